From an optimization exercise on the open Yosys and OpenROAD flow, aimed at small area; shortcuts taken in it are not production practice. RTL that was checked went through simulation tests only; none was proved equivalent to the original. Order is by start time. A run may have started before the one above it ended, and the first run may already hold edits. Some runs may be left out. An edit can pass the tests and still lose a function that they never use. The RTL of runs 2 to 6, 9 to 11, 19 and 23 was laid out without a check of its function.

<file path="flow/config.mk">
export PLATFORM = sky130hd
export DESIGN_NAME = top
export DESIGN_NICKNAME = top
export VERILOG_FILES = /design/flow/design.v
export SDC_FILE = /design/flow/constraint.sdc
export NUM_CORES = 8
export LEC_CHECK = 0
export CAP_MARGIN = 20
export CORE_AREA = 10 10 790 790
export DIE_AREA = 0 0 800 800
export SLEW_MARGIN = 20
</file>
<file path="flow/constraint.sdc">
create_clock -name core_clock -period 10.0 [get_ports {clk}]
set_input_delay 2.0000 -clock core_clock [delete_from_list [all_inputs] [get_ports {clk}]]
set_output_delay 2.0000 -clock core_clock [all_outputs]
set_load 0.01 [all_outputs]
</file>
<file path="flow/design.v">
module ring_buffer#(
    parameter DATA_WIDTH = 4,
    parameter BUFFER_SIZE = 4,
    parameter DATA_OF_SET = 4
)(
    input logic                                                     clk,
    input logic                                                     rst,
    input logic                                                     wen,
    input logic                                                     ren,
    input logic [DATA_OF_SET - 1:0][DATA_WIDTH - 1:0]               din,
    output logic                                                    full_flag,
    output logic                                                    empty_flag,
    output logic [DATA_OF_SET - 1:0][DATA_WIDTH - 1:0]              dout
);
    logic [BUFFER_SIZE - 1:0][DATA_OF_SET - 1:0][DATA_WIDTH - 1:0]  buffer;
    logic [$clog2(BUFFER_SIZE) - 1:0]                               wptr, rptr;
    assign dout = buffer[rptr];
    assign full_flag = (rptr == wptr);
    assign empty_flag = (rptr == (wptr - 1'b1));
    always_ff @(posedge clk) begin
        if(wen && !full_flag)
            buffer[wptr] <= din;
    end
    always_ff @(posedge clk or posedge rst) begin
        if(rst) begin
            wptr <= 0;
            rptr <= ~0;
        end else begin
            if(wen && !full_flag) begin
                if(wptr == ~0)
                    wptr <= 0;
                else 
                    wptr <= wptr + 1;
            end
            if(ren && !empty_flag) begin
                if(rptr == ~0)
                    rptr <= 0;
                else
                    rptr <= rptr + 1;
            end
        end
    end
endmodule
module buffer#(
    parameter DATA_WIDTH = 32,
    parameter BUFFER_SIZE = 32,
    parameter DATA_OF_SET = 128,
    parameter IN_NUM_OF_SET = 16,
    parameter OUT_NUM_OF_SET = 3
)(
    input logic                                                                 clk,
    input logic                                                                 rst,
    input logic                                                                 wen,
    input logic [IN_NUM_OF_SET - 1:0][DATA_OF_SET - 1:0][DATA_WIDTH - 1:0]      din,
    output logic full_flag,
    output logic [OUT_NUM_OF_SET - 1:0][DATA_OF_SET - 1:0][DATA_WIDTH - 1:0]    dout,
    output logic [OUT_NUM_OF_SET - 1:0]                                         valid
);
    logic [IN_NUM_OF_SET - 1:0]                                                 full_flag_tmp;
    logic [IN_NUM_OF_SET - 1:0]                                                 empty_flag_tmp;
    logic [IN_NUM_OF_SET - 1:0][DATA_OF_SET - 1:0][DATA_WIDTH - 1:0]            dout_tmp;
    logic [IN_NUM_OF_SET - 1:0]                                                 ren;
    logic [$clog2(IN_NUM_OF_SET) - 1:0]                                         index;
    logic [$clog2(IN_NUM_OF_SET) - 1:0]                                         index_reg;
    logic [$clog2(IN_NUM_OF_SET) - 1:0]                                         index_after;
    assign full_flag = |full_flag_tmp;
    assign index_after = index + OUT_NUM_OF_SET;
    genvar i;
    generate
        for(i = 0;i < IN_NUM_OF_SET;i++) begin
            ring_buffer #(
                .DATA_WIDTH(DATA_WIDTH),
                .BUFFER_SIZE(BUFFER_SIZE),
                .DATA_OF_SET(DATA_OF_SET)
            ) i_buffer(
                                .clk(clk),
                                .rst(rst),
                                .wen(wen),
                                .ren(ren[i]),
                                .din(din[i]),
                                .full_flag(full_flag_tmp[i]),
                                .empty_flag(empty_flag_tmp[i]),
                                .dout(dout_tmp[i])
            );
            assign ren[i] = empty_flag_tmp[i] ? 1'b0 :
                              (index >= index_after) ? 
                              ((i >= index) || (i < index_after)) :  
                              ((i >= index) && (i < index_after));
        end
        for(i = 0;i < OUT_NUM_OF_SET;i++) begin
            assign dout[i] = dout_tmp[(IN_NUM_OF_SET - 1) & (index_reg + i)];
        end                                 
    endgenerate
    always_ff @(posedge clk or posedge rst) begin
        if(rst) begin
            index <= 0;
            index_reg <= 0;
        end else if(&empty_flag_tmp) begin
            index <= 0;
            index_reg <= 0;
        end else begin
            index <= index + OUT_NUM_OF_SET;
            index_reg <= index;
        end
    end
    integer n;
    integer j;
    always_ff @(posedge clk or posedge rst) begin
        if(rst)
            valid <= '0;
        else
            for(j = 0;j < OUT_NUM_OF_SET;j++)
                valid[j] <= ren[(IN_NUM_OF_SET - 1) & (index + j)];
    end
endmodule
module hadamard_product_unit#(
    parameter WIDTH = 32,
    parameter SIZE = 9
)(
    input logic [SIZE - 1:0][WIDTH - 1:0]               kernel,
    input logic [SIZE - 1:0][WIDTH - 1:0]               patch,
    input logic                                         buffer_valid,
    output logic                                        mul_valid,
    output logic [SIZE - 1:0][WIDTH - 1:0]              dout
);
    genvar i;
    generate
        for(i = 0; i < SIZE; i++) begin
            multiple_unit #(
                .WIDTH(WIDTH)
            ) i_multiple(
                .a(kernel[i]),
                .b(patch[i]),
                .y(dout[i])
            );
        end
    endgenerate
    assign mul_valid = buffer_valid;
endmodule
module multiple_unit#(
    parameter WIDTH = 32
)(
    input logic [WIDTH - 1:0] a,
    input logic [WIDTH - 1:0] b,
    output logic [WIDTH - 1:0] y
);
    assign y = a * b;
endmodule
module adder_tree#(
    parameter WIDTH = 32,
    parameter KERNEL_SIZE = 9
)(
    input logic clk,
    input logic rst,
    input logic [KERNEL_SIZE - 1:0][WIDTH - 1:0]            din,
    input logic                                             mul_valid,
    output logic                                            adder_valid,
    output logic [WIDTH - 1:0]                              dout
);
    logic [KERNEL_SIZE - 1:0][WIDTH - 1:0]                  input_pipeline_reg;
    logic [6:0][WIDTH - 1:0]                                midway_adder_wire;
    logic                                                   mul_valid_reg;
    logic [WIDTH - 1:0]                                     dout_tmp; 
    adder #(
        .WIDTH(WIDTH)
    ) adder0(
        .a(     input_pipeline_reg[0]),
        .b(     input_pipeline_reg[1]),
        .y(     midway_adder_wire[3]));
    adder #(
        .WIDTH(WIDTH)
    ) adder1(
        .a(     input_pipeline_reg[2]),
        .b(     input_pipeline_reg[3]),
        .y(     midway_adder_wire[4]));
    adder #(
        .WIDTH(WIDTH)
    ) addder2(
        .a(     input_pipeline_reg[4]),
        .b(     input_pipeline_reg[5]),
        .y(     midway_adder_wire[5]));
    adder #(
        .WIDTH(WIDTH)
    ) addder3(
        .a(     input_pipeline_reg[6]),
        .b(     input_pipeline_reg[7]),
        .y(     midway_adder_wire[6]));
    adder #(
        .WIDTH(WIDTH)
    ) addder4(
        .a(     midway_adder_wire[3]),
        .b(     midway_adder_wire[4]),
        .y(     midway_adder_wire[1]));
    adder #(
        .WIDTH(WIDTH)
    ) addder5(
        .a(     midway_adder_wire[5]),
        .b(     midway_adder_wire[6]),
        .y(     midway_adder_wire[2]));
    adder #(
        .WIDTH(WIDTH)
    ) addder6(
        .a(     midway_adder_wire[1]),
        .b(     midway_adder_wire[2]),
        .y(     midway_adder_wire[0]));
    adder #(
        .WIDTH(WIDTH)
    ) addder7(
        .a(     midway_adder_wire[0]),
        .b(     input_pipeline_reg[8]),
        .y(     dout_tmp));
    assign dout = mul_valid_reg ? dout_tmp : 1'b0;
    assign adder_valid = mul_valid_reg;
    always_ff @(posedge clk or posedge rst) begin
        if(rst) begin
            input_pipeline_reg <= 0;
            mul_valid_reg <= 0;
        end else begin
            input_pipeline_reg <= din;
            mul_valid_reg <= mul_valid;
        end
    end
endmodule
module adder#(
    parameter WIDTH = 32
)(
    input logic [WIDTH - 1:0] a,
    input logic [WIDTH - 1:0] b,
    output logic [WIDTH - 1:0] y);
    assign y = a + b;
endmodule
module for_output #(
    parameter DATA_WIDTH = 32,
    parameter KERNEL_SIZE = 9,
    parameter NUM_OF_MUL = 14,
    parameter DATA_OF_SET = 128,
    parameter OUT_NUM_OF_SET = 3
)(
    input logic                                                                                 clk,
    input logic                                                                                 rst,
    input logic [OUT_NUM_OF_SET - 1:0]                                                          adder_valid, 
    input logic [OUT_NUM_OF_SET - 1:0][NUM_OF_MUL - 1:0][DATA_WIDTH - 1:0]                      din,  
    input logic [1:0]                                                                           op,  
    output logic [7:0][DATA_OF_SET - 1:0][DATA_WIDTH - 1:0]                                     res,  
    output logic [7:0]                                                                          res_valid,  
    output logic                                                                                full_flag
); 
    logic [2:0]                                                                                 res_index;  
    logic                                                                                       dout_valid;  
    logic [DATA_OF_SET - 1:0][DATA_WIDTH - 1:0]                                                 dout;  
    logic [1:0][KERNEL_SIZE - 1:0][NUM_OF_MUL - 1:0][DATA_WIDTH - 1:0]                          dout_buf;  
    logic [$clog2(KERNEL_SIZE) - 1:0]                                                           index;  
    logic                                                                                       dout_buf_flag;  
    logic [1:0]                                                                                 op_reg;
    logic [DATA_OF_SET - 3:0][DATA_WIDTH - 1:0]                                                 dout_body;
    localparam logic [1:0] NONE  = 2'd0;
    localparam logic [1:0] READ  = 2'd1;
    localparam logic [1:0] WRITE = 2'd2;
    always_ff @(posedge clk or posedge rst) begin
        if(rst)
            op_reg <= NONE;
        else
            op_reg <= op;
    end
    always_ff @(posedge clk or posedge rst) begin
        if(rst)
            full_flag <= 1'b0;
        else if(op == WRITE)
            full_flag <= 1'b0;
        else if(res_valid[7] && dout_valid)
            full_flag <= 1'b1;
    end
    always_ff @(posedge clk or posedge rst) begin  
        if(rst) begin
            index <= 1'b0;
            dout_buf_flag <= 1'b0;
            dout_valid <= 1'b0;
        end else if(op == WRITE) begin
            index <= 1'b0;
            dout_buf_flag <= 1'b0;
            dout_valid <= 1'b0;
        end else if(!full_flag) begin
             if((adder_valid == 3'b111)) begin  
                if(index == (KERNEL_SIZE - OUT_NUM_OF_SET)) begin  
                    index <= 2'b00;
                    dout_valid <= 1'b1;
                    dout_buf_flag <= !dout_buf_flag;
                end else if(index == (KERNEL_SIZE - OUT_NUM_OF_SET + 2'b01)) begin  
                    index <= 2'b01;
                    dout_valid <= 1'b1;
                    dout_buf_flag <= !dout_buf_flag;
                end else if(index == (KERNEL_SIZE - OUT_NUM_OF_SET + 2'b10)) begin  
                    index <= 2'b10;
                    dout_valid <= 1'b1;
                    dout_buf_flag <= !dout_buf_flag;
                end else begin  
                    index <= index + 2'b11;
                    dout_valid <= 1'b0;
                end
            end else if(((adder_valid == 3'b011) || (adder_valid == 3'b101) || (adder_valid == 3'b110))) begin  
                if(index == (KERNEL_SIZE - OUT_NUM_OF_SET + 2'b01)) begin  
                    index <= 2'b00;
                    dout_valid <= 1'b1;
                    dout_buf_flag <= !dout_buf_flag;
                end else if(index == (KERNEL_SIZE - OUT_NUM_OF_SET + 2'b10)) begin  
                    index <= 2'b01;
                    dout_valid <= 1'b1;
                    dout_buf_flag <= !dout_buf_flag;
                end else begin  
                    index <= index + 2'b10;
                    dout_valid <= 1'b0;
                end
            end else if((((adder_valid == 3'b001) || (adder_valid == 3'b010) || (adder_valid == 3'b100)))) begin  
                if(index == (KERNEL_SIZE - OUT_NUM_OF_SET + 2'b10)) begin  
                    index <= 2'b00;
                    dout_valid <= 1'b1;
                    dout_buf_flag <= !dout_buf_flag;
                end else begin  
                    index <= index + 2'b01;
                    dout_valid <= 1'b0;
                end
            end
        end
    end
    always_ff @(posedge clk) begin
        if(!rst && (op != WRITE) && !full_flag) begin
            case(adder_valid)
                3'b111: if(index == (KERNEL_SIZE - OUT_NUM_OF_SET + 2'b01)) begin  
                                                    dout_buf[dout_buf_flag][index] <= din[0];
                                                    dout_buf[dout_buf_flag][index + 2'b01] <= din[1];
                                                    dout_buf[!dout_buf_flag][0] <= din[2];
                                                end else if(index == KERNEL_SIZE - OUT_NUM_OF_SET + 2'b10) begin  
                                                    dout_buf[dout_buf_flag][index] <= din[0];
                                                    dout_buf[!dout_buf_flag][0] <= din[1];
                                                    dout_buf[!dout_buf_flag][1] <= din[2];
                                                end else begin  
                                                    dout_buf[dout_buf_flag][index] <= din[0];
                                                    dout_buf[dout_buf_flag][index + 2'b01] <= din[1];
                                                    dout_buf[dout_buf_flag][index + 2'b10] <= din[2];
                                                end
                3'b110: if(index == KERNEL_SIZE - OUT_NUM_OF_SET + 2'b10) begin  
                            dout_buf[dout_buf_flag][index] <= din[1];
                            dout_buf[!dout_buf_flag][0] <= din[2];
                        end else begin
                            dout_buf[dout_buf_flag][index] <= din[1];
                            dout_buf[dout_buf_flag][index + 2'b01] <= din[2];
                        end
                3'b101: if(index == KERNEL_SIZE - OUT_NUM_OF_SET + 2'b10) begin  
                            dout_buf[dout_buf_flag][index] <= din[0];
                            dout_buf[!dout_buf_flag][0] <= din[2];
                        end else begin
                            dout_buf[dout_buf_flag][index] <= din[0];
                            dout_buf[dout_buf_flag][index + 2'b01] <= din[2];
                        end
                3'b011: if(index == KERNEL_SIZE - OUT_NUM_OF_SET + 2'b10) begin  
                            dout_buf[dout_buf_flag][index] <= din[0];
                            dout_buf[!dout_buf_flag][0] <= din[1];
                        end else begin
                            dout_buf[dout_buf_flag][index] <= din[0];
                            dout_buf[dout_buf_flag][index + 2'b01] <= din[1];
                        end
                3'b100: dout_buf[dout_buf_flag][index] <= din[2];
                3'b010: dout_buf[dout_buf_flag][index] <= din[1];
                3'b001: dout_buf[dout_buf_flag][index] <= din[0];
            endcase
        end
    end
    genvar i;
    generate
        for(i = 0;i < KERNEL_SIZE;i++) begin
            always_comb begin
                if(rst) 
                    dout_body[((NUM_OF_MUL * (i + 1)) - 1):(NUM_OF_MUL * i)] = 1'b0;
                else if(dout_valid)
                    dout_body[((NUM_OF_MUL * (i + 1)) - 1):(NUM_OF_MUL * i)] = dout_buf[!dout_buf_flag][i];
                else begin
                    case (index)
                    4'b0000:
                    begin
                        dout_body[((NUM_OF_MUL * (i + 1)) - 1):(NUM_OF_MUL * i)] = dout_buf[!dout_buf_flag][i];
                    end
                    4'b0001:
                    begin
                        if(i < 1)
                            dout_body[((NUM_OF_MUL * (i + 1)) - 1):(NUM_OF_MUL * i)] = dout_buf[dout_buf_flag][i];
                        else
                            dout_body[((NUM_OF_MUL * (i + 1)) - 1):(NUM_OF_MUL * i)] = 1'b0;                    
                    end
                    4'b0010:
                    begin
                        if(i < 2)
                            dout_body[((NUM_OF_MUL * (i + 1)) - 1):(NUM_OF_MUL * i)] = dout_buf[dout_buf_flag][i];
                        else
                            dout_body[((NUM_OF_MUL * (i + 1)) - 1):(NUM_OF_MUL * i)] = 1'b0;                    
                    end
                    4'b0011:
                    begin
                        if(i < 3)
                            dout_body[((NUM_OF_MUL * (i + 1)) - 1):(NUM_OF_MUL * i)] = dout_buf[dout_buf_flag][i];
                        else
                            dout_body[((NUM_OF_MUL * (i + 1)) - 1):(NUM_OF_MUL * i)] = 1'b0;                    
                    end
                    4'b0100:
                    begin
                        if(i < 4)
                            dout_body[((NUM_OF_MUL * (i + 1)) - 1):(NUM_OF_MUL * i)] = dout_buf[dout_buf_flag][i];
                        else
                            dout_body[((NUM_OF_MUL * (i + 1)) - 1):(NUM_OF_MUL * i)] = 1'b0;                    
                    end
                    4'b0101:
                    begin
                        if(i < 5)
                            dout_body[((NUM_OF_MUL * (i + 1)) - 1):(NUM_OF_MUL * i)] = dout_buf[dout_buf_flag][i];
                        else
                            dout_body[((NUM_OF_MUL * (i + 1)) - 1):(NUM_OF_MUL * i)] = 1'b0;                    
                    end
                    4'b0110:
                    begin
                        if(i < 6)
                            dout_body[((NUM_OF_MUL * (i + 1)) - 1):(NUM_OF_MUL * i)] = dout_buf[dout_buf_flag][i];
                        else
                            dout_body[((NUM_OF_MUL * (i + 1)) - 1):(NUM_OF_MUL * i)] = 1'b0;                    
                    end
                    4'b0111:
                    begin
                        if(i < 7)
                            dout_body[((NUM_OF_MUL * (i + 1)) - 1):(NUM_OF_MUL * i)] = dout_buf[dout_buf_flag][i];
                        else
                            dout_body[((NUM_OF_MUL * (i + 1)) - 1):(NUM_OF_MUL * i)] = 1'b0;                    
                    end
                    4'b1000:
                    begin
                        if(i < 8)
                            dout_body[((NUM_OF_MUL * (i + 1)) - 1):(NUM_OF_MUL * i)] = dout_buf[dout_buf_flag][i];
                        else
                            dout_body[((NUM_OF_MUL * (i + 1)) - 1):(NUM_OF_MUL * i)] = 1'b0;                    
                    end
                    default:
                        dout_body[((NUM_OF_MUL * (i + 1)) - 1):(NUM_OF_MUL * i)] = 1'b0;
                    endcase
                end
            end
        end
    endgenerate
    assign dout[DATA_OF_SET - 3:0] = dout_body;
    assign dout[DATA_OF_SET - 1] = 1'b0;
    assign dout[DATA_OF_SET - 2] = 1'b0;
    always_ff @(posedge clk or posedge rst) begin
        if(rst)
            res_index <= 1'b0;
        else if(op_reg == WRITE)
            res_index <= 1'b0;
        else if(dout_valid && res_index != 4'b0111)
            res_index <= res_index + 1'b1;
    end
    always_ff @(posedge clk or posedge rst) begin
        if(rst) begin
            res <= 0;
            res_valid <= 0;
        end else if(op_reg == WRITE) begin
            res <= 0;
            res_valid <= 0;
        end
        else if(!full_flag) begin 
            case(res_index)
                3'b000: 
                begin
                    res[0] <= dout;
                    if(dout_valid || index != 0)
                        res_valid[0] <= 1'b1;
                end
                3'b001: 
                begin
                    res[1] <= dout;
                    if(dout_valid || index != 0)
                        res_valid[1] <= 1'b1;
                end
                3'b010:
                begin 
                    res[2] <= dout;
                    if(dout_valid || index != 0)
                        res_valid[2] <= 1'b1; 
                end
                3'b011: 
                begin
                    res[3] <= dout;
                    if(dout_valid || index != 0)
                        res_valid[3] <= 1'b1;
                end
                3'b100: 
                begin
                    res[4] <= dout;
                    if(dout_valid || index != 0)
                        res_valid[4] <= 1'b1;
                end
                3'b101:
                begin
                    res[5] <= dout;
                    if(dout_valid || index != 0)
                        res_valid[5] <= 1'b1;
                end
                3'b110: 
                begin
                    res[6] <= dout;
                    if(dout_valid || index != 0)
                        res_valid[6] <= 1'b1;
                end
                3'b111: 
                begin
                    res[7] <= dout;
                    if(dout_valid || index != 0)
                        res_valid[7] <= 1'b1;
                end
                default:
                    res_valid <= 0;
            endcase
        end    
    end
endmodule
module top #(
    parameter DATA_WIDTH = 8,
    parameter BUFFER_SIZE = 2,
    parameter KERNEL_SIZE = 9,
    parameter NUM_OF_MUL = 2,
    parameter DATA_OF_SET = 20,
    parameter IN_NUM_OF_SET = 4,
    parameter OUT_NUM_OF_SET = 3
)(
    input logic                                                                         clk,
    input logic                                                                         rst,
    input logic [IN_NUM_OF_SET * DATA_OF_SET * DATA_WIDTH - 1:0]                        din,
    input logic [KERNEL_SIZE * DATA_WIDTH - 1:0]                                        kernel,
    input logic [1:0]                                                                   op,
    output logic [8 * DATA_OF_SET * DATA_WIDTH - 1:0]                                   dout,
    output logic                                                                        dout_valid
);
    localparam logic [1:0] NONE  = 2'd0;
    localparam logic [1:0] READ  = 2'd1;
    localparam logic [1:0] WRITE = 2'd2;
    logic [IN_NUM_OF_SET - 1:0][DATA_OF_SET - 1:0][DATA_WIDTH - 1:0]                    din_a;
    logic [KERNEL_SIZE - 1:0][DATA_WIDTH - 1:0]                                         kernel_a;
    logic [7:0][DATA_OF_SET - 1:0][DATA_WIDTH - 1:0]                                    dout_a;
    assign din_a = din;
    assign kernel_a = kernel;
    assign dout = dout_a;
    logic                                                                               wen;
    logic                                                                               full_flag;
    logic [OUT_NUM_OF_SET - 1:0]                                                        buffer_valid;
    logic [OUT_NUM_OF_SET - 1:0]                                                        mul_valid;
    logic [OUT_NUM_OF_SET - 1:0]                                                        adder_valid;
    logic [OUT_NUM_OF_SET - 1:0][NUM_OF_MUL - 1:0]                                      mul_valid_u;
    logic [OUT_NUM_OF_SET - 1:0][NUM_OF_MUL - 1:0]                                      adder_valid_u;
    logic [OUT_NUM_OF_SET - 1:0][DATA_OF_SET - 1:0][DATA_WIDTH - 1:0]                   dout_buffer;
    logic [OUT_NUM_OF_SET - 1:0][NUM_OF_MUL - 1:0][KERNEL_SIZE - 1:0][DATA_WIDTH - 1:0] dout_mul_unit;
    logic [OUT_NUM_OF_SET - 1:0][NUM_OF_MUL - 1:0][DATA_WIDTH - 1:0]                    dout_adder_tree;
    logic [7:0][DATA_OF_SET - 1:0][DATA_WIDTH - 1:0]                                    res;
    logic [7:0]                                                                         res_valid;
    logic [1:0]                                                                         op_reg;
    logic                                                                               full_flag_for_output;
    logic [5:0] cnt;
    always_ff @(posedge clk or posedge rst) begin
        if(rst) begin
            op_reg <= NONE;
            cnt <= 6'b0;
        end else begin
            op_reg <= op;
            if(cnt == 6'b100000 || ((op == READ) && (op_reg == READ)))
                cnt <= 6'b0;
            else if((op == READ) && (op_reg != READ))
                cnt <= cnt + 6'b1;
        end
    end
    assign wen = ((op == READ) && (op_reg != READ) && (cnt == 6'b0));
    assign dout_valid = ((op == WRITE) && (op_reg != WRITE));
    buffer #(
                                    .DATA_WIDTH(DATA_WIDTH),
                                    .BUFFER_SIZE(BUFFER_SIZE),
                                    .DATA_OF_SET(DATA_OF_SET),
                                    .IN_NUM_OF_SET(IN_NUM_OF_SET),
                                    .OUT_NUM_OF_SET(OUT_NUM_OF_SET)
    ) buffer_first(
                                    .clk(clk),
                                    .rst(rst),
                                    .wen(wen),
                                    .din(din_a),
                                    .full_flag(full_flag),
                                    .dout(dout_buffer),
                                    .valid(buffer_valid)
    );
    genvar i, j;
    generate
        for(i = 0;i < OUT_NUM_OF_SET;i++) begin : g_set
            for(j = 0;j < NUM_OF_MUL;j++) begin : g_mul
                hadamard_product_unit #(
                                    .WIDTH(DATA_WIDTH),
                                    .SIZE(KERNEL_SIZE)
                ) mul_i(
                                    .kernel(kernel_a),
                                    .patch(dout_buffer[i][(9 * j + 8):9 * j]),
                                    .dout(dout_mul_unit[i][j]),
                                    .buffer_valid(buffer_valid[i]),
                                    .mul_valid(mul_valid_u[i][j])
                );
                adder_tree #(
                                    .WIDTH(DATA_WIDTH),
                                    .KERNEL_SIZE(KERNEL_SIZE)
                ) adder_tree_i (
                                    .clk(clk),
                                    .rst(rst),
                                    .din(dout_mul_unit[i][j]),
                                    .dout(dout_adder_tree[i][j]),
                                    .mul_valid(mul_valid[i]),
                                    .adder_valid(adder_valid_u[i][j])
                );
            end
            assign mul_valid[i] = mul_valid_u[i][0];
            assign adder_valid[i] = adder_valid_u[i][0];
        end
        for(i = 0;i < 8;i++) begin : g_out
            assign dout_a[i] = res_valid[i] ? res[i] : '0;
        end
    endgenerate
    for_output #(
                                    .DATA_WIDTH(DATA_WIDTH),
                                    .KERNEL_SIZE(KERNEL_SIZE),
                                    .NUM_OF_MUL(NUM_OF_MUL),
                                    .DATA_OF_SET(DATA_OF_SET),
                                    .OUT_NUM_OF_SET(OUT_NUM_OF_SET)
    ) out(
                                    .clk(clk),
                                    .rst(rst),
                                    .adder_valid(adder_valid),
                                    .din(dout_adder_tree),
                                    .op(op),
                                    .res(res),
                                    .res_valid(res_valid),
                                    .full_flag(full_flag_for_output)
    );
endmodule
</file>
<file path="flow/run.sh">
#!/bin/bash
# synth_recipe.tcl (not shown) runs the flow's synth.tcl, then flattens the netlist and writes it again
# the make line also repeats each setting of config.mk as NAME=value (left out here)
make -C /OpenROAD-flow-scripts/flow DESIGN_CONFIG=/design/flow/config.mk WORK_HOME=/design/flow/orfs CLKGATE_MAP_FILE= SYNTH_SCRIPT=/design/flow/synth_recipe.tcl finish
</file>
==> results by group, run 1 <==
Outcome
  • Status: finished clean

Worst setup path
  • Crit path largest cell delay: ~1.0 ns
  • Worst Setup End Kind: flop
  • Setup crit start kind: flop
  • Crit Path Max Fanout: 25
  • Crit Path Category: reg -> reg
  • Critical-path cell list: buf_4, ha_1, nand2_1, xnor2_1, ha_1, a31oi_1, o21a_1, nor2_1, nor3_1, ha_1, nand2_1, or3_1, a21oi_1, o21a_1, nor2_1, a2111oi_0, a21oi_1
  • Crit path max-delay cell type: a21oi_1
  • Critical Path AT: ~8.1 ns
  • Worst EP required: ~11 ns
  • Most frequent CP cell: ha_1

Floorplan
  • Initial Util: 35.3%
  • Die height: about 800 um
  • Io pins: 1997
  • Die footprint: around 640000 sq um
  • # rows: roughly 290
  • DIE WIDTH: roughly 800 um
  • Core area: slightly above 600000 sq um

Place
  • Place WS: roughly 2.9 ns
  • HPWL after DPL: 743000 um
  • I/O Buffers: around 1800
  • RD Place Congestion: around 1.0

Finish
  • Final #Nets: about 26000
  • Most frequent cells in the layout: 2507 x nand2_1, 1899 x o21ai_0, 1796 x clkdlybuf4s50_1, 1608 x and2_1, 1606 x dfrtp_1
  • Area grow syn2layout: 18.8%
  • Fill cell count: just under 60000
  • Share of cells above drive strength 1: between 7 and 8%
  • Most common cell after layout, fill and taps aside: nand2_1

Synth
  • Ys flop type: dfrtp_1
  • Flops & latches, synth: slightly above 3000
  • Register area share after synthesis: between 30% and 40%
  • Asr flop ratio synth: a little over half
  • Post-synth EDFFs: about 1400
  • Largest cells by area after synthesis: edfxtp_1 20%, dfrtp_1 19%, fa_1 8.6%
  • Area leader, netlist: edfxtp_1
  • Avg Cell Area, Syn: ~9.5 sq um
  • Synth unique cells: between 100 and 150
  • Post-synthesis cell count: roughly 23000
  • Post-synth top area share: slightly above 20%
  • Synthesis Warnings: 5
  • Cell area after synthesis: 214000 sq um

STA
  • Period utilization: between 70% and 80%
  • RSZ-0062 raised after global routing: no
  • Max-slew violations: 0
  • Worst rel slew slack: 7.54%
  • Setup TNS: 0 ns
  • Minimum clock period: roughly 7.4 ns
  • Setup Viol. Count Final: 0
  • Final Hold Viols: 0
  • Fmax achieved: between 100 and 150 MHz
  • Slew of the pin with the lowest slew margin: around 1.4 ns
  • Fin worst setup slack: roughly 2.6 ns
  • Max Clock Skew: approximately 0.098 ns

CTS
  • CTS root buf: clkbuf_16
  • Clock slew at reported path FFs: ~0.070 ns
  • Post-CTS Setup Bufs: 0
  • Worst-Skew Late Latency: 1.07 ns
  • CTS resizes: 0
  • Cts hold-fix bufs: 0
  • CTS H-tree lvls: 5
  • CTS Buf Count: roughly 370
  • CTS tree: yes
  • # clock sinks: between 3000 and 4000
  • CTS max path bufs: 4

Global routing
  • Initial antenna violation count: approximately 170
  • First-pass GRT wire length: roughly 1400000 um
  • Gr ovfl total: 0
  • Maximum number of pins on one net before global-route repair: between 150 and 200
  • Gr usage total: just over 30%
  • Vias in the first global route: between 150k and 200k

Routing
  • Routed wire length per instance: approximately 32 um
  • Vias: 186000
  • Total Routed Length: 1040000 um
  • Iter 0 DRT Violations: between 20000 and 30000
  • Drc violations: 0
  • Detailed-router iteration count before antenna repair: 14
  • DR vias/cell: between 5 and 6
  • Final ANT Viol Nets: 0

Flow run
  • MaxCap Viol Count: 0

Worst hold path
  • Worst Hold Class: reg -> reg
worst paths after layout:
kind | start | end | slack [ns] | cells past startpoint
max in group asynchronous | rst | out.res[293] | 4.96 | 6
max | out.index[2] | out.dout_buf[165] | 2.65 | 17
max reg2reg | out.index[2] | out.dout_buf[165] | 2.65 | 17
min reg2reg | buffer_first.valid[1] | g_set[1].g_mul[0].adder_tree_i.mul_valid_reg | 0.35 | 0
min in group asynchronous | rst | out.index[1] | 1.75 | 3
min | buffer_first.valid[1] | g_set[1].g_mul[0].adder_tree_i.mul_valid_reg | 0.35 | 0
through the flow:
stage,area [sq um],util [%],cells,hold WS [ns]
after floorplan,215000,-,22700,0.331
after global placement,242000,39.8,31400,0.340
after detailed placement,242000,39.8,31400,0.343
after CTS,254000,41.8,32000,0.356
after global routing,254000,41.9,32100,0.364
final,254000,42.0,32200,0.352
logic make-up after synthesis:
kind of cell	share of synthesized area, %
and+or+nand+nor	17.0
AOI/OAI and AO/OA	14.5
buffers and inverters	6.09
DFF	39.2
adders and majority gates	14.1
xor gates and xnor gates	4.22
muxes	4.88
other	0.00175
per-layer routing:
metal	GRT usage (%)	wire [um]	vias to the layer above
met4	19.8	80600	52
met2	46.5	445000	12600
li1	-	-	79000
met5	0.0372	471	-
met3	10.0	121000	3140
met1	38.8	393000	91500
area by class of cell:
cell class                      count  area (sq um)  share of cell area [%]
Multi-Input combinational cell  16300        119000                    46.7
Sequential cell                  3068         84100                    33.0
Timing Repair Buffer             2404         23200                    9.11
Tap cell                         8064         10100                    3.96
Clock buffer                      487          9930                    3.90
Inverter                         1561          5880                    2.31
Clock inverter                    178          2160                   0.849
Antenna cell                      162           405                   0.159
critical path, delay by kind of cell, from the launching register on:
kind	cells	cell delay [ns]
adder cells (fa/ha/maj)	3	1.49
AO/OA/AOI/OAI	6	2.70
AND/OR/NAND/NOR	6	2.13
buffers and inverters	1	0.28
flip-flops	1	0.32
XOR/XNOR	1	0.17
cell usage after synthesis (all sizes together) (26+ instances only):
cell type and number:
nand3 356, a21o 143, o21ai 2045, o22ai 214, nor4 35, o21a 28, nand2b 295, dfrtp 1624
nor3 150, nand4 38, a31oi 166, clkbuf 1331, edfxtp 1440, o221ai 95, a21boi 119, o211ai 126
xnor3 29, a221o 151, xnor2 886, fa 918, a22oi 74, buf 399, or3 37, inv 1559
mux2i 628, mux4 57, nor2 919, a211oi 158, a2111oi 53, a21oi 1251, and2 1641, xor2 65
nand2 2552, mux2 256, and3 26, a221oi 174, a22o 104, nor2b 1179, ha 945
Power of run 1 is left out: the tool's default activity adds up to more than one toggle a clock period on the data nets, which glitch-free logic cannot reach.
==> run 2: changes to the inputs <==
==> flow/design.v (replaced) <==
module buffer (
    input  logic             clk,
    input  logic             wen,
    input  logic [639:0]     din,
    output logic [3:0][143:0] dout
);
    always_ff @(posedge clk) begin
        for (int s = 0; s < 4; s++)
            if (wen) dout[s] <= din[s*160 +: 144];
    end
endmodule
module hadamard_product_unit (
    input  logic [71:0]  kernel,
    input  logic [143:0] patch,
    output logic [15:0]  dout
);
    for (genvar j = 0; j < 2; j++) begin : g_dp
        dot9 u_dp (.k(kernel), .p(patch[j*72 +: 72]), .y(dout[j*8 +: 8]));
    end
endmodule
module dot9 (
    input  logic [71:0] k,
    input  logic [71:0] p,
    output logic [7:0]  y
);
    logic pn1, pn2, pn3, pn4, pn5, pn6, pn7, pn8, pn9, pn10, pn11, pn12, pn13, pn14, pn15, pn16;
    logic pn17, pn18, pn19, pn20, pn21, pn22, pn23, pn24, pn25, pn26, pn27, pn28, pn29, pn30, pn31, pn32;
    logic pn33, pn34, pn35, pn36, pn37, pn38, pn39, pn40, pn41, pn42, pn43, pn44, pn45, pn46, pn47, pn48;
    logic pn49, pn50, pn51, pn52, pn53, pn54, pn55, pn56, pn57, pn58, pn59, pn60, pn61, pn62, pn63, pn64;
    logic pn65, pn66, pn67, pn68, pn69, pn70, pn71, pn72, pn73, pn74, pn75, pn76, pn77, pn78, pn79, pn80;
    logic pn81, pn82, pn83, pn84, pn85, pn86, pn87, pn88, pn89, pn90, pn91, pn92, pn93, pn94, pn95, pn96;
    logic pn97, pn98, pn99, pn100, pn101, pn102, pn103, pn104, pn105, pn106, pn107, pn108, pn109, pn110, pn111, pn112;
    logic pn113, pn114, pn115, pn116, pn117, pn118, pn119, pn120, pn121, pn122, pn123, pn124, pn125, pn126, pn127, pn128;
    logic pn129, pn130, pn131, pn132, pn133, pn134, pn135, pn136, pn137, pn138, pn139, pn140, pn141, pn142, pn143, pn144;
    logic pn145, pn146, pn147, pn148, pn149, pn150, pn151, pn152, pn153, pn154, pn155, pn156, pn157, pn158, pn159, pn160;
    logic pn161, pn162, pn163, pn164, pn165, pn166, pn167, pn168, pn169, pn170, pn171, pn172, pn173, pn174, pn175, pn176;
    logic pn177, pn178, pn179, pn180, pn181, pn182, pn183, pn184, pn185, pn186, pn187, pn188, pn189, pn190, pn191, pn192;
    logic pn193, pn194, pn195, pn196, pn197, pn198, pn199, pn200, pn201, pn202, pn203, pn204, pn205, pn206, pn207, pn208;
    logic pn209, pn210, pn211, pn212, pn213, pn214, pn215, pn216, pn217, pn218, pn219, pn220, pn221, pn222, pn223, pn224;
    logic pn225, pn226, pn227, pn228, pn229, pn230, pn231, pn232, pn233, pn234, pn235, pn236, pn237, pn238, pn239, pn240;
    logic pn241, pn242, pn243, pn244, pn245, pn246, pn247, pn248, pn249, pn250, pn251, pn252, pn253, pn254, pn255, pn256;
    logic pn257, pn258, pn259, pn260, pn261, pn262, pn263, pn264, pn265, pn266, pn267, pn268, pn269, pn270, pn271, pn272;
    logic pn273, pn274, pn275, pn276, pn277, pn278, pn279, pn280, pn281, pn282, pn283, pn284, pn285, pn286, pn287, pn288;
    logic pn289, pn290, pn291, pn292, pn293, pn294, pn295, pn296, pn297, pn298, pn299, pn300, pn301, pn302, pn303, pn304;
    logic pn305, pn306, pn307, pn308, pn309, pn310, pn311, pn312, pn313, pn314, pn315, pn316, pn317, pn318, pn319, pn320;
    logic pn321, pn322, pn323, pn324, s325, c326, s327, c328, s329, c330, s331, c332, s333, c334, s335, c336;
    logic s337, c338, s339, c340, s341, c342, s343, c344, s345, c346, s347, c348, s349, c350, s351, c352;
    logic s353, c354, s355, c356, s357, c358, s359, c360, s361, c362, s363, c364, s365, c366, s367, c368;
    logic s369, c370, s371, c372, s373, c374, s375, c376, s377, c378, s379, c380, s381, c382, s383, c384;
    logic s385, c386, s387, c388, s389, c390, s391, c392, s393, c394, s395, c396, s397, c398, s399, c400;
    logic s401, c402, s403, c404, s405, c406, s407, c408, s409, c410, s411, c412, s413, c414, s415, c416;
    logic s417, c418, s419, c420, s421, c422, s423, c424, s425, c426, s427, c428, s429, c430, s431, c432;
    logic s433, c434, s435, c436, s437, c438, s439, c440, s441, c442, s443, c444, s445, c446, s447, c448;
    logic s449, c450, s451, c452, s453, c454, s455, c456, s457, c458, s459, c460, s461, c462, s463, c464;
    logic s465, c466, s467, c468, s469, c470, s471, c472, s473, c474, s475, c476, s477, c478, s479, c480;
    logic s481, c482, s483, c484, s485, c486, s487, c488, s489, c490, s491, c492, s493, c494, s495, c496;
    logic s497, c498, s499, c500, s501, c502, s503, c504, s505, c506, s507, c508, s509, c510, s511, c512;
    logic s513, c514, s515, c516, s517, c518, s519, c520, s521, c522, s523, c524, s525, c526, s527, c528;
    logic s529, c530, s531, c532, s533, c534, s535, c536, s537, c538, s539, c540, s541, c542, s543, c544;
    logic s545, c546, s547, c548, s549, c550, s551, c552, s553, c554, s555, c556, s557, c558, s559, c560;
    logic s561, c562, s563, c564, s565, c566, s567, c568, s569, c570, s571, c572, s573, c574, s575, c576;
    logic s577, c578, s579, c580, s581, c582, s583, c584, s585, c586, s587, c588, s589, c590, s591, c592;
    logic s593, c594, s595, c596, s597, c598, s599, c600, s601, c602, s603, c604, s605, c606, s607, c608;
    logic s609, c610, s611, c612, s613, c614, s615, c616, s617, c618, s619, c620, s621, c622, s623, c624;
    logic s625, c626, s627, c628, s629, c630, s631, c632, s633, c634, s635, c636, s637, c638, s639, c640;
    logic s641, c642, s643, c644, s645, c646, s647, c648, s649, c650, s651, c652, s653, c654, s655, c656;
    logic s657, c658, s659, c660, s661, c662, s663, c664, s665, c666, s667, c668, s669, c670, s671, c672;
    logic s673, c674, s675, c676, s677, c678, s679, c680, s681, c682, s683, c684, s685, c686, s687, c688;
    logic s689, c690, s691, c692, s693, c694, s695, c696, s697, c698, s699, c700, s701, c702, s703, c704;
    logic s705, c706, s707, c708, s709, c710, s711, c712, s713, c714, s715, c716, x717, x718, x719, x720;
    logic x721, x722, x723, x724, x725, x726, x727, x728, x729, x730, x731, x732, x733, x734, x735, x736;
    logic x737, x738, x739, x740, x741, x742, x743, x744, x745, x746, x747, x748, x749, x750, x751, x752;
    logic x753, x754, x755, x756, x757, x758, x759, x760, x761, x762, x763, x764, x765, x766, x767, x768;
    logic x769, x770, x771, x772, x773, x774, x775, x776, x777, x778, x779, x780, x781, x782, x783, x784;
    logic x785, x786, x787, x788, x789, x790, x791, x792, x793, x794, x795, x796, x797, x798, x799, x800;
    logic x801, x802, x803, x804, x805, x806, x807, x808, x809, x810, x811, x812, x813, x814, x815, x816;
    logic x817, x818, x819, x820, x821, x822, x823, x824, x825, x826, x827, x828, x829, x830, x831, x832;
    logic x833, x834, x835, x836, x837, x838, x839, x840, x841;
    assign pn1 = ~(k[0] & p[0]);
    assign pn2 = ~(k[0] & p[1]);
    assign pn3 = ~(k[0] & p[2]);
    assign pn4 = ~(k[0] & p[3]);
    assign pn5 = ~(k[0] & p[4]);
    assign pn6 = ~(k[0] & p[5]);
    assign pn7 = ~(k[0] & p[6]);
    assign pn8 = ~(k[0] & p[7]);
    assign pn9 = ~(k[1] & p[0]);
    assign pn10 = ~(k[1] & p[1]);
    assign pn11 = ~(k[1] & p[2]);
    assign pn12 = ~(k[1] & p[3]);
    assign pn13 = ~(k[1] & p[4]);
    assign pn14 = ~(k[1] & p[5]);
    assign pn15 = ~(k[1] & p[6]);
    assign pn16 = ~(k[2] & p[0]);
    assign pn17 = ~(k[2] & p[1]);
    assign pn18 = ~(k[2] & p[2]);
    assign pn19 = ~(k[2] & p[3]);
    assign pn20 = ~(k[2] & p[4]);
    assign pn21 = ~(k[2] & p[5]);
    assign pn22 = ~(k[3] & p[0]);
    assign pn23 = ~(k[3] & p[1]);
    assign pn24 = ~(k[3] & p[2]);
    assign pn25 = ~(k[3] & p[3]);
    assign pn26 = ~(k[3] & p[4]);
    assign pn27 = ~(k[4] & p[0]);
    assign pn28 = ~(k[4] & p[1]);
    assign pn29 = ~(k[4] & p[2]);
    assign pn30 = ~(k[4] & p[3]);
    assign pn31 = ~(k[5] & p[0]);
    assign pn32 = ~(k[5] & p[1]);
    assign pn33 = ~(k[5] & p[2]);
    assign pn34 = ~(k[6] & p[0]);
    assign pn35 = ~(k[6] & p[1]);
    assign pn36 = ~(k[7] & p[0]);
    assign pn37 = ~(k[8] & p[8]);
    assign pn38 = ~(k[8] & p[9]);
    assign pn39 = ~(k[8] & p[10]);
    assign pn40 = ~(k[8] & p[11]);
    assign pn41 = ~(k[8] & p[12]);
    assign pn42 = ~(k[8] & p[13]);
    assign pn43 = ~(k[8] & p[14]);
    assign pn44 = ~(k[8] & p[15]);
    assign pn45 = ~(k[9] & p[8]);
    assign pn46 = ~(k[9] & p[9]);
    assign pn47 = ~(k[9] & p[10]);
    assign pn48 = ~(k[9] & p[11]);
    assign pn49 = ~(k[9] & p[12]);
    assign pn50 = ~(k[9] & p[13]);
    assign pn51 = ~(k[9] & p[14]);
    assign pn52 = ~(k[10] & p[8]);
    assign pn53 = ~(k[10] & p[9]);
    assign pn54 = ~(k[10] & p[10]);
    assign pn55 = ~(k[10] & p[11]);
    assign pn56 = ~(k[10] & p[12]);
    assign pn57 = ~(k[10] & p[13]);
    assign pn58 = ~(k[11] & p[8]);
    assign pn59 = ~(k[11] & p[9]);
    assign pn60 = ~(k[11] & p[10]);
    assign pn61 = ~(k[11] & p[11]);
    assign pn62 = ~(k[11] & p[12]);
    assign pn63 = ~(k[12] & p[8]);
    assign pn64 = ~(k[12] & p[9]);
    assign pn65 = ~(k[12] & p[10]);
    assign pn66 = ~(k[12] & p[11]);
    assign pn67 = ~(k[13] & p[8]);
    assign pn68 = ~(k[13] & p[9]);
    assign pn69 = ~(k[13] & p[10]);
    assign pn70 = ~(k[14] & p[8]);
    assign pn71 = ~(k[14] & p[9]);
    assign pn72 = ~(k[15] & p[8]);
    assign pn73 = ~(k[16] & p[16]);
    assign pn74 = ~(k[16] & p[17]);
    assign pn75 = ~(k[16] & p[18]);
    assign pn76 = ~(k[16] & p[19]);
    assign pn77 = ~(k[16] & p[20]);
    assign pn78 = ~(k[16] & p[21]);
    assign pn79 = ~(k[16] & p[22]);
    assign pn80 = ~(k[16] & p[23]);
    assign pn81 = ~(k[17] & p[16]);
    assign pn82 = ~(k[17] & p[17]);
    assign pn83 = ~(k[17] & p[18]);
    assign pn84 = ~(k[17] & p[19]);
    assign pn85 = ~(k[17] & p[20]);
    assign pn86 = ~(k[17] & p[21]);
    assign pn87 = ~(k[17] & p[22]);
    assign pn88 = ~(k[18] & p[16]);
    assign pn89 = ~(k[18] & p[17]);
    assign pn90 = ~(k[18] & p[18]);
    assign pn91 = ~(k[18] & p[19]);
    assign pn92 = ~(k[18] & p[20]);
    assign pn93 = ~(k[18] & p[21]);
    assign pn94 = ~(k[19] & p[16]);
    assign pn95 = ~(k[19] & p[17]);
    assign pn96 = ~(k[19] & p[18]);
    assign pn97 = ~(k[19] & p[19]);
    assign pn98 = ~(k[19] & p[20]);
    assign pn99 = ~(k[20] & p[16]);
    assign pn100 = ~(k[20] & p[17]);
    assign pn101 = ~(k[20] & p[18]);
    assign pn102 = ~(k[20] & p[19]);
    assign pn103 = ~(k[21] & p[16]);
    assign pn104 = ~(k[21] & p[17]);
    assign pn105 = ~(k[21] & p[18]);
    assign pn106 = ~(k[22] & p[16]);
    assign pn107 = ~(k[22] & p[17]);
    assign pn108 = ~(k[23] & p[16]);
    assign pn109 = ~(k[24] & p[24]);
    assign pn110 = ~(k[24] & p[25]);
    assign pn111 = ~(k[24] & p[26]);
    assign pn112 = ~(k[24] & p[27]);
    assign pn113 = ~(k[24] & p[28]);
    assign pn114 = ~(k[24] & p[29]);
    assign pn115 = ~(k[24] & p[30]);
    assign pn116 = ~(k[24] & p[31]);
    assign pn117 = ~(k[25] & p[24]);
    assign pn118 = ~(k[25] & p[25]);
    assign pn119 = ~(k[25] & p[26]);
    assign pn120 = ~(k[25] & p[27]);
    assign pn121 = ~(k[25] & p[28]);
    assign pn122 = ~(k[25] & p[29]);
    assign pn123 = ~(k[25] & p[30]);
    assign pn124 = ~(k[26] & p[24]);
    assign pn125 = ~(k[26] & p[25]);
    assign pn126 = ~(k[26] & p[26]);
    assign pn127 = ~(k[26] & p[27]);
    assign pn128 = ~(k[26] & p[28]);
    assign pn129 = ~(k[26] & p[29]);
    assign pn130 = ~(k[27] & p[24]);
    assign pn131 = ~(k[27] & p[25]);
    assign pn132 = ~(k[27] & p[26]);
    assign pn133 = ~(k[27] & p[27]);
    assign pn134 = ~(k[27] & p[28]);
    assign pn135 = ~(k[28] & p[24]);
    assign pn136 = ~(k[28] & p[25]);
    assign pn137 = ~(k[28] & p[26]);
    assign pn138 = ~(k[28] & p[27]);
    assign pn139 = ~(k[29] & p[24]);
    assign pn140 = ~(k[29] & p[25]);
    assign pn141 = ~(k[29] & p[26]);
    assign pn142 = ~(k[30] & p[24]);
    assign pn143 = ~(k[30] & p[25]);
    assign pn144 = ~(k[31] & p[24]);
    assign pn145 = ~(k[32] & p[32]);
    assign pn146 = ~(k[32] & p[33]);
    assign pn147 = ~(k[32] & p[34]);
    assign pn148 = ~(k[32] & p[35]);
    assign pn149 = ~(k[32] & p[36]);
    assign pn150 = ~(k[32] & p[37]);
    assign pn151 = ~(k[32] & p[38]);
    assign pn152 = ~(k[32] & p[39]);
    assign pn153 = ~(k[33] & p[32]);
    assign pn154 = ~(k[33] & p[33]);
    assign pn155 = ~(k[33] & p[34]);
    assign pn156 = ~(k[33] & p[35]);
    assign pn157 = ~(k[33] & p[36]);
    assign pn158 = ~(k[33] & p[37]);
    assign pn159 = ~(k[33] & p[38]);
    assign pn160 = ~(k[34] & p[32]);
    assign pn161 = ~(k[34] & p[33]);
    assign pn162 = ~(k[34] & p[34]);
    assign pn163 = ~(k[34] & p[35]);
    assign pn164 = ~(k[34] & p[36]);
    assign pn165 = ~(k[34] & p[37]);
    assign pn166 = ~(k[35] & p[32]);
    assign pn167 = ~(k[35] & p[33]);
    assign pn168 = ~(k[35] & p[34]);
    assign pn169 = ~(k[35] & p[35]);
    assign pn170 = ~(k[35] & p[36]);
    assign pn171 = ~(k[36] & p[32]);
    assign pn172 = ~(k[36] & p[33]);
    assign pn173 = ~(k[36] & p[34]);
    assign pn174 = ~(k[36] & p[35]);
    assign pn175 = ~(k[37] & p[32]);
    assign pn176 = ~(k[37] & p[33]);
    assign pn177 = ~(k[37] & p[34]);
    assign pn178 = ~(k[38] & p[32]);
    assign pn179 = ~(k[38] & p[33]);
    assign pn180 = ~(k[39] & p[32]);
    assign pn181 = ~(k[40] & p[40]);
    assign pn182 = ~(k[40] & p[41]);
    assign pn183 = ~(k[40] & p[42]);
    assign pn184 = ~(k[40] & p[43]);
    assign pn185 = ~(k[40] & p[44]);
    assign pn186 = ~(k[40] & p[45]);
    assign pn187 = ~(k[40] & p[46]);
    assign pn188 = ~(k[40] & p[47]);
    assign pn189 = ~(k[41] & p[40]);
    assign pn190 = ~(k[41] & p[41]);
    assign pn191 = ~(k[41] & p[42]);
    assign pn192 = ~(k[41] & p[43]);
    assign pn193 = ~(k[41] & p[44]);
    assign pn194 = ~(k[41] & p[45]);
    assign pn195 = ~(k[41] & p[46]);
    assign pn196 = ~(k[42] & p[40]);
    assign pn197 = ~(k[42] & p[41]);
    assign pn198 = ~(k[42] & p[42]);
    assign pn199 = ~(k[42] & p[43]);
    assign pn200 = ~(k[42] & p[44]);
    assign pn201 = ~(k[42] & p[45]);
    assign pn202 = ~(k[43] & p[40]);
    assign pn203 = ~(k[43] & p[41]);
    assign pn204 = ~(k[43] & p[42]);
    assign pn205 = ~(k[43] & p[43]);
    assign pn206 = ~(k[43] & p[44]);
    assign pn207 = ~(k[44] & p[40]);
    assign pn208 = ~(k[44] & p[41]);
    assign pn209 = ~(k[44] & p[42]);
    assign pn210 = ~(k[44] & p[43]);
    assign pn211 = ~(k[45] & p[40]);
    assign pn212 = ~(k[45] & p[41]);
    assign pn213 = ~(k[45] & p[42]);
    assign pn214 = ~(k[46] & p[40]);
    assign pn215 = ~(k[46] & p[41]);
    assign pn216 = ~(k[47] & p[40]);
    assign pn217 = ~(k[48] & p[48]);
    assign pn218 = ~(k[48] & p[49]);
    assign pn219 = ~(k[48] & p[50]);
    assign pn220 = ~(k[48] & p[51]);
    assign pn221 = ~(k[48] & p[52]);
    assign pn222 = ~(k[48] & p[53]);
    assign pn223 = ~(k[48] & p[54]);
    assign pn224 = ~(k[48] & p[55]);
    assign pn225 = ~(k[49] & p[48]);
    assign pn226 = ~(k[49] & p[49]);
    assign pn227 = ~(k[49] & p[50]);
    assign pn228 = ~(k[49] & p[51]);
    assign pn229 = ~(k[49] & p[52]);
    assign pn230 = ~(k[49] & p[53]);
    assign pn231 = ~(k[49] & p[54]);
    assign pn232 = ~(k[50] & p[48]);
    assign pn233 = ~(k[50] & p[49]);
    assign pn234 = ~(k[50] & p[50]);
    assign pn235 = ~(k[50] & p[51]);
    assign pn236 = ~(k[50] & p[52]);
    assign pn237 = ~(k[50] & p[53]);
    assign pn238 = ~(k[51] & p[48]);
    assign pn239 = ~(k[51] & p[49]);
    assign pn240 = ~(k[51] & p[50]);
    assign pn241 = ~(k[51] & p[51]);
    assign pn242 = ~(k[51] & p[52]);
    assign pn243 = ~(k[52] & p[48]);
    assign pn244 = ~(k[52] & p[49]);
    assign pn245 = ~(k[52] & p[50]);
    assign pn246 = ~(k[52] & p[51]);
    assign pn247 = ~(k[53] & p[48]);
    assign pn248 = ~(k[53] & p[49]);
    assign pn249 = ~(k[53] & p[50]);
    assign pn250 = ~(k[54] & p[48]);
    assign pn251 = ~(k[54] & p[49]);
    assign pn252 = ~(k[55] & p[48]);
    assign pn253 = ~(k[56] & p[56]);
    assign pn254 = ~(k[56] & p[57]);
    assign pn255 = ~(k[56] & p[58]);
    assign pn256 = ~(k[56] & p[59]);
    assign pn257 = ~(k[56] & p[60]);
    assign pn258 = ~(k[56] & p[61]);
    assign pn259 = ~(k[56] & p[62]);
    assign pn260 = ~(k[56] & p[63]);
    assign pn261 = ~(k[57] & p[56]);
    assign pn262 = ~(k[57] & p[57]);
    assign pn263 = ~(k[57] & p[58]);
    assign pn264 = ~(k[57] & p[59]);
    assign pn265 = ~(k[57] & p[60]);
    assign pn266 = ~(k[57] & p[61]);
    assign pn267 = ~(k[57] & p[62]);
    assign pn268 = ~(k[58] & p[56]);
    assign pn269 = ~(k[58] & p[57]);
    assign pn270 = ~(k[58] & p[58]);
    assign pn271 = ~(k[58] & p[59]);
    assign pn272 = ~(k[58] & p[60]);
    assign pn273 = ~(k[58] & p[61]);
    assign pn274 = ~(k[59] & p[56]);
    assign pn275 = ~(k[59] & p[57]);
    assign pn276 = ~(k[59] & p[58]);
    assign pn277 = ~(k[59] & p[59]);
    assign pn278 = ~(k[59] & p[60]);
    assign pn279 = ~(k[60] & p[56]);
    assign pn280 = ~(k[60] & p[57]);
    assign pn281 = ~(k[60] & p[58]);
    assign pn282 = ~(k[60] & p[59]);
    assign pn283 = ~(k[61] & p[56]);
    assign pn284 = ~(k[61] & p[57]);
    assign pn285 = ~(k[61] & p[58]);
    assign pn286 = ~(k[62] & p[56]);
    assign pn287 = ~(k[62] & p[57]);
    assign pn288 = ~(k[63] & p[56]);
    assign pn289 = ~(k[64] & p[64]);
    assign pn290 = ~(k[64] & p[65]);
    assign pn291 = ~(k[64] & p[66]);
    assign pn292 = ~(k[64] & p[67]);
    assign pn293 = ~(k[64] & p[68]);
    assign pn294 = ~(k[64] & p[69]);
    assign pn295 = ~(k[64] & p[70]);
    assign pn296 = ~(k[64] & p[71]);
    assign pn297 = ~(k[65] & p[64]);
    assign pn298 = ~(k[65] & p[65]);
    assign pn299 = ~(k[65] & p[66]);
    assign pn300 = ~(k[65] & p[67]);
    assign pn301 = ~(k[65] & p[68]);
    assign pn302 = ~(k[65] & p[69]);
    assign pn303 = ~(k[65] & p[70]);
    assign pn304 = ~(k[66] & p[64]);
    assign pn305 = ~(k[66] & p[65]);
    assign pn306 = ~(k[66] & p[66]);
    assign pn307 = ~(k[66] & p[67]);
    assign pn308 = ~(k[66] & p[68]);
    assign pn309 = ~(k[66] & p[69]);
    assign pn310 = ~(k[67] & p[64]);
    assign pn311 = ~(k[67] & p[65]);
    assign pn312 = ~(k[67] & p[66]);
    assign pn313 = ~(k[67] & p[67]);
    assign pn314 = ~(k[67] & p[68]);
    assign pn315 = ~(k[68] & p[64]);
    assign pn316 = ~(k[68] & p[65]);
    assign pn317 = ~(k[68] & p[66]);
    assign pn318 = ~(k[68] & p[67]);
    assign pn319 = ~(k[69] & p[64]);
    assign pn320 = ~(k[69] & p[65]);
    assign pn321 = ~(k[69] & p[66]);
    assign pn322 = ~(k[70] & p[64]);
    assign pn323 = ~(k[70] & p[65]);
    assign pn324 = ~(k[71] & p[64]);
    fa u_s325 (.a(pn1), .b(pn37), .c(pn73), .s(s325), .co(c326));
    fa u_s327 (.a(pn109), .b(pn145), .c(pn181), .s(s327), .co(c328));
    fa u_s329 (.a(pn217), .b(pn253), .c(pn289), .s(s329), .co(c330));
    fa u_s331 (.a(s325), .b(s327), .c(s329), .s(s331), .co(c332));
    fa u_s333 (.a(pn2), .b(pn9), .c(pn38), .s(s333), .co(c334));
    fa u_s335 (.a(pn45), .b(pn74), .c(pn81), .s(s335), .co(c336));
    fa u_s337 (.a(pn110), .b(pn117), .c(pn146), .s(s337), .co(c338));
    fa u_s339 (.a(pn153), .b(pn182), .c(pn189), .s(s339), .co(c340));
    fa u_s341 (.a(pn218), .b(pn225), .c(pn254), .s(s341), .co(c342));
    fa u_s343 (.a(pn261), .b(pn290), .c(pn297), .s(s343), .co(c344));
    fa u_s345 (.a(c326), .b(c328), .c(c330), .s(s345), .co(c346));
    fa u_s347 (.a(s333), .b(s335), .c(s337), .s(s347), .co(c348));
    fa u_s349 (.a(s339), .b(s341), .c(s343), .s(s349), .co(c350));
    fa u_s351 (.a(c332), .b(s345), .c(s347), .s(s351), .co(c352));
    assign s353 = ~(s349 ^ s351);
    assign c354 = s349 | s351;
    fa u_s355 (.a(pn3), .b(pn10), .c(pn16), .s(s355), .co(c356));
    fa u_s357 (.a(pn39), .b(pn46), .c(pn52), .s(s357), .co(c358));
    fa u_s359 (.a(pn75), .b(pn82), .c(pn88), .s(s359), .co(c360));
    fa u_s361 (.a(pn111), .b(pn118), .c(pn124), .s(s361), .co(c362));
    fa u_s363 (.a(pn147), .b(pn154), .c(pn160), .s(s363), .co(c364));
    fa u_s365 (.a(pn183), .b(pn190), .c(pn196), .s(s365), .co(c366));
    fa u_s367 (.a(pn219), .b(pn226), .c(pn232), .s(s367), .co(c368));
    fa u_s369 (.a(pn255), .b(pn262), .c(pn268), .s(s369), .co(c370));
    fa u_s371 (.a(pn291), .b(pn298), .c(pn304), .s(s371), .co(c372));
    fa u_s373 (.a(c334), .b(c336), .c(c338), .s(s373), .co(c374));
    fa u_s375 (.a(c340), .b(c342), .c(c344), .s(s375), .co(c376));
    fa u_s377 (.a(s355), .b(s357), .c(s359), .s(s377), .co(c378));
    fa u_s379 (.a(s361), .b(s363), .c(s365), .s(s379), .co(c380));
    fa u_s381 (.a(s367), .b(s369), .c(s371), .s(s381), .co(c382));
    fa u_s383 (.a(c346), .b(c348), .c(c350), .s(s383), .co(c384));
    fa u_s385 (.a(s373), .b(s375), .c(s377), .s(s385), .co(c386));
    fa u_s387 (.a(s379), .b(s381), .c(c352), .s(s387), .co(c388));
    fa u_s389 (.a(s383), .b(s385), .c(c354), .s(s389), .co(c390));
    assign s391 = ~(s387 ^ s389);
    assign c392 = s387 | s389;
    fa u_s393 (.a(pn4), .b(pn11), .c(pn17), .s(s393), .co(c394));
    fa u_s395 (.a(pn22), .b(pn40), .c(pn47), .s(s395), .co(c396));
    fa u_s397 (.a(pn53), .b(pn58), .c(pn76), .s(s397), .co(c398));
    fa u_s399 (.a(pn83), .b(pn89), .c(pn94), .s(s399), .co(c400));
    fa u_s401 (.a(pn112), .b(pn119), .c(pn125), .s(s401), .co(c402));
    fa u_s403 (.a(pn130), .b(pn148), .c(pn155), .s(s403), .co(c404));
    fa u_s405 (.a(pn161), .b(pn166), .c(pn184), .s(s405), .co(c406));
    fa u_s407 (.a(pn191), .b(pn197), .c(pn202), .s(s407), .co(c408));
    fa u_s409 (.a(pn220), .b(pn227), .c(pn233), .s(s409), .co(c410));
    fa u_s411 (.a(pn238), .b(pn256), .c(pn263), .s(s411), .co(c412));
    fa u_s413 (.a(pn269), .b(pn274), .c(pn292), .s(s413), .co(c414));
    fa u_s415 (.a(pn299), .b(pn305), .c(pn310), .s(s415), .co(c416));
    fa u_s417 (.a(c356), .b(c358), .c(c360), .s(s417), .co(c418));
    fa u_s419 (.a(c362), .b(c364), .c(c366), .s(s419), .co(c420));
    fa u_s421 (.a(c368), .b(c370), .c(c372), .s(s421), .co(c422));
    fa u_s423 (.a(s393), .b(s395), .c(s397), .s(s423), .co(c424));
    fa u_s425 (.a(s399), .b(s401), .c(s403), .s(s425), .co(c426));
    fa u_s427 (.a(s405), .b(s407), .c(s409), .s(s427), .co(c428));
    fa u_s429 (.a(s411), .b(s413), .c(s415), .s(s429), .co(c430));
    fa u_s431 (.a(c374), .b(c376), .c(c378), .s(s431), .co(c432));
    fa u_s433 (.a(c380), .b(c382), .c(s417), .s(s433), .co(c434));
    fa u_s435 (.a(s419), .b(s421), .c(s423), .s(s435), .co(c436));
    fa u_s437 (.a(s425), .b(s427), .c(s429), .s(s437), .co(c438));
    fa u_s439 (.a(c384), .b(c386), .c(s431), .s(s439), .co(c440));
    fa u_s441 (.a(s433), .b(s435), .c(s437), .s(s441), .co(c442));
    fa u_s443 (.a(c388), .b(s439), .c(s441), .s(s443), .co(c444));
    fa u_s445 (.a(c390), .b(s443), .c(c392), .s(s445), .co(c446));
    fa u_s447 (.a(pn5), .b(pn12), .c(pn18), .s(s447), .co(c448));
    fa u_s449 (.a(pn23), .b(pn27), .c(pn41), .s(s449), .co(c450));
    fa u_s451 (.a(pn48), .b(pn54), .c(pn59), .s(s451), .co(c452));
    fa u_s453 (.a(pn63), .b(pn77), .c(pn84), .s(s453), .co(c454));
    fa u_s455 (.a(pn90), .b(pn95), .c(pn99), .s(s455), .co(c456));
    fa u_s457 (.a(pn113), .b(pn120), .c(pn126), .s(s457), .co(c458));
    fa u_s459 (.a(pn131), .b(pn135), .c(pn149), .s(s459), .co(c460));
    fa u_s461 (.a(pn156), .b(pn162), .c(pn167), .s(s461), .co(c462));
    fa u_s463 (.a(pn171), .b(pn185), .c(pn192), .s(s463), .co(c464));
    fa u_s465 (.a(pn198), .b(pn203), .c(pn207), .s(s465), .co(c466));
    fa u_s467 (.a(pn221), .b(pn228), .c(pn234), .s(s467), .co(c468));
    fa u_s469 (.a(pn239), .b(pn243), .c(pn257), .s(s469), .co(c470));
    fa u_s471 (.a(pn264), .b(pn270), .c(pn275), .s(s471), .co(c472));
    fa u_s473 (.a(pn279), .b(pn293), .c(pn300), .s(s473), .co(c474));
    fa u_s475 (.a(pn306), .b(pn311), .c(pn315), .s(s475), .co(c476));
    fa u_s477 (.a(c394), .b(c396), .c(c398), .s(s477), .co(c478));
    fa u_s479 (.a(c400), .b(c402), .c(c404), .s(s479), .co(c480));
    fa u_s481 (.a(c406), .b(c408), .c(c410), .s(s481), .co(c482));
    fa u_s483 (.a(c412), .b(c414), .c(c416), .s(s483), .co(c484));
    fa u_s485 (.a(s447), .b(s449), .c(s451), .s(s485), .co(c486));
    fa u_s487 (.a(s453), .b(s455), .c(s457), .s(s487), .co(c488));
    fa u_s489 (.a(s459), .b(s461), .c(s463), .s(s489), .co(c490));
    fa u_s491 (.a(s465), .b(s467), .c(s469), .s(s491), .co(c492));
    fa u_s493 (.a(s471), .b(s473), .c(s475), .s(s493), .co(c494));
    fa u_s495 (.a(c418), .b(c420), .c(c422), .s(s495), .co(c496));
    fa u_s497 (.a(c424), .b(c426), .c(c428), .s(s497), .co(c498));
    fa u_s499 (.a(c430), .b(s477), .c(s479), .s(s499), .co(c500));
    fa u_s501 (.a(s481), .b(s483), .c(s485), .s(s501), .co(c502));
    fa u_s503 (.a(s487), .b(s489), .c(s491), .s(s503), .co(c504));
    fa u_s505 (.a(s493), .b(c432), .c(c434), .s(s505), .co(c506));
    fa u_s507 (.a(s495), .b(c436), .c(c438), .s(s507), .co(c508));
    fa u_s509 (.a(s497), .b(s499), .c(s501), .s(s509), .co(c510));
    fa u_s511 (.a(s503), .b(c440), .c(s505), .s(s511), .co(c512));
    fa u_s513 (.a(c442), .b(s507), .c(s509), .s(s513), .co(c514));
    fa u_s515 (.a(s511), .b(c444), .c(s513), .s(s515), .co(c516));
    assign s517 = ~(c446 ^ s515);
    assign c518 = c446 | s515;
    fa u_s519 (.a(pn6), .b(pn13), .c(pn19), .s(s519), .co(c520));
    fa u_s521 (.a(pn24), .b(pn28), .c(pn31), .s(s521), .co(c522));
    fa u_s523 (.a(pn42), .b(pn49), .c(pn55), .s(s523), .co(c524));
    fa u_s525 (.a(pn60), .b(pn64), .c(pn67), .s(s525), .co(c526));
    fa u_s527 (.a(pn78), .b(pn85), .c(pn91), .s(s527), .co(c528));
    fa u_s529 (.a(pn96), .b(pn100), .c(pn103), .s(s529), .co(c530));
    fa u_s531 (.a(pn114), .b(pn121), .c(pn127), .s(s531), .co(c532));
    fa u_s533 (.a(pn132), .b(pn136), .c(pn139), .s(s533), .co(c534));
    fa u_s535 (.a(pn150), .b(pn157), .c(pn163), .s(s535), .co(c536));
    fa u_s537 (.a(pn168), .b(pn172), .c(pn175), .s(s537), .co(c538));
    fa u_s539 (.a(pn186), .b(pn193), .c(pn199), .s(s539), .co(c540));
    fa u_s541 (.a(pn204), .b(pn208), .c(pn211), .s(s541), .co(c542));
    fa u_s543 (.a(pn222), .b(pn229), .c(pn235), .s(s543), .co(c544));
    fa u_s545 (.a(pn240), .b(pn244), .c(pn247), .s(s545), .co(c546));
    fa u_s547 (.a(pn258), .b(pn265), .c(pn271), .s(s547), .co(c548));
    fa u_s549 (.a(pn276), .b(pn280), .c(pn283), .s(s549), .co(c550));
    fa u_s551 (.a(pn294), .b(pn301), .c(pn307), .s(s551), .co(c552));
    fa u_s553 (.a(pn312), .b(pn316), .c(pn319), .s(s553), .co(c554));
    fa u_s555 (.a(c448), .b(c450), .c(c452), .s(s555), .co(c556));
    fa u_s557 (.a(c454), .b(c456), .c(c458), .s(s557), .co(c558));
    fa u_s559 (.a(c460), .b(c462), .c(c464), .s(s559), .co(c560));
    fa u_s561 (.a(c466), .b(c468), .c(c470), .s(s561), .co(c562));
    fa u_s563 (.a(c472), .b(c474), .c(c476), .s(s563), .co(c564));
    fa u_s565 (.a(s519), .b(s521), .c(s523), .s(s565), .co(c566));
    fa u_s567 (.a(s525), .b(s527), .c(s529), .s(s567), .co(c568));
    fa u_s569 (.a(s531), .b(s533), .c(s535), .s(s569), .co(c570));
    fa u_s571 (.a(s537), .b(s539), .c(s541), .s(s571), .co(c572));
    fa u_s573 (.a(s543), .b(s545), .c(s547), .s(s573), .co(c574));
    fa u_s575 (.a(s549), .b(s551), .c(s553), .s(s575), .co(c576));
    fa u_s577 (.a(c478), .b(c480), .c(c482), .s(s577), .co(c578));
    fa u_s579 (.a(c484), .b(c486), .c(c488), .s(s579), .co(c580));
    fa u_s581 (.a(c490), .b(c492), .c(c494), .s(s581), .co(c582));
    fa u_s583 (.a(s555), .b(s557), .c(s559), .s(s583), .co(c584));
    fa u_s585 (.a(s561), .b(s563), .c(s565), .s(s585), .co(c586));
    fa u_s587 (.a(s567), .b(s569), .c(s571), .s(s587), .co(c588));
    fa u_s589 (.a(s573), .b(s575), .c(c496), .s(s589), .co(c590));
    fa u_s591 (.a(c498), .b(c500), .c(s577), .s(s591), .co(c592));
    fa u_s593 (.a(c502), .b(c504), .c(s579), .s(s593), .co(c594));
    fa u_s595 (.a(s581), .b(s583), .c(s585), .s(s595), .co(c596));
    fa u_s597 (.a(s587), .b(c506), .c(s589), .s(s597), .co(c598));
    fa u_s599 (.a(c508), .b(s591), .c(c510), .s(s599), .co(c600));
    fa u_s601 (.a(s593), .b(s595), .c(c512), .s(s601), .co(c602));
    fa u_s603 (.a(s597), .b(c514), .c(s599), .s(s603), .co(c604));
    fa u_s605 (.a(s601), .b(c516), .c(s603), .s(s605), .co(c606));
    assign s607 = ~(c518 ^ s605);
    assign c608 = c518 | s605;
    fa u_s609 (.a(pn7), .b(pn14), .c(pn20), .s(s609), .co(c610));
    fa u_s611 (.a(pn25), .b(pn29), .c(pn32), .s(s611), .co(c612));
    fa u_s613 (.a(pn34), .b(pn43), .c(pn50), .s(s613), .co(c614));
    fa u_s615 (.a(pn56), .b(pn61), .c(pn65), .s(s615), .co(c616));
    fa u_s617 (.a(pn68), .b(pn70), .c(pn79), .s(s617), .co(c618));
    fa u_s619 (.a(pn86), .b(pn92), .c(pn97), .s(s619), .co(c620));
    fa u_s621 (.a(pn101), .b(pn104), .c(pn106), .s(s621), .co(c622));
    fa u_s623 (.a(pn115), .b(pn122), .c(pn128), .s(s623), .co(c624));
    fa u_s625 (.a(pn133), .b(pn137), .c(pn140), .s(s625), .co(c626));
    fa u_s627 (.a(pn142), .b(pn151), .c(pn158), .s(s627), .co(c628));
    fa u_s629 (.a(pn164), .b(pn169), .c(pn173), .s(s629), .co(c630));
    fa u_s631 (.a(pn176), .b(pn178), .c(pn187), .s(s631), .co(c632));
    fa u_s633 (.a(pn194), .b(pn200), .c(pn205), .s(s633), .co(c634));
    fa u_s635 (.a(pn209), .b(pn212), .c(pn214), .s(s635), .co(c636));
    fa u_s637 (.a(pn223), .b(pn230), .c(pn236), .s(s637), .co(c638));
    fa u_s639 (.a(pn241), .b(pn245), .c(pn248), .s(s639), .co(c640));
    fa u_s641 (.a(pn250), .b(pn259), .c(pn266), .s(s641), .co(c642));
    fa u_s643 (.a(pn272), .b(pn277), .c(pn281), .s(s643), .co(c644));
    fa u_s645 (.a(pn284), .b(pn286), .c(pn295), .s(s645), .co(c646));
    fa u_s647 (.a(pn302), .b(pn308), .c(pn313), .s(s647), .co(c648));
    fa u_s649 (.a(pn317), .b(pn320), .c(pn322), .s(s649), .co(c650));
    fa u_s651 (.a(c520), .b(c522), .c(c524), .s(s651), .co(c652));
    fa u_s653 (.a(c526), .b(c528), .c(c530), .s(s653), .co(c654));
    fa u_s655 (.a(c532), .b(c534), .c(c536), .s(s655), .co(c656));
    fa u_s657 (.a(c538), .b(c540), .c(c542), .s(s657), .co(c658));
    fa u_s659 (.a(c544), .b(c546), .c(c548), .s(s659), .co(c660));
    fa u_s661 (.a(c550), .b(c552), .c(c554), .s(s661), .co(c662));
    fa u_s663 (.a(s609), .b(s611), .c(s613), .s(s663), .co(c664));
    fa u_s665 (.a(s615), .b(s617), .c(s619), .s(s665), .co(c666));
    fa u_s667 (.a(s621), .b(s623), .c(s625), .s(s667), .co(c668));
    fa u_s669 (.a(s627), .b(s629), .c(s631), .s(s669), .co(c670));
    fa u_s671 (.a(s633), .b(s635), .c(s637), .s(s671), .co(c672));
    fa u_s673 (.a(s639), .b(s641), .c(s643), .s(s673), .co(c674));
    fa u_s675 (.a(s645), .b(s647), .c(s649), .s(s675), .co(c676));
    fa u_s677 (.a(c556), .b(c558), .c(c560), .s(s677), .co(c678));
    fa u_s679 (.a(c562), .b(c564), .c(c566), .s(s679), .co(c680));
    fa u_s681 (.a(c568), .b(c570), .c(c572), .s(s681), .co(c682));
    fa u_s683 (.a(c574), .b(c576), .c(s651), .s(s683), .co(c684));
    fa u_s685 (.a(s653), .b(s655), .c(s657), .s(s685), .co(c686));
    fa u_s687 (.a(s659), .b(s661), .c(s663), .s(s687), .co(c688));
    fa u_s689 (.a(s665), .b(s667), .c(s669), .s(s689), .co(c690));
    fa u_s691 (.a(s671), .b(s673), .c(s675), .s(s691), .co(c692));
    fa u_s693 (.a(c578), .b(c580), .c(c582), .s(s693), .co(c694));
    fa u_s695 (.a(c584), .b(s677), .c(c586), .s(s695), .co(c696));
    fa u_s697 (.a(c588), .b(s679), .c(s681), .s(s697), .co(c698));
    fa u_s699 (.a(s683), .b(s685), .c(s687), .s(s699), .co(c700));
    fa u_s701 (.a(s689), .b(s691), .c(c590), .s(s701), .co(c702));
    fa u_s703 (.a(c592), .b(c594), .c(s693), .s(s703), .co(c704));
    fa u_s705 (.a(c596), .b(s695), .c(s697), .s(s705), .co(c706));
    fa u_s707 (.a(s699), .b(c598), .c(s701), .s(s707), .co(c708));
    fa u_s709 (.a(c600), .b(s703), .c(s705), .s(s709), .co(c710));
    fa u_s711 (.a(c602), .b(s707), .c(c604), .s(s711), .co(c712));
    fa u_s713 (.a(s709), .b(c606), .c(s711), .s(s713), .co(c714));
    assign s715 = ~(c608 ^ s713);
    assign c716 = c608 | s713;
    assign x717 = pn8 ^ pn15;
    assign x718 = pn21 ^ pn26;
    assign x719 = pn30 ^ pn33;
    assign x720 = pn35 ^ pn36;
    assign x721 = pn44 ^ pn51;
    assign x722 = pn57 ^ pn62;
    assign x723 = pn66 ^ pn69;
    assign x724 = pn71 ^ pn72;
    assign x725 = pn80 ^ pn87;
    assign x726 = pn93 ^ pn98;
    assign x727 = pn102 ^ pn105;
    assign x728 = pn107 ^ pn108;
    assign x729 = pn116 ^ pn123;
    assign x730 = pn129 ^ pn134;
    assign x731 = pn138 ^ pn141;
    assign x732 = pn143 ^ pn144;
    assign x733 = pn152 ^ pn159;
    assign x734 = pn165 ^ pn170;
    assign x735 = pn174 ^ pn177;
    assign x736 = pn179 ^ pn180;
    assign x737 = pn188 ^ pn195;
    assign x738 = pn201 ^ pn206;
    assign x739 = pn210 ^ pn213;
    assign x740 = pn215 ^ pn216;
    assign x741 = pn224 ^ pn231;
    assign x742 = pn237 ^ pn242;
    assign x743 = pn246 ^ pn249;
    assign x744 = pn251 ^ pn252;
    assign x745 = pn260 ^ pn267;
    assign x746 = pn273 ^ pn278;
    assign x747 = pn282 ^ pn285;
    assign x748 = pn287 ^ pn288;
    assign x749 = pn296 ^ pn303;
    assign x750 = pn309 ^ pn314;
    assign x751 = pn318 ^ pn321;
    assign x752 = pn323 ^ pn324;
    assign x753 = x717 ^ x718;
    assign x754 = x719 ^ x720;
    assign x755 = x721 ^ x722;
    assign x756 = x723 ^ x724;
    assign x757 = x725 ^ x726;
    assign x758 = x727 ^ x728;
    assign x759 = x729 ^ x730;
    assign x760 = x731 ^ x732;
    assign x761 = x733 ^ x734;
    assign x762 = x735 ^ x736;
    assign x763 = x737 ^ x738;
    assign x764 = x739 ^ x740;
    assign x765 = x741 ^ x742;
    assign x766 = x743 ^ x744;
    assign x767 = x745 ^ x746;
    assign x768 = x747 ^ x748;
    assign x769 = x749 ^ x750;
    assign x770 = x751 ^ x752;
    assign x771 = c610 ^ c612;
    assign x772 = c614 ^ c616;
    assign x773 = c618 ^ c620;
    assign x774 = c622 ^ c624;
    assign x775 = c626 ^ c628;
    assign x776 = c630 ^ c632;
    assign x777 = c634 ^ c636;
    assign x778 = c638 ^ c640;
    assign x779 = c642 ^ c644;
    assign x780 = c646 ^ c648;
    assign x781 = c650 ^ x753;
    assign x782 = x754 ^ x755;
    assign x783 = x756 ^ x757;
    assign x784 = x758 ^ x759;
    assign x785 = x760 ^ x761;
    assign x786 = x762 ^ x763;
    assign x787 = x764 ^ x765;
    assign x788 = x766 ^ x767;
    assign x789 = x768 ^ x769;
    assign x790 = x770 ^ x771;
    assign x791 = x772 ^ x773;
    assign x792 = x774 ^ x775;
    assign x793 = x776 ^ x777;
    assign x794 = x778 ^ x779;
    assign x795 = x780 ^ c652;
    assign x796 = c654 ^ c656;
    assign x797 = c658 ^ c660;
    assign x798 = c662 ^ x781;
    assign x799 = x782 ^ x783;
    assign x800 = x784 ^ x785;
    assign x801 = x786 ^ x787;
    assign x802 = x788 ^ x789;
    assign x803 = c664 ^ c666;
    assign x804 = c668 ^ c670;
    assign x805 = c672 ^ c674;
    assign x806 = c676 ^ x790;
    assign x807 = x791 ^ x792;
    assign x808 = x793 ^ x794;
    assign x809 = x795 ^ x796;
    assign x810 = x797 ^ x798;
    assign x811 = x799 ^ x800;
    assign x812 = x801 ^ x802;
    assign x813 = x803 ^ x804;
    assign x814 = x805 ^ c678;
    assign x815 = c680 ^ c682;
    assign x816 = c684 ^ c686;
    assign x817 = x806 ^ x807;
    assign x818 = x808 ^ c688;
    assign x819 = c690 ^ c692;
    assign x820 = x809 ^ x810;
    assign x821 = x811 ^ x812;
    assign x822 = x813 ^ x814;
    assign x823 = x815 ^ x816;
    assign x824 = x817 ^ x818;
    assign x825 = x819 ^ c694;
    assign x826 = c696 ^ c698;
    assign x827 = x820 ^ x821;
    assign x828 = x822 ^ c700;
    assign x829 = x823 ^ c702;
    assign x830 = x824 ^ x825;
    assign x831 = x826 ^ x827;
    assign x832 = x828 ^ c704;
    assign x833 = c706 ^ x829;
    assign x834 = x830 ^ x831;
    assign x835 = c708 ^ x832;
    assign x836 = x833 ^ x834;
    assign x837 = c710 ^ x835;
    assign x838 = x836 ^ x837;
    assign x839 = c712 ^ x838;
    assign x840 = x839 ^ c714;
    assign x841 = x840 ^ c716;
    assign y[0] = ~s331;
    assign y[1] = ~s353;
    assign y[2] = ~s391;
    assign y[3] = ~s445;
    assign y[4] = ~s517;
    assign y[5] = ~s607;
    assign y[6] = ~s715;
    assign y[7] = x841;
endmodule
module fa (input logic a, input logic b, input logic c, output logic s, output logic co);
    assign s  = a ^ b ^ c;
    assign co = (a & b) | (c & (a ^ b));
endmodule
module for_output (
    input  logic          clk,
    input  logic          rst,
    input  logic [1:0]    op,
    input  logic          wr_reg,    
    input  logic          arr3,      
    input  logic          arr1,      
    input  logic [15:0]   lane0,     
    input  logic [15:0]   lane1,
    input  logic [15:0]   lane2,
    output logic [1279:0] dout
);
    localparam logic [1:0] WRITE = 2'd2;
    logic [3:0] index;       
    logic       dv;          
    logic       full;
    logic [2:0] res_index;
    logic [7:0] res_valid;
    logic [7:0] res_inval;   
    always_ff @(posedge clk or posedge rst) begin
        if (rst)
            full <= 1'b0;
        else if (op == WRITE)
            full <= 1'b0;
        else if (res_valid[7] && dv)
            full <= 1'b1;
    end
    logic [4:0] sum;
    assign sum = index + (arr3 ? 5'd3 : 5'd1);
    always_ff @(posedge clk or posedge rst) begin
        if (rst) begin
            index <= 4'd0;
            dv    <= 1'b0;
        end else if (op == WRITE) begin
            index <= 4'd0;
            dv    <= 1'b0;
        end else if (!full && (arr3 || arr1)) begin
            if (sum >= 5'd9) begin
                index <= 4'(sum - 5'd9);
                dv    <= 1'b1;
            end else begin
                index <= sum[3:0];
                dv    <= 1'b0;
            end
        end
    end
    always_ff @(posedge clk or posedge rst) begin
        if (rst)
            res_index <= 3'd0;
        else if (wr_reg)
            res_index <= 3'd0;
        else if (dv && res_index != 3'd7)
            res_index <= res_index + 3'd1;
    end
    always_ff @(posedge clk or posedge rst) begin
        if (rst) begin
            res_valid <= '0;
            res_inval <= '1;
        end else if (wr_reg) begin
            res_valid <= '0;
            res_inval <= '1;
        end else if (!full && (dv || index != 4'd0)) begin
            res_valid[res_index] <= 1'b1;
            res_inval[res_index] <= 1'b0;
        end
    end
    logic       acc_d;       
    logic       n3_d;        
    logic [3:0] i_d;         
    always_ff @(posedge clk or posedge rst) begin
        if (rst) begin
            acc_d <= 1'b0;
            n3_d  <= 1'b0;
            i_d   <= 4'd0;
        end else begin
            acc_d <= (arr3 || arr1) && (op != WRITE) && !full;
            n3_d  <= arr3;
            i_d   <= index;
        end
    end
    logic wr_now;
    assign wr_now = acc_d && !full && !wr_reg;
    logic [8:0][15:0] bus;
    logic [8:0]       to_cur;     
    logic [8:0]       to_next;    
    always_comb begin
        for (int e = 0; e < 9; e++) begin
            bus[e]     = '0;
            to_cur[e]  = 1'b0;
            to_next[e] = 1'b0;
            for (int k = 0; k < 3; k++) begin
                if ((k == 0 || n3_d) && (32'(i_d) + k == e)) begin
                    bus[e]    = (k == 0) ? lane0 : (k == 1) ? lane1 : lane2;
                    to_cur[e] = 1'b1;
                end
                if ((k == 0 || n3_d) && (32'(i_d) + k == e + 9)) begin
                    bus[e]     = (k == 0) ? lane0 : (k == 1) ? lane1 : lane2;
                    to_next[e] = 1'b1;
                end
            end
            if (e >= 32'(i_d) + (n3_d ? 3 : 1))
                to_cur[e] = 1'b1;    
        end
    end
    logic [7:0][8:0][15:0] rows_n;
    always_ff @(posedge clk) begin
        for (int r = 0; r < 8; r++)
            for (int e = 0; e < 9; e++)
                if (wr_now && ((to_cur[e] && r >= res_index) || (to_next[e] && r > res_index)))
                    rows_n[r][e] <= ~bus[e];
    end
    for (genvar r = 0; r < 8; r++) begin : g_row
        assign dout[r*160 +: 144]       = ~(rows_n[r] | {144{res_inval[r]}});
        assign dout[r*160 + 144 +: 16]  = 16'd0;
    end
endmodule
module top #(
    parameter DATA_WIDTH = 8,
    parameter BUFFER_SIZE = 2,
    parameter KERNEL_SIZE = 9,
    parameter NUM_OF_MUL = 2,
    parameter DATA_OF_SET = 20,
    parameter IN_NUM_OF_SET = 4,
    parameter OUT_NUM_OF_SET = 3
)(
    input  logic          clk,
    input  logic          rst,
    input  logic [639:0]  din,
    input  logic [71:0]   kernel,
    input  logic [1:0]    op,
    output logic [1279:0] dout,
    output logic          dout_valid
);
    localparam logic [1:0] READ  = 2'd1;
    localparam logic [1:0] WRITE = 2'd2;
    logic       rd_reg, wr_reg;    
    logic [5:0] cnt;               
    logic       wen;
    always_ff @(posedge clk or posedge rst) begin
        if (rst) begin
            rd_reg <= 1'b0;
            wr_reg <= 1'b0;
            cnt    <= 6'd0;
        end else begin
            rd_reg <= (op == READ);
            wr_reg <= (op == WRITE);
            if (cnt == 6'd32 || ((op == READ) && rd_reg))
                cnt <= 6'd0;
            else if ((op == READ) && !rd_reg)
                cnt <= cnt + 6'd1;
        end
    end
    assign wen        = (op == READ) && !rd_reg && (cnt == 6'd0);
    assign dout_valid = (op == WRITE) && !wr_reg;
    logic [4:1] ph;
    always_ff @(posedge clk or posedge rst) begin
        if (rst) ph <= '0;
        else     ph <= {ph[3:1], wen};
    end
    logic [3:0][143:0] set_q;
    buffer u_buf (.clk(clk), .wen(wen), .din(din), .dout(set_q));
    logic [71:0] kernel_d;
    always_ff @(posedge clk) kernel_d <= kernel;
    logic [15:0] x_res, y_res;
    hadamard_product_unit u_y (
        .kernel(kernel),
        .patch(ph[3] ? set_q[3] : set_q[0]),
        .dout(y_res)
    );
    hadamard_product_unit u_x (
        .kernel(ph[3] ? kernel_d : kernel),
        .patch(ph[3] ? set_q[2] : set_q[1]),
        .dout(x_res)
    );
    logic [15:0] ry, ry_d, rx, rx_d;
    always_ff @(posedge clk) begin
        ry   <= y_res;
        ry_d <= ry;
        rx   <= x_res;
        rx_d <= rx;
    end
    for_output u_out (
        .clk(clk),
        .rst(rst),
        .op(op),
        .wr_reg(wr_reg),
        .arr3(ph[3]),
        .arr1(ph[4]),
        .lane0(ry_d),
        .lane1(rx_d),
        .lane2(rx),
        .dout(dout)
    );
endmodule
--- a/flow/config.mk
+++ b/flow/config.mk
@@ -8,4 +8,5 @@
 export CAP_MARGIN = 20
-export CORE_AREA = 10 10 790 790
-export DIE_AREA = 0 0 800 800
+export CORE_AREA = 10 10 470 470
+export DIE_AREA = 0 0 480 480
 export SLEW_MARGIN = 20
+export SYNTH_HIERARCHICAL = 1
==> results by group, run 2 <==
Outcome
  • Status: stopped before the end
  • Failed at: I/O pin placement
  • Log Error: [ERROR PPL-0024] Number of IO pins (1997) exceeds maximum number of available positions (1738). Increase the die perimeter from 1920.00um to 2715.92um.

Synth
  • Flops & latches, synth: 1900 (-38%)
  • Area leader, netlist: edfxtp_1
  • Register area share after synthesis: 57.9% (+19 points)
  • Asr flop ratio synth: 1.89% (-51 points)
  • Avg Cell Area, Syn: 13.4 sq um (+41%)
  • Largest cells by area after synthesis: edfxtp_1 54%, fa_1 16%, nand2_1 5.4%
  • Cell area after synthesis: 95900 sq um (-55%)
  • Most frequent cells after synthesis: 1728 x edfxtp_1, 1378 x nand2_1, 1192 x nor2_1
  • Post-synth top area share: 54.1% (+34 points)
  • Synthesis Warnings: 9 (+4)
  • Top-count cell post-synth: edfxtp_1
  • Post-synthesis cell count: 7147 (-68%)
  • Post-synth EDFFs: 1728 (+20%)
  • Synth unique cells: 84 (-24%)
  • Ys flop type: edfxtp_1

Floorplan
  • Initial Util: 45.7% (+10 points)
  • DIE WIDTH: 480 um (-40%)
  • Die height: 480 um (-40%)
  • # rows: 168 (-41%)
==> run 2: cells by family after synthesis <==
logic type / Yosys count / synth area share, %
AOI/OAI and AO/OA: 303 / 2.48
adders and majority gates: 804 / 16.5
xor gates and xnor gates: 500 / 4.76
and+or+nand+nor: 2684 / 10.9
buffers and inverters: 561 / 2.95
other: 1 / 0.00391
DFF: 1900 / 57.9
muxes: 394 / 4.58
==> run 2: per-module statistics from Yosys (local to each module, per instance), a selection <==
module,cells,flops+latches,cell area (sq um)
top,586,148,7510
for_output,3289,1176,45700
dot9,483,0,2540
fa,1,0,20.0
buffer,576,576,17300
==> run 3: changes to the inputs <==
--- a/flow/config.mk
+++ b/flow/config.mk
@@ -8,4 +8,4 @@
 export CAP_MARGIN = 20
-export CORE_AREA = 10 10 470 470
-export DIE_AREA = 0 0 480 480
+export CORE_AREA = 10 10 1150 200
+export DIE_AREA = 0 0 1160 210
 export SLEW_MARGIN = 20
==> results by group, run 3 <==
Outcome
  • Status: complete, but fails checks
  • Blocking Checks: capacitance limit, slew limit

Floorplan
  • Initial Util: 44.8% (-0.84 points)
  • Core area: between 200000 and 250000 sq um
  • Io pins: ~2000
  • # rows: 69 (-59%)
  • DIE WIDTH: 1160 um (+140%)
  • Die footprint: around 240000 sq um
  • Die height: 210 um (-56%)

Synth
  • Most frequent cells after synthesis: 1728 x edfxtp_1, 1378 x nand2_1, 1192 x nor2_1
  • Area leader, netlist: edfxtp_1
  • Synth unique cells: 84 (unchanged)
  • Top-count cell post-synth: edfxtp_1
  • Synthesis Warnings: 9 (unchanged)
  • Multiplexer area fraction after synthesis: 4.58% (unchanged)
  • Post-synthesis cell count: 7147 (unchanged)
  • Synth Area in Compound Gates: 2.48% (unchanged)
  • Synth Area in XOR/XNOR: 4.76% (unchanged)
  • Ys flop type: edfxtp_1
  • Flops & latches, synth: 1900 (unchanged)
  • Asr flop ratio synth: 1.89% (unchanged)
  • Register area share after synthesis: 57.9% (unchanged)
  • Largest cells by area after synthesis: edfxtp_1 54%, fa_1 16%, nand2_1 5.4%
  • Post-Synth Simple-Gate Area: 10.9% (unchanged)
  • Largest family of logic cells by synthesized area: adder cells
  • Post-synth EDFFs: 1728 (unchanged)
  • Cell area after synthesis: 95900 sq um (unchanged)
  • Avg Cell Area, Syn: 13.4 sq um (unchanged)
  • Post-synth top area share: 54.1% (unchanged)
  • Post-synthesis adder-cell area fraction: 16.5% (unchanged)

CTS
  • CTS H-tree lvls: 4
  • CTS Buf Count: 140
  • Cts hold-fix bufs: 0
  • Clock slew at reported path FFs: ~0.090 ns
  • CTS resizes: 0
  • CTS root buf: clkbuf_16
  • Worst-Skew Late Latency: approximately 0.89 ns
  • CTS max path bufs: 4
  • # clock sinks: 1900
  • Post-CTS Setup Bufs: 0
  • CTS tree: yes

STA
  • RSZ-0062 raised after global routing: no
  • Max-slew violations: about 150
  • Setup Viol. Count Final: 0
  • Minimum clock period: approximately 9.3 ns
  • Slew of the pin with the lowest slew margin: ~1.9 ns
  • Period utilization: between 90% and 100%
  • Max Clock Skew: around 0.10 ns
  • Final Hold Viols: 0
  • Fmax achieved: 107 MHz
  • Fin Hold WS: approximately 0.31 ns
  • Worst rel slew slack: -23.5%

Routing
  • Detailed-router iteration count before antenna repair: 30
  • Drc violations: 0
  • Vias: 76700
  • DR vias/cell: roughly 6.2
  • Total Routed Length: roughly 550000 um
  • Routed wire length per instance: between 40 and 50 um
  • Final ANT Viol Nets: 0
  • Iter 0 DRT Violations: 15000

Worst setup path
  • Worst Setup End Kind: flop
  • Worst EP required: around 11 ns
  • Setup crit start kind: primary input
  • Crit Path Category: in -> reg
  • Critical Path AT: 10.08 ns
  • Crit Path Max Fanout: 6
  • R2R cell count: 23

Global routing
  • Initial antenna violation count: 79
  • Vias in the first global route: between 70000 and 80000
  • Gr ovfl total: 0
  • Gr usage total: roughly 44%
  • First-pass GRT wire length: between 700000 and 800000 um
  • Maximum number of pins on one net before global-route repair: approximately 180

Finish
  • Register name with the most flops: u_out.rows_n
  • Fill cell count: 17400
  • Number of flip-flops in the largest register: between 1000 and 1500
  • Share of cells above drive strength 1: between 10% and 20%
  • Most frequent cells in the layout: 1804 x clkdlybuf4s50_1, 1728 x edfxtp_1, 1378 x nand2_1, 1189 x nor2_1, 765 x fa_1
  • Area grow syn2layout: 30.2%
  • Final #Nets: around 11000
  • Largest regs: u_out.rows_n (1152), u_buf.dout (576), kernel_d (72)
  • Most common cell after layout, fill and taps aside: clkdlybuf4s50_1

Place
  • RD Place Congestion: approximately 1.2
  • I/O Buffers: roughly 1800
  • HPWL after DPL: ~440000 um

Worst hold path
  • Hold Crit Depth: 0
  • Worst Hold Class: reg -> reg

Flow run
  • MaxCap Viol Count: 5
## run 3: cell families after synthesis
| kind of cell | Yosys count |
|---|---|
| other | 1 |
| adder cells (fa/ha/maj) | 804 |
| buffers and inverters | 561 |
| multiplexers | 394 |
| flip-flops | 1900 |
| AND/OR/NAND/NOR | 2684 |
| AO/OA/AOI/OAI | 303 |
| XOR/XNOR | 500 |
## run 3: cell type report
class	instances	area [sq um]	area share, %
tap	2911	3640	2.92
clock inverter	74	717	0.574
inverter	85	319	0.256
sequential	1900	55600	44.5
antenna	252	631	0.505
multi-input combinational	4813	38700	31.0
timing repair buffer	2234	21600	17.3
clock buffer	168	3740	3.00
## run 3: critical path: stages
cell             delay [ns]
clkdlybuf4s50_1        0.89
buf_4                  0.29
nand2_1                0.09
fa_1                   0.44
fa_1                   0.80
fa_1                   0.66
fa_1                   0.60
fa_1                   0.74
fa_1                   0.48
fa_1                   0.49
buf_12                 0.16
inv_1                  0.07
ha_1                   0.36
ha_1                   0.25
xor2_1                 0.19
xnor2_1                0.18
buf_4                  0.20
xnor2_1                0.14
xnor2_1                0.15
xnor3_1                0.23
xnor3_1                0.41
buf_12                 0.18
## run 3: metrics by stage
stage          area [sq um]  worst slack [ns]  TNS [ns]  cells  util (%)
3_3_place_gp         119000             0.355         0  11900      55.8
6_report             125000             0.691         0  12400      58.4
3_5_place_dp         120000             0.349         0  11900      55.9
2_1_floorplan         96400             -6.99  -3758.91   7274         -
5_1_grt              125000             0.894         0  12400      58.3
4_1_cts              124000              1.24         0  12200      58.0
## run 3: layer usage
| layer | wire (um) | up-vias | GRT usage (%) |
|---|---|---|---|
| met4 | 9630 | 70 | 6.18 |
| li1 | - | 28300 | - |
| met5 | 5320 | - | 18.8 |
| met1 | 223000 | 40400 | 59.5 |
| met3 | 118000 | 716 | 34.6 |
| met2 | 197000 | 7233 | 51.8 |
## run 3: modules after synthesis (local to each module, per instance), excerpt
| module | flip-flops and latches | cells | area, sq um | times used |
|---|---|---|---|---|
| dot9 | 0 | 483 | 2540 | 4 |
| top | 148 | 586 | 7510 | 1 |
| fa | 0 | 1 | 20.0 | 764 |
| for_output | 1176 | 3289 | 45700 | 1 |
| buffer | 576 | 576 | 17300 | 1 |
## run 3: worst paths after layout
| kind | startpoint | endpoint | slack [ns] |
|---|---|---|---|
| max | kernel[17] | ry[7] | 0.69 |
| min | ry[0] | ry_d[0] | 0.31 |
| max reg2reg | ph[3] | ry[7] | 1.11 |
| min reg2reg | ry[0] | ry_d[0] | 0.31 |
| max in group asynchronous | rst | u_out.index[0] | 7.24 |
| min in group asynchronous | rst | cnt[0] | 1.95 |
Power of run 3 is not shown: the default activity estimate is doubtful for this run.
==> run 4: changes to the inputs <==
==> flow/design.v (replaced) <==
module buffer (
    input  logic             clk,
    input  logic             wen,
    input  logic [639:0]     din,
    output logic [3:0][143:0] dout
);
    always_ff @(posedge clk) begin
        for (int s = 0; s < 4; s++)
            if (wen) dout[s] <= din[s*160 +: 144];
    end
endmodule
module hadamard_product_unit (
    input  logic [71:0]  kernel,
    input  logic [143:0] patch,
    output logic [15:0]  dout
);
    logic [71:0] kernel3;
    times3 u_k3 (.k(kernel), .k3(kernel3));
    for (genvar j = 0; j < 2; j++) begin : g_dp
        logic [35:0] d1, d2, d3;
        r4dec u_dec (.p(patch[j*72 +: 72]), .d1(d1), .d2(d2), .d3(d3));
        dot9 u_dp (.k(kernel), .k3(kernel3), .p(patch[j*72 +: 72]),
                   .d1(d1), .d2(d2), .d3(d3), .y(dout[j*8 +: 8]));
    end
endmodule
module dot9 (
    input  logic [71:0] k,     
    input  logic [71:0] k3,    
    input  logic [71:0] p,     
    input  logic [35:0] d1,    
    input  logic [35:0] d2,    
    input  logic [35:0] d3,    
    output logic [7:0]  y
);
    logic pn1, pn2, pn3, pn4, pn5, pn6, pn7, pn8, pn9, pn10, pn11, pn12, pn13, pn14, pn15, pn16;
    logic pn17, pn18, pn19, pn20, pn21, pn22, pn23, pn24, pn25, pn26, pn27, pn28, pn29, pn30, pn31, pn32;
    logic pn33, pn34, pn35, pn36, pn37, pn38, pn39, pn40, pn41, pn42, pn43, pn44, pn45, pn46, pn47, pn48;
    logic pn49, pn50, pn51, pn52, pn53, pn54, pn55, pn56, pn57, pn58, pn59, pn60, pn61, pn62, pn63, pn64;
    logic pn65, pn66, pn67, pn68, pn69, pn70, pn71, pn72, pn73, pn74, pn75, pn76, pn77, pn78, pn79, pn80;
    logic pn81, pn82, pn83, pn84, pn85, pn86, pn87, pn88, pn89, pn90, pn91, pn92, pn93, pn94, pn95, pn96;
    logic pn97, pn98, pn99, pn100, pn101, pn102, pn103, pn104, pn105, pn106, pn107, pn108, pn109, pn110, pn111, pn112;
    logic pn113, pn114, pn115, pn116, pn117, pn118, pn119, pn120, pn121, pn122, pn123, pn124, pn125, pn126, pn127, pn128;
    logic pn129, pn130, pn131, pn132, pn133, pn134, pn135, pn136, pn137, pn138, pn139, pn140, pn141, pn142, pn143, pn144;
    logic pn145, pn146, pn147, pn148, pn149, pn150, pn151, pn152, pn153, pn154, pn155, pn156, pn157, pn158, pn159, pn160;
    logic pn161, pn162, pn163, pn164, pn165, pn166, pn167, pn168, pn169, pn170, pn171, pn172, pn173, pn174, pn175, pn176;
    logic pn177, pn178, pn179, pn180, s181, c182, s183, c184, s185, c186, s187, c188, s189, c190, s191, c192;
    logic s193, c194, s195, c196, s197, c198, s199, c200, s201, c202, s203, c204, s205, c206, s207, c208;
    logic s209, c210, s211, c212, s213, c214, s215, c216, s217, c218, s219, c220, s221, c222, s223, c224;
    logic s225, c226, s227, c228, s229, c230, s231, c232, s233, c234, s235, c236, s237, c238, s239, c240;
    logic s241, c242, s243, c244, s245, c246, s247, c248, s249, c250, s251, c252, s253, c254, s255, c256;
    logic s257, c258, s259, c260, s261, c262, s263, c264, s265, c266, s267, c268, s269, c270, s271, c272;
    logic s273, c274, s275, c276, s277, c278, s279, c280, s281, c282, s283, c284, s285, c286, s287, c288;
    logic s289, c290, s291, c292, s293, c294, s295, c296, s297, c298, s299, c300, s301, c302, s303, c304;
    logic s305, c306, s307, c308, s309, c310, s311, c312, s313, c314, s315, c316, s317, c318, s319, c320;
    logic s321, c322, s323, c324, s325, c326, s327, c328, s329, c330, s331, c332, s333, c334, s335, c336;
    logic s337, c338, s339, c340, s341, c342, s343, c344, s345, c346, s347, c348, s349, c350, s351, c352;
    logic s353, c354, s355, c356, s357, c358, s359, c360, s361, c362, s363, c364, s365, c366, s367, c368;
    logic s369, c370, s371, c372, s373, c374, s375, c376, s377, c378, s379, c380, s381, c382, s383, c384;
    logic s385, c386, s387, c388, s389, c390, s391, c392, s393, c394, s395, c396, s397, c398, s399, c400;
    logic s401, c402, s403, c404, x405, x406, x407, x408, x409, x410, x411, x412, x413, x414, x415, x416;
    logic x417, x418, x419, x420, x421, x422, x423, x424, x425, x426, x427, x428, x429, x430, x431, x432;
    logic x433, x434, x435, x436, x437, x438, x439, x440, x441, x442, x443, x444, x445, x446, x447, x448;
    logic x449, x450, x451, x452, x453, x454, x455, x456, x457, x458, x459, x460, x461, x462, x463, x464;
    logic x465, x466, x467, x468, x469;
    assign pn1 = ~(k[0] & p[0]);
    assign pn2 = ~((d1[0] & k[1]) | (d2[0] & k[0]) | (d3[0] & k3[1]));
    assign pn3 = ~((d1[0] & k[2]) | (d2[0] & k[1]) | (d3[0] & k3[2]));
    assign pn4 = ~((d1[0] & k[3]) | (d2[0] & k[2]) | (d3[0] & k3[3]));
    assign pn5 = ~((d1[0] & k[4]) | (d2[0] & k[3]) | (d3[0] & k3[4]));
    assign pn6 = ~((d1[0] & k[5]) | (d2[0] & k[4]) | (d3[0] & k3[5]));
    assign pn7 = ~((d1[0] & k[6]) | (d2[0] & k[5]) | (d3[0] & k3[6]));
    assign pn8 = ~((d1[0] & k[7]) | (d2[0] & k[6]) | (d3[0] & k3[7]));
    assign pn9 = ~(k[0] & p[2]);
    assign pn10 = ~((d1[1] & k[1]) | (d2[1] & k[0]) | (d3[1] & k3[1]));
    assign pn11 = ~((d1[1] & k[2]) | (d2[1] & k[1]) | (d3[1] & k3[2]));
    assign pn12 = ~((d1[1] & k[3]) | (d2[1] & k[2]) | (d3[1] & k3[3]));
    assign pn13 = ~((d1[1] & k[4]) | (d2[1] & k[3]) | (d3[1] & k3[4]));
    assign pn14 = ~((d1[1] & k[5]) | (d2[1] & k[4]) | (d3[1] & k3[5]));
    assign pn15 = ~(k[0] & p[4]);
    assign pn16 = ~((d1[2] & k[1]) | (d2[2] & k[0]) | (d3[2] & k3[1]));
    assign pn17 = ~((d1[2] & k[2]) | (d2[2] & k[1]) | (d3[2] & k3[2]));
    assign pn18 = ~((d1[2] & k[3]) | (d2[2] & k[2]) | (d3[2] & k3[3]));
    assign pn19 = ~(k[0] & p[6]);
    assign pn20 = ~((d1[3] & k[1]) | (d2[3] & k[0]) | (d3[3] & k3[1]));
    assign pn21 = ~(k[8] & p[8]);
    assign pn22 = ~((d1[4] & k[9]) | (d2[4] & k[8]) | (d3[4] & k3[9]));
    assign pn23 = ~((d1[4] & k[10]) | (d2[4] & k[9]) | (d3[4] & k3[10]));
    assign pn24 = ~((d1[4] & k[11]) | (d2[4] & k[10]) | (d3[4] & k3[11]));
    assign pn25 = ~((d1[4] & k[12]) | (d2[4] & k[11]) | (d3[4] & k3[12]));
    assign pn26 = ~((d1[4] & k[13]) | (d2[4] & k[12]) | (d3[4] & k3[13]));
    assign pn27 = ~((d1[4] & k[14]) | (d2[4] & k[13]) | (d3[4] & k3[14]));
    assign pn28 = ~((d1[4] & k[15]) | (d2[4] & k[14]) | (d3[4] & k3[15]));
    assign pn29 = ~(k[8] & p[10]);
    assign pn30 = ~((d1[5] & k[9]) | (d2[5] & k[8]) | (d3[5] & k3[9]));
    assign pn31 = ~((d1[5] & k[10]) | (d2[5] & k[9]) | (d3[5] & k3[10]));
    assign pn32 = ~((d1[5] & k[11]) | (d2[5] & k[10]) | (d3[5] & k3[11]));
    assign pn33 = ~((d1[5] & k[12]) | (d2[5] & k[11]) | (d3[5] & k3[12]));
    assign pn34 = ~((d1[5] & k[13]) | (d2[5] & k[12]) | (d3[5] & k3[13]));
    assign pn35 = ~(k[8] & p[12]);
    assign pn36 = ~((d1[6] & k[9]) | (d2[6] & k[8]) | (d3[6] & k3[9]));
    assign pn37 = ~((d1[6] & k[10]) | (d2[6] & k[9]) | (d3[6] & k3[10]));
    assign pn38 = ~((d1[6] & k[11]) | (d2[6] & k[10]) | (d3[6] & k3[11]));
    assign pn39 = ~(k[8] & p[14]);
    assign pn40 = ~((d1[7] & k[9]) | (d2[7] & k[8]) | (d3[7] & k3[9]));
    assign pn41 = ~(k[16] & p[16]);
    assign pn42 = ~((d1[8] & k[17]) | (d2[8] & k[16]) | (d3[8] & k3[17]));
    assign pn43 = ~((d1[8] & k[18]) | (d2[8] & k[17]) | (d3[8] & k3[18]));
    assign pn44 = ~((d1[8] & k[19]) | (d2[8] & k[18]) | (d3[8] & k3[19]));
    assign pn45 = ~((d1[8] & k[20]) | (d2[8] & k[19]) | (d3[8] & k3[20]));
    assign pn46 = ~((d1[8] & k[21]) | (d2[8] & k[20]) | (d3[8] & k3[21]));
    assign pn47 = ~((d1[8] & k[22]) | (d2[8] & k[21]) | (d3[8] & k3[22]));
    assign pn48 = ~((d1[8] & k[23]) | (d2[8] & k[22]) | (d3[8] & k3[23]));
    assign pn49 = ~(k[16] & p[18]);
    assign pn50 = ~((d1[9] & k[17]) | (d2[9] & k[16]) | (d3[9] & k3[17]));
    assign pn51 = ~((d1[9] & k[18]) | (d2[9] & k[17]) | (d3[9] & k3[18]));
    assign pn52 = ~((d1[9] & k[19]) | (d2[9] & k[18]) | (d3[9] & k3[19]));
    assign pn53 = ~((d1[9] & k[20]) | (d2[9] & k[19]) | (d3[9] & k3[20]));
    assign pn54 = ~((d1[9] & k[21]) | (d2[9] & k[20]) | (d3[9] & k3[21]));
    assign pn55 = ~(k[16] & p[20]);
    assign pn56 = ~((d1[10] & k[17]) | (d2[10] & k[16]) | (d3[10] & k3[17]));
    assign pn57 = ~((d1[10] & k[18]) | (d2[10] & k[17]) | (d3[10] & k3[18]));
    assign pn58 = ~((d1[10] & k[19]) | (d2[10] & k[18]) | (d3[10] & k3[19]));
    assign pn59 = ~(k[16] & p[22]);
    assign pn60 = ~((d1[11] & k[17]) | (d2[11] & k[16]) | (d3[11] & k3[17]));
    assign pn61 = ~(k[24] & p[24]);
    assign pn62 = ~((d1[12] & k[25]) | (d2[12] & k[24]) | (d3[12] & k3[25]));
    assign pn63 = ~((d1[12] & k[26]) | (d2[12] & k[25]) | (d3[12] & k3[26]));
    assign pn64 = ~((d1[12] & k[27]) | (d2[12] & k[26]) | (d3[12] & k3[27]));
    assign pn65 = ~((d1[12] & k[28]) | (d2[12] & k[27]) | (d3[12] & k3[28]));
    assign pn66 = ~((d1[12] & k[29]) | (d2[12] & k[28]) | (d3[12] & k3[29]));
    assign pn67 = ~((d1[12] & k[30]) | (d2[12] & k[29]) | (d3[12] & k3[30]));
    assign pn68 = ~((d1[12] & k[31]) | (d2[12] & k[30]) | (d3[12] & k3[31]));
    assign pn69 = ~(k[24] & p[26]);
    assign pn70 = ~((d1[13] & k[25]) | (d2[13] & k[24]) | (d3[13] & k3[25]));
    assign pn71 = ~((d1[13] & k[26]) | (d2[13] & k[25]) | (d3[13] & k3[26]));
    assign pn72 = ~((d1[13] & k[27]) | (d2[13] & k[26]) | (d3[13] & k3[27]));
    assign pn73 = ~((d1[13] & k[28]) | (d2[13] & k[27]) | (d3[13] & k3[28]));
    assign pn74 = ~((d1[13] & k[29]) | (d2[13] & k[28]) | (d3[13] & k3[29]));
    assign pn75 = ~(k[24] & p[28]);
    assign pn76 = ~((d1[14] & k[25]) | (d2[14] & k[24]) | (d3[14] & k3[25]));
    assign pn77 = ~((d1[14] & k[26]) | (d2[14] & k[25]) | (d3[14] & k3[26]));
    assign pn78 = ~((d1[14] & k[27]) | (d2[14] & k[26]) | (d3[14] & k3[27]));
    assign pn79 = ~(k[24] & p[30]);
    assign pn80 = ~((d1[15] & k[25]) | (d2[15] & k[24]) | (d3[15] & k3[25]));
    assign pn81 = ~(k[32] & p[32]);
    assign pn82 = ~((d1[16] & k[33]) | (d2[16] & k[32]) | (d3[16] & k3[33]));
    assign pn83 = ~((d1[16] & k[34]) | (d2[16] & k[33]) | (d3[16] & k3[34]));
    assign pn84 = ~((d1[16] & k[35]) | (d2[16] & k[34]) | (d3[16] & k3[35]));
    assign pn85 = ~((d1[16] & k[36]) | (d2[16] & k[35]) | (d3[16] & k3[36]));
    assign pn86 = ~((d1[16] & k[37]) | (d2[16] & k[36]) | (d3[16] & k3[37]));
    assign pn87 = ~((d1[16] & k[38]) | (d2[16] & k[37]) | (d3[16] & k3[38]));
    assign pn88 = ~((d1[16] & k[39]) | (d2[16] & k[38]) | (d3[16] & k3[39]));
    assign pn89 = ~(k[32] & p[34]);
    assign pn90 = ~((d1[17] & k[33]) | (d2[17] & k[32]) | (d3[17] & k3[33]));
    assign pn91 = ~((d1[17] & k[34]) | (d2[17] & k[33]) | (d3[17] & k3[34]));
    assign pn92 = ~((d1[17] & k[35]) | (d2[17] & k[34]) | (d3[17] & k3[35]));
    assign pn93 = ~((d1[17] & k[36]) | (d2[17] & k[35]) | (d3[17] & k3[36]));
    assign pn94 = ~((d1[17] & k[37]) | (d2[17] & k[36]) | (d3[17] & k3[37]));
    assign pn95 = ~(k[32] & p[36]);
    assign pn96 = ~((d1[18] & k[33]) | (d2[18] & k[32]) | (d3[18] & k3[33]));
    assign pn97 = ~((d1[18] & k[34]) | (d2[18] & k[33]) | (d3[18] & k3[34]));
    assign pn98 = ~((d1[18] & k[35]) | (d2[18] & k[34]) | (d3[18] & k3[35]));
    assign pn99 = ~(k[32] & p[38]);
    assign pn100 = ~((d1[19] & k[33]) | (d2[19] & k[32]) | (d3[19] & k3[33]));
    assign pn101 = ~(k[40] & p[40]);
    assign pn102 = ~((d1[20] & k[41]) | (d2[20] & k[40]) | (d3[20] & k3[41]));
    assign pn103 = ~((d1[20] & k[42]) | (d2[20] & k[41]) | (d3[20] & k3[42]));
    assign pn104 = ~((d1[20] & k[43]) | (d2[20] & k[42]) | (d3[20] & k3[43]));
    assign pn105 = ~((d1[20] & k[44]) | (d2[20] & k[43]) | (d3[20] & k3[44]));
    assign pn106 = ~((d1[20] & k[45]) | (d2[20] & k[44]) | (d3[20] & k3[45]));
    assign pn107 = ~((d1[20] & k[46]) | (d2[20] & k[45]) | (d3[20] & k3[46]));
    assign pn108 = ~((d1[20] & k[47]) | (d2[20] & k[46]) | (d3[20] & k3[47]));
    assign pn109 = ~(k[40] & p[42]);
    assign pn110 = ~((d1[21] & k[41]) | (d2[21] & k[40]) | (d3[21] & k3[41]));
    assign pn111 = ~((d1[21] & k[42]) | (d2[21] & k[41]) | (d3[21] & k3[42]));
    assign pn112 = ~((d1[21] & k[43]) | (d2[21] & k[42]) | (d3[21] & k3[43]));
    assign pn113 = ~((d1[21] & k[44]) | (d2[21] & k[43]) | (d3[21] & k3[44]));
    assign pn114 = ~((d1[21] & k[45]) | (d2[21] & k[44]) | (d3[21] & k3[45]));
    assign pn115 = ~(k[40] & p[44]);
    assign pn116 = ~((d1[22] & k[41]) | (d2[22] & k[40]) | (d3[22] & k3[41]));
    assign pn117 = ~((d1[22] & k[42]) | (d2[22] & k[41]) | (d3[22] & k3[42]));
    assign pn118 = ~((d1[22] & k[43]) | (d2[22] & k[42]) | (d3[22] & k3[43]));
    assign pn119 = ~(k[40] & p[46]);
    assign pn120 = ~((d1[23] & k[41]) | (d2[23] & k[40]) | (d3[23] & k3[41]));
    assign pn121 = ~(k[48] & p[48]);
    assign pn122 = ~((d1[24] & k[49]) | (d2[24] & k[48]) | (d3[24] & k3[49]));
    assign pn123 = ~((d1[24] & k[50]) | (d2[24] & k[49]) | (d3[24] & k3[50]));
    assign pn124 = ~((d1[24] & k[51]) | (d2[24] & k[50]) | (d3[24] & k3[51]));
    assign pn125 = ~((d1[24] & k[52]) | (d2[24] & k[51]) | (d3[24] & k3[52]));
    assign pn126 = ~((d1[24] & k[53]) | (d2[24] & k[52]) | (d3[24] & k3[53]));
    assign pn127 = ~((d1[24] & k[54]) | (d2[24] & k[53]) | (d3[24] & k3[54]));
    assign pn128 = ~((d1[24] & k[55]) | (d2[24] & k[54]) | (d3[24] & k3[55]));
    assign pn129 = ~(k[48] & p[50]);
    assign pn130 = ~((d1[25] & k[49]) | (d2[25] & k[48]) | (d3[25] & k3[49]));
    assign pn131 = ~((d1[25] & k[50]) | (d2[25] & k[49]) | (d3[25] & k3[50]));
    assign pn132 = ~((d1[25] & k[51]) | (d2[25] & k[50]) | (d3[25] & k3[51]));
    assign pn133 = ~((d1[25] & k[52]) | (d2[25] & k[51]) | (d3[25] & k3[52]));
    assign pn134 = ~((d1[25] & k[53]) | (d2[25] & k[52]) | (d3[25] & k3[53]));
    assign pn135 = ~(k[48] & p[52]);
    assign pn136 = ~((d1[26] & k[49]) | (d2[26] & k[48]) | (d3[26] & k3[49]));
    assign pn137 = ~((d1[26] & k[50]) | (d2[26] & k[49]) | (d3[26] & k3[50]));
    assign pn138 = ~((d1[26] & k[51]) | (d2[26] & k[50]) | (d3[26] & k3[51]));
    assign pn139 = ~(k[48] & p[54]);
    assign pn140 = ~((d1[27] & k[49]) | (d2[27] & k[48]) | (d3[27] & k3[49]));
    assign pn141 = ~(k[56] & p[56]);
    assign pn142 = ~((d1[28] & k[57]) | (d2[28] & k[56]) | (d3[28] & k3[57]));
    assign pn143 = ~((d1[28] & k[58]) | (d2[28] & k[57]) | (d3[28] & k3[58]));
    assign pn144 = ~((d1[28] & k[59]) | (d2[28] & k[58]) | (d3[28] & k3[59]));
    assign pn145 = ~((d1[28] & k[60]) | (d2[28] & k[59]) | (d3[28] & k3[60]));
    assign pn146 = ~((d1[28] & k[61]) | (d2[28] & k[60]) | (d3[28] & k3[61]));
    assign pn147 = ~((d1[28] & k[62]) | (d2[28] & k[61]) | (d3[28] & k3[62]));
    assign pn148 = ~((d1[28] & k[63]) | (d2[28] & k[62]) | (d3[28] & k3[63]));
    assign pn149 = ~(k[56] & p[58]);
    assign pn150 = ~((d1[29] & k[57]) | (d2[29] & k[56]) | (d3[29] & k3[57]));
    assign pn151 = ~((d1[29] & k[58]) | (d2[29] & k[57]) | (d3[29] & k3[58]));
    assign pn152 = ~((d1[29] & k[59]) | (d2[29] & k[58]) | (d3[29] & k3[59]));
    assign pn153 = ~((d1[29] & k[60]) | (d2[29] & k[59]) | (d3[29] & k3[60]));
    assign pn154 = ~((d1[29] & k[61]) | (d2[29] & k[60]) | (d3[29] & k3[61]));
    assign pn155 = ~(k[56] & p[60]);
    assign pn156 = ~((d1[30] & k[57]) | (d2[30] & k[56]) | (d3[30] & k3[57]));
    assign pn157 = ~((d1[30] & k[58]) | (d2[30] & k[57]) | (d3[30] & k3[58]));
    assign pn158 = ~((d1[30] & k[59]) | (d2[30] & k[58]) | (d3[30] & k3[59]));
    assign pn159 = ~(k[56] & p[62]);
    assign pn160 = ~((d1[31] & k[57]) | (d2[31] & k[56]) | (d3[31] & k3[57]));
    assign pn161 = ~(k[64] & p[64]);
    assign pn162 = ~((d1[32] & k[65]) | (d2[32] & k[64]) | (d3[32] & k3[65]));
    assign pn163 = ~((d1[32] & k[66]) | (d2[32] & k[65]) | (d3[32] & k3[66]));
    assign pn164 = ~((d1[32] & k[67]) | (d2[32] & k[66]) | (d3[32] & k3[67]));
    assign pn165 = ~((d1[32] & k[68]) | (d2[32] & k[67]) | (d3[32] & k3[68]));
    assign pn166 = ~((d1[32] & k[69]) | (d2[32] & k[68]) | (d3[32] & k3[69]));
    assign pn167 = ~((d1[32] & k[70]) | (d2[32] & k[69]) | (d3[32] & k3[70]));
    assign pn168 = ~((d1[32] & k[71]) | (d2[32] & k[70]) | (d3[32] & k3[71]));
    assign pn169 = ~(k[64] & p[66]);
    assign pn170 = ~((d1[33] & k[65]) | (d2[33] & k[64]) | (d3[33] & k3[65]));
    assign pn171 = ~((d1[33] & k[66]) | (d2[33] & k[65]) | (d3[33] & k3[66]));
    assign pn172 = ~((d1[33] & k[67]) | (d2[33] & k[66]) | (d3[33] & k3[67]));
    assign pn173 = ~((d1[33] & k[68]) | (d2[33] & k[67]) | (d3[33] & k3[68]));
    assign pn174 = ~((d1[33] & k[69]) | (d2[33] & k[68]) | (d3[33] & k3[69]));
    assign pn175 = ~(k[64] & p[68]);
    assign pn176 = ~((d1[34] & k[65]) | (d2[34] & k[64]) | (d3[34] & k3[65]));
    assign pn177 = ~((d1[34] & k[66]) | (d2[34] & k[65]) | (d3[34] & k3[66]));
    assign pn178 = ~((d1[34] & k[67]) | (d2[34] & k[66]) | (d3[34] & k3[67]));
    assign pn179 = ~(k[64] & p[70]);
    assign pn180 = ~((d1[35] & k[65]) | (d2[35] & k[64]) | (d3[35] & k3[65]));
    fa u_s181 (.a(pn1), .b(pn21), .c(pn41), .s(s181), .co(c182));
    fa u_s183 (.a(pn61), .b(pn81), .c(pn101), .s(s183), .co(c184));
    fa u_s185 (.a(pn121), .b(pn141), .c(pn161), .s(s185), .co(c186));
    fa u_s187 (.a(s181), .b(s183), .c(s185), .s(s187), .co(c188));
    fa u_s189 (.a(pn2), .b(pn22), .c(pn42), .s(s189), .co(c190));
    fa u_s191 (.a(pn62), .b(pn82), .c(pn102), .s(s191), .co(c192));
    fa u_s193 (.a(pn122), .b(pn142), .c(pn162), .s(s193), .co(c194));
    fa u_s195 (.a(c182), .b(c184), .c(c186), .s(s195), .co(c196));
    fa u_s197 (.a(c188), .b(s189), .c(s191), .s(s197), .co(c198));
    fa u_s199 (.a(s193), .b(s195), .c(s197), .s(s199), .co(c200));
    fa u_s201 (.a(pn9), .b(pn29), .c(pn49), .s(s201), .co(c202));
    fa u_s203 (.a(pn69), .b(pn89), .c(pn109), .s(s203), .co(c204));
    fa u_s205 (.a(pn129), .b(pn149), .c(pn169), .s(s205), .co(c206));
    fa u_s207 (.a(s201), .b(s203), .c(s205), .s(s207), .co(c208));
    fa u_s209 (.a(pn3), .b(pn23), .c(pn43), .s(s209), .co(c210));
    fa u_s211 (.a(pn63), .b(pn83), .c(pn103), .s(s211), .co(c212));
    fa u_s213 (.a(pn123), .b(pn143), .c(pn163), .s(s213), .co(c214));
    fa u_s215 (.a(c190), .b(c192), .c(c194), .s(s215), .co(c216));
    fa u_s217 (.a(c196), .b(s207), .c(c198), .s(s217), .co(c218));
    fa u_s219 (.a(s209), .b(s211), .c(s213), .s(s219), .co(c220));
    fa u_s221 (.a(s215), .b(c200), .c(s217), .s(s221), .co(c222));
    assign s223 = ~(s219 ^ s221);
    assign c224 = s219 | s221;
    fa u_s225 (.a(pn10), .b(pn30), .c(pn50), .s(s225), .co(c226));
    fa u_s227 (.a(pn70), .b(pn90), .c(pn110), .s(s227), .co(c228));
    fa u_s229 (.a(pn130), .b(pn150), .c(pn170), .s(s229), .co(c230));
    fa u_s231 (.a(c202), .b(c204), .c(c206), .s(s231), .co(c232));
    fa u_s233 (.a(c208), .b(s225), .c(s227), .s(s233), .co(c234));
    fa u_s235 (.a(s229), .b(s231), .c(pn4), .s(s235), .co(c236));
    fa u_s237 (.a(pn24), .b(pn44), .c(pn64), .s(s237), .co(c238));
    fa u_s239 (.a(pn84), .b(pn104), .c(pn124), .s(s239), .co(c240));
    fa u_s241 (.a(pn144), .b(pn164), .c(c210), .s(s241), .co(c242));
    fa u_s243 (.a(c212), .b(c214), .c(c216), .s(s243), .co(c244));
    fa u_s245 (.a(s233), .b(c218), .c(c220), .s(s245), .co(c246));
    fa u_s247 (.a(s235), .b(s237), .c(s239), .s(s247), .co(c248));
    fa u_s249 (.a(s241), .b(s243), .c(c222), .s(s249), .co(c250));
    fa u_s251 (.a(s245), .b(s247), .c(c224), .s(s251), .co(c252));
    assign s253 = ~(s249 ^ s251);
    assign c254 = s249 | s251;
    fa u_s255 (.a(pn15), .b(pn35), .c(pn55), .s(s255), .co(c256));
    fa u_s257 (.a(pn75), .b(pn95), .c(pn115), .s(s257), .co(c258));
    fa u_s259 (.a(pn135), .b(pn155), .c(pn175), .s(s259), .co(c260));
    fa u_s261 (.a(s255), .b(s257), .c(s259), .s(s261), .co(c262));
    fa u_s263 (.a(pn11), .b(pn31), .c(pn51), .s(s263), .co(c264));
    fa u_s265 (.a(pn71), .b(pn91), .c(pn111), .s(s265), .co(c266));
    fa u_s267 (.a(pn131), .b(pn151), .c(pn171), .s(s267), .co(c268));
    fa u_s269 (.a(c226), .b(c228), .c(c230), .s(s269), .co(c270));
    fa u_s271 (.a(c232), .b(s261), .c(c234), .s(s271), .co(c272));
    fa u_s273 (.a(s263), .b(s265), .c(s267), .s(s273), .co(c274));
    fa u_s275 (.a(s269), .b(pn5), .c(pn25), .s(s275), .co(c276));
    fa u_s277 (.a(pn45), .b(pn65), .c(pn85), .s(s277), .co(c278));
    fa u_s279 (.a(pn105), .b(pn125), .c(pn145), .s(s279), .co(c280));
    fa u_s281 (.a(pn165), .b(c236), .c(c238), .s(s281), .co(c282));
    fa u_s283 (.a(c240), .b(c242), .c(c244), .s(s283), .co(c284));
    fa u_s285 (.a(s271), .b(s273), .c(c246), .s(s285), .co(c286));
    fa u_s287 (.a(c248), .b(s275), .c(s277), .s(s287), .co(c288));
    fa u_s289 (.a(s279), .b(s281), .c(s283), .s(s289), .co(c290));
    fa u_s291 (.a(c250), .b(s285), .c(s287), .s(s291), .co(c292));
    fa u_s293 (.a(s289), .b(c252), .c(s291), .s(s293), .co(c294));
    assign s295 = ~(c254 ^ s293);
    assign c296 = c254 | s293;
    fa u_s297 (.a(pn16), .b(pn36), .c(pn56), .s(s297), .co(c298));
    fa u_s299 (.a(pn76), .b(pn96), .c(pn116), .s(s299), .co(c300));
    fa u_s301 (.a(pn136), .b(pn156), .c(pn176), .s(s301), .co(c302));
    fa u_s303 (.a(c256), .b(c258), .c(c260), .s(s303), .co(c304));
    fa u_s305 (.a(c262), .b(s297), .c(s299), .s(s305), .co(c306));
    fa u_s307 (.a(s301), .b(s303), .c(pn12), .s(s307), .co(c308));
    fa u_s309 (.a(pn32), .b(pn52), .c(pn72), .s(s309), .co(c310));
    fa u_s311 (.a(pn92), .b(pn112), .c(pn132), .s(s311), .co(c312));
    fa u_s313 (.a(pn152), .b(pn172), .c(c264), .s(s313), .co(c314));
    fa u_s315 (.a(c266), .b(c268), .c(c270), .s(s315), .co(c316));
    fa u_s317 (.a(s305), .b(c272), .c(c274), .s(s317), .co(c318));
    fa u_s319 (.a(s307), .b(s309), .c(s311), .s(s319), .co(c320));
    fa u_s321 (.a(s313), .b(s315), .c(pn6), .s(s321), .co(c322));
    fa u_s323 (.a(pn26), .b(pn46), .c(pn66), .s(s323), .co(c324));
    fa u_s325 (.a(pn86), .b(pn106), .c(pn126), .s(s325), .co(c326));
    fa u_s327 (.a(pn146), .b(pn166), .c(c276), .s(s327), .co(c328));
    fa u_s329 (.a(c278), .b(c280), .c(c282), .s(s329), .co(c330));
    fa u_s331 (.a(c284), .b(s317), .c(s319), .s(s331), .co(c332));
    fa u_s333 (.a(c286), .b(c288), .c(c290), .s(s333), .co(c334));
    fa u_s335 (.a(s321), .b(s323), .c(s325), .s(s335), .co(c336));
    fa u_s337 (.a(s327), .b(s329), .c(s331), .s(s337), .co(c338));
    fa u_s339 (.a(c292), .b(s333), .c(s335), .s(s339), .co(c340));
    fa u_s341 (.a(s337), .b(c294), .c(s339), .s(s341), .co(c342));
    assign s343 = ~(c296 ^ s341);
    assign c344 = c296 | s341;
    fa u_s345 (.a(pn19), .b(pn39), .c(pn59), .s(s345), .co(c346));
    fa u_s347 (.a(pn79), .b(pn99), .c(pn119), .s(s347), .co(c348));
    fa u_s349 (.a(pn139), .b(pn159), .c(pn179), .s(s349), .co(c350));
    fa u_s351 (.a(s345), .b(s347), .c(s349), .s(s351), .co(c352));
    fa u_s353 (.a(pn17), .b(pn37), .c(pn57), .s(s353), .co(c354));
    fa u_s355 (.a(pn77), .b(pn97), .c(pn117), .s(s355), .co(c356));
    fa u_s357 (.a(pn137), .b(pn157), .c(pn177), .s(s357), .co(c358));
    fa u_s359 (.a(c298), .b(c300), .c(c302), .s(s359), .co(c360));
    fa u_s361 (.a(c304), .b(s351), .c(c306), .s(s361), .co(c362));
    fa u_s363 (.a(s353), .b(s355), .c(s357), .s(s363), .co(c364));
    fa u_s365 (.a(s359), .b(pn13), .c(pn33), .s(s365), .co(c366));
    fa u_s367 (.a(pn53), .b(pn73), .c(pn93), .s(s367), .co(c368));
    fa u_s369 (.a(pn113), .b(pn133), .c(pn153), .s(s369), .co(c370));
    fa u_s371 (.a(pn173), .b(c308), .c(c310), .s(s371), .co(c372));
    fa u_s373 (.a(c312), .b(c314), .c(c316), .s(s373), .co(c374));
    fa u_s375 (.a(s361), .b(s363), .c(c318), .s(s375), .co(c376));
    fa u_s377 (.a(c320), .b(s365), .c(s367), .s(s377), .co(c378));
    fa u_s379 (.a(s369), .b(s371), .c(s373), .s(s379), .co(c380));
    fa u_s381 (.a(c322), .b(c324), .c(c326), .s(s381), .co(c382));
    fa u_s383 (.a(c328), .b(c330), .c(pn7), .s(s383), .co(c384));
    fa u_s385 (.a(pn27), .b(pn47), .c(pn67), .s(s385), .co(c386));
    fa u_s387 (.a(pn87), .b(pn107), .c(pn127), .s(s387), .co(c388));
    fa u_s389 (.a(pn147), .b(pn167), .c(c332), .s(s389), .co(c390));
    fa u_s391 (.a(s375), .b(s377), .c(s379), .s(s391), .co(c392));
    fa u_s393 (.a(c334), .b(c336), .c(s381), .s(s393), .co(c394));
    fa u_s395 (.a(s383), .b(s385), .c(s387), .s(s395), .co(c396));
    fa u_s397 (.a(c338), .b(s389), .c(s391), .s(s397), .co(c398));
    fa u_s399 (.a(c340), .b(s393), .c(s395), .s(s399), .co(c400));
    fa u_s401 (.a(s397), .b(c342), .c(s399), .s(s401), .co(c402));
    assign s403 = ~(c344 ^ s401);
    assign c404 = c344 | s401;
    assign x405 = pn20 ^ pn40;
    assign x406 = pn60 ^ pn80;
    assign x407 = pn100 ^ pn120;
    assign x408 = pn140 ^ pn160;
    assign x409 = pn180 ^ c346;
    assign x410 = c348 ^ c350;
    assign x411 = x405 ^ x406;
    assign x412 = x407 ^ x408;
    assign x413 = x409 ^ x410;
    assign x414 = c352 ^ x411;
    assign x415 = x412 ^ x413;
    assign x416 = pn18 ^ pn38;
    assign x417 = pn58 ^ pn78;
    assign x418 = pn98 ^ pn118;
    assign x419 = pn138 ^ pn158;
    assign x420 = pn178 ^ c354;
    assign x421 = c356 ^ c358;
    assign x422 = c360 ^ x414;
    assign x423 = x415 ^ x416;
    assign x424 = x417 ^ x418;
    assign x425 = x419 ^ x420;
    assign x426 = x421 ^ x422;
    assign x427 = c362 ^ c364;
    assign x428 = x423 ^ x424;
    assign x429 = x425 ^ x426;
    assign x430 = pn14 ^ pn34;
    assign x431 = pn54 ^ pn74;
    assign x432 = pn94 ^ pn114;
    assign x433 = pn134 ^ pn154;
    assign x434 = pn174 ^ c366;
    assign x435 = c368 ^ c370;
    assign x436 = c372 ^ c374;
    assign x437 = x427 ^ x428;
    assign x438 = x429 ^ x430;
    assign x439 = x431 ^ x432;
    assign x440 = x433 ^ x434;
    assign x441 = x435 ^ x436;
    assign x442 = x437 ^ c376;
    assign x443 = c378 ^ c380;
    assign x444 = x438 ^ x439;
    assign x445 = x440 ^ x441;
    assign x446 = c382 ^ x442;
    assign x447 = x443 ^ pn8;
    assign x448 = pn28 ^ pn48;
    assign x449 = pn68 ^ pn88;
    assign x450 = pn108 ^ pn128;
    assign x451 = pn148 ^ pn168;
    assign x452 = c384 ^ c386;
    assign x453 = c388 ^ x444;
    assign x454 = x445 ^ c390;
    assign x455 = c392 ^ x446;
    assign x456 = x447 ^ x448;
    assign x457 = x449 ^ x450;
    assign x458 = x451 ^ x452;
    assign x459 = x453 ^ c394;
    assign x460 = x454 ^ c396;
    assign x461 = x455 ^ x456;
    assign x462 = x457 ^ x458;
    assign x463 = c398 ^ x459;
    assign x464 = x460 ^ x461;
    assign x465 = x462 ^ c400;
    assign x466 = x463 ^ x464;
    assign x467 = x465 ^ x466;
    assign x468 = c402 ^ x467;
    assign x469 = c404 ^ x468;
    assign y[0] = ~s187;
    assign y[1] = ~s199;
    assign y[2] = ~s223;
    assign y[3] = ~s253;
    assign y[4] = ~s295;
    assign y[5] = ~s343;
    assign y[6] = ~s403;
    assign y[7] = x469;
endmodule
module r4dec (
    input  logic [71:0] p,
    output logic [35:0] d1,
    output logic [35:0] d2,
    output logic [35:0] d3
);
    for (genvar i = 0; i < 36; i++) begin : g_d
        assign d1[i] = p[2*i] & ~p[2*i+1];
        assign d2[i] = ~p[2*i] & p[2*i+1];
        assign d3[i] = p[2*i] & p[2*i+1];
    end
endmodule
module times3 (
    input  logic [71:0] k,
    output logic [71:0] k3
);
    for (genvar m = 0; m < 9; m++) begin : g_m
        logic [7:0] a, y;
        logic [7:1] c;
        assign a = k[m*8 +: 8];
        assign y[0] = a[0];
        assign y[1] = a[1] ^ a[0];
        assign c[1] = a[1] & a[0];
        for (genvar b = 2; b < 7; b++) begin : g_b
            fa u_fa (.a(a[b]), .b(a[b-1]), .c(c[b-1]), .s(y[b]), .co(c[b]));
        end
        assign y[7] = a[7] ^ a[6] ^ c[6];
        assign k3[m*8 +: 8] = y;
    end
endmodule
module fa (input logic a, input logic b, input logic c, output logic s, output logic co);
    assign s  = a ^ b ^ c;
    assign co = (a & b) | (c & (a ^ b));
endmodule
module for_output (
    input  logic          clk,
    input  logic          rst,
    input  logic [1:0]    op,
    input  logic          wr_reg,    
    input  logic          arr3,      
    input  logic          arr1,      
    input  logic [15:0]   lane0,     
    input  logic [15:0]   lane1,
    input  logic [15:0]   lane2,
    output logic [1279:0] dout
);
    localparam logic [1:0] WRITE = 2'd2;
    logic [3:0] index;       
    logic       dv;          
    logic       full;
    logic [2:0] res_index;
    logic [7:0] res_valid;
    logic [7:0] res_inval;   
    always_ff @(posedge clk or posedge rst) begin
        if (rst)
            full <= 1'b0;
        else if (op == WRITE)
            full <= 1'b0;
        else if (res_valid[7] && dv)
            full <= 1'b1;
    end
    logic [4:0] sum;
    assign sum = index + (arr3 ? 5'd3 : 5'd1);
    always_ff @(posedge clk or posedge rst) begin
        if (rst) begin
            index <= 4'd0;
            dv    <= 1'b0;
        end else if (op == WRITE) begin
            index <= 4'd0;
            dv    <= 1'b0;
        end else if (!full && (arr3 || arr1)) begin
            if (sum >= 5'd9) begin
                index <= 4'(sum - 5'd9);
                dv    <= 1'b1;
            end else begin
                index <= sum[3:0];
                dv    <= 1'b0;
            end
        end
    end
    always_ff @(posedge clk or posedge rst) begin
        if (rst)
            res_index <= 3'd0;
        else if (wr_reg)
            res_index <= 3'd0;
        else if (dv && res_index != 3'd7)
            res_index <= res_index + 3'd1;
    end
    always_ff @(posedge clk or posedge rst) begin
        if (rst) begin
            res_valid <= '0;
            res_inval <= '1;
        end else if (wr_reg) begin
            res_valid <= '0;
            res_inval <= '1;
        end else if (!full && (dv || index != 4'd0)) begin
            res_valid[res_index] <= 1'b1;
            res_inval[res_index] <= 1'b0;
        end
    end
    logic       acc_d;       
    logic       n3_d;        
    logic [3:0] i_d;         
    always_ff @(posedge clk or posedge rst) begin
        if (rst) begin
            acc_d <= 1'b0;
            n3_d  <= 1'b0;
            i_d   <= 4'd0;
        end else begin
            acc_d <= (arr3 || arr1) && (op != WRITE) && !full;
            n3_d  <= arr3;
            i_d   <= index;
        end
    end
    logic wr_now;
    assign wr_now = acc_d && !full && !wr_reg;
    logic [8:0][15:0] bus;
    logic [8:0]       to_cur;     
    logic [8:0]       to_next;    
    always_comb begin
        for (int e = 0; e < 9; e++) begin
            bus[e]     = '0;
            to_cur[e]  = 1'b0;
            to_next[e] = 1'b0;
            for (int k = 0; k < 3; k++) begin
                if ((k == 0 || n3_d) && (32'(i_d) + k == e)) begin
                    bus[e]    = (k == 0) ? lane0 : (k == 1) ? lane1 : lane2;
                    to_cur[e] = 1'b1;
                end
                if ((k == 0 || n3_d) && (32'(i_d) + k == e + 9)) begin
                    bus[e]     = (k == 0) ? lane0 : (k == 1) ? lane1 : lane2;
                    to_next[e] = 1'b1;
                end
            end
            if (e >= 32'(i_d) + (n3_d ? 3 : 1))
                to_cur[e] = 1'b1;    
        end
    end
    logic [7:0][8:0][15:0] rows_n;
    always_ff @(posedge clk) begin
        for (int r = 0; r < 8; r++)
            for (int e = 0; e < 9; e++)
                if (wr_now && ((to_cur[e] && r >= res_index) || (to_next[e] && r > res_index)))
                    rows_n[r][e] <= ~bus[e];
    end
    for (genvar r = 0; r < 8; r++) begin : g_row
        assign dout[r*160 +: 144]       = ~(rows_n[r] | {144{res_inval[r]}});
        assign dout[r*160 + 144 +: 16]  = 16'd0;
    end
endmodule
module top #(
    parameter DATA_WIDTH = 8,
    parameter BUFFER_SIZE = 2,
    parameter KERNEL_SIZE = 9,
    parameter NUM_OF_MUL = 2,
    parameter DATA_OF_SET = 20,
    parameter IN_NUM_OF_SET = 4,
    parameter OUT_NUM_OF_SET = 3
)(
    input  logic          clk,
    input  logic          rst,
    input  logic [639:0]  din,
    input  logic [71:0]   kernel,
    input  logic [1:0]    op,
    output logic [1279:0] dout,
    output logic          dout_valid
);
    localparam logic [1:0] READ  = 2'd1;
    localparam logic [1:0] WRITE = 2'd2;
    logic       rd_reg, wr_reg;    
    logic [5:0] cnt;               
    logic       wen;
    always_ff @(posedge clk or posedge rst) begin
        if (rst) begin
            rd_reg <= 1'b0;
            wr_reg <= 1'b0;
            cnt    <= 6'd0;
        end else begin
            rd_reg <= (op == READ);
            wr_reg <= (op == WRITE);
            if (cnt == 6'd32 || ((op == READ) && rd_reg))
                cnt <= 6'd0;
            else if ((op == READ) && !rd_reg)
                cnt <= cnt + 6'd1;
        end
    end
    assign wen        = (op == READ) && !rd_reg && (cnt == 6'd0);
    assign dout_valid = (op == WRITE) && !wr_reg;
    logic [4:1] ph;
    always_ff @(posedge clk or posedge rst) begin
        if (rst) ph <= '0;
        else     ph <= {ph[3:1], wen};
    end
    logic [3:0][143:0] set_q;
    buffer u_buf (.clk(clk), .wen(wen), .din(din), .dout(set_q));
    logic [71:0] kernel_d;
    always_ff @(posedge clk) kernel_d <= kernel;
    logic [15:0] x_res, y_res;
    hadamard_product_unit u_y (
        .kernel(kernel),
        .patch(ph[3] ? set_q[3] : set_q[0]),
        .dout(y_res)
    );
    hadamard_product_unit u_x (
        .kernel(ph[3] ? kernel_d : kernel),
        .patch(ph[3] ? set_q[2] : set_q[1]),
        .dout(x_res)
    );
    logic [15:0] ry, ry_d, rx, rx_d;
    always_ff @(posedge clk) begin
        ry   <= y_res;
        ry_d <= ry;
        rx   <= x_res;
        rx_d <= rx;
    end
    for_output u_out (
        .clk(clk),
        .rst(rst),
        .op(op),
        .wr_reg(wr_reg),
        .arr3(ph[3]),
        .arr1(ph[4]),
        .lane0(ry_d),
        .lane1(rx_d),
        .lane2(rx),
        .dout(dout)
    );
endmodule
==> flow/flow/run.sh (new file) <==
#!/bin/bash
# The standard layout (standard.sh), with two placement settings changed:
#  - plain buf_1 cells as the port buffers (every port still gets one);
#  - pins may sit one routing track apart, so a smaller die holds them.
set -o pipefail
export BUFFER_PORTS_ARGS="-buffer_cell sky130_fd_sc_hd__buf_1"
export PLACE_PINS_ARGS="-min_distance 1 -min_distance_in_tracks"
bash standard.sh > standard.log 2>&1
==> flow/standard.sh (new file) <==
#!/bin/bash
# synth_recipe.tcl (not shown) runs the flow's synth.tcl, then flattens the netlist and writes it again
# the make line also repeats each setting of config.mk as NAME=value (left out here)
make -C /OpenROAD-flow-scripts/flow DESIGN_CONFIG=/design/flow/config.mk WORK_HOME=/design/flow/orfs CLKGATE_MAP_FILE= SYNTH_SCRIPT=/design/flow/synth_recipe.tcl "${@:-finish}"
--- a/flow/config.mk
+++ b/flow/config.mk
@@ -8,4 +8,6 @@
 export CAP_MARGIN = 20
-export CORE_AREA = 10 10 1150 200
-export DIE_AREA = 0 0 1160 210
+export CORE_AREA = 10 10 450 450
+export CTS_BUF_LIST = sky130_fd_sc_hd__clkbuf_4 sky130_fd_sc_hd__clkbuf_8
+export DIE_AREA = 0 0 460 460
+export PLACE_DENSITY = 0.65
 export SLEW_MARGIN = 20
removed: flow/run.sh
==> results by group, run 4 <==
Worst setup path
  • R2R Setup Slk: 1.24 ns (+0.13 ns)
  • Most frequent CP cell: fa_1
  • Critical-path cell list: buf_12, mux2_2, ha_1, a222oi_1, fa_1, fa_1, fa_1, fa_1, fa_1, fa_1, fa_1, fa_1, inv_1, ha_1, xor2_1, xnor2_1, xnor2_1, xnor2_1, xnor2_1, xnor3_1
  • R2R cell count: 20 (-13%)
  • Worst EP required: 10.96 ns (+0.19 ns)
  • Crit path max-delay cell type: a222oi_1
  • Critical Path AT: 9.71 ns (-0.37 ns)
  • Reg2reg start: ph[3]
  • RR Endpoint: rx[7]
  • Crit Path Max Fanout: 45 (+39)
  • End of the critical path: rx[7]
  • Worst Setup End Kind: flop
  • Crit Path Category: reg -> reg
  • Crit path largest cell delay: 0.76 ns (-0.13 ns)
  • Setup crit start kind: flop
  • Worst setup path startpoint: ph[3]

CTS
  • CTS Buf Count: 322 (+130%)
  • Clock slew at reported path FFs: 0.06 ns (-0.03 ns)
  • CTS root buf: clkbuf_8
  • CTS H-tree lvls: 5 (+1)
  • Cts hold-fix bufs: 0 (unchanged)
  • # clock sinks: 1900 (unchanged)
  • Post-CTS Setup Bufs: 0 (unchanged)
  • Worst-Skew Late Latency: 1.11 ns (+0.22 ns)
  • CTS tree: yes
  • CTS max path bufs: 4 (unchanged)
  • CTS resizes: 0 (unchanged)

STA
  • Max-slew violations: 0 (-100%)
  • Max Clock Skew: 0.0904 ns (-0.0106 ns)
  • Slew of the pin with the lowest slew margin: 1.36 ns (-0.498 ns)
  • Fin Hold WS: 0.295 ns (-0.0197 ns)
  • Worst rel slew slack: 9.63% (+33 points)
  • Period utilization: 87.6% (-5.5 points)
  • Fin worst setup slack: 1.24 ns (+0.554 ns)
  • Final Hold Viols: 0 (unchanged)
  • Fmax achieved: 114 MHz (+6.3%)
  • RSZ-0062 raised after global routing: no
  • Minimum clock period: 8.76 ns (-0.554 ns)
  • Setup Viol. Count Final: 0 (unchanged)

Finish
  • Most frequent cells in the layout: 1804 x buf_1, 1728 x edfxtp_1, 1191 x nor2_1, 704 x a222oi_1, 520 x fa_1
  • Final #Nets: 10100 (-5.6%)
  • Fin cells: 11600 (-6.9%)
  • Share of cells above drive strength 1: 20.8% (+8.5 points)
  • Number of flip-flops in the largest register: 1152 (unchanged)
  • Sequential cell area: 55600 sq um (unchanged)
  • Largest regs: u_out.rows_n (1152), u_buf.dout (576), kernel_d (72)
  • Area grow syn2layout: 19.6%
  • Register name with the most flops: u_out.rows_n
  • Fill cell count: 15700 (-9.8%)
  • Multi-input gate area: 37200 sq um (-3.9%)
  • Most common cell after layout, fill and taps aside: buf_1

Floorplan
  • Die footprint: 212000 sq um (-13%)
  • Io pins: 1997 (unchanged)
  • Die height: 460 um (+120%)
  • Core area: 193000 sq um (-10%)
  • Initial Util: 49.0% (+4.2 points)
  • DIE WIDTH: 460 um (-60%)
  • # rows: 161 (+130%)

Global routing
  • Gr ovfl total: 0 (unchanged)
  • Gr usage total: 39.5% (-4.2 points)
  • Vias in the first global route: 71500 (+1.4%)
  • Maximum number of pins on one net before global-route repair: 156 (-12%)
  • Initial antenna violation count: 54 (-32%)
  • First-pass GRT wire length: 583000 um (-17%)

Routing
  • Total Routed Length: 434000 um (-21%)
  • Routed wire length per instance: 37.5 um (-16%)
  • Detailed-router iteration count before antenna repair: 15 (-50%)
  • Final ANT Viol Nets: 0 (unchanged)
  • Vias: 73800 (-3.9%)
  • DR vias/cell: 6.37 (+3.2%)
  • Iter 0 DRT Violations: 14900 (-0.41%)
  • Drc violations: 0 (unchanged)

Worst hold path
  • Worst Hold Class: reg -> reg
  • Hold path startpoint: ry[0]
  • Hold Crit Depth: 0 (unchanged)

Synth
  • Avg Cell Area, Syn: 14.5 sq um (+8.0%)
  • Synthesis Warnings: 9 (unchanged)
  • Post-synthesis cell count: 6509 (-8.9%)
  • Cell area after synthesis: 94400 sq um (-1.6%)

Place
  • I/O Buffers: 1804 (unchanged)
  • HPWL after DPL: 338000 um (-24%)
  • RD Place Congestion: 1.08 (-10%)
  • Place WS: 0.319 ns (-0.0298 ns)
  • Dpl cells: 11000 (-8.0%)

Outcome
  • Status: finished clean

Flow run
  • MaxCap Viol Count: 0 (-5)
-- run 4: critical path: cells and delay by family, from the launching register on --
| family | cells | cell delay [ns] |
|---|---|---|
| xor+xnor | 6 | 1.22 |
| compound gates | 1 | 0.76 |
| buf+inv | 2 | 0.38 |
| fa+ha+maj | 10 | 4.98 |
| mux | 1 | 0.47 |
| flops | 1 | 0.73 |
-- run 4: per-stage QoR --
step | setup TNS (ns) | cell area (sq um) | util [%]
after floorplan | -3758.91 | 94800 | -
after global placement | 0 | 106000 | 55.2
after detailed placement | 0 | 106000 | 55.3
after CTS | 0 | 113000 | 58.5
after global routing | 0 | 113000 | 58.6
final | 0 | 113000 | 58.6
-- run 4: how the worst min path moves through the flow --
stage,end,slack (ns)
3_3_place_gp,ry_d[4],0.31
4_1_cts,ry_d[0],0.29
5_1_grt,ry_d[0],0.32
2_1_floorplan,ry_d[0],0.31
6_report,ry_d[0],0.29
3_5_place_dp,ry_d[14],0.31
-- run 4: cell type report --
type | count | share of cell area, %
Multi-Input combinational cell | 4219 | 32.9
Tap cell | 2526 | 2.80
Inverter | 77 | 0.256
Antenna cell | 40 | 0.0887
Clock inverter | 113 | 0.734
Timing Repair Buffer | 2278 | 9.24
Sequential cell | 1900 | 49.2
Clock buffer | 432 | 4.70
-- run 4: routing by layer --
metal | vias to the layer above | global-route usage (%) | part of all wire (%)
li1 | 29200 | - | -
met3 | 1329 | 13.8 | 13
met4 | 26 | 22.4 | 7.0
met1 | 36700 | 51.1 | 37
met5 | - | 0.633 | 0.042
met2 | 6562 | 57.6 | 43
Power of run 4 is not shown: the default activity estimate is doubtful for this run.
==> run 5: changes to the inputs <==
==> flow/design.v (replaced) <==
module buffer (
    input  logic             clk,
    input  logic             wen,
    input  logic [639:0]     din,
    output logic [3:0][143:0] dout
);
    always_ff @(posedge clk) begin
        for (int s = 0; s < 4; s++)
            if (wen) dout[s] <= din[s*160 +: 144];
    end
endmodule
module hadamard_product_unit (
    input  logic [71:0]  kernel,
    input  logic [143:0] patch,
    output logic [15:0]  dout
);
    logic [71:0] kernel3;
    times3 u_k3 (.k(kernel), .k3(kernel3));
    for (genvar j = 0; j < 2; j++) begin : g_dp
        logic [26:0] d1, d2, d3;
        r4dec u_dec (.p(patch[j*72 +: 72]), .d1(d1), .d2(d2), .d3(d3));
        dot9 u_dp (.k(kernel), .k3(kernel3), .p(patch[j*72 +: 72]),
                   .d1(d1), .d2(d2), .d3(d3), .y(dout[j*8 +: 8]));
    end
endmodule
module dot9 (
    input  logic [71:0] k,     
    input  logic [71:0] k3,    
    input  logic [71:0] p,     
    input  logic [26:0] d1,    
    input  logic [26:0] d2,    
    input  logic [26:0] d3,    
    output logic [7:0]  y
);
    logic pn1, pn2, pn3, pn4, pn5, pn6, pn7, pn8, pn9, pn10, pn11, pn12, pn13, pn14, pn15, pn16;
    logic pn17, pn18, pn19, pn20, pn21, pn22, pn23, pn24, pn25, pn26, pn27, pn28, pn29, pn30, pn31, pn32;
    logic pn33, pn34, pn35, pn36, pn37, pn38, pn39, pn40, pn41, pn42, pn43, pn44, pn45, pn46, pn47, pn48;
    logic pn49, pn50, pn51, pn52, pn53, pn54, pn55, pn56, pn57, pn58, pn59, pn60, pn61, pn62, pn63, pn64;
    logic pn65, pn66, pn67, pn68, pn69, pn70, pn71, pn72, pn73, pn74, pn75, pn76, pn77, pn78, pn79, pn80;
    logic pn81, pn82, pn83, pn84, pn85, pn86, pn87, pn88, pn89, pn90, pn91, pn92, pn93, pn94, pn95, pn96;
    logic pn97, pn98, pn99, pn100, pn101, pn102, pn103, pn104, pn105, pn106, pn107, pn108, pn109, pn110, pn111, pn112;
    logic pn113, pn114, pn115, pn116, pn117, pn118, pn119, pn120, pn121, pn122, pn123, pn124, pn125, pn126, pn127, pn128;
    logic pn129, pn130, pn131, pn132, pn133, pn134, pn135, pn136, pn137, pn138, pn139, pn140, pn141, pn142, pn143, pn144;
    logic pn145, pn146, pn147, pn148, pn149, pn150, pn151, pn152, pn153, pn154, pn155, pn156, pn157, pn158, pn159, pn160;
    logic pn161, pn162, pn163, pn164, pn165, pn166, pn167, pn168, pn169, pn170, pn171, pn172, pn173, pn174, pn175, pn176;
    logic pn177, pn178, pn179, pn180, pn181, pn182, pn183, pn184, pn185, pn186, pn187, pn188, pn189, s190, c191, s192;
    logic c193, s194, c195, s196, c197, s198, c199, s200, c201, s202, c203, s204, c205, s206, c207, s208;
    logic c209, s210, c211, s212, c213, s214, c215, s216, c217, s218, c219, s220, c221, s222, c223, s224;
    logic c225, s226, c227, s228, c229, s230, c231, s232, c233, s234, c235, s236, c237, s238, c239, s240;
    logic c241, s242, c243, s244, c245, s246, c247, s248, c249, s250, c251, s252, c253, s254, c255, s256;
    logic c257, s258, c259, s260, c261, s262, c263, s264, c265, s266, c267, s268, c269, s270, c271, s272;
    logic c273, s274, c275, s276, c277, s278, c279, s280, c281, s282, c283, s284, c285, s286, c287, s288;
    logic c289, s290, c291, s292, c293, s294, c295, s296, c297, s298, c299, s300, c301, s302, c303, s304;
    logic c305, s306, c307, s308, c309, s310, c311, s312, c313, s314, c315, s316, c317, s318, c319, s320;
    logic c321, s322, c323, s324, c325, s326, c327, s328, c329, s330, c331, s332, c333, s334, c335, s336;
    logic c337, s338, c339, s340, c341, s342, c343, s344, c345, s346, c347, s348, c349, s350, c351, s352;
    logic c353, s354, c355, s356, c357, s358, c359, s360, c361, s362, c363, s364, c365, s366, c367, s368;
    logic c369, s370, c371, s372, c373, s374, c375, s376, c377, s378, c379, s380, c381, s382, c383, s384;
    logic c385, s386, c387, s388, c389, s390, c391, s392, c393, s394, c395, s396, c397, s398, c399, s400;
    logic c401, s402, c403, s404, c405, s406, c407, s408, c409, s410, c411, s412, c413, x414, x415, x416;
    logic x417, x418, x419, x420, x421, x422, x423, x424, x425, x426, x427, x428, x429, x430, x431, x432;
    logic x433, x434, x435, x436, x437, x438, x439, x440, x441, x442, x443, x444, x445, x446, x447, x448;
    logic x449, x450, x451, x452, x453, x454, x455, x456, x457, x458, x459, x460, x461, x462, x463, x464;
    logic x465, x466, x467, x468, x469, x470, x471, x472, x473, x474, x475, x476, x477, x478, x479, x480;
    logic x481, x482, x483, x484, x485, x486, x487;
    assign pn1 = ~(k[0] & p[0]);
    assign pn2 = ~((d1[0] & k[1]) | (d2[0] & k[0]) | (d3[0] & k3[1]));
    assign pn3 = ~((d1[0] & k[2]) | (d2[0] & k[1]) | (d3[0] & k3[2]));
    assign pn4 = ~((d1[0] & k[3]) | (d2[0] & k[2]) | (d3[0] & k3[3]));
    assign pn5 = ~((d1[0] & k[4]) | (d2[0] & k[3]) | (d3[0] & k3[4]));
    assign pn6 = ~((d1[0] & k[5]) | (d2[0] & k[4]) | (d3[0] & k3[5]));
    assign pn7 = ~((d1[0] & k[6]) | (d2[0] & k[5]) | (d3[0] & k3[6]));
    assign pn8 = ~((d1[0] & k[7]) | (d2[0] & k[6]) | (d3[0] & k3[7]));
    assign pn9 = ~(k[0] & p[2]);
    assign pn10 = ~((d1[1] & k[1]) | (d2[1] & k[0]) | (d3[1] & k3[1]));
    assign pn11 = ~((d1[1] & k[2]) | (d2[1] & k[1]) | (d3[1] & k3[2]));
    assign pn12 = ~((d1[1] & k[3]) | (d2[1] & k[2]) | (d3[1] & k3[3]));
    assign pn13 = ~((d1[1] & k[4]) | (d2[1] & k[3]) | (d3[1] & k3[4]));
    assign pn14 = ~((d1[1] & k[5]) | (d2[1] & k[4]) | (d3[1] & k3[5]));
    assign pn15 = ~(k[0] & p[4]);
    assign pn16 = ~((d1[2] & k[1]) | (d2[2] & k[0]) | (d3[2] & k3[1]));
    assign pn17 = ~((d1[2] & k[2]) | (d2[2] & k[1]) | (d3[2] & k3[2]));
    assign pn18 = ~((d1[2] & k[3]) | (d2[2] & k[2]) | (d3[2] & k3[3]));
    assign pn19 = ~(k[0] & p[6]);
    assign pn20 = ~(k[1] & p[6]);
    assign pn21 = ~(k[0] & p[7]);
    assign pn22 = ~(k[8] & p[8]);
    assign pn23 = ~((d1[3] & k[9]) | (d2[3] & k[8]) | (d3[3] & k3[9]));
    assign pn24 = ~((d1[3] & k[10]) | (d2[3] & k[9]) | (d3[3] & k3[10]));
    assign pn25 = ~((d1[3] & k[11]) | (d2[3] & k[10]) | (d3[3] & k3[11]));
    assign pn26 = ~((d1[3] & k[12]) | (d2[3] & k[11]) | (d3[3] & k3[12]));
    assign pn27 = ~((d1[3] & k[13]) | (d2[3] & k[12]) | (d3[3] & k3[13]));
    assign pn28 = ~((d1[3] & k[14]) | (d2[3] & k[13]) | (d3[3] & k3[14]));
    assign pn29 = ~((d1[3] & k[15]) | (d2[3] & k[14]) | (d3[3] & k3[15]));
    assign pn30 = ~(k[8] & p[10]);
    assign pn31 = ~((d1[4] & k[9]) | (d2[4] & k[8]) | (d3[4] & k3[9]));
    assign pn32 = ~((d1[4] & k[10]) | (d2[4] & k[9]) | (d3[4] & k3[10]));
    assign pn33 = ~((d1[4] & k[11]) | (d2[4] & k[10]) | (d3[4] & k3[11]));
    assign pn34 = ~((d1[4] & k[12]) | (d2[4] & k[11]) | (d3[4] & k3[12]));
    assign pn35 = ~((d1[4] & k[13]) | (d2[4] & k[12]) | (d3[4] & k3[13]));
    assign pn36 = ~(k[8] & p[12]);
    assign pn37 = ~((d1[5] & k[9]) | (d2[5] & k[8]) | (d3[5] & k3[9]));
    assign pn38 = ~((d1[5] & k[10]) | (d2[5] & k[9]) | (d3[5] & k3[10]));
    assign pn39 = ~((d1[5] & k[11]) | (d2[5] & k[10]) | (d3[5] & k3[11]));
    assign pn40 = ~(k[8] & p[14]);
    assign pn41 = ~(k[9] & p[14]);
    assign pn42 = ~(k[8] & p[15]);
    assign pn43 = ~(k[16] & p[16]);
    assign pn44 = ~((d1[6] & k[17]) | (d2[6] & k[16]) | (d3[6] & k3[17]));
    assign pn45 = ~((d1[6] & k[18]) | (d2[6] & k[17]) | (d3[6] & k3[18]));
    assign pn46 = ~((d1[6] & k[19]) | (d2[6] & k[18]) | (d3[6] & k3[19]));
    assign pn47 = ~((d1[6] & k[20]) | (d2[6] & k[19]) | (d3[6] & k3[20]));
    assign pn48 = ~((d1[6] & k[21]) | (d2[6] & k[20]) | (d3[6] & k3[21]));
    assign pn49 = ~((d1[6] & k[22]) | (d2[6] & k[21]) | (d3[6] & k3[22]));
    assign pn50 = ~((d1[6] & k[23]) | (d2[6] & k[22]) | (d3[6] & k3[23]));
    assign pn51 = ~(k[16] & p[18]);
    assign pn52 = ~((d1[7] & k[17]) | (d2[7] & k[16]) | (d3[7] & k3[17]));
    assign pn53 = ~((d1[7] & k[18]) | (d2[7] & k[17]) | (d3[7] & k3[18]));
    assign pn54 = ~((d1[7] & k[19]) | (d2[7] & k[18]) | (d3[7] & k3[19]));
    assign pn55 = ~((d1[7] & k[20]) | (d2[7] & k[19]) | (d3[7] & k3[20]));
    assign pn56 = ~((d1[7] & k[21]) | (d2[7] & k[20]) | (d3[7] & k3[21]));
    assign pn57 = ~(k[16] & p[20]);
    assign pn58 = ~((d1[8] & k[17]) | (d2[8] & k[16]) | (d3[8] & k3[17]));
    assign pn59 = ~((d1[8] & k[18]) | (d2[8] & k[17]) | (d3[8] & k3[18]));
    assign pn60 = ~((d1[8] & k[19]) | (d2[8] & k[18]) | (d3[8] & k3[19]));
    assign pn61 = ~(k[16] & p[22]);
    assign pn62 = ~(k[17] & p[22]);
    assign pn63 = ~(k[16] & p[23]);
    assign pn64 = ~(k[24] & p[24]);
    assign pn65 = ~((d1[9] & k[25]) | (d2[9] & k[24]) | (d3[9] & k3[25]));
    assign pn66 = ~((d1[9] & k[26]) | (d2[9] & k[25]) | (d3[9] & k3[26]));
    assign pn67 = ~((d1[9] & k[27]) | (d2[9] & k[26]) | (d3[9] & k3[27]));
    assign pn68 = ~((d1[9] & k[28]) | (d2[9] & k[27]) | (d3[9] & k3[28]));
    assign pn69 = ~((d1[9] & k[29]) | (d2[9] & k[28]) | (d3[9] & k3[29]));
    assign pn70 = ~((d1[9] & k[30]) | (d2[9] & k[29]) | (d3[9] & k3[30]));
    assign pn71 = ~((d1[9] & k[31]) | (d2[9] & k[30]) | (d3[9] & k3[31]));
    assign pn72 = ~(k[24] & p[26]);
    assign pn73 = ~((d1[10] & k[25]) | (d2[10] & k[24]) | (d3[10] & k3[25]));
    assign pn74 = ~((d1[10] & k[26]) | (d2[10] & k[25]) | (d3[10] & k3[26]));
    assign pn75 = ~((d1[10] & k[27]) | (d2[10] & k[26]) | (d3[10] & k3[27]));
    assign pn76 = ~((d1[10] & k[28]) | (d2[10] & k[27]) | (d3[10] & k3[28]));
    assign pn77 = ~((d1[10] & k[29]) | (d2[10] & k[28]) | (d3[10] & k3[29]));
    assign pn78 = ~(k[24] & p[28]);
    assign pn79 = ~((d1[11] & k[25]) | (d2[11] & k[24]) | (d3[11] & k3[25]));
    assign pn80 = ~((d1[11] & k[26]) | (d2[11] & k[25]) | (d3[11] & k3[26]));
    assign pn81 = ~((d1[11] & k[27]) | (d2[11] & k[26]) | (d3[11] & k3[27]));
    assign pn82 = ~(k[24] & p[30]);
    assign pn83 = ~(k[25] & p[30]);
    assign pn84 = ~(k[24] & p[31]);
    assign pn85 = ~(k[32] & p[32]);
    assign pn86 = ~((d1[12] & k[33]) | (d2[12] & k[32]) | (d3[12] & k3[33]));
    assign pn87 = ~((d1[12] & k[34]) | (d2[12] & k[33]) | (d3[12] & k3[34]));
    assign pn88 = ~((d1[12] & k[35]) | (d2[12] & k[34]) | (d3[12] & k3[35]));
    assign pn89 = ~((d1[12] & k[36]) | (d2[12] & k[35]) | (d3[12] & k3[36]));
    assign pn90 = ~((d1[12] & k[37]) | (d2[12] & k[36]) | (d3[12] & k3[37]));
    assign pn91 = ~((d1[12] & k[38]) | (d2[12] & k[37]) | (d3[12] & k3[38]));
    assign pn92 = ~((d1[12] & k[39]) | (d2[12] & k[38]) | (d3[12] & k3[39]));
    assign pn93 = ~(k[32] & p[34]);
    assign pn94 = ~((d1[13] & k[33]) | (d2[13] & k[32]) | (d3[13] & k3[33]));
    assign pn95 = ~((d1[13] & k[34]) | (d2[13] & k[33]) | (d3[13] & k3[34]));
    assign pn96 = ~((d1[13] & k[35]) | (d2[13] & k[34]) | (d3[13] & k3[35]));
    assign pn97 = ~((d1[13] & k[36]) | (d2[13] & k[35]) | (d3[13] & k3[36]));
    assign pn98 = ~((d1[13] & k[37]) | (d2[13] & k[36]) | (d3[13] & k3[37]));
    assign pn99 = ~(k[32] & p[36]);
    assign pn100 = ~((d1[14] & k[33]) | (d2[14] & k[32]) | (d3[14] & k3[33]));
    assign pn101 = ~((d1[14] & k[34]) | (d2[14] & k[33]) | (d3[14] & k3[34]));
    assign pn102 = ~((d1[14] & k[35]) | (d2[14] & k[34]) | (d3[14] & k3[35]));
    assign pn103 = ~(k[32] & p[38]);
    assign pn104 = ~(k[33] & p[38]);
    assign pn105 = ~(k[32] & p[39]);
    assign pn106 = ~(k[40] & p[40]);
    assign pn107 = ~((d1[15] & k[41]) | (d2[15] & k[40]) | (d3[15] & k3[41]));
    assign pn108 = ~((d1[15] & k[42]) | (d2[15] & k[41]) | (d3[15] & k3[42]));
    assign pn109 = ~((d1[15] & k[43]) | (d2[15] & k[42]) | (d3[15] & k3[43]));
    assign pn110 = ~((d1[15] & k[44]) | (d2[15] & k[43]) | (d3[15] & k3[44]));
    assign pn111 = ~((d1[15] & k[45]) | (d2[15] & k[44]) | (d3[15] & k3[45]));
    assign pn112 = ~((d1[15] & k[46]) | (d2[15] & k[45]) | (d3[15] & k3[46]));
    assign pn113 = ~((d1[15] & k[47]) | (d2[15] & k[46]) | (d3[15] & k3[47]));
    assign pn114 = ~(k[40] & p[42]);
    assign pn115 = ~((d1[16] & k[41]) | (d2[16] & k[40]) | (d3[16] & k3[41]));
    assign pn116 = ~((d1[16] & k[42]) | (d2[16] & k[41]) | (d3[16] & k3[42]));
    assign pn117 = ~((d1[16] & k[43]) | (d2[16] & k[42]) | (d3[16] & k3[43]));
    assign pn118 = ~((d1[16] & k[44]) | (d2[16] & k[43]) | (d3[16] & k3[44]));
    assign pn119 = ~((d1[16] & k[45]) | (d2[16] & k[44]) | (d3[16] & k3[45]));
    assign pn120 = ~(k[40] & p[44]);
    assign pn121 = ~((d1[17] & k[41]) | (d2[17] & k[40]) | (d3[17] & k3[41]));
    assign pn122 = ~((d1[17] & k[42]) | (d2[17] & k[41]) | (d3[17] & k3[42]));
    assign pn123 = ~((d1[17] & k[43]) | (d2[17] & k[42]) | (d3[17] & k3[43]));
    assign pn124 = ~(k[40] & p[46]);
    assign pn125 = ~(k[41] & p[46]);
    assign pn126 = ~(k[40] & p[47]);
    assign pn127 = ~(k[48] & p[48]);
    assign pn128 = ~((d1[18] & k[49]) | (d2[18] & k[48]) | (d3[18] & k3[49]));
    assign pn129 = ~((d1[18] & k[50]) | (d2[18] & k[49]) | (d3[18] & k3[50]));
    assign pn130 = ~((d1[18] & k[51]) | (d2[18] & k[50]) | (d3[18] & k3[51]));
    assign pn131 = ~((d1[18] & k[52]) | (d2[18] & k[51]) | (d3[18] & k3[52]));
    assign pn132 = ~((d1[18] & k[53]) | (d2[18] & k[52]) | (d3[18] & k3[53]));
    assign pn133 = ~((d1[18] & k[54]) | (d2[18] & k[53]) | (d3[18] & k3[54]));
    assign pn134 = ~((d1[18] & k[55]) | (d2[18] & k[54]) | (d3[18] & k3[55]));
    assign pn135 = ~(k[48] & p[50]);
    assign pn136 = ~((d1[19] & k[49]) | (d2[19] & k[48]) | (d3[19] & k3[49]));
    assign pn137 = ~((d1[19] & k[50]) | (d2[19] & k[49]) | (d3[19] & k3[50]));
    assign pn138 = ~((d1[19] & k[51]) | (d2[19] & k[50]) | (d3[19] & k3[51]));
    assign pn139 = ~((d1[19] & k[52]) | (d2[19] & k[51]) | (d3[19] & k3[52]));
    assign pn140 = ~((d1[19] & k[53]) | (d2[19] & k[52]) | (d3[19] & k3[53]));
    assign pn141 = ~(k[48] & p[52]);
    assign pn142 = ~((d1[20] & k[49]) | (d2[20] & k[48]) | (d3[20] & k3[49]));
    assign pn143 = ~((d1[20] & k[50]) | (d2[20] & k[49]) | (d3[20] & k3[50]));
    assign pn144 = ~((d1[20] & k[51]) | (d2[20] & k[50]) | (d3[20] & k3[51]));
    assign pn145 = ~(k[48] & p[54]);
    assign pn146 = ~(k[49] & p[54]);
    assign pn147 = ~(k[48] & p[55]);
    assign pn148 = ~(k[56] & p[56]);
    assign pn149 = ~((d1[21] & k[57]) | (d2[21] & k[56]) | (d3[21] & k3[57]));
    assign pn150 = ~((d1[21] & k[58]) | (d2[21] & k[57]) | (d3[21] & k3[58]));
    assign pn151 = ~((d1[21] & k[59]) | (d2[21] & k[58]) | (d3[21] & k3[59]));
    assign pn152 = ~((d1[21] & k[60]) | (d2[21] & k[59]) | (d3[21] & k3[60]));
    assign pn153 = ~((d1[21] & k[61]) | (d2[21] & k[60]) | (d3[21] & k3[61]));
    assign pn154 = ~((d1[21] & k[62]) | (d2[21] & k[61]) | (d3[21] & k3[62]));
    assign pn155 = ~((d1[21] & k[63]) | (d2[21] & k[62]) | (d3[21] & k3[63]));
    assign pn156 = ~(k[56] & p[58]);
    assign pn157 = ~((d1[22] & k[57]) | (d2[22] & k[56]) | (d3[22] & k3[57]));
    assign pn158 = ~((d1[22] & k[58]) | (d2[22] & k[57]) | (d3[22] & k3[58]));
    assign pn159 = ~((d1[22] & k[59]) | (d2[22] & k[58]) | (d3[22] & k3[59]));
    assign pn160 = ~((d1[22] & k[60]) | (d2[22] & k[59]) | (d3[22] & k3[60]));
    assign pn161 = ~((d1[22] & k[61]) | (d2[22] & k[60]) | (d3[22] & k3[61]));
    assign pn162 = ~(k[56] & p[60]);
    assign pn163 = ~((d1[23] & k[57]) | (d2[23] & k[56]) | (d3[23] & k3[57]));
    assign pn164 = ~((d1[23] & k[58]) | (d2[23] & k[57]) | (d3[23] & k3[58]));
    assign pn165 = ~((d1[23] & k[59]) | (d2[23] & k[58]) | (d3[23] & k3[59]));
    assign pn166 = ~(k[56] & p[62]);
    assign pn167 = ~(k[57] & p[62]);
    assign pn168 = ~(k[56] & p[63]);
    assign pn169 = ~(k[64] & p[64]);
    assign pn170 = ~((d1[24] & k[65]) | (d2[24] & k[64]) | (d3[24] & k3[65]));
    assign pn171 = ~((d1[24] & k[66]) | (d2[24] & k[65]) | (d3[24] & k3[66]));
    assign pn172 = ~((d1[24] & k[67]) | (d2[24] & k[66]) | (d3[24] & k3[67]));
    assign pn173 = ~((d1[24] & k[68]) | (d2[24] & k[67]) | (d3[24] & k3[68]));
    assign pn174 = ~((d1[24] & k[69]) | (d2[24] & k[68]) | (d3[24] & k3[69]));
    assign pn175 = ~((d1[24] & k[70]) | (d2[24] & k[69]) | (d3[24] & k3[70]));
    assign pn176 = ~((d1[24] & k[71]) | (d2[24] & k[70]) | (d3[24] & k3[71]));
    assign pn177 = ~(k[64] & p[66]);
    assign pn178 = ~((d1[25] & k[65]) | (d2[25] & k[64]) | (d3[25] & k3[65]));
    assign pn179 = ~((d1[25] & k[66]) | (d2[25] & k[65]) | (d3[25] & k3[66]));
    assign pn180 = ~((d1[25] & k[67]) | (d2[25] & k[66]) | (d3[25] & k3[67]));
    assign pn181 = ~((d1[25] & k[68]) | (d2[25] & k[67]) | (d3[25] & k3[68]));
    assign pn182 = ~((d1[25] & k[69]) | (d2[25] & k[68]) | (d3[25] & k3[69]));
    assign pn183 = ~(k[64] & p[68]);
    assign pn184 = ~((d1[26] & k[65]) | (d2[26] & k[64]) | (d3[26] & k3[65]));
    assign pn185 = ~((d1[26] & k[66]) | (d2[26] & k[65]) | (d3[26] & k3[66]));
    assign pn186 = ~((d1[26] & k[67]) | (d2[26] & k[66]) | (d3[26] & k3[67]));
    assign pn187 = ~(k[64] & p[70]);
    assign pn188 = ~(k[65] & p[70]);
    assign pn189 = ~(k[64] & p[71]);
    fa u_s190 (.a(pn1), .b(pn22), .c(pn43), .s(s190), .co(c191));
    fa u_s192 (.a(pn64), .b(pn85), .c(pn106), .s(s192), .co(c193));
    fa u_s194 (.a(pn127), .b(pn148), .c(pn169), .s(s194), .co(c195));
    fa u_s196 (.a(s190), .b(s192), .c(s194), .s(s196), .co(c197));
    fa u_s198 (.a(pn2), .b(pn23), .c(pn44), .s(s198), .co(c199));
    fa u_s200 (.a(pn65), .b(pn86), .c(pn107), .s(s200), .co(c201));
    fa u_s202 (.a(pn128), .b(pn149), .c(pn170), .s(s202), .co(c203));
    fa u_s204 (.a(c191), .b(c193), .c(c195), .s(s204), .co(c205));
    fa u_s206 (.a(c197), .b(s198), .c(s200), .s(s206), .co(c207));
    fa u_s208 (.a(s202), .b(s204), .c(s206), .s(s208), .co(c209));
    fa u_s210 (.a(pn9), .b(pn30), .c(pn51), .s(s210), .co(c211));
    fa u_s212 (.a(pn72), .b(pn93), .c(pn114), .s(s212), .co(c213));
    fa u_s214 (.a(pn135), .b(pn156), .c(pn177), .s(s214), .co(c215));
    fa u_s216 (.a(s210), .b(s212), .c(s214), .s(s216), .co(c217));
    fa u_s218 (.a(pn3), .b(pn24), .c(pn45), .s(s218), .co(c219));
    fa u_s220 (.a(pn66), .b(pn87), .c(pn108), .s(s220), .co(c221));
    fa u_s222 (.a(pn129), .b(pn150), .c(pn171), .s(s222), .co(c223));
    fa u_s224 (.a(c199), .b(c201), .c(c203), .s(s224), .co(c225));
    fa u_s226 (.a(c205), .b(s216), .c(c207), .s(s226), .co(c227));
    fa u_s228 (.a(s218), .b(s220), .c(s222), .s(s228), .co(c229));
    fa u_s230 (.a(s224), .b(c209), .c(s226), .s(s230), .co(c231));
    assign s232 = ~(s228 ^ s230);
    assign c233 = s228 | s230;
    fa u_s234 (.a(pn10), .b(pn31), .c(pn52), .s(s234), .co(c235));
    fa u_s236 (.a(pn73), .b(pn94), .c(pn115), .s(s236), .co(c237));
    fa u_s238 (.a(pn136), .b(pn157), .c(pn178), .s(s238), .co(c239));
    fa u_s240 (.a(c211), .b(c213), .c(c215), .s(s240), .co(c241));
    fa u_s242 (.a(c217), .b(s234), .c(s236), .s(s242), .co(c243));
    fa u_s244 (.a(s238), .b(s240), .c(pn4), .s(s244), .co(c245));
    fa u_s246 (.a(pn25), .b(pn46), .c(pn67), .s(s246), .co(c247));
    fa u_s248 (.a(pn88), .b(pn109), .c(pn130), .s(s248), .co(c249));
    fa u_s250 (.a(pn151), .b(pn172), .c(c219), .s(s250), .co(c251));
    fa u_s252 (.a(c221), .b(c223), .c(c225), .s(s252), .co(c253));
    fa u_s254 (.a(s242), .b(c227), .c(c229), .s(s254), .co(c255));
    fa u_s256 (.a(s244), .b(s246), .c(s248), .s(s256), .co(c257));
    fa u_s258 (.a(s250), .b(s252), .c(c231), .s(s258), .co(c259));
    fa u_s260 (.a(s254), .b(s256), .c(c233), .s(s260), .co(c261));
    assign s262 = ~(s258 ^ s260);
    assign c263 = s258 | s260;
    fa u_s264 (.a(pn15), .b(pn36), .c(pn57), .s(s264), .co(c265));
    fa u_s266 (.a(pn78), .b(pn99), .c(pn120), .s(s266), .co(c267));
    fa u_s268 (.a(pn141), .b(pn162), .c(pn183), .s(s268), .co(c269));
    fa u_s270 (.a(s264), .b(s266), .c(s268), .s(s270), .co(c271));
    fa u_s272 (.a(pn11), .b(pn32), .c(pn53), .s(s272), .co(c273));
    fa u_s274 (.a(pn74), .b(pn95), .c(pn116), .s(s274), .co(c275));
    fa u_s276 (.a(pn137), .b(pn158), .c(pn179), .s(s276), .co(c277));
    fa u_s278 (.a(c235), .b(c237), .c(c239), .s(s278), .co(c279));
    fa u_s280 (.a(c241), .b(s270), .c(c243), .s(s280), .co(c281));
    fa u_s282 (.a(s272), .b(s274), .c(s276), .s(s282), .co(c283));
    fa u_s284 (.a(s278), .b(pn5), .c(pn26), .s(s284), .co(c285));
    fa u_s286 (.a(pn47), .b(pn68), .c(pn89), .s(s286), .co(c287));
    fa u_s288 (.a(pn110), .b(pn131), .c(pn152), .s(s288), .co(c289));
    fa u_s290 (.a(pn173), .b(c245), .c(c247), .s(s290), .co(c291));
    fa u_s292 (.a(c249), .b(c251), .c(c253), .s(s292), .co(c293));
    fa u_s294 (.a(s280), .b(s282), .c(c255), .s(s294), .co(c295));
    fa u_s296 (.a(c257), .b(s284), .c(s286), .s(s296), .co(c297));
    fa u_s298 (.a(s288), .b(s290), .c(s292), .s(s298), .co(c299));
    fa u_s300 (.a(c259), .b(s294), .c(s296), .s(s300), .co(c301));
    fa u_s302 (.a(s298), .b(c261), .c(s300), .s(s302), .co(c303));
    assign s304 = ~(c263 ^ s302);
    assign c305 = c263 | s302;
    fa u_s306 (.a(pn16), .b(pn37), .c(pn58), .s(s306), .co(c307));
    fa u_s308 (.a(pn79), .b(pn100), .c(pn121), .s(s308), .co(c309));
    fa u_s310 (.a(pn142), .b(pn163), .c(pn184), .s(s310), .co(c311));
    fa u_s312 (.a(c265), .b(c267), .c(c269), .s(s312), .co(c313));
    fa u_s314 (.a(c271), .b(s306), .c(s308), .s(s314), .co(c315));
    fa u_s316 (.a(s310), .b(s312), .c(pn12), .s(s316), .co(c317));
    fa u_s318 (.a(pn33), .b(pn54), .c(pn75), .s(s318), .co(c319));
    fa u_s320 (.a(pn96), .b(pn117), .c(pn138), .s(s320), .co(c321));
    fa u_s322 (.a(pn159), .b(pn180), .c(c273), .s(s322), .co(c323));
    fa u_s324 (.a(c275), .b(c277), .c(c279), .s(s324), .co(c325));
    fa u_s326 (.a(s314), .b(c281), .c(c283), .s(s326), .co(c327));
    fa u_s328 (.a(s316), .b(s318), .c(s320), .s(s328), .co(c329));
    fa u_s330 (.a(s322), .b(s324), .c(pn6), .s(s330), .co(c331));
    fa u_s332 (.a(pn27), .b(pn48), .c(pn69), .s(s332), .co(c333));
    fa u_s334 (.a(pn90), .b(pn111), .c(pn132), .s(s334), .co(c335));
    fa u_s336 (.a(pn153), .b(pn174), .c(c285), .s(s336), .co(c337));
    fa u_s338 (.a(c287), .b(c289), .c(c291), .s(s338), .co(c339));
    fa u_s340 (.a(c293), .b(s326), .c(s328), .s(s340), .co(c341));
    fa u_s342 (.a(c295), .b(c297), .c(c299), .s(s342), .co(c343));
    fa u_s344 (.a(s330), .b(s332), .c(s334), .s(s344), .co(c345));
    fa u_s346 (.a(s336), .b(s338), .c(s340), .s(s346), .co(c347));
    fa u_s348 (.a(c301), .b(s342), .c(s344), .s(s348), .co(c349));
    fa u_s350 (.a(s346), .b(c303), .c(s348), .s(s350), .co(c351));
    assign s352 = ~(c305 ^ s350);
    assign c353 = c305 | s350;
    fa u_s354 (.a(pn19), .b(pn40), .c(pn61), .s(s354), .co(c355));
    fa u_s356 (.a(pn82), .b(pn103), .c(pn124), .s(s356), .co(c357));
    fa u_s358 (.a(pn145), .b(pn166), .c(pn187), .s(s358), .co(c359));
    fa u_s360 (.a(s354), .b(s356), .c(s358), .s(s360), .co(c361));
    fa u_s362 (.a(pn17), .b(pn38), .c(pn59), .s(s362), .co(c363));
    fa u_s364 (.a(pn80), .b(pn101), .c(pn122), .s(s364), .co(c365));
    fa u_s366 (.a(pn143), .b(pn164), .c(pn185), .s(s366), .co(c367));
    fa u_s368 (.a(c307), .b(c309), .c(c311), .s(s368), .co(c369));
    fa u_s370 (.a(c313), .b(s360), .c(c315), .s(s370), .co(c371));
    fa u_s372 (.a(s362), .b(s364), .c(s366), .s(s372), .co(c373));
    fa u_s374 (.a(s368), .b(pn13), .c(pn34), .s(s374), .co(c375));
    fa u_s376 (.a(pn55), .b(pn76), .c(pn97), .s(s376), .co(c377));
    fa u_s378 (.a(pn118), .b(pn139), .c(pn160), .s(s378), .co(c379));
    fa u_s380 (.a(pn181), .b(c317), .c(c319), .s(s380), .co(c381));
    fa u_s382 (.a(c321), .b(c323), .c(c325), .s(s382), .co(c383));
    fa u_s384 (.a(s370), .b(s372), .c(c327), .s(s384), .co(c385));
    fa u_s386 (.a(c329), .b(s374), .c(s376), .s(s386), .co(c387));
    fa u_s388 (.a(s378), .b(s380), .c(s382), .s(s388), .co(c389));
    fa u_s390 (.a(c331), .b(c333), .c(c335), .s(s390), .co(c391));
    fa u_s392 (.a(c337), .b(c339), .c(pn7), .s(s392), .co(c393));
    fa u_s394 (.a(pn28), .b(pn49), .c(pn70), .s(s394), .co(c395));
    fa u_s396 (.a(pn91), .b(pn112), .c(pn133), .s(s396), .co(c397));
    fa u_s398 (.a(pn154), .b(pn175), .c(c341), .s(s398), .co(c399));
    fa u_s400 (.a(s384), .b(s386), .c(s388), .s(s400), .co(c401));
    fa u_s402 (.a(c343), .b(c345), .c(s390), .s(s402), .co(c403));
    fa u_s404 (.a(s392), .b(s394), .c(s396), .s(s404), .co(c405));
    fa u_s406 (.a(c347), .b(s398), .c(s400), .s(s406), .co(c407));
    fa u_s408 (.a(c349), .b(s402), .c(s404), .s(s408), .co(c409));
    fa u_s410 (.a(s406), .b(c351), .c(s408), .s(s410), .co(c411));
    assign s412 = ~(c353 ^ s410);
    assign c413 = c353 | s410;
    assign x414 = pn20 ^ pn21;
    assign x415 = pn41 ^ pn42;
    assign x416 = pn62 ^ pn63;
    assign x417 = pn83 ^ pn84;
    assign x418 = pn104 ^ pn105;
    assign x419 = pn125 ^ pn126;
    assign x420 = pn146 ^ pn147;
    assign x421 = pn167 ^ pn168;
    assign x422 = pn188 ^ pn189;
    assign x423 = x414 ^ x415;
    assign x424 = x416 ^ x417;
    assign x425 = x418 ^ x419;
    assign x426 = x420 ^ x421;
    assign x427 = x422 ^ c355;
    assign x428 = c357 ^ c359;
    assign x429 = x423 ^ x424;
    assign x430 = x425 ^ x426;
    assign x431 = x427 ^ x428;
    assign x432 = x429 ^ x430;
    assign x433 = c361 ^ x431;
    assign x434 = x432 ^ pn18;
    assign x435 = pn39 ^ pn60;
    assign x436 = pn81 ^ pn102;
    assign x437 = pn123 ^ pn144;
    assign x438 = pn165 ^ pn186;
    assign x439 = c363 ^ c365;
    assign x440 = c367 ^ c369;
    assign x441 = x433 ^ x434;
    assign x442 = x435 ^ x436;
    assign x443 = x437 ^ x438;
    assign x444 = x439 ^ x440;
    assign x445 = c371 ^ c373;
    assign x446 = x441 ^ x442;
    assign x447 = x443 ^ x444;
    assign x448 = pn14 ^ pn35;
    assign x449 = pn56 ^ pn77;
    assign x450 = pn98 ^ pn119;
    assign x451 = pn140 ^ pn161;
    assign x452 = pn182 ^ c375;
    assign x453 = c377 ^ c379;
    assign x454 = c381 ^ c383;
    assign x455 = x445 ^ x446;
    assign x456 = x447 ^ x448;
    assign x457 = x449 ^ x450;
    assign x458 = x451 ^ x452;
    assign x459 = x453 ^ x454;
    assign x460 = x455 ^ c385;
    assign x461 = c387 ^ c389;
    assign x462 = x456 ^ x457;
    assign x463 = x458 ^ x459;
    assign x464 = c391 ^ x460;
    assign x465 = x461 ^ pn8;
    assign x466 = pn29 ^ pn50;
    assign x467 = pn71 ^ pn92;
    assign x468 = pn113 ^ pn134;
    assign x469 = pn155 ^ pn176;
    assign x470 = c393 ^ c395;
    assign x471 = c397 ^ x462;
    assign x472 = x463 ^ c399;
    assign x473 = c401 ^ x464;
    assign x474 = x465 ^ x466;
    assign x475 = x467 ^ x468;
    assign x476 = x469 ^ x470;
    assign x477 = x471 ^ c403;
    assign x478 = x472 ^ c405;
    assign x479 = x473 ^ x474;
    assign x480 = x475 ^ x476;
    assign x481 = c407 ^ x477;
    assign x482 = x478 ^ x479;
    assign x483 = x480 ^ c409;
    assign x484 = x481 ^ x482;
    assign x485 = x483 ^ x484;
    assign x486 = c411 ^ x485;
    assign x487 = c413 ^ x486;
    assign y[0] = ~s196;
    assign y[1] = ~s208;
    assign y[2] = ~s232;
    assign y[3] = ~s262;
    assign y[4] = ~s304;
    assign y[5] = ~s352;
    assign y[6] = ~s412;
    assign y[7] = ~x487;
endmodule
module r4dec (
    input  logic [71:0] p,
    output logic [26:0] d1,
    output logic [26:0] d2,
    output logic [26:0] d3
);
    for (genvar m = 0; m < 9; m++) begin : g_m
        for (genvar i = 0; i < 3; i++) begin : g_d
            assign d1[m*3+i] = p[m*8+2*i] & ~p[m*8+2*i+1];
            assign d2[m*3+i] = ~p[m*8+2*i] & p[m*8+2*i+1];
            assign d3[m*3+i] = p[m*8+2*i] & p[m*8+2*i+1];
        end
    end
endmodule
module times3 (
    input  logic [71:0] k,
    output logic [71:0] k3
);
    for (genvar m = 0; m < 9; m++) begin : g_m
        logic [7:0] a, y;
        logic [7:1] c;
        assign a = k[m*8 +: 8];
        assign y[0] = a[0];
        assign y[1] = a[1] ^ a[0];
        assign c[1] = a[1] & a[0];
        for (genvar b = 2; b < 7; b++) begin : g_b
            fa u_fa (.a(a[b]), .b(a[b-1]), .c(c[b-1]), .s(y[b]), .co(c[b]));
        end
        assign y[7] = a[7] ^ a[6] ^ c[6];
        assign k3[m*8 +: 8] = y;
    end
endmodule
module fa (input logic a, input logic b, input logic c, output logic s, output logic co);
    assign s  = a ^ b ^ c;
    assign co = (a & b) | (c & (a ^ b));
endmodule
module for_output (
    input  logic          clk,
    input  logic          rst,
    input  logic [1:0]    op,
    input  logic          wr_reg,    
    input  logic          arr3,      
    input  logic          arr1,      
    input  logic [15:0]   lane0,     
    input  logic [15:0]   lane1,
    input  logic [15:0]   lane2,
    output logic [1279:0] dout
);
    localparam logic [1:0] WRITE = 2'd2;
    logic [3:0] index;       
    logic       dv;          
    logic       full;
    logic [2:0] res_index;
    logic [7:0] res_valid;
    logic [7:0] res_inval;   
    always_ff @(posedge clk or posedge rst) begin
        if (rst)
            full <= 1'b0;
        else if (op == WRITE)
            full <= 1'b0;
        else if (res_valid[7] && dv)
            full <= 1'b1;
    end
    logic [4:0] sum;
    assign sum = index + (arr3 ? 5'd3 : 5'd1);
    always_ff @(posedge clk or posedge rst) begin
        if (rst) begin
            index <= 4'd0;
            dv    <= 1'b0;
        end else if (op == WRITE) begin
            index <= 4'd0;
            dv    <= 1'b0;
        end else if (!full && (arr3 || arr1)) begin
            if (sum >= 5'd9) begin
                index <= 4'(sum - 5'd9);
                dv    <= 1'b1;
            end else begin
                index <= sum[3:0];
                dv    <= 1'b0;
            end
        end
    end
    always_ff @(posedge clk or posedge rst) begin
        if (rst)
            res_index <= 3'd0;
        else if (wr_reg)
            res_index <= 3'd0;
        else if (dv && res_index != 3'd7)
            res_index <= res_index + 3'd1;
    end
    always_ff @(posedge clk or posedge rst) begin
        if (rst) begin
            res_valid <= '0;
            res_inval <= '1;
        end else if (wr_reg) begin
            res_valid <= '0;
            res_inval <= '1;
        end else if (!full && (dv || index != 4'd0)) begin
            res_valid[res_index] <= 1'b1;
            res_inval[res_index] <= 1'b0;
        end
    end
    logic       acc_d;       
    logic       n3_d;        
    logic [3:0] i_d;         
    always_ff @(posedge clk or posedge rst) begin
        if (rst) begin
            acc_d <= 1'b0;
            n3_d  <= 1'b0;
            i_d   <= 4'd0;
        end else begin
            acc_d <= (arr3 || arr1) && (op != WRITE) && !full;
            n3_d  <= arr3;
            i_d   <= index;
        end
    end
    logic wr_now;
    assign wr_now = acc_d && !full && !wr_reg;
    logic [8:0][15:0] bus;
    logic [8:0]       to_cur;     
    logic [8:0]       to_next;    
    always_comb begin
        for (int e = 0; e < 9; e++) begin
            bus[e]     = '0;
            to_cur[e]  = 1'b0;
            to_next[e] = 1'b0;
            for (int k = 0; k < 3; k++) begin
                if ((k == 0 || n3_d) && (32'(i_d) + k == e)) begin
                    bus[e]    = (k == 0) ? lane0 : (k == 1) ? lane1 : lane2;
                    to_cur[e] = 1'b1;
                end
                if ((k == 0 || n3_d) && (32'(i_d) + k == e + 9)) begin
                    bus[e]     = (k == 0) ? lane0 : (k == 1) ? lane1 : lane2;
                    to_next[e] = 1'b1;
                end
            end
            if (e >= 32'(i_d) + (n3_d ? 3 : 1))
                to_cur[e] = 1'b1;    
        end
    end
    logic [7:0][8:0][15:0] rows_n;
    always_ff @(posedge clk) begin
        for (int r = 0; r < 8; r++)
            for (int e = 0; e < 9; e++)
                if (wr_now && ((to_cur[e] && r >= res_index) || (to_next[e] && r > res_index)))
                    rows_n[r][e] <= ~bus[e];
    end
    for (genvar r = 0; r < 8; r++) begin : g_row
        assign dout[r*160 +: 144]       = ~(rows_n[r] | {144{res_inval[r]}});
        assign dout[r*160 + 144 +: 16]  = 16'd0;
    end
endmodule
module top #(
    parameter DATA_WIDTH = 8,
    parameter BUFFER_SIZE = 2,
    parameter KERNEL_SIZE = 9,
    parameter NUM_OF_MUL = 2,
    parameter DATA_OF_SET = 20,
    parameter IN_NUM_OF_SET = 4,
    parameter OUT_NUM_OF_SET = 3
)(
    input  logic          clk,
    input  logic          rst,
    input  logic [639:0]  din,
    input  logic [71:0]   kernel,
    input  logic [1:0]    op,
    output logic [1279:0] dout,
    output logic          dout_valid
);
    localparam logic [1:0] READ  = 2'd1;
    localparam logic [1:0] WRITE = 2'd2;
    logic       rd_reg, wr_reg;    
    logic [5:0] cnt;               
    logic       wen;
    always_ff @(posedge clk or posedge rst) begin
        if (rst) begin
            rd_reg <= 1'b0;
            wr_reg <= 1'b0;
            cnt    <= 6'd0;
        end else begin
            rd_reg <= (op == READ);
            wr_reg <= (op == WRITE);
            if (cnt == 6'd32 || ((op == READ) && rd_reg))
                cnt <= 6'd0;
            else if ((op == READ) && !rd_reg)
                cnt <= cnt + 6'd1;
        end
    end
    assign wen        = (op == READ) && !rd_reg && (cnt == 6'd0);
    assign dout_valid = (op == WRITE) && !wr_reg;
    logic [4:1] ph;
    always_ff @(posedge clk or posedge rst) begin
        if (rst) ph <= '0;
        else     ph <= {ph[3:1], wen};
    end
    logic [3:0][143:0] set_q;
    buffer u_buf (.clk(clk), .wen(wen), .din(din), .dout(set_q));
    logic [71:0] kernel_d;
    always_ff @(posedge clk) kernel_d <= kernel;
    logic [15:0] x_res, y_res;
    hadamard_product_unit u_y (
        .kernel(kernel),
        .patch(ph[3] ? set_q[3] : set_q[0]),
        .dout(y_res)
    );
    hadamard_product_unit u_x (
        .kernel(ph[3] ? kernel_d : kernel),
        .patch(ph[3] ? set_q[2] : set_q[1]),
        .dout(x_res)
    );
    logic [15:0] ry, ry_d, rx, rx_d;
    always_ff @(posedge clk) begin
        ry   <= y_res;
        ry_d <= ry;
        rx   <= x_res;
        rx_d <= rx;
    end
    for_output u_out (
        .clk(clk),
        .rst(rst),
        .op(op),
        .wr_reg(wr_reg),
        .arr3(ph[3]),
        .arr1(ph[4]),
        .lane0(ry_d),
        .lane1(rx_d),
        .lane2(rx),
        .dout(dout)
    );
endmodule
==> flow/flow/run.sh (replaced) <==
#!/bin/bash
# The standard layout (standard.sh) with these placement settings changed:
#  - plain buf_1 cells as the port buffers (every port still gets one);
#  - pins may sit one routing track apart, so a smaller die holds them;
#  - clock tree: larger sink clusters, small clock buffers, no dummy loads;
#  - one tie cell for the constant outputs (as synthesis leaves it).
set -o pipefail
export BUFFER_PORTS_ARGS="-buffer_cell sky130_fd_sc_hd__buf_1"
export PLACE_PINS_ARGS="-min_distance 1 -min_distance_in_tracks"
export CTS_ARGS="-sink_clustering_enable -repair_clock_nets -dont_use_dummy_load -buf_list {sky130_fd_sc_hd__clkbuf_4 sky130_fd_sc_hd__clkbuf_8} -sink_clustering_size 18 -sink_clustering_max_diameter 40"
export SKIP_REPAIR_TIE_FANOUT=1
bash standard.sh > standard.log 2>&1
--- a/flow/config.mk
+++ b/flow/config.mk
@@ -7,3 +7,3 @@
 export LEC_CHECK = 0
-export CAP_MARGIN = 20
+export CAP_MARGIN = 10
 export CORE_AREA = 10 10 450 450
@@ -12,3 +12,3 @@
 export PLACE_DENSITY = 0.65
-export SLEW_MARGIN = 20
+export SLEW_MARGIN = 10
 export SYNTH_HIERARCHICAL = 1
==> results by group, run 5 <==
Outcome
  • Status: finished clean

Worst setup path
  • Worst EP required: 10.86 ns (-0.10 ns)
  • End of the critical path: ry[15]
  • CP bufs+invs: 3 (+1)
  • Critical Path AT: 9.76 ns (+0.05 ns)
  • Crit Path Category: reg -> reg
  • RR Endpoint: ry[15]
  • Crit path max-delay cell type: dfrtp_4
  • Crit path largest cell delay: 0.79 ns (+0.03 ns)
  • Crit Path Max Fanout: 32 (-29%)
  • Worst setup path startpoint: ph[3]
  • Setup crit start kind: flop
  • R2R Setup Slk: 1.10 ns (-0.14 ns)
  • R2R cell count: 22 (+10%)
  • Family with the most delay on the worst path: adder cells
  • Critical-path cell list: buf_4, buf_4, mux2_2, nand2_1, fa_1, fa_1, fa_1, fa_1, fa_1, fa_1, fa_1, fa_1, fa_1, fa_1, inv_1, ha_1, xnor2_1, xnor2_1, xnor2_1, xnor2_1, xnor2_1, xnor3_1
  • Worst Setup End Kind: flop
  • WP depth: 22 (+10%)
  • Most frequent CP cell: fa_1
  • Reg2reg start: ph[3]

Place
  • HPWL after DPL: 318000 um (-6.0%)
  • I/O Buffers: 1804 (unchanged)
  • Place WS: 0.449 ns (+0.130 ns)
  • RD Place Congestion: 1.07 (-0.71%)

STA
  • Max-slew violations: 0 (unchanged)
  • Max Clock Skew: 0.132 ns (+0.0412 ns)
  • Slew of the pin with the lowest slew margin: 1.40 ns (+0.0410 ns)
  • Worst rel slew slack: 6.90% (-2.7 points)
  • Setup TNS: 0 ns (unchanged)
  • Fin worst setup slack: 1.10 ns (-0.141 ns)
  • Period utilization: 89.0% (+1.4 points)
  • Fin Hold WS: 0.279 ns (-0.0156 ns)
  • RSZ-0062 raised after global routing: no
  • Setup Viol. Count Final: 0 (unchanged)
  • Fmax achieved: 112 MHz (-1.6%)
  • Final Hold Viols: 0 (unchanged)
  • Minimum clock period: 8.90 ns (+0.141 ns)

Floorplan
  • Io pins: 1997 (unchanged)
  • Die height: 460 um (unchanged)
  • Die footprint: 212000 sq um (unchanged)
  • # rows: 161 (unchanged)
  • Core area: 193000 sq um (unchanged)
  • Initial Util: 48.6% (-0.37 points)
  • DIE WIDTH: 460 um (unchanged)

Global routing
  • Met1 global-route usage: 46.9% (-4.2 points)
  • Initial antenna violation count: 63 (+17%)
  • Gr usage total: 37.7% (-1.8 points)
  • Maximum number of pins on one net before global-route repair: 197 (+26%)
  • Vias in the first global route: 70000 (-2.0%)
  • Gr ovfl total: 0 (unchanged)
  • Met2 Use GR: 54.3% (-3.3 points)
  • Global-route track usage on met3: 14.3% (+0.47 points)
  • GR peak layer: met2
  • First-pass GRT wire length: 557000 um (-4.4%)

Synth
  • Post-synthesis cell count: 6461 (-0.74%)
  • Avg Cell Area, Syn: 14.5 sq um (about the same)
  • Synthesis Warnings: 9 (unchanged)
  • Cell area after synthesis: 93600 sq um (-0.76%)

Finish
  • Register name with the most flops: u_out.rows_n
  • Number of flip-flops in the largest register: 1152 (unchanged)
  • Final #Nets: 9712 (-3.7%)
  • Share of cells above drive strength 1: 16.5% (-4.2 points)
  • Most common cell after layout, fill and taps aside: buf_1
  • Largest regs: u_out.rows_n (1152), u_buf.dout (576), kernel_d (72)
  • Area grow syn2layout: 15.1%
  • Most frequent cells in the layout: 1804 x buf_1, 1728 x edfxtp_1, 1192 x nor2_1, 668 x a222oi_1, 520 x fa_1
  • Fill cell count: 15900 (+1.6%)

Routing
  • Drc violations: 0 (unchanged)
  • Routed wire length per instance: 37.7 um (+0.68%)
  • Iter 0 DRT Violations: 14700 (-1.4%)
  • DR vias/cell: 6.47 (+1.6%)
  • Total Routed Length: 415000 um (-4.5%)
  • Detailed-router iteration count before antenna repair: 21 (+6)
  • Final ANT Viol Nets: 0 (unchanged)
  • Vias: 71100 (-3.6%)

CTS
  • Cts hold-fix bufs: 0 (unchanged)
  • CTS resizes: 0 (unchanged)
  • CTS tree: yes
  • Clock slew at reported path FFs: 0.09 ns (+0.03 ns)
  • Post-CTS Setup Bufs: 0 (unchanged)
  • # clock sinks: 1900 (unchanged)
  • CTS Buf Count: 227 (-30%)
  • CTS root buf: clkbuf_8
  • Worst-Skew Late Latency: 1.09 ns (-0.02 ns)
  • CTS max path bufs: 3 (-1)
  • CTS H-tree lvls: 4 (-1)

Worst hold path
  • Worst Hold Class: reg -> reg

Flow run
  • MaxCap Viol Count: 0 (unchanged)
[run 5: layer usage]
metal | wire length, um | share of wire, % | up-vias
met4 | 34900 | 8.4 | 28
met3 | 60500 | 15 | 1330
li1 | - | - | 28100
met1 | 144000 | 35 | 35200
met5 | 286 | 0.069 | -
met2 | 175000 | 42 | 6442
[run 5: how the worst min path moves through the flow]
stage | from | endpoint | slack (ns) | cells past startpoint
floorplan | ry[0] | ry_d[0] | 0.31 | 0
global route | ry[7] | ry_d[7] | 0.29 | 0
CTS | ry[7] | ry_d[7] | 0.28 | 0
detailed placement | ry[6] | ry_d[6] | 0.31 | 0
finish | ry[7] | ry_d[7] | 0.28 | 0
global placement | ry[7] | ry_d[7] | 0.32 | 0
[run 5: cell type report]
| type | count | area, sq um | area share, % |
|---|---|---|---|
| Tap cell | 2526 | 3160 | 2.93 |
| Inverter | 77 | 289 | 0.268 |
| Antenna cell | 47 | 118 | 0.109 |
| Timing Repair Buffer | 2166 | 9580 | 8.89 |
| Clock buffer | 227 | 3120 | 2.90 |
| Multi-Input combinational cell | 4048 | 35900 | 33.3 |
| Sequential cell | 1900 | 55600 | 51.6 |
[run 5: metrics by stage]
| step | cells | utilization, % | area, sq um |
|---|---|---|---|
| final | 11000 | 56.0 | 108000 |
| after CTS | 10900 | 55.9 | 108000 |
| after global routing | 11000 | 55.9 | 108000 |
| after global placement | 10700 | 54.3 | 104000 |
| after detailed placement | 10700 | 54.3 | 104000 |
| after floorplan | 6461 | - | 93700 |
[run 5: worst register-to-register path, delay by kind of cell, from the launching register on]
family	cells	cell delay, ns
xor gates and xnor gates	6	1.47
buffers and inverters	3	0.99
and+or+nand+nor	1	0.12
adders and majority gates	11	4.92
muxes	1	0.47
DFF	1	0.79
Power of run 5 is not shown: the default activity estimate is doubtful for this run.
==> run 6: changes to the inputs <==
==> flow/flow/run.sh (replaced) <==
#!/bin/bash
# The standard layout (standard.sh) with these placement settings changed:
#  - plain buf_1 cells as the port buffers (every port still gets one);
#  - pins may sit one routing track apart, so a smaller die holds them;
#  - clock tree: larger sink clusters, small clock buffers, no dummy loads.
set -o pipefail
export BUFFER_PORTS_ARGS="-buffer_cell sky130_fd_sc_hd__buf_1"
export PLACE_PINS_ARGS="-min_distance 1 -min_distance_in_tracks"
export CTS_ARGS="-sink_clustering_enable -repair_clock_nets -dont_use_dummy_load -buf_list {sky130_fd_sc_hd__clkbuf_4 sky130_fd_sc_hd__clkbuf_8} -sink_clustering_size 16 -sink_clustering_max_diameter 50"
bash standard.sh > standard.log 2>&1
--- a/flow/config.mk
+++ b/flow/config.mk
@@ -7,3 +7,3 @@
 export LEC_CHECK = 0
-export CAP_MARGIN = 10
+export CAP_MARGIN = 20
 export CORE_AREA = 10 10 450 450
@@ -12,3 +12,3 @@
 export PLACE_DENSITY = 0.65
-export SLEW_MARGIN = 10
+export SLEW_MARGIN = 20
 export SYNTH_HIERARCHICAL = 1
==> results by group, run 6 <==
Outcome
  • Status: finished clean

Finish
  • Number of flip-flops in the largest register: 1152 (unchanged)
  • Most frequent cells in the layout: 1804 x buf_1, 1728 x edfxtp_1, 1192 x nor2_1, 668 x a222oi_1, 520 x fa_1
  • Fill cell count: 15900 (-0.11%)
  • Area grow syn2layout: 15.0% (about the same)
  • Register name with the most flops: u_out.rows_n
  • Final #Nets: 9799 (+0.90%)
  • Sequential cell area: 55600 sq um (unchanged)
  • Share of cells above drive strength 1: 15.9% (-0.64 points)
  • Most common cell after layout, fill and taps aside: buf_1
  • Largest regs: u_out.rows_n (1152), u_buf.dout (576), kernel_d (72)
  • Multi-input gate area: 36600 sq um (+1.9%)

Place
  • I/O Buffers: 1804 (unchanged)
  • RD Place Congestion: 1.04 (-3.1%)
  • Place WS: 0.426 ns (-0.0234 ns)
  • HPWL after DPL: 342000 um (+7.6%)

STA
  • Period utilization: 90.2% (+1.3 points)
  • Slew of the pin with the lowest slew margin: 1.23 ns (-0.171 ns)
  • Max Clock Skew: 0.131 ns (-0.000259 ns)
  • RSZ-0062 raised after global routing: no
  • Max-slew violations: 0 (unchanged)
  • Fin worst setup slack: 0.975 ns (-0.128 ns)
  • Final Hold Viols: 0 (unchanged)
  • Fmax achieved: 111 MHz (-1.4%)
  • Setup Viol. Count Final: 0 (unchanged)
  • Worst rel slew slack: 18.3% (+11 points)
  • Fin Hold WS: 0.251 ns (-0.0279 ns)
  • Minimum clock period: 9.02 ns (+0.128 ns)

Floorplan
  • Initial Util: 48.6% (unchanged)
  • Die footprint: 212000 sq um (unchanged)
  • Core area: 193000 sq um (unchanged)
  • Die height: 460 um (unchanged)
  • DIE WIDTH: 460 um (unchanged)
  • # rows: 161 (unchanged)
  • Io pins: 1997 (unchanged)

CTS
  • CTS root buf: clkbuf_8
  • # clock sinks: 1900 (unchanged)
  • CTS resizes: 0 (unchanged)
  • CTS H-tree lvls: 4 (unchanged)
  • Clock slew at reported path FFs: 0.10 ns (about the same)
  • CTS max path bufs: 3 (unchanged)
  • CTS tree: yes
  • CTS Buf Count: 168 (-26%)
  • Cts hold-fix bufs: 0 (unchanged)
  • Post-CTS Setup Bufs: 0 (unchanged)
  • Worst-Skew Late Latency: 1.05 ns (-0.04 ns)

Routing
  • DR vias/cell: 6.50 (+0.47%)
  • Iter 0 DRT Violations: 14600 (-0.34%)
  • Final ANT Viol Nets: 0 (unchanged)
  • Detailed-router iteration count before antenna repair: 19 (-9.5%)
  • Drc violations: 0 (unchanged)
  • Routed wire length per instance: 39.7 um (+5.3%)
  • Vias: 71900 (+1.2%)
  • Total Routed Length: 440000 um (+6.1%)

Worst setup path
  • Crit Path Max Fanout: 42 (+31%)
  • Worst Setup End Kind: flop
  • Crit Path Category: reg -> reg
  • Critical-path cell list: buf_12, buf_4, mux2_2, and2b_2, a222oi_1, fa_1, fa_1, fa_1, fa_1, fa_1, fa_1, fa_1, fa_1, fa_1, inv_1, ha_1, xnor2_1, xnor2_1, xnor2_1, xnor2_1, xnor2_1, xnor3_1
  • Crit path max-delay cell type: dfrtp_4
  • Critical Path AT: 9.83 ns (+0.07 ns)
  • Crit path largest cell delay: 0.87 ns (+0.08 ns)
  • Most frequent CP cell: fa_1
  • Setup crit start kind: flop
  • Worst EP required: 10.80 ns (-0.06 ns)

Global routing
  • Initial antenna violation count: 52 (-17%)
  • Met2 Use GR: 59.1% (+4.8 points)
  • Global-route track usage on met3: 14.1% (-0.15 points)
  • Met1 global-route usage: 51.6% (+4.7 points)
  • First-pass GRT wire length: 589000 um (+5.8%)
  • Gr usage total: 40.1% (+2.5 points)
  • Gr ovfl total: 0 (unchanged)
  • Maximum number of pins on one net before global-route repair: 181 (-8.1%)
  • Vias in the first global route: 70400 (+0.49%)
  • GR peak layer: met2

Synth
  • Post-synthesis cell count: 6461 (unchanged)
  • Synthesis Warnings: 9 (unchanged)
  • Avg Cell Area, Syn: 14.5 sq um (unchanged)
  • Cell area after synthesis: 93600 sq um (unchanged)

Flow run
  • MaxCap Viol Count: 0 (unchanged)

Worst hold path
  • Worst Hold Class: reg -> reg
run 6: cell count changes in the layout (fill, tap and decap cells not counted), sizes merged:
cell | previous run | this run
buf | 2166 | 2174
clkbuf | 227 | 177
clkdlybuf4s18 | 0 | 1
conb | 1 | 128
diode | 47 | 38
clkdlybuf4s15 | 0 | 1
run 6: worst paths after layout:
check / slack [ns] / cells after the start / to / from
setup / recovery: 0.98 / 22 / rx[7] / ph[3]
hold / removal: 0.25 / 0 / ry_d[12] / ry[12]
setup reg to reg: 0.98 / 22 / rx[7] / ph[3]
hold reg to reg: 0.25 / 0 / ry_d[12] / ry[12]
max in group asynchronous: 8.17 / 2 / u_out.i_d[1] / rst
min in group asynchronous: 1.01 / 2 / cnt[2] / rst
run 6: final cells by class:
type                    instances  share of cell area [%]
flip-flops and latches       1900                    51.6
multi-input cells            4175                    34.0
repair buffers               2185                    8.98
well taps                    2526                    2.93
clock buffers                 168                    2.15
inverters                      77                   0.268
diodes                         38                  0.0883
run 6: metrics by stage:
| step | cell area (sq um) | instances | TNS (ns) | utilization, % |
|---|---|---|---|---|
| 5_1_grt | 108000 | 11100 | 0 | 55.9 |
| 2_1_floorplan | 94100 | 6588 | -3758.91 | - |
| 6_report | 108000 | 11100 | 0 | 55.9 |
| 3_3_place_gp | 105000 | 10800 | 0 | 54.5 |
| 3_5_place_dp | 105000 | 10800 | 0 | 54.5 |
| 4_1_cts | 107000 | 11000 | 0 | 55.7 |
run 6: critical path: cells and delay by family, from the launching register on:
kind            cells  cell delay, ns
compound gates      1            0.66
xor+xnor            6            1.27
fa+ha+maj          10            4.54
buf+inv             3            0.66
flops               1            0.87
mux                 1            0.46
simple gates        1            0.28
run 6: layer usage:
layer / up-vias / wire, um / part of all wire [%]
li1: 28200 / - / -
met1: 35900 / 157000 / 36
met2: 6504 / 190000 / 43
met3: 1336 / 62100 / 14
met4: 24 / 29800 / 6.8
met5: - / 334 / 0.076
Power of run 6 is not shown: the default activity estimate is doubtful for this run.
==> run 7: changes to the inputs <==
--- a/flow/design.v
+++ b/flow/design.v
@@ -645,5 +645,11 @@
     logic [4:1] ph;
+    logic       ph3_n;     
     always_ff @(posedge clk or posedge rst) begin
-        if (rst) ph <= '0;
-        else     ph <= {ph[3:1], wen};
+        if (rst) begin
+            ph    <= '0;
+            ph3_n <= 1'b1;
+        end else begin
+            ph    <= {ph[3:1], wen};
+            ph3_n <= !ph[2];
+        end
     end
@@ -654,5 +660,10 @@
     logic [15:0] x_res, y_res;
+    logic [143:0] y_patch, x_patch;
+    logic [71:0]  x_kernel;
+    assign y_patch  = ({144{ph[3]}} & set_q[3]) | ({144{ph3_n}} & set_q[0]);
+    assign x_patch  = ({144{ph[3]}} & set_q[2]) | ({144{ph3_n}} & set_q[1]);
+    assign x_kernel = ({72{ph[3]}} & kernel_d)  | ({72{ph3_n}} & kernel);
     hadamard_product_unit u_y (
         .kernel(kernel),
-        .patch(ph[3] ? set_q[3] : set_q[0]),
+        .patch(y_patch),
         .dout(y_res)
@@ -660,4 +671,4 @@
     hadamard_product_unit u_x (
-        .kernel(ph[3] ? kernel_d : kernel),
-        .patch(ph[3] ? set_q[2] : set_q[1]),
+        .kernel(x_kernel),
+        .patch(x_patch),
         .dout(x_res)
==> flow/flow/run.sh (replaced) <==
#!/bin/bash
# The standard layout (standard.sh) with these placement settings changed:
#  - plain buf_1 cells as the port buffers (every port still gets one);
#  - pins may sit one routing track apart, so a smaller die holds them;
#  - clock tree: larger sink clusters, small clock buffers, no dummy loads;
#  - one tie cell for the constant outputs (as synthesis leaves it).
set -o pipefail
export BUFFER_PORTS_ARGS="-buffer_cell sky130_fd_sc_hd__buf_1"
export PLACE_PINS_ARGS="-min_distance 1 -min_distance_in_tracks"
export CTS_ARGS="-sink_clustering_enable -repair_clock_nets -dont_use_dummy_load -buf_list {sky130_fd_sc_hd__clkbuf_4 sky130_fd_sc_hd__clkbuf_8} -sink_clustering_size 18 -sink_clustering_max_diameter 40"
export SKIP_REPAIR_TIE_FANOUT=1
bash standard.sh > standard.log 2>&1
--- a/flow/config.mk
+++ b/flow/config.mk
@@ -7,3 +7,3 @@
 export LEC_CHECK = 0
-export CAP_MARGIN = 20
+export CAP_MARGIN = 10
 export CORE_AREA = 10 10 450 450
@@ -12,3 +12,3 @@
 export PLACE_DENSITY = 0.65
-export SLEW_MARGIN = 20
+export SLEW_MARGIN = 10
 export SYNTH_HIERARCHICAL = 1
==> results by group, run 7 <==
Outcome
  • Status: finished clean

Routing
  • Detailed-router iteration count before antenna repair: 19 (unchanged)
  • Final ANT Viol Nets: 0 (unchanged)
  • Routed wire length per instance: 38.8 um (-2.4%)
  • DR vias/cell: 6.59 (+1.4%)
  • Drc violations: 0 (unchanged)
  • Vias: 72900 (+1.3%)
  • Iter 0 DRT Violations: 15700 (+7.4%)
  • Total Routed Length: 429000 um (-2.5%)

STA
  • Setup Viol. Count Final: 0 (unchanged)
  • Minimum clock period: 8.99 ns (-0.0348 ns)
  • Fin Hold WS: 0.302 ns (+0.0504 ns)
  • Fmax achieved: 111 MHz (+0.39%)
  • Max Clock Skew: 0.150 ns (+0.0184 ns)
  • RSZ-0062 raised after global routing: no
  • Fin worst setup slack: 1.01 ns (+0.0348 ns)
  • Slew of the pin with the lowest slew margin: 1.41 ns (+0.187 ns)
  • Period utilization: 89.9% (-0.35 points)
  • Max-slew violations: 0 (unchanged)
  • Setup TNS: 0 ns (unchanged)
  • Final Hold Viols: 0 (unchanged)
  • Worst rel slew slack: 5.84% (-12 points)

Worst hold path
  • Hold path startpoint: ry[8]
  • Worst Hold Class: reg -> reg

Global routing
  • Vias in the first global route: 70500 (+0.15%)
  • First-pass GRT wire length: 575000 um (-2.3%)
  • Gr usage total: 39.0% (-1.2 points)
  • Maximum number of pins on one net before global-route repair: 172 (-5.0%)
  • Initial antenna violation count: 38 (-27%)
  • Gr ovfl total: 0 (unchanged)

Floorplan
  • DIE WIDTH: 460 um (unchanged)
  • Io pins: 1997 (unchanged)
  • Initial Util: 48.3% (-0.37 points)
  • Core area: 193000 sq um (unchanged)
  • # rows: 161 (unchanged)
  • Die height: 460 um (unchanged)
  • Die footprint: 212000 sq um (unchanged)

Finish
  • Final #Nets: 9793 (-0.061%)
  • Sequential cell area: 55600 sq um (about the same)
  • Multi-input gate area: 35000 sq um (-4.4%)
  • Register name with the most flops: u_out.rows_n
  • Most common cell after layout, fill and taps aside: buf_1
  • Number of flip-flops in the largest register: 1152 (unchanged)
  • Fill cell count: 16100 (+1.5%)
  • Largest regs: u_out.rows_n (1152), u_buf.dout (576), kernel_d (72)
  • Most frequent cells in the layout: 1804 x buf_1, 1728 x edfxtp_1, 1192 x nor2_1, 668 x a222oi_1, 520 x fa_1
  • Area grow syn2layout: 15.7%
  • Share of cells above drive strength 1: 13.0% (-2.9 points)

Worst setup path
  • Crit Path Category: reg -> reg
  • Worst EP required: 10.82 ns (+0.02 ns)
  • Worst Setup End Kind: flop
  • End of the critical path: ry[15]
  • Reg2reg start: ph[3]
  • R2R cell count: 22 (unchanged)
  • R2R Setup Slk: 1.01 ns (+0.03 ns)
  • Crit Path Max Fanout: 53 (+26%)
  • Critical Path AT: 9.81 ns (-0.02 ns)
  • RR Endpoint: ry[15]
  • Setup crit start kind: flop
  • Worst setup path startpoint: ph[3]

CTS
  • Cts hold-fix bufs: 0 (unchanged)
  • CTS resizes: 0 (unchanged)
  • # clock sinks: 1901 (+0.053%)
  • Clock slew at reported path FFs: 0.08 ns (-0.02 ns)
  • Worst-Skew Late Latency: 1.09 ns (+0.04 ns)
  • CTS max path bufs: 3 (unchanged)
  • CTS root buf: clkbuf_8
  • CTS Buf Count: 229 (+36%)
  • CTS H-tree lvls: 4 (unchanged)
  • CTS tree: yes
  • Post-CTS Setup Bufs: 0 (unchanged)

Synth
  • Cell area after synthesis: 92900 sq um (-0.76%)
  • Avg Cell Area, Syn: 14.3 sq um (-1.4%)
  • Post-synthesis cell count: 6503 (+0.65%)
  • Synthesis Warnings: 9 (unchanged)

Place
  • RD Place Congestion: 1.02 (-1.9%)
  • I/O Buffers: 1804 (unchanged)
  • HPWL after DPL: 331000 um (-3.3%)
  • Place WS: 0.355 ns (-0.0706 ns)

Flow run
  • MaxCap Viol Count: 0 (unchanged)
run 7: metal layers:
metal  track usage, %  part of all wire [%]  vias up
met5             2.69                 0.051        -
li1                 -                     -    28600
met4             21.8                   6.7       24
met3             13.4                    14     1269
met2             57.7                    44     6563
met1             49.9                    36    36400
run 7: how the worst min path moves through the flow:
stage               endpoint  cells past startpoint
floorplan            ry_d[0]                      0
global placement    ry_d[10]                      0
detailed placement   ry_d[3]                      0
CTS                  ry_d[8]                      0
global route         ry_d[8]                      0
finish               ry_d[8]                      0
run 7: worst max-delay path, cell delays in order, from the launching register on:
cell and delay [ns]:
dfrtp_4 1.07, buf_4 0.44, a22o_1 0.49, nand2_1 0.16, fa_1 0.56, fa_1 0.42
fa_1 0.51, fa_1 0.42, fa_1 0.42, fa_1 0.42, fa_1 0.46, fa_1 0.46
fa_1 0.51, fa_1 0.52, inv_1 0.06, ha_1 0.22, xnor2_1 0.13, buf_4 0.15
xnor2_1 0.40, xnor2_1 0.15, xnor2_1 0.20, xnor2_1 0.14, xnor3_1 0.41
run 7: cell type report:
type	instances	area share (%)
flip-flops and latches	1901	51.7
multi-input cells	4048	32.5
repair buffers	2243	9.55
well taps	2526	2.94
clock buffers	229	2.93
inverters	78	0.272
diodes	30	0.0698
run 7: stage by stage:
| stage | std cells | util [%] | area [sq um] |
|---|---|---|---|
| floorplan | 6503 | - | 92900 |
| global placement | 10800 | 54.1 | 104000 |
| detailed placement | 10800 | 54.1 | 104000 |
| CTS | 11000 | 55.8 | 107000 |
| global route | 11000 | 55.8 | 108000 |
| finish | 11100 | 55.8 | 108000 |
Power of run 7 is not shown: the default activity estimate is doubtful for this run.
==> run 8: changes to the inputs <==
--- a/flow/flow/run.sh
+++ b/flow/flow/run.sh
@@ -9,3 +9,3 @@
 export PLACE_PINS_ARGS="-min_distance 1 -min_distance_in_tracks"
-export CTS_ARGS="-sink_clustering_enable -repair_clock_nets -dont_use_dummy_load -buf_list {sky130_fd_sc_hd__clkbuf_4 sky130_fd_sc_hd__clkbuf_8} -sink_clustering_size 18 -sink_clustering_max_diameter 40"
+export CTS_ARGS="-sink_clustering_enable -repair_clock_nets -dont_use_dummy_load -buf_list {sky130_fd_sc_hd__clkbuf_4 sky130_fd_sc_hd__clkbuf_8} -sink_clustering_size 20 -sink_clustering_max_diameter 45"
 export SKIP_REPAIR_TIE_FANOUT=1
--- a/flow/config.mk
+++ b/flow/config.mk
@@ -9,3 +9,2 @@
 export CORE_AREA = 10 10 450 450
-export CTS_BUF_LIST = sky130_fd_sc_hd__clkbuf_4 sky130_fd_sc_hd__clkbuf_8
 export DIE_AREA = 0 0 460 460
==> results by group, run 8 <==
STA
  • Minimum clock period: 8.98 ns (-0.0141 ns)
  • Max-slew violations: 0 (unchanged)
  • Max Clock Skew: 0.151 ns (+0.00104 ns)
  • Period utilization: 89.8% (-0.14 points)
  • Setup Viol. Count Final: 0 (unchanged)
  • Worst rel slew slack: 9.51% (+3.7 points)
  • Slew of the pin with the lowest slew margin: 1.36 ns (-0.0569 ns)
  • Final Hold Viols: 0 (unchanged)
  • Fin Hold WS: 0.325 ns (+0.0232 ns)
  • RSZ-0062 raised after global routing: no
  • Fmax achieved: 111 MHz (+0.16%)

CTS
  • CTS tree: yes
  • Worst-Skew Late Latency: 1.09 ns (about the same)
  • CTS H-tree lvls: 4 (unchanged)
  • # clock sinks: 1901 (unchanged)
  • CTS resizes: 0 (unchanged)
  • CTS Buf Count: 188 (-18%)
  • Clock slew at reported path FFs: 0.09 ns (about the same)
  • Post-CTS Setup Bufs: 0 (unchanged)
  • CTS max path bufs: 3 (unchanged)
  • Cts hold-fix bufs: 0 (unchanged)
  • CTS root buf: clkbuf_8

Finish
  • Multi-input gate area: 35000 sq um (about the same)
  • Area grow syn2layout: 15.1%
  • Final #Nets: 9753 (-0.41%)
  • Most common cell after layout, fill and taps aside: buf_1
  • Register name with the most flops: u_out.rows_n
  • Design area: 107000 sq um (-0.52%)
  • Largest regs: u_out.rows_n (1152), u_buf.dout (576), kernel_d (72)
  • Share of cells above drive strength 1: 12.6% (-0.41 points)
  • Most frequent cells in the layout: 1804 x buf_1, 1728 x edfxtp_1, 1192 x nor2_1, 668 x a222oi_1, 520 x fa_1
  • Sequential cell area: 55600 sq um (unchanged)
  • Number of flip-flops in the largest register: 1152 (unchanged)
  • Fill cell count: 16200 (+0.40%)

Worst setup path
  • Worst EP required: 10.82 ns (about the same)
  • Crit Path Max Fanout: 53 (unchanged)
  • CP bufs+invs: 3 (unchanged)
  • Crit path largest cell delay: 1.08 ns (about the same)
  • Critical-path cell list: buf_4, a22o_1, nand2_1, fa_1, fa_1, fa_1, fa_1, fa_1, fa_1, fa_1, fa_1, fa_1, fa_1, inv_1, ha_1, xnor2_1, buf_4, xnor2_1, xnor2_1, xnor2_1, xnor2_1, xnor3_1
  • Crit path max-delay cell type: dfrtp_4
  • Critical Path AT: 9.79 ns (-0.02 ns)
  • Most frequent CP cell: fa_1
  • Worst Setup End Kind: flop
  • Crit Path Category: reg -> reg
  • Setup crit start kind: flop
  • Family with the most delay on the worst path: adder cells

Outcome
  • Status: finished clean

Routing
  • Iter 0 DRT Violations: 16100 (+2.5%)
  • Total Routed Length: 429000 um (about the same)
  • Detailed-router iteration count before antenna repair: 17 (-2)
  • Routed wire length per instance: 39.0 um (+0.44%)
  • Final ANT Viol Nets: 0 (unchanged)
  • DR vias/cell: 6.57 (-0.23%)
  • Vias: 72400 (-0.58%)
  • Drc violations: 0 (unchanged)

Worst hold path
  • Worst Hold Class: reg -> reg

Global routing
  • Initial antenna violation count: 45 (+18%)
  • Gr ovfl total: 0 (unchanged)
  • Maximum number of pins on one net before global-route repair: 172 (unchanged)
  • First-pass GRT wire length: 574000 um (-0.22%)
  • Gr usage total: 38.9% (about the same)
  • Vias in the first global route: 69900 (-0.89%)

Floorplan
  • Die height: 460 um (unchanged)
  • Initial Util: 48.3% (unchanged)
  • Core area: 193000 sq um (unchanged)
  • Io pins: 1997 (unchanged)
  • # rows: 161 (unchanged)
  • Die footprint: 212000 sq um (unchanged)
  • DIE WIDTH: 460 um (unchanged)

Synth
  • Post-synthesis cell count: 6503 (unchanged)
  • Avg Cell Area, Syn: 14.3 sq um (unchanged)
  • Cell area after synthesis: 92900 sq um (unchanged)
  • Synthesis Warnings: 9 (unchanged)

Place
  • Area of placed instances: 104000 sq um (unchanged)
  • HPWL after DPL: 331000 um (unchanged)
  • RD Place Congestion: 1.02 (unchanged)
  • I/O Buffers: 1804 (unchanged)

Flow run
  • MaxCap Viol Count: 0 (unchanged)
==> run 8: worst register-to-register path, stage by stage (launching register included) <==
cell	delay [ns]
dfrtp_4	1.08
buf_4	0.54
a22o_1	0.47
nand2_1	0.16
fa_1	0.55
fa_1	0.42
fa_1	0.51
fa_1	0.42
fa_1	0.42
fa_1	0.42
fa_1	0.46
fa_1	0.46
fa_1	0.51
fa_1	0.54
inv_1	0.06
ha_1	0.22
xnor2_1	0.13
buf_4	0.14
xnor2_1	0.42
xnor2_1	0.16
xnor2_1	0.20
xnor2_1	0.14
xnor3_1	0.39
==> run 8: layout make-up <==
| class | instances | area share, % |
|---|---|---|
| repair buffers | 2244 | 9.61 |
| flip-flops and latches | 1901 | 52.0 |
| inverters | 78 | 0.274 |
| multi-input cells | 4048 | 32.7 |
| diodes | 32 | 0.0749 |
| well taps | 2526 | 2.95 |
| clock buffers | 188 | 2.42 |
==> run 8: path summary, 6_finish.rpt <==
kind	depth (start not counted)	to	slack, ns	start
worst max-delay path	22	ry[15]	1.02	ph[3]
worst min-delay path	0	ry_d[2]	0.33	ry[2]
worst max register to register	22	ry[15]	1.02	ph[3]
worst min register to register	0	ry_d[2]	0.33	ry[2]
max in group asynchronous	2	u_out.index[2]	7.83	rst
min in group asynchronous	2	cnt[0]	1.39	rst
==> run 8: per-layer routing <==
metal | routed length, um | global-route usage (%) | vias to the layer above
met4 | 28200 | 20.5 | 34
li1 | - | - | 28600
met2 | 187000 | 58.1 | 6434
met1 | 154000 | 49.5 | 36200
met5 | 361 | 3.73 | -
met3 | 59500 | 13.9 | 1244
==> run 8: per-stage QoR <==
stage	instances	setup slack, ns	utilization (%)	setup TNS, ns
after floorplan	6503	-6.99	-	-3758.91
after global placement	10800	0.384	54.1	0
after detailed placement	10800	0.355	54.1	0
after CTS	11000	1.05	55.5	0
after global routing	11000	0.742	55.5	0
final	11000	1.02	55.5	0
Power of run 8 is not shown: the default activity estimate is doubtful for this run.
==> run 9: changes to the inputs <==
--- a/flow/design.v
+++ b/flow/design.v
@@ -2,5 +2,7 @@
     input  logic             clk,
-    input  logic             wen,
+    input  logic             wen,       
+    input  logic             keep3,     
     input  logic [639:0]     din,
-    output logic [3:0][143:0] dout
+    output logic [3:0][143:0] dout,
+    output logic [143:0]     set3_kept
 );
@@ -9,2 +11,3 @@
             if (wen) dout[s] <= din[s*160 +: 144];
+        if (keep3) set3_kept <= dout[3];
     end
@@ -12,5 +15,9 @@
 module hadamard_product_unit (
-    input  logic [71:0]  kernel,
-    input  logic [143:0] patch,
-    output logic [15:0]  dout
+    input  logic [71:0] kernel,
+    input  logic [71:0] p0,
+    input  logic [71:0] p1,
+    input  logic [71:0] p2,
+    output logic [7:0]  y0,
+    output logic [7:0]  y1,
+    output logic [7:0]  y2
 );
@@ -18,7 +25,11 @@
     times3 u_k3 (.k(kernel), .k3(kernel3));
-    for (genvar j = 0; j < 2; j++) begin : g_dp
+    logic [2:0][71:0] p;
+    logic [2:0][7:0]  y;
+    assign p = {p2, p1, p0};
+    assign {y2, y1, y0} = y;
+    for (genvar j = 0; j < 3; j++) begin : g_dp
         logic [26:0] d1, d2, d3;
-        r4dec u_dec (.p(patch[j*72 +: 72]), .d1(d1), .d2(d2), .d3(d3));
-        dot9 u_dp (.k(kernel), .k3(kernel3), .p(patch[j*72 +: 72]),
-                   .d1(d1), .d2(d2), .d3(d3), .y(dout[j*8 +: 8]));
+        r4dec u_dec (.p(p[j]), .d1(d1), .d2(d2), .d3(d3));
+        dot9 u_dp (.k(kernel), .k3(kernel3), .p(p[j]),
+                   .d1(d1), .d2(d2), .d3(d3), .y(y[j]));
     end
@@ -645,3 +656,3 @@
     logic [4:1] ph;
-    logic       ph3_n;     
+    logic       ph2_n, ph4_n;    
     always_ff @(posedge clk or posedge rst) begin
@@ -649,6 +660,8 @@
             ph    <= '0;
-            ph3_n <= 1'b1;
+            ph2_n <= 1'b1;
+            ph4_n <= 1'b1;
         end else begin
             ph    <= {ph[3:1], wen};
-            ph3_n <= !ph[2];
+            ph2_n <= !ph[1];
+            ph4_n <= !ph[3];
         end
@@ -656,28 +669,35 @@
     logic [3:0][143:0] set_q;
-    buffer u_buf (.clk(clk), .wen(wen), .din(din), .dout(set_q));
+    logic [143:0]      set3_q;
+    buffer u_buf (.clk(clk), .wen(wen), .keep3(ph[3]), .din(din), .dout(set_q), .set3_kept(set3_q));
     logic [71:0] kernel_d;
     always_ff @(posedge clk) kernel_d <= kernel;
-    logic [15:0] x_res, y_res;
-    logic [143:0] y_patch, x_patch;
-    logic [71:0]  x_kernel;
-    assign y_patch  = ({144{ph[3]}} & set_q[3]) | ({144{ph3_n}} & set_q[0]);
-    assign x_patch  = ({144{ph[3]}} & set_q[2]) | ({144{ph3_n}} & set_q[1]);
-    assign x_kernel = ({72{ph[3]}} & kernel_d)  | ({72{ph3_n}} & kernel);
-    hadamard_product_unit u_y (
-        .kernel(kernel),
-        .patch(y_patch),
-        .dout(y_res)
+    logic [71:0] k_src;
+    assign k_src = ({72{ph[2]}} & kernel) | ({72{ph2_n}} & kernel_d);
+    logic [71:0] pu0, pu1, pu2;
+    assign pu0 = ({72{ph[2]}} & set_q[0][71:0])   | ({72{ph[3]}} & set_q[1][143:72]) | ({72{ph[4]}} & set3_q[71:0]);
+    assign pu1 = ({72{ph[2]}} & set_q[0][143:72]) | ({72{ph[3]}} & set_q[2][71:0])   | ({72{ph[4]}} & set3_q[143:72]);
+    assign pu2 = ({72{ph[2]}} & set_q[1][71:0])   | ({72{ph2_n}} & set_q[2][143:72]);
+    logic [7:0] u0, u1, u2;
+    hadamard_product_unit u_dp (
+        .kernel(k_src),
+        .p0(pu0),
+        .p1(pu1),
+        .p2(pu2),
+        .y0(u0),
+        .y1(u1),
+        .y2(u2)
     );
-    hadamard_product_unit u_x (
-        .kernel(x_kernel),
-        .patch(x_patch),
-        .dout(x_res)
-    );
-    logic [15:0] ry, ry_d, rx, rx_d;
+    logic [7:0] r0, r1, r2, r0_d, r1_d, r2_d;
     always_ff @(posedge clk) begin
-        ry   <= y_res;
-        ry_d <= ry;
-        rx   <= x_res;
-        rx_d <= rx;
-    end
+        r0   <= u0;
+        r1   <= u1;
+        r2   <= u2;
+        r0_d <= r0;
+        r1_d <= r1;
+        r2_d <= r2;
+    end
+    logic [15:0] lane0, lane1, lane2;
+    assign lane0 = ({16{ph[4]}} & {r1_d, r0_d}) | ({16{ph4_n}} & {r1, r0});
+    assign lane1 = {r0, r2_d};
+    assign lane2 = {r2, r1};
     for_output u_out (
@@ -689,5 +709,5 @@
         .arr1(ph[4]),
-        .lane0(ry_d),
-        .lane1(rx_d),
-        .lane2(rx),
+        .lane0(lane0),
+        .lane1(lane1),
+        .lane2(lane2),
         .dout(dout)
--- a/flow/flow/run.sh
+++ b/flow/flow/run.sh
@@ -9,3 +9,3 @@
 export PLACE_PINS_ARGS="-min_distance 1 -min_distance_in_tracks"
-export CTS_ARGS="-sink_clustering_enable -repair_clock_nets -dont_use_dummy_load -buf_list {sky130_fd_sc_hd__clkbuf_4 sky130_fd_sc_hd__clkbuf_8} -sink_clustering_size 20 -sink_clustering_max_diameter 45"
+export CTS_ARGS="-sink_clustering_enable -repair_clock_nets -dont_use_dummy_load -buf_list {sky130_fd_sc_hd__clkbuf_4 sky130_fd_sc_hd__clkbuf_8} -sink_clustering_size 16 -sink_clustering_max_diameter 50"
 export SKIP_REPAIR_TIE_FANOUT=1
--- a/flow/config.mk
+++ b/flow/config.mk
@@ -7,3 +7,3 @@
 export LEC_CHECK = 0
-export CAP_MARGIN = 10
+export CAP_MARGIN = 25
 export CORE_AREA = 10 10 450 450
@@ -11,3 +11,3 @@
 export PLACE_DENSITY = 0.65
-export SLEW_MARGIN = 10
+export SLEW_MARGIN = 25
 export SYNTH_HIERARCHICAL = 1
==> results by group, run 9 <==
Place
  • RD Place Congestion: 1.03 (+1.2%)
  • I/O Buffers: 1804 (unchanged)
  • HPWL after DPL: 304000 um (-8.1%)

Global routing
  • Vias in the first global route: roughly 70000
  • Gr ovfl total: 30
  • Maximum number of pins on one net before global-route repair: 173
  • First-pass GRT wire length: between 500000 and 600000 um
  • Gr usage total: between 30% and 40%

CTS
  • CTS root buf: clkbuf_8
  • CTS max path bufs: 3 (unchanged)
  • # clock sinks: 2030 (+6.8%)
  • CTS H-tree lvls: 4 (unchanged)
  • Cts hold-fix bufs: 0 (unchanged)
  • Post-CTS Setup Bufs: 0 (unchanged)
  • CTS Buf Count: 175 (-6.9%)
  • CTS resizes: 0 (unchanged)

Floorplan
  • # rows: 161 (unchanged)
  • Io pins: 1997 (unchanged)
  • DIE WIDTH: 460 um (unchanged)
  • Initial Util: 47.2% (-1.1 points)
  • Die height: 460 um (unchanged)

Outcome
  • Failed at: global routing
  • Status: stopped before the end
  • Log Error: [ERROR GRT-0116] Global routing finished with congestion. Check the congestion regions in the DRC Viewer.

Synth
  • Cell area after synthesis: 90800 sq um (-2.3%)
  • Avg Cell Area, Syn: 14.7 sq um (+2.6%)
  • Synthesis Warnings: 9 (unchanged)
  • Post-synthesis cell count: 6191 (-4.8%)
run 9: stage by stage:
step	worst slack [ns]	cells	hold WS (ns)	area (sq um)	util, %
2_1_floorplan	-6.99	6191	0.329	90800	-
3_3_place_gp	0.465	10400	0.358	102000	52.8
3_5_place_dp	0.435	10400	0.371	102000	53.0
4_1_cts	1.15	10600	0.369	104000	54.2
run 9: per-layer routing:
layer	track usage, %	GRT overflow
met3	12.0	1
met5	1.38	0
met4	27.6	11
met2	59.4	18
met1	43.8	0
run 9: how the worst min path moves through the flow:
stage | endpoint | slack [ns] | startpoint
3_5_place_dp | ph[2] | 0.37 | ph[1]
3_3_place_gp | ph[2] | 0.36 | ph[1]
2_1_floorplan | r2_d[0] | 0.33 | r2[0]
4_1_cts | u_buf.set3_kept[141] | 0.37 | u_buf.dout[573]
==> run 10: changes to the inputs <==
--- a/flow/flow/run.sh
+++ b/flow/flow/run.sh
@@ -9,3 +9,3 @@
 export PLACE_PINS_ARGS="-min_distance 1 -min_distance_in_tracks"
-export CTS_ARGS="-sink_clustering_enable -repair_clock_nets -dont_use_dummy_load -buf_list {sky130_fd_sc_hd__clkbuf_4 sky130_fd_sc_hd__clkbuf_8} -sink_clustering_size 16 -sink_clustering_max_diameter 50"
+export CTS_ARGS="-sink_clustering_enable -repair_clock_nets -dont_use_dummy_load -buf_list {sky130_fd_sc_hd__clkbuf_4 sky130_fd_sc_hd__clkbuf_8} -sink_clustering_size 20 -sink_clustering_max_diameter 45"
 export SKIP_REPAIR_TIE_FANOUT=1
--- a/flow/config.mk
+++ b/flow/config.mk
@@ -10,3 +10,3 @@
 export DIE_AREA = 0 0 460 460
-export PLACE_DENSITY = 0.65
+export PLACE_DENSITY = 0.55
 export SLEW_MARGIN = 25
==> results by group, run 10 <==
Routing
  • DR vias/cell: 6.26
  • Total Routed Length: 401000 um
  • Detailed-router iteration count before antenna repair: 17
  • Iter 0 DRT Violations: around 13000
  • Routed wire length per instance: between 30 and 40 um
  • Vias: between 60000 and 70000
  • Drc violations: 0
  • Final ANT Viol Nets: 0

Floorplan
  • # rows: 161 (unchanged)
  • DIE WIDTH: 460 um (unchanged)
  • Io pins: 1997 (unchanged)
  • Die height: 460 um (unchanged)
  • Initial Util: 47.2% (unchanged)
  • Core area: 193000 sq um
  • Die footprint: roughly 210000 sq um

CTS
  • Post-CTS Setup Bufs: 0 (unchanged)
  • CTS H-tree lvls: 4 (unchanged)
  • # clock sinks: 2030 (unchanged)
  • CTS Buf Count: 209 (+19%)
  • CTS root buf: clkbuf_8
  • Clock slew at reported path FFs: about 0.09 ns
  • CTS max path bufs: 3 (unchanged)
  • CTS resizes: 0 (unchanged)
  • Worst-Skew Late Latency: 1.07 ns
  • CTS tree: yes
  • Cts hold-fix bufs: 0 (unchanged)

Worst setup path
  • Reg2reg start: ph[2]
  • Crit Path Category: reg -> reg
  • Worst Setup End Kind: flop
  • Critical-path cell list: buf_4, a22o_1, buf_4, nand2_1, fa_1, fa_1, fa_1, fa_1, fa_1, fa_1, fa_1, fa_1, fa_1, fa_1, inv_1, ha_1, xnor2_1, xnor2_1, xnor2_1, xnor2_1, xnor2_1, xnor3_1
  • Setup crit start kind: flop
  • Worst setup path startpoint: ph[2]
  • Crit path max-delay cell type: dfrtp_4
  • End of the critical path: r0[7]
  • Critical Path AT: 9.72 ns
  • Family with the most delay on the worst path: adder cells
  • R2R Setup Slk: approximately 1.1 ns
  • CP bufs+invs: 3
  • Worst EP required: ~11 ns
  • Crit path largest cell delay: 1.06 ns
  • RR Endpoint: r0[7]
  • Most frequent CP cell: fa_1
  • WP depth: 22
  • R2R cell count: 22
  • Crit Path Max Fanout: 54

Global routing
  • Initial antenna violation count: 57
  • Vias in the first global route: approximately 65000
  • Gr usage total: 36.3%
  • Maximum number of pins on one net before global-route repair: approximately 190
  • First-pass GRT wire length: roughly 530000 um
  • Gr ovfl total: 0

Synth
  • Synthesis Warnings: 9 (unchanged)
  • Post-synthesis cell count: 6191 (unchanged)
  • Cell area after synthesis: 90800 sq um (unchanged)
  • Avg Cell Area, Syn: 14.7 sq um (unchanged)

Place
  • HPWL after DPL: 307000 um (+0.94%)
  • I/O Buffers: 1804 (unchanged)
  • RD Place Congestion: 0.985 (-4.3%)
  • Dpl cells: 10400 (-0.19%)

Outcome
  • Status: finished clean

Worst hold path
  • Worst Hold Class: reg -> reg
  • Hold path startpoint: u_buf.dout[475]

Finish
  • Most common cell after layout, fill and taps aside: edfxtp_1
  • Core Util, Final: around 55%
  • Register name with the most flops: u_out.rows_n
  • Final #Nets: slightly above 9000
  • Share of cells above drive strength 1: between 10% and 20%
  • Fill cell count: roughly 17000
  • Number of flip-flops in the largest register: between 1000 and 1500
  • Fin cells: between 10000 and 15000
  • Largest regs: u_out.rows_n (1152), u_buf.dout (576), u_buf.set3_kept (144)
  • Most frequent cells in the layout: 1872 x edfxtp_1, 1805 x buf_1, 1190 x nor2_1, 677 x a222oi_1, 368 x fa_1
  • Area grow syn2layout: 15.6%

Flow run
  • MaxCap Viol Count: 0

STA
  • Fmax achieved: roughly 110 MHz
  • Worst rel slew slack: between 20% and 30%
  • Minimum clock period: 8.92 ns
  • RSZ-0062 raised after global routing: no
  • Slew of the pin with the lowest slew margin: 1.14 ns
  • Setup Viol. Count Final: 0
  • Period utilization: around nine tenths
  • Max Clock Skew: 0.132 ns
  • Max-slew violations: 0
  • Final Hold Viols: 0
-- run 10: worst min-delay path by stage --
stage	to	slack, ns	cells after the start
after detailed placement	ph[2]	0.36	0
after CTS	u_buf.set3_kept[43]	0.39	0
after global routing	u_buf.set3_kept[43]	0.39	0
final	u_buf.set3_kept[43]	0.38	0
after global placement	ph[2]	0.36	0
after floorplan	r2_d[0]	0.33	0
-- run 10: metal layers --
layer / part of all wire [%] / GRT usage [%] / routed length [um]
met2: 46 / 57.4 / 185000
met5: 0.057 / 1.49 / 230
met4: 7.5 / 22.8 / 29900
met1: 35 / 43.7 / 141000
met3: 11 / 10.3 / 44700
-- run 10: worst register-to-register path, delay by kind of cell, from the launching register on --
| kind | cells | cell delay (ns) |
|---|---|---|
| adders and majority gates | 11 | 5.08 |
| xor gates and xnor gates | 6 | 1.32 |
| DFF | 1 | 1.06 |
| buffers and inverters | 3 | 0.91 |
| AOI/OAI and AO/OA | 1 | 0.25 |
| and+or+nand+nor | 1 | 0.16 |
-- run 10: final cells by class --
| class | instances | area [sq um] | share of cell area [%] |
|---|---|---|---|
| Antenna cell | 47 | 118 | 0.112 |
| Multi-Input combinational cell | 3477 | 28600 | 27.2 |
| Tap cell | 2526 | 3160 | 3.01 |
| Inverter | 213 | 800 | 0.761 |
| Clock buffer | 209 | 2880 | 2.74 |
| Timing Repair Buffer | 2189 | 9880 | 9.41 |
| Sequential cell | 2030 | 59600 | 56.8 |
-- run 10: stage by stage --
stage          setup TNS [ns]  cell area [sq um]  setup WS [ns]  hold slack [ns]
2_1_floorplan        -3758.91              90800          -6.99            0.329
3_3_place_gp                0             102000          0.374            0.359
3_5_place_dp                0             102000          0.374            0.361
4_1_cts                     0             105000           1.10            0.385
5_1_grt                     0             105000          0.859            0.392
6_report                    0             105000           1.08            0.383
Power of run 10 is not shown: the default activity estimate is doubtful for this run.
==> run 11: changes to the inputs <==
--- a/flow/config.mk
+++ b/flow/config.mk
@@ -8,5 +8,5 @@
 export CAP_MARGIN = 25
-export CORE_AREA = 10 10 450 450
-export DIE_AREA = 0 0 460 460
-export PLACE_DENSITY = 0.55
+export CORE_AREA = 10 10 470 470
+export DIE_AREA = 0 0 480 480
+export PLACE_DENSITY = 0.6
 export SLEW_MARGIN = 25
==> results by group, run 11 <==
STA
  • RSZ-0062 raised after global routing: no
  • Fmax achieved: 112 MHz (-0.27%)
  • Slew of the pin with the lowest slew margin: 1.23 ns (+0.0835 ns)
  • Worst rel slew slack: 18.1% (-5.4 points)
  • Fin Hold WS: 0.329 ns (-0.0544 ns)
  • Setup Viol. Count Final: 0 (unchanged)
  • Minimum clock period: 8.94 ns (+0.0243 ns)
  • Max-slew violations: 0 (unchanged)
  • Max Clock Skew: 0.164 ns (+0.0325 ns)
  • Final Hold Viols: 0 (unchanged)
  • Period utilization: 89.4% (+0.24 points)

Place
  • I/O Buffers: 1804 (unchanged)
  • HPWL after DPL: 308000 um (+0.40%)
  • RD Place Congestion: 1.03 (+4.9%)
  • Dpl cells: 10700 (+2.7%)

Worst setup path
  • Crit Path Category: reg -> reg
  • R2R Setup Slk: 1.06 ns (-0.02 ns)
  • Crit Path Max Fanout: 62 (+15%)
  • Worst EP required: 10.82 ns (+0.02 ns)
  • Critical Path AT: 9.77 ns (+0.05 ns)
  • Setup crit start kind: flop
  • Worst Setup End Kind: flop

Global routing
  • First-pass GRT wire length: 551000 um (+3.2%)
  • Vias in the first global route: 68000 (+4.3%)
  • Gr usage total: 34.3% (-2.0 points)
  • Maximum number of pins on one net before global-route repair: 183 (-1.1%)
  • Gr ovfl total: 0 (unchanged)
  • Initial antenna violation count: 88 (+54%)

Finish
  • Most common cell after layout, fill and taps aside: edfxtp_1
  • Largest regs: u_out.rows_n (1152), u_buf.dout (576), u_buf.set3_kept (144)
  • Register name with the most flops: u_out.rows_n
  • Fin cells: 11000 (+2.9%)
  • Area grow syn2layout: 16.2%
  • Sequential cell area: 59600 sq um (about the same)
  • Multi-input gate area: 28500 sq um (-0.14%)
  • Most frequent cells in the layout: 1872 x edfxtp_1, 1804 x buf_1, 1188 x nor2_1, 677 x a222oi_1, 368 x fa_1
  • Final #Nets: 9259 (+0.14%)
  • Fill cell count: 18400 (+11%)
  • Share of cells above drive strength 1: 12.0% (+0.15 points)
  • Number of flip-flops in the largest register: 1152 (unchanged)

Flow run
  • MaxCap Viol Count: 0 (unchanged)

Floorplan
  • DIE WIDTH: 480 um (+4.3%)
  • Io pins: 1997 (unchanged)
  • # rows: 168 (+4.3%)
  • Die height: 480 um (+4.3%)
  • Core area: 210000 sq um (+9.0%)
  • Initial Util: 43.2% (-3.9 points)
  • Die footprint: 230000 sq um (+8.9%)

CTS
  • CTS max path bufs: 3 (unchanged)
  • Post-CTS Setup Bufs: 0 (unchanged)
  • # clock sinks: 2030 (unchanged)
  • CTS Buf Count: 217 (+3.8%)
  • Clock slew at reported path FFs: 0.10 ns (about the same)
  • CTS H-tree lvls: 4 (unchanged)
  • CTS tree: yes
  • CTS root buf: clkbuf_8
  • CTS resizes: 0 (unchanged)
  • Worst-Skew Late Latency: 1.10 ns (+0.03 ns)
  • Cts hold-fix bufs: 0 (unchanged)

Outcome
  • Status: finished clean

Synth
  • Cell area after synthesis: 90800 sq um (unchanged)
  • Avg Cell Area, Syn: 14.7 sq um (unchanged)
  • Post-synthesis cell count: 6191 (unchanged)
  • Synthesis Warnings: 9 (unchanged)

Routing
  • Drc violations: 0 (unchanged)
  • Total Routed Length: 415000 um (+3.3%)
  • Vias: 68300 (+2.1%)
  • DR vias/cell: 6.21 (-0.80%)
  • Routed wire length per instance: 37.7 um (+0.41%)
  • Detailed-router iteration count before antenna repair: 16 (-1)
  • Final ANT Viol Nets: 0 (unchanged)
  • Iter 0 DRT Violations: 12800 (+0.44%)

Worst hold path
  • Worst Hold Class: reg -> reg
-- run 11: cell count changes in the layout (fill, tap and decap cells not counted), moves of 3 or more --
cell	change
clkbuf_8	+8
mux2i_2	+5
a21oi_4	-6
buf_2	-3
diode_2	+20
a21oi_1	+6
mux2i_1	-5
buf_4	+8
-- run 11: per-stage QoR --
step	utilization [%]	setup WS, ns	cell area, sq um	setup TNS (ns)
2_1_floorplan	-	-6.99	90800	-3758.91
3_3_place_gp	48.5	0.316	102000	0
3_5_place_dp	48.7	0.304	102000	0
4_1_cts	50.1	1.13	105000	0
5_1_grt	50.2	0.827	105000	0
6_report	50.2	1.06	105000	0
-- run 11: final timing paths --
check / endpoint / startpoint / cells past startpoint
worst min register to register: u_buf.set3_kept[102] / u_buf.dout[534] / 0
min in group asynchronous: ph[3] / rst / 2
max in group asynchronous: ph[2] / rst / 2
worst min-delay path: u_buf.set3_kept[102] / u_buf.dout[534] / 0
worst max register to register: r2[7] / ph2_n / 21
worst max-delay path: r2[7] / ph2_n / 21
-- run 11: area by class of cell --
cell class,count,area share [%]
diodes,67,0.159
clock buffers,217,2.83
inverters,213,0.758
multi-input cells,3477,27.0
flip-flops and latches,2030,56.5
well taps,2805,3.33
repair buffers,2194,9.36
-- run 11: worst max-delay path: stages (launching register included) --
cell      delay, ns
dfstp_4        1.07
buf_4          0.29
a22o_1         0.22
ha_1           0.20
fa_1           0.70
a222oi_1       0.67
fa_1           0.60
fa_1           0.43
fa_1           0.42
fa_1           0.47
fa_1           0.45
fa_1           0.48
fa_1           0.52
fa_1           0.50
inv_1          0.06
ha_1           0.26
xnor2_1        0.17
xnor2_1        0.26
xnor2_1        0.13
xnor2_1        0.21
xnor2_1        0.15
xnor3_1        0.40
-- run 11: layer usage --
layer	GRT usage, %	wire [um]	up-vias
li1	-	-	27200
met1	38.8	137000	33900
met2	53.1	188000	5654
met3	11.6	50100	1529
met4	26.9	38700	42
met5	0.559	391	-
Power of run 11 is not shown: the default activity estimate is doubtful for this run.
==> run 12: changes to the inputs <==
--- a/flow/design.v
+++ b/flow/design.v
@@ -16,5 +16,5 @@
     input  logic [71:0] kernel,
-    input  logic [71:0] p0,
-    input  logic [71:0] p1,
-    input  logic [71:0] p2,
+    input  logic [71:0] p0_n,    
+    input  logic [71:0] p1_n,
+    input  logic [71:0] p2_n,
     output logic [7:0]  y0,
@@ -25,5 +25,5 @@
     times3 u_k3 (.k(kernel), .k3(kernel3));
-    logic [2:0][71:0] p;
+    logic [2:0][71:0] p_n;
     logic [2:0][7:0]  y;
-    assign p = {p2, p1, p0};
+    assign p_n = {p2_n, p1_n, p0_n};
     assign {y2, y1, y0} = y;
@@ -31,4 +31,4 @@
         logic [26:0] d1, d2, d3;
-        r4dec u_dec (.p(p[j]), .d1(d1), .d2(d2), .d3(d3));
-        dot9 u_dp (.k(kernel), .k3(kernel3), .p(p[j]),
+        r4dec u_dec (.p_n(p_n[j]), .d1(d1), .d2(d2), .d3(d3));
+        dot9 u_dp (.k(kernel), .k3(kernel3), .p_n(p_n[j]),
                    .d1(d1), .d2(d2), .d3(d3), .y(y[j]));
@@ -39,3 +39,3 @@
     input  logic [71:0] k3,    
-    input  logic [71:0] p,     
+    input  logic [71:0] p_n,    
     input  logic [26:0] d1,    
@@ -76,3 +76,3 @@
     logic x481, x482, x483, x484, x485, x486, x487;
-    assign pn1 = ~(k[0] & p[0]);
+    assign pn1 = ~(k[0] & ~p_n[0]);
     assign pn2 = ~((d1[0] & k[1]) | (d2[0] & k[0]) | (d3[0] & k3[1]));
@@ -84,3 +84,3 @@
     assign pn8 = ~((d1[0] & k[7]) | (d2[0] & k[6]) | (d3[0] & k3[7]));
-    assign pn9 = ~(k[0] & p[2]);
+    assign pn9 = ~(k[0] & ~p_n[2]);
     assign pn10 = ~((d1[1] & k[1]) | (d2[1] & k[0]) | (d3[1] & k3[1]));
@@ -90,3 +90,3 @@
     assign pn14 = ~((d1[1] & k[5]) | (d2[1] & k[4]) | (d3[1] & k3[5]));
-    assign pn15 = ~(k[0] & p[4]);
+    assign pn15 = ~(k[0] & ~p_n[4]);
     assign pn16 = ~((d1[2] & k[1]) | (d2[2] & k[0]) | (d3[2] & k3[1]));
@@ -94,6 +94,6 @@
     assign pn18 = ~((d1[2] & k[3]) | (d2[2] & k[2]) | (d3[2] & k3[3]));
-    assign pn19 = ~(k[0] & p[6]);
-    assign pn20 = ~(k[1] & p[6]);
-    assign pn21 = ~(k[0] & p[7]);
-    assign pn22 = ~(k[8] & p[8]);
+    assign pn19 = ~(k[0] & ~p_n[6]);
+    assign pn20 = ~(k[1] & ~p_n[6]);
+    assign pn21 = ~(k[0] & ~p_n[7]);
+    assign pn22 = ~(k[8] & ~p_n[8]);
     assign pn23 = ~((d1[3] & k[9]) | (d2[3] & k[8]) | (d3[3] & k3[9]));
@@ -105,3 +105,3 @@
     assign pn29 = ~((d1[3] & k[15]) | (d2[3] & k[14]) | (d3[3] & k3[15]));
-    assign pn30 = ~(k[8] & p[10]);
+    assign pn30 = ~(k[8] & ~p_n[10]);
     assign pn31 = ~((d1[4] & k[9]) | (d2[4] & k[8]) | (d3[4] & k3[9]));
@@ -111,3 +111,3 @@
     assign pn35 = ~((d1[4] & k[13]) | (d2[4] & k[12]) | (d3[4] & k3[13]));
-    assign pn36 = ~(k[8] & p[12]);
+    assign pn36 = ~(k[8] & ~p_n[12]);
     assign pn37 = ~((d1[5] & k[9]) | (d2[5] & k[8]) | (d3[5] & k3[9]));
@@ -115,6 +115,6 @@
     assign pn39 = ~((d1[5] & k[11]) | (d2[5] & k[10]) | (d3[5] & k3[11]));
-    assign pn40 = ~(k[8] & p[14]);
-    assign pn41 = ~(k[9] & p[14]);
-    assign pn42 = ~(k[8] & p[15]);
-    assign pn43 = ~(k[16] & p[16]);
+    assign pn40 = ~(k[8] & ~p_n[14]);
+    assign pn41 = ~(k[9] & ~p_n[14]);
+    assign pn42 = ~(k[8] & ~p_n[15]);
+    assign pn43 = ~(k[16] & ~p_n[16]);
     assign pn44 = ~((d1[6] & k[17]) | (d2[6] & k[16]) | (d3[6] & k3[17]));
@@ -126,3 +126,3 @@
     assign pn50 = ~((d1[6] & k[23]) | (d2[6] & k[22]) | (d3[6] & k3[23]));
-    assign pn51 = ~(k[16] & p[18]);
+    assign pn51 = ~(k[16] & ~p_n[18]);
     assign pn52 = ~((d1[7] & k[17]) | (d2[7] & k[16]) | (d3[7] & k3[17]));
@@ -132,3 +132,3 @@
     assign pn56 = ~((d1[7] & k[21]) | (d2[7] & k[20]) | (d3[7] & k3[21]));
-    assign pn57 = ~(k[16] & p[20]);
+    assign pn57 = ~(k[16] & ~p_n[20]);
     assign pn58 = ~((d1[8] & k[17]) | (d2[8] & k[16]) | (d3[8] & k3[17]));
@@ -136,6 +136,6 @@
     assign pn60 = ~((d1[8] & k[19]) | (d2[8] & k[18]) | (d3[8] & k3[19]));
-    assign pn61 = ~(k[16] & p[22]);
-    assign pn62 = ~(k[17] & p[22]);
-    assign pn63 = ~(k[16] & p[23]);
-    assign pn64 = ~(k[24] & p[24]);
+    assign pn61 = ~(k[16] & ~p_n[22]);
+    assign pn62 = ~(k[17] & ~p_n[22]);
+    assign pn63 = ~(k[16] & ~p_n[23]);
+    assign pn64 = ~(k[24] & ~p_n[24]);
     assign pn65 = ~((d1[9] & k[25]) | (d2[9] & k[24]) | (d3[9] & k3[25]));
@@ -147,3 +147,3 @@
     assign pn71 = ~((d1[9] & k[31]) | (d2[9] & k[30]) | (d3[9] & k3[31]));
-    assign pn72 = ~(k[24] & p[26]);
+    assign pn72 = ~(k[24] & ~p_n[26]);
     assign pn73 = ~((d1[10] & k[25]) | (d2[10] & k[24]) | (d3[10] & k3[25]));
@@ -153,3 +153,3 @@
     assign pn77 = ~((d1[10] & k[29]) | (d2[10] & k[28]) | (d3[10] & k3[29]));
-    assign pn78 = ~(k[24] & p[28]);
+    assign pn78 = ~(k[24] & ~p_n[28]);
     assign pn79 = ~((d1[11] & k[25]) | (d2[11] & k[24]) | (d3[11] & k3[25]));
@@ -157,6 +157,6 @@
     assign pn81 = ~((d1[11] & k[27]) | (d2[11] & k[26]) | (d3[11] & k3[27]));
-    assign pn82 = ~(k[24] & p[30]);
-    assign pn83 = ~(k[25] & p[30]);
-    assign pn84 = ~(k[24] & p[31]);
-    assign pn85 = ~(k[32] & p[32]);
+    assign pn82 = ~(k[24] & ~p_n[30]);
+    assign pn83 = ~(k[25] & ~p_n[30]);
+    assign pn84 = ~(k[24] & ~p_n[31]);
+    assign pn85 = ~(k[32] & ~p_n[32]);
     assign pn86 = ~((d1[12] & k[33]) | (d2[12] & k[32]) | (d3[12] & k3[33]));
@@ -168,3 +168,3 @@
     assign pn92 = ~((d1[12] & k[39]) | (d2[12] & k[38]) | (d3[12] & k3[39]));
-    assign pn93 = ~(k[32] & p[34]);
+    assign pn93 = ~(k[32] & ~p_n[34]);
     assign pn94 = ~((d1[13] & k[33]) | (d2[13] & k[32]) | (d3[13] & k3[33]));
@@ -174,3 +174,3 @@
     assign pn98 = ~((d1[13] & k[37]) | (d2[13] & k[36]) | (d3[13] & k3[37]));
-    assign pn99 = ~(k[32] & p[36]);
+    assign pn99 = ~(k[32] & ~p_n[36]);
     assign pn100 = ~((d1[14] & k[33]) | (d2[14] & k[32]) | (d3[14] & k3[33]));
@@ -178,6 +178,6 @@
     assign pn102 = ~((d1[14] & k[35]) | (d2[14] & k[34]) | (d3[14] & k3[35]));
-    assign pn103 = ~(k[32] & p[38]);
-    assign pn104 = ~(k[33] & p[38]);
-    assign pn105 = ~(k[32] & p[39]);
-    assign pn106 = ~(k[40] & p[40]);
+    assign pn103 = ~(k[32] & ~p_n[38]);
+    assign pn104 = ~(k[33] & ~p_n[38]);
+    assign pn105 = ~(k[32] & ~p_n[39]);
+    assign pn106 = ~(k[40] & ~p_n[40]);
     assign pn107 = ~((d1[15] & k[41]) | (d2[15] & k[40]) | (d3[15] & k3[41]));
@@ -189,3 +189,3 @@
     assign pn113 = ~((d1[15] & k[47]) | (d2[15] & k[46]) | (d3[15] & k3[47]));
-    assign pn114 = ~(k[40] & p[42]);
+    assign pn114 = ~(k[40] & ~p_n[42]);
     assign pn115 = ~((d1[16] & k[41]) | (d2[16] & k[40]) | (d3[16] & k3[41]));
@@ -195,3 +195,3 @@
     assign pn119 = ~((d1[16] & k[45]) | (d2[16] & k[44]) | (d3[16] & k3[45]));
-    assign pn120 = ~(k[40] & p[44]);
+    assign pn120 = ~(k[40] & ~p_n[44]);
     assign pn121 = ~((d1[17] & k[41]) | (d2[17] & k[40]) | (d3[17] & k3[41]));
@@ -199,6 +199,6 @@
     assign pn123 = ~((d1[17] & k[43]) | (d2[17] & k[42]) | (d3[17] & k3[43]));
-    assign pn124 = ~(k[40] & p[46]);
-    assign pn125 = ~(k[41] & p[46]);
-    assign pn126 = ~(k[40] & p[47]);
-    assign pn127 = ~(k[48] & p[48]);
+    assign pn124 = ~(k[40] & ~p_n[46]);
+    assign pn125 = ~(k[41] & ~p_n[46]);
+    assign pn126 = ~(k[40] & ~p_n[47]);
+    assign pn127 = ~(k[48] & ~p_n[48]);
     assign pn128 = ~((d1[18] & k[49]) | (d2[18] & k[48]) | (d3[18] & k3[49]));
@@ -210,3 +210,3 @@
     assign pn134 = ~((d1[18] & k[55]) | (d2[18] & k[54]) | (d3[18] & k3[55]));
-    assign pn135 = ~(k[48] & p[50]);
+    assign pn135 = ~(k[48] & ~p_n[50]);
     assign pn136 = ~((d1[19] & k[49]) | (d2[19] & k[48]) | (d3[19] & k3[49]));
@@ -216,3 +216,3 @@
     assign pn140 = ~((d1[19] & k[53]) | (d2[19] & k[52]) | (d3[19] & k3[53]));
-    assign pn141 = ~(k[48] & p[52]);
+    assign pn141 = ~(k[48] & ~p_n[52]);
     assign pn142 = ~((d1[20] & k[49]) | (d2[20] & k[48]) | (d3[20] & k3[49]));
@@ -220,6 +220,6 @@
     assign pn144 = ~((d1[20] & k[51]) | (d2[20] & k[50]) | (d3[20] & k3[51]));
-    assign pn145 = ~(k[48] & p[54]);
-    assign pn146 = ~(k[49] & p[54]);
-    assign pn147 = ~(k[48] & p[55]);
-    assign pn148 = ~(k[56] & p[56]);
+    assign pn145 = ~(k[48] & ~p_n[54]);
+    assign pn146 = ~(k[49] & ~p_n[54]);
+    assign pn147 = ~(k[48] & ~p_n[55]);
+    assign pn148 = ~(k[56] & ~p_n[56]);
     assign pn149 = ~((d1[21] & k[57]) | (d2[21] & k[56]) | (d3[21] & k3[57]));
@@ -231,3 +231,3 @@
     assign pn155 = ~((d1[21] & k[63]) | (d2[21] & k[62]) | (d3[21] & k3[63]));
-    assign pn156 = ~(k[56] & p[58]);
+    assign pn156 = ~(k[56] & ~p_n[58]);
     assign pn157 = ~((d1[22] & k[57]) | (d2[22] & k[56]) | (d3[22] & k3[57]));
@@ -237,3 +237,3 @@
     assign pn161 = ~((d1[22] & k[61]) | (d2[22] & k[60]) | (d3[22] & k3[61]));
-    assign pn162 = ~(k[56] & p[60]);
+    assign pn162 = ~(k[56] & ~p_n[60]);
     assign pn163 = ~((d1[23] & k[57]) | (d2[23] & k[56]) | (d3[23] & k3[57]));
@@ -241,6 +241,6 @@
     assign pn165 = ~((d1[23] & k[59]) | (d2[23] & k[58]) | (d3[23] & k3[59]));
-    assign pn166 = ~(k[56] & p[62]);
-    assign pn167 = ~(k[57] & p[62]);
-    assign pn168 = ~(k[56] & p[63]);
-    assign pn169 = ~(k[64] & p[64]);
+    assign pn166 = ~(k[56] & ~p_n[62]);
+    assign pn167 = ~(k[57] & ~p_n[62]);
+    assign pn168 = ~(k[56] & ~p_n[63]);
+    assign pn169 = ~(k[64] & ~p_n[64]);
     assign pn170 = ~((d1[24] & k[65]) | (d2[24] & k[64]) | (d3[24] & k3[65]));
@@ -252,3 +252,3 @@
     assign pn176 = ~((d1[24] & k[71]) | (d2[24] & k[70]) | (d3[24] & k3[71]));
-    assign pn177 = ~(k[64] & p[66]);
+    assign pn177 = ~(k[64] & ~p_n[66]);
     assign pn178 = ~((d1[25] & k[65]) | (d2[25] & k[64]) | (d3[25] & k3[65]));
@@ -258,3 +258,3 @@
     assign pn182 = ~((d1[25] & k[69]) | (d2[25] & k[68]) | (d3[25] & k3[69]));
-    assign pn183 = ~(k[64] & p[68]);
+    assign pn183 = ~(k[64] & ~p_n[68]);
     assign pn184 = ~((d1[26] & k[65]) | (d2[26] & k[64]) | (d3[26] & k3[65]));
@@ -262,5 +262,5 @@
     assign pn186 = ~((d1[26] & k[67]) | (d2[26] & k[66]) | (d3[26] & k3[67]));
-    assign pn187 = ~(k[64] & p[70]);
-    assign pn188 = ~(k[65] & p[70]);
-    assign pn189 = ~(k[64] & p[71]);
+    assign pn187 = ~(k[64] & ~p_n[70]);
+    assign pn188 = ~(k[65] & ~p_n[70]);
+    assign pn189 = ~(k[64] & ~p_n[71]);
     fa u_s190 (.a(pn1), .b(pn22), .c(pn43), .s(s190), .co(c191));
@@ -466,3 +466,3 @@
 module r4dec (
-    input  logic [71:0] p,
+    input  logic [71:0] p_n,
     output logic [26:0] d1,
@@ -473,5 +473,5 @@
         for (genvar i = 0; i < 3; i++) begin : g_d
-            assign d1[m*3+i] = p[m*8+2*i] & ~p[m*8+2*i+1];
-            assign d2[m*3+i] = ~p[m*8+2*i] & p[m*8+2*i+1];
-            assign d3[m*3+i] = p[m*8+2*i] & p[m*8+2*i+1];
+            assign d1[m*3+i] = ~p_n[m*8+2*i] & p_n[m*8+2*i+1];
+            assign d2[m*3+i] = p_n[m*8+2*i] & ~p_n[m*8+2*i+1];
+            assign d3[m*3+i] = ~(p_n[m*8+2*i] | p_n[m*8+2*i+1]);
         end
@@ -675,6 +675,6 @@
     assign k_src = ({72{ph[2]}} & kernel) | ({72{ph2_n}} & kernel_d);
-    logic [71:0] pu0, pu1, pu2;
-    assign pu0 = ({72{ph[2]}} & set_q[0][71:0])   | ({72{ph[3]}} & set_q[1][143:72]) | ({72{ph[4]}} & set3_q[71:0]);
-    assign pu1 = ({72{ph[2]}} & set_q[0][143:72]) | ({72{ph[3]}} & set_q[2][71:0])   | ({72{ph[4]}} & set3_q[143:72]);
-    assign pu2 = ({72{ph[2]}} & set_q[1][71:0])   | ({72{ph2_n}} & set_q[2][143:72]);
+    logic [71:0] pu0_n, pu1_n, pu2_n;
+    assign pu0_n = ~(({72{ph[2]}} & set_q[0][71:0])   | ({72{ph[3]}} & set_q[1][143:72]) | ({72{ph[4]}} & set3_q[71:0]));
+    assign pu1_n = ~(({72{ph[2]}} & set_q[0][143:72]) | ({72{ph[3]}} & set_q[2][71:0])   | ({72{ph[4]}} & set3_q[143:72]));
+    assign pu2_n = ~(({72{ph[2]}} & set_q[1][71:0])   | ({72{ph2_n}} & set_q[2][143:72]));
     logic [7:0] u0, u1, u2;
@@ -682,5 +682,5 @@
         .kernel(k_src),
-        .p0(pu0),
-        .p1(pu1),
-        .p2(pu2),
+        .p0_n(pu0_n),
+        .p1_n(pu1_n),
+        .p2_n(pu2_n),
         .y0(u0),
--- a/flow/config.mk
+++ b/flow/config.mk
@@ -8,5 +8,5 @@
 export CAP_MARGIN = 25
-export CORE_AREA = 10 10 470 470
-export DIE_AREA = 0 0 480 480
-export PLACE_DENSITY = 0.6
+export CORE_AREA = 10 10 450 450
+export DIE_AREA = 0 0 460 460
+export PLACE_DENSITY = 0.55
 export SLEW_MARGIN = 25
==> results by group, run 12 <==
Outcome
  • Status: stopped before the end
  • Failed at: global routing
  • Log Error: [ERROR GRT-0116] Global routing finished with congestion. Check the congestion regions in the DRC Viewer.

CTS
  • CTS root buf: clkbuf_8
  • CTS H-tree lvls: 4 (unchanged)
  • Post-CTS Setup Bufs: 0 (unchanged)
  • CTS max path bufs: 3 (unchanged)
  • # clock sinks: 2030 (unchanged)
  • CTS resizes: 0 (unchanged)
  • CTS Buf Count: 207 (-4.6%)
  • Cts hold-fix bufs: 0 (unchanged)

Floorplan
  • Die height: 460 um (-4.2%)
  • # rows: 161 (-4.2%)
  • Initial Util: 47.0% (+3.7 points)
  • DIE WIDTH: 460 um (-4.2%)
  • Io pins: 1997 (unchanged)

Place
  • Dpl cells: 10300 (-3.4%)
  • I/O Buffers: 1804 (unchanged)
  • HPWL after DPL: 304000 um (-1.4%)
  • RD Place Congestion: 1.01 (-2.7%)
  • Place WS: 0.370 ns (+0.0654 ns)

Global routing
  • Maximum number of pins on one net before global-route repair: slightly below 200
  • Vias in the first global route: around 70000
  • Gr ovfl total: 7
  • First-pass GRT wire length: approximately 560000 um
  • Gr usage total: 38.1%

Synth
  • Synthesis Warnings: 9 (unchanged)
  • Cell area after synthesis: 90400 sq um (-0.41%)
  • Avg Cell Area, Syn: 14.8 sq um (+1.1%)
  • Post-synthesis cell count: 6101 (-1.5%)
## run 12: worst max-delay path by stage
stage               start     to  slack [ns]
4_1_cts             ph[2]  r1[7]        1.12
2_1_floorplan       op[1]  ph[1]       -6.99
3_5_place_dp   kernel[32]  r1[7]        0.37
3_3_place_gp   kernel[32]  r1[7]        0.45
## run 12: layer usage
metal  overflow  GRT usage [%]
met5          0          0.746
met4          2           28.2
met3          0           12.7
met2          5           59.1
met1          0           44.1
## run 12: stage by stage
stage	TNS [ns]	instance area (sq um)	hold slack [ns]
floorplan	-3758.91	90400	0.329
global placement	0	101000	0.358
detailed placement	0	101000	0.366
CTS	0	104000	0.358
==> run 13: changes to the inputs <==
--- a/flow/flow/run.sh
+++ b/flow/flow/run.sh
@@ -9,3 +9,3 @@
 export PLACE_PINS_ARGS="-min_distance 1 -min_distance_in_tracks"
-export CTS_ARGS="-sink_clustering_enable -repair_clock_nets -dont_use_dummy_load -buf_list {sky130_fd_sc_hd__clkbuf_4 sky130_fd_sc_hd__clkbuf_8} -sink_clustering_size 20 -sink_clustering_max_diameter 45"
+export CTS_ARGS="-sink_clustering_enable -repair_clock_nets -dont_use_dummy_load -buf_list {sky130_fd_sc_hd__clkbuf_16} -sink_clustering_size 30 -sink_clustering_max_diameter 70"
 export SKIP_REPAIR_TIE_FANOUT=1
==> results by group, run 13 <==
Outcome
  • Status: stopped before the end
  • Failed at: global routing
  • Log Error: [ERROR GRT-0116] Global routing finished with congestion. Check the congestion regions in the DRC Viewer.

Synth
  • Cell area after synthesis: 90400 sq um (unchanged)
  • Synthesis Warnings: 9 (unchanged)
  • Post-synthesis cell count: 6101 (unchanged)
  • Avg Cell Area, Syn: 14.8 sq um (unchanged)

CTS
  • Cts hold-fix bufs: 0 (unchanged)
  • CTS Buf Count: 109 (-47%)
  • CTS max path bufs: 3 (unchanged)
  • Post-CTS Setup Bufs: 0 (unchanged)
  • CTS root buf: clkbuf_16
  • CTS resizes: 0 (unchanged)
  • # clock sinks: 2030 (unchanged)
  • CTS H-tree lvls: 3 (-1)

Floorplan
  • Die height: 460 um (unchanged)
  • Initial Util: 47.0% (unchanged)
  • DIE WIDTH: 460 um (unchanged)
  • # rows: 161 (unchanged)
  • Io pins: 1997 (unchanged)

Place
  • I/O Buffers: 1804 (unchanged)
  • RD Place Congestion: 1.01 (unchanged)
  • Dpl cells: 10300 (unchanged)
  • HPWL after DPL: 304000 um (unchanged)

Global routing
  • First-pass GRT wire length: 555000 um
  • Gr usage total: 37.9%
  • Maximum number of pins on one net before global-route repair: just under 200
  • Vias in the first global route: 70100
  • Gr ovfl total: 5
[run 13: through the flow]
step / area [sq um] / util (%) / setup slack [ns] / TNS, ns
2_1_floorplan: 90400 / - / -6.99 / -3758.91
3_3_place_gp: 101000 / 52.6 / 0.446 / 0
3_5_place_dp: 101000 / 52.7 / 0.370 / 0
4_1_cts: 104000 / 54.1 / 1.04 / 0
[run 13: routing by layer]
layer / overflow / GRT usage (%)
met1: 0 / 44.1
met2: 4 / 58.9
met3: 0 / 12.1
met4: 1 / 27.9
met5: 0 / 0.679
[run 13: how the worst max path moves through the flow]
| stage | cells past startpoint | endpoint | startpoint | slack (ns) |
|---|---|---|---|---|
| 4_1_cts | 21 | r1[7] | ph[2] | 1.04 |
| 3_5_place_dp | 22 | r1[7] | kernel[32] | 0.37 |
| 3_3_place_gp | 22 | r1[7] | kernel[32] | 0.45 |
| 2_1_floorplan | 2 | ph[1] | op[1] | -6.99 |
==> run 14: changes to the inputs <==
--- a/flow/flow/run.sh
+++ b/flow/flow/run.sh
@@ -9,3 +9,3 @@
 export PLACE_PINS_ARGS="-min_distance 1 -min_distance_in_tracks"
-export CTS_ARGS="-sink_clustering_enable -repair_clock_nets -dont_use_dummy_load -buf_list {sky130_fd_sc_hd__clkbuf_16} -sink_clustering_size 30 -sink_clustering_max_diameter 70"
+export CTS_ARGS="-sink_clustering_enable -repair_clock_nets -dont_use_dummy_load -buf_list {sky130_fd_sc_hd__clkbuf_4 sky130_fd_sc_hd__clkbuf_8} -sink_clustering_size 20 -sink_clustering_max_diameter 45"
 export SKIP_REPAIR_TIE_FANOUT=1
--- a/flow/config.mk
+++ b/flow/config.mk
@@ -8,4 +8,4 @@
 export CAP_MARGIN = 25
-export CORE_AREA = 10 10 450 450
-export DIE_AREA = 0 0 460 460
+export CORE_AREA = 10 10 550 550
+export DIE_AREA = 0 0 560 560
 export PLACE_DENSITY = 0.55
==> results by group, run 14 <==
CTS
  • Cts hold-fix bufs: 0 (unchanged)
  • Post-CTS Setup Bufs: 0 (unchanged)
  • CTS max path bufs: 4 (+1)
  • Clock slew at reported path FFs: 0.07 ns
  • CTS tree: yes
  • CTS resizes: 0 (unchanged)
  • CTS root buf: clkbuf_8
  • CTS Buf Count: 244 (+120%)
  • CTS H-tree lvls: 4 (+1)
  • Worst-Skew Late Latency: approximately 1.1 ns
  • # clock sinks: 2030 (unchanged)

Finish
  • Share of cells above drive strength 1: between 10% and 20%
  • Largest regs: u_out.rows_n (1152), u_buf.dout (576), u_buf.set3_kept (144)
  • Register name with the most flops: u_out.rows_n
  • Final #Nets: approximately 9300
  • Area grow syn2layout: 19.5%
  • Core Util, Final: between 30% and 40%
  • Fin cells: about 12000
  • Design area: 108000 sq um
  • Number of flip-flops in the largest register: ~1200
  • Most frequent cells in the layout: 1872 x edfxtp_1, 1804 x buf_1, 1287 x nor2_1, 614 x a222oi_1, 395 x buf_4
  • Most common cell after layout, fill and taps aside: edfxtp_1

Worst setup path
  • R2R Setup Slk: 0.79 ns
  • Setup crit start kind: flop
  • R2R cell count: 23
  • Worst Setup End Kind: flop
  • Critical Path AT: roughly 10 ns
  • Crit Path Category: reg -> reg
  • Worst EP required: 10.81 ns
  • Crit Path Max Fanout: 86

STA
  • Setup TNS: 0 ns
  • Fmax achieved: about 110 MHz
  • Final Hold Viols: 0
  • Minimum clock period: 9.21 ns
  • RSZ-0062 raised after global routing: no
  • Slew of the pin with the lowest slew margin: approximately 1.2 ns
  • Worst rel slew slack: a little under a fifth
  • Setup Viol. Count Final: 0
  • Max Clock Skew: 0.218 ns
  • Max-slew violations: 0
  • Period utilization: 92.1%

Routing
  • Final ANT Viol Nets: 0
  • Iter 0 DRT Violations: 12800
  • Routed wire length per instance: between 30 and 40 um
  • Total Routed Length: 439000 um
  • Detailed-router iteration count before antenna repair: 14
  • Vias: 68600
  • DR vias/cell: approximately 5.7
  • Drc violations: 0

Global routing
  • First-pass GRT wire length: between 500000 and 600000 um
  • Maximum number of pins on one net before global-route repair: 186
  • Initial antenna violation count: 80
  • Gr usage total: a little over a quarter
  • Vias in the first global route: around 68000
  • Gr ovfl total: 0

Place
  • RD Place Congestion: 1.00 (-0.52%)
  • Dpl cells: 11800 (+14%)
  • Area of placed instances: 104000 sq um (+2.7%)
  • I/O Buffers: 1804 (unchanged)
  • HPWL after DPL: 326000 um (+7.5%)

Synth
  • Avg Cell Area, Syn: 14.8 sq um (unchanged)
  • Synthesis Warnings: 9 (unchanged)
  • Post-synthesis cell count: 6101 (unchanged)
  • Cell area after synthesis: 90400 sq um (unchanged)

Floorplan
  • Die footprint: about 310000 sq um
  • Die height: 560 um (+22%)
  • Initial Util: 31.1% (-16 points)
  • DIE WIDTH: 560 um (+22%)
  • Core area: between 200000 and 300000 sq um
  • # rows: 198 (+23%)
  • Io pins: 1997 (unchanged)

Outcome
  • Status: finished clean

Worst hold path
  • Hold Crit Depth: 0
  • Worst Hold Class: reg -> reg

Flow run
  • MaxCap Viol Count: 0
-- run 14: critical path, cell delays in order (launching register included) --
cell and delay (ns):
dfrtp_4 0.66, buf_12 0.29, a222oi_1 0.98, buf_4 0.29
and2b_2 0.28, a222oi_1 0.44, fa_1 0.58, fa_1 0.44
fa_1 0.41, fa_1 0.43, fa_1 0.48, fa_1 0.45
fa_1 0.47, fa_1 0.50, fa_1 0.54, inv_1 0.06
ha_1 0.20, xnor2_1 0.26, buf_4 0.17, xnor2_1 0.13
xnor2_1 0.11, xnor2_1 0.21, xnor2_1 0.15, xnor3_1 0.41
-- run 14: final cells by class --
type                       instances  area, sq um
antenna                           51          128
clock buffer                     244         3360
fill                           28100       183000
inverter                          52          195
multi-input combinational       3568        29200
sequential                      2030        59600
tap                             3900         4880
timing repair buffer            2255        10600
-- run 14: path summary, 6_finish.rpt --
check                                      from              endpoint
worst min-delay path            u_buf.dout[572]  u_buf.set3_kept[140]
worst min register to register  u_buf.dout[572]  u_buf.set3_kept[140]
worst max-delay path                      ph[3]                 r1[7]
worst max register to register            ph[3]                 r1[7]
max in group asynchronous                   rst                 ph[2]
min in group asynchronous                   rst          u_out.i_d[1]
-- run 14: layer usage --
layer	vias up	share of wire, %	track usage [%]
met3	1189	11	8.24
met2	5462	45	41.1
li1	27300	-	-
met5	-	0.10	1.49
met1	34600	37	32.6
met4	46	6.5	14.4
-- run 14: through the flow --
stage	setup WS, ns	hold slack (ns)
after floorplan	-6.99	0.329
after global placement	0.339	0.359
after detailed placement	0.282	0.374
after CTS	0.882	0.267
after global routing	0.649	0.303
final	0.787	0.305
Power of run 14 is not shown: the default activity estimate is doubtful for this run.
==> run 15: changes to the inputs <==
--- a/flow/config.mk
+++ b/flow/config.mk
@@ -8,4 +8,4 @@
 export CAP_MARGIN = 25
-export CORE_AREA = 10 10 550 550
-export DIE_AREA = 0 0 560 560
+export CORE_AREA = 10 10 510 510
+export DIE_AREA = 0 0 520 520
 export PLACE_DENSITY = 0.55
==> results by group, run 15 <==
Place
  • Dpl cells: 11200 (-5.3%)
  • I/O Buffers: 1804 (unchanged)
  • HPWL after DPL: 309000 um (-5.4%)
  • RD Place Congestion: 1.01 (+1.1%)

Outcome
  • Status: finished clean

CTS
  • # clock sinks: 2030 (unchanged)
  • Cts hold-fix bufs: 0 (unchanged)
  • CTS tree: yes
  • Post-CTS Setup Bufs: 0 (unchanged)
  • CTS max path bufs: 3 (-1)
  • Clock slew at reported path FFs: 0.08 ns (about the same)
  • CTS H-tree lvls: 4 (unchanged)
  • CTS Buf Count: 229 (-6.1%)
  • CTS root buf: clkbuf_8
  • CTS resizes: 0 (unchanged)
  • Worst-Skew Late Latency: 1.12 ns (-0.02 ns)

Global routing
  • Gr usage total: 29.5% (+3.1 points)
  • Initial antenna violation count: 73 (-8.8%)
  • First-pass GRT wire length: 559000 um (-3.9%)
  • Gr ovfl total: 0 (unchanged)
  • Vias in the first global route: 67700 (-0.76%)
  • Maximum number of pins on one net before global-route repair: 174 (-6.5%)

Worst setup path
  • Critical-path cell list: buf_12, buf_4, a222oi_1, buf_4, and2b_2, a222oi_1, fa_1, fa_1, fa_1, fa_1, fa_1, fa_1, fa_1, fa_1, fa_1, inv_1, ha_1, xnor2_1, xnor2_1, xnor2_1, xnor2_1, xnor2_1, xnor3_1
  • Crit Path Max Fanout: 51 (-41%)
  • Worst EP required: 10.87 ns (+0.06 ns)
  • Crit Path Category: reg -> reg
  • Most frequent CP cell: fa_1
  • Crit path largest cell delay: 0.87 ns (-0.11 ns)
  • Crit path max-delay cell type: a222oi_1
  • Worst Setup End Kind: flop
  • Setup crit start kind: flop
  • Critical Path AT: 10.17 ns (+0.15 ns)

Routing
  • Detailed-router iteration count before antenna repair: 15 (+1)
  • Iter 0 DRT Violations: 13800 (+7.8%)
  • Total Routed Length: 422000 um (-4.0%)
  • Final ANT Viol Nets: 0 (unchanged)
  • Drc violations: 0 (unchanged)
  • Vias: 68100 (-0.72%)
  • Routed wire length per instance: 36.8 um (+1.4%)
  • DR vias/cell: 5.94 (+4.9%)

Synth
  • Avg Cell Area, Syn: 14.8 sq um (unchanged)
  • Cell area after synthesis: 90400 sq um (unchanged)
  • Synthesis Warnings: 9 (unchanged)
  • Post-synthesis cell count: 6101 (unchanged)

Worst hold path
  • Worst Hold Class: reg -> reg

Finish
  • Core Util, Final: 42.7% (+5.6 points)
  • Area grow syn2layout: 17.5%
  • Fin cells: 11500 (-5.3%)
  • Largest regs: u_out.rows_n (1152), u_buf.dout (576), u_buf.set3_kept (144)
  • Register name with the most flops: u_out.rows_n
  • Sequential cell area: 59600 sq um (about the same)
  • Final #Nets: 9205 (-0.78%)
  • Most frequent cells in the layout: 1872 x edfxtp_1, 1804 x buf_1, 1286 x nor2_1, 614 x a222oi_1, 368 x fa_1
  • Fill cell count: 23100 (-18%)
  • Number of flip-flops in the largest register: 1152 (unchanged)
  • Most common cell after layout, fill and taps aside: edfxtp_1
  • Share of cells above drive strength 1: 11.4% (-1.1 points)
  • Multi-input gate area: 29100 sq um (-0.50%)

Floorplan
  • Die footprint: 270000 sq um (-14%)
  • Io pins: 1997 (unchanged)
  • DIE WIDTH: 520 um (-7.1%)
  • # rows: 183 (-7.6%)
  • Initial Util: 36.4% (+5.2 points)
  • Die height: 520 um (-7.1%)
  • Core area: 249000 sq um (-14%)

STA
  • Minimum clock period: 9.31 ns (+0.0938 ns)
  • Setup Viol. Count Final: 0 (unchanged)
  • Final Hold Viols: 0 (unchanged)
  • Slew of the pin with the lowest slew margin: 1.19 ns (-0.0205 ns)
  • Max-slew violations: 0 (unchanged)
  • Period utilization: 93.1% (+0.94 points)
  • Worst rel slew slack: 20.5% (+1.4 points)
  • RSZ-0062 raised after global routing: no
  • Fmax achieved: 107 MHz (-1.0%)
  • Max Clock Skew: 0.238 ns (+0.0199 ns)

Flow run
  • MaxCap Viol Count: 0 (unchanged)
## run 15: critical path, delay by kind of cell (launching register included)
family	cells	cell delay, ns
XOR/XNOR	6	1.38
adder cells (fa/ha/maj)	10	4.43
AO/OA/AOI/OAI	2	1.29
flip-flops	1	0.75
AND/OR/NAND/NOR	1	0.28
buffers and inverters	4	0.92
## run 15: cell type report
| class | count | area share, % |
|---|---|---|
| Inverter | 52 | 0.184 |
| Sequential cell | 2030 | 56.1 |
| Clock buffer | 229 | 2.97 |
| Tap cell | 3330 | 3.92 |
| Timing Repair Buffer | 2198 | 9.34 |
| Multi-Input combinational cell | 3568 | 27.4 |
| Antenna cell | 48 | 0.113 |
## run 15: layer usage
metal	up-vias	GRT usage, %	share of wire, %
met1	34000	35.2	35
met4	44	20.3	8.1
met5	-	0.737	0.073
met3	1347	9.47	12
met2	5590	45.4	45
li1	27200	-	-
## run 15: metrics by stage
stage	setup slack [ns]	TNS [ns]	instance area, sq um	hold WS, ns
3_3_place_gp	0.359	0	103000	0.356
4_1_cts	0.764	0	106000	0.292
2_1_floorplan	-6.99	-3758.91	90400	0.329
6_report	0.693	0	106000	0.324
3_5_place_dp	0.325	0	103000	0.358
5_1_grt	0.512	0	106000	0.311
## run 15: final timing paths
path,startpoint,slack (ns),to,depth (start not counted)
max,ph[3],0.69,r1[7],23
min,u_buf.dout[476],0.32,u_buf.set3_kept[44],0
max reg2reg,ph[3],0.69,r1[7],23
min reg2reg,u_buf.dout[476],0.32,u_buf.set3_kept[44],0
max in group asynchronous,rst,8.44,u_out.res_index[0],2
min in group asynchronous,rst,1.02,ph[3],2
Power of run 15 is not shown: the default activity estimate is doubtful for this run.
==> run 16: changes to the inputs <==
--- a/flow/flow/run.sh
+++ b/flow/flow/run.sh
@@ -5,3 +5,4 @@
 #  - clock tree: larger sink clusters, small clock buffers, no dummy loads;
-#  - one tie cell for the constant outputs (as synthesis leaves it).
+#  - one tie cell for the constant outputs (as synthesis leaves it);
+#  - global routing may use 90% of each layer's tracks (the platform allows 80%).
 set -o pipefail
@@ -11,2 +12,3 @@
 export SKIP_REPAIR_TIE_FANOUT=1
+export FASTROUTE_TCL="$(pwd)/flow/fastroute.tcl"
 bash standard.sh > standard.log 2>&1
==> flow/flow/fastroute.tcl (new file) <==
# The platform's global-routing setup (platforms/sky130hd/fastroute.tcl) with
# the layer capacity adjustment lowered from 0.2 to 0.1.
set_global_routing_layer_adjustment $::env(MIN_ROUTING_LAYER)-$::env(MAX_ROUTING_LAYER) 0.1

set_routing_layers -clock $::env(MIN_CLK_ROUTING_LAYER)-$::env(MAX_ROUTING_LAYER)
set_routing_layers -signal $::env(MIN_ROUTING_LAYER)-$::env(MAX_ROUTING_LAYER)
--- a/flow/config.mk
+++ b/flow/config.mk
@@ -8,4 +8,4 @@
 export CAP_MARGIN = 25
-export CORE_AREA = 10 10 510 510
-export DIE_AREA = 0 0 520 520
+export CORE_AREA = 10 10 450 450
+export DIE_AREA = 0 0 460 460
 export PLACE_DENSITY = 0.55
==> results by group, run 16 <==
Worst setup path
  • Critical-path cell list: buf_12, a222oi_1, nor2_1, a222oi_1, fa_1, fa_1, fa_1, fa_1, fa_1, fa_1, fa_1, fa_1, fa_1, inv_1, ha_1, xnor2_1, xnor2_1, xnor2_1, xnor2_1, xnor2_1, xnor3_1
  • Setup crit start kind: flop
  • CP bufs+invs: 2 (-2)
  • WP depth: 21 (-8.7%)
  • Worst EP required: 10.89 ns (+0.02 ns)
  • Reg2reg start: ph[2]
  • Critical Path AT: 9.95 ns (-0.22 ns)
  • Most frequent CP cell: fa_1
  • Family with the most delay on the worst path: adder cells
  • Crit path max-delay cell type: a222oi_1
  • RR Endpoint: r1[7]
  • Worst setup path startpoint: ph[2]
  • Worst Setup End Kind: flop
  • R2R cell count: 21 (-8.7%)
  • R2R Setup Slk: 0.93 ns (+0.24 ns)
  • Crit Path Max Fanout: 54 (+5.9%)
  • Crit Path Category: reg -> reg
  • Crit path largest cell delay: 0.90 ns (+0.03 ns)
  • End of the critical path: r1[7]

Floorplan
  • Io pins: 1997 (unchanged)
  • Die footprint: 212000 sq um (-22%)
  • Initial Util: 47.0% (+11 points)
  • DIE WIDTH: 460 um (-12%)
  • Core area: 193000 sq um (-23%)
  • Die height: 460 um (-12%)
  • # rows: 161 (-12%)

STA
  • Slew of the pin with the lowest slew margin: 1.25 ns (+0.0552 ns)
  • Max Clock Skew: 0.152 ns (-0.0857 ns)
  • Max-slew violations: 0 (unchanged)
  • Minimum clock period: 9.07 ns (-0.241 ns)
  • Fmax achieved: 110 MHz (+2.7%)
  • Final Hold Viols: 0 (unchanged)
  • Worst rel slew slack: 16.8% (-3.7 points)
  • RSZ-0062 raised after global routing: no
  • Period utilization: 90.7% (-2.4 points)
  • Setup Viol. Count Final: 0 (unchanged)

CTS
  • Worst-Skew Late Latency: 1.08 ns (-0.04 ns)
  • CTS resizes: 0 (unchanged)
  • Clock slew at reported path FFs: 0.10 ns (+0.02 ns)
  • CTS root buf: clkbuf_8
  • Cts hold-fix bufs: 0 (unchanged)
  • CTS H-tree lvls: 4 (unchanged)
  • CTS Buf Count: 201 (-12%)
  • # clock sinks: 2030 (unchanged)
  • Post-CTS Setup Bufs: 0 (unchanged)
  • CTS tree: yes
  • CTS max path bufs: 3 (unchanged)

Routing
  • Final ANT Viol Nets: 0 (unchanged)
  • Drc violations: 0 (unchanged)
  • DR vias/cell: 6.37 (+7.1%)
  • Detailed-router iteration count before antenna repair: 17 (+2)
  • Routed wire length per instance: 37.7 um (+2.4%)
  • Total Routed Length: 399000 um (-5.4%)
  • Iter 0 DRT Violations: 14200 (+3.2%)
  • Vias: 67400 (-1.0%)

Synth
  • Synthesis Warnings: 9 (unchanged)
  • Avg Cell Area, Syn: 14.8 sq um (unchanged)
  • Cell area after synthesis: 90400 sq um (unchanged)
  • Post-synthesis cell count: 6101 (unchanged)

Finish
  • Final #Nets: 9127 (-0.85%)
  • Most frequent cells in the layout: 1872 x edfxtp_1, 1806 x buf_1, 1287 x nor2_1, 614 x a222oi_1, 367 x fa_1
  • Sequential cell area: 59600 sq um (unchanged)
  • Area grow syn2layout: 15.4%
  • Most common cell after layout, fill and taps aside: edfxtp_1
  • Fin cells: 10600 (-7.6%)
  • Fill cell count: 16400 (-29%)
  • Share of cells above drive strength 1: 10.4% (-0.99 points)
  • Register name with the most flops: u_out.rows_n
  • Multi-input gate area: 29000 sq um (-0.44%)
  • Number of flip-flops in the largest register: 1152 (unchanged)
  • Largest regs: u_out.rows_n (1152), u_buf.dout (576), u_buf.set3_kept (144)

Global routing
  • Maximum number of pins on one net before global-route repair: 198 (+14%)
  • Vias in the first global route: 65600 (-3.1%)
  • Gr ovfl total: 0 (unchanged)
  • Gr usage total: 32.2% (+2.7 points)
  • First-pass GRT wire length: 532000 um (-4.9%)
  • Initial antenna violation count: 81 (+11%)

Place
  • HPWL after DPL: 296000 um (-4.1%)
  • I/O Buffers: 1804 (unchanged)
  • Dpl cells: 10300 (-7.6%)
  • RD Place Congestion: 0.980 (-3.1%)

Worst hold path
  • Hold Crit Depth: 0 (unchanged)
  • Worst Hold Class: reg -> reg

Outcome
  • Status: finished clean

Flow run
  • MaxCap Viol Count: 0 (unchanged)
==> run 16: worst min path at each step <==
stage	from	end
3_3_place_gp	ph[1]	ph[2]
5_1_grt	u_buf.dout[508]	u_buf.set3_kept[76]
6_report	u_buf.dout[508]	u_buf.set3_kept[76]
4_1_cts	u_buf.dout[508]	u_buf.set3_kept[76]
3_5_place_dp	ph[1]	ph[2]
2_1_floorplan	r2[0]	r2_d[0]
==> run 16: cell type report <==
cell class | instances | share of cell area, %
flip-flops and latches | 2030 | 57.1
multi-input cells | 3568 | 27.7
repair buffers | 2148 | 9.13
well taps | 2526 | 3.03
clock buffers | 201 | 2.65
inverters | 52 | 0.187
diodes | 59 | 0.141
==> run 16: layer usage <==
layer  vias to the layer above  part of all wire, %  wire length [um]  track usage [%]
li1                      27000                    -                 -                -
met1                     33500                   34            137000             38.5
met2                      5476                   46            182000             51.6
met3                      1328                   12             46300             9.00
met4                        58                  8.2             32700             21.0
met5                         -                0.090               360                0
==> run 16: metrics by stage <==
stage / utilization [%] / setup WS, ns / setup TNS (ns) / hold slack, ns / cell area, sq um
6_report: 54.2 / 0.934 / 0 / 0.362 / 104000
5_1_grt: 54.2 / 0.601 / 0 / 0.376 / 104000
4_1_cts: 54.0 / 1.03 / 0 / 0.362 / 104000
3_5_place_dp: 52.6 / 0.305 / 0 / 0.369 / 101000
3_3_place_gp: 52.4 / 0.370 / 0 / 0.357 / 101000
2_1_floorplan: - / -6.99 / -3758.91 / 0.329 / 90400
==> run 16: worst register-to-register path, stage by stage (launching register included) <==
cell and delay [ns]:
dfrtp_4 0.80, buf_12 0.37, a222oi_1 0.91, nor2_1 0.34, a222oi_1 0.54, fa_1 0.58, fa_1 0.51, fa_1 0.40
fa_1 0.44, fa_1 0.41, fa_1 0.46, fa_1 0.46, fa_1 0.50, fa_1 0.55, inv_1 0.06, ha_1 0.21
xnor2_1 0.32, xnor2_1 0.21, xnor2_1 0.17, xnor2_1 0.15, xnor2_1 0.16, xnor3_1 0.42
Power of run 16 is not shown: the default activity estimate is doubtful for this run.
==> run 17: changes to the inputs <==
--- a/flow/config.mk
+++ b/flow/config.mk
@@ -8,5 +8,5 @@
 export CAP_MARGIN = 25
-export CORE_AREA = 10 10 450 450
-export DIE_AREA = 0 0 460 460
-export PLACE_DENSITY = 0.55
+export CORE_AREA = 10 10 430 430
+export DIE_AREA = 0 0 440 440
+export PLACE_DENSITY = 0.6
 export SLEW_MARGIN = 25
==> results by group, run 17 <==
Outcome
  • Status: finished clean

Floorplan
  • Initial Util: 51.5% (+4.5 points)
  • # rows: 154 (-4.3%)
  • Die footprint: 194000 sq um (-8.5%)
  • Core area: 176000 sq um (-8.8%)
  • Die height: 440 um (-4.3%)
  • Io pins: 1997 (unchanged)
  • DIE WIDTH: 440 um (-4.3%)

STA
  • Setup Viol. Count Final: 0 (unchanged)
  • Slew of the pin with the lowest slew margin: 1.25 ns (-0.00157 ns)
  • Fin Hold WS: 0.364 ns (+0.00211 ns)
  • Max Clock Skew: 0.143 ns (-0.00920 ns)
  • Final Hold Viols: 0 (unchanged)
  • RSZ-0062 raised after global routing: no
  • Fmax achieved: 112 MHz (+1.3%)
  • Period utilization: 89.5% (-1.2 points)
  • Minimum clock period: 8.95 ns (-0.117 ns)
  • Worst rel slew slack: 16.8% (about the same)
  • Setup TNS: 0 ns (unchanged)
  • Max-slew violations: 0 (unchanged)
  • Fin worst setup slack: 1.05 ns (+0.117 ns)

Global routing
  • First-pass GRT wire length: 523000 um (-1.6%)
  • Vias in the first global route: 65000 (-0.88%)
  • Gr usage total: 34.8% (+2.5 points)
  • Maximum number of pins on one net before global-route repair: 193 (-2.5%)
  • Gr ovfl total: 0 (unchanged)
  • Initial antenna violation count: 70 (-14%)

Worst setup path
  • Setup crit start kind: flop
  • Most frequent CP cell: fa_1
  • Worst Setup End Kind: flop
  • Crit Path Max Fanout: 43 (-20%)
  • Crit path largest cell delay: 0.97 ns (+0.07 ns)
  • R2R Setup Slk: 1.05 ns (+0.12 ns)
  • CP bufs+invs: 4 (+2)
  • Critical-path cell list: buf_4, a22o_1, buf_4, ha_1, buf_4, a222oi_1, fa_1, fa_1, fa_1, fa_1, fa_1, fa_1, fa_1, fa_1, inv_1, ha_1, xnor2_1, xnor2_1, xnor2_1, xnor2_1, xnor2_1, xnor3_1
  • Crit Path Category: reg -> reg
  • Critical Path AT: 9.73 ns (-0.22 ns)
  • Reg2reg start: ph[2]
  • Crit path max-delay cell type: dfrtp_4
  • RR Endpoint: r0[7]
  • R2R cell count: 22 (+4.8%)
  • Family with the most delay on the worst path: adder cells
  • Worst EP required: 10.78 ns (-0.11 ns)

Routing
  • Iter 0 DRT Violations: 14200 (-0.54%)
  • Vias: 67800 (+0.64%)
  • Routed wire length per instance: 37.9 um (+0.64%)
  • Detailed-router iteration count before antenna repair: 15 (-2)
  • Total Routed Length: 393000 um (-1.3%)
  • DR vias/cell: 6.54 (+2.7%)
  • Final ANT Viol Nets: 0 (unchanged)
  • Drc violations: 0 (unchanged)

CTS
  • Cts hold-fix bufs: 0 (unchanged)
  • # clock sinks: 2030 (unchanged)
  • CTS H-tree lvls: 4 (unchanged)
  • CTS tree: yes
  • CTS root buf: clkbuf_8
  • CTS resizes: 0 (unchanged)
  • Clock slew at reported path FFs: 0.09 ns (about the same)
  • Worst-Skew Late Latency: 1.06 ns (-0.02 ns)
  • Post-CTS Setup Bufs: 0 (unchanged)
  • CTS max path bufs: 3 (unchanged)
  • CTS Buf Count: 190 (-5.5%)

Synth
  • Cell area after synthesis: 90400 sq um (unchanged)
  • Post-synthesis cell count: 6101 (unchanged)
  • Avg Cell Area, Syn: 14.8 sq um (unchanged)
  • Synthesis Warnings: 9 (unchanged)

Finish
  • Largest regs: u_out.rows_n (1152), u_buf.dout (576), u_buf.set3_kept (144)
  • Core Util, Final: 59.2% (+4.9 points)
  • Number of flip-flops in the largest register: 1152 (unchanged)
  • Final #Nets: 9112 (-0.16%)
  • Share of cells above drive strength 1: 10.1% (-0.23 points)
  • Most frequent cells in the layout: 1872 x edfxtp_1, 1805 x buf_1, 1286 x nor2_1, 614 x a222oi_1, 368 x fa_1
  • Area grow syn2layout: 14.9%
  • Most common cell after layout, fill and taps aside: edfxtp_1
  • Register name with the most flops: u_out.rows_n

Worst hold path
  • Hold Crit Depth: 0 (unchanged)
  • Hold path startpoint: u_buf.dout[487]
  • WHS Endpoint: u_buf.set3_kept[55]
  • Worst Hold Class: reg -> reg

Flow run
  • MaxCap Viol Count: 0 (unchanged)

Place
  • RD Place Congestion: 0.994 (+1.4%)
  • I/O Buffers: 1804 (unchanged)
  • HPWL after DPL: 291000 um (-1.6%)
  • Place WS: 0.370 ns (+0.0652 ns)
==> run 17: how the worst max path moves through the flow <==
| stage | from | endpoint | slack, ns | cells past startpoint |
|---|---|---|---|---|
| detailed placement | kernel[40] | r1[7] | 0.37 | 22 |
| global route | ph[2] | r2[7] | 0.76 | 21 |
| global placement | kernel[40] | r1[7] | 0.34 | 22 |
| floorplan | op[1] | ph[1] | -6.99 | 2 |
| CTS | ph[2] | r0[7] | 1.18 | 22 |
| finish | ph[2] | r0[7] | 1.05 | 22 |
==> run 17: area by class of cell <==
type	instances	area, sq um
Sequential cell	2030	59600
Fill cell	14400	71800
Multi-Input combinational cell	3568	29000
Tap cell	2340	2930
Inverter	52	195
Clock buffer	190	2620
Antenna cell	53	133
Timing Repair Buffer	2144	9480
==> run 17: metal layers <==
layer	part of all wire [%]	GRT usage, %	vias up
met5	0.065	0	-
met4	9.0	23.6	40
met3	12	10.3	1437
met2	45	55.4	5668
met1	33	41.0	33700
li1	-	-	27000
==> run 17: worst register-to-register path, stage by stage (launching register included) <==
cell and delay, ns:
dfrtp_4 0.97, buf_4 0.45, a22o_1 0.20, buf_4 0.21
ha_1 0.65, buf_4 0.33, a222oi_1 0.50, fa_1 0.51
fa_1 0.53, fa_1 0.48, fa_1 0.49, fa_1 0.45
fa_1 0.46, fa_1 0.50, fa_1 0.51, inv_1 0.05
ha_1 0.22, xnor2_1 0.22, xnor2_1 0.20, xnor2_1 0.13
xnor2_1 0.20, xnor2_1 0.14, xnor3_1 0.41
==> run 17: through the flow <==
stage,cells,area [sq um]
3_3_place_gp,10100,101000
3_5_place_dp,10100,101000
6_report,10400,104000
4_1_cts,10300,104000
2_1_floorplan,6101,90400
5_1_grt,10400,104000
Power of run 17 is not shown: the default activity estimate is doubtful for this run.
==> run 18: changes to the inputs <==
--- a/flow/flow/run.sh
+++ b/flow/flow/run.sh
@@ -10,3 +10,3 @@
 export PLACE_PINS_ARGS="-min_distance 1 -min_distance_in_tracks"
-export CTS_ARGS="-sink_clustering_enable -repair_clock_nets -dont_use_dummy_load -buf_list {sky130_fd_sc_hd__clkbuf_4 sky130_fd_sc_hd__clkbuf_8} -sink_clustering_size 20 -sink_clustering_max_diameter 45"
+export CTS_ARGS="-sink_clustering_enable -repair_clock_nets -dont_use_dummy_load -buf_list {sky130_fd_sc_hd__clkbuf_16} -sink_clustering_size 30 -sink_clustering_max_diameter 60"
 export SKIP_REPAIR_TIE_FANOUT=1
--- a/flow/config.mk
+++ b/flow/config.mk
@@ -8,5 +8,5 @@
 export CAP_MARGIN = 25
-export CORE_AREA = 10 10 430 430
-export DIE_AREA = 0 0 440 440
-export PLACE_DENSITY = 0.6
+export CORE_AREA = 10 10 450 450
+export DIE_AREA = 0 0 460 460
+export PLACE_DENSITY = 0.55
 export SLEW_MARGIN = 25
==> results by group, run 18 <==
Worst setup path
  • Family with the most delay on the worst path: adder cells
  • WP depth: 21 (-4.5%)
  • Crit Path Category: reg -> reg
  • Crit path largest cell delay: 0.93 ns (-0.04 ns)
  • Most frequent CP cell: fa_1
  • Worst Setup End Kind: flop
  • Critical-path cell list: buf_12, a222oi_1, nor2_1, a222oi_1, fa_1, fa_1, fa_1, fa_1, fa_1, fa_1, fa_1, fa_1, fa_1, inv_1, ha_1, xnor2_1, xnor2_1, xnor2_1, xnor2_1, xnor2_1, xnor3_1
  • Setup crit start kind: flop
  • Crit path max-delay cell type: a222oi_1
  • Critical Path AT: 9.81 ns (+0.08 ns)
  • R2R cell count: 21 (-4.5%)
  • Crit Path Max Fanout: 54 (+26%)
  • Worst EP required: 10.68 ns (-0.10 ns)
  • CP bufs+invs: 2 (-2)

CTS
  • CTS max path bufs: 3 (unchanged)
  • # clock sinks: 2030 (unchanged)
  • CTS root buf: clkbuf_16
  • Clock slew at reported path FFs: 0.10 ns (about the same)
  • Post-CTS Setup Bufs: 0 (unchanged)
  • Cts hold-fix bufs: 0 (unchanged)
  • CTS H-tree lvls: 4 (unchanged)
  • CTS resizes: 0 (unchanged)
  • CTS Buf Count: 132 (-31%)
  • CTS tree: yes
  • Worst-Skew Late Latency: 0.83 ns (-0.23 ns)

Worst hold path
  • Hold Crit Depth: 0 (unchanged)
  • Worst Hold Class: reg -> reg

STA
  • RSZ-0062 raised after global routing: no
  • Final Hold Viols: 0 (unchanged)
  • Worst rel slew slack: 17.9% (+1.1 points)
  • Max Clock Skew: 0.0860 ns (-0.0572 ns)
  • Setup Viol. Count Final: 0 (unchanged)
  • Fin worst setup slack: 0.872 ns (-0.179 ns)
  • Max-slew violations: 0 (unchanged)
  • Period utilization: 91.3% (+1.8 points)
  • Slew of the pin with the lowest slew margin: 1.23 ns (-0.0154 ns)
  • Minimum clock period: 9.13 ns (+0.179 ns)
  • Fmax achieved: 110 MHz (-2.0%)

Place
  • HPWL after DPL: 296000 um (+1.6%)
  • Dpl cells: 10300 (+1.9%)
  • I/O Buffers: 1804 (unchanged)
  • RD Place Congestion: 0.980 (-1.4%)
  • Place WS: 0.305 ns (-0.0652 ns)

Finish
  • Fin cells: 10500 (+1.3%)
  • Share of cells above drive strength 1: 9.58% (-0.55 points)
  • Number of flip-flops in the largest register: 1152 (unchanged)
  • Final #Nets: 9059 (-0.58%)
  • Fill cell count: 16300 (+13%)
  • Most frequent cells in the layout: 1872 x edfxtp_1, 1806 x buf_1, 1287 x nor2_1, 614 x a222oi_1, 367 x fa_1
  • Sequential cell area: 59600 sq um (unchanged)
  • Core Util, Final: 54.5% (-4.7 points)
  • Area grow syn2layout: 16.0%
  • Most common cell after layout, fill and taps aside: edfxtp_1
  • Multi-input gate area: 29000 sq um (about the same)
  • Register name with the most flops: u_out.rows_n
  • Largest regs: u_out.rows_n (1152), u_buf.dout (576), u_buf.set3_kept (144)

Floorplan
  • Io pins: 1997 (unchanged)
  • # rows: 161 (+4.5%)
  • Die height: 460 um (+4.5%)
  • Die footprint: 212000 sq um (+9.3%)
  • Initial Util: 47.0% (-4.5 points)
  • DIE WIDTH: 460 um (+4.5%)
  • Core area: 193000 sq um (+9.6%)

Global routing
  • Maximum number of pins on one net before global-route repair: 198 (+2.6%)
  • Initial antenna violation count: 74 (+5.7%)
  • First-pass GRT wire length: 530000 um (+1.3%)
  • Gr usage total: 32.1% (-2.6 points)
  • Vias in the first global route: 64900 (-0.089%)
  • Gr ovfl total: 0 (unchanged)

Synth
  • Avg Cell Area, Syn: 14.8 sq um (unchanged)
  • Synthesis Warnings: 9 (unchanged)
  • Post-synthesis cell count: 6101 (unchanged)
  • Cell area after synthesis: 90400 sq um (unchanged)

Routing
  • Vias: 67600 (-0.36%)
  • Final ANT Viol Nets: 0 (unchanged)
  • Detailed-router iteration count before antenna repair: 15 (unchanged)
  • DR top layer: met5
  • Routed wire length per instance: 37.9 um (-0.14%)
  • WL met2: 182000 um (+2.0%)
  • Iter 0 DRT Violations: 14300 (+1.3%)
  • Total Routed Length: 398000 um (+1.1%)
  • DR vias/cell: 6.43 (-1.6%)
  • Routed wl met3: 45700 um (-6.7%)
  • Wire length on met1: 137000 um (+4.8%)
  • Drc violations: 0 (unchanged)

Outcome
  • Status: finished clean

Flow run
  • MaxCap Viol Count: 0 (unchanged)
-- run 18: routing by layer --
| layer | GRT usage, % | up-vias |
|---|---|---|
| li1 | - | 26900 |
| met5 | 0 | - |
| met3 | 8.42 | 1277 |
| met2 | 51.3 | 5495 |
| met1 | 38.8 | 33800 |
| met4 | 21.2 | 54 |
-- run 18: final timing paths --
kind / startpoint / to / slack, ns
worst max-delay path: ph[2] / r1[7] / 0.87
worst min register to register: u_buf.dout[547] / u_buf.set3_kept[115] / 0.33
worst min-delay path: u_buf.dout[547] / u_buf.set3_kept[115] / 0.33
worst max register to register: ph[2] / r1[7] / 0.87
min in group asynchronous: rst / u_out.res_index[1] / 1.28
max in group asynchronous: rst / ph[4] / 8.15
-- run 18: cell type report --
cell class                 instances  share of cell area (%)
sequential                      2030                    56.8
tap                             2526                    3.01
timing repair buffer            2149                    9.11
multi-input combinational       3568                    27.6
inverter                          52                   0.186
antenna                           53                   0.126
clock buffer                     132                    3.15
-- run 18: metrics by stage --
stage	cell area [sq um]	hold WS [ns]	setup TNS [ns]
after floorplan	90400	0.329	-3758.91
after detailed placement	101000	0.369	0
after global routing	105000	0.332	0
final	105000	0.334	0
after global placement	101000	0.357	0
after CTS	105000	0.344	0
Power of run 18 is not shown: the default activity estimate is doubtful for this run.
==> run 19: changes to the inputs <==
--- a/flow/design.v
+++ b/flow/design.v
@@ -518,3 +518,2 @@
     logic [2:0] res_index;
-    logic [7:0] res_valid;
     logic [7:0] res_inval;   
@@ -525,3 +524,3 @@
             full <= 1'b0;
-        else if (res_valid[7] && dv)
+        else if (!res_inval[7] && dv)
             full <= 1'b1;
@@ -556,16 +555,13 @@
     always_ff @(posedge clk or posedge rst) begin
-        if (rst) begin
-            res_valid <= '0;
+        if (rst)
             res_inval <= '1;
-        end else if (wr_reg) begin
-            res_valid <= '0;
+        else if (wr_reg)
             res_inval <= '1;
-        end else if (!full && (dv || index != 4'd0)) begin
-            res_valid[res_index] <= 1'b1;
+        else if (!full && (dv || index != 4'd0))
             res_inval[res_index] <= 1'b0;
-        end
     end
     logic       acc_d;       
-    logic       n3_d;        
+    logic       n3_d;
     logic [3:0] i_d;         
+    assign n3_d = arr1;
     always_ff @(posedge clk or posedge rst) begin
@@ -573,3 +569,2 @@
             acc_d <= 1'b0;
-            n3_d  <= 1'b0;
             i_d   <= 4'd0;
@@ -577,3 +572,2 @@
             acc_d <= (arr3 || arr1) && (op != WRITE) && !full;
-            n3_d  <= arr3;
             i_d   <= index;
--- a/flow/flow/run.sh
+++ b/flow/flow/run.sh
@@ -10,3 +10,3 @@
 export PLACE_PINS_ARGS="-min_distance 1 -min_distance_in_tracks"
-export CTS_ARGS="-sink_clustering_enable -repair_clock_nets -dont_use_dummy_load -buf_list {sky130_fd_sc_hd__clkbuf_16} -sink_clustering_size 30 -sink_clustering_max_diameter 60"
+export CTS_ARGS="-sink_clustering_enable -repair_clock_nets -dont_use_dummy_load -buf_list {sky130_fd_sc_hd__clkbuf_4 sky130_fd_sc_hd__clkbuf_8} -sink_clustering_size 20 -sink_clustering_max_diameter 45"
 export SKIP_REPAIR_TIE_FANOUT=1
--- a/flow/config.mk
+++ b/flow/config.mk
@@ -10,2 +10,3 @@
 export DIE_AREA = 0 0 460 460
+export GPL_TIMING_DRIVEN = 0
 export PLACE_DENSITY = 0.55
==> results by group, run 19 <==
Worst setup path
  • Worst Setup End Kind: flop
  • Most frequent CP cell: fa_1
  • Crit Path Max Fanout: 23 (-57%)
  • Worst setup path startpoint: ph2_n
  • Worst EP required: 10.82 ns (+0.14 ns)
  • Crit path max-delay cell type: dfstp_2
  • R2R cell count: 21 (unchanged)
  • Crit path largest cell delay: 0.87 ns (-0.06 ns)
  • Critical Path AT: 10.85 ns (+1.04 ns)
  • Setup crit start kind: flop
  • Critical-path cell list: clkbuf_2, a22o_2, ha_1, a222oi_1, fa_1, fa_1, fa_1, fa_1, fa_1, fa_1, fa_1, fa_1, fa_1, inv_1, ha_1, xnor2_1, xnor2_1, xnor2_1, xnor2_1, xnor2_1, xnor3_1
  • Reg2reg start: ph2_n
  • Crit Path Category: reg -> reg
  • RR Endpoint: r1[7]
  • R2R Setup Slk: -0.03 ns (-0.91 ns)

Global routing
  • Gr usage total: 33.8% (+1.7 points)
  • First-pass GRT wire length: 552000 um (+4.2%)
  • Vias in the first global route: 67500 (+4.0%)
  • Maximum number of pins on one net before global-route repair: 129 (-35%)
  • Gr ovfl total: 0 (unchanged)
  • Initial antenna violation count: 84 (+14%)

STA
  • Fin worst setup slack: -0.0342 ns (-0.906 ns)
  • Minimum clock period: 10.03 ns (+0.906 ns)
  • Worst rel slew slack: 12.3% (-5.7 points)
  • Period utilization: 100% (+9.1 points)
  • Setup Viol. Count Final: 1 (+1)
  • Fmax achieved: 99.7 MHz (-9.0%)
  • Max Clock Skew: 0.126 ns (+0.0401 ns)
  • Slew of the pin with the lowest slew margin: 1.32 ns (+0.0848 ns)
  • Final Hold Viols: 0 (unchanged)
  • Max-slew violations: 0 (unchanged)
  • RSZ-0062 raised after global routing: no

Floorplan
  • Die height: 460 um (unchanged)
  • Core area: 193000 sq um (unchanged)
  • Io pins: 1997 (unchanged)
  • Initial Util: 46.9% (-0.090 points)
  • DIE WIDTH: 460 um (unchanged)
  • Die footprint: 212000 sq um (unchanged)
  • # rows: 161 (unchanged)

Synth
  • Synthesis Warnings: 9 (unchanged)
  • Cell area after synthesis: 90300 sq um (-0.19%)
  • Avg Cell Area, Syn: 14.9 sq um (+0.45%)
  • Post-synthesis cell count: 6062 (-0.64%)

CTS
  • CTS root buf: clkbuf_8
  • CTS H-tree lvls: 4 (unchanged)
  • Cts hold-fix bufs: 0 (unchanged)
  • Clock slew at reported path FFs: 0.07 ns (-0.03 ns)
  • CTS max path bufs: 3 (unchanged)
  • Worst-Skew Late Latency: 1.07 ns (+0.24 ns)
  • # clock sinks: 2028 (-0.099%)
  • CTS Buf Count: 209 (+58%)
  • CTS tree: yes

Routing
  • Final ANT Viol Nets: 0 (unchanged)
  • Drc violations: 0 (unchanged)
  • Detailed-router iteration count before antenna repair: 14 (-1)
  • Vias: 69400 (+2.7%)
  • Routed wire length per instance: 38.0 um (+0.34%)
  • Iter 0 DRT Violations: 14100 (-1.9%)
  • DR vias/cell: 6.31 (-1.9%)
  • Total Routed Length: 418000 um (+5.1%)

Outcome
  • Status: complete, but fails checks
  • Blocking Checks: setup timing

Place
  • I/O Buffers: 1804 (unchanged)
  • HPWL after DPL: 324000 um (+9.4%)
  • RD Place Congestion: 0.959 (-2.1%)

Worst hold path
  • Worst Hold Class: reg -> reg
  • WHS Endpoint: r2_d[2]
  • Hold Crit Depth: 0 (unchanged)
  • Hold path startpoint: r2[2]

Finish
  • Number of flip-flops in the largest register: 1152 (unchanged)
  • Final #Nets: 9539 (+5.3%)
  • Most frequent cells in the layout: 1872 x edfxtp_1, 1871 x buf_1, 1286 x nor2_1, 661 x a222oi_1, 360 x fa_1
  • Core Util, Final: 56.0% (+1.5 points)
  • Largest regs: u_out.rows_n (1152), u_buf.dout (576), u_buf.set3_kept (144)
  • Share of cells above drive strength 1: 13.2% (+3.6 points)
  • Register name with the most flops: u_out.rows_n
  • Most common cell after layout, fill and taps aside: edfxtp_1
  • Area grow syn2layout: 19.4%

Flow run
  • MaxCap Viol Count: 0 (unchanged)
[run 19: changes by cell type in the layout (fill, tap and decap cells not counted), sizes merged, moves of 15 or more]
cell	previous run	this run
clkdlybuf4s15	0	15
a222oi	614	661
nand2	59	87
or2	27	8
a22o	153	104
clkbuf	136	423
buf	2138	2298
clkdlybuf4s18	7	69
a21oi	134	85
[run 19: per-stage QoR]
| step | setup slack (ns) | cell area [sq um] | setup TNS, ns | hold slack [ns] | instances |
|---|---|---|---|---|---|
| after floorplan | -6.99 | 90300 | -3758.91 | 0.329 | 6062 |
| after CTS | 0.0458 | 107000 | 0 | 0.349 | 10900 |
| after detailed placement | -0.579 | 105000 | -1.14 | 0.333 | 10700 |
| after global placement | -12.22 | 100000 | -6880.35 | 0.332 | 10400 |
| final | -0.0342 | 108000 | -0.0342 | 0.347 | 11000 |
| after global routing | 0.00812 | 108000 | 0 | 0.356 | 11000 |
[run 19: worst max-delay path, delay by kind of cell (launching register included)]
kind	cells	cell delay [ns]
compound gates	2	1.57
xor+xnor	6	1.56
fa+ha+maj	11	5.21
buf+inv	2	0.61
flops	1	0.87
[run 19: cell type report]
| type | count | area, sq um |
|---|---|---|
| well taps | 2526 | 3160 |
| multi-input cells | 3522 | 29200 |
| flip-flops and latches | 2028 | 59500 |
| fillers | 16100 | 84800 |
| inverters | 56 | 210 |
| clock buffers | 209 | 2880 |
| repair buffers | 2142 | 10300 |
| plain buffers | 454 | 2300 |
| diodes | 67 | 168 |
[run 19: worst max-delay path by stage]
| stage | endpoint | slack [ns] | cells past startpoint |
|---|---|---|---|
| floorplan | ph[1] | -6.99 | 2 |
| global placement | u_buf.dout[115] | -12.22 | 3 |
| detailed placement | r1[7] | -0.58 | 22 |
| CTS | r1[7] | 0.05 | 23 |
| global route | r1[7] | 0.008 | 23 |
| finish | r1[7] | -0.03 | 21 |
[run 19: repair_timing]
action | CTS | global route
pin swaps | 1 | 4
setup endpoints to repair | 3 | 2
gates resized for setup | 3 | 6
setup buffers | 1 | 2
[run 19: per-layer routing]
layer	up-vias	global-route usage (%)	share of wire, %
li1	27800	-	-
met1	34100	38.6	33
met2	5855	54.6	46
met3	1605	9.65	11
met4	36	24.8	9.3
met5	-	0	0.060
Power of run 19 is not shown: the default activity estimate is doubtful for this run.
==> run 20: changes to the inputs <==
--- a/flow/design.v
+++ b/flow/design.v
@@ -1,8 +1,7 @@
 module buffer (
-    input  logic             clk,
-    input  logic             wen,       
-    input  logic             keep3,     
-    input  logic [639:0]     din,
+    input  logic              clk,
+    input  logic              wen,       
+    input  logic [639:0]      din,
     output logic [3:0][143:0] dout,
-    output logic [143:0]     set3_kept
+    output logic [143:0]      set3_kept  
 );
@@ -11,3 +10,3 @@
             if (wen) dout[s] <= din[s*160 +: 144];
-        if (keep3) set3_kept <= dout[3];
+        set3_kept <= dout[3];
     end
@@ -664,3 +663,3 @@
     logic [143:0]      set3_q;
-    buffer u_buf (.clk(clk), .wen(wen), .keep3(ph[3]), .din(din), .dout(set_q), .set3_kept(set3_q));
+    buffer u_buf (.clk(clk), .wen(wen), .din(din), .dout(set_q), .set3_kept(set3_q));
     logic [71:0] kernel_d;
--- a/flow/flow/run.sh
+++ b/flow/flow/run.sh
@@ -10,3 +10,3 @@
 export PLACE_PINS_ARGS="-min_distance 1 -min_distance_in_tracks"
-export CTS_ARGS="-sink_clustering_enable -repair_clock_nets -dont_use_dummy_load -buf_list {sky130_fd_sc_hd__clkbuf_4 sky130_fd_sc_hd__clkbuf_8} -sink_clustering_size 20 -sink_clustering_max_diameter 45"
+export CTS_ARGS="-sink_clustering_enable -repair_clock_nets -dont_use_dummy_load -buf_list {sky130_fd_sc_hd__clkbuf_4 sky130_fd_sc_hd__clkbuf_8} -sink_clustering_size 18 -sink_clustering_max_diameter 45"
 export SKIP_REPAIR_TIE_FANOUT=1
--- a/flow/config.mk
+++ b/flow/config.mk
@@ -8,6 +8,5 @@
 export CAP_MARGIN = 25
-export CORE_AREA = 10 10 450 450
-export DIE_AREA = 0 0 460 460
-export GPL_TIMING_DRIVEN = 0
-export PLACE_DENSITY = 0.55
+export CORE_AREA = 10 10 430 430
+export DIE_AREA = 0 0 440 440
+export PLACE_DENSITY = 0.6
 export SLEW_MARGIN = 25
==> results by group, run 20 <==
Finish
  • Most frequent cells in the layout: 1804 x buf_1, 1728 x edfxtp_1, 1285 x nor2_1, 661 x a222oi_1, 368 x fa_1
  • Multi-input gate area: 28800 sq um (-1.5%)
  • Share of cells above drive strength 1: 10.7% (-2.5 points)
  • Final #Nets: 9096 (-4.6%)
  • Most common cell after layout, fill and taps aside: buf_1
  • Number of flip-flops in the largest register: 1152 (unchanged)
  • Area grow syn2layout: 15.3%
  • Sequential cell area: 58100 sq um (-2.3%)
  • Register name with the most flops: u_out.rows_n
  • Fill cell count: 14500 (-9.9%)
  • Largest regs: u_out.rows_n (1152), u_buf.dout (576), u_buf.set3_kept (144)

CTS
  • Clock slew at reported path FFs: 0.09 ns (+0.02 ns)
  • CTS max path bufs: 3 (unchanged)
  • CTS root buf: clkbuf_8
  • CTS Buf Count: 189 (-9.6%)
  • Worst-Skew Late Latency: 1.06 ns (about the same)
  • CTS resizes: 0 (-3)
  • CTS H-tree lvls: 4 (unchanged)
  • # clock sinks: 2028 (unchanged)
  • CTS tree: yes
  • Cts hold-fix bufs: 0 (unchanged)
  • Post-CTS Setup Bufs: 0 (-1)

Worst setup path
  • Most frequent CP cell: fa_1
  • Critical-path cell list: buf_12, a22o_1, ha_1, a222oi_1, fa_1, fa_1, fa_1, fa_1, fa_1, fa_1, fa_1, fa_1, fa_1, inv_1, ha_1, xnor2_1, xnor2_1, buf_4, xnor2_1, xnor2_1, xnor2_1, xnor3_1
  • Worst Setup End Kind: flop
  • Crit path largest cell delay: 1.01 ns (+0.14 ns)
  • R2R Setup Slk: 0.97 ns (+1.01 ns)
  • Crit Path Max Fanout: 58 (+150%)
  • Critical Path AT: 9.81 ns (-1.04 ns)
  • Crit Path Category: reg -> reg
  • Setup crit start kind: flop
  • Crit path max-delay cell type: dfrtp_4
  • Worst EP required: 10.78 ns (-0.04 ns)

Routing
  • Total Routed Length: 395000 um (-5.6%)
  • Final ANT Viol Nets: 0 (unchanged)
  • Vias: 67800 (-2.4%)
  • Drc violations: 0 (unchanged)
  • Routed wire length per instance: 38.1 um (+0.21%)
  • DR vias/cell: 6.54 (+3.6%)
  • Detailed-router iteration count before antenna repair: 19 (+5)
  • Iter 0 DRT Violations: 14700 (+4.8%)

Place
  • HPWL after DPL: 293000 um (-9.6%)
  • RD Place Congestion: 1.01 (+5.8%)
  • I/O Buffers: 1804 (unchanged)
  • Place WS: 0.364 ns (+0.943 ns)

Global routing
  • Gr ovfl total: 0 (unchanged)
  • First-pass GRT wire length: 523000 um (-5.1%)
  • Vias in the first global route: 64700 (-4.2%)
  • Maximum number of pins on one net before global-route repair: 178 (+38%)
  • Initial antenna violation count: 69 (-18%)
  • Gr usage total: 34.8% (+1.0 points)

Flow run
  • MaxCap Viol Count: 0 (unchanged)

Worst hold path
  • Worst Hold Class: reg -> reg

STA
  • Period utilization: 90.3% (-10 points)
  • Fmax achieved: 111 MHz (+11%)
  • RSZ-0062 raised after global routing: no
  • Worst rel slew slack: 17.9% (+5.6 points)
  • Max-slew violations: 0 (unchanged)
  • Max Clock Skew: 0.155 ns (+0.0293 ns)
  • Fin worst setup slack: 0.972 ns (+1.01 ns)
  • Final Hold Viols: 0 (unchanged)
  • Setup Viol. Count Final: 0 (-1)
  • Minimum clock period: 9.03 ns (-1.01 ns)
  • Slew of the pin with the lowest slew margin: 1.23 ns (-0.0836 ns)
  • Setup TNS: 0 ns (+0.0342 ns)

Synth
  • Avg Cell Area, Syn: 14.6 sq um (-1.6%)
  • Cell area after synthesis: 88800 sq um (-1.6%)
  • Post-synthesis cell count: 6062 (unchanged)
  • Synthesis Warnings: 9 (unchanged)

Floorplan
  • Initial Util: 50.5% (+3.7 points)
  • DIE WIDTH: 440 um (-4.3%)
  • Die height: 440 um (-4.3%)
  • Die footprint: 194000 sq um (-8.5%)
  • # rows: 154 (-4.3%)
  • Io pins: 1997 (unchanged)
  • Core area: 176000 sq um (-8.8%)

Outcome
  • Status: finished clean
[run 20: final timing paths]
path | startpoint | to | cells past startpoint
max reg2reg | ph[2] | r0[7] | 22
min in group asynchronous | rst | ph[4] | 2
min | u_buf.dout[530] | u_buf.set3_kept[98] | 0
max in group asynchronous | rst | ph[3] | 2
min reg2reg | u_buf.dout[530] | u_buf.set3_kept[98] | 0
max | ph[2] | r0[7] | 22
[run 20: layout make-up]
cell class	instances	area share, %
Antenna cell	57	0.139
Timing Repair Buffer	2173	9.43
Tap cell	2340	2.86
Multi-Input combinational cell	3522	28.1
Clock buffer	189	2.54
Inverter	56	0.205
Sequential cell	2028	56.8
[run 20: critical path, delay by kind of cell, from the launching register on]
family	cells	cell delay (ns)
AO/OA/AOI/OAI	2	0.63
XOR/XNOR	6	1.27
adder cells (fa/ha/maj)	11	5.34
buffers and inverters	3	0.53
flip-flops	1	1.01
[run 20: stage by stage]
stage,cell area [sq um],std cells,util [%],hold slack [ns]
2_1_floorplan,88800,6062,-,0.323
3_3_place_gp,99200,10100,56.5,0.324
3_5_place_dp,99500,10100,56.6,0.327
4_1_cts,102000,10300,58.1,0.217
5_1_grt,102000,10400,58.3,0.238
6_report,102000,10400,58.3,0.211
[run 20: metal layers]
metal | wire length, um | track usage (%) | share of wire [%]
met5 | 425 | 0.397 | 0.11
met4 | 34900 | 22.9 | 8.9
met3 | 52500 | 10.5 | 13
met2 | 177000 | 55.3 | 45
met1 | 130000 | 41.5 | 33
Power of run 20 is not shown: the default activity estimate is doubtful for this run.
==> run 21: changes to the inputs <==
--- a/flow/flow/run.sh
+++ b/flow/flow/run.sh
@@ -3,3 +3,4 @@
 #  - plain buf_1 cells as the port buffers (every port still gets one);
-#  - pins may sit one routing track apart, so a smaller die holds them;
+#  - pins may sit one routing track apart, so a smaller die holds them, and
+#    the eight result rows' pins for the same bit sit together;
 #  - clock tree: larger sink clusters, small clock buffers, no dummy loads;
@@ -9,3 +10,9 @@
 export BUFFER_PORTS_ARGS="-buffer_cell sky130_fd_sc_hd__buf_1"
-export PLACE_PINS_ARGS="-min_distance 1 -min_distance_in_tracks"
+groups=""
+for e in $(seq 0 143); do
+  g=""
+  for r in $(seq 0 7); do g="$g dout[$((r * 160 + e))]"; done
+  groups="$groups -group_pins {$g }"
+done
+export PLACE_PINS_ARGS="-min_distance 1 -min_distance_in_tracks$groups"
 export CTS_ARGS="-sink_clustering_enable -repair_clock_nets -dont_use_dummy_load -buf_list {sky130_fd_sc_hd__clkbuf_4 sky130_fd_sc_hd__clkbuf_8} -sink_clustering_size 18 -sink_clustering_max_diameter 45"
==> results by group, run 21 <==
Outcome
  • Status: finished clean

Worst setup path
  • Worst EP required: 10.88 ns (+0.10 ns)
  • Worst Setup End Kind: flop
  • Crit Path Max Fanout: 51 (-12%)
  • Critical-path cell list: buf_4, a222oi_1, buf_4, and2b_2, a222oi_1, fa_1, fa_1, fa_1, fa_1, fa_1, fa_1, fa_1, fa_1, fa_1, inv_1, ha_1, xnor2_1, xnor2_1, xnor2_1, xnor2_1, xnor2_1, xnor3_1
  • R2R cell count: 22 (unchanged)
  • Most frequent CP cell: fa_1
  • Setup crit start kind: flop
  • Critical Path AT: 9.82 ns (about the same)
  • Crit path largest cell delay: 0.73 ns (-0.28 ns)
  • CP bufs+invs: 3 (unchanged)
  • Crit path max-delay cell type: a222oi_1
  • R2R Setup Slk: 1.05 ns (+0.08 ns)
  • RR Endpoint: r1[7]
  • Reg2reg start: ph[2]
  • Family with the most delay on the worst path: adder cells
  • Crit Path Category: reg -> reg

STA
  • Setup Viol. Count Final: 0 (unchanged)
  • Max Clock Skew: 0.121 ns (-0.0341 ns)
  • Minimum clock period: 8.95 ns (-0.0810 ns)
  • Worst rel slew slack: 20.2% (+2.3 points)
  • RSZ-0062 raised after global routing: no
  • Period utilization: 89.5% (-0.81 points)
  • Slew of the pin with the lowest slew margin: 1.20 ns (-0.0346 ns)
  • Setup TNS: 0 ns (unchanged)
  • Max-slew violations: 0 (unchanged)
  • Final Hold Viols: 0 (unchanged)
  • Fmax achieved: 112 MHz (+0.91%)

Worst hold path
  • WHS Endpoint: u_buf.set3_kept[106]
  • Worst Hold Class: reg -> reg
  • Hold Crit Depth: 0 (unchanged)
  • Hold path startpoint: u_buf.dout[538]

Routing
  • Vias: 67800 (+0.093%)
  • Drc violations: 0 (unchanged)
  • Final ANT Viol Nets: 0 (unchanged)
  • Routed wire length per instance: 37.6 um (-1.2%)
  • DR vias/cell: 6.55 (+0.13%)
  • Total Routed Length: 390000 um (-1.3%)
  • Iter 0 DRT Violations: 14500 (-1.6%)
  • Detailed-router iteration count before antenna repair: 19 (unchanged)

Finish
  • Final #Nets: 9093 (-0.033%)
  • Register name with the most flops: u_out.rows_n
  • Number of flip-flops in the largest register: 1152 (unchanged)
  • Share of cells above drive strength 1: 10.6% (-0.15 points)
  • Core Util, Final: 58.2% (-0.13 points)
  • Fill cell count: 14400 (-0.52%)
  • Largest regs: u_out.rows_n (1152), u_buf.dout (576), u_buf.set3_kept (144)
  • Most common cell after layout, fill and taps aside: buf_1
  • Most frequent cells in the layout: 1804 x buf_1, 1728 x edfxtp_1, 1284 x nor2_1, 661 x a222oi_1, 368 x fa_1
  • Area grow syn2layout: 15.1%

Global routing
  • Vias in the first global route: 65200 (+0.80%)
  • Gr ovfl total: 0 (unchanged)
  • Gr usage total: 34.3% (-0.50 points)
  • Maximum number of pins on one net before global-route repair: 154 (-13%)
  • First-pass GRT wire length: 518000 um (-0.98%)
  • Initial antenna violation count: 78 (+13%)

Floorplan
  • # rows: 154 (unchanged)
  • Io pins: 1997 (unchanged)
  • Die height: 440 um (unchanged)
  • Die footprint: 194000 sq um (unchanged)
  • DIE WIDTH: 440 um (unchanged)
  • Core area: 176000 sq um (unchanged)
  • Initial Util: 50.5% (unchanged)

CTS
  • Worst-Skew Late Latency: 1.05 ns (about the same)
  • # clock sinks: 2028 (unchanged)
  • CTS root buf: clkbuf_8
  • CTS resizes: 0 (unchanged)
  • CTS max path bufs: 3 (unchanged)
  • CTS H-tree lvls: 4 (unchanged)
  • Cts hold-fix bufs: 0 (unchanged)
  • CTS Buf Count: 189 (unchanged)
  • CTS tree: yes
  • Post-CTS Setup Bufs: 0 (unchanged)
  • Clock slew at reported path FFs: 0.08 ns (about the same)

Place
  • HPWL after DPL: 284000 um (-2.9%)
  • RD Place Congestion: 0.974 (-4.0%)
  • I/O Buffers: 1804 (unchanged)

Synth
  • Cell area after synthesis: 88800 sq um (unchanged)
  • Synthesis Warnings: 9 (unchanged)
  • Post-synthesis cell count: 6062 (unchanged)
  • Avg Cell Area, Syn: 14.6 sq um (unchanged)

Flow run
  • MaxCap Viol Count: 0 (unchanged)
[run 21: stage by stage]
step	worst slack [ns]	cells	instance area, sq um	hold WS [ns]
after floorplan	-6.99	6062	88800	0.323
after global placement	0.465	10100	99000	0.324
after detailed placement	0.407	10100	99200	0.327
after CTS	1.17	10300	102000	0.299
after global routing	0.843	10400	102000	0.309
final	1.05	10400	102000	0.300
[run 21: worst max-delay path by stage]
stage	to	start	depth (start not counted)
6_report	r1[7]	ph[2]	22
5_1_grt	r1[7]	ph[2]	22
4_1_cts	r1[7]	ph[2]	22
3_5_place_dp	r1[7]	kernel[32]	21
3_3_place_gp	r2[7]	kernel[32]	21
2_1_floorplan	ph[1]	op[1]	2
[run 21: final cells by class]
type | count | area [sq um] | area share [%]
multi-input combinational | 3522 | 28700 | 28.0
sequential | 2028 | 58100 | 56.9
clock buffer | 189 | 2600 | 2.55
inverter | 56 | 210 | 0.206
antenna | 56 | 140 | 0.137
timing repair buffer | 2170 | 9540 | 9.33
tap | 2340 | 2930 | 2.86
[run 21: worst reg2reg max path, stage by stage, from the launching register on]
cell	delay, ns
dfrtp_4	0.71
buf_4	0.51
a222oi_1	0.74
buf_4	0.29
and2b_2	0.28
a222oi_1	0.53
fa_1	0.55
fa_1	0.52
fa_1	0.41
fa_1	0.42
fa_1	0.42
fa_1	0.47
fa_1	0.47
fa_1	0.51
fa_1	0.49
inv_1	0.04
ha_1	0.21
xnor2_1	0.21
xnor2_1	0.17
xnor2_1	0.11
xnor2_1	0.22
xnor2_1	0.15
xnor3_1	0.42
[run 21: layer usage]
metal  GRT usage (%)  share of wire [%]  vias up
li1                -                  -    26800
met1            40.1                 33    33700
met2            54.6                 45     5808
met3            10.3                 12     1490
met4            24.4                9.2       40
met5               0              0.064        -
Power of run 21 is not shown: the default activity estimate is doubtful for this run.
==> run 22: changes to the inputs <==
--- a/flow/flow/run.sh
+++ b/flow/flow/run.sh
@@ -17,3 +17,3 @@
 export PLACE_PINS_ARGS="-min_distance 1 -min_distance_in_tracks$groups"
-export CTS_ARGS="-sink_clustering_enable -repair_clock_nets -dont_use_dummy_load -buf_list {sky130_fd_sc_hd__clkbuf_4 sky130_fd_sc_hd__clkbuf_8} -sink_clustering_size 18 -sink_clustering_max_diameter 45"
+export CTS_ARGS="-sink_clustering_enable -repair_clock_nets -dont_use_dummy_load -buf_list {sky130_fd_sc_hd__clkbuf_4 sky130_fd_sc_hd__clkbuf_8} -sink_clustering_size 20 -sink_clustering_max_diameter 50"
 export SKIP_REPAIR_TIE_FANOUT=1
--- a/flow/config.mk
+++ b/flow/config.mk
@@ -8,5 +8,5 @@
 export CAP_MARGIN = 25
-export CORE_AREA = 10 10 430 430
-export DIE_AREA = 0 0 440 440
-export PLACE_DENSITY = 0.6
+export CORE_AREA = 10 10 410 410
+export DIE_AREA = 0 0 420 420
+export PLACE_DENSITY = 0.65
 export SLEW_MARGIN = 25
==> results by group, run 22 <==
CTS
  • Post-CTS Setup Bufs: 0 (unchanged)
  • CTS tree: yes
  • Worst-Skew Late Latency: 0.97 ns (-0.08 ns)
  • CTS root buf: clkbuf_8
  • # clock sinks: 2028 (unchanged)
  • Clock slew at reported path FFs: 0.10 ns (+0.02 ns)
  • CTS Buf Count: 154 (-19%)
  • CTS resizes: 0 (unchanged)
  • CTS max path bufs: 3 (unchanged)
  • Cts hold-fix bufs: 0 (unchanged)
  • CTS H-tree lvls: 4 (unchanged)

Worst hold path
  • Hold path startpoint: u_buf.dout[434]
  • WHS Endpoint: u_buf.set3_kept[2]
  • Worst Hold Class: reg -> reg
  • Hold Crit Depth: 0 (unchanged)

Floorplan
  • Io pins: 1997 (unchanged)
  • DIE WIDTH: 420 um (-4.5%)
  • # rows: 146 (-5.2%)
  • Core area: 159000 sq um (-9.7%)
  • Die footprint: 176000 sq um (-8.9%)
  • Initial Util: 55.9% (+5.4 points)
  • Die height: 420 um (-4.5%)

Global routing
  • Gr ovfl total: 0 (unchanged)
  • Gr usage total: 37.1% (+2.8 points)
  • First-pass GRT wire length: 511000 um (-1.5%)
  • Vias in the first global route: 65200 (-0.0015%)
  • Initial antenna violation count: 72 (-7.7%)
  • Maximum number of pins on one net before global-route repair: 194 (+26%)

STA
  • Max Clock Skew: 0.172 ns (+0.0512 ns)
  • RSZ-0062 raised after global routing: no
  • Max-slew violations: 0 (unchanged)
  • Worst rel slew slack: 18.9% (-1.3 points)
  • Slew of the pin with the lowest slew margin: 1.22 ns (+0.0188 ns)
  • Period utilization: 91.4% (+2.0 points)
  • Minimum clock period: 9.14 ns (+0.198 ns)
  • Setup Viol. Count Final: 0 (unchanged)
  • Fin worst setup slack: 0.855 ns (-0.198 ns)
  • Final Hold Viols: 0 (unchanged)
  • Fmax achieved: 109 MHz (-2.2%)

Routing
  • Final ANT Viol Nets: 0 (unchanged)
  • Drc violations: 0 (unchanged)
  • Detailed-router iteration count before antenna repair: 19 (unchanged)
  • Total Routed Length: 383000 um (-1.6%)
  • Iter 0 DRT Violations: 15900 (+9.7%)
  • Routed wire length per instance: 38.1 um (+1.2%)
  • Vias: 68600 (+1.1%)
  • DR vias/cell: 6.81 (+4.0%)

Place
  • I/O Buffers: 1804 (unchanged)
  • Place WS: 0.422 ns (+0.0149 ns)
  • Dpl cells: 9801 (-2.8%)
  • RD Place Congestion: 0.998 (+2.4%)
  • HPWL after DPL: 281000 um (-1.1%)

Finish
  • Fill cell count: 12200 (-15%)
  • Largest regs: u_out.rows_n (1152), u_buf.dout (576), u_buf.set3_kept (144)
  • Register name with the most flops: u_out.rows_n
  • Most common cell after layout, fill and taps aside: buf_1
  • Most frequent cells in the layout: 1805 x buf_1, 1728 x edfxtp_1, 1283 x nor2_1, 661 x a222oi_1, 368 x fa_1
  • Fin cells: 10100 (-2.8%)
  • Area grow syn2layout: 14.2%
  • Number of flip-flops in the largest register: 1152 (unchanged)
  • Final #Nets: 9056 (-0.41%)
  • Share of cells above drive strength 1: 10.3% (-0.33 points)
  • Core Util, Final: 63.9% (+5.7 points)

Worst setup path
  • Worst Setup End Kind: flop
  • RR Endpoint: r0[7]
  • Reg2reg start: ph[2]
  • Crit Path Category: reg -> reg
  • Setup crit start kind: flop
  • Crit Path Max Fanout: 49 (-3.9%)
  • R2R Setup Slk: 0.86 ns (-0.20 ns)
  • Worst EP required: 10.68 ns (-0.20 ns)
  • Critical Path AT: 9.82 ns (about the same)
  • R2R cell count: 22 (unchanged)

Synth
  • Synthesis Warnings: 9 (unchanged)
  • Cell area after synthesis: 88800 sq um (unchanged)
  • Avg Cell Area, Syn: 14.6 sq um (unchanged)
  • Post-synthesis cell count: 6062 (unchanged)

Flow run
  • MaxCap Viol Count: 0 (unchanged)

Outcome
  • Status: finished clean
run 22: area by class of cell:
type                            count  area (sq um)  share of cell area, %
Sequential cell                  2028         58100                   57.3
Multi-Input combinational cell   3522         28700                   28.3
Timing Repair Buffer             2168          9530                   9.40
Tap cell                         2072          2590                   2.56
Clock buffer                      154          2120                   2.09
Inverter                           56           210                  0.207
Antenna cell                       71           178                  0.175
run 22: metal layers:
layer | vias to the layer above | global-route usage (%) | wire length (um)
li1 | 26700 | - | -
met1 | 33600 | 44.4 | 124000
met2 | 6580 | 59.1 | 175000
met3 | 1576 | 10.2 | 50100
met4 | 20 | 25.3 | 34400
met5 | - | 0 | 123
run 22: worst max-delay path by stage:
stage | from | endpoint
floorplan | op[1] | ph[1]
global placement | kernel[33] | r0[7]
detailed placement | kernel[9] | r1[7]
CTS | ph[2] | r0[7]
global route | ph[2] | r0[7]
finish | ph[2] | r0[7]
run 22: critical path: stages, from the launching register on:
cell      delay [ns]
dfrtp_4         0.74
buf_4           0.37
a222oi_1        0.97
buf_4           0.29
and2b_2         0.28
a222oi_1        0.41
fa_1            0.52
fa_1            0.49
fa_1            0.40
fa_1            0.44
fa_1            0.43
fa_1            0.46
fa_1            0.46
fa_1            0.51
fa_1            0.50
inv_1           0.04
ha_1            0.23
xnor2_1         0.27
xnor2_1         0.19
xnor2_1         0.17
xnor2_1         0.16
xnor2_1         0.15
xnor3_1         0.40
run 22: stage by stage:
stage / hold WS, ns / setup TNS, ns / instance area [sq um]
4_1_cts: 0.266 / 0 / 101000
3_3_place_gp: 0.323 / 0 / 98600
5_1_grt: 0.266 / 0 / 101000
2_1_floorplan: 0.323 / -3758.91 / 88800
6_report: 0.270 / 0 / 101000
3_5_place_dp: 0.327 / 0 / 98800
Power of run 22 is not shown: the default activity estimate is doubtful for this run.
==> run 23: changes to the inputs <==
--- a/flow/design.v
+++ b/flow/design.v
@@ -18,2 +18,5 @@
     input  logic [71:0] p2_n,
+    input  logic [2:0][26:0] d1,    
+    input  logic [2:0][26:0] d2,
+    input  logic [2:0][26:0] d3,
     output logic [7:0]  y0,
@@ -29,6 +32,4 @@
     for (genvar j = 0; j < 3; j++) begin : g_dp
-        logic [26:0] d1, d2, d3;
-        r4dec u_dec (.p_n(p_n[j]), .d1(d1), .d2(d2), .d3(d3));
         dot9 u_dp (.k(kernel), .k3(kernel3), .p_n(p_n[j]),
-                   .d1(d1), .d2(d2), .d3(d3), .y(y[j]));
+                   .d1(d1[j]), .d2(d2[j]), .d3(d3[j]), .y(y[j]));
     end
@@ -464,16 +465,2 @@
 endmodule
-module r4dec (
-    input  logic [71:0] p_n,
-    output logic [26:0] d1,
-    output logic [26:0] d2,
-    output logic [26:0] d3
-);
-    for (genvar m = 0; m < 9; m++) begin : g_m
-        for (genvar i = 0; i < 3; i++) begin : g_d
-            assign d1[m*3+i] = ~p_n[m*8+2*i] & p_n[m*8+2*i+1];
-            assign d2[m*3+i] = p_n[m*8+2*i] & ~p_n[m*8+2*i+1];
-            assign d3[m*3+i] = ~(p_n[m*8+2*i] | p_n[m*8+2*i+1]);
-        end
-    end
-endmodule
 module times3 (
@@ -672,2 +659,14 @@
     assign pu2_n = ~(({72{ph[2]}} & set_q[1][71:0])   | ({72{ph2_n}} & set_q[2][143:72]));
+    logic [2:0][26:0] d1, d2, d3;
+    logic [2:0][71:0] pu_n;
+    assign pu_n = {pu2_n, pu1_n, pu0_n};
+    for (genvar j = 0; j < 3; j++) begin : g_dec
+        for (genvar m = 0; m < 9; m++) begin : g_m
+            for (genvar i = 0; i < 3; i++) begin : g_i
+                assign d1[j][m*3+i] = ~pu_n[j][m*8+2*i] & pu_n[j][m*8+2*i+1];
+                assign d2[j][m*3+i] = pu_n[j][m*8+2*i] & ~pu_n[j][m*8+2*i+1];
+                assign d3[j][m*3+i] = ~(pu_n[j][m*8+2*i] | pu_n[j][m*8+2*i+1]);
+            end
+        end
+    end
     logic [7:0] u0, u1, u2;
@@ -678,2 +677,5 @@
         .p2_n(pu2_n),
+        .d1(d1),
+        .d2(d2),
+        .d3(d3),
         .y0(u0),
--- a/flow/flow/run.sh
+++ b/flow/flow/run.sh
@@ -17,3 +17,3 @@
 export PLACE_PINS_ARGS="-min_distance 1 -min_distance_in_tracks$groups"
-export CTS_ARGS="-sink_clustering_enable -repair_clock_nets -dont_use_dummy_load -buf_list {sky130_fd_sc_hd__clkbuf_4 sky130_fd_sc_hd__clkbuf_8} -sink_clustering_size 20 -sink_clustering_max_diameter 50"
+export CTS_ARGS="-sink_clustering_enable -repair_clock_nets -dont_use_dummy_load -buf_list {sky130_fd_sc_hd__clkbuf_4 sky130_fd_sc_hd__clkbuf_8} -sink_clustering_size 18 -sink_clustering_max_diameter 45"
 export SKIP_REPAIR_TIE_FANOUT=1
--- a/flow/config.mk
+++ b/flow/config.mk
@@ -8,5 +8,5 @@
 export CAP_MARGIN = 25
-export CORE_AREA = 10 10 410 410
-export DIE_AREA = 0 0 420 420
-export PLACE_DENSITY = 0.65
+export CORE_AREA = 10 10 430 430
+export DIE_AREA = 0 0 440 440
+export PLACE_DENSITY = 0.6
 export SLEW_MARGIN = 25
==> results by group, run 23 <==
Floorplan
  • # rows: 154 (+5.5%)
  • Initial Util: 50.3% (-5.6 points)
  • Die footprint: 194000 sq um (+9.8%)
  • DIE WIDTH: 440 um (+4.8%)
  • Io pins: 1997 (unchanged)
  • Core area: 176000 sq um (+11%)
  • Die height: 440 um (+4.8%)

Global routing
  • Initial antenna violation count: 54 (-25%)
  • Maximum number of pins on one net before global-route repair: 165 (-15%)
  • Gr usage total: 34.6% (-2.5 points)
  • First-pass GRT wire length: 521000 um (+2.0%)
  • Gr ovfl total: 0 (unchanged)
  • Vias in the first global route: 65000 (-0.38%)

STA
  • Final Hold Viols: 0 (unchanged)
  • Fin worst setup slack: 0.786 ns (-0.0687 ns)
  • Slew of the pin with the lowest slew margin: 1.19 ns (-0.0296 ns)
  • Max-slew violations: 0 (unchanged)
  • Period utilization: 92.1% (+0.69 points)
  • Setup Viol. Count Final: 0 (unchanged)
  • Worst rel slew slack: 20.9% (+2.0 points)
  • Setup TNS: 0 ns (unchanged)
  • Max Clock Skew: 0.148 ns (-0.0244 ns)
  • Fmax achieved: 109 MHz (-0.75%)
  • RSZ-0062 raised after global routing: no
  • Minimum clock period: 9.21 ns (+0.0687 ns)

Finish
  • Share of cells above drive strength 1: 8.72% (-1.5 points)
  • Register name with the most flops: u_out.rows_n
  • Area grow syn2layout: 15.3%
  • Multi-input gate area: 28100 sq um (-1.9%)
  • Most frequent cells in the layout: 1804 x buf_1, 1728 x edfxtp_1, 1277 x nor2_1, 662 x a222oi_1, 367 x fa_1
  • Final #Nets: 9107 (+0.56%)
  • Sequential cell area: 58100 sq um (about the same)
  • Fill cell count: 14400 (+18%)
  • Most common cell after layout, fill and taps aside: buf_1
  • Number of flip-flops in the largest register: 1152 (unchanged)
  • Largest regs: u_out.rows_n (1152), u_buf.dout (576), u_buf.set3_kept (144)

Routing
  • Final ANT Viol Nets: 0 (unchanged)
  • Drc violations: 0 (unchanged)
  • Total Routed Length: 392000 um (+2.3%)
  • Vias: 67400 (-1.7%)
  • Iter 0 DRT Violations: 14100 (-11%)
  • Routed wire length per instance: 37.9 um (-0.44%)
  • Detailed-router iteration count before antenna repair: 16 (-3)
  • DR vias/cell: 6.51 (-4.3%)

CTS
  • CTS H-tree lvls: 4 (unchanged)
  • CTS root buf: clkbuf_8
  • CTS resizes: 0 (unchanged)
  • Worst-Skew Late Latency: 1.08 ns (+0.11 ns)
  • # clock sinks: 2028 (unchanged)
  • CTS Buf Count: 196 (+27%)
  • Post-CTS Setup Bufs: 0 (unchanged)
  • CTS tree: yes
  • Clock slew at reported path FFs: 0.08 ns (-0.02 ns)
  • Cts hold-fix bufs: 0 (unchanged)
  • CTS max path bufs: 3 (unchanged)

Worst setup path
  • Critical Path AT: 10.05 ns (+0.23 ns)
  • Crit Path Max Fanout: 44 (-10%)
  • R2R Setup Slk: 0.79 ns (-0.07 ns)
  • Crit Path Category: reg -> reg
  • Most frequent CP cell: fa_1
  • CP bufs+invs: 4 (+1)
  • Setup crit start kind: flop
  • Family with the most delay on the worst path: adder cells
  • Worst EP required: 10.83 ns (+0.15 ns)
  • Crit path max-delay cell type: a222oi_1
  • Worst Setup End Kind: flop
  • RR Endpoint: r1[7]
  • Crit path largest cell delay: 0.92 ns (-0.05 ns)
  • R2R cell count: 23 (+4.5%)
  • Critical-path cell list: buf_4, a222oi_1, buf_4, nor2b_1, a222oi_1, buf_4, fa_1, fa_1, fa_1, fa_1, fa_1, fa_1, fa_1, fa_1, fa_1, inv_1, ha_1, xnor2_1, xnor2_1, xnor2_1, xnor2_1, xnor2_1, xnor3_1
  • Reg2reg start: ph[2]

Outcome
  • Status: finished clean

Place
  • I/O Buffers: 1804 (unchanged)
  • RD Place Congestion: 1.00 (+0.30%)
  • Place WS: 0.412 ns (-0.00989 ns)
  • HPWL after DPL: 286000 um (+1.7%)

Flow run
  • MaxCap Viol Count: 0 (unchanged)

Synth
  • Synthesis Warnings: 9 (unchanged)
  • Post-synthesis cell count: 6048 (-0.23%)
  • Cell area after synthesis: 88400 sq um (-0.46%)
  • Avg Cell Area, Syn: 14.6 sq um (-0.23%)

Worst hold path
  • Hold Crit Depth: 0 (unchanged)
  • Hold path startpoint: u_buf.dout[502]
  • Worst Hold Class: reg -> reg
  • WHS Endpoint: u_buf.set3_kept[70]
## run 23: worst max path at each step
stage                    start  endpoint  slack, ns  cells after the start
floorplan                op[1]     ph[1]      -6.96                      2
global placement    kernel[25]     r0[7]       0.47                     21
detailed placement  kernel[25]     r1[7]       0.41                     21
CTS                      ph[2]     r1[7]       0.97                     23
global route             ph[2]     r1[7]       0.58                     23
finish                   ph[2]     r1[7]       0.79                     23
## run 23: final cells by class
type	count	area share, %
multi-input combinational	3511	27.6
clock buffer	196	2.65
timing repair buffer	2189	9.57
antenna	30	0.0737
sequential	2028	57.0
inverter	55	0.203
tap	2340	2.87
## run 23: per-layer routing
| metal | part of all wire, % | vias up | wire (um) | GRT usage, % |
|---|---|---|---|---|
| met3 | 13 | 1493 | 49300 | 10.4 |
| li1 | - | 26800 | - | - |
| met4 | 10 | 50 | 39300 | 26.5 |
| met1 | 33 | 33200 | 129000 | 40.7 |
| met2 | 44 | 5909 | 174000 | 53.8 |
| met5 | 0.074 | - | 289 | 0.0248 |
## run 23: through the flow
step | util (%) | cells | hold WS, ns | instance area, sq um
global placement | 56.1 | 10100 | 0.323 | 98600
floorplan | - | 6048 | 0.323 | 88400
finish | 58.0 | 10300 | 0.270 | 102000
global route | 58.0 | 10300 | 0.294 | 102000
CTS | 57.8 | 10300 | 0.264 | 102000
detailed placement | 56.2 | 10100 | 0.327 | 98800
Power of run 23 is not shown: the default activity estimate is doubtful for this run.
==> run 24: changes to the inputs <==
--- a/flow/design.v
+++ b/flow/design.v
@@ -636,3 +636,3 @@
     logic [4:1] ph;
-    logic       ph2_n, ph4_n;    
+    logic       ph2_n;     
     always_ff @(posedge clk or posedge rst) begin
@@ -641,3 +641,2 @@
             ph2_n <= 1'b1;
-            ph4_n <= 1'b1;
         end else begin
@@ -645,3 +644,2 @@
             ph2_n <= !ph[1];
-            ph4_n <= !ph[3];
         end
@@ -656,5 +654,5 @@
     logic [71:0] pu0_n, pu1_n, pu2_n;
-    assign pu0_n = ~(({72{ph[2]}} & set_q[0][71:0])   | ({72{ph[3]}} & set_q[1][143:72]) | ({72{ph[4]}} & set3_q[71:0]));
-    assign pu1_n = ~(({72{ph[2]}} & set_q[0][143:72]) | ({72{ph[3]}} & set_q[2][71:0])   | ({72{ph[4]}} & set3_q[143:72]));
-    assign pu2_n = ~(({72{ph[2]}} & set_q[1][71:0])   | ({72{ph2_n}} & set_q[2][143:72]));
+    assign pu0_n = ~(({72{ph[2]}} & set_q[2][71:0])   | ({72{ph[3]}} & set_q[0][71:0])   | ({72{ph[4]}} & set3_q[71:0]));
+    assign pu1_n = ~(({72{ph[2]}} & set_q[2][143:72]) | ({72{ph[3]}} & set_q[0][143:72]) | ({72{ph[4]}} & set3_q[143:72]));
+    assign pu2_n = ~(({72{ph[2]}} & set_q[1][71:0])   | ({72{ph2_n}} & set_q[1][143:72]));
     logic [2:0][26:0] d1, d2, d3;
@@ -694,5 +692,5 @@
     logic [15:0] lane0, lane1, lane2;
-    assign lane0 = ({16{ph[4]}} & {r1_d, r0_d}) | ({16{ph4_n}} & {r1, r0});
-    assign lane1 = {r0, r2_d};
-    assign lane2 = {r2, r1};
+    assign lane0 = {r1, r0};
+    assign lane1 = {r2, r2_d};
+    assign lane2 = {r1_d, r0_d};
     for_output u_out (
--- a/flow/config.mk
+++ b/flow/config.mk
@@ -8,5 +8,5 @@
 export CAP_MARGIN = 25
-export CORE_AREA = 10 10 430 430
-export DIE_AREA = 0 0 440 440
-export PLACE_DENSITY = 0.6
+export CORE_AREA = 10 10 410 410
+export DIE_AREA = 0 0 420 420
+export PLACE_DENSITY = 0.65
 export SLEW_MARGIN = 25
==> results by group, run 24 <==
Outcome
  • Status: finished clean

Finish
  • Most common cell after layout, fill and taps aside: buf_1
  • Share of cells above drive strength 1: 8.47% (-0.25 points)
  • Largest regs: u_out.rows_n (1152), u_buf.dout (576), u_buf.set3_kept (144)
  • Fin cells: 10000 (-2.9%)
  • Multi-input gate area: 28000 sq um (-0.21%)
  • Register name with the most flops: u_out.rows_n
  • Most frequent cells in the layout: 1804 x buf_1, 1728 x edfxtp_1, 1277 x nor2_1, 662 x a222oi_1, 368 x fa_1
  • Area grow syn2layout: 14.7%
  • Sequential cell area: 58100 sq um (about the same)
  • Final #Nets: 9062 (-0.49%)
  • Number of flip-flops in the largest register: 1152 (unchanged)
  • Fill cell count: 12200 (-16%)

Synth
  • Avg Cell Area, Syn: 14.6 sq um (+0.17%)
  • Cell area after synthesis: 88200 sq um (-0.21%)
  • Post-synthesis cell count: 6025 (-0.38%)
  • Synthesis Warnings: 9 (unchanged)

Worst hold path
  • Worst Hold Class: reg -> reg

Floorplan
  • # rows: 146 (-5.2%)
  • DIE WIDTH: 420 um (-4.5%)
  • Die footprint: 176000 sq um (-8.9%)
  • Die height: 420 um (-4.5%)
  • Initial Util: 55.6% (+5.3 points)
  • Io pins: 1997 (unchanged)
  • Core area: 159000 sq um (-9.7%)

Worst setup path
  • Most frequent CP cell: fa_1
  • Crit path max-delay cell type: dfrtp_4
  • Setup crit start kind: flop
  • Worst Setup End Kind: flop
  • Worst EP required: 10.74 ns (-0.09 ns)
  • Crit Path Max Fanout: 33 (-25%)
  • Critical Path AT: 9.75 ns (-0.30 ns)
  • Crit path largest cell delay: 0.86 ns (-0.06 ns)
  • Critical-path cell list: buf_12, buf_12, buf_4, a22o_1, buf_4, fa_1, buf_4, a222oi_1, fa_1, fa_1, fa_1, fa_1, fa_1, fa_1, fa_1, inv_1, ha_1, xnor2_1, xnor2_1, xnor2_1, xnor2_1, xnor2_1, xnor3_1
  • Crit Path Category: reg -> reg

Place
  • Dpl cells: 9792 (-2.9%)
  • HPWL after DPL: 274000 um (-4.1%)
  • RD Place Congestion: 0.998 (-0.28%)
  • I/O Buffers: 1804 (unchanged)

Routing
  • Total Routed Length: 379000 um (-3.5%)
  • Detailed-router iteration count before antenna repair: 20 (+4)
  • Final ANT Viol Nets: 0 (unchanged)
  • Iter 0 DRT Violations: 15700 (+11%)
  • Routed wire length per instance: 37.7 um (-0.56%)
  • Vias: 67900 (+0.76%)
  • DR vias/cell: 6.76 (+3.8%)
  • Drc violations: 0 (unchanged)

Global routing
  • First-pass GRT wire length: 503000 um (-3.5%)
  • Initial antenna violation count: 72 (+33%)
  • Met2 Use GR: 56.6% (+2.8 points)
  • Gr usage total: 36.6% (+2.0 points)
  • Gr ovfl total: 0 (unchanged)
  • Vias in the first global route: 64200 (-1.1%)
  • Met1 global-route usage: 44.0% (+3.3 points)
  • Global-route track usage on met3: 11.6% (+1.3 points)
  • GR peak layer: met2
  • Maximum number of pins on one net before global-route repair: 156 (-5.5%)

CTS
  • CTS Buf Count: 180 (-8.2%)
  • CTS tree: yes
  • CTS max path bufs: 3 (unchanged)
  • Post-CTS Setup Bufs: 0 (unchanged)
  • # clock sinks: 2027 (-0.049%)
  • CTS resizes: 0 (unchanged)
  • CTS root buf: clkbuf_8
  • Worst-Skew Late Latency: 1.01 ns (-0.07 ns)
  • Cts hold-fix bufs: 0 (unchanged)
  • Clock slew at reported path FFs: 0.10 ns (+0.02 ns)
  • CTS H-tree lvls: 4 (unchanged)

STA
  • Slew of the pin with the lowest slew margin: 1.18 ns (-0.00506 ns)
  • Max Clock Skew: 0.142 ns (-0.00546 ns)
  • Period utilization: 90.1% (-2.0 points)
  • Fmax achieved: 111 MHz (+2.3%)
  • Max-slew violations: 0 (unchanged)
  • Worst rel slew slack: 21.2% (+0.34 points)
  • Minimum clock period: 9.01 ns (-0.205 ns)
  • Setup Viol. Count Final: 0 (unchanged)
  • RSZ-0062 raised after global routing: no
  • Final Hold Viols: 0 (unchanged)

Flow run
  • MaxCap Viol Count: 0 (unchanged)
[run 24: path summary, 6_finish.rpt]
path / from / to / slack [ns] / cells after the start
setup / recovery: ph[2] / r0[7] / 0.99 / 23
max in group asynchronous: rst / u_out.i_d[1] / 8.18 / 2
hold reg to reg: u_buf.dout[484] / u_buf.set3_kept[52] / 0.30 / 0
setup reg to reg: ph[2] / r0[7] / 0.99 / 23
min in group asynchronous: rst / rd_reg / 1.05 / 2
hold / removal: u_buf.dout[484] / u_buf.set3_kept[52] / 0.30 / 0
[run 24: worst max-delay path, delay by kind of cell (launching register included)]
family	cells	cell delay, ns
adder cells (fa/ha/maj)	9	4.32
AO/OA/AOI/OAI	2	0.61
buffers and inverters	6	1.53
XOR/XNOR	6	1.32
flip-flops	1	0.86
[run 24: per-stage QoR]
step                      hold WS (ns)  setup TNS (ns)  setup slack [ns]  util [%]  instance area (sq um)
after detailed placement         0.327               0             0.451      61.9                  98300
final                            0.304               0             0.991      63.7                 101000
after floorplan                  0.323        -3779.15             -7.03         -                  88200
after global routing             0.315               0             0.792      63.7                 101000
after global placement           0.324               0             0.527      61.7                  98000
after CTS                        0.304               0              1.14      63.5                 101000
[run 24: area by class of cell]
class / count / share of cell area [%]
antenna: 42 / 0.104
sequential: 2027 / 57.4
clock buffer: 180 / 2.45
multi-input combinational: 3494 / 27.7
tap: 2072 / 2.56
timing repair buffer: 2179 / 9.51
inverter: 54 / 0.200
[run 24: routing by layer]
metal	vias up	share of wire, %
met5	-	0.11
met4	62	9.1
met3	1516	14
met2	6514	44
met1	33200	33
li1	26700	-
Power of run 24 is not shown: the default activity estimate is doubtful for this run.
==> run 25: changes to the inputs <==
--- a/flow/config.mk
+++ b/flow/config.mk
@@ -8,5 +8,5 @@
 export CAP_MARGIN = 25
-export CORE_AREA = 10 10 410 410
-export DIE_AREA = 0 0 420 420
-export PLACE_DENSITY = 0.65
+export CORE_AREA = 10 10 395 395
+export DIE_AREA = 0 0 405 405
+export PLACE_DENSITY = 0.7
 export SLEW_MARGIN = 25
==> results by group, run 25 <==
Finish
  • Most common cell after layout, fill and taps aside: buf_1
  • Largest regs: u_out.rows_n (1152), u_buf.dout (576), u_buf.set3_kept (144)
  • Design area: 101000 sq um (-0.40%)
  • Number of flip-flops in the largest register: 1152 (unchanged)
  • Register name with the most flops: u_out.rows_n
  • Area grow syn2layout: 14.2%
  • Fin cells: 9870 (-1.8%)
  • Most frequent cells in the layout: 1804 x buf_1, 1728 x edfxtp_1, 1276 x nor2_1, 662 x a222oi_1, 368 x fa_1
  • Share of cells above drive strength 1: 7.99% (-0.48 points)
  • Final #Nets: 9015 (-0.52%)

Worst setup path
  • Crit path max-delay cell type: a222oi_1
  • Crit Path Category: reg -> reg
  • RR Endpoint: r1[7]
  • Worst Setup End Kind: flop
  • R2R cell count: 21 (-8.7%)
  • R2R Setup Slk: 0.90 ns (-0.09 ns)
  • Crit Path Max Fanout: 53 (+61%)
  • Crit path largest cell delay: 0.96 ns (+0.10 ns)
  • Critical-path cell list: buf_4, a222oi_1, nor2_1, a222oi_1, fa_1, fa_1, fa_1, fa_1, fa_1, fa_1, fa_1, fa_1, fa_1, inv_1, ha_1, xnor2_1, xnor2_1, xnor2_1, xnor2_1, xnor2_1, xnor3_1
  • Worst EP required: 10.75 ns (about the same)
  • Setup crit start kind: flop
  • Critical Path AT: 9.85 ns (+0.10 ns)
  • Most frequent CP cell: fa_1
  • Reg2reg start: ph[3]

Routing
  • Routed wire length per instance: 38.0 um (+1.0%)
  • Vias: 68800 (+1.3%)
  • Total Routed Length: 376000 um (-0.79%)
  • Final ANT Viol Nets: 0 (unchanged)
  • Iter 0 DRT Violations: 16600 (+5.5%)
  • DR vias/cell: 6.97 (+3.2%)
  • Drc violations: 0 (unchanged)
  • Detailed-router iteration count before antenna repair: 28 (+40%)

CTS
  • Post-CTS Setup Bufs: 0 (unchanged)
  • CTS H-tree lvls: 4 (unchanged)
  • Cts hold-fix bufs: 0 (unchanged)
  • Worst-Skew Late Latency: 1.00 ns (about the same)
  • CTS tree: yes
  • CTS resizes: 0 (unchanged)
  • CTS Buf Count: 168 (-6.7%)
  • Clock slew at reported path FFs: 0.09 ns (about the same)
  • CTS max path bufs: 3 (unchanged)
  • CTS root buf: clkbuf_8
  • # clock sinks: 2027 (unchanged)

STA
  • Period utilization: 91.0% (+0.94 points)
  • Fmax achieved: 110 MHz (-1.0%)
  • Max Clock Skew: 0.160 ns (+0.0176 ns)
  • RSZ-0062 raised after global routing: no
  • Minimum clock period: 9.10 ns (+0.0944 ns)
  • Final Hold Viols: 0 (unchanged)
  • Setup Viol. Count Final: 0 (unchanged)
  • Setup TNS: 0 ns (unchanged)
  • Max-slew violations: 0 (unchanged)
  • Worst rel slew slack: 18.0% (-3.2 points)
  • Slew of the pin with the lowest slew margin: 1.23 ns (+0.0476 ns)

Synth
  • Post-synthesis cell count: 6025 (unchanged)
  • Synthesis Warnings: 9 (unchanged)
  • Avg Cell Area, Syn: 14.6 sq um (unchanged)
  • Cell area after synthesis: 88200 sq um (unchanged)

Worst hold path
  • Hold path startpoint: u_buf.dout[482]
  • WHS Endpoint: u_buf.set3_kept[50]
  • Worst Hold Class: reg -> reg
  • Hold Crit Depth: 0 (unchanged)

Floorplan
  • Io pins: 1997 (unchanged)
  • DIE WIDTH: 405 um (-3.6%)
  • Initial Util: 59.8% (+4.2 points)
  • Die footprint: 164000 sq um (-7.0%)
  • # rows: 141 (-3.4%)
  • Die height: 405 um (-3.6%)
  • Core area: 147000 sq um (-7.1%)

Flow run
  • MaxCap Viol Count: 0 (unchanged)

Global routing
  • Gr usage total: 39.1% (+2.5 points)
  • First-pass GRT wire length: 500000 um (-0.66%)
  • Global-route track usage on met3: 13.2% (+1.5 points)
  • Gr ovfl total: 0 (unchanged)
  • Met2 Use GR: 59.0% (+2.4 points)
  • Maximum number of pins on one net before global-route repair: 192 (+23%)
  • GR peak layer: met2
  • Vias in the first global route: 64800 (+0.92%)
  • Initial antenna violation count: 69 (-4.2%)
  • Met1 global-route usage: 47.2% (+3.1 points)

Place
  • RD Place Congestion: 1.03 (+3.2%)
  • I/O Buffers: 1804 (unchanged)
  • HPWL after DPL: 270000 um (-1.6%)
  • Area of placed instances: 97900 sq um (-0.45%)
  • Dpl cells: 9594 (-2.0%)

Outcome
  • Status: finished clean
## run 25: through the flow
step | setup slack, ns | hold slack (ns) | util [%]
3_5_place_dp | 0.282 | 0.327 | 66.4
4_1_cts | 1.12 | 0.287 | 67.9
3_3_place_gp | 0.375 | 0.323 | 66.2
5_1_grt | 0.719 | 0.284 | 68.3
6_report | 0.897 | 0.287 | 68.3
2_1_floorplan | -7.03 | 0.323 | -
## run 25: layout make-up
type	instances	area (sq um)
flip-flops and latches	2027	58100
clock buffers	168	2310
diodes	53	133
well taps	1930	2410
multi-input cells	3494	28100
fillers	10500	46700
repair buffers	2144	9440
inverters	54	203
## run 25: worst max-delay path, delay by kind of cell (launching register included)
| family | cells | cell delay [ns] |
|---|---|---|
| flops | 1 | 0.79 |
| compound gates | 2 | 1.63 |
| fa+ha+maj | 10 | 4.50 |
| xor+xnor | 6 | 1.23 |
| simple gates | 1 | 0.33 |
| buf+inv | 2 | 0.37 |
## run 25: metal layers
metal / vias to the layer above / part of all wire [%]
met1: 33200 / 32
met3: 1765 / 15
li1: 26600 / -
met5: - / 0.10
met2: 7230 / 43
met4: 46 / 10
## run 25: worst max-delay path by stage
stage                    from  endpoint  slack, ns  depth (start not counted)
detailed placement  kernel[1]     r0[7]       0.28                         22
floorplan               op[1]     ph[1]      -7.03                          2
global placement    kernel[1]     r0[7]       0.38                         22
CTS                     ph[3]     r0[7]       1.12                         21
finish                  ph[3]     r1[7]       0.90                         21
global route            ph[3]     r0[7]       0.72                         21
Power of run 25 is not shown: the default activity estimate is doubtful for this run.
==> run 26: changes to the inputs <==
==> flow/config.mk (replaced) <==
export PLATFORM = sky130hd
export DESIGN_NAME = top
export DESIGN_NICKNAME = top
export VERILOG_FILES = /design/flow/design.v
export SDC_FILE = /design/flow/constraint.sdc
export NUM_CORES = 8
export LEC_CHECK = 0
export CAP_MARGIN = 20
export CORE_AREA = 10 10 410 410
export DIE_AREA = 0 0 420 420
export PLACE_DENSITY = 0.65
export SLEW_MARGIN = 20
export SYNTH_HIERARCHICAL = 1
==> results by group, run 26 <==
STA
  • Max-slew violations: 0 (unchanged)
  • Final Hold Viols: 0 (unchanged)
  • Fin worst setup slack: 1.01 ns (+0.109 ns)
  • Fmax achieved: 111 MHz (+1.2%)
  • Slew of the pin with the lowest slew margin: 1.28 ns (+0.0491 ns)
  • Period utilization: 89.9% (-1.1 points)
  • Minimum clock period: 8.99 ns (-0.109 ns)
  • Max Clock Skew: 0.141 ns (-0.0191 ns)
  • Setup Viol. Count Final: 0 (unchanged)
  • Worst rel slew slack: 14.8% (-3.3 points)
  • Fin Hold WS: 0.292 ns (+0.00431 ns)
  • RSZ-0062 raised after global routing: no

Routing
  • Iter 0 DRT Violations: 15400 (-7.2%)
  • Total Routed Length: 378000 um (+0.73%)
  • Final ANT Viol Nets: 0 (unchanged)
  • Routed wire length per instance: 37.7 um (-0.84%)
  • DR vias/cell: 6.75 (-3.1%)
  • Drc violations: 0 (unchanged)
  • Vias: 67700 (-1.6%)
  • Detailed-router iteration count before antenna repair: 22 (-21%)

CTS
  • CTS H-tree lvls: 4 (unchanged)
  • Cts hold-fix bufs: 0 (unchanged)
  • CTS root buf: clkbuf_8
  • Clock slew at reported path FFs: 0.10 ns (about the same)
  • CTS resizes: 0 (unchanged)
  • Worst-Skew Late Latency: 1.02 ns (+0.02 ns)
  • CTS max path bufs: 3 (unchanged)
  • Post-CTS Setup Bufs: 0 (unchanged)
  • # clock sinks: 2027 (unchanged)
  • CTS tree: yes
  • CTS Buf Count: 179 (+6.5%)

Global routing
  • Initial antenna violation count: 65 (-5.8%)
  • Gr usage total: 36.7% (-2.4 points)
  • Gr ovfl total: 0 (unchanged)
  • First-pass GRT wire length: 504000 um (+0.84%)
  • Vias in the first global route: 63900 (-1.5%)
  • Maximum number of pins on one net before global-route repair: 156 (-19%)

Worst hold path
  • WHS Endpoint: u_buf.set3_kept[126]
  • Hold path startpoint: u_buf.dout[558]
  • Hold Crit Depth: 0 (unchanged)
  • Worst Hold Class: reg -> reg

Finish
  • Core Util, Final: 63.6% (-4.7 points)
  • Register name with the most flops: u_out.rows_n
  • Multi-input gate area: 28000 sq um (-0.56%)
  • Sequential cell area: 58100 sq um (about the same)
  • Share of cells above drive strength 1: 8.22% (+0.23 points)
  • Largest regs: u_out.rows_n (1152), u_buf.dout (576), u_buf.set3_kept (144)
  • Most frequent cells in the layout: 1804 x buf_1, 1728 x edfxtp_1, 1280 x nor2_1, 662 x a222oi_1, 368 x fa_1
  • Fill cell count: 12100 (+15%)
  • Area grow syn2layout: 14.4%
  • Final #Nets: 9047 (+0.35%)
  • Most common cell after layout, fill and taps aside: buf_1
  • Number of flip-flops in the largest register: 1152 (unchanged)

Floorplan
  • Die footprint: 176000 sq um (+7.5%)
  • Core area: 159000 sq um (+7.6%)
  • Io pins: 1997 (unchanged)
  • # rows: 146 (+3.5%)
  • Initial Util: 55.6% (-4.2 points)
  • Die height: 420 um (+3.7%)
  • DIE WIDTH: 420 um (+3.7%)

Place
  • I/O Buffers: 1804 (unchanged)
  • HPWL after DPL: 274000 um (+1.5%)
  • Place WS: 0.460 ns (+0.178 ns)
  • RD Place Congestion: 0.998 (-3.1%)

Worst setup path
  • Crit path max-delay cell type: dfrtp_4
  • RR Endpoint: r0[7]
  • Worst EP required: 10.75 ns (about the same)
  • Most frequent CP cell: fa_1
  • Crit Path Category: reg -> reg
  • Worst Setup End Kind: flop
  • Crit path largest cell delay: 0.88 ns (-0.08 ns)
  • Reg2reg start: ph[2]
  • R2R cell count: 23 (+9.5%)
  • Critical-path cell list: buf_12, buf_12, buf_4, a22o_1, buf_4, fa_1, buf_4, a222oi_1, fa_1, fa_1, fa_1, fa_1, fa_1, fa_1, fa_1, inv_1, ha_1, xnor2_1, xnor2_1, xnor2_1, xnor2_1, xnor2_1, xnor3_1
  • CP bufs+invs: 6 (+4)
  • Family with the most delay on the worst path: adder cells
  • Crit Path Max Fanout: 33 (-38%)
  • Critical Path AT: 9.74 ns (-0.11 ns)
  • Setup crit start kind: flop
  • R2R Setup Slk: 1.01 ns (+0.11 ns)

Flow run
  • MaxCap Viol Count: 0 (unchanged)

Synth
  • Avg Cell Area, Syn: 14.6 sq um (unchanged)
  • Post-synthesis cell count: 6025 (unchanged)
  • Synthesis Warnings: 9 (unchanged)
  • Cell area after synthesis: 88200 sq um (unchanged)

Outcome
  • Status: finished clean
==> run 26: changes by cell type in the layout (fill, tap and decap cells not counted), moves of 10 or more <==
cell,change
a21oi_4,-15
buf_4,+42
a21oi_2,+10
diode_2,-17
clkbuf_8,+11
clkbuf_2,-17
==> run 26: stage by stage <==
stage / TNS, ns / cells / area [sq um]
6_report: 0 / 10000 / 101000
5_1_grt: 0 / 10000 / 101000
4_1_cts: 0 / 9951 / 101000
3_5_place_dp: 0 / 9772 / 98100
3_3_place_gp: 0 / 9760 / 98000
2_1_floorplan: -3779.15 / 6025 / 88200
==> run 26: worst max-delay path by stage <==
stage / depth (start not counted) / slack (ns) / start / end
2_1_floorplan: 2 / -7.03 / op[1] / ph[1]
3_3_place_gp: 21 / 0.53 / kernel[25] / r0[7]
3_5_place_dp: 21 / 0.46 / kernel[25] / r1[7]
4_1_cts: 23 / 1.18 / ph[2] / r1[7]
5_1_grt: 23 / 0.76 / ph[2] / r0[7]
6_report: 23 / 1.01 / ph[2] / r0[7]
==> run 26: worst register-to-register path, cell delays in order (launching register included) <==
cell,delay (ns)
dfrtp_4,0.88
buf_12,0.35
buf_12,0.26
buf_4,0.21
a22o_1,0.25
buf_4,0.43
fa_1,0.80
buf_4,0.30
a222oi_1,0.37
fa_1,0.51
fa_1,0.41
fa_1,0.45
fa_1,0.50
fa_1,0.44
fa_1,0.51
fa_1,0.52
inv_1,0.05
ha_1,0.20
xnor2_1,0.23
xnor2_1,0.18
xnor2_1,0.11
xnor2_1,0.21
xnor2_1,0.14
xnor3_1,0.44
==> run 26: layout make-up <==
| class | count | area share [%] |
|---|---|---|
| flip-flops and latches | 2027 | 57.6 |
| repair buffers | 2165 | 9.41 |
| well taps | 2072 | 2.57 |
| inverters | 54 | 0.201 |
| clock buffers | 179 | 2.44 |
| multi-input cells | 3494 | 27.7 |
| diodes | 36 | 0.0892 |
==> run 26: per-layer routing <==
metal	vias up	global-route usage, %	routed length [um]
li1	26600	-	-
met1	33100	44.4	124000
met2	6456	56.9	168000
met3	1491	11.7	53000
met4	46	24.2	33400
met5	-	0	303
Power of run 26 is not shown: the default activity estimate is doubtful for this run.
==> run 27: changes to the inputs <==
--- a/flow/config.mk
+++ b/flow/config.mk
@@ -8,5 +8,5 @@
 export CAP_MARGIN = 20
-export CORE_AREA = 10 10 410 410
-export DIE_AREA = 0 0 420 420
-export PLACE_DENSITY = 0.65
+export CORE_AREA = 10 10 395 395
+export DIE_AREA = 0 0 405 405
+export PLACE_DENSITY = 0.7
 export SLEW_MARGIN = 20
==> results by group, run 27 <==
Place
  • HPWL after DPL: 270000 um (-1.6%)
  • RD Place Congestion: 1.03 (+3.2%)
  • I/O Buffers: 1804 (unchanged)
  • Place WS: 0.342 ns (-0.118 ns)

Outcome
  • Log Error: [ERROR DRT-1231] Pin _3144_/B does not have access point
  • Failed at: detailed routing
  • Status: stopped before the end

CTS
  • CTS H-tree lvls: 4 (unchanged)
  • Cts hold-fix bufs: 0 (unchanged)
  • CTS resizes: 0 (unchanged)
  • CTS max path bufs: 3 (unchanged)
  • CTS Buf Count: 170 (-5.0%)
  • # clock sinks: 2027 (unchanged)
  • Post-CTS Setup Bufs: 0 (unchanged)
  • CTS root buf: clkbuf_8

Global routing
  • First-pass GRT wire length: 499000 um (-0.88%)
  • Maximum number of pins on one net before global-route repair: 192 (+23%)
  • Gr usage total: 39.1% (+2.4 points)
  • Gr ovfl total: 0 (unchanged)
  • Initial antenna violation count: 75 (+15%)
  • Vias in the first global route: 65000 (+1.8%)

Floorplan
  • Initial Util: 59.8% (+4.2 points)
  • DIE WIDTH: 405 um (-3.6%)
  • # rows: 141 (-3.4%)
  • Die height: 405 um (-3.6%)
  • Io pins: 1997 (unchanged)

Synth
  • Post-synthesis cell count: 6025 (unchanged)
  • Cell area after synthesis: 88200 sq um (unchanged)
  • Avg Cell Area, Syn: 14.6 sq um (unchanged)
  • Synthesis Warnings: 9 (unchanged)
run 27: metrics by stage:
step                util, %  area (sq um)  cells
floorplan                 -         88200   6025
global placement       66.2         97600   9575
detailed placement     66.2         97700   9584
CTS                    67.8        100000   9754
global route           68.1        100000   9830
run 27: worst max-delay path by stage:
stage	depth (start not counted)	startpoint	end	slack, ns
after floorplan	2	op[1]	ph[1]	-7.03
after global placement	22	kernel[1]	r0[7]	0.38
after detailed placement	22	kernel[1]	r0[7]	0.34
after CTS	21	ph[3]	r0[7]	1.09
after global routing	21	ph[3]	r0[7]	0.72
run 27: routing by layer:
metal and global-route usage [%]:
met5 0, met4 28.6, met3 12.9, met2 59.5, met1 46.9
==> run 28: changes to the inputs <==
--- a/flow/flow/run.sh
+++ b/flow/flow/run.sh
@@ -17,3 +17,3 @@
 export PLACE_PINS_ARGS="-min_distance 1 -min_distance_in_tracks$groups"
-export CTS_ARGS="-sink_clustering_enable -repair_clock_nets -dont_use_dummy_load -buf_list {sky130_fd_sc_hd__clkbuf_4 sky130_fd_sc_hd__clkbuf_8} -sink_clustering_size 18 -sink_clustering_max_diameter 45"
+export CTS_ARGS="-sink_clustering_enable -repair_clock_nets -dont_use_dummy_load -buf_list {sky130_fd_sc_hd__clkbuf_4 sky130_fd_sc_hd__clkbuf_8} -sink_clustering_size 20 -sink_clustering_max_diameter 45"
 export SKIP_REPAIR_TIE_FANOUT=1
==> results by group, run 28 <==
Outcome
  • Status: finished clean

Routing
  • DR vias/cell: 6.94
  • Final ANT Viol Nets: 0
  • Total Routed Length: about 370000 um
  • Drc violations: 0
  • Routed wire length per instance: 38.0 um
  • Vias: a little under 70000
  • Iter 0 DRT Violations: between 15000 and 20000
  • Detailed-router iteration count before antenna repair: 20

Place
  • I/O Buffers: 1804 (unchanged)
  • RD Place Congestion: 1.03 (unchanged)
  • HPWL after DPL: 270000 um (unchanged)
  • Area of placed instances: 97700 sq um (unchanged)

CTS
  • Cts hold-fix bufs: 0 (unchanged)
  • Clock slew at reported path FFs: around 0.08 ns
  • CTS Buf Count: 166 (-2.4%)
  • Worst-Skew Late Latency: about 0.98 ns
  • CTS root buf: clkbuf_8
  • CTS resizes: 0 (unchanged)
  • CTS H-tree lvls: 4 (unchanged)
  • Post-CTS Setup Bufs: 0 (unchanged)
  • CTS tree: yes
  • # clock sinks: 2027 (unchanged)
  • CTS max path bufs: 3 (unchanged)

STA
  • Fmax achieved: ~110 MHz
  • RSZ-0062 raised after global routing: no
  • Max-slew violations: 0
  • Minimum clock period: around 9.1 ns
  • Setup Viol. Count Final: 0
  • Slew of the pin with the lowest slew margin: between 1 and 1.5 ns
  • Worst rel slew slack: around 9%
  • Max Clock Skew: about 0.15 ns
  • Period utilization: about nine tenths
  • Final Hold Viols: 0

Global routing
  • Gr ovfl total: 0 (unchanged)
  • Gr usage total: 39.0% (-0.076 points)
  • Vias in the first global route: 65000 (-0.045%)
  • First-pass GRT wire length: 499000 um (-0.11%)
  • Initial antenna violation count: 75 (unchanged)
  • Maximum number of pins on one net before global-route repair: 192 (unchanged)

Worst setup path
  • Crit Path Category: reg -> reg
  • Worst EP required: between 10 and 15 ns
  • Critical Path AT: between 9 and 10 ns
  • Worst Setup End Kind: flop
  • Setup crit start kind: flop
  • Crit Path Max Fanout: 53

Finish
  • Register name with the most flops: u_out.rows_n
  • Final #Nets: 8986
  • Largest regs: u_out.rows_n (1152), u_buf.dout (576), u_buf.set3_kept (144)
  • Share of cells above drive strength 1: under 10%
  • Design area: between 100000 and 150000 sq um
  • Most common cell after layout, fill and taps aside: buf_1
  • Most frequent cells in the layout: 1804 x buf_1, 1728 x edfxtp_1, 1278 x nor2_1, 662 x a222oi_1, 368 x fa_1
  • Number of flip-flops in the largest register: approximately 1200
  • Fill cell count: 10700
  • Area grow syn2layout: 13.8%

Floorplan
  • Core area: about 150000 sq um
  • Io pins: 1997 (unchanged)
  • DIE WIDTH: 405 um (unchanged)
  • Die height: 405 um (unchanged)
  • # rows: 141 (unchanged)
  • Die footprint: 164000 sq um
  • Initial Util: 59.8% (unchanged)

Synth
  • Post-synthesis cell count: 6025 (unchanged)
  • Cell area after synthesis: 88200 sq um (unchanged)
  • Avg Cell Area, Syn: 14.6 sq um (unchanged)
  • Synthesis Warnings: 9 (unchanged)

Worst hold path
  • Worst Hold Class: reg -> reg

Flow run
  • MaxCap Viol Count: 0
[run 28: worst paths after layout]
check                                       to  depth (start not counted)       startpoint  slack [ns]
max                                      r0[7]                         21            ph[3]        0.86
min                        u_buf.set3_kept[18]                          0  u_buf.dout[450]        0.27
max reg2reg                              r0[7]                         21            ph[3]        0.86
max in group asynchronous         u_out.i_d[0]                          2              rst        8.19
min in group asynchronous               cnt[3]                          2              rst        1.07
min reg2reg                u_buf.set3_kept[18]                          0  u_buf.dout[450]        0.27
[run 28: critical path: stages, from the launching register on]
cell,delay (ns)
dfrtp_4,0.80
buf_4,0.35
a222oi_1,0.97
nor2b_1,0.43
a222oi_1,0.54
fa_1,0.51
fa_1,0.39
fa_1,0.43
fa_1,0.43
fa_1,0.44
fa_1,0.49
fa_1,0.58
fa_1,0.44
fa_1,0.49
inv_1,0.04
ha_1,0.20
xnor2_1,0.31
xnor2_1,0.18
xnor2_1,0.15
xnor2_1,0.16
xnor2_1,0.14
xnor3_1,0.41
[run 28: cell type report]
cell class	count	area, sq um	share of cell area, %
clock buffers	166	2280	2.28
flip-flops and latches	2027	58100	57.9
well taps	1930	2410	2.41
repair buffers	2117	9170	9.13
multi-input cells	3494	28100	28.0
inverters	54	203	0.202
diodes	49	123	0.122
[run 28: per-stage QoR]
| stage | hold slack, ns | TNS, ns | cells | worst slack, ns | utilization [%] |
|---|---|---|---|---|---|
| 6_report | 0.274 | 0 | 9837 | 0.862 | 68.1 |
| 3_3_place_gp | 0.323 | 0 | 9575 | 0.375 | 66.2 |
| 2_1_floorplan | 0.323 | -3779.15 | 6025 | -7.03 | - |
| 4_1_cts | 0.254 | 0 | 9750 | 1.07 | 67.8 |
| 5_1_grt | 0.263 | 0 | 9828 | 0.707 | 68.0 |
| 3_5_place_dp | 0.327 | 0 | 9584 | 0.342 | 66.2 |
[run 28: routing by layer]
metal | track usage [%] | up-vias | routed length (um) | share of wire (%)
met2 | 59.3 | 7011 | 162000 | 43
met1 | 46.7 | 33000 | 118000 | 32
li1 | - | 26500 | - | -
met4 | 28.8 | 54 | 37900 | 10
met3 | 12.9 | 1753 | 55500 | 15
met5 | 0 | - | 352 | 0.094
Power of run 28 is not shown: the default activity estimate is doubtful for this run.
==> run 29: changes to the inputs <==
--- a/flow/flow/run.sh
+++ b/flow/flow/run.sh
@@ -17,3 +17,3 @@
 export PLACE_PINS_ARGS="-min_distance 1 -min_distance_in_tracks$groups"
-export CTS_ARGS="-sink_clustering_enable -repair_clock_nets -dont_use_dummy_load -buf_list {sky130_fd_sc_hd__clkbuf_4 sky130_fd_sc_hd__clkbuf_8} -sink_clustering_size 20 -sink_clustering_max_diameter 45"
+export CTS_ARGS="-sink_clustering_enable -repair_clock_nets -dont_use_dummy_load -buf_list {sky130_fd_sc_hd__clkbuf_4 sky130_fd_sc_hd__clkbuf_8} -sink_clustering_size 19 -sink_clustering_max_diameter 44"
 export SKIP_REPAIR_TIE_FANOUT=1
==> results by group, run 29 <==
Outcome
  • Status: finished clean

STA
  • RSZ-0062 raised after global routing: no
  • Fmax achieved: 109 MHz (about the same)
  • Worst rel slew slack: 9.49% (+0.51 points)
  • Minimum clock period: 9.14 ns (-0.00109 ns)
  • Max Clock Skew: 0.149 ns (-0.00285 ns)
  • Setup Viol. Count Final: 0 (unchanged)
  • Slew of the pin with the lowest slew margin: 1.36 ns (-0.00766 ns)
  • Setup TNS: 0 ns (unchanged)
  • Period utilization: 91.4% (about the same)
  • Final Hold Viols: 0 (unchanged)
  • Max-slew violations: 0 (unchanged)

Worst hold path
  • Hold path startpoint: u_buf.dout[450]
  • Worst Hold Class: reg -> reg
  • WHS Endpoint: u_buf.set3_kept[18]
  • Hold Crit Depth: 0 (unchanged)

CTS
  • # clock sinks: 2027 (unchanged)
  • Post-CTS Setup Bufs: 0 (unchanged)
  • CTS root buf: clkbuf_8
  • Clock slew at reported path FFs: 0.08 ns (about the same)
  • CTS max path bufs: 3 (unchanged)
  • CTS Buf Count: 175 (+5.4%)
  • CTS H-tree lvls: 4 (unchanged)
  • CTS resizes: 0 (unchanged)
  • CTS tree: yes
  • Cts hold-fix bufs: 0 (unchanged)
  • Worst-Skew Late Latency: 1.01 ns (+0.03 ns)

Floorplan
  • DIE WIDTH: 405 um (unchanged)
  • Die height: 405 um (unchanged)
  • # rows: 141 (unchanged)
  • Core area: 147000 sq um (unchanged)
  • Io pins: 1997 (unchanged)
  • Initial Util: 59.8% (unchanged)
  • Die footprint: 164000 sq um (unchanged)

Finish
  • Area grow syn2layout: 14.0%
  • Design area: 101000 sq um (+0.16%)
  • Number of flip-flops in the largest register: 1152 (unchanged)
  • Most frequent cells in the layout: 1804 x buf_1, 1728 x edfxtp_1, 1278 x nor2_1, 662 x a222oi_1, 368 x fa_1
  • Fin cells: 9849 (+0.12%)
  • Share of cells above drive strength 1: 7.65% (+0.082 points)
  • Largest regs: u_out.rows_n (1152), u_buf.dout (576), u_buf.set3_kept (144)
  • Most common cell after layout, fill and taps aside: buf_1
  • Final #Nets: 8993 (+0.078%)
  • Fill cell count: 10700 (-0.0094%)
  • Register name with the most flops: u_out.rows_n

Worst setup path
  • Most frequent CP cell: fa_1
  • R2R Setup Slk: 0.86 ns (about the same)
  • Crit Path Max Fanout: 53 (unchanged)
  • Reg2reg start: ph[3]
  • Crit path max-delay cell type: a222oi_1
  • Crit path largest cell delay: 0.96 ns (about the same)
  • Worst EP required: 10.77 ns (+0.02 ns)
  • R2R cell count: 21 (unchanged)
  • Critical-path cell list: buf_4, a222oi_1, nor2b_1, a222oi_1, fa_1, fa_1, fa_1, fa_1, fa_1, fa_1, fa_1, fa_1, fa_1, inv_1, ha_1, xnor2_1, xnor2_1, xnor2_1, xnor2_1, xnor2_1, xnor3_1
  • Crit Path Category: reg -> reg
  • Setup crit start kind: flop
  • Worst Setup End Kind: flop
  • RR Endpoint: r0[7]
  • Critical Path AT: 9.91 ns (+0.02 ns)

Routing
  • Total Routed Length: 375000 um (+0.44%)
  • Final ANT Viol Nets: 0 (unchanged)
  • Drc violations: 0 (unchanged)
  • DR vias/cell: 6.96 (+0.18%)
  • Routed wire length per instance: 38.1 um (+0.32%)
  • Vias: 68500 (+0.31%)
  • Detailed-router iteration count before antenna repair: 22 (+10%)
  • Iter 0 DRT Violations: 16500 (+1.7%)

Place
  • HPWL after DPL: 270000 um (unchanged)
  • Dpl cells: 9584 (unchanged)
  • Area of placed instances: 97700 sq um (unchanged)
  • I/O Buffers: 1804 (unchanged)
  • RD Place Congestion: 1.03 (unchanged)

Synth
  • Avg Cell Area, Syn: 14.6 sq um (unchanged)
  • Post-synthesis cell count: 6025 (unchanged)
  • Synthesis Warnings: 9 (unchanged)
  • Cell area after synthesis: 88200 sq um (unchanged)

Global routing
  • First-pass GRT wire length: 499000 um (+0.15%)
  • Gr usage total: 39.1% (+0.081 points)
  • Vias in the first global route: 65200 (+0.32%)
  • Initial antenna violation count: 75 (unchanged)
  • Gr ovfl total: 0 (unchanged)
  • Maximum number of pins on one net before global-route repair: 192 (unchanged)

Flow run
  • MaxCap Viol Count: 0 (unchanged)
[run 29: area by class of cell]
type | instances | area [sq um] | share of cell area (%)
antenna | 54 | 135 | 0.134
clock buffer | 175 | 2410 | 2.40
inverter | 54 | 203 | 0.202
multi-input combinational | 3494 | 28100 | 28.0
sequential | 2027 | 58100 | 57.8
tap | 1930 | 2410 | 2.40
timing repair buffer | 2115 | 9160 | 9.11
[run 29: worst max path at each step]
stage                         start  cells after the start  slack (ns)     to
after floorplan               op[1]                      2       -7.03  ph[1]
after global placement    kernel[1]                     22        0.38  r0[7]
after detailed placement  kernel[1]                     22        0.34  r0[7]
after CTS                     ph[3]                     21        1.09  r0[7]
after global routing          ph[3]                     21        0.72  r0[7]
final                         ph[3]                     21        0.86  r0[7]
[run 29: metrics by stage]
| step | setup slack (ns) | hold WS, ns | util, % |
|---|---|---|---|
| 2_1_floorplan | -7.03 | 0.323 | - |
| 3_3_place_gp | 0.375 | 0.323 | 66.2 |
| 3_5_place_dp | 0.342 | 0.327 | 66.2 |
| 4_1_cts | 1.09 | 0.270 | 67.9 |
| 5_1_grt | 0.723 | 0.272 | 68.1 |
| 6_report | 0.863 | 0.285 | 68.2 |
[run 29: metal layers]
metal / vias up / wire (um) / track usage [%]
met5: - / 326 / 0
met4: 52 / 37800 / 29.5
met3: 1799 / 55300 / 12.8
met2: 6960 / 163000 / 59.1
met1: 33200 / 119000 / 46.9
li1: 26500 / - / -
[run 29: worst max-delay path, delay by kind of cell (launching register included)]
kind,cells,cell delay (ns)
AND/OR/NAND/NOR,1,0.43
XOR/XNOR,6,1.33
AO/OA/AOI/OAI,2,1.51
adder cells (fa/ha/maj),10,4.42
flip-flops,1,0.78
buffers and inverters,2,0.40
Power of run 29 is not shown: the default activity estimate is doubtful for this run.

==> static timing again, ports no longer ideal <==
Ports are ideal in the flow. The routed layouts listed here were re-timed in OpenROAD.
Step 1 (the two cells are an assumption about what drives the block):
set clk [get_ports {clk}]
set_driving_cell -lib_cell sky130_fd_sc_hd__clkbuf_16 $clk
set_driving_cell -lib_cell sky130_fd_sc_hd__buf_2 [delete_from_list [all_inputs] $clk]
Step 2, shift: input delay + t, output delay - t, t = (earliest + latest rising clock arrival at the registers) / 2. This alone moves slack from input paths to output paths.
Slacks: ideal / step 1 / step 2; pairs: ideal / step 1.
run	t, ns	slack for setup (ns)	worst setup path at the end	latest minus earliest clock arrival (ns)
run 1	1.149	2.648 / 2.648 / 2.648	register to register	0.110 / 0.109
run 3	0.940	0.691 / 0.740 / -0.200	input to register	0.137 / 0.138
run 4	1.172	1.244 / 1.244 / 0.163	input to register	0.107 / 0.106
run 5	1.107	1.104 / 1.104 / 0.167	input to register	0.160 / 0.160
run 6	1.059	0.975 / 0.975 / 0.201	input to register	0.137 / 0.137
run 7	1.094	1.010 / 1.010 / 0.219	input to register	0.171 / 0.172
run 8	1.105	1.024 / 1.024 / 0.155	input to register	0.159 / 0.160
run 10	1.093	1.082 / 1.082 / 0.192	input to register	0.132 / 0.132
run 11	1.099	1.058 / 1.058 / 0.039	input to register	0.188 / 0.189
run 14	1.101	0.787 / 0.787 / 0.051	input to register	0.257 / 0.257
run 15	1.095	0.693 / 0.693 / 0.073	input to register	0.241 / 0.241
run 16	1.077	0.934 / 0.934 / 0.149	input to register	0.187 / 0.187
run 17	1.071	1.052 / 1.052 / 0.012	input to register	0.150 / 0.150
run 18	0.882	0.872 / 0.872 / 0.114	input to register	0.117 / 0.116
run 19	1.095	-0.034 / -0.034 / -0.705	input to register	0.135 / 0.135
run 20	1.068	0.972 / 0.972 / 0.070	input to register	0.155 / 0.156
run 21	1.073	1.053 / 1.053 / 0.056	input to register	0.137 / 0.137
run 22	0.979	0.855 / 0.855 / 0.074	input to register	0.172 / 0.172
run 23	1.091	0.786 / 0.786 / 0.095	input to register	0.156 / 0.156
run 24	1.038	0.991 / 0.991 / 0.131	input to register	0.145 / 0.144
run 25	1.005	0.897 / 0.897 / -0.054	input to register	0.160 / 0.160
run 26	1.046	1.006 / 1.006 / 0.197	input to register	0.143 / 0.143
run 28	1.010	0.862 / 0.862 / -0.017	input to register	0.175 / 0.175
run 29	1.026	0.863 / 0.863 / -0.001	input to register	0.157 / 0.157
For run 4, which loses most, drivers alone change the setup slack by 0.000 ns; drivers and shift together by -1.081 ns.
